This design comes from an exercise in tuning for small area, a short achievable clock period and few clock cycles on the open sky130 flow, not from production work. RTL that was checked went through simulation tests only; none was proved equivalent to the original. Order is by start time. A run may have started before the one above it ended, and the first run may already hold edits. Some runs may be left out. An edit can pass the tests and still lose a function that they never use. Function not checked in runs 3, 4, 7, 9 to 21, 23 to 25, 28, 33 and 37: the RTL went through the layout flow alone. No activity file was given, so power comes from the tool's default toggle rates.

<file path="flow/run.sh">
#!/bin/bash
# synth_recipe.tcl (not shown) runs the flow's synth.tcl, then flattens the netlist and writes it again
# the make line also repeats each setting of config.mk as NAME=value (left out here)
make -C /OpenROAD-flow-scripts/flow DESIGN_CONFIG=/design/flow/config.mk WORK_HOME=/design/flow/orfs CLKGATE_MAP_FILE= SYNTH_SCRIPT=/design/flow/synth_recipe.tcl finish
</file>
<file path="flow/design.v">
module alu #(
   NBW_DATA       = 32
)(
   input  logic [NBW_DATA-1:0]   i_srcA,
   input  logic [NBW_DATA-1:0]   i_srcB,
   input  logic [3:0]            i_aluControl,
   output logic [NBW_DATA-1:0]   o_result,
   output logic                  o_zero
);
   always_comb begin
      case (i_aluControl)
         4'b0000: o_result = i_srcA + i_srcB;  
         4'b0001: o_result = i_srcA - i_srcB;  
         4'b0010: o_result = i_srcA & i_srcB;  
         4'b0011: o_result = i_srcA | i_srcB;  
         4'b0111: o_result = i_srcA ^ i_srcB;  
         4'b0101: o_result = (($signed(i_srcA)) < ($signed(i_srcB))) ? 32'b1 : 32'b0;  
         4'b0100: o_result = (i_srcA < i_srcB) ? 32'b1 : 32'b0;  
         4'b1000: o_result = (i_srcA << i_srcB[4:0]);  
         4'b1001: o_result = (i_srcA >> i_srcB[4:0]);  
         4'b1011: o_result = ($signed(i_srcA) >>> i_srcB[4:0]);  
         default: o_result = i_srcB;  
      endcase
   end
   assign o_zero = (o_result == '0) ? 1'b1 : 1'b0;
endmodule
module extend #(
   parameter   NBW_INST       = 32,
   parameter   NBW_REGISTER   = 32
)(
   input  logic [NBW_INST-1:0]      i_inst,
   input  logic [2:0]               i_immSrc,
   output logic [NBW_REGISTER-1:0]  o_immExt
);
   always_comb begin
      case(i_immSrc)
         3'b000: o_immExt = {{20{i_inst[31]}}, i_inst[31:20]};
         3'b001: o_immExt = {{20{i_inst[31]}}, i_inst[31:25], i_inst[11:7]};
         3'b010: o_immExt = {{20{i_inst[31]}}, i_inst[7], i_inst[30:25], i_inst[11:8], 1'b0};
         3'b011: o_immExt = {{12{i_inst[31]}}, i_inst[19:12], i_inst[20], i_inst[30:21], 1'b0};
         3'b100: o_immExt = {i_inst[31:12], 12'd0};
         default: o_immExt = {{20{i_inst[31]}}, i_inst[31:20]};
      endcase
   end
endmodule
module ctrl_unit #(
)(
   input  logic [6:0]   i_op,
   input  logic [2:0]   i_funct3,
   input  logic         i_funct7,
   output logic         o_regWrite,
   output logic [1:0]   o_resultSrc,
   output logic         o_memWrite,
   output logic         o_jump,
   output logic         o_branch,
   output logic [3:0]   o_aluControl,
   output logic         o_aluSrc,
   output logic [2:0]   o_immSrc,
   output logic         o_err_flag
);
   logic [1:0] ALUOp_w;
   logic [1:0] err_flag_w;
   assign o_err_flag = |err_flag_w;
   always_comb begin : Main_Decoder
      err_flag_w[0] = 1'b0;
      case(i_op)
         7'b0000011: begin  
            o_regWrite = 1'b1;
            o_immSrc = 3'b000;
            o_aluSrc = 1'b1;
            o_memWrite = 1'b0;
            o_resultSrc = 2'b01;
            o_branch = 1'b0;
            ALUOp_w = 2'b00;
            o_jump = 1'b0;
         end
         7'b0100011: begin  
            o_regWrite = 1'b0;
            o_immSrc = 3'b001;
            o_aluSrc = 1'b1;
            o_memWrite = 1'b1;
            o_resultSrc = 2'b00;  
            o_branch = 1'b0;
            ALUOp_w = 2'b00;
            o_jump = 1'b0;
         end
         7'b0110011: begin  
            o_regWrite = 1'b1;
            o_immSrc = 3'b000;  
            o_aluSrc = 1'b0;
            o_memWrite = 1'b0;
            o_resultSrc = 2'b00;
            o_branch = 1'b0;
            ALUOp_w = 2'b10;
            o_jump = 1'b0;
         end
         7'b1100011: begin  
            o_regWrite = 1'b0;
            o_immSrc = 3'b010;
            o_aluSrc = 1'b0;
            o_memWrite = 1'b0;
            o_resultSrc = 2'b00;  
            o_branch = 1'b1;
            ALUOp_w = 2'b01;
            o_jump = 1'b0;
         end
         7'b0010011: begin  
            o_regWrite = 1'b1;
            o_immSrc = 3'b000;
            o_aluSrc = 1'b1;
            o_memWrite = 1'b0;
            o_resultSrc = 2'b00;
            o_branch = 1'b0;
            ALUOp_w = 2'b10;
            o_jump = 1'b0;
         end
         7'b1101111: begin  
            o_regWrite = 1'b1;
            o_immSrc = 3'b011;
            o_aluSrc = 1'b0;
            o_memWrite = 1'b0;
            o_resultSrc = 2'b10;
            o_branch = 1'b0;
            ALUOp_w = 2'b11;  
            o_jump = 1'b1;
         end
         7'b1100111: begin  
            o_regWrite = 1'b1;
            o_immSrc = 3'b000;
            o_aluSrc = 1'b1;
            o_memWrite = 1'b0;
            o_resultSrc = 2'b10;
            o_branch = 1'b0;
            ALUOp_w = 2'b11;  
            o_jump = 1'b1;
         end
         7'b0110111: begin  
            o_regWrite = 1'b1;
            o_immSrc = 3'b100;
            o_aluSrc = 1'b1;
            o_memWrite = 1'b0;
            o_resultSrc = 2'b00;
            o_branch = 1'b0;
            ALUOp_w = 2'b11;
            o_jump = 1'b0;
         end
         7'b0010111: begin  
            o_regWrite = 1'b1;
            o_immSrc = 3'b100;
            o_aluSrc = 1'b0;
            o_memWrite = 1'b0;
            o_resultSrc = 2'b11;
            o_branch = 1'b0;
            ALUOp_w = 2'b11;
            o_jump = 1'b0;
         end
         default: begin
            o_regWrite = 1'b0;
            o_immSrc = 3'b000;
            o_aluSrc = 1'b0;
            o_memWrite = 1'b0;
            o_resultSrc = 2'b00;
            o_branch = 1'b0;
            ALUOp_w = 2'b11;
            o_jump = 1'b0;
            err_flag_w[0] = |i_op;
         end
      endcase
   end
   always_comb begin : ALU_Decoder
      err_flag_w[1] = 1'b0;
      case(ALUOp_w)
         2'b00: o_aluControl = 4'b0000;  
         2'b01: begin  
            case(i_funct3)
               3'b000:  o_aluControl = 4'b0001;  
               3'b001:  o_aluControl = 4'b0001;  
               3'b100:  o_aluControl = 4'b0101;  
               3'b101:  o_aluControl = 4'b0101;  
               3'b110:  o_aluControl = 4'b0100;  
               3'b111:  o_aluControl = 4'b0100;  
               default: begin
                  o_aluControl = 4'b0001;
                  err_flag_w[1] = 1'b1;
               end
            endcase
         end
         2'b10: begin
            case(i_funct3)
               3'b000: begin
                  if ({i_op[5],i_funct7} == 2'b11) begin 
                     o_aluControl = 4'b0001;  
                  end
                  else begin
                     o_aluControl = 4'b0000;  
                  end
               end
               3'b001: o_aluControl = 4'b1000;  
               3'b101: begin
                  case(i_funct7)
                     1'b0: o_aluControl = 4'b1001;  
                     1'b1: o_aluControl = 4'b1011;  
                  endcase
               end
               3'b010: o_aluControl = 4'b0101;  
               3'b011: o_aluControl = 4'b0100;  
               3'b100: o_aluControl = 4'b0111;  
               3'b110: o_aluControl = 4'b0011;  
               3'b111: o_aluControl = 4'b0010;  
               default: begin
                  o_aluControl = 4'b0000;
                  err_flag_w[1] = 1'b1;
               end
            endcase
         end
         default: o_aluControl = 4'b1111;  
      endcase
   end
endmodule
module reg_file #(
   parameter NBW_ADDR      = 5,
   parameter NBW_DATA      = 32
)(
   input  logic                  clk,
   input  logic                  rst_async_n,
   input  logic                  i_wr_en,
   input  logic [NBW_ADDR-1:0]   i_rd_addr_1,
   input  logic [NBW_ADDR-1:0]   i_rd_addr_2,
   input  logic [NBW_ADDR-1:0]   i_wr_addr,
   input  logic [NBW_DATA-1:0]   i_wr_dt,
   output logic [NBW_DATA-1:0]   o_rd_dt_1,
   output logic [NBW_DATA-1:0]   o_rd_dt_2
);
   logic [NBW_DATA-1:0]    reg_dt [(2**NBW_ADDR)-1:0];
   assign o_rd_dt_1 = reg_dt[i_rd_addr_1];
   assign o_rd_dt_2 = reg_dt[i_rd_addr_2];
   always_ff @( negedge clk or negedge rst_async_n ) begin
      if(!rst_async_n) begin
         for (int i = 0; i < (2**NBW_ADDR); i++) begin
            reg_dt[i] <= {NBW_DATA{1'b0}};
         end
      end
      else if (i_wr_en && (i_wr_addr != '0)) begin
         reg_dt[i_wr_addr] <= i_wr_dt;
      end
   end
endmodule
module ariscv_dec #(
   parameter NBW_INST      = 32,
   parameter NBW_PC        = 32,
   parameter NBW_REGISTER  = 32,
   parameter NBW_ADDR      = 5
)(
   input  logic                     de_aclk,
   input  logic                     reg_aclk,
   input  logic                     rst_async_n,
   input  logic [NBW_INST-1:0]      i_inst,
   input  logic [NBW_PC-1:0]        i_pc,
   input  logic [NBW_PC-1:0]        i_pc_plus4,
   input  logic [NBW_REGISTER-1:0]  i_wr_dt_reg,
   input  logic [NBW_ADDR-1:0]      i_wr_addr_reg,
   input  logic                     i_wr_en_reg,
   output logic [NBW_REGISTER-1:0]  o_rd1,
   output logic [NBW_REGISTER-1:0]  o_rd2,
   output logic [NBW_REGISTER-1:0]  o_immExt,
   output logic [NBW_ADDR-1:0]      o_wr_addr_reg,
   output logic [NBW_PC-1:0]        o_pc,
   output logic [NBW_PC-1:0]        o_pc_plus4,
   output logic                     o_regWrite,
   output logic [1:0]               o_resultSrc,
   output logic                     o_memWrite,
   output logic                     o_jump,
   output logic                     o_branch,
   output logic [3:0]               o_aluControl,
   output logic                     o_aluSrc,
   output logic [2:0]               o_funct3,
   input  logic                     i_flush_de,
   output logic [NBW_ADDR-1:0]      o_rs1_de,
   output logic [NBW_ADDR-1:0]      o_rs2_de
);
   logic [NBW_REGISTER-1:0]   immExt_w, immExt_ff;
   logic [NBW_REGISTER-1:0]   rd1_w, rd1_ff;
   logic [NBW_REGISTER-1:0]   rd2_w, rd2_ff;
   logic [NBW_ADDR-1:0]       rs1_w, rs1_ff, rs2_w, rs2_ff;
   logic         regWrite_w;
   logic [1:0]   resultSrc_w;
   logic         memWrite_w;
   logic         jump_w;
   logic         branch_w;
   logic [3:0]   aluControl_w;
   logic         aluSrc_w;
   logic [2:0]   immSrc_w;
   logic         err_flag_w, err_flag_ff;
   assign o_rd1 = rd1_ff;
   assign o_rd2 = rd2_ff;
   assign o_immExt = immExt_ff;
   assign o_rs1_de = rs1_ff;
   assign o_rs2_de = rs2_ff;
   assign rs1_w = i_inst[19:15];
   assign rs2_w = i_inst[24:20];
   always_ff @(posedge de_aclk or negedge rst_async_n) begin
      if (!rst_async_n) begin
         rd1_ff         <= '0;
         rd2_ff         <= '0;
         rs1_ff         <= '0;
         rs2_ff         <= '0;
         immExt_ff      <= '0;
         o_wr_addr_reg  <= '0;
         o_pc           <= '0;
         o_pc_plus4     <= '0;
         o_jump         <= '0;
         o_branch       <= '0;
         o_aluControl   <= '0;
         o_aluSrc       <= '0;
         o_memWrite     <= '0;
         o_regWrite     <= '0;
         o_resultSrc    <= '0;
         o_funct3       <= '0;
         err_flag_ff    <= '0;
      end
      else if (i_flush_de) begin
         rd1_ff         <= '0;
         rd2_ff         <= '0;
         rs1_ff         <= '0;
         rs2_ff         <= '0;
         immExt_ff      <= '0;
         o_wr_addr_reg  <= '0;
         o_pc           <= '0;
         o_pc_plus4     <= '0;
         o_jump         <= '0;
         o_branch       <= '0;
         o_aluControl   <= '0;
         o_aluSrc       <= '0;
         o_memWrite     <= '0;
         o_regWrite     <= '0;
         o_resultSrc    <= '0;
         o_funct3       <= '0;
         err_flag_ff    <= '0;
      end
      else begin
         rd1_ff         <= rd1_w;
         rd2_ff         <= rd2_w;
         rs1_ff         <= rs1_w;
         rs2_ff         <= rs2_w;
         immExt_ff      <= immExt_w;
         o_wr_addr_reg  <= i_inst[11:7];
         o_pc           <= i_pc;
         o_pc_plus4     <= i_pc_plus4;
         o_jump         <= jump_w;
         o_branch       <= branch_w;
         o_aluControl   <= aluControl_w;
         o_aluSrc       <= aluSrc_w;
         o_memWrite     <= memWrite_w;
         o_regWrite     <= regWrite_w;
         o_resultSrc    <= resultSrc_w;
         o_funct3       <= i_inst[14:12];
         err_flag_ff    <= err_flag_w || err_flag_ff;
      end
   end
   reg_file #(
      .NBW_ADDR      (NBW_ADDR),
      .NBW_DATA      (NBW_REGISTER)
   ) uu_reg_file (
      .clk           (reg_aclk),
      .rst_async_n   (rst_async_n),
      .i_wr_en       (i_wr_en_reg),
      .i_rd_addr_1   (rs1_w),
      .i_rd_addr_2   (rs2_w),
      .i_wr_addr     (i_wr_addr_reg),
      .i_wr_dt       (i_wr_dt_reg),
      .o_rd_dt_1     (rd1_w),
      .o_rd_dt_2     (rd2_w)
   );
   extend #(
      .NBW_INST      (NBW_INST),
      .NBW_REGISTER  (NBW_REGISTER)
   ) uu_extend (
      .i_inst        (i_inst),
      .i_immSrc      (immSrc_w),
      .o_immExt      (immExt_w)
   );
   ctrl_unit #(
   ) uu_ctrl_unit (
      .i_op          (i_inst[6:0]),
      .i_funct3      (i_inst[14:12]),
      .i_funct7      (i_inst[30]),
      .o_regWrite    (regWrite_w),
      .o_resultSrc   (resultSrc_w),
      .o_memWrite    (memWrite_w),
      .o_jump        (jump_w),
      .o_branch      (branch_w),
      .o_aluControl  (aluControl_w),
      .o_aluSrc      (aluSrc_w),
      .o_immSrc      (immSrc_w),
      .o_err_flag    (err_flag_w)
   );
endmodule
module ariscv_exec #(
   parameter NBW_PC                 = 32,
   parameter NBW_REGISTER           = 32,
   parameter NBW_ADDR               = 5
)(
   input  logic                     em_aclk,
   input  logic                     rst_async_n,
   input  logic [NBW_REGISTER-1:0]  i_rd1,
   input  logic [NBW_REGISTER-1:0]  i_rd2,
   input  logic [NBW_REGISTER-1:0]  i_immExt,
   input  logic [NBW_ADDR-1:0]      i_wr_addr_reg,
   input  logic [NBW_PC-1:0]        i_pc,
   input  logic [NBW_PC-1:0]        i_pc_plus4,
   input  logic                     i_regWrite,
   input  logic [1:0]               i_resultSrc,
   input  logic                     i_memWrite,
   input  logic                     i_jump,
   input  logic                     i_branch,
   input  logic [3:0]               i_aluControl,
   input  logic                     i_aluSrc,
   input  logic [2:0]               i_funct3,
   output logic [NBW_REGISTER-1:0]  o_aluResult,
   output logic [NBW_REGISTER-1:0]  o_writeData,
   output logic [NBW_ADDR-1:0]      o_wr_addr_reg,
   output logic [NBW_PC-1:0]        o_pc_plus4,
   output logic                     o_regWrite,
   output logic [1:0]               o_resultSrc,
   output logic                     o_memWrite,
   output logic [2:0]               o_funct3,
   output logic [NBW_PC-1:0]        o_pcTarget_ff,
   output logic [NBW_PC-1:0]        o_pcTarget,
   output logic                     o_PCSrc,
   input  logic [1:0]               i_forwardA,
   input  logic [1:0]               i_forwardB,
   input  logic [NBW_REGISTER-1:0]  i_result_wb
);
   logic  [NBW_REGISTER-1:0]        alu_srcB_w;
   logic                            zero_w;
   logic  [NBW_REGISTER-1:0]        aluResult_w, aluResult_ff;
   logic  [NBW_REGISTER-1:0]        writeData_w, writeData_ff;
   logic  [NBW_ADDR-1:0]            wr_addr_reg_w, wr_addr_reg_ff;
   logic  [NBW_PC-1:0]              pc_plus4_w, pc_plus4_ff;
   logic  [NBW_REGISTER-1:0]        srcA_forward_w, srcB_forward_w;
   assign o_aluResult = aluResult_ff;
   assign o_writeData = writeData_ff;
   assign o_wr_addr_reg = wr_addr_reg_ff;
   assign o_pc_plus4 = pc_plus4_ff;
   assign alu_srcB_w = (i_aluSrc) ? i_immExt : srcB_forward_w;
   assign o_pcTarget = (i_aluSrc) ? (i_immExt + srcA_forward_w) : (i_immExt + i_pc);
   assign o_PCSrc = i_jump | (i_branch & (zero_w ^ i_funct3[0] ^ i_funct3[2]));
   assign writeData_w = srcB_forward_w;
   assign wr_addr_reg_w = i_wr_addr_reg;
   assign pc_plus4_w = i_pc_plus4;
   always_comb begin : forwarding
      case(i_forwardA)
         2'b01:   srcA_forward_w = i_result_wb;
         2'b10:   srcA_forward_w = aluResult_ff;
         default: srcA_forward_w = i_rd1;
      endcase
      case(i_forwardB)
         2'b01:   srcB_forward_w = i_result_wb;
         2'b10:   srcB_forward_w = aluResult_ff;
         default: srcB_forward_w = i_rd2;
      endcase
   end
   always_ff @(posedge em_aclk or negedge rst_async_n) begin : em_reg
      if(!rst_async_n) begin
         aluResult_ff <= '0;
         writeData_ff <= '0;
         wr_addr_reg_ff <= '0;
         pc_plus4_ff <= '0;
         o_regWrite  <= '0;
         o_resultSrc <= '0;
         o_memWrite  <= '0;
         o_funct3 <= '0;
         o_pcTarget_ff <= '0;
      end
      else begin
         aluResult_ff <= aluResult_w;
         writeData_ff <= writeData_w;
         wr_addr_reg_ff <= wr_addr_reg_w;
         pc_plus4_ff <= pc_plus4_w;
         o_regWrite  <= i_regWrite;
         o_resultSrc <= i_resultSrc;
         o_memWrite  <= i_memWrite;
         o_funct3 <= i_funct3;
         o_pcTarget_ff <= o_pcTarget;
      end
   end
   alu #(
      .NBW_DATA      (NBW_REGISTER)
   ) uu_alu (
      .i_srcA        (srcA_forward_w),
      .i_srcB        (alu_srcB_w),
      .i_aluControl  (i_aluControl),
      .o_result      (aluResult_w),
      .o_zero        (zero_w)
   );
endmodule
module ariscv_fetch #(
   parameter NBW_INST   = 32,
   parameter NBW_PC     = 32
)(
   input  logic                  rst_async_n,
   input  logic                  pc_aclk,
   input  logic                  fd_aclk,
   input  logic                  i_pc_src,
   input  logic [NBW_PC-1:0]     i_pc_target,
   output logic [NBW_PC-1:0]     o_pc_fd,
   output logic [NBW_PC-1:0]     o_pc_plus4,
   output logic [NBW_INST-1:0]   o_inst,
   input  logic [NBW_INST-1:0]   i_inst,
   output logic [NBW_PC-1:0]     o_pc_mem,
   input logic                   i_stall_pc,
   input logic                   i_stall_fd,
   input logic                   i_flush_fd
);
   logic [NBW_PC-1:0]      pc_plus4_w;
   logic [NBW_PC-1:0]      next_pc_w;
   logic [NBW_PC-1:0]      pc_ff;
   logic [NBW_PC-1:0]      pc_fd_ff;
   logic [NBW_PC-1:0]      pc_plus4_ff;
   logic [NBW_INST-1:0]    inst_ff;
   assign o_pc_mem = pc_ff;
   assign o_inst = inst_ff;
   assign o_pc_fd = pc_fd_ff;
   assign o_pc_plus4 = pc_plus4_ff;
   assign pc_plus4_w = pc_ff + {{(NBW_PC-3){1'b0}}, 3'd4};
   assign next_pc_w = (i_pc_src) ?i_pc_target :pc_plus4_w;
   always_ff @(posedge pc_aclk or negedge rst_async_n) begin : pc_reg
      if (!rst_async_n) begin
         pc_ff <= '0;
      end
      else if (~i_stall_pc) begin
         pc_ff <= next_pc_w;
      end
   end
   always_ff @(posedge fd_aclk or negedge rst_async_n) begin : fd_reg
      if(!rst_async_n) begin
         inst_ff     <= '0;
         pc_fd_ff    <= '0;
         pc_plus4_ff <= '0;
      end
      else if (i_flush_fd) begin
         inst_ff     <= '0;
         pc_fd_ff    <= '0;
         pc_plus4_ff <= '0;
      end
      else if (~i_stall_fd)  begin
         inst_ff     <= i_inst;
         pc_fd_ff    <= pc_ff;
         pc_plus4_ff <= pc_plus4_w;
      end
   end
endmodule
module ariscv_mem #(
   parameter NBW_REGISTER        = 32,
   parameter NBW_ADDR            = 5,
   parameter NBW_PC              = 32
)(
   input  logic                     aclk,
   input  logic                     rst_async_n,
   input  logic [NBW_REGISTER-1:0]  i_aluResult,
   input  logic [NBW_REGISTER-1:0]  i_writeData,
   input  logic [NBW_ADDR-1:0]      i_wr_addr_reg,
   input  logic [NBW_PC-1:0]        i_pc_plus4,
   input  logic                     i_regWrite,
   input  logic [1:0]               i_resultSrc,
   input  logic                     i_memWrite,
   input  logic [2:0]               i_funct3,
   input  logic [NBW_PC-1:0]        i_pcTarget,
   output logic [NBW_REGISTER-1:0]  o_aluResult,
   output logic [NBW_REGISTER-1:0]  o_readData,
   output logic [NBW_ADDR-1:0]      o_wr_addr_reg,
   output logic [NBW_PC-1:0]        o_pc_plus4,
   output logic [NBW_PC-1:0]        o_pcTarget,
   output logic                     o_regWrite,
   output logic [1:0]               o_resultSrc,
   output logic [NBW_REGISTER-1:0]  o_writeData,
   output logic [NBW_REGISTER-1:0]  o_writeAddr,
   output logic                     o_memWrite,
   output logic [2:0]               o_writeWidth,
   input  logic [NBW_REGISTER-1:0]  i_readData
);
   assign o_writeData = i_writeData;
   assign o_writeAddr = i_aluResult;
   assign o_memWrite = i_memWrite;
   assign o_writeWidth = i_funct3;
   always_ff @( posedge aclk or negedge rst_async_n ) begin : mw_reg
      if(!rst_async_n) begin
         o_aluResult    <= '0;
         o_readData     <= '0;
         o_wr_addr_reg  <= '0;
         o_pc_plus4     <= '0;
         o_regWrite     <= '0;
         o_resultSrc    <= '0;
         o_pcTarget     <= '0;
      end
      else begin
         o_aluResult    <= i_aluResult;
         o_readData     <= i_readData;
         o_wr_addr_reg  <= i_wr_addr_reg;
         o_pc_plus4     <= i_pc_plus4;
         o_regWrite     <= i_regWrite;
         o_resultSrc    <= i_resultSrc;
         o_pcTarget     <= i_pcTarget;
      end
   end
endmodule
module ariscv_wb #(
   parameter NBW_REGISTER        = 32,
   parameter NBW_PC              = 32,
   parameter NBW_ADDR            = 5
)(
   input  logic [NBW_REGISTER-1:0]        i_readData,
   input  logic [NBW_REGISTER-1:0]        i_aluResult,
   input  logic [NBW_PC-1:0]              i_pc_plus4,
   input  logic [NBW_PC-1:0]              i_pcTarget,
   input  logic [NBW_ADDR-1:0]            i_wr_addr_reg,
   input  logic                           i_regWrite,
   input  logic [1:0]                     i_resultSrc,
   output logic [NBW_REGISTER-1:0]        o_result,
   output logic [NBW_ADDR-1:0]            o_wr_addr_reg,
   output logic                           o_regWrite
);
   assign o_wr_addr_reg = i_wr_addr_reg;
   assign o_regWrite = i_regWrite;
   always_comb begin
      case (i_resultSrc)
         2'b00: o_result = i_aluResult;
         2'b01: o_result = i_readData;
         2'b10: o_result = i_pc_plus4;
         2'b11: o_result = i_pcTarget;
      endcase
   end
endmodule
module ariscv_dtpath #(
   parameter NBW_ACLK      = 6,
   parameter NBW_INST      = 32,
   parameter NBW_REGISTER  = 32,
   parameter NBW_ADDR      = 32,
   parameter NBW_PC        = 32
)(
   input  logic [NBW_ACLK-1:0]   i_aclk,
   input  logic                  rst_async_n,
   input  logic [NBW_INST-1:0]   i_inst,
   output logic [NBW_PC-1:0]     o_pc,
   output logic [NBW_REGISTER-1:0]  o_writeData,
   output logic [NBW_REGISTER-1:0]  o_writeAddr,
   output logic                     o_memWrite,
   output logic [2:0]               o_writeWidth,
   input  logic [NBW_REGISTER-1:0]  i_readData
);
   logic                      pc_src;
   logic [NBW_PC-1:0]         pc_target;
   logic [NBW_PC-1:0]         pc_fd;
   logic [NBW_PC-1:0]         pc_plus4_fd;
   logic [NBW_INST-1:0]       inst;
   logic [NBW_REGISTER-1:0]   rd1;
   logic [NBW_REGISTER-1:0]   rd2;
   logic [NBW_REGISTER-1:0]   immExt;
   logic [NBW_ADDR-1:0]       wr_addr_reg_de;
   logic [NBW_PC-1:0]         pc_de;
   logic [NBW_PC-1:0]         pc_plus4_de;
   logic                      regWrite_de;
   logic [1:0]                resultSrc_de;
   logic                      memWrite_de;
   logic                      jump;
   logic                      branch;
   logic [3:0]                aluControl;
   logic                      aluSrc;
   logic [2:0]                funct3_de;
   logic [NBW_REGISTER-1:0]   wr_dt_reg;
   logic [NBW_ADDR-1:0]       wr_addr_reg_wd;
   logic                      wr_en_reg;
   logic [NBW_REGISTER-1:0]   aluResult_em;
   logic [NBW_REGISTER-1:0]   writeData;
   logic [NBW_ADDR-1:0]       wr_addr_reg_em;
   logic [NBW_PC-1:0]         pc_plus4_em;
   logic                      regWrite_em;
   logic [1:0]                resultSrc_em;
   logic                      memWrite_em;
   logic [2:0]                funct3_em;
   logic [NBW_PC-1:0]         pcTarget_em;
   logic [NBW_REGISTER-1:0]   aluResult_mw;
   logic [NBW_REGISTER-1:0]   readData_mw;
   logic [NBW_ADDR-1:0]       wr_addr_reg_mw;
   logic [NBW_PC-1:0]         pc_plus4_mw;
   logic [NBW_PC-1:0]         pcTarget_mw;
   logic                      regWrite_mw;
   logic [1:0]                resultSrc_mw;
   logic                      lw_stall;
   logic                      stall_pc;
   logic                      stall_fd;
   logic                      flush_fd;
   logic                      flush_de;
   logic [1:0]                forwardA_E;
   logic [1:0]                forwardB_E;
   logic [NBW_ADDR-1:0]       rs1_fd;
   logic [NBW_ADDR-1:0]       rs2_fd;
   logic [NBW_ADDR-1:0]       rs1_de;
   logic [NBW_ADDR-1:0]       rs2_de;
   assign rs1_fd = inst[19:15];
   assign rs2_fd = inst[24:20];
   assign lw_stall   = ((resultSrc_de[0]) & ((rs1_fd == wr_addr_reg_de) | (rs2_fd == wr_addr_reg_de))) ?1'b1 :1'b0;
   assign stall_pc   = lw_stall;
   assign stall_fd   = lw_stall;
   assign flush_fd   = pc_src;
   assign flush_de   = lw_stall | pc_src;
   always_comb begin : forwarding
      if (((rs1_de == wr_addr_reg_em) & regWrite_em) & (rs1_de != 0)) begin
         forwardA_E = 2'b10;
      end
      else if (((rs1_de == wr_addr_reg_wd) & wr_en_reg) & (rs1_de != 0)) begin
         forwardA_E = 2'b01;
      end
      else begin
         forwardA_E = 2'b00;
      end
      if (((rs2_de == wr_addr_reg_em) & regWrite_em) & (rs2_de != 0)) begin
         forwardB_E = 2'b10;
      end
      else if (((rs2_de == wr_addr_reg_wd) & wr_en_reg) & (rs2_de != 0)) begin
         forwardB_E = 2'b01;
      end
      else begin
         forwardB_E = 2'b00;
      end
   end
   ariscv_fetch #(
      .NBW_INST         (NBW_INST),
      .NBW_PC           (NBW_PC)
   ) uu_fetch (
      .rst_async_n      (rst_async_n),
      .pc_aclk          (i_aclk[0]),
      .fd_aclk          (i_aclk[1]),
      .i_pc_src         (pc_src),
      .i_pc_target      (pc_target),
      .o_pc_fd          (pc_fd),
      .o_pc_plus4       (pc_plus4_fd),
      .o_inst           (inst),
      .i_inst           (i_inst),
      .o_pc_mem         (o_pc),
      .i_stall_pc       (stall_pc),
      .i_stall_fd       (stall_fd),
      .i_flush_fd       (flush_fd)
   );
   ariscv_dec #(
      .NBW_INST      (NBW_INST),
      .NBW_PC        (NBW_PC),
      .NBW_REGISTER  (NBW_REGISTER),
      .NBW_ADDR      (NBW_ADDR)
   ) uu_dec (
      .de_aclk          (i_aclk[2]),
      .reg_aclk         (i_aclk[5]),
      .rst_async_n      (rst_async_n),
      .i_inst           (inst),
      .i_pc             (pc_fd),
      .i_pc_plus4       (pc_plus4_fd),
      .i_wr_dt_reg      (wr_dt_reg),
      .i_wr_addr_reg    (wr_addr_reg_wd),
      .i_wr_en_reg      (wr_en_reg),
      .o_rd1            (rd1),
      .o_rd2            (rd2),
      .o_immExt         (immExt),
      .o_wr_addr_reg    (wr_addr_reg_de),
      .o_pc             (pc_de),
      .o_pc_plus4       (pc_plus4_de),
      .o_regWrite       (regWrite_de),
      .o_resultSrc      (resultSrc_de),
      .o_memWrite       (memWrite_de),
      .o_jump           (jump),
      .o_branch         (branch),
      .o_aluControl     (aluControl),
      .o_aluSrc         (aluSrc),
      .o_funct3         (funct3_de),
      .i_flush_de      (flush_de),
      .o_rs1_de        (rs1_de),
      .o_rs2_de        (rs2_de)
   );
   ariscv_exec #(
      .NBW_PC        (NBW_PC),
      .NBW_REGISTER  (NBW_REGISTER),
      .NBW_ADDR      (NBW_ADDR)
   ) uu_exec (
      .em_aclk       (i_aclk[3]),
      .rst_async_n   (rst_async_n),
      .i_rd1         (rd1),
      .i_rd2         (rd2),
      .i_immExt      (immExt),
      .i_wr_addr_reg (wr_addr_reg_de),
      .i_pc          (pc_de),
      .i_pc_plus4    (pc_plus4_de),
      .i_regWrite    (regWrite_de),
      .i_resultSrc   (resultSrc_de),
      .i_memWrite    (memWrite_de),
      .i_jump        (jump),
      .i_branch      (branch),
      .i_aluControl  (aluControl),
      .i_aluSrc      (aluSrc),
      .i_funct3      (funct3_de),
      .o_aluResult   (aluResult_em),
      .o_writeData   (writeData),
      .o_wr_addr_reg (wr_addr_reg_em),
      .o_pc_plus4    (pc_plus4_em),
      .o_regWrite    (regWrite_em),
      .o_resultSrc   (resultSrc_em),
      .o_memWrite    (memWrite_em),
      .o_funct3      (funct3_em),
      .o_pcTarget_ff (pcTarget_em),
      .o_pcTarget    (pc_target),
      .o_PCSrc       (pc_src),
      .i_forwardA    (forwardA_E),
      .i_forwardB    (forwardB_E),
      .i_result_wb   (wr_dt_reg)
   );
   ariscv_mem #(
      .NBW_REGISTER  (NBW_REGISTER),
      .NBW_ADDR      (NBW_ADDR),
      .NBW_PC        (NBW_PC)
   ) uu_mem (
      .aclk          (i_aclk[4]),
      .rst_async_n   (rst_async_n),
      .i_aluResult   (aluResult_em),
      .i_writeData   (writeData),
      .i_wr_addr_reg (wr_addr_reg_em),
      .i_pc_plus4    (pc_plus4_em),
      .i_regWrite    (regWrite_em),
      .i_resultSrc   (resultSrc_em),
      .i_memWrite    (memWrite_em),
      .i_funct3      (funct3_em),
      .i_pcTarget    (pcTarget_em),
      .o_aluResult   (aluResult_mw),
      .o_readData    (readData_mw),
      .o_wr_addr_reg (wr_addr_reg_mw),
      .o_pc_plus4    (pc_plus4_mw),
      .o_pcTarget    (pcTarget_mw),
      .o_regWrite    (regWrite_mw),
      .o_resultSrc   (resultSrc_mw),
      .o_writeData   (o_writeData),
      .o_writeAddr   (o_writeAddr),
      .o_memWrite    (o_memWrite),
      .o_writeWidth  (o_writeWidth),
      .i_readData    (i_readData)
   );
   ariscv_wb #(
      .NBW_REGISTER  (NBW_REGISTER),
      .NBW_PC        (NBW_PC),
      .NBW_ADDR      (NBW_ADDR)
   ) uu_wb (
      .i_readData       (readData_mw),
      .i_aluResult      (aluResult_mw),
      .i_pc_plus4       (pc_plus4_mw),
      .i_pcTarget       (pcTarget_mw),
      .i_wr_addr_reg    (wr_addr_reg_mw),
      .i_regWrite       (regWrite_mw),
      .i_resultSrc      (resultSrc_mw),
      .o_result         (wr_dt_reg),
      .o_wr_addr_reg    (wr_addr_reg_wd),
      .o_regWrite       (wr_en_reg)
   );
endmodule
module ariscv #(
   parameter NBW_ACLK      = 6,
   parameter NBW_INST      = 32,
   parameter NBW_REGISTER  = 32,
   parameter NBW_ADDR      = 5,
   parameter NBW_PC        = 32
)(
   input logic                                  clk,
   input logic                                  rst_async_n,
   input  logic [NBW_INST-1:0]                  i_inst,
   output logic [NBW_PC-1:0]                    o_pc,
   output logic [NBW_REGISTER-1:0]              o_writeData,
   output logic [NBW_REGISTER-1:0]              o_writeAddr,
   output logic                                 o_memWrite,
   output logic [2:0]                           o_writeWidth,
   input  logic [NBW_REGISTER-1:0]              i_readData
);
   ariscv_dtpath #(
      .NBW_ACLK      (NBW_ACLK),
      .NBW_INST      (NBW_INST),
      .NBW_REGISTER  (NBW_REGISTER),
      .NBW_ADDR      (NBW_ADDR),
      .NBW_PC        (NBW_PC)
   ) uu_dtpath (
      .i_aclk        ({NBW_ACLK{clk}}),
      .rst_async_n   (rst_async_n),
      .i_inst        (i_inst),
      .o_pc          (o_pc),
      .o_writeData   (o_writeData),
      .o_writeAddr   (o_writeAddr),
      .o_memWrite    (o_memWrite),
      .o_writeWidth  (o_writeWidth),
      .i_readData    (i_readData)
   );
endmodule
</file>
<file path="flow/constraint.sdc">
create_clock -name core_clock -period 11.0 [get_ports {clk}]
set_input_delay 2.2000 -clock core_clock [delete_from_list [all_inputs] [get_ports {clk}]]
set_output_delay 2.2000 -clock core_clock [all_outputs]
set_load 0.01 [all_outputs]
</file>
<file path="flow/config.mk">
export PLATFORM = sky130hd
export DESIGN_NAME = ariscv
export DESIGN_NICKNAME = ariscv
export VERILOG_FILES = /design/flow/design.v
export SDC_FILE = /design/flow/constraint.sdc
export NUM_CORES = 8
export LEC_CHECK = 0
export CAP_MARGIN = 20
export CORE_MARGIN = 2
export CORE_UTILIZATION = 40
export SLEW_MARGIN = 20
</file>
==> qor.txt, run 1 <==
SYNTHESIS
----------------------------------------------------------------------------------------------------
Most frequently used flop master after synthesis                                        sky130_fd_sc_hd__dfrtn_1
Synthesized area per cell                                                                   9.37 µm²
Number of distinct library cell variants in the gate-level netlist after synthesis                95
Warnings from Yosys                                                                               11
Top cells by instance count after synthesis                                             sky130_fd_sc_hd__nand2_1 (1329), sky130_fd_sc_hd__o21ai_0 (1181), sky130_fd_sc_hd__dfrtn_1 (1024)
Syn Std Cell Area                                                                         0.0802 mm²
Yosys top cell area share                                                                      31.9%
Fraction of the yosys area taken by sequential cells                                           50.3%
EDFF count, synth                                                                                  0
Most area-hungry cell type in the Yosys netlist                                         sky130_fd_sc_hd__dfrtn_1
Post-synthesis instance total                                                                   8561
Synth area leaders                                                                      sky130_fd_sc_hd__dfrtn_1 (32%), sky130_fd_sc_hd__dfrtp_1 (18%), sky130_fd_sc_hd__o21ai_0 (7.4%)
Most frequently used cell type in the post-synthesis netlist                            sky130_fd_sc_hd__nand2_1
Flip-flop and latch count after synthesis                                                       1613
Fraction of registers with async set or reset after synthesis                                   100%

ROUTING
----------------------------------------------------------------------------------------------------
Detailed-routing iteration count for the pre-antenna-repair pass                                  14
Iteration-0 DRC count of the detailed router                                                   14200
Routed Wire Length                                                                         410000 µm
Final antenna-violating net count                                                                  0
Vias per Instance                                                                               6.88
DRC violations left                                                                                0
Wire length per cell                                                                         36.7 µm
Via count                                                                                      77000

GLOBAL ROUTE
----------------------------------------------------------------------------------------------------
Routing usage on met2                                                                          53.3%
Vias in the first global route                                                                 72000
Grt total ovfl                                                                                     0
Met1 routing resource usage after global routing                                               52.5%
Tot GR Track Use                                                                               39.2%
Pin count of the biggest net entering global routing                                             159
Global-route wire length before repair                                                     568000 µm
Busiest grt layer                                                                               met2
Met3 track demand over resource in global routing                                              14.0%
Initial antenna violation count                                                                   23

FLOORPLANNING
----------------------------------------------------------------------------------------------------
Number of top-level pins                                                                         166
X dimension of the die                                                                        452 µm
Core outline area                                                                          0.199 mm²
Initial standard-cell utilization of the core                                                  40.2%
Cell row count                                                                                   164
Die height                                                                                    452 µm
Area enclosed by the die boundary                                                          0.204 mm²

STA
----------------------------------------------------------------------------------------------------
Final min period                                                                             9.52 ns
Final setup TNS                                                                                 0 ns
Relative max-transition margin                                                                 6.50%
Final-report setup violation count                                                                 0
Setup repair after global routing missed its margin                                            false
Clock tree skew after final layout                                                          0.127 ns
Final count of pins violating max slew                                                             0
Maximum operating frequency                                                                  105 MHz
Slew at the pin closest to its max-slew limit                                                1.39 ns
Final-report hold violation count                                                                  0
Final period util                                                                              86.6%

LAYOUT
----------------------------------------------------------------------------------------------------
Fill cell count                                                                                19000
Area added between synthesis and finish                                                        13.5%
Max FFs per register                                                                            1024
Non-filler instance count after layout                                                         11200
Largest register by flop count                                                          uu_dtpath.uu_dec.uu_reg_file.reg_dt
Share of final-layout standard cells stronger than drive strength 1                            9.15%
Final-stage net count                                                                           8569

CRITICAL PATH
----------------------------------------------------------------------------------------------------
Critical-path maximum fanout                                                                      57
Critical Path AT                                                                            10.24 ns
Worst Reg2Reg Path Length in Cells                                                                28
Slowest-stage cell, CP                                                                  sky130_fd_sc_hd__dfrtp_4
R2r startpoint                                                                          uu_dtpath.uu_mem.o_resultSrc[0]
Crit Reg-Reg Endpoint                                                                   uu_dtpath.uu_fetch.pc_ff[18]
Nature of the critical path endpoint                                                        register
Maximum cell stage delay along the critical path                                             0.73 ns
Critical Path Start Type                                                                    register
Setup slack, reg-to-reg                                                                      1.48 ns
Critical setup path kind                                                                     reg2reg
Critical path required time                                                                 11.71 ns

MIN PATH
----------------------------------------------------------------------------------------------------
Tightest Hold Check Type                                                                     reg2reg
Hold Crit Endpoint                                                                      uu_dtpath.uu_mem.o_pc_plus4[23]
Cell depth of the worst min-delay path                                                             0
Worst Min Path Start                                                                    uu_dtpath.uu_exec.pc_plus4_ff[23]

CTS
----------------------------------------------------------------------------------------------------
Clock tree from TritonCTS                                                                        yes
Deepest level of the CTS H-tree                                                                    4
Hold-fix buffer count after cts                                                                    0
Later-pin clock latency in the skew report                                                   0.89 ns
Buffers inserted during post-CTS setup optimization                                                0
Max Root-Sink Buffers                                                                              3
TritonCTS Buffers                                                                                175
CTS root buffer                                                                         sky130_fd_sc_hd__clkbuf_16
Clock-pin slew reported for the worst setup and hold paths after clock tree synthesis        0.06 ns
Number of resized instances in the post-cts repair step                                            0
Number of clock sinks                                                                           1613

POWER
----------------------------------------------------------------------------------------------------
Final Total Pwr                                                                             0.0157 W
Worst supply voltage drop on vdd                                                            0.156 mV
Power per unit of standard cell area                                                      172 mW/mm²
Leakage component of the power                                                               38.5 nW

JOB
----------------------------------------------------------------------------------------------------
Number of max-capacitance violations reported                                                      0

PLACED DESIGN
----------------------------------------------------------------------------------------------------
IO buf count                                                                                     165
Placed insts                                                                                   10800
Post-DP HPWL                                                                               250000 µm
Routability congestion estimate from global placement                                           1.02

RUN STATUS
----------------------------------------------------------------------------------------------------
Run status                                                                  timing/DRC/antenna clean

metrics by stage:
step	hold WS (ns)	instance area, µm²	util, %	worst slack (ns)
after detailed placement	0.335	85100	42.7	1.81
after global routing	0.327	91000	45.6	1.17
after global placement	0.332	85100	42.7	1.80
after CTS	0.315	90900	45.6	1.77
final	0.316	91000	45.7	1.48
after floorplan	0.331	80200	-	3.29
power by group:
group          internal [W]  leakage, nW  switching, W
Clock               0.00339         2.84       0.00266
Sequential          0.00661         21.7      0.000522
Combinational      0.000888         13.9       0.00163
Total                0.0109         38.5       0.00481
cells by family after synthesis:
logic type | share of synthesized area (%)
AOI/OAI and AO/OA | 25.7
xor gates and xnor gates | 1.04
adders and majority gates | 2.12
buffers and inverters | 4.46
DFF | 50.3
muxes | 2.77
and+or+nand+nor | 13.6
worst max-delay path, delay by kind of cell, from the launching register on:
family | cells | cell delay, ns
compound gates | 10 | 3.16
xor+xnor | 1 | 0.09
fa+ha+maj | 2 | 0.68
buf+inv | 4 | 0.88
flops | 1 | 0.73
mux | 3 | 0.88
simple gates | 8 | 2.88
routing by layer:
layer | vias up | routed length (µm)
met2 | 6354 | 163000
met5 | - | 116
met4 | 12 | 33100
met1 | 37700 | 158000
met3 | 1834 | 56000
li1 | 31000 | -
worst max path at each step:
stage                                            startpoint                                         end  slack, ns
after floorplan                  uu_dtpath.uu_dec.rs2_ff[1]                 uu_dtpath.uu_fetch.pc_ff[0]       3.29
after global placement      uu_dtpath.uu_mem.o_resultSrc[0]                uu_dtpath.uu_fetch.pc_ff[17]       1.80
after detailed placement    uu_dtpath.uu_mem.o_resultSrc[0]                uu_dtpath.uu_fetch.pc_ff[17]       1.81
after CTS                 uu_dtpath.uu_mem.o_wr_addr_reg[2]  uu_dtpath.uu_dec.uu_reg_file.reg_dt[6][22]       1.77
after global routing        uu_dtpath.uu_mem.o_resultSrc[0]                uu_dtpath.uu_fetch.pc_ff[17]       1.17
final                       uu_dtpath.uu_mem.o_resultSrc[0]                uu_dtpath.uu_fetch.pc_ff[18]       1.48
cell type report:
| cell class | count | area [µm²] | share of cell area, % |
|---|---|---|---|
| timing repair buffer | 423 | 3840 | 4.21 |
| clock inverter | 61 | 679 | 0.746 |
| multi-input combinational | 6032 | 37200 | 40.9 |
| inverter | 124 | 468 | 0.514 |
| antenna | 13 | 32.5 | 0.0357 |
| clock buffer | 257 | 5120 | 5.63 |
| sequential | 1613 | 40400 | 44.3 |
| tap | 2656 | 3320 | 3.65 |
cells in the final DEF, fill, tap and decap left out, drive strengths merged, types with 32 or more instances in the layout:
cell type | Yosys | layout
and2 | 94 | 94
xnor2 | 75 | 75
nor2 | 418 | 418
clkdlybuf4s50 | 0 | 164
or3 | 63 | 63
nor3 | 99 | 99
and3 | 33 | 33
clkinv | 2 | 44
mux2 | 76 | 76
a22o | 322 | 322
dfrtp | 589 | 589
buf | 105 | 259
mux2i | 127 | 127
dfrtn | 1024 | 1024
nand2 | 1330 | 1330
o211ai | 54 | 54
clkbuf | 687 | 257
nand3 | 171 | 171
o31ai | 32 | 32
a31oi | 57 | 57
a211oi | 85 | 85
a21oi | 346 | 346
o32ai | 69 | 69
a221oi | 336 | 336
ha | 131 | 131
a22oi | 343 | 343
inv | 122 | 130
nand4 | 154 | 154
o21ai | 1205 | 1205
Testbench counts, summed over its fixed seeds: cycles 425,228.
==> inputs of run 2 (changes only) <==
==> flow/design.v (replaced) <==
module alu (
   input  logic [31:0]  i_a,
   input  logic [31:0]  i_b,
   input  logic [2:0]   i_op,
   input  logic         i_sub,       
   input  logic         i_arith,     
   output logic [31:0]  o_result,
   output logic         o_lt,
   output logic         o_ltu
);
   logic [32:0] sum;
   logic        lt, ltu;
   logic [31:0] shin, shout, shr;
   logic        left;
   assign sum = {1'b0, i_a} + {1'b0, i_b ^ {32{i_sub}}} + {32'd0, i_sub};
   assign ltu = ~sum[32];
   assign lt  = (i_a[31] ^ i_b[31]) ? i_a[31] : sum[31];
   assign o_lt  = lt;
   assign o_ltu = ltu;
   assign left = ~i_op[2];
   always_comb begin
      for (int i = 0; i < 32; i++) shin[i] = left ? i_a[31-i] : i_a[i];
   end
   assign shr = 32'($signed({i_arith & i_a[31], shin}) >>> i_b[4:0]);
   always_comb begin
      for (int i = 0; i < 32; i++) shout[i] = left ? shr[31-i] : shr[i];
   end
   always_comb begin
      case (i_op)
         3'd0:    o_result = sum[31:0];
         3'd1:    o_result = shout;
         3'd2:    o_result = {31'd0, lt};
         3'd3:    o_result = {31'd0, ltu};
         3'd4:    o_result = i_a ^ i_b;
         3'd5:    o_result = shout;
         3'd6:    o_result = i_a | i_b;
         default: o_result = i_a & i_b;
      endcase
   end
endmodule
module reg_file (
   input  logic         clk,
   input  logic         i_wr_en,
   input  logic [4:0]   i_wr_addr,
   input  logic [31:0]  i_wr_dt,
   input  logic [4:0]   i_rd_addr_1,
   input  logic [4:0]   i_rd_addr_2,
   output logic [31:0]  o_rd_dt_1,
   output logic [31:0]  o_rd_dt_2
);
   logic [31:0] regs [1:31];
   always_ff @(posedge clk) begin
      if (i_wr_en) regs[i_wr_addr] <= i_wr_dt;
   end
   always_comb begin
      o_rd_dt_1 = '0;
      o_rd_dt_2 = '0;
      for (int i = 1; i < 32; i++) begin
         o_rd_dt_1 = o_rd_dt_1 | ({32{i_rd_addr_1 == 5'(i)}} & regs[i]);
         o_rd_dt_2 = o_rd_dt_2 | ({32{i_rd_addr_2 == 5'(i)}} & regs[i]);
      end
   end
endmodule
module ariscv #(
   parameter NBW_ACLK      = 6,
   parameter NBW_INST      = 32,
   parameter NBW_REGISTER  = 32,
   parameter NBW_ADDR      = 5,
   parameter NBW_PC        = 32
)(
   input  logic                        clk,
   input  logic                        rst_async_n,
   input  logic [NBW_INST-1:0]         i_inst,
   output logic [NBW_PC-1:0]           o_pc,
   output logic [NBW_REGISTER-1:0]     o_writeData,
   output logic [NBW_REGISTER-1:0]     o_writeAddr,
   output logic                        o_memWrite,
   output logic [2:0]                  o_writeWidth,
   input  logic [NBW_REGISTER-1:0]     i_readData
);
   localparam logic [4:0] OP_LOAD = 5'b00000, OP_STORE = 5'b01000, OP_BRANCH = 5'b11000,
                          OP_JALR = 5'b11001, OP_JAL   = 5'b11011, OP_OPIMM  = 5'b00100,
                          OP_OP   = 5'b01100, OP_AUIPC = 5'b00101, OP_LUI    = 5'b01101;
   logic [11:2]   pc_q;
   logic          x_redirect;
   logic [11:2]   x_target;
   logic [4:0]    f_op;
   logic          f_jal, f_bck, f_pred, f_auipc;
   logic [11:2]   f_off, f_target;
   logic [12:2]   f_pc4;
   logic [12:2]   f_alt;
   assign o_pc = {20'd0, pc_q, 2'b00};
   assign f_op    = i_inst[6:2];
   assign f_jal   = (f_op == OP_JAL);
   assign f_bck   = (f_op == OP_BRANCH) & i_inst[31];
   assign f_pred  = f_jal | f_bck;
   assign f_auipc = (f_op == OP_AUIPC);
   assign f_off   = f_jal ? {i_inst[20], i_inst[30:22]} : {i_inst[7], i_inst[30:25], i_inst[11:9]};
   assign f_target = pc_q + f_off;
   assign f_pc4   = {1'b0, pc_q} + 11'd1;
   assign f_alt   = f_auipc ? {1'b0, pc_q} : (f_pred | (f_op != OP_BRANCH)) ? f_pc4 : {1'b0, f_target};
   always_ff @(posedge clk or negedge rst_async_n) begin
      if (!rst_async_n)   pc_q <= '0;
      else if (x_redirect) pc_q <= x_target;
      else if (f_pred)     pc_q <= f_target;
      else                 pc_q <= f_pc4[11:2];
   end
   logic          d_valid;
   logic [31:0]   d_ir;
   logic          d_pred;
   logic [12:2]   d_alt;
   always_ff @(posedge clk or negedge rst_async_n) begin
      if (!rst_async_n) d_valid <= 1'b0;
      else              d_valid <= ~x_redirect;
   end
   always_ff @(posedge clk) begin
      d_ir   <= i_inst;
      d_pred <= f_pred;
      d_alt  <= f_alt;
   end
   logic [4:0]    d_op;
   logic [2:0]    d_f3;
   logic [4:0]    d_rs1, d_rs2, d_rd;
   logic [31:0]   d_imm;
   logic          d_wen;
   logic [31:0]   d_rd1, d_rd2;
   assign d_op  = d_ir[6:2];
   assign d_f3  = d_ir[14:12];
   assign d_rs1 = d_ir[19:15];
   assign d_rs2 = d_ir[24:20];
   assign d_rd  = d_ir[11:7];
   always_comb begin
      case (d_op)
         OP_STORE: d_imm = {{20{d_ir[31]}}, d_ir[31:25], d_ir[11:7]};
         OP_LUI:   d_imm = {d_ir[31:12], 12'd0};
         OP_AUIPC: d_imm = {d_ir[31:12], d_alt[11:2], 2'b00};
         default:  d_imm = {{20{d_ir[31]}}, d_ir[31:20]};
      endcase
   end
   assign d_wen = (d_op != OP_STORE) & (d_op != OP_BRANCH) & (d_rd != 5'd0);
   logic          x_valid, x_wen;
   logic [4:0]    x_rd;
   logic [31:0]   x_result;
   logic          x_we;
   assign x_we = x_valid & x_wen;
   reg_file uu_rf (
      .clk         (clk),
      .i_wr_en     (x_we),
      .i_wr_addr   (x_rd),
      .i_wr_dt     (x_result),
      .i_rd_addr_1 (d_rs1),
      .i_rd_addr_2 (d_rs2),
      .o_rd_dt_1   (d_rd1),
      .o_rd_dt_2   (d_rd2)
   );
   logic [31:0]   x_a, x_b, x_imm;
   logic [2:0]    x_f3;
   logic [2:0]    x_aluop;
   logic          x_sub, x_arith, x_useimm;
   logic          x_load, x_store, x_branch, x_jalr, x_jal, x_lui;
   logic          x_pred;
   logic [12:2]   x_alt;
   always_ff @(posedge clk or negedge rst_async_n) begin
      if (!rst_async_n) x_valid <= 1'b0;
      else              x_valid <= d_valid & ~x_redirect;
   end
   always_ff @(posedge clk) begin
      x_a      <= (x_we && x_rd == d_rs1) ? x_result : d_rd1;
      x_b      <= (x_we && x_rd == d_rs2) ? x_result : d_rd2;
      x_imm    <= d_imm;
      x_rd     <= d_rd;
      x_wen    <= d_wen;
      x_f3     <= d_f3;
      x_aluop  <= (d_op == OP_OP || d_op == OP_OPIMM) ? d_f3 : 3'd0;
      x_sub    <= (d_op == OP_OP && d_f3 == 3'd0 && d_ir[30]) || d_op == OP_BRANCH ||
                  ((d_op == OP_OP || d_op == OP_OPIMM) && d_f3[2:1] == 2'b01);
      x_arith  <= d_ir[30];
      x_useimm <= (d_op != OP_OP) & (d_op != OP_BRANCH);
      x_load   <= (d_op == OP_LOAD);
      x_store  <= (d_op == OP_STORE);
      x_branch <= (d_op == OP_BRANCH);
      x_jalr   <= (d_op == OP_JALR);
      x_jal    <= (d_op == OP_JAL) | (d_op == OP_JALR);
      x_lui    <= (d_op == OP_LUI) | (d_op == OP_AUIPC);
      x_pred   <= d_pred;
      x_alt    <= d_alt;
   end
   logic [31:0]   x_srcb, x_alu;
   logic          x_lt, x_ltu, x_eq, x_cond, x_taken;
   logic [11:0]   x_addr;
   assign x_srcb = x_useimm ? x_imm : x_b;
   alu uu_alu (
      .i_a      (x_a),
      .i_b      (x_srcb),
      .i_op     (x_aluop),
      .i_sub    (x_sub),
      .i_arith  (x_arith),
      .o_result (x_alu),
      .o_lt     (x_lt),
      .o_ltu    (x_ltu)
   );
   assign x_eq = (x_a == x_b);
   always_comb begin
      case (x_f3[2:1])
         2'b00:   x_cond = x_eq;
         2'b10:   x_cond = x_lt;
         default: x_cond = x_ltu;
      endcase
   end
   assign x_taken = x_cond ^ x_f3[0];
   assign x_addr = x_a[11:0] + x_imm[11:0];
   assign x_redirect = x_valid & (x_jalr | (x_branch & (x_taken ^ x_pred)));
   assign x_target   = x_jalr ? x_addr[11:2] : x_alt[11:2];
   always_comb begin
      if (x_load)      x_result = i_readData;
      else if (x_jal)  x_result = {19'd0, x_alt, 2'b00};
      else if (x_lui)  x_result = x_imm;
      else             x_result = x_alu;
   end
   assign o_writeAddr  = {20'd0, x_addr};
   assign o_writeData  = x_b;
   assign o_writeWidth = x_f3;
   assign o_memWrite   = x_valid & x_store;
endmodule
==> run 2 against run 1 <==
Against the previous run:
- maximum frequency increased by 49%
- highest routed layer unchanged
- worst hold slack improved by 0.010 ns
- still clean on timing, DRC and antenna
- largest cell class unchanged
- cell count shrank 39%
- critical path type is now reg2out
- global-route usage fell by 1.6 points
- sequential power down 17%
- clock power shrank 32%
- core utilization grew 0.32 points
- via count decreased by 35%
- critical path depth decreased by 17
==> qor.txt, run 2 <==
RUN STATUS
----------------------------------------------------------------------------------------------------
Run status                                                                  timing/DRC/antenna clean

LAYOUT
----------------------------------------------------------------------------------------------------
Max FFs per register                                                                             992   -3.1%
Non-filler instance count after layout                                                          6794   -39%
Most frequent standard cell in the layout excluding fill and tap cells                  sky130_fd_sc_hd__edfxtp_1
Commonest non-fill, non-tap cells in the layout                                         sky130_fd_sc_hd__edfxtp_1 (992), sky130_fd_sc_hd__a22oi_1 (807), sky130_fd_sc_hd__nand2_1 (364)
Area added between synthesis and finish                                                        14.4%
Final-stage net count                                                                           4977   -42%
Largest register by flop count                                                            uu_rf.regs
Sequential cell area in the final layout                                                  0.0335 mm²   -17%
Post-layout util                                                                               46.0%   +0.32 points
Share of final-layout standard cells stronger than drive strength 1                            11.3%   +2.2 points
Fill cell count                                                                                12700   -33%
Footprint of the multi-input gates                                                        0.0221 mm²   -41%

ROUTING
----------------------------------------------------------------------------------------------------
Routed Wire Length                                                                         282000 µm   -31%
Final antenna-violating net count                                                                  0   unchanged
Wire length per cell                                                                         41.6 µm   +13%
Via count                                                                                      50200   -35%
DRC violations left                                                                                0   unchanged
Vias per Instance                                                                               7.39   +7.4%
Detailed-routing iteration count for the pre-antenna-repair pass                                  12   -2
Iteration-0 DRC count of the detailed router                                                   11300   -20%

FLOORPLANNING
----------------------------------------------------------------------------------------------------
Cell row count                                                                                   138   -16%
Number of top-level pins                                                                         166   unchanged
Core outline area                                                                          0.141 mm²   -29%
Initial standard-cell utilization of the core                                                  40.2%   about the same
X dimension of the die                                                                        381 µm   -16%
Die height                                                                                    381 µm   -16%
Area enclosed by the die boundary                                                          0.145 mm²   -29%

JOB
----------------------------------------------------------------------------------------------------
Number of max-capacitance violations reported                                                      0   unchanged

STA
----------------------------------------------------------------------------------------------------
Clock tree skew after final layout                                                         0.0644 ns   -0.0630 ns
Slew at the pin closest to its max-slew limit                                                1.34 ns   -0.0534 ns
Final-report hold violation count                                                                  0   unchanged
Setup repair after global routing missed its margin                                            false
Final min period                                                                             6.39 ns   -3.13 ns
Relative max-transition margin                                                                 10.6%   +4.1 points
Final setup TNS                                                                                 0 ns   unchanged
Final count of pins violating max slew                                                             0   unchanged
Final period util                                                                              58.1%   -28 points
Final-report setup violation count                                                                 0   unchanged
Maximum operating frequency                                                                  156 MHz   +49%

SYNTHESIS
----------------------------------------------------------------------------------------------------
Mux cell area share after synthesis                                                            3.70%   +0.92 points
Dominant combinational cell family by area after synthesis                              compound AO/OA/AOI/OAI gates
Top cells by instance count after synthesis                                             sky130_fd_sc_hd__edfxtp_1 (992), sky130_fd_sc_hd__a22oi_1 (807), sky130_fd_sc_hd__nand2_1 (365)
Warnings from Yosys                                                                                3   -8
Adder-cell area share of the yosys netlist                                                     2.67%   +0.55 points
Most area-hungry cell type in the Yosys netlist                                         sky130_fd_sc_hd__edfxtp_1
EDFF count, synth                                                                                992   +992
Synthesized area per cell                                                                   12.1 µm²   +29%
Post-synthesis instance total                                                                   4698   -45%
Flip-flop and latch count after synthesis                                                       1175   -27%
Fraction of registers with async set or reset after synthesis                                  1.02%   -99 points
Most frequently used cell type in the post-synthesis netlist                            sky130_fd_sc_hd__edfxtp_1
Synth area leaders                                                                      sky130_fd_sc_hd__edfxtp_1 (53%), sky130_fd_sc_hd__a22oi_1 (11%), sky130_fd_sc_hd__dfxtp_1 (6.0%)
Synthesized-area fraction occupied by ao, oa, aoi and oai cells                                19.8%   -5.9 points
Number of distinct library cell variants in the gate-level netlist after synthesis                97   +2.1%
Post-synthesis share of cell area spent on xor and xnor gates                                  1.90%   +0.86 points
Most frequently used flop master after synthesis                                        sky130_fd_sc_hd__edfxtp_1
Fraction of the yosys area taken by sequential cells                                           59.1%   +8.8 points
Simple-gate share of the synthesized area                                                      9.35%   -4.3 points
Yosys top cell area share                                                                      52.5%   +21 points
Syn Std Cell Area                                                                         0.0567 mm²   -29%

CTS
----------------------------------------------------------------------------------------------------
TritonCTS Buffers                                                                                116   -34%
Number of resized instances in the post-cts repair step                                            0   unchanged
Deepest level of the CTS H-tree                                                                    3   -1
Hold-fix buffer count after cts                                                                    0   unchanged
Clock tree from TritonCTS                                                                        yes
Number of clock sinks                                                                           1175   -27%
CTS root buffer                                                                         sky130_fd_sc_hd__clkbuf_16
Later-pin clock latency in the skew report                                                   0.80 ns   -0.09 ns
Buffers inserted during post-CTS setup optimization                                                0   unchanged
Clock-pin slew reported for the worst setup and hold paths after clock tree synthesis        0.06 ns   about the same
Max Root-Sink Buffers                                                                              3   unchanged

PLACED DESIGN
----------------------------------------------------------------------------------------------------
IO buf count                                                                                     121   -27%
Routability congestion estimate from global placement                                           1.04   +2.1%
Post-DP HPWL                                                                               169000 µm   -33%
Placed insts                                                                                    6562   -39%

GLOBAL ROUTE
----------------------------------------------------------------------------------------------------
Grt total ovfl                                                                                     0   unchanged
Global-route wire length before repair                                                     379000 µm   -33%
Pin count of the biggest net entering global routing                                              49   -69%
Initial antenna violation count                                                                   13   -43%
Tot GR Track Use                                                                               37.6%   -1.6 points
Busiest grt layer                                                                               met2
Routing usage on met2                                                                          52.9%   -0.35 points
Met3 track demand over resource in global routing                                              15.3%   +1.3 points
Vias in the first global route                                                                 46600   -35%
Met1 routing resource usage after global routing                                               45.9%   -6.6 points

CRITICAL PATH
----------------------------------------------------------------------------------------------------
Critical setup path kind                                                                     reg2out
Critical-path maximum fanout                                                                       8   -86%
Nature of the critical path endpoint                                                      output pin
Critical Path AT                                                                             4.19 ns   -6.05 ns
Critical path required time                                                                  8.80 ns   -2.91 ns
Critical Path Start Type                                                                    register

MIN PATH
----------------------------------------------------------------------------------------------------
Tightest Hold Check Type                                                                     reg2reg

POWER
----------------------------------------------------------------------------------------------------
Leakage component of the power                                                               22.2 nW   -42%
Power per unit of standard cell area                                                      198 mW/mm²   +15%
Worst supply voltage drop on vdd                                                            0.153 mV   -1.6%

-- run 2: critical path, stage by stage, from the launching register on --
cell and delay, ns:
sky130_fd_sc_hd__dfxtp_1 0.58, sky130_fd_sc_hd__ha_1 0.27, sky130_fd_sc_hd__inv_1 0.06, sky130_fd_sc_hd__fa_1 0.41, sky130_fd_sc_hd__nor2b_1 0.12, sky130_fd_sc_hd__o21ai_0 0.10, sky130_fd_sc_hd__a21boi_0 0.35, sky130_fd_sc_hd__o311ai_0 0.28
sky130_fd_sc_hd__a21oi_1 0.21, sky130_fd_sc_hd__a21oi_1 0.10, sky130_fd_sc_hd__xnor2_1 0.31, sky130_fd_sc_hd__clkdlybuf4s50_1 0.64
-- run 2: logic make-up (layout without fill, tap and decap cells) --
family                     Yosys count  in the layout
muxes                              182            182
AOI/OAI and AO/OA                 1509           1509
and+or+nand+nor                   1122           1122
buffers and inverters              467            623
adders and majority gates          119            119
other                                1             51
DFF                               1175           1175
xor gates and xnor gates           123            123
-- run 2: cell type report --
type	instances	area share [%]
Antenna cell	9	0.0347
Clock buffer	150	4.85
Clock inverter	71	1.13
Inverter	110	0.641
Multi-Input combinational cell	3097	34.1
Sequential cell	1175	51.7
Tap cell	1890	3.65
Timing Repair Buffer	292	3.89
-- run 2: per-stage QoR --
step                worst slack [ns]  hold WS (ns)  power (W)  instance area, µm²
floorplan                       5.73         0.310    0.00741               56900
global placement                4.85         0.312    0.00864               60900
detailed placement              4.85         0.315    0.00867               60900
CTS                             4.66         0.329     0.0127               64800
global route                    4.42         0.335     0.0131               64800
finish                          4.61         0.326     0.0128               64900
-- run 2: final timing paths --
kind,from,endpoint,slack [ns],depth (start not counted)
max,x_a[0],o_writeAddr[10],4.61,11
min,d_alt[12],x_alt[12],0.33,0
max reg2reg,x_useimm,uu_rf.regs[12][13],4.83,13
min reg2reg,d_alt[12],x_alt[12],0.33,0
max in group asynchronous,rst_async_n,pc_q[11],8.76,1
min in group asynchronous,rst_async_n,pc_q[3],1.83,1
-- run 2: routing by layer --
layer | up-vias | wire, µm
met5 | - | 85
met1 | 24000 | 93600
met2 | 5602 | 113000
li1 | 18900 | -
met4 | 10 | 27200
met3 | 1656 | 48200
-- run 2: power by group --
group | leakage [nW] | switching, W | internal, W
combinational | 9.78 | 0.00197 | 0.000859
clock | 1.88 | 0.00183 | 0.00226
sequential | 10.6 | 0.000305 | 0.00562
Testbench counts for the RTL of run 2, summed over its fixed seeds: cycles 378,374.
==> inputs of run 3 (changes only) <==
==> flow/design.v (replaced) <==
module alu (
   input  logic [31:0]  i_a,
   input  logic [31:0]  i_b,
   input  logic         i_sub,       
   input  logic         i_arith,     
   input  logic         i_left,      
   input  logic         i_sel_sum,
   input  logic         i_sel_sh,
   input  logic         i_sel_xor,
   input  logic         i_sel_or,
   input  logic         i_sel_and,
   input  logic         i_sel_lt,
   input  logic         i_sel_ltu,
   input  logic         i_sel_b,
   output logic [31:0]  o_result,
   output logic         o_lt,
   output logic         o_ltu
);
   logic [32:0] sum;
   logic [31:0] shin, shout, shr;
   assign sum   = {1'b0, i_a} + {1'b0, i_b ^ {32{i_sub}}} + {32'd0, i_sub};
   assign o_ltu = ~sum[32];
   assign o_lt  = (i_a[31] ^ i_b[31]) ? i_a[31] : sum[31];
   always_comb begin
      for (int i = 0; i < 32; i++) shin[i] = i_left ? i_a[31-i] : i_a[i];
   end
   assign shr = 32'($signed({i_arith & i_a[31], shin}) >>> i_b[4:0]);
   always_comb begin
      for (int i = 0; i < 32; i++) shout[i] = i_left ? shr[31-i] : shr[i];
   end
   assign o_result = ({32{i_sel_sum}} & sum[31:0])
                   | ({32{i_sel_sh}}  & shout)
                   | ({32{i_sel_xor}} & (i_a ^ i_b))
                   | ({32{i_sel_or}}  & (i_a | i_b))
                   | ({32{i_sel_and}} & (i_a & i_b))
                   | ({32{i_sel_b}}   & i_b)
                   | {31'd0, (i_sel_lt & o_lt) | (i_sel_ltu & o_ltu)};
endmodule
module reg_file (
   input  logic         clk,
   input  logic         i_wr_en,
   input  logic [4:0]   i_wr_addr,
   input  logic [31:0]  i_wr_dt,
   input  logic [4:0]   i_rd_addr_1,
   input  logic [4:0]   i_rd_addr_2,
   output logic [31:0]  o_rd_dt_1,
   output logic [31:0]  o_rd_dt_2
);
   logic [31:0] regs [1:31];
   always_ff @(posedge clk) begin
      if (i_wr_en) regs[i_wr_addr] <= i_wr_dt;
   end
   always_comb begin
      o_rd_dt_1 = '0;
      o_rd_dt_2 = '0;
      for (int i = 1; i < 32; i++) begin
         o_rd_dt_1 = o_rd_dt_1 | ({32{i_rd_addr_1 == 5'(i)}} & regs[i]);
         o_rd_dt_2 = o_rd_dt_2 | ({32{i_rd_addr_2 == 5'(i)}} & regs[i]);
      end
   end
endmodule
module ariscv #(
   parameter NBW_ACLK      = 6,
   parameter NBW_INST      = 32,
   parameter NBW_REGISTER  = 32,
   parameter NBW_ADDR      = 5,
   parameter NBW_PC        = 32
)(
   input  logic                        clk,
   input  logic                        rst_async_n,
   input  logic [NBW_INST-1:0]         i_inst,
   output logic [NBW_PC-1:0]           o_pc,
   output logic [NBW_REGISTER-1:0]     o_writeData,
   output logic [NBW_REGISTER-1:0]     o_writeAddr,
   output logic                        o_memWrite,
   output logic [2:0]                  o_writeWidth,
   input  logic [NBW_REGISTER-1:0]     i_readData
);
   localparam logic [4:0] OP_LOAD = 5'b00000, OP_STORE = 5'b01000, OP_BRANCH = 5'b11000,
                          OP_JALR = 5'b11001, OP_JAL   = 5'b11011, OP_OPIMM  = 5'b00100,
                          OP_OP   = 5'b01100, OP_AUIPC = 5'b00101, OP_LUI    = 5'b01101;
   logic          x_redirect;
   logic [11:2]   x_target;
   logic          d_stall;
   logic [11:2]   pc_q;
   logic [4:0]    f_op;
   logic          f_jal, f_br, f_pred, f_auipc;
   logic [11:2]   f_off, f_target;
   logic [12:2]   f_pc4;
   logic [12:2]   f_alt;
   assign o_pc = {20'd0, pc_q, 2'b00};
   assign f_op    = i_inst[6:2];
   assign f_jal   = (f_op == OP_JAL);
   assign f_br    = (f_op == OP_BRANCH) & (i_inst[31] | i_inst[12]);
   assign f_pred  = f_jal | f_br;
   assign f_auipc = (f_op == OP_AUIPC);
   assign f_off   = f_jal ? {i_inst[20], i_inst[30:22]} : {i_inst[7], i_inst[30:25], i_inst[11:9]};
   assign f_target = pc_q + f_off;
   assign f_pc4   = {1'b0, pc_q} + 11'd1;
   assign f_alt   = f_auipc ? {1'b0, pc_q} : (f_pred | (f_op != OP_BRANCH)) ? f_pc4 : {1'b0, f_target};
   always_ff @(posedge clk or negedge rst_async_n) begin
      if (!rst_async_n)    pc_q <= '0;
      else if (x_redirect) pc_q <= x_target;
      else if (d_stall)    pc_q <= pc_q;
      else if (f_pred)     pc_q <= f_target;
      else                 pc_q <= f_pc4[11:2];
   end
   logic          d_valid;
   logic [31:0]   d_ir;
   logic          d_pred;
   logic [12:2]   d_alt;
   always_ff @(posedge clk or negedge rst_async_n) begin
      if (!rst_async_n)  d_valid <= 1'b0;
      else if (!d_stall) d_valid <= ~x_redirect;
      else               d_valid <= d_valid & ~x_redirect;
   end
   always_ff @(posedge clk) begin
      if (!d_stall) begin
         d_ir   <= i_inst;
         d_pred <= f_pred;
         d_alt  <= f_alt;
      end
   end
   logic [4:0]    d_op;
   logic [2:0]    d_f3;
   logic [4:0]    d_rs1, d_rs2, d_rd;
   logic [31:0]   d_imm;
   logic          d_wen, d_useimm, d_mem, d_opx;
   logic [31:0]   d_rd1, d_rd2;
   assign d_op  = d_ir[6:2];
   assign d_f3  = d_ir[14:12];
   assign d_rs1 = d_ir[19:15];
   assign d_rs2 = d_ir[24:20];
   assign d_rd  = d_ir[11:7];
   always_comb begin
      case (d_op)
         OP_STORE: d_imm = {{20{d_ir[31]}}, d_ir[31:25], d_ir[11:7]};
         OP_LUI:   d_imm = {d_ir[31:12], 12'd0};
         OP_AUIPC: d_imm = {d_ir[31:12], d_alt[11:2], 2'b00};
         default:  d_imm = {{20{d_ir[31]}}, d_ir[31:20]};
      endcase
   end
   assign d_wen    = (d_op != OP_STORE) & (d_op != OP_BRANCH) & (d_rd != 5'd0);
   assign d_useimm = (d_op != OP_OP) & (d_op != OP_BRANCH) & (d_op != OP_STORE);
   assign d_mem    = (d_op == OP_LOAD) | (d_op == OP_STORE) | (d_op == OP_JALR);
   assign d_opx    = (d_op == OP_OP) | (d_op == OP_OPIMM);
   logic          x_valid, x_wen;
   logic [4:0]    x_rd;
   logic [31:0]   x_result;
   logic          x_we;
   logic          fwd_a, fwd_b;
   assign x_we  = x_valid & x_wen;
   assign fwd_a = x_we & (x_rd == d_rs1);
   assign fwd_b = x_we & (x_rd == d_rs2) & ~d_useimm;
   assign d_stall = d_valid & d_mem & fwd_a;
   reg_file uu_rf (
      .clk         (clk),
      .i_wr_en     (x_we),
      .i_wr_addr   (x_rd),
      .i_wr_dt     (x_result),
      .i_rd_addr_1 (d_rs1),
      .i_rd_addr_2 (d_rs2),
      .o_rd_dt_1   (d_rd1),
      .o_rd_dt_2   (d_rd2)
   );
   logic [31:0]   x_a, x_b;
   logic [11:0]   x_addr;
   logic [2:0]    x_f3;
   logic          x_sub, x_arith, x_left;
   logic          x_sel_sum, x_sel_sh, x_sel_xor, x_sel_or, x_sel_and, x_sel_lt, x_sel_ltu, x_sel_b;
   logic          x_load, x_store, x_branch, x_jalr, x_link;
   logic          x_pred;
   logic [12:2]   x_alt;
   always_ff @(posedge clk or negedge rst_async_n) begin
      if (!rst_async_n) x_valid <= 1'b0;
      else              x_valid <= d_valid & ~x_redirect & ~d_stall;
   end
   always_ff @(posedge clk) begin
      x_a       <= fwd_a ? x_result : d_rd1;
      x_b       <= fwd_b ? x_result : (d_useimm ? d_imm : d_rd2);
      x_addr    <= d_rd1[11:0] + d_imm[11:0];
      x_rd      <= d_rd;
      x_wen     <= d_wen;
      x_f3      <= d_f3;
      x_sub     <= (d_op == OP_BRANCH) | (d_opx & (d_f3[2:1] == 2'b01)) |
                   ((d_op == OP_OP) & (d_f3 == 3'd0) & d_ir[30]);
      x_arith   <= d_ir[30];
      x_left    <= ~d_f3[2];
      x_sel_sum <= d_opx & (d_f3 == 3'd0);
      x_sel_sh  <= d_opx & (d_f3[1:0] == 2'b01);
      x_sel_xor <= d_opx & (d_f3 == 3'd4);
      x_sel_or  <= d_opx & (d_f3 == 3'd6);
      x_sel_and <= d_opx & (d_f3 == 3'd7);
      x_sel_lt  <= d_opx & (d_f3 == 3'd2);
      x_sel_ltu <= d_opx & (d_f3 == 3'd3);
      x_sel_b   <= (d_op == OP_LUI) | (d_op == OP_AUIPC);
      x_load    <= (d_op == OP_LOAD);
      x_store   <= (d_op == OP_STORE);
      x_branch  <= (d_op == OP_BRANCH);
      x_jalr    <= (d_op == OP_JALR);
      x_link    <= (d_op == OP_JAL) | (d_op == OP_JALR);
      x_pred    <= d_pred;
      x_alt     <= d_alt;
   end
   logic [31:0]   x_alu;
   logic          x_lt, x_ltu, x_eq, x_cond, x_taken;
   alu uu_alu (
      .i_a       (x_a),
      .i_b       (x_b),
      .i_sub     (x_sub),
      .i_arith   (x_arith),
      .i_left    (x_left),
      .i_sel_sum (x_sel_sum),
      .i_sel_sh  (x_sel_sh),
      .i_sel_xor (x_sel_xor),
      .i_sel_or  (x_sel_or),
      .i_sel_and (x_sel_and),
      .i_sel_lt  (x_sel_lt),
      .i_sel_ltu (x_sel_ltu),
      .i_sel_b   (x_sel_b),
      .o_result  (x_alu),
      .o_lt      (x_lt),
      .o_ltu     (x_ltu)
   );
   assign x_eq = (x_a == x_b);
   always_comb begin
      case (x_f3[2:1])
         2'b00:   x_cond = x_eq;
         2'b10:   x_cond = x_lt;
         default: x_cond = x_ltu;
      endcase
   end
   assign x_taken = x_cond ^ x_f3[0];
   assign x_redirect = x_valid & (x_jalr | (x_branch & (x_taken ^ x_pred)));
   assign x_target   = x_jalr ? x_addr[11:2] : x_alt[11:2];
   assign x_result = x_load ? i_readData : (x_alu | {19'd0, {11{x_link}} & x_alt, 2'b00});
   assign o_writeAddr  = {20'd0, x_addr};
   assign o_writeData  = x_b;
   assign o_writeWidth = x_f3;
   assign o_memWrite   = x_valid & x_store;
endmodule
--- a/flow/config.mk
+++ b/flow/config.mk
@@ -8,4 +8,5 @@
 export CAP_MARGIN = 20
 export CORE_MARGIN = 2
 export CORE_UTILIZATION = 40
+export SETUP_SLACK_MARGIN = 5
 export SLEW_MARGIN = 20
==> run 3 against run 2 <==
Against the previous run:
- register-to-register slack better by 0.33 ns
- global-route usage decreased by 1.3 points
- worst hold slack improved by 0.014 ns
- synthesized cell count decreased by 8.0%
- critical path depth grew 7
- clock power down 7.6%
- die area decreased by 2.5%
- design area decreased by 3.0%
- first-iteration DRC count is 0.13% higher
- cell count decreased by 7.4%
==> qor.txt, run 3 <==
RUN STATUS
----------------------------------------------------------------------------------------------------
Run status                                                                  timing/DRC/antenna clean

SYNTHESIS
----------------------------------------------------------------------------------------------------
Most area-hungry cell type in the Yosys netlist                                         sky130_fd_sc_hd__edfxtp_1
Post-synthesis instance total                                                                   4320   -8.0%
Simple-gate share of the synthesized area                                                      8.04%   -1.3 points
Synthesized area per cell                                                                   12.8 µm²   +6.0%
Fraction of the yosys area taken by sequential cells                                           60.8%   +1.7 points
Post-synthesis share of cell area spent on xor and xnor gates                                  1.38%   -0.52 points
Number of distinct library cell variants in the gate-level netlist after synthesis                77   -21%
EDFF count, synth                                                                               1034   +4.2%
Synthesized-area fraction occupied by ao, oa, aoi and oai cells                                20.4%   +0.62 points
Dominant combinational cell family by area after synthesis                              compound AO/OA/AOI/OAI gates
Most frequently used cell type in the post-synthesis netlist                            sky130_fd_sc_hd__edfxtp_1
Fraction of registers with async set or reset after synthesis                                  1.04%   +0.014 points
Top cells by instance count after synthesis                                             sky130_fd_sc_hd__edfxtp_1 (1034), sky130_fd_sc_hd__a22oi_1 (490), sky130_fd_sc_hd__clkbuf_1 (248)
Warnings from Yosys                                                                                3   unchanged
Adder-cell area share of the yosys netlist                                                     2.74%   +0.070 points
Yosys top cell area share                                                                      56.2%   +3.7 points
Synth area leaders                                                                      sky130_fd_sc_hd__edfxtp_1 (56%), sky130_fd_sc_hd__a22oi_1 (6.7%), sky130_fd_sc_hd__dfxtp_1 (4.1%)
Mux cell area share after synthesis                                                            3.19%   -0.51 points
Flip-flop and latch count after synthesis                                                       1159   -1.4%
Syn Std Cell Area                                                                         0.0553 mm²   -2.6%
Most frequently used flop master after synthesis                                        sky130_fd_sc_hd__edfxtp_1

CTS
----------------------------------------------------------------------------------------------------
Later-pin clock latency in the skew report                                                   0.76 ns   -0.04 ns
Clock tree from TritonCTS                                                                        yes
Number of clock sinks                                                                           1159   -1.4%
Max Root-Sink Buffers                                                                              3   unchanged
TritonCTS Buffers                                                                                110   -5.2%
Deepest level of the CTS H-tree                                                                    3   unchanged
Clock-pin slew reported for the worst setup and hold paths after clock tree synthesis        0.07 ns   about the same
CTS root buffer                                                                         sky130_fd_sc_hd__clkbuf_16
Hold-fix buffer count after cts                                                                    0   unchanged

LAYOUT
----------------------------------------------------------------------------------------------------
Largest register by flop count                                                            uu_rf.regs
Max FFs per register                                                                             992   unchanged
Share of final-layout standard cells stronger than drive strength 1                            11.7%   +0.42 points
Final-stage net count                                                                           4582   -7.9%
Commonest non-fill, non-tap cells in the layout                                         sky130_fd_sc_hd__edfxtp_1 (1034), sky130_fd_sc_hd__a22oi_1 (490), sky130_fd_sc_hd__nand2_1 (240)
Most frequent standard cell in the layout excluding fill and tap cells                  sky130_fd_sc_hd__edfxtp_1
Largest registers                                                                       uu_rf.regs: 992 flops, x_a: 32 flops, x_b: 32 flops
Area added between synthesis and finish                                                        13.8%

STA
----------------------------------------------------------------------------------------------------
Final min period                                                                             5.84 ns   -0.555 ns
Maximum operating frequency                                                                  171 MHz   +9.5%
Final setup TNS                                                                                 0 ns   unchanged
Final period util                                                                              53.1%   -5.0 points
Final count of pins violating max slew                                                             0   unchanged
Relative max-transition margin                                                                 9.75%   -0.89 points
Clock tree skew after final layout                                                         0.0372 ns   -0.0272 ns
Slew at the pin closest to its max-slew limit                                                1.35 ns   +0.0166 ns
Setup repair after global routing missed its margin                                             true
Final-report setup violation count                                                                 0   unchanged
Final-report hold violation count                                                                  0   unchanged
Worst setup margin                                                                           5.16 ns   +0.555 ns

FLOORPLANNING
----------------------------------------------------------------------------------------------------
X dimension of the die                                                                        376 µm   -1.3%
Core outline area                                                                          0.137 mm²   -2.7%
Initial standard-cell utilization of the core                                                  40.2%   +0.043 points
Die height                                                                                    376 µm   -1.3%
Cell row count                                                                                   136   -1.4%
Number of top-level pins                                                                         166   unchanged
Area enclosed by the die boundary                                                          0.141 mm²   -2.5%

PLACED DESIGN
----------------------------------------------------------------------------------------------------
Routability congestion estimate from global placement                                          0.969   -7.3%
Post-place setup slack                                                                       4.18 ns   -0.669 ns
Post-DP HPWL                                                                               147000 µm   -13%
IO buf count                                                                                     121   unchanged

POWER
----------------------------------------------------------------------------------------------------
Share of total power in the clock network                                                      34.7%   +2.8 points
Worst supply voltage drop on vdd                                                            0.129 mV   -16%
Switching Power                                                                            0.00314 W   -23%
Power per unit of standard cell area                                                      173 mW/mm²   -12%
Leakage component of the power                                                               21.5 nW   -3.2%
Switching share of power                                                                       28.8%   -3.1 points
Sequential group share of total power                                                          48.3%   +2.2 points
Combinational cell fraction of total power                                                     17.0%   -5.0 points
Internal                                                                                   0.00775 W   -11%

ROUTING
----------------------------------------------------------------------------------------------------
Routed Wire Length                                                                         265000 µm   -6.1%
Vias per Instance                                                                               7.57   +2.4%
Wire length per cell                                                                         42.2 µm   +1.4%
Via count                                                                                      47600   -5.2%
Final antenna-violating net count                                                                  0   unchanged
Detailed-routing iteration count for the pre-antenna-repair pass                                   9   -3
DRC violations left                                                                                0   unchanged
Iteration-0 DRC count of the detailed router                                                   11300   +0.13%

CRITICAL PATH
----------------------------------------------------------------------------------------------------
Critical Path Start Type                                                                    register
Slowest-stage cell, CP                                                                  sky130_fd_sc_hd__or4_1
Crit path to                                                                              x_addr[10]
Critical Path AT                                                                             6.52 ns   +2.33 ns
Critical path launch point                                                                  d_ir[15]
Critical-path maximum fanout                                                                      19   +11
Critical path required time                                                                 11.68 ns   +2.88 ns
Critical setup path kind                                                                     reg2reg
Nature of the critical path endpoint                                                        register
CP dominant cell by count                                                               sky130_fd_sc_hd__a21oi_1
Cell breakdown of the critical path                                                     nand2b_1 > nor2_4 > buf_4 > a22oi_1 > nand3_1 > or4_1 > ha_1 > fa_1 > a21o_1 > a21oi_1 > o21bai_1 > a21oi_1 > nor2b_1 > o21a_1 > o21ai_0 > nand2b_1 > a21oi_1 > xnor2_1
Setup slack, reg-to-reg                                                                      5.16 ns   +0.33 ns
Crit Reg-Reg Endpoint                                                                     x_addr[10]
Maximum cell stage delay along the critical path                                             0.77 ns   +0.13 ns
R2r startpoint                                                                              d_ir[15]
Worst Reg2Reg Path Length in Cells                                                                18   +5

GLOBAL ROUTE
----------------------------------------------------------------------------------------------------
Grt total ovfl                                                                                     0   unchanged
Initial antenna violation count                                                                   11   -2
Vias in the first global route                                                                 43600   -6.4%
Pin count of the biggest net entering global routing                                              62   +27%
Global-route wire length before repair                                                     355000 µm   -6.3%
Tot GR Track Use                                                                               36.3%   -1.3 points

MIN PATH
----------------------------------------------------------------------------------------------------
Tightest Hold Check Type                                                                     reg2reg

JOB
----------------------------------------------------------------------------------------------------
Number of max-capacitance violations reported                                                      0   unchanged

==> run 3: cell count changes in the layout (fill, tap and decap cells not counted), sizes merged, moves of 58 or more <==
cell    previous run  this run
dfxtp            171       113
a22oi            807       490
xnor2            102        34
mux2i            131        38
a221oi            33       173
nand2            365       240
a22o              57       212
==> run 3: layout make-up <==
cell class,count,area [µm²]
inverters,114,429
well taps,1794,2240
clock buffers,140,2980
multi-input cells,2743,20700
diodes,6,15.0
flip-flops and latches,1159,33600
fillers,12100,74400
repair buffers,269,2350
clock inverters,65,529
==> run 3: worst max-delay path: cells and delay by family, from the launching register on <==
family	cells	cell delay [ns]
and+or+nand+nor	6	2.15
AOI/OAI and AO/OA	8	1.56
adders and majority gates	2	0.81
DFF	1	0.67
buffers and inverters	1	0.44
xor gates and xnor gates	1	0.13
==> run 3: kinds of logic (layout without fill, tap and decap cells) <==
logic type / Yosys count / after routing
buffers and inverters: 459 / 588
and+or+nand+nor: 913 / 913
adders and majority gates: 119 / 119
other: 1 / 48
AOI/OAI and AO/OA: 1464 / 1464
DFF: 1159 / 1159
xor gates and xnor gates: 87 / 87
muxes: 118 / 118
==> run 3: per-stage QoR <==
step,util [%],cells,power (W),instance area [µm²],hold WS (ns)
floorplan,-,4361,0.00632,55400,0.323
global placement,43.2,6076,0.00710,59300,0.332
detailed placement,43.2,6076,0.00711,59300,0.335
CTS,45.7,6281,0.0108,62800,0.342
global route,45.8,6284,0.0112,62900,0.348
finish,45.8,6290,0.0109,62900,0.340
==> run 3: worst min path at each step <==
stage,from,end,cells after the start
final,d_alt[12],x_alt[12],0
after global routing,d_alt[12],x_alt[12],0
after CTS,d_alt[12],x_alt[12],0
after detailed placement,d_alt[12],x_alt[12],0
after global placement,d_pred,x_pred,0
after floorplan,d_alt[12],x_alt[12],0
==> run 3: what timing repair did <==
| item | 4_1_cts | 5_1_grt |
|---|---|---|
| endpoints found under the setup margin | 1 | 3 |
| setup buffers | 0 | 0 |
| endpoints found under the hold margin | 0 | 0 |
| gates resized for setup | 1 | 3 |
==> run 3: layer usage <==
metal / GRT usage [%] / vias to the layer above / part of all wire, %
met5: 0 / - / 0.041
met4: 23.5 / 16 / 8.5
met3: 16.0 / 1513 / 17
met2: 52.6 / 5252 / 41
met1: 43.8 / 23100 / 33
li1: - / 17800 / -
==> run 3: power groups by stage <==
stage / Clock, W / Sequential (W) / Combinational (W)
after floorplan: 0 / 0.00523 / 0.00109
after global placement: 0 / 0.00535 / 0.00175
after detailed placement: 0 / 0.00535 / 0.00177
after CTS: 0.00377 / 0.00526 / 0.00178
after global routing: 0.00394 / 0.00527 / 0.00194
final: 0.00378 / 0.00526 / 0.00185
==> inputs of run 4 (changes only) <==
--- a/flow/design.v
+++ b/flow/design.v
@@ -41,8 +41,10 @@
    input  logic         i_wr_en,
    input  logic [4:0]   i_wr_addr,
    input  logic [31:0]  i_wr_dt,
-   input  logic [4:0]   i_rd_addr_1,
-   input  logic [4:0]   i_rd_addr_2,
+   input  logic [3:0]   i_rd1_lo,
+   input  logic [7:0]   i_rd1_hi,
+   input  logic [3:0]   i_rd2_lo,
+   input  logic [7:0]   i_rd2_hi,
    output logic [31:0]  o_rd_dt_1,
    output logic [31:0]  o_rd_dt_2
 );
@@ -54,8 +56,8 @@
       o_rd_dt_1 = '0;
       o_rd_dt_2 = '0;
       for (int i = 1; i < 32; i++) begin
-         o_rd_dt_1 = o_rd_dt_1 | ({32{i_rd_addr_1 == 5'(i)}} & regs[i]);
-         o_rd_dt_2 = o_rd_dt_2 | ({32{i_rd_addr_2 == 5'(i)}} & regs[i]);
+         o_rd_dt_1 = o_rd_dt_1 | ({32{i_rd1_lo[i%4] & i_rd1_hi[i/4]}} & regs[i]);
+         o_rd_dt_2 = o_rd_dt_2 | ({32{i_rd2_lo[i%4] & i_rd2_hi[i/4]}} & regs[i]);
       end
    end
 endmodule
@@ -85,7 +87,7 @@
    logic [11:2]   pc_q;
    logic [4:0]    f_op;
    logic          f_jal, f_br, f_pred, f_auipc;
-   logic [11:2]   f_off, f_target;
+   logic [11:2]   f_tj, f_tb, f_target;
    logic [12:2]   f_pc4;
    logic [12:2]   f_alt;
    assign o_pc = {20'd0, pc_q, 2'b00};
@@ -94,21 +96,25 @@
    assign f_br    = (f_op == OP_BRANCH) & (i_inst[31] | i_inst[12]);
    assign f_pred  = f_jal | f_br;
    assign f_auipc = (f_op == OP_AUIPC);
-   assign f_off   = f_jal ? {i_inst[20], i_inst[30:22]} : {i_inst[7], i_inst[30:25], i_inst[11:9]};
-   assign f_target = pc_q + f_off;
+   assign f_tj    = pc_q + {i_inst[20], i_inst[30:22]};
+   assign f_tb    = pc_q + {i_inst[7], i_inst[30:25], i_inst[11:9]};
+   assign f_target = f_jal ? f_tj : f_tb;
    assign f_pc4   = {1'b0, pc_q} + 11'd1;
-   assign f_alt   = f_auipc ? {1'b0, pc_q} : (f_pred | (f_op != OP_BRANCH)) ? f_pc4 : {1'b0, f_target};
+   assign f_alt   = f_auipc ? {1'b0, pc_q} : (f_pred | (f_op != OP_BRANCH)) ? f_pc4 : {1'b0, f_tb};
    always_ff @(posedge clk or negedge rst_async_n) begin
       if (!rst_async_n)    pc_q <= '0;
       else if (x_redirect) pc_q <= x_target;
       else if (d_stall)    pc_q <= pc_q;
-      else if (f_pred)     pc_q <= f_target;
+      else if (f_jal)      pc_q <= f_tj;
+      else if (f_br)       pc_q <= f_tb;
       else                 pc_q <= f_pc4[11:2];
    end
    logic          d_valid;
    logic [31:0]   d_ir;
    logic          d_pred;
    logic [12:2]   d_alt;
+   logic [3:0]    d_rs1_lo, d_rs2_lo;
+   logic [7:0]    d_rs1_hi, d_rs2_hi;
    always_ff @(posedge clk or negedge rst_async_n) begin
       if (!rst_async_n)  d_valid <= 1'b0;
       else if (!d_stall) d_valid <= ~x_redirect;
@@ -119,6 +125,14 @@
          d_ir   <= i_inst;
          d_pred <= f_pred;
          d_alt  <= f_alt;
+         for (int i = 0; i < 4; i++) begin
+            d_rs1_lo[i] <= (i_inst[16:15] == 2'(i));
+            d_rs2_lo[i] <= (i_inst[21:20] == 2'(i));
+         end
+         for (int i = 0; i < 8; i++) begin
+            d_rs1_hi[i] <= (i_inst[19:17] == 3'(i));
+            d_rs2_hi[i] <= (i_inst[24:22] == 3'(i));
+         end
       end
    end
    logic [4:0]    d_op;
@@ -158,8 +172,10 @@
       .i_wr_en     (x_we),
       .i_wr_addr   (x_rd),
       .i_wr_dt     (x_result),
-      .i_rd_addr_1 (d_rs1),
-      .i_rd_addr_2 (d_rs2),
+      .i_rd1_lo    (d_rs1_lo),
+      .i_rd1_hi    (d_rs1_hi),
+      .i_rd2_lo    (d_rs2_lo),
+      .i_rd2_hi    (d_rs2_hi),
       .o_rd_dt_1   (d_rd1),
       .o_rd_dt_2   (d_rd2)
    );
==> flow/flow/run.sh (new file) <==
#!/bin/bash
# The standard layout, with the resizer asked for more setup slack than
# the 11 ns clock needs. The SDC and every other setting are the standard flow's own.
# ORFS writes each step's log under orfs/logs/; the make output goes to flow.log.
set -o pipefail
bash standard.sh SETUP_SLACK_MARGIN=6.5 finish > flow.log 2>&1
==> flow/standard.sh (new file) <==
#!/bin/bash
# synth_recipe.tcl (not shown) runs the flow's synth.tcl, then flattens the netlist and writes it again
# the make line also repeats each setting of config.mk as NAME=value (left out here)
make -C /OpenROAD-flow-scripts/flow DESIGN_CONFIG=/design/flow/config.mk WORK_HOME=/design/flow/orfs CLKGATE_MAP_FILE= SYNTH_SCRIPT=/design/flow/synth_recipe.tcl "${@:-finish}"
--- a/flow/config.mk
+++ b/flow/config.mk
@@ -8,5 +8,4 @@
 export CAP_MARGIN = 20
 export CORE_MARGIN = 2
 export CORE_UTILIZATION = 40
-export SETUP_SLACK_MARGIN = 5
 export SLEW_MARGIN = 20
removed: flow/run.sh
==> run 4 against run 3 <==
Against the previous run:
- design area grew 3.3%
- synthesized area is 2.4% higher
- maximum frequency rose by 29%
- register-to-register slack better by 1.3 ns
- count of clock-buffer cells in the layout rose by 16
- via count rose by 2.0%
- clock skew is 0.020 ns higher
- largest power group unchanged
==> qor.txt, run 4 <==
FLOORPLANNING
----------------------------------------------------------------------------------------------------
Core outline area                                                                          0.140 mm²   +1.9%
Area enclosed by the die boundary                                                          0.144 mm²   +2.3%
Initial standard-cell utilization of the core                                                  40.4%   +0.20 points
Cell row count                                                                                   137   +0.74%
Number of top-level pins                                                                         166   unchanged
X dimension of the die                                                                        380 µm   +1.2%
Die height                                                                                    380 µm   +1.2%

CTS
----------------------------------------------------------------------------------------------------
CTS root buffer                                                                         sky130_fd_sc_hd__clkbuf_16
Clock tree from TritonCTS                                                                        yes
Later-pin clock latency in the skew report                                                   0.81 ns   +0.05 ns
Number of clock sinks                                                                           1183   +2.1%
Max Root-Sink Buffers                                                                              3   unchanged
Deepest level of the CTS H-tree                                                                    4   +1
TritonCTS Buffers                                                                                130   +18%
Clock-pin slew reported for the worst setup and hold paths after clock tree synthesis        0.06 ns   about the same

CRITICAL PATH
----------------------------------------------------------------------------------------------------
Family with the most delay on the worst path                                            compound AO/OA/AOI/OAI gates
Setup slack, reg-to-reg                                                                      6.49 ns   +1.33 ns
CP dominant cell by count                                                               sky130_fd_sc_hd__a21oi_1
Nature of the critical path endpoint                                                        register
Critical setup path kind                                                                     reg2reg
Critical path required time                                                                 11.43 ns   -0.25 ns
Slowest-stage cell, CP                                                                  sky130_fd_sc_hd__a21oi_1
Critical-path maximum fanout                                                                      32   +13
Count of buffer and inverter cells on the critical path                                            1   unchanged
Critical Path Start Type                                                                    register
Cell breakdown of the critical path                                                     buf_12 > xor2_1 > ha_1 > a21oi_1 > a21boi_0 > a311o_1 > a21oi_1 > o21ai_1 > a31oi_1 > xnor2_1 > a21oi_1 > nor2_2
Maximum cell stage delay along the critical path                                             0.87 ns   +0.10 ns
Critical Path AT                                                                             4.94 ns   -1.58 ns

STA
----------------------------------------------------------------------------------------------------
Final-report setup violation count                                                                 0   unchanged
Final period util                                                                              41.0%   -12 points
Relative max-transition margin                                                                 17.0%   +7.2 points
Slew at the pin closest to its max-slew limit                                                1.24 ns   -0.118 ns
Final min period                                                                             4.51 ns   -1.33 ns
Worst setup margin                                                                           6.49 ns   +1.33 ns
Final setup TNS                                                                                 0 ns   unchanged
Final-report hold violation count                                                                  0   unchanged
Maximum operating frequency                                                                  222 MHz   +29%
Setup repair after global routing missed its margin                                             true
Clock tree skew after final layout                                                         0.0570 ns   +0.0198 ns
Final count of pins violating max slew                                                             0   unchanged

POWER
----------------------------------------------------------------------------------------------------
Power per unit of standard cell area                                                      181 mW/mm²   +4.7%
Switching Power                                                                            0.00344 W   +9.6%
Worst supply voltage drop on vdd                                                            0.160 mV   +24%
Share of total power in the clock network                                                      37.3%   +2.6 points
Sequential group share of total power                                                          45.6%   -2.7 points
Combinational cell fraction of total power                                                     17.1%   about the same
Leakage component of the power                                                               22.1 nW   +2.8%
Switching share of power                                                                       29.2%   +0.40 points
Internal                                                                                   0.00833 W   +7.5%

SYNTHESIS
----------------------------------------------------------------------------------------------------
Most frequently used cell type in the post-synthesis netlist                            sky130_fd_sc_hd__edfxtp_1
Yosys top cell area share                                                                      56.2%   about the same
EDFF count, synth                                                                               1058   +2.3%
Fraction of the yosys area taken by sequential cells                                           60.7%   -0.13 points
Most frequently used flop master after synthesis                                        sky130_fd_sc_hd__edfxtp_1
Top cells by instance count after synthesis                                             sky130_fd_sc_hd__edfxtp_1 (1058), sky130_fd_sc_hd__a22oi_1 (363), sky130_fd_sc_hd__a221oi_1 (296)
Most area-hungry cell type in the Yosys netlist                                         sky130_fd_sc_hd__edfxtp_1
Post-synthesis instance total                                                                   4323   +0.069%
Synthesized area per cell                                                                   13.1 µm²   +2.3%
Flip-flop and latch count after synthesis                                                       1183   +2.1%
Synth area leaders                                                                      sky130_fd_sc_hd__edfxtp_1 (56%), sky130_fd_sc_hd__a22oi_1 (4.8%), sky130_fd_sc_hd__a221oi_1 (4.6%)
Number of distinct library cell variants in the gate-level netlist after synthesis                94   +22%
Fraction of registers with async set or reset after synthesis                                  1.01%   -0.021 points
Warnings from Yosys                                                                                3   unchanged
Syn Std Cell Area                                                                         0.0566 mm²   +2.4%

LAYOUT
----------------------------------------------------------------------------------------------------
Largest register by flop count                                                            uu_rf.regs
Largest registers                                                                       uu_rf.regs: 992 flops, x_a: 32 flops, x_b: 32 flops
Share of final-layout standard cells stronger than drive strength 1                            13.8%   +2.1 points
Fill cell count                                                                                12500   +2.9%
Most frequent standard cell in the layout excluding fill and tap cells                  sky130_fd_sc_hd__edfxtp_1
Area added between synthesis and finish                                                        14.8%
Final-stage net count                                                                           4606   +0.52%
Commonest non-fill, non-tap cells in the layout                                         sky130_fd_sc_hd__edfxtp_1 (1058), sky130_fd_sc_hd__a22oi_1 (363), sky130_fd_sc_hd__a221oi_1 (294)
Max FFs per register                                                                             992   unchanged
Final Instance Area                                                                       0.0649 mm²   +3.3%

GLOBAL ROUTE
----------------------------------------------------------------------------------------------------
Pin count of the biggest net entering global routing                                              58   -6.5%
Tot GR Track Use                                                                               36.4%   +0.13 points
Global-route wire length before repair                                                     367000 µm   +3.2%
Grt total ovfl                                                                                     0   unchanged
Vias in the first global route                                                                 44500   +2.1%
Initial antenna violation count                                                                   13   +2

PLACED DESIGN
----------------------------------------------------------------------------------------------------
IO buf count                                                                                     121   unchanged
Area of placed instances                                                                  0.0603 mm²   +1.7%
Post-place setup slack                                                                       5.45 ns   +1.27 ns
Post-DP HPWL                                                                               159000 µm   +7.6%
Routability congestion estimate from global placement                                          0.973   +0.49%

ROUTING
----------------------------------------------------------------------------------------------------
Wire length per cell                                                                         43.1 µm   +2.2%
Final antenna-violating net count                                                                  0   unchanged
Detailed-routing iteration count for the pre-antenna-repair pass                                  11   +2
Via count                                                                                      48600   +2.0%
Routed Wire Length                                                                         276000 µm   +4.2%
Iteration-0 DRC count of the detailed router                                                   11500   +1.4%
DRC violations left                                                                                0   unchanged
Vias per Instance                                                                               7.58   +0.15%

MIN PATH
----------------------------------------------------------------------------------------------------
Tightest Hold Check Type                                                                     reg2reg

RUN STATUS
----------------------------------------------------------------------------------------------------
Run status                                                                  timing/DRC/antenna clean

JOB
----------------------------------------------------------------------------------------------------
Number of max-capacitance violations reported                                                      0   unchanged

-- run 4: cell count changes in the layout (fill, tap and decap cells not counted), moves of 62 or more --
cell                       previous run  this run
sky130_fd_sc_hd__a22oi_1            490       363
sky130_fd_sc_hd__nand2_1            240       171
sky130_fd_sc_hd__a221o_1             71         2
sky130_fd_sc_hd__a221oi_1           172       294
sky130_fd_sc_hd__a22o_1             212       279
sky130_fd_sc_hd__nor2_4              94        32
-- run 4: metrics by stage --
stage          cells  hold WS (ns)  utilization (%)  power (W)
2_1_floorplan   4364         0.323                -    0.00651
6_report        6409         0.346             46.4     0.0118
5_1_grt         6400         0.350             46.4     0.0120
3_3_place_gp    6141         0.328             43.1    0.00734
4_1_cts         6384         0.345             46.2     0.0117
3_5_place_dp    6141         0.331             43.1    0.00735
-- run 4: repair_timing --
item / CTS / global route
endpoints found under the setup margin: 347 / 309
gates resized for setup: 31 / 29
setup buffers: 6 / 7
hold buffers: 0 / 0
pin swaps: 3 / 4
cloned: 2 / 3
-- run 4: worst paths after layout --
path / to / depth (start not counted) / start
max: uu_rf.regs[12][17] / 12 / x_sub
min: x_alt[12] / 0 / d_alt[12]
max reg2reg: uu_rf.regs[12][17] / 12 / x_sub
min reg2reg: x_alt[12] / 0 / d_alt[12]
max in group asynchronous: pc_q[5] / 1 / rst_async_n
min in group asynchronous: x_valid / 1 / rst_async_n
-- run 4: layer usage --
metal | vias to the layer above | share of wire [%] | wire length (µm) | track usage, %
met5 | - | 0.30 | 819 | 0.794
met4 | 18 | 9.6 | 26500 | 26.5
met3 | 1646 | 17 | 45900 | 15.1
met2 | 5462 | 41 | 112000 | 51.9
met1 | 23500 | 33 | 91100 | 44.2
li1 | 17900 | - | - | -
-- run 4: cell families after synthesis --
logic type / count (synthesis) / synth area share, %
simple gates: 811 / 7.31
mux: 122 / 3.60
fa+ha+maj: 123 / 2.77
buf+inv: 515 / 3.86
xor+xnor: 87 / 1.35
flops: 1183 / 60.7
compound gates: 1481 / 20.4
other cells: 1 / 0.00663
-- run 4: area by class of cell --
type | count | area, µm² | share of cell area [%]
Inverter | 122 | 469 | 0.723
Multi-Input combinational cell | 2668 | 20800 | 32.1
Timing Repair inverter | 3 | 22.5 | 0.0347
Timing Repair Buffer | 309 | 2700 | 4.16
Clock buffer | 156 | 3390 | 5.22
Antenna cell | 13 | 32.5 | 0.0501
Clock inverter | 79 | 821 | 1.26
Tap cell | 1876 | 2350 | 3.61
Sequential cell | 1183 | 34300 | 52.9
-- run 4: power groups by stage --
stage                     logic [W]  registers [W]  clock network, W
final                       0.00202        0.00537           0.00439
after global routing        0.00211        0.00538           0.00455
after global placement      0.00189        0.00545                 0
after CTS                   0.00192        0.00536           0.00438
after detailed placement    0.00190        0.00545                 0
after floorplan             0.00117        0.00534                 0
==> inputs of run 5 (changes only) <==
--- a/flow/design.v
+++ b/flow/design.v
@@ -113,6 +113,8 @@
    logic [31:0]   d_ir;
    logic          d_pred;
    logic [12:2]   d_alt;
+   logic          d_useimm, d_mem, d_wen, d_opx, d_load, d_store, d_branch, d_jalr, d_link, d_upper;
+   logic [1:0]    d_immsel;
    logic [3:0]    d_rs1_lo, d_rs2_lo;
    logic [7:0]    d_rs1_hi, d_rs2_hi;
    always_ff @(posedge clk or negedge rst_async_n) begin
@@ -125,6 +127,17 @@
          d_ir   <= i_inst;
          d_pred <= f_pred;
          d_alt  <= f_alt;
+         d_useimm <= (f_op != OP_OP) & (f_op != OP_BRANCH) & (f_op != OP_STORE);
+         d_mem    <= (f_op == OP_LOAD) | (f_op == OP_STORE) | (f_op == OP_JALR);
+         d_wen    <= (f_op != OP_STORE) & (f_op != OP_BRANCH) & (i_inst[11:7] != 5'd0);
+         d_opx    <= (f_op == OP_OP) | (f_op == OP_OPIMM);
+         d_load   <= (f_op == OP_LOAD);
+         d_store  <= (f_op == OP_STORE);
+         d_branch <= (f_op == OP_BRANCH);
+         d_jalr   <= (f_op == OP_JALR);
+         d_link   <= (f_op == OP_JAL) | (f_op == OP_JALR);
+         d_upper  <= (f_op == OP_LUI) | (f_op == OP_AUIPC);
+         d_immsel <= (f_op == OP_STORE) ? 2'd1 : (f_op == OP_LUI) ? 2'd2 : f_auipc ? 2'd3 : 2'd0;
          for (int i = 0; i < 4; i++) begin
             d_rs1_lo[i] <= (i_inst[16:15] == 2'(i));
             d_rs2_lo[i] <= (i_inst[21:20] == 2'(i));
@@ -135,29 +148,22 @@
          end
       end
    end
-   logic [4:0]    d_op;
    logic [2:0]    d_f3;
    logic [4:0]    d_rs1, d_rs2, d_rd;
    logic [31:0]   d_imm;
-   logic          d_wen, d_useimm, d_mem, d_opx;
    logic [31:0]   d_rd1, d_rd2;
-   assign d_op  = d_ir[6:2];
    assign d_f3  = d_ir[14:12];
    assign d_rs1 = d_ir[19:15];
    assign d_rs2 = d_ir[24:20];
    assign d_rd  = d_ir[11:7];
    always_comb begin
-      case (d_op)
-         OP_STORE: d_imm = {{20{d_ir[31]}}, d_ir[31:25], d_ir[11:7]};
-         OP_LUI:   d_imm = {d_ir[31:12], 12'd0};
-         OP_AUIPC: d_imm = {d_ir[31:12], d_alt[11:2], 2'b00};
-         default:  d_imm = {{20{d_ir[31]}}, d_ir[31:20]};
+      case (d_immsel)
+         2'd1:    d_imm = {{20{d_ir[31]}}, d_ir[31:25], d_ir[11:7]};
+         2'd2:    d_imm = {d_ir[31:12], 12'd0};
+         2'd3:    d_imm = {d_ir[31:12], d_alt[11:2], 2'b00};
+         default: d_imm = {{20{d_ir[31]}}, d_ir[31:20]};
       endcase
    end
-   assign d_wen    = (d_op != OP_STORE) & (d_op != OP_BRANCH) & (d_rd != 5'd0);
-   assign d_useimm = (d_op != OP_OP) & (d_op != OP_BRANCH) & (d_op != OP_STORE);
-   assign d_mem    = (d_op == OP_LOAD) | (d_op == OP_STORE) | (d_op == OP_JALR);
-   assign d_opx    = (d_op == OP_OP) | (d_op == OP_OPIMM);
    logic          x_valid, x_wen;
    logic [4:0]    x_rd;
    logic [31:0]   x_result;
@@ -198,8 +204,8 @@
       x_rd      <= d_rd;
       x_wen     <= d_wen;
       x_f3      <= d_f3;
-      x_sub     <= (d_op == OP_BRANCH) | (d_opx & (d_f3[2:1] == 2'b01)) |
-                   ((d_op == OP_OP) & (d_f3 == 3'd0) & d_ir[30]);
+      x_sub     <= d_branch | (d_opx & (d_f3[2:1] == 2'b01)) |
+                   (~d_useimm & d_opx & (d_f3 == 3'd0) & d_ir[30]);
       x_arith   <= d_ir[30];
       x_left    <= ~d_f3[2];
       x_sel_sum <= d_opx & (d_f3 == 3'd0);
@@ -209,12 +215,12 @@
       x_sel_and <= d_opx & (d_f3 == 3'd7);
       x_sel_lt  <= d_opx & (d_f3 == 3'd2);
       x_sel_ltu <= d_opx & (d_f3 == 3'd3);
-      x_sel_b   <= (d_op == OP_LUI) | (d_op == OP_AUIPC);
-      x_load    <= (d_op == OP_LOAD);
-      x_store   <= (d_op == OP_STORE);
-      x_branch  <= (d_op == OP_BRANCH);
-      x_jalr    <= (d_op == OP_JALR);
-      x_link    <= (d_op == OP_JAL) | (d_op == OP_JALR);
+      x_sel_b   <= d_upper;
+      x_load    <= d_load;
+      x_store   <= d_store;
+      x_branch  <= d_branch;
+      x_jalr    <= d_jalr;
+      x_link    <= d_link;
       x_pred    <= d_pred;
       x_alt     <= d_alt;
    end
==> flow/flow/run.sh (replaced) <==
#!/bin/bash
# The standard layout, with the resizer asked for more setup slack than
# the 11 ns clock needs. The SDC and every other setting are the standard flow's own.
# ORFS writes each step's log under orfs/logs/; the make output goes to flow.log.
set -o pipefail
bash standard.sh SETUP_SLACK_MARGIN=7 finish > flow.log 2>&1
==> run 5 against run 4 <==
Against the previous run:
- the layout now fails its checks (max-capacitance violations, max-slew violations)
- clock power down 9.3%
- via count up 3.9%
- maximum frequency rose by 9.8%
- core utilization is 0.98 points higher
- power is 1.0% higher
- first-iteration DRC count is 1.8% higher
- setup slack improved by 0.40 ns
- sequential power up 0.7%
- combinational power grew 24%
- sequential share of layout area decreased by 1.9 points
- flip-flop and latch count is 7 higher
- global-route usage grew 0.27 points
- critical path type unchanged
- highest routed layer unchanged
==> qor.txt, run 5 <==
SYNTHESIS
----------------------------------------------------------------------------------------------------
Fraction of the yosys area taken by sequential cells                                           60.0%   -0.71 points
Post-synthesis instance total                                                                   4496   +4.0%
Synth area leaders                                                                      sky130_fd_sc_hd__edfxtp_1 (56%), sky130_fd_sc_hd__a22oi_1 (6.2%), sky130_fd_sc_hd__dfxtp_1 (3.9%)
Fraction of registers with async set or reset after synthesis                                  1.01%   -0.0060 points
Yosys top cell area share                                                                      55.5%   -0.63 points
Most frequently used flop master after synthesis                                        sky130_fd_sc_hd__edfxtp_1
Most frequently used cell type in the post-synthesis netlist                            sky130_fd_sc_hd__edfxtp_1
EDFF count, synth                                                                               1065   +0.66%
Syn Std Cell Area                                                                         0.0576 mm²   +1.8%
Most area-hungry cell type in the Yosys netlist                                         sky130_fd_sc_hd__edfxtp_1
Warnings from Yosys                                                                                3   unchanged
Flip-flop and latch count after synthesis                                                       1190   +0.59%
Number of distinct library cell variants in the gate-level netlist after synthesis                92   -2.1%
Synthesized area per cell                                                                   12.8 µm²   -2.1%
Top cells by instance count after synthesis                                             sky130_fd_sc_hd__edfxtp_1 (1065), sky130_fd_sc_hd__a22oi_1 (476), sky130_fd_sc_hd__clkbuf_1 (309)

FLOORPLANNING
----------------------------------------------------------------------------------------------------
X dimension of the die                                                                        383 µm   +0.89%
Initial standard-cell utilization of the core                                                  40.2%   -0.26 points
Die height                                                                                    383 µm   +0.89%
Core outline area                                                                          0.143 mm²   +2.5%
Cell row count                                                                                   139   +1.5%
Area enclosed by the die boundary                                                          0.147 mm²   +1.8%
Number of top-level pins                                                                         166   unchanged

CRITICAL PATH
----------------------------------------------------------------------------------------------------
Worst Reg2Reg Path Length in Cells                                                                19   +7
Nature of the critical path endpoint                                                        register
Critical Path AT                                                                             4.61 ns   -0.33 ns
Critical-path maximum fanout                                                                      16   -50%
Setup slack, reg-to-reg                                                                      6.89 ns   +0.40 ns
Crit Reg-Reg Endpoint                                                                   uu_rf.regs[18][27]
Critical setup path kind                                                                     reg2reg
Critical path required time                                                                 11.51 ns   +0.08 ns
Critical Path Start Type                                                                    register
R2r startpoint                                                                                 x_sub

POWER
----------------------------------------------------------------------------------------------------
Power per unit of standard cell area                                                      175 mW/mm²   -3.4%
Worst supply voltage drop on vdd                                                            0.170 mV   +6.1%
Share of total power in the clock network                                                      33.4%   -3.9 points
Switching Power                                                                            0.00358 W   +4.0%
Internal                                                                                   0.00832 W   -0.18%
Leakage component of the power                                                               23.1 nW   +4.5%
Combinational cell fraction of total power                                                     21.1%   +4.0 points
Sequential group share of total power                                                          45.5%   about the same
Switching share of power                                                                       30.1%   +0.85 points

STA
----------------------------------------------------------------------------------------------------
Final setup TNS                                                                                 0 ns   unchanged
Final-report hold violation count                                                                  0   unchanged
Clock tree skew after final layout                                                          0.105 ns   +0.0484 ns
Final-report setup violation count                                                                 0   unchanged
Final period util                                                                              37.3%   -3.6 points
Slew at the pin closest to its max-slew limit                                                2.29 ns   +1.05 ns
Final min period                                                                             4.11 ns   -0.401 ns
Relative max-transition margin                                                                -52.4%   -69 points
Maximum operating frequency                                                                  243 MHz   +9.8%
Final count of pins violating max slew                                                             5   +5
Setup repair after global routing missed its margin                                             true
Worst hold margin                                                                           0.343 ns   -0.00266 ns

GLOBAL ROUTE
----------------------------------------------------------------------------------------------------
Global-route wire length before repair                                                     375000 µm   +2.2%
Initial antenna violation count                                                                   11   -2
Pin count of the biggest net entering global routing                                              53   -8.6%
Vias in the first global route                                                                 45900   +2.9%
Grt total ovfl                                                                                     0   unchanged
Tot GR Track Use                                                                               36.7%   +0.27 points

MIN PATH
----------------------------------------------------------------------------------------------------
Hold Crit Endpoint                                                                           x_store
Cell depth of the worst min-delay path                                                             0   unchanged
Tightest Hold Check Type                                                                     reg2reg
Worst Min Path Start                                                                         d_store

ROUTING
----------------------------------------------------------------------------------------------------
Vias per Instance                                                                               7.55   -0.35%
Iteration-0 DRC count of the detailed router                                                   11700   +1.8%
Routed Wire Length                                                                         284000 µm   +3.0%
DRC violations left                                                                                0   unchanged
Detailed-routing iteration count for the pre-antenna-repair pass                                  12   +1
Final antenna-violating net count                                                                  0   unchanged
Via count                                                                                      50500   +3.9%
Wire length per cell                                                                         42.6 µm   -1.3%

LAYOUT
----------------------------------------------------------------------------------------------------
Final-stage net count                                                                           4866   +5.6%
Area added between synthesis and finish                                                        18.0%
Largest register by flop count                                                            uu_rf.regs
Max FFs per register                                                                             992   unchanged
Commonest non-fill, non-tap cells in the layout                                         sky130_fd_sc_hd__edfxtp_1 (1065), sky130_fd_sc_hd__a22oi_1 (476), sky130_fd_sc_hd__a22o_1 (237), sky130_fd_sc_hd__a221oi_1 (237), sky130_fd_sc_hd__buf_4 (215)
Share of final-layout standard cells stronger than drive strength 1                            18.5%   +4.7 points
Most frequent standard cell in the layout excluding fill and tap cells                  sky130_fd_sc_hd__edfxtp_1
Largest registers                                                                       uu_rf.regs: 992 flops, x_a: 32 flops, x_b: 32 flops
Fill cell count                                                                                12600   +1.1%

CTS
----------------------------------------------------------------------------------------------------
Later-pin clock latency in the skew report                                                   0.80 ns   about the same
Hold-fix buffer count after cts                                                                    0   unchanged
Max Root-Sink Buffers                                                                              3   unchanged
CTS root buffer                                                                         sky130_fd_sc_hd__clkbuf_16
Clock tree from TritonCTS                                                                        yes
Clock-pin slew reported for the worst setup and hold paths after clock tree synthesis        0.07 ns   about the same
Number of clock sinks                                                                           1190   +0.59%
Deepest level of the CTS H-tree                                                                    3   -1
TritonCTS Buffers                                                                                117   -10%

PLACED DESIGN
----------------------------------------------------------------------------------------------------
Post-DP HPWL                                                                               157000 µm   -1.2%
Routability congestion estimate from global placement                                          0.964   -0.90%
IO buf count                                                                                     121   unchanged

JOB
----------------------------------------------------------------------------------------------------
Number of max-capacitance violations reported                                                      1   +1

RUN STATUS
----------------------------------------------------------------------------------------------------
Run status                                                                              complete, but fails checks
Checks that blocked a clean result                                                      max-capacitance violations, max-slew violations

==> run 5: cell types whose count changed in the layout (fill, tap and decap cells not counted), sizes merged, moves of 27 or more <==
cell and change:
a221oi -45, a222oi -31, a22o -41, a22oi +113, buf +82, clkdlybuf4s50 -34, clkinvlp +35, dlygate4sd2 +27
nand2 -47, nand3 +40
==> run 5: logic make-up (layout without fill, tap and decap cells) <==
family	count (synthesis)	after routing	synth area share, %
AOI/OAI and AO/OA	1546	1551	20.3
xor gates and xnor gates	86	86	1.31
adders and majority gates	123	123	2.72
buffers and inverters	552	781	3.98
DFF	1190	1190	60.0
muxes	156	156	4.03
other	1	50	0.00651
and+or+nand+nor	842	844	7.62
==> run 5: layout make-up <==
| cell class | count | area [µm²] | share of cell area [%] |
|---|---|---|---|
| antenna | 8 | 20.0 | 0.0295 |
| clock buffer | 141 | 3070 | 4.52 |
| clock inverter | 74 | 651 | 0.958 |
| inverter | 142 | 608 | 0.895 |
| multi-input combinational | 2802 | 22400 | 33.0 |
| sequential | 1190 | 34600 | 50.9 |
| tap | 1903 | 2380 | 3.50 |
| timing repair buffer | 402 | 4050 | 5.96 |
| timing repair inverter | 22 | 163 | 0.239 |
==> run 5: worst max-delay path by stage <==
| stage | start | to |
|---|---|---|
| after CTS | d_rs1_lo[3] | x_addr[10] |
| after global placement | x_sub | uu_rf.regs[11][0] |
| after global routing | x_sub | uu_rf.regs[19][29] |
| after floorplan | i_inst[22] | pc_q[8] |
| final | x_sub | uu_rf.regs[18][27] |
| after detailed placement | x_sub | uu_rf.regs[7][0] |
==> run 5: critical path, cell delays in order (launching register included) <==
cell                       delay (ns)
sky130_fd_sc_hd__dfxtp_4         0.40
sky130_fd_sc_hd__buf_12          0.17
sky130_fd_sc_hd__buf_8           0.13
sky130_fd_sc_hd__xor2_4          0.18
sky130_fd_sc_hd__ha_4            0.29
sky130_fd_sc_hd__buf_6           0.10
sky130_fd_sc_hd__nand3_2         0.06
sky130_fd_sc_hd__o211ai_1        0.19
sky130_fd_sc_hd__buf_4           0.19
sky130_fd_sc_hd__o221ai_4        0.18
sky130_fd_sc_hd__o31a_1          0.38
sky130_fd_sc_hd__o22a_2          0.26
sky130_fd_sc_hd__a211oi_4        0.31
sky130_fd_sc_hd__buf_4           0.18
sky130_fd_sc_hd__o21ai_4         0.06
sky130_fd_sc_hd__buf_4           0.15
sky130_fd_sc_hd__a31oi_4         0.18
sky130_fd_sc_hd__buf_12          0.18
sky130_fd_sc_hd__nor2_4          0.05
sky130_fd_sc_hd__buf_12          0.20
==> run 5: metal layers <==
| layer | vias to the layer above | global-route usage (%) | share of wire, % |
|---|---|---|---|
| met5 | - | 0.780 | 0.090 |
| met4 | 12 | 24.4 | 9.1 |
| met3 | 1723 | 16.5 | 18 |
| met2 | 5842 | 51.9 | 40 |
| met1 | 24200 | 45.0 | 33 |
| li1 | 18700 | - | - |
==> run 5: stage by stage <==
stage                     instances  setup WS, ns  utilization (%)  power [W]  cell area [µm²]
final                          6684          6.89             47.4     0.0119            67900
after global routing           6676          6.82             47.4     0.0122            67900
after CTS                      6609          6.98             46.5     0.0116            66600
after detailed placement       6293          5.28             42.7    0.00752            61200
after global placement         6292          5.39             42.7    0.00751            61100
after floorplan                4537          6.87                -    0.00667            57900
==> run 5: power groups by stage <==
stage	sequential, W	combinational, W	clock [W]
global route	0.00541	0.00261	0.00413
floorplan	0.00538	0.00128	0
CTS	0.00539	0.00224	0.00396
detailed placement	0.00551	0.00201	0
finish	0.00541	0.00251	0.00398
global placement	0.00551	0.00200	0
==> run 5: repair_timing <==
action / 4_1_cts / 5_1_grt
resized for setup: 241 / 156
setup buffers: 77 / 48
endpoints found under the setup margin: 1093 / 663
gates cloned: 24 / 18
pin swaps: 31 / 75
Testbench counts for the RTL of run 5, summed over its fixed seeds: cycles 367,173.
==> inputs of run 6 (changes only) <==
==> flow/flow/run.sh (replaced) <==
#!/bin/bash
# The standard layout, with the resizer asked for more setup slack than
# the 11 ns clock needs. The SDC and every other setting are the standard flow's own.
# ORFS writes each step's log under orfs/logs/; the make output goes to flow.log.
set -o pipefail
bash standard.sh SETUP_SLACK_MARGIN=7.5 finish > flow.log 2>&1
==> run 6 against run 5 <==
Against the previous run:
- largest cell class unchanged
- worst hold slack got worse by 0.00099 ns
- synthesized area is the same
- register-to-register slack gained 0.18 ns
- setup slack better by 0.18 ns
- the run now finishes clean
- count of clock-buffer cells in the layout fell by 5
- design area grew 5.8%
- maximum frequency increased by 4.5%
- die area unchanged
- critical path type unchanged
==> qor.txt, run 6 <==
RUN STATUS
----------------------------------------------------------------------------------------------------
Run status                                                                  timing/DRC/antenna clean

STA
----------------------------------------------------------------------------------------------------
Maximum operating frequency                                                                  254 MHz   +4.5%
Final min period                                                                             3.93 ns   -0.176 ns
Slew at the pin closest to its max-slew limit                                                1.25 ns   -1.04 ns
Clock tree skew after final layout                                                          0.120 ns   +0.0143 ns
Setup repair after global routing missed its margin                                             true
Final setup TNS                                                                                 0 ns   unchanged
Relative max-transition margin                                                                 16.6%   +69 points
Final-report setup violation count                                                                 0   unchanged
Final period util                                                                              35.7%   -1.6 points
Final count of pins violating max slew                                                             0   -5
Final-report hold violation count                                                                  0   unchanged
Worst setup margin                                                                           7.07 ns   +0.176 ns

CTS
----------------------------------------------------------------------------------------------------
Deepest level of the CTS H-tree                                                                    3   unchanged
Clock tree from TritonCTS                                                                        yes
Max Root-Sink Buffers                                                                              3   unchanged
CTS root buffer                                                                         sky130_fd_sc_hd__clkbuf_16
Later-pin clock latency in the skew report                                                   0.80 ns   about the same
Hold-fix buffer count after cts                                                                    0   unchanged
Number of clock sinks                                                                           1190   unchanged
TritonCTS Buffers                                                                                115   -1.7%
Clock-pin slew reported for the worst setup and hold paths after clock tree synthesis        0.07 ns   about the same

FLOORPLANNING
----------------------------------------------------------------------------------------------------
Die height                                                                                    383 µm   unchanged
X dimension of the die                                                                        383 µm   unchanged
Initial standard-cell utilization of the core                                                  40.2%   unchanged
Area enclosed by the die boundary                                                          0.147 mm²   unchanged
Cell row count                                                                                   139   unchanged
Number of top-level pins                                                                         166   unchanged
Core outline area                                                                          0.143 mm²   unchanged

SYNTHESIS
----------------------------------------------------------------------------------------------------
Number of distinct library cell variants in the gate-level netlist after synthesis                92   unchanged
Top cells by instance count after synthesis                                             sky130_fd_sc_hd__edfxtp_1 (1065), sky130_fd_sc_hd__a22oi_1 (476), sky130_fd_sc_hd__clkbuf_1 (309)
EDFF count, synth                                                                               1065   unchanged
Most frequently used flop master after synthesis                                        sky130_fd_sc_hd__edfxtp_1
Fraction of the yosys area taken by sequential cells                                           60.0%   unchanged
Fraction of registers with async set or reset after synthesis                                  1.01%   unchanged
Post-synthesis instance total                                                                   4496   unchanged
Synthesized area per cell                                                                   12.8 µm²   unchanged
Most area-hungry cell type in the Yosys netlist                                         sky130_fd_sc_hd__edfxtp_1
Yosys top cell area share                                                                      55.5%   unchanged
Syn Std Cell Area                                                                         0.0576 mm²   unchanged
Warnings from Yosys                                                                                3   unchanged
Synth area leaders                                                                      sky130_fd_sc_hd__edfxtp_1 (56%), sky130_fd_sc_hd__a22oi_1 (6.2%), sky130_fd_sc_hd__dfxtp_1 (3.9%)
Flip-flop and latch count after synthesis                                                       1190   unchanged
Most frequently used cell type in the post-synthesis netlist                            sky130_fd_sc_hd__edfxtp_1

ROUTING
----------------------------------------------------------------------------------------------------
Final antenna-violating net count                                                                  0   unchanged
DRC violations left                                                                                0   unchanged
Via count                                                                                      52700   +4.4%
Detailed-routing iteration count for the pre-antenna-repair pass                                  12   unchanged
Routed Wire Length                                                                         298000 µm   +4.9%
Vias per Instance                                                                               7.60   +0.68%
Iteration-0 DRC count of the detailed router                                                   12800   +9.8%
Wire length per cell                                                                         43.1 µm   +1.2%

CRITICAL PATH
----------------------------------------------------------------------------------------------------
Maximum cell stage delay along the critical path                                             0.40 ns   about the same
Crit Reg-Reg Endpoint                                                                   uu_rf.regs[30][28]
Critical Path AT                                                                             4.41 ns   -0.20 ns
Slowest-stage cell, CP                                                                  sky130_fd_sc_hd__o32a_4
Cell breakdown of the critical path                                                     buf_12 > buf_8 > xor2_1 > ha_1 > nand4_1 > buf_4 > nor3_4 > o2111ai_4 > a31oi_4 > o31a_1 > buf_6 > o21a_1 > nor3_4 > buf_6 > o32a_4
Critical setup path kind                                                                     reg2reg
Critical-path maximum fanout                                                                       8   -8
R2r startpoint                                                                                 x_sub
Critical Path Start Type                                                                    register
Setup slack, reg-to-reg                                                                      7.07 ns   +0.18 ns
Critical path required time                                                                 11.48 ns   -0.03 ns
Family with the most delay on the worst path                                            compound AO/OA/AOI/OAI gates
Count of buffer and inverter cells on the critical path                                            5   -3
Nature of the critical path endpoint                                                        register
Worst Reg2Reg Path Length in Cells                                                                15   -4

GLOBAL ROUTE
----------------------------------------------------------------------------------------------------
Tot GR Track Use                                                                               38.9%   +2.2 points
Vias in the first global route                                                                 48300   +5.4%
Global-route wire length before repair                                                     396000 µm   +5.7%
Routing usage on met2                                                                          54.1%   +2.2 points
Grt total ovfl                                                                                     0   unchanged
Pin count of the biggest net entering global routing                                              54   +1.9%
Initial antenna violation count                                                                   21   +10
Met3 track demand over resource in global routing                                              20.4%   +3.9 points
Busiest grt layer                                                                               met2
Met1 routing resource usage after global routing                                               46.1%   +1.1 points

MIN PATH
----------------------------------------------------------------------------------------------------
Hold Crit Endpoint                                                                            x_load
Tightest Hold Check Type                                                                     reg2reg
Worst Min Path Start                                                                          d_load
Cell depth of the worst min-delay path                                                             0   unchanged

LAYOUT
----------------------------------------------------------------------------------------------------
Share of final-layout standard cells stronger than drive strength 1                            27.4%   +8.9 points
Final Instance Area                                                                       0.0719 mm²   +5.8%
Footprint of the multi-input gates                                                        0.0238 mm²   +6.3%
Max FFs per register                                                                             992   unchanged
Final-stage net count                                                                           5101   +4.8%
Sequential cell area in the final layout                                                  0.0347 mm²   +0.29%
Largest registers                                                                       uu_rf.regs: 992 flops, x_a: 32 flops, x_b: 32 flops
Largest register by flop count                                                            uu_rf.regs
Most frequent standard cell in the layout excluding fill and tap cells                  sky130_fd_sc_hd__edfxtp_1
Area added between synthesis and finish                                                        24.9%
Commonest non-fill, non-tap cells in the layout                                         sky130_fd_sc_hd__edfxtp_1 (1065), sky130_fd_sc_hd__a22oi_1 (474), sky130_fd_sc_hd__buf_4 (350)
Fill cell count                                                                                12200   -3.1%
Post-layout util                                                                               50.2%   +2.8 points

POWER
----------------------------------------------------------------------------------------------------
Leakage component of the power                                                               24.8 nW   +7.3%
Worst supply voltage drop on vdd                                                            0.143 mV   -16%
Power per unit of standard cell area                                                      173 mW/mm²   -1.4%

PLACED DESIGN
----------------------------------------------------------------------------------------------------
IO buf count                                                                                     121   unchanged
Routability congestion estimate from global placement                                          0.977   +1.3%
Post-DP HPWL                                                                               161000 µm   +3.1%
Area of placed instances                                                                  0.0613 mm²   +0.26%
Post-place setup slack                                                                       5.69 ns   +0.404 ns

JOB
----------------------------------------------------------------------------------------------------
Number of max-capacitance violations reported                                                      0   -1

-- run 6: cell families after synthesis --
group | synth area share, %
AOI/OAI and AO/OA | 20.3
DFF | 60.0
and+or+nand+nor | 7.62
buffers and inverters | 3.98
muxes | 4.03
adders and majority gates | 2.72
xor gates and xnor gates | 1.31
other | 0.00651
-- run 6: through the flow --
stage,hold slack (ns),power (W),cells
2_1_floorplan,0.323,0.00669,4537
3_3_place_gp,0.327,0.00753,6296
3_5_place_dp,0.329,0.00754,6296
4_1_cts,0.345,0.0120,6822
5_1_grt,0.349,0.0127,6919
6_report,0.342,0.0124,6931
-- run 6: cell type report --
type                            count  share of cell area [%]
Sequential cell                  1190                    48.3
Inverter                          142                   0.908
Multi-Input combinational cell   2809                    33.1
Clock buffer                      136                    4.23
Clock inverter                     81                    1.09
Tap cell                         1903                    3.31
Timing Repair Buffer              625                    8.71
Timing Repair inverter             29                   0.311
Antenna cell                       16                  0.0557
-- run 6: how the worst max path moves through the flow --
stage | start | to | slack, ns | cells after the start
global placement | x_b[0] | uu_rf.regs[16][16] | 5.71 | 12
finish | x_sub | uu_rf.regs[30][28] | 7.07 | 15
detailed placement | i_inst[22] | pc_q[8] | 5.69 | 13
global route | x_sub | x_a[28] | 7.05 | 16
CTS | d_rs1_lo[3] | x_addr[10] | 7.16 | 17
floorplan | i_inst[22] | pc_q[8] | 6.86 | 12
-- run 6: routing by layer --
metal  wire length (µm)  up-vias  part of all wire, %
met5               1240        -                 0.41
met4              29400       37                  9.9
met3              55700     1928                   19
met2             117000     6149                   39
met1              94900    25400                   32
li1                   -    19200                    -
-- run 6: repair_timing --
action,CTS,global route
pin swaps,128,111
gates resized for setup,839,240
setup endpoints to repair,1411,1073
setup buffers,257,76
cloned,52,14
-- run 6: power breakdown --
group          leakage [nW]  switching [W]  internal (W)
registers              11.1       0.000252       0.00516
logic                  11.9        0.00171       0.00127
clock network          1.83        0.00186       0.00217
==> inputs of run 7 (changes only) <==
--- a/flow/design.v
+++ b/flow/design.v
@@ -14,27 +14,58 @@
    input  logic         i_sel_b,
    output logic [31:0]  o_result,
    output logic         o_lt,
-   output logic         o_ltu
+   output logic         o_ltu,
+   output logic         o_eq         
 );
    logic [32:0] sum;
-   logic [31:0] shin, shout, shr;
-   assign sum   = {1'b0, i_a} + {1'b0, i_b ^ {32{i_sub}}} + {32'd0, i_sub};
+   logic [31:0] shin, shl, shr, x;
+   add_sk #(.W(32)) uu_add (.i_a(i_a), .i_b(i_b), .i_cin(i_sub), .o_sum(sum[31:0]), .o_cout(sum[32]));
    assign o_ltu = ~sum[32];
-   assign o_lt  = (i_a[31] ^ i_b[31]) ? i_a[31] : sum[31];
+   assign o_lt  = (i_a[31] ^ ~i_b[31]) ? i_a[31] : sum[31];
+   assign x     = i_a ^ i_b;
+   assign o_eq  = &x;
    always_comb begin
       for (int i = 0; i < 32; i++) shin[i] = i_left ? i_a[31-i] : i_a[i];
    end
    assign shr = 32'($signed({i_arith & i_a[31], shin}) >>> i_b[4:0]);
    always_comb begin
-      for (int i = 0; i < 32; i++) shout[i] = i_left ? shr[31-i] : shr[i];
+      for (int i = 0; i < 32; i++) shl[i] = shr[31-i];
    end
    assign o_result = ({32{i_sel_sum}} & sum[31:0])
-                   | ({32{i_sel_sh}}  & shout)
-                   | ({32{i_sel_xor}} & (i_a ^ i_b))
+                   | ({32{i_sel_sh & ~i_left}} & shr)
+                   | ({32{i_sel_sh & i_left}}  & shl)
+                   | ({32{i_sel_xor}} & x)
                    | ({32{i_sel_or}}  & (i_a | i_b))
                    | ({32{i_sel_and}} & (i_a & i_b))
                    | ({32{i_sel_b}}   & i_b)
                    | {31'd0, (i_sel_lt & o_lt) | (i_sel_ltu & o_ltu)};
+endmodule
+module add_sk #(
+   parameter W = 32
+)(
+   input  logic [W-1:0]  i_a,
+   input  logic [W-1:0]  i_b,
+   input  logic          i_cin,
+   output logic [W-1:0]  o_sum,
+   output logic          o_cout
+);
+   logic [W:0] g0, p0, G, P;
+   assign g0 = {i_a & i_b, i_cin};
+   assign p0 = {i_a ^ i_b, 1'b0};
+   always_comb begin
+      G = g0;
+      P = p0;
+      for (int l = 0; (1 << l) <= W; l++) begin
+         for (int i = W; i >= 0; i--) begin
+            if ((i >> l) & 1) begin
+               G[i] = G[i] | (P[i] & G[((i >> l) << l) - 1]);
+               P[i] = P[i] & P[((i >> l) << l) - 1];
+            end
+         end
+      end
+   end
+   assign o_sum  = p0[W:1] ^ G[W-1:0];
+   assign o_cout = G[W];
 endmodule
 module reg_file (
    input  logic         clk,
@@ -96,8 +127,8 @@
    assign f_br    = (f_op == OP_BRANCH) & (i_inst[31] | i_inst[12]);
    assign f_pred  = f_jal | f_br;
    assign f_auipc = (f_op == OP_AUIPC);
-   assign f_tj    = pc_q + {i_inst[20], i_inst[30:22]};
-   assign f_tb    = pc_q + {i_inst[7], i_inst[30:25], i_inst[11:9]};
+   add_sk #(.W(10)) uu_tj (.i_a(pc_q), .i_b({i_inst[20], i_inst[30:22]}), .i_cin(1'b0), .o_sum(f_tj), .o_cout());
+   add_sk #(.W(10)) uu_tb (.i_a(pc_q), .i_b({i_inst[7], i_inst[30:25], i_inst[11:9]}), .i_cin(1'b0), .o_sum(f_tb), .o_cout());
    assign f_target = f_jal ? f_tj : f_tb;
    assign f_pc4   = {1'b0, pc_q} + 11'd1;
    assign f_alt   = f_auipc ? {1'b0, pc_q} : (f_pred | (f_op != OP_BRANCH)) ? f_pc4 : {1'b0, f_tb};
@@ -164,6 +195,9 @@
          default: d_imm = {{20{d_ir[31]}}, d_ir[31:20]};
       endcase
    end
+   logic          d_sub;
+   assign d_sub = d_branch | (d_opx & (d_f3[2:1] == 2'b01)) |
+                  (~d_useimm & d_opx & (d_f3 == 3'd0) & d_ir[30]);
    logic          x_valid, x_wen;
    logic [4:0]    x_rd;
    logic [31:0]   x_result;
@@ -185,6 +219,8 @@
       .o_rd_dt_1   (d_rd1),
       .o_rd_dt_2   (d_rd2)
    );
+   logic [11:0]   d_addr;
+   add_sk #(.W(12)) uu_addr (.i_a(d_rd1[11:0]), .i_b(d_imm[11:0]), .i_cin(1'b0), .o_sum(d_addr), .o_cout());
    logic [31:0]   x_a, x_b;
    logic [11:0]   x_addr;
    logic [2:0]    x_f3;
@@ -199,13 +235,12 @@
    end
    always_ff @(posedge clk) begin
       x_a       <= fwd_a ? x_result : d_rd1;
-      x_b       <= fwd_b ? x_result : (d_useimm ? d_imm : d_rd2);
-      x_addr    <= d_rd1[11:0] + d_imm[11:0];
+      x_b       <= {32{d_sub}} ^ (fwd_b ? x_result : (d_useimm ? d_imm : d_rd2));
+      x_addr    <= d_addr;
       x_rd      <= d_rd;
       x_wen     <= d_wen;
       x_f3      <= d_f3;
-      x_sub     <= d_branch | (d_opx & (d_f3[2:1] == 2'b01)) |
-                   (~d_useimm & d_opx & (d_f3 == 3'd0) & d_ir[30]);
+      x_sub     <= d_sub;
       x_arith   <= d_ir[30];
       x_left    <= ~d_f3[2];
       x_sel_sum <= d_opx & (d_f3 == 3'd0);
@@ -242,9 +277,9 @@
       .i_sel_b   (x_sel_b),
       .o_result  (x_alu),
       .o_lt      (x_lt),
-      .o_ltu     (x_ltu)
+      .o_ltu     (x_ltu),
+      .o_eq      (x_eq)
    );
-   assign x_eq = (x_a == x_b);
    always_comb begin
       case (x_f3[2:1])
          2'b00:   x_cond = x_eq;
==> flow/flow/run.sh (replaced) <==
#!/bin/bash
# The standard layout (standard.sh: its synthesis and ORFS steps, its SDC),
# with these changes to how the layout is made:
#  - the resizer is asked for more setup slack than the 11 ns clock needs;
#  - no gate cloning in timing repair (clones added after the last design
#    repair could leave slew violations);
#  - CTS without dummy loads;
#  - ports buffered with buf_2 instead of the default delay buffer.
# ORFS writes each step's log under orfs/logs/; make's output goes to flow.log.
set -o pipefail
bash standard.sh SETUP_SLACK_MARGIN=7 SKIP_GATE_CLONING=1 \
  "CTS_ARGS=-sink_clustering_enable -repair_clock_nets -dont_use_dummy_load" \
  "BUFFER_PORTS_ARGS=-buffer_cell sky130_fd_sc_hd__buf_2" \
  finish > flow.log 2>&1
==> run 7 against run 6 <==
Against the previous run:
- setup slack lost 0.15 ns
- count of clock-buffer cells in the layout shrank 20
- synthesized area shrank 0.68%
- synthesized cell count shrank 2.3%
- power shrank 11%
- core utilization shrank 4.5 points
- sequential share of layout area grew 5.1 points
- clock power shrank 14%
- cell count shrank 7.7%
- largest cell class unchanged
- wire length shrank 3.6%
- design area shrank 9.9%
==> qor.txt, run 7 <==
LAYOUT
----------------------------------------------------------------------------------------------------
Final-stage net count                                                                           4663   -8.6%
Most frequent standard cell in the layout excluding fill and tap cells                  sky130_fd_sc_hd__edfxtp_1
Commonest non-fill, non-tap cells in the layout                                         sky130_fd_sc_hd__edfxtp_1 (1065), sky130_fd_sc_hd__a22oi_1 (386), sky130_fd_sc_hd__a22o_1 (279), sky130_fd_sc_hd__a221oi_1 (279), sky130_fd_sc_hd__buf_4 (170)
Max FFs per register                                                                             992   unchanged
Area added between synthesis and finish                                                        13.3%
Largest register by flop count                                                            uu_rf.regs
Fill cell count                                                                                12500   +2.9%
Share of final-layout standard cells stronger than drive strength 1                            18.2%   -9.2 points
Largest registers                                                                       uu_rf.regs: 992 flops, x_a: 32 flops, x_b: 32 flops
Non-filler instance count after layout                                                          6398   -7.7%

ROUTING
----------------------------------------------------------------------------------------------------
Detailed-routing iteration count for the pre-antenna-repair pass                                  11   -1
Wire length per cell                                                                         45.0 µm   +4.4%
Final antenna-violating net count                                                                  0   unchanged
Highest Signal Layer                                                                            met5
Sum of met3 wire segment lengths after detailed routing                                     52700 µm   -5.4%
Vias per Instance                                                                               7.82   +2.8%
DRC violations left                                                                                0   unchanged
Via count                                                                                      50000   -5.1%
DRT met1 WL                                                                                 94800 µm   about the same
Iteration-0 DRC count of the detailed router                                                   12200   -5.0%
Routed Wire Length                                                                         288000 µm   -3.6%
Detail Route met2 WL                                                                       116000 µm   -1.2%

FLOORPLANNING
----------------------------------------------------------------------------------------------------
Cell row count                                                                                   138   -0.72%
X dimension of the die                                                                        382 µm   -0.34%
Area enclosed by the die boundary                                                          0.146 mm²   -0.68%
Die height                                                                                    382 µm   -0.34%
Number of top-level pins                                                                         166   unchanged
Core outline area                                                                          0.142 mm²   -1.1%
Initial standard-cell utilization of the core                                                  40.3%   +0.16 points

STA
----------------------------------------------------------------------------------------------------
Final count of pins violating max slew                                                             0   unchanged
Final min period                                                                             4.09 ns   +0.154 ns
Final-report setup violation count                                                                 0   unchanged
Worst setup margin                                                                           6.91 ns   -0.154 ns
Final period util                                                                              37.1%   +1.4 points
Final-report hold violation count                                                                  0   unchanged
Final setup TNS                                                                                 0 ns   unchanged
Clock tree skew after final layout                                                          0.131 ns   +0.0111 ns
Slew at the pin closest to its max-slew limit                                                1.26 ns   +0.0109 ns
Relative max-transition margin                                                                 15.5%   -1.2 points
Maximum operating frequency                                                                  245 MHz   -3.8%
Setup repair after global routing missed its margin                                             true

CRITICAL PATH
----------------------------------------------------------------------------------------------------
Critical Path AT                                                                             4.69 ns   +0.28 ns
Nature of the critical path endpoint                                                        register
Critical-path maximum fanout                                                                      17   +9
Critical setup path kind                                                                     reg2reg
Critical Path Start Type                                                                    register
Cell breakdown of the critical path                                                     and2_2 > buf_4 > a221o_1 > a221oi_1 > nand4_1 > nor3_2 > or3_1 > o21ai_1 > xnor2_1
Maximum cell stage delay along the critical path                                             0.67 ns   +0.27 ns
Family with the most delay on the worst path                                            simple AND/OR/NAND/NOR gates
Critical path required time                                                                 11.61 ns   +0.13 ns
Count of buffer and inverter cells on the critical path                                            1   -4
Slowest-stage cell, CP                                                                  sky130_fd_sc_hd__edfxtp_1

GLOBAL ROUTE
----------------------------------------------------------------------------------------------------
Grt total ovfl                                                                                     0   unchanged
Pin count of the biggest net entering global routing                                              70   +30%
Vias in the first global route                                                                 45400   -6.1%
Initial antenna violation count                                                                   22   +4.8%
Tot GR Track Use                                                                               37.8%   -1.1 points
Global-route wire length before repair                                                     382000 µm   -3.7%

CTS
----------------------------------------------------------------------------------------------------
CTS root buffer                                                                         sky130_fd_sc_hd__clkbuf_16
TritonCTS Buffers                                                                                116   +0.87%
Later-pin clock latency in the skew report                                                   0.79 ns   about the same
Clock-pin slew reported for the worst setup and hold paths after clock tree synthesis        0.06 ns   about the same
Max Root-Sink Buffers                                                                              3   unchanged
Number of clock sinks                                                                           1190   unchanged
Clock tree from TritonCTS                                                                        yes
Deepest level of the CTS H-tree                                                                    3   unchanged
Hold-fix buffer count after cts                                                                    0   unchanged

SYNTHESIS
----------------------------------------------------------------------------------------------------
Synth area leaders                                                                      sky130_fd_sc_hd__edfxtp_1 (56%), sky130_fd_sc_hd__a22oi_1 (5.1%), sky130_fd_sc_hd__a221oi_1 (4.4%)
Top cells by instance count after synthesis                                             sky130_fd_sc_hd__edfxtp_1 (1065), sky130_fd_sc_hd__a22oi_1 (388), sky130_fd_sc_hd__a221oi_1 (288)
Yosys top cell area share                                                                      55.9%   +0.38 points
Number of distinct library cell variants in the gate-level netlist after synthesis               103   +12%
Most frequently used flop master after synthesis                                        sky130_fd_sc_hd__edfxtp_1
Most area-hungry cell type in the Yosys netlist                                         sky130_fd_sc_hd__edfxtp_1
Syn Std Cell Area                                                                         0.0572 mm²   -0.68%
Most frequently used cell type in the post-synthesis netlist                            sky130_fd_sc_hd__edfxtp_1
Fraction of registers with async set or reset after synthesis                                  1.01%   unchanged
EDFF count, synth                                                                               1065   unchanged
Fraction of the yosys area taken by sequential cells                                           60.4%   +0.41 points
Post-synthesis instance total                                                                   4394   -2.3%
Warnings from Yosys                                                                                6   +3
Synthesized area per cell                                                                   13.0 µm²   +1.6%
Flip-flop and latch count after synthesis                                                       1190   unchanged

POWER
----------------------------------------------------------------------------------------------------
Power per unit of standard cell area                                                      171 mW/mm²   -0.82%
Final Total Pwr                                                                             0.0111 W   -11%
Leakage component of the power                                                               21.7 nW   -12%
Worst supply voltage drop on vdd                                                            0.143 mV   about the same

JOB
----------------------------------------------------------------------------------------------------
Number of max-capacitance violations reported                                                      0   unchanged

PLACED DESIGN
----------------------------------------------------------------------------------------------------
IO buf count                                                                                     121   unchanged
Post-DP HPWL                                                                               164000 µm   +1.5%
Post-place setup slack                                                                       4.92 ns   -0.767 ns
Placed insts                                                                                    6199   -1.5%
Routability congestion estimate from global placement                                           1.00   +2.5%

MIN PATH
----------------------------------------------------------------------------------------------------
Tightest Hold Check Type                                                                     reg2reg

RUN STATUS
----------------------------------------------------------------------------------------------------
Run status                                                                  timing/DRC/antenna clean

run 7: changes by cell type in the layout (fill, tap and decap cells not counted), sizes merged, moves of 40 or more:
cell           before  now
clkdlybuf4s50      46    0
clkinvlp           51    8
a221oi            253  293
buf               554  337
a22o              238  279
clkinv             60    2
a22oi             476  388
run 7: final cells by class:
type                    count  area (µm²)  area share [%]
clock buffers             116        2900            4.48
inverters                 127         526           0.811
well taps                1890        2360            3.65
flip-flops and latches   1190       34600            53.4
repair buffers            337        2670            4.12
multi-input cells        2721       21700            33.5
diodes                     17        42.5          0.0657
run 7: what timing repair did:
action,CTS,global route
resized for setup,164,94
pin swaps,31,24
setup endpoints to repair,1043,223
setup buffers,34,31
run 7: worst paths after layout:
kind                             start  depth (start not counted)  slack [ns]      end
setup reg to reg           d_rs2_hi[2]                          9        6.91  x_b[17]
min in group asynchronous  rst_async_n                          1        1.35  pc_q[6]
max in group asynchronous  rst_async_n                          1        9.42  pc_q[8]
setup / recovery           d_rs2_hi[2]                          9        6.91  x_b[17]
hold reg to reg                 d_pred                          0        0.34   x_pred
hold / removal                  d_pred                          0        0.34   x_pred
run 7: kinds of logic (layout without fill, tap and decap cells):
group	count (synthesis)	count (layout)	synth area share [%]
multiplexers	139	139	3.76
AND/OR/NAND/NOR	828	828	7.46
AO/OA/AOI/OAI	1536	1536	20.8
buffers and inverters	524	580	3.94
XOR/XNOR	72	72	1.12
flip-flops	1190	1190	60.4
other	1	59	0.00656
adder cells (fa/ha/maj)	104	104	2.49
run 7: worst register-to-register path: cells and delay by family (launching register included):
kind,cells,cell delay [ns]
DFF,1,0.67
xor gates and xnor gates,1,0.23
AOI/OAI and AO/OA,3,0.87
and+or+nand+nor,4,1.75
buffers and inverters,1,0.45
run 7: stage by stage:
step           area (µm²)  hold WS (ns)  util (%)
2_1_floorplan       57500         0.323         -
3_3_place_gp        60200         0.327      42.4
3_5_place_dp        60200         0.327      42.4
4_1_cts             64100         0.340      45.2
5_1_grt             64800         0.348      45.7
6_report            64800         0.339      45.7
run 7: per-layer routing:
metal  vias to the layer above  global-route usage, %
li1                      18200                      -
met2                      5867                   53.3
met5                         -                  0.661
met3                      1648                   19.2
met1                     24300                   45.9
met4                        34                   23.0
run 7: power by group:
part | leakage [nW] | internal [W] | switching, W
Sequential | 11.1 | 0.00515 | 0.000275
Clock | 1.43 | 0.00183 | 0.00165
Combinational | 9.19 | 0.000798 | 0.00139
Total | 21.7 | 0.00778 | 0.00331
==> inputs of run 8 (changes only) <==
==> flow/design.v: back to that of run 5 <==
==> run 8 against run 7 <==
Against the previous run:
- still clean on timing, DRC and antenna
- synthesized cell count is 2.3% higher
- wire length is 3.7% lower
- global-route usage is 1.7 points lower
- critical endpoint is now x_addr[11]
==> qor.txt, run 8 <==
RUN STATUS
----------------------------------------------------------------------------------------------------
Run status                                                                  timing/DRC/antenna clean

LAYOUT
----------------------------------------------------------------------------------------------------
Max FFs per register                                                                             992   unchanged
Commonest non-fill, non-tap cells in the layout                                         sky130_fd_sc_hd__edfxtp_1 (1065), sky130_fd_sc_hd__a22oi_1 (476), sky130_fd_sc_hd__a221oi_1 (242)
Share of final-layout standard cells stronger than drive strength 1                            18.0%   -0.17 points
Fill cell count                                                                                12700   +1.5%
Final-stage net count                                                                           4819   +3.3%
Largest registers                                                                       uu_rf.regs: 992 flops, x_a: 32 flops, x_b: 32 flops
Largest register by flop count                                                            uu_rf.regs
Area added between synthesis and finish                                                        13.7%
Most frequent standard cell in the layout excluding fill and tap cells                  sky130_fd_sc_hd__edfxtp_1

ROUTING
----------------------------------------------------------------------------------------------------
Highest Signal Layer                                                                            met5
Routed Wire Length                                                                         277000 µm   -3.7%
Sum of met3 wire segment lengths after detailed routing                                     48800 µm   -7.5%
Wire length per cell                                                                         42.4 µm   -5.7%
DRC violations left                                                                                0   unchanged
Vias per Instance                                                                               7.58   -3.1%
Via count                                                                                      49500   -1.0%
Final antenna-violating net count                                                                  0   unchanged
Iteration-0 DRC count of the detailed router                                                   11000   -10%
Detail Route met2 WL                                                                       113000 µm   -2.6%
DRT met1 WL                                                                                 92800 µm   -2.1%
Detailed-routing iteration count for the pre-antenna-repair pass                                  10   -1

CRITICAL PATH
----------------------------------------------------------------------------------------------------
Critical setup path kind                                                                     reg2reg
Maximum cell stage delay along the critical path                                             0.57 ns   -0.10 ns
Cell breakdown of the critical path                                                     and2_2 > buf_6 > a22o_1 > a221oi_1 > nand4_1 > or3_1 > ha_1 > inv_1 > o21bai_1 > a21oi_2 > o21ai_1 > o41ai_2 > xnor2_1
Nature of the critical path endpoint                                                        register
Critical-path maximum fanout                                                                      27   +10
Critical path required time                                                                 11.59 ns   -0.02 ns
Critical Path Start Type                                                                    register
Critical Path AT                                                                             4.61 ns   -0.08 ns
Slowest-stage cell, CP                                                                  sky130_fd_sc_hd__or3_1

FLOORPLANNING
----------------------------------------------------------------------------------------------------
Initial standard-cell utilization of the core                                                  40.2%   -0.16 points
Area enclosed by the die boundary                                                          0.147 mm²   +0.68%
Core outline area                                                                          0.143 mm²   +1.1%
X dimension of the die                                                                        383 µm   +0.34%
Number of top-level pins                                                                         166   unchanged
Cell row count                                                                                   139   +0.72%
Die height                                                                                    383 µm   +0.34%

GLOBAL ROUTE
----------------------------------------------------------------------------------------------------
Grt total ovfl                                                                                     0   unchanged
Initial antenna violation count                                                                    7   -68%
Vias in the first global route                                                                 45700   +0.70%
Global-route wire length before repair                                                     370000 µm   -3.1%
Pin count of the biggest net entering global routing                                              43   -39%
Tot GR Track Use                                                                               36.1%   -1.7 points

STA
----------------------------------------------------------------------------------------------------
Worst hold margin                                                                           0.342 ns   +0.00238 ns
Setup repair after global routing missed its margin                                             true
Final period util                                                                              36.6%   -0.60 points
Slew at the pin closest to its max-slew limit                                                1.33 ns   +0.0735 ns
Relative max-transition margin                                                                 10.5%   -4.9 points
Clock tree skew after final layout                                                          0.102 ns   -0.0287 ns
Final setup TNS                                                                                 0 ns   unchanged
Final-report setup violation count                                                                 0   unchanged
Final-report hold violation count                                                                  0   unchanged
Final count of pins violating max slew                                                             0   unchanged
Final min period                                                                             4.02 ns   -0.0657 ns
Maximum operating frequency                                                                  249 MHz   +1.6%

SYNTHESIS
----------------------------------------------------------------------------------------------------
Most frequently used flop master after synthesis                                        sky130_fd_sc_hd__edfxtp_1
Fraction of registers with async set or reset after synthesis                                  1.01%   unchanged
Flip-flop and latch count after synthesis                                                       1190   unchanged
Most frequently used cell type in the post-synthesis netlist                            sky130_fd_sc_hd__edfxtp_1
Top cells by instance count after synthesis                                             sky130_fd_sc_hd__edfxtp_1 (1065), sky130_fd_sc_hd__a22oi_1 (476), sky130_fd_sc_hd__clkbuf_1 (309)
Most area-hungry cell type in the Yosys netlist                                         sky130_fd_sc_hd__edfxtp_1
Number of distinct library cell variants in the gate-level netlist after synthesis                92   -11%
Warnings from Yosys                                                                                3   -3
Synth area leaders                                                                      sky130_fd_sc_hd__edfxtp_1 (56%), sky130_fd_sc_hd__a22oi_1 (6.2%), sky130_fd_sc_hd__dfxtp_1 (3.9%)
Fraction of the yosys area taken by sequential cells                                           60.0%   -0.41 points
Yosys top cell area share                                                                      55.5%   -0.38 points
Post-synthesis instance total                                                                   4496   +2.3%
Synthesized area per cell                                                                   12.8 µm²   -1.6%
Syn Std Cell Area                                                                         0.0576 mm²   +0.69%
EDFF count, synth                                                                               1065   unchanged

CTS
----------------------------------------------------------------------------------------------------
Deepest level of the CTS H-tree                                                                    3   unchanged
Later-pin clock latency in the skew report                                                   0.77 ns   -0.02 ns
Number of clock sinks                                                                           1190   unchanged
Hold-fix buffer count after cts                                                                    0   unchanged
TritonCTS Buffers                                                                                118   +1.7%
Max Root-Sink Buffers                                                                              3   unchanged
Clock tree from TritonCTS                                                                        yes
CTS root buffer                                                                         sky130_fd_sc_hd__clkbuf_16
Clock-pin slew reported for the worst setup and hold paths after clock tree synthesis        0.06 ns   about the same

JOB
----------------------------------------------------------------------------------------------------
Number of max-capacitance violations reported                                                      0   unchanged

PLACED DESIGN
----------------------------------------------------------------------------------------------------
Routability congestion estimate from global placement                                          0.978   -2.3%
Post-DP HPWL                                                                               159000 µm   -2.8%
IO buf count                                                                                     121   unchanged

POWER
----------------------------------------------------------------------------------------------------
Worst supply voltage drop on vdd                                                            0.150 mV   +5.2%
Final Total Pwr                                                                             0.0112 W   +0.58%
Power per unit of standard cell area                                                      170 mW/mm²   -0.50%
Leakage component of the power                                                               22.4 nW   +3.0%

MIN PATH
----------------------------------------------------------------------------------------------------
Tightest Hold Check Type                                                                     reg2reg

## run 8: changes by cell type in the layout (fill, tap and decap cells not counted), moves of 26 or more
cell                       before  now
sky130_fd_sc_hd__a221oi_1     279  242
sky130_fd_sc_hd__a22o_1       279  238
sky130_fd_sc_hd__a22oi_1      386  476
sky130_fd_sc_hd__buf_4        170  213
sky130_fd_sc_hd__ha_1          72  115
sky130_fd_sc_hd__nand3_1      117  148
sky130_fd_sc_hd__o21ai_0       83  109
## run 8: worst paths after layout
| check | startpoint | end | slack [ns] | cells after the start |
|---|---|---|---|---|
| max in group asynchronous | rst_async_n | x_valid | 9.40 | 1 |
| hold / removal | d_jalr | x_jalr | 0.34 | 0 |
| min in group asynchronous | rst_async_n | pc_q[3] | 1.37 | 1 |
| setup reg to reg | d_rs1_hi[2] | x_addr[11] | 6.98 | 13 |
| setup / recovery | d_rs1_hi[2] | x_addr[11] | 6.98 | 13 |
| hold reg to reg | d_jalr | x_jalr | 0.34 | 0 |
## run 8: logic make-up after synthesis
logic type               synth area share [%]
AO/OA/AOI/OAI                            20.3
flip-flops                               60.0
AND/OR/NAND/NOR                          7.62
buffers and inverters                    3.98
multiplexers                             4.03
adder cells (fa/ha/maj)                  2.72
XOR/XNOR                                 1.31
other                                 0.00651
## run 8: final cells by class
type / instances / area, µm² / area share (%)
flip-flops and latches: 1190 / 34500 / 52.7
well taps: 1903 / 2380 / 3.64
diodes: 4 / 10.0 / 0.0153
multi-input cells: 2795 / 22000 / 33.6
inverters: 142 / 614 / 0.938
clock buffers: 118 / 2950 / 4.51
repair buffers: 383 / 3010 / 4.60
## run 8: routing by layer
| metal | up-vias | global-route usage [%] |
|---|---|---|
| met5 | - | 0.942 |
| met4 | 16 | 22.2 |
| li1 | 18500 | - |
| met3 | 1457 | 17.0 |
| met2 | 5604 | 51.4 |
| met1 | 24000 | 44.2 |
## run 8: timing repair
action,in CTS,in global routing
pin swaps,21,31
setup buffers,64,47
resized for setup,118,80
endpoints found under the setup margin,1031,565
## run 8: power by group
part	switching [W]	internal, W	leakage [nW]	total, W
clock network	0.00162	0.00186	1.45	0.00349
logic	0.00140	0.000856	9.83	0.00225
registers	0.000274	0.00515	11.1	0.00542
total	0.00329	0.00787	22.4	0.0112
## run 8: through the flow
stage | worst slack (ns) | utilization [%] | cell area [µm²] | std cells
3_3_place_gp | 5.47 | 42.3 | 60600 | 6301
4_1_cts | 6.85 | 45.1 | 64600 | 6483
2_1_floorplan | 6.87 | - | 57900 | 4537
6_report | 6.98 | 45.7 | 65500 | 6535
5_1_grt | 6.93 | 45.7 | 65500 | 6532
3_5_place_dp | 5.42 | 42.3 | 60600 | 6301
## run 8: critical path, delay by kind of cell, from the launching register on
kind            cells  cell delay, ns
flops               1            0.51
fa+ha+maj           1            0.44
buf+inv             2            0.42
xor+xnor            1            0.12
compound gates      6            1.25
simple gates        3            1.13
Testbench counts for the RTL of run 8, summed over its fixed seeds: cycles 367,173.
==> inputs of run 9 (changes only) <==
--- a/flow/design.v
+++ b/flow/design.v
@@ -3,9 +3,9 @@
    input  logic [31:0]  i_b,
    input  logic         i_sub,       
    input  logic         i_arith,     
-   input  logic         i_left,      
    input  logic         i_sel_sum,
-   input  logic         i_sel_sh,
+   input  logic         i_sel_srx,   
+   input  logic         i_sel_sll,   
    input  logic         i_sel_xor,
    input  logic         i_sel_or,
    input  logic         i_sel_and,
@@ -14,27 +14,55 @@
    input  logic         i_sel_b,
    output logic [31:0]  o_result,
    output logic         o_lt,
-   output logic         o_ltu
+   output logic         o_ltu,
+   output logic         o_eq         
 );
    logic [32:0] sum;
-   logic [31:0] shin, shout, shr;
-   assign sum   = {1'b0, i_a} + {1'b0, i_b ^ {32{i_sub}}} + {32'd0, i_sub};
+   logic [31:0] shl, shr, x;
+   add_sk #(.W(32)) uu_add (.i_a(i_a), .i_b(i_b), .i_cin(i_sub), .o_sum(sum[31:0]), .o_cout(sum[32]));
    assign o_ltu = ~sum[32];
-   assign o_lt  = (i_a[31] ^ i_b[31]) ? i_a[31] : sum[31];
-   always_comb begin
-      for (int i = 0; i < 32; i++) shin[i] = i_left ? i_a[31-i] : i_a[i];
-   end
-   assign shr = 32'($signed({i_arith & i_a[31], shin}) >>> i_b[4:0]);
-   always_comb begin
-      for (int i = 0; i < 32; i++) shout[i] = i_left ? shr[31-i] : shr[i];
+   assign o_lt  = (i_a[31] ^ ~i_b[31]) ? i_a[31] : sum[31];
+   assign x     = i_a ^ i_b;
+   assign o_eq  = &x;
+   assign shr = 32'($signed({i_arith & i_a[31], i_a}) >>> i_b[4:0]);
+   always_comb begin
+      for (int i = 0; i < 32; i++) shl[i] = shr[31-i];
    end
    assign o_result = ({32{i_sel_sum}} & sum[31:0])
-                   | ({32{i_sel_sh}}  & shout)
-                   | ({32{i_sel_xor}} & (i_a ^ i_b))
+                   | ({32{i_sel_srx}} & shr)
+                   | ({32{i_sel_sll}} & shl)
+                   | ({32{i_sel_xor}} & x)
                    | ({32{i_sel_or}}  & (i_a | i_b))
                    | ({32{i_sel_and}} & (i_a & i_b))
                    | ({32{i_sel_b}}   & i_b)
                    | {31'd0, (i_sel_lt & o_lt) | (i_sel_ltu & o_ltu)};
+endmodule
+module add_sk #(
+   parameter W = 32
+)(
+   input  logic [W-1:0]  i_a,
+   input  logic [W-1:0]  i_b,
+   input  logic          i_cin,
+   output logic [W-1:0]  o_sum,
+   output logic          o_cout
+);
+   logic [W:0] g0, p0, G, P;
+   assign g0 = {i_a & i_b, i_cin};
+   assign p0 = {i_a ^ i_b, 1'b0};
+   always_comb begin
+      G = g0;
+      P = p0;
+      for (int l = 0; (1 << l) <= W; l++) begin
+         for (int i = W; i >= 0; i--) begin
+            if ((i >> l) & 1) begin
+               G[i] = G[i] | (P[i] & G[((i >> l) << l) - 1]);
+               P[i] = P[i] & P[((i >> l) << l) - 1];
+            end
+         end
+      end
+   end
+   assign o_sum  = p0[W:1] ^ G[W-1:0];
+   assign o_cout = G[W];
 endmodule
 module reg_file (
    input  logic         clk,
@@ -49,15 +77,28 @@
    output logic [31:0]  o_rd_dt_2
 );
    logic [31:0] regs [1:31];
+   logic [31:1] wsel, sel1, sel2;
+   logic        hit1, hit2;
+   always_comb begin
+      for (int i = 1; i < 32; i++) begin
+         wsel[i] = i_wr_en & (i_wr_addr == 5'(i));
+         sel1[i] = i_rd1_lo[i%4] & i_rd1_hi[i/4];
+         sel2[i] = i_rd2_lo[i%4] & i_rd2_hi[i/4];
+      end
+   end
    always_ff @(posedge clk) begin
-      if (i_wr_en) regs[i_wr_addr] <= i_wr_dt;
-   end
-   always_comb begin
-      o_rd_dt_1 = '0;
-      o_rd_dt_2 = '0;
       for (int i = 1; i < 32; i++) begin
-         o_rd_dt_1 = o_rd_dt_1 | ({32{i_rd1_lo[i%4] & i_rd1_hi[i/4]}} & regs[i]);
-         o_rd_dt_2 = o_rd_dt_2 | ({32{i_rd2_lo[i%4] & i_rd2_hi[i/4]}} & regs[i]);
+         if (wsel[i]) regs[i] <= i_wr_dt;
+      end
+   end
+   assign hit1 = |(sel1 & wsel);
+   assign hit2 = |(sel2 & wsel);
+   always_comb begin
+      o_rd_dt_1 = {32{hit1}} & i_wr_dt;
+      o_rd_dt_2 = {32{hit2}} & i_wr_dt;
+      for (int i = 1; i < 32; i++) begin
+         o_rd_dt_1 = o_rd_dt_1 | ({32{sel1[i] & ~wsel[i]}} & regs[i]);
+         o_rd_dt_2 = o_rd_dt_2 | ({32{sel2[i] & ~wsel[i]}} & regs[i]);
       end
    end
 endmodule
@@ -96,8 +137,8 @@
    assign f_br    = (f_op == OP_BRANCH) & (i_inst[31] | i_inst[12]);
    assign f_pred  = f_jal | f_br;
    assign f_auipc = (f_op == OP_AUIPC);
-   assign f_tj    = pc_q + {i_inst[20], i_inst[30:22]};
-   assign f_tb    = pc_q + {i_inst[7], i_inst[30:25], i_inst[11:9]};
+   add_sk #(.W(10)) uu_tj (.i_a(pc_q), .i_b({i_inst[20], i_inst[30:22]}), .i_cin(1'b0), .o_sum(f_tj), .o_cout());
+   add_sk #(.W(10)) uu_tb (.i_a(pc_q), .i_b({i_inst[7], i_inst[30:25], i_inst[11:9]}), .i_cin(1'b0), .o_sum(f_tb), .o_cout());
    assign f_target = f_jal ? f_tj : f_tb;
    assign f_pc4   = {1'b0, pc_q} + 11'd1;
    assign f_alt   = f_auipc ? {1'b0, pc_q} : (f_pred | (f_op != OP_BRANCH)) ? f_pc4 : {1'b0, f_tb};
@@ -164,6 +205,18 @@
          default: d_imm = {{20{d_ir[31]}}, d_ir[31:20]};
       endcase
    end
+   logic          d_sub, d_sll;
+   logic [31:0]   d_a, d_a_rev;
+   assign d_sll = d_opx & (d_f3 == 3'd1);
+   assign d_a   = fwd_a ? x_result : d_rd1;
+   always_comb begin
+      for (int i = 0; i < 32; i++) d_a_rev[i] = d_a[31-i];
+   end
+   assign d_sub = d_branch | (d_opx & (d_f3[2:1] == 2'b01)) |
+                  (~d_useimm & d_opx & (d_f3 == 3'd0) & d_ir[30]);
+   logic          w_we;
+   logic [4:0]    w_rd;
+   logic [31:0]   w_data;
    logic          x_valid, x_wen;
    logic [4:0]    x_rd;
    logic [31:0]   x_result;
@@ -175,9 +228,9 @@
    assign d_stall = d_valid & d_mem & fwd_a;
    reg_file uu_rf (
       .clk         (clk),
-      .i_wr_en     (x_we),
-      .i_wr_addr   (x_rd),
-      .i_wr_dt     (x_result),
+      .i_wr_en     (w_we),
+      .i_wr_addr   (w_rd),
+      .i_wr_dt     (w_data),
       .i_rd1_lo    (d_rs1_lo),
       .i_rd1_hi    (d_rs1_hi),
       .i_rd2_lo    (d_rs2_lo),
@@ -185,11 +238,13 @@
       .o_rd_dt_1   (d_rd1),
       .o_rd_dt_2   (d_rd2)
    );
+   logic [11:0]   d_addr;
+   add_sk #(.W(12)) uu_addr (.i_a(d_rd1[11:0]), .i_b(d_imm[11:0]), .i_cin(1'b0), .o_sum(d_addr), .o_cout());
    logic [31:0]   x_a, x_b;
    logic [11:0]   x_addr;
    logic [2:0]    x_f3;
-   logic          x_sub, x_arith, x_left;
-   logic          x_sel_sum, x_sel_sh, x_sel_xor, x_sel_or, x_sel_and, x_sel_lt, x_sel_ltu, x_sel_b;
+   logic          x_sub, x_arith;
+   logic          x_sel_sum, x_sel_srx, x_sel_sll, x_sel_xor, x_sel_or, x_sel_and, x_sel_lt, x_sel_ltu, x_sel_b;
    logic          x_load, x_store, x_branch, x_jalr, x_link;
    logic          x_pred;
    logic [12:2]   x_alt;
@@ -198,18 +253,17 @@
       else              x_valid <= d_valid & ~x_redirect & ~d_stall;
    end
    always_ff @(posedge clk) begin
-      x_a       <= fwd_a ? x_result : d_rd1;
-      x_b       <= fwd_b ? x_result : (d_useimm ? d_imm : d_rd2);
-      x_addr    <= d_rd1[11:0] + d_imm[11:0];
+      x_a       <= d_sll ? d_a_rev : d_a;
+      x_b       <= {32{d_sub}} ^ (fwd_b ? x_result : (d_useimm ? d_imm : d_rd2));
+      x_addr    <= d_addr;
       x_rd      <= d_rd;
       x_wen     <= d_wen;
       x_f3      <= d_f3;
-      x_sub     <= d_branch | (d_opx & (d_f3[2:1] == 2'b01)) |
-                   (~d_useimm & d_opx & (d_f3 == 3'd0) & d_ir[30]);
+      x_sub     <= d_sub;
       x_arith   <= d_ir[30];
-      x_left    <= ~d_f3[2];
       x_sel_sum <= d_opx & (d_f3 == 3'd0);
-      x_sel_sh  <= d_opx & (d_f3[1:0] == 2'b01);
+      x_sel_srx <= d_opx & (d_f3 == 3'd5);
+      x_sel_sll <= d_sll;
       x_sel_xor <= d_opx & (d_f3 == 3'd4);
       x_sel_or  <= d_opx & (d_f3 == 3'd6);
       x_sel_and <= d_opx & (d_f3 == 3'd7);
@@ -231,9 +285,9 @@
       .i_b       (x_b),
       .i_sub     (x_sub),
       .i_arith   (x_arith),
-      .i_left    (x_left),
       .i_sel_sum (x_sel_sum),
-      .i_sel_sh  (x_sel_sh),
+      .i_sel_srx (x_sel_srx),
+      .i_sel_sll (x_sel_sll),
       .i_sel_xor (x_sel_xor),
       .i_sel_or  (x_sel_or),
       .i_sel_and (x_sel_and),
@@ -242,9 +296,9 @@
       .i_sel_b   (x_sel_b),
       .o_result  (x_alu),
       .o_lt      (x_lt),
-      .o_ltu     (x_ltu)
+      .o_ltu     (x_ltu),
+      .o_eq      (x_eq)
    );
-   assign x_eq = (x_a == x_b);
    always_comb begin
       case (x_f3[2:1])
          2'b00:   x_cond = x_eq;
@@ -256,6 +310,14 @@
    assign x_redirect = x_valid & (x_jalr | (x_branch & (x_taken ^ x_pred)));
    assign x_target   = x_jalr ? x_addr[11:2] : x_alt[11:2];
    assign x_result = x_load ? i_readData : (x_alu | {19'd0, {11{x_link}} & x_alt, 2'b00});
+   always_ff @(posedge clk or negedge rst_async_n) begin
+      if (!rst_async_n) w_we <= 1'b0;
+      else              w_we <= x_we;
+   end
+   always_ff @(posedge clk) begin
+      w_rd   <= x_rd;
+      w_data <= x_result;
+   end
    assign o_writeAddr  = {20'd0, x_addr};
    assign o_writeData  = x_b;
    assign o_writeWidth = x_f3;
==> run 9 against run 8 <==
Against the previous run:
- flip-flop and latch count grew 38
- count of clock-buffer cells in the layout up 15
- synthesized area increased by 1.9%
- worst hold slack got worse by 0.0076 ns
- wire length up 7.3%
- first-iteration DRC count rose by 17%
- core utilization increased by 1.8 points
- maximum frequency decreased by 4.9%
- design area rose by 5.6%
- sequential power increased by 4.6%
- clock skew fell by 0.018 ns
- critical endpoint is now x_addr[8]
==> qor.txt, run 9 <==
GLOBAL ROUTE
----------------------------------------------------------------------------------------------------
Grt total ovfl                                                                                     0   unchanged
Global-route wire length before repair                                                     397000 µm   +7.3%
Initial antenna violation count                                                                   23   +16
Pin count of the biggest net entering global routing                                              74   +72%
Vias in the first global route                                                                 48400   +5.8%
Tot GR Track Use                                                                               38.0%   +1.9 points

ROUTING
----------------------------------------------------------------------------------------------------
Wire length per cell                                                                         43.4 µm   +2.4%
Vias per Instance                                                                               7.71   +1.7%
Routed Wire Length                                                                         297000 µm   +7.3%
DRC violations left                                                                                0   unchanged
Iteration-0 DRC count of the detailed router                                                   12800   +17%
Via count                                                                                      52800   +6.6%
Detailed-routing iteration count for the pre-antenna-repair pass                                  10   unchanged
Final antenna-violating net count                                                                  0   unchanged

LAYOUT
----------------------------------------------------------------------------------------------------
Max FFs per register                                                                             992   unchanged
Non-filler instance count after layout                                                          6848   +4.8%
Commonest non-fill, non-tap cells in the layout                                         sky130_fd_sc_hd__edfxtp_1 (1065), sky130_fd_sc_hd__a22oi_1 (693), sky130_fd_sc_hd__buf_4 (297)
Area added between synthesis and finish                                                        17.9%
Most frequent standard cell in the layout excluding fill and tap cells                  sky130_fd_sc_hd__edfxtp_1
Share of final-layout standard cells stronger than drive strength 1                            20.7%   +2.7 points
Largest register by flop count                                                            uu_rf.regs
Fill cell count                                                                                12700   +0.031%
Sequential cell area in the final layout                                                  0.0354 mm²   +2.5%
Footprint of the multi-input gates                                                        0.0234 mm²   +6.3%
Final-stage net count                                                                           5079   +5.4%
Post-layout util                                                                               47.5%   +1.8 points

FLOORPLANNING
----------------------------------------------------------------------------------------------------
Number of top-level pins                                                                         166   unchanged
Cell row count                                                                                   140   +0.72%
X dimension of the die                                                                        387 µm   +0.94%
Core outline area                                                                          0.146 mm²   +1.7%
Initial standard-cell utilization of the core                                                  40.3%   +0.081 points
Die height                                                                                    387 µm   +0.94%
Area enclosed by the die boundary                                                          0.150 mm²   +1.9%

SYNTHESIS
----------------------------------------------------------------------------------------------------
Synthesized-area fraction occupied by ao, oa, aoi and oai cells                                21.6%   +1.2 points
Warnings from Yosys                                                                                7   +4
Adder-cell area share of the yosys netlist                                                     2.42%   -0.30 points
Syn Std Cell Area                                                                         0.0587 mm²   +1.9%
Most area-hungry cell type in the Yosys netlist                                         sky130_fd_sc_hd__edfxtp_1
Fraction of registers with async set or reset after synthesis                                  1.06%   +0.050 points
Number of distinct library cell variants in the gate-level netlist after synthesis                92   unchanged
Yosys top cell area share                                                                      54.5%   -1.0 points
Fraction of the yosys area taken by sequential cells                                           60.2%   +0.19 points
Post-synthesis share of cell area spent on xor and xnor gates                                  1.01%   -0.29 points
Most frequently used flop master after synthesis                                        sky130_fd_sc_hd__edfxtp_1
Synthesized area per cell                                                                   12.7 µm²   -0.83%
Dominant combinational cell family by area after synthesis                              compound AO/OA/AOI/OAI gates
Mux cell area share after synthesis                                                            3.07%   -0.97 points
Top cells by instance count after synthesis                                             sky130_fd_sc_hd__edfxtp_1 (1065), sky130_fd_sc_hd__a22oi_1 (699), sky130_fd_sc_hd__clkbuf_1 (241)
EDFF count, synth                                                                               1065   unchanged
Simple-gate share of the synthesized area                                                      7.98%   +0.36 points
Post-synthesis instance total                                                                   4620   +2.8%
Flip-flop and latch count after synthesis                                                       1228   +3.2%
Most frequently used cell type in the post-synthesis netlist                            sky130_fd_sc_hd__edfxtp_1
Synth area leaders                                                                      sky130_fd_sc_hd__edfxtp_1 (54%), sky130_fd_sc_hd__a22oi_1 (8.9%), sky130_fd_sc_hd__dfxtp_1 (5.1%)

PLACED DESIGN
----------------------------------------------------------------------------------------------------
Routability congestion estimate from global placement                                          0.978   about the same
Post-DP HPWL                                                                               164000 µm   +3.2%
IO buf count                                                                                     121   unchanged
Placed insts                                                                                    6502   +3.2%

POWER
----------------------------------------------------------------------------------------------------
Worst supply voltage drop on vdd                                                            0.151 mV   +0.64%
Leakage component of the power                                                               23.3 nW   +4.1%
Power per unit of standard cell area                                                      169 mW/mm²   -0.80%
Final Total Pwr                                                                             0.0117 W   +4.8%

CTS
----------------------------------------------------------------------------------------------------
Later-pin clock latency in the skew report                                                   0.81 ns   +0.04 ns
Max Root-Sink Buffers                                                                              3   unchanged
Number of clock sinks                                                                           1228   +3.2%
TritonCTS Buffers                                                                                133   +13%
CTS root buffer                                                                         sky130_fd_sc_hd__clkbuf_16
Clock tree from TritonCTS                                                                        yes
Hold-fix buffer count after cts                                                                    0   unchanged
Deepest level of the CTS H-tree                                                                    4   +1
Clock-pin slew reported for the worst setup and hold paths after clock tree synthesis        0.06 ns   about the same

JOB
----------------------------------------------------------------------------------------------------
Number of max-capacitance violations reported                                                      0   unchanged

STA
----------------------------------------------------------------------------------------------------
Final-report hold violation count                                                                  0   unchanged
Final-report setup violation count                                                                 0   unchanged
Final period util                                                                              38.4%   +1.9 points
Maximum operating frequency                                                                  236 MHz   -4.9%
Clock tree skew after final layout                                                         0.0845 ns   -0.0176 ns
Final setup TNS                                                                                 0 ns   unchanged
Final count of pins violating max slew                                                             0   unchanged
Slew at the pin closest to its max-slew limit                                                1.22 ns   -0.116 ns
Worst hold margin                                                                           0.334 ns   -0.00763 ns
Final min period                                                                             4.23 ns   +0.208 ns
Setup repair after global routing missed its margin                                             true
Relative max-transition margin                                                                 18.8%   +8.2 points

RUN STATUS
----------------------------------------------------------------------------------------------------
Run status                                                                  timing/DRC/antenna clean

MIN PATH
----------------------------------------------------------------------------------------------------
Tightest Hold Check Type                                                                     reg2reg

CRITICAL PATH
----------------------------------------------------------------------------------------------------
Critical setup path kind                                                                     reg2reg
Critical Path Start Type                                                                    register
Critical Path AT                                                                             4.85 ns   +0.24 ns
Critical path required time                                                                 11.62 ns   +0.03 ns
Critical-path maximum fanout                                                                      19   -30%
Nature of the critical path endpoint                                                        register

## run 9: worst max-delay path: stages (launching register included)
cell and delay (ns):
sky130_fd_sc_hd__dfrtp_2 0.47, sky130_fd_sc_hd__buf_6 0.14, sky130_fd_sc_hd__and4b_4 0.29, sky130_fd_sc_hd__buf_6 0.16, sky130_fd_sc_hd__a21oi_4 0.06, sky130_fd_sc_hd__buf_6 0.28
sky130_fd_sc_hd__a22oi_1 0.26, sky130_fd_sc_hd__nand4_1 0.20, sky130_fd_sc_hd__nor4_4 0.64, sky130_fd_sc_hd__o21ai_2 0.17, sky130_fd_sc_hd__ha_1 0.38, sky130_fd_sc_hd__a21oi_1 0.22
sky130_fd_sc_hd__o21ai_2 0.10, sky130_fd_sc_hd__nand2_2 0.12, sky130_fd_sc_hd__nand2b_4 0.07, sky130_fd_sc_hd__fa_2 0.38, sky130_fd_sc_hd__xor2_1 0.17
## run 9: kinds of logic (layout without fill, tap and decap cells)
group	count (synthesis)	after routing
AO/OA/AOI/OAI	1691	1691
flip-flops	1228	1228
AND/OR/NAND/NOR	869	869
buffers and inverters	525	771
multiplexers	134	134
adder cells (fa/ha/maj)	104	104
XOR/XNOR	68	68
other	1	66
## run 9: worst paths after layout
kind | slack, ns | depth (start not counted) | to | start
max | 6.77 | 16 | x_addr[8] | w_we
min | 0.33 | 0 | x_store | d_store
max reg2reg | 6.77 | 16 | x_addr[8] | w_we
min reg2reg | 0.33 | 0 | x_store | d_store
max in group asynchronous | 9.36 | 1 | w_we | rst_async_n
min in group asynchronous | 1.36 | 1 | pc_q[8] | rst_async_n
## run 9: power by group
group,total (W),switching (W),internal (W)
combinational,0.00219,0.00136,0.000829
sequential,0.00567,0.000351,0.00532
clock,0.00383,0.00172,0.00211
total,0.0117,0.00343,0.00826
## run 9: what timing repair did
action / CTS / global route
resized for setup: 215 / 131
buffers inserted: 146 / 41
pin swaps: 50 / 59
endpoints found under the setup margin: 103 / 125
## run 9: area by class of cell
cell class / count / area share [%]
Sequential cell: 1228 / 51.2
Multi-Input combinational cell: 2908 / 33.8
Timing Repair Buffer: 497 / 5.91
Clock buffer: 133 / 4.81
Tap cell: 1917 / 3.47
Inverter: 141 / 0.792
Antenna cell: 24 / 0.0868
## run 9: per-layer routing
layer,vias to the layer above,track usage (%),wire length [µm]
li1,19400,-,-
met1,25500,45.9,97200
met2,5998,53.9,120000
met3,1789,18.9,54100
met4,32,23.8,25400
met5,-,0.415,313
## run 9: stage by stage
stage,area (µm²),setup WS (ns)
final,69200,6.77
after global routing,69100,6.73
after CTS,68100,6.91
after detailed placement,62600,4.69
after global placement,62600,4.74
after floorplan,59000,6.71
==> inputs of run 10 (changes only) <==
==> flow/design.v: back to that of run 7 <==
--- a/flow/config.mk
+++ b/flow/config.mk
@@ -7,5 +7,6 @@
 export LEC_CHECK = 0
 export CAP_MARGIN = 20
 export CORE_MARGIN = 2
-export CORE_UTILIZATION = 40
+export CORE_UTILIZATION = 55
+export PLACE_DENSITY = 0.7
 export SLEW_MARGIN = 20
==> run 10 against run 9 <==
Against the previous run:
- core utilization increased by 15 points
- clock skew increased by 0.018 ns
- critical path type unchanged
- power decreased by 4.3%
- largest cell class unchanged
- setup slack improved by 0.044 ns
- cell count decreased by 13%
- highest routed layer unchanged
- non-clock buffer count decreased by 105
- sequential share of layout area increased by 2.2 points
- global-route usage increased by 13 points
==> qor.txt, run 10 <==
STA
----------------------------------------------------------------------------------------------------
Slew at the pin closest to its max-slew limit                                                1.37 ns   +0.155 ns
Setup repair after global routing missed its margin                                             true
Relative max-transition margin                                                                 7.85%   -11 points
Final-report hold violation count                                                                  0   unchanged
Final setup TNS                                                                                 0 ns   unchanged
Final period util                                                                              38.0%   -0.40 points
Final min period                                                                             4.18 ns   -0.0441 ns
Maximum operating frequency                                                                  239 MHz   +1.1%
Final-report setup violation count                                                                 0   unchanged
Final count of pins violating max slew                                                             0   unchanged
Clock tree skew after final layout                                                          0.102 ns   +0.0176 ns

ROUTING
----------------------------------------------------------------------------------------------------
DRC violations left                                                                                0   unchanged
Routed Wire Length                                                                         279000 µm   -6.1%
Via count                                                                                      50300   -4.6%
Detailed-routing iteration count for the pre-antenna-repair pass                                  11   +1
Vias per Instance                                                                               8.48   +10%
Final antenna-violating net count                                                                  0   unchanged
Iteration-0 DRC count of the detailed router                                                   13400   +4.7%
Wire length per cell                                                                         47.0 µm   +8.3%

POWER
----------------------------------------------------------------------------------------------------
Power per unit of standard cell area                                                      172 mW/mm²   +1.9%
Worst supply voltage drop on vdd                                                            0.131 mV   -13%
Leakage component of the power                                                               22.1 nW   -5.2%

SYNTHESIS
----------------------------------------------------------------------------------------------------
Synth area leaders                                                                      sky130_fd_sc_hd__edfxtp_1 (56%), sky130_fd_sc_hd__a22oi_1 (5.1%), sky130_fd_sc_hd__a221oi_1 (4.4%)
Synthesized-area fraction occupied by ao, oa, aoi and oai cells                                20.8%   -0.76 points
Mux cell area share after synthesis                                                            3.76%   +0.69 points
Fraction of registers with async set or reset after synthesis                                  1.01%   -0.050 points
Simple-gate share of the synthesized area                                                      7.46%   -0.52 points
Most frequently used cell type in the post-synthesis netlist                            sky130_fd_sc_hd__edfxtp_1
Post-synthesis instance total                                                                   4394   -4.9%
Post-synthesis share of cell area spent on xor and xnor gates                                  1.12%   +0.10 points
Top cells by instance count after synthesis                                             sky130_fd_sc_hd__edfxtp_1 (1065), sky130_fd_sc_hd__a22oi_1 (388), sky130_fd_sc_hd__a221oi_1 (288)
Dominant combinational cell family by area after synthesis                              compound AO/OA/AOI/OAI gates
Syn Std Cell Area                                                                         0.0572 mm²   -2.5%
Most area-hungry cell type in the Yosys netlist                                         sky130_fd_sc_hd__edfxtp_1
Most frequently used flop master after synthesis                                        sky130_fd_sc_hd__edfxtp_1
EDFF count, synth                                                                               1065   unchanged
Fraction of the yosys area taken by sequential cells                                           60.4%   +0.23 points
Adder-cell area share of the yosys netlist                                                     2.49%   +0.063 points
Yosys top cell area share                                                                      55.9%   +1.4 points
Warnings from Yosys                                                                                6   -1
Number of distinct library cell variants in the gate-level netlist after synthesis               103   +12%
Flip-flop and latch count after synthesis                                                       1190   -3.1%
Synthesized area per cell                                                                   13.0 µm²   +2.5%

CRITICAL PATH
----------------------------------------------------------------------------------------------------
Setup slack, reg-to-reg                                                                      6.82 ns   +0.04 ns
Worst Reg2Reg Path Length in Cells                                                                 9   -7
Maximum cell stage delay along the critical path                                             1.05 ns   +0.41 ns
Critical-path maximum fanout                                                                      17   -2
Count of buffer and inverter cells on the critical path                                            1   -2
Critical setup path kind                                                                     reg2reg
Critical path required time                                                                 11.56 ns   -0.06 ns
Family with the most delay on the worst path                                            simple AND/OR/NAND/NOR gates
CP dominant cell by count                                                               sky130_fd_sc_hd__nor3_1
Critical Path Start Type                                                                    register
Nature of the critical path endpoint                                                        register
WP depth                                                                                           9   -7
Slowest-stage cell, CP                                                                  sky130_fd_sc_hd__nor3_1
Critical Path AT                                                                             4.75 ns   -0.10 ns
Cell breakdown of the critical path                                                     and2_2 > buf_4 > a22o_1 > a221oi_1 > nand4_1 > nor3_1 > nor3_1 > a21oi_1 > xnor2_1

LAYOUT
----------------------------------------------------------------------------------------------------
Final-stage net count                                                                           4720   -7.1%
Max FFs per register                                                                             992   unchanged
Largest register by flop count                                                            uu_rf.regs
Share of final-layout standard cells stronger than drive strength 1                            19.8%   -0.91 points
Non-filler instance count after layout                                                          5937   -13%
Most frequent standard cell in the layout excluding fill and tap cells                  sky130_fd_sc_hd__edfxtp_1
Area added between synthesis and finish                                                        13.5%
Largest registers                                                                       uu_rf.regs: 992 flops, x_a: 32 flops, x_b: 32 flops
Commonest non-fill, non-tap cells in the layout                                         sky130_fd_sc_hd__edfxtp_1 (1065), sky130_fd_sc_hd__a22oi_1 (387), sky130_fd_sc_hd__a22o_1 (279)

JOB
----------------------------------------------------------------------------------------------------
Number of max-capacitance violations reported                                                      0   unchanged

CTS
----------------------------------------------------------------------------------------------------
Hold-fix buffer count after cts                                                                    0   unchanged
Max Root-Sink Buffers                                                                              3   unchanged
CTS root buffer                                                                         sky130_fd_sc_hd__clkbuf_16
Clock tree from TritonCTS                                                                        yes
Later-pin clock latency in the skew report                                                   0.78 ns   -0.03 ns
TritonCTS Buffers                                                                                118   -11%
Clock-pin slew reported for the worst setup and hold paths after clock tree synthesis        0.06 ns   about the same
Deepest level of the CTS H-tree                                                                    3   -1
Number of clock sinks                                                                           1190   -3.1%

GLOBAL ROUTE
----------------------------------------------------------------------------------------------------
Initial antenna violation count                                                                   19   -17%
Grt total ovfl                                                                                     0   unchanged
Vias in the first global route                                                                 46600   -3.7%
Tot GR Track Use                                                                               50.6%   +13 points
Global-route wire length before repair                                                     372000 µm   -6.3%
Pin count of the biggest net entering global routing                                              54   -27%

FLOORPLANNING
----------------------------------------------------------------------------------------------------
Die height                                                                                    326 µm   -16%
Initial standard-cell utilization of the core                                                  55.3%   +15 points
X dimension of the die                                                                        326 µm   -16%
Number of top-level pins                                                                         166   unchanged
Core outline area                                                                          0.103 mm²   -29%
Area enclosed by the die boundary                                                          0.107 mm²   -29%
Cell row count                                                                                   118   -16%

PLACED DESIGN
----------------------------------------------------------------------------------------------------
IO buf count                                                                                     121   unchanged
Placed insts                                                                                    5699   -12%
Post-DP HPWL                                                                               159000 µm   -3.5%
Routability congestion estimate from global placement                                           1.02   +4.3%

MIN PATH
----------------------------------------------------------------------------------------------------
Tightest Hold Check Type                                                                     reg2reg
Cell depth of the worst min-delay path                                                             0   unchanged

RUN STATUS
----------------------------------------------------------------------------------------------------
Run status                                                                  timing/DRC/antenna clean

## run 10: changes by cell type in the layout (fill, tap and decap cells not counted), sizes merged, moves of 25 or more
cell and change:
nor2 +43, buf -103, a222oi +35, nor3 +53, and2 +53, a2111oi -44
and4 -37, a22o +127, a22oi -311, a221oi +130, nand2 -87, o22ai -25
dfxtp -37
## run 10: path summary, 6_finish.rpt
| path | from | endpoint |
|---|---|---|
| setup / recovery | d_rs2_hi[7] | x_b[16] |
| hold / removal | d_alt[12] | x_alt[12] |
| setup reg to reg | d_rs2_hi[7] | x_b[16] |
| hold reg to reg | d_alt[12] | x_alt[12] |
| max in group asynchronous | rst_async_n | pc_q[4] |
| min in group asynchronous | rst_async_n | x_valid |
## run 10: worst reg2reg max path, delay by kind of cell (launching register included)
family / cells / cell delay (ns)
buffers and inverters: 1 / 0.49
and+or+nand+nor: 4 / 1.95
xor gates and xnor gates: 1 / 0.08
DFF: 1 / 0.77
AOI/OAI and AO/OA: 3 / 0.73
## run 10: routing by layer
metal	track usage [%]	part of all wire (%)	wire length, µm	up-vias
li1	-	-	-	18200
met3	26.2	19	53200	2063
met4	37.8	11	30600	34
met5	3.11	0.32	884	-
met2	69.6	39	109000	6147
met1	59.9	31	85200	23800
## run 10: cells by family after synthesis
logic type                 after synthesis
xor gates and xnor gates                72
AOI/OAI and AO/OA                     1536
adders and majority gates              104
muxes                                  139
DFF                                   1190
other                                    1
buffers and inverters                  524
and+or+nand+nor                        828
## run 10: layout make-up
cell class,count,area (µm²)
Timing Repair Buffer,392,3270
Fill cell,7788,38400
Multi-Input combinational cell,2721,21800
Sequential cell,1190,34600
Tap cell,1380,1730
Clock buffer,118,2950
Antenna cell,9,22.5
Inverter,127,536
## run 10: timing repair
item,CTS,global route
buffers inserted,56,54
pin swaps,37,34
resized for setup,183,146
endpoints found under the setup margin,727,264
## run 10: stage by stage
step           hold WS, ns  utilization, %  instance area, µm²  setup slack, ns  power (W)
2_1_floorplan        0.323               -               57500             6.45    0.00660
3_3_place_gp         0.325            57.7               59600             5.51    0.00737
3_5_place_dp         0.328            57.7               59600             5.48    0.00739
4_1_cts              0.341            61.7               63800             6.93     0.0109
5_1_grt              0.344            62.8               64900             6.84     0.0114
6_report             0.340            62.8               64900             6.82     0.0112
## run 10: power breakdown
| part | total [W] | switching, W | internal, W |
|---|---|---|---|
| sequential | 0.00542 | 0.000260 | 0.00516 |
| combinational | 0.00230 | 0.00145 | 0.000851 |
| clock | 0.00347 | 0.00161 | 0.00186 |
| total | 0.0112 | 0.00332 | 0.00787 |
==> inputs of run 11 (changes only) <==
--- a/flow/design.v
+++ b/flow/design.v
@@ -13,6 +13,7 @@
    input  logic         i_sel_ltu,
    input  logic         i_sel_b,
    output logic [31:0]  o_result,
+   output logic [31:0]  o_sum,
    output logic         o_lt,
    output logic         o_ltu,
    output logic         o_eq         
@@ -20,6 +21,7 @@
    logic [32:0] sum;
    logic [31:0] shin, shl, shr, x;
    add_sk #(.W(32)) uu_add (.i_a(i_a), .i_b(i_b), .i_cin(i_sub), .o_sum(sum[31:0]), .o_cout(sum[32]));
+   assign o_sum = sum[31:0];
    assign o_ltu = ~sum[32];
    assign o_lt  = (i_a[31] ^ ~i_b[31]) ? i_a[31] : sum[31];
    assign x     = i_a ^ i_b;
@@ -114,7 +116,7 @@
                           OP_OP   = 5'b01100, OP_AUIPC = 5'b00101, OP_LUI    = 5'b01101;
    logic          x_redirect;
    logic [11:2]   x_target;
-   logic          d_stall;
+   logic          d_replay;
    logic [11:2]   pc_q;
    logic [4:0]    f_op;
    logic          f_jal, f_br, f_pred, f_auipc;
@@ -131,11 +133,11 @@
    add_sk #(.W(10)) uu_tb (.i_a(pc_q), .i_b({i_inst[7], i_inst[30:25], i_inst[11:9]}), .i_cin(1'b0), .o_sum(f_tb), .o_cout());
    assign f_target = f_jal ? f_tj : f_tb;
    assign f_pc4   = {1'b0, pc_q} + 11'd1;
-   assign f_alt   = f_auipc ? {1'b0, pc_q} : (f_pred | (f_op != OP_BRANCH)) ? f_pc4 : {1'b0, f_tb};
+   assign f_alt   = (f_auipc | (f_op == OP_LOAD) | (f_op == OP_STORE)) ? {1'b0, pc_q} : (f_pred | (f_op != OP_BRANCH)) ? f_pc4 : {1'b0, f_tb};
    always_ff @(posedge clk or negedge rst_async_n) begin
       if (!rst_async_n)    pc_q <= '0;
       else if (x_redirect) pc_q <= x_target;
-      else if (d_stall)    pc_q <= pc_q;
+      else if (d_replay)    pc_q <= d_alt[11:2];
       else if (f_jal)      pc_q <= f_tj;
       else if (f_br)       pc_q <= f_tb;
       else                 pc_q <= f_pc4[11:2];
@@ -150,33 +152,30 @@
    logic [7:0]    d_rs1_hi, d_rs2_hi;
    always_ff @(posedge clk or negedge rst_async_n) begin
       if (!rst_async_n)  d_valid <= 1'b0;
-      else if (!d_stall) d_valid <= ~x_redirect;
-      else               d_valid <= d_valid & ~x_redirect;
+      else               d_valid <= ~x_redirect & ~d_replay;
    end
    always_ff @(posedge clk) begin
-      if (!d_stall) begin
-         d_ir   <= i_inst;
-         d_pred <= f_pred;
-         d_alt  <= f_alt;
-         d_useimm <= (f_op != OP_OP) & (f_op != OP_BRANCH) & (f_op != OP_STORE);
-         d_mem    <= (f_op == OP_LOAD) | (f_op == OP_STORE) | (f_op == OP_JALR);
-         d_wen    <= (f_op != OP_STORE) & (f_op != OP_BRANCH) & (i_inst[11:7] != 5'd0);
-         d_opx    <= (f_op == OP_OP) | (f_op == OP_OPIMM);
-         d_load   <= (f_op == OP_LOAD);
-         d_store  <= (f_op == OP_STORE);
-         d_branch <= (f_op == OP_BRANCH);
-         d_jalr   <= (f_op == OP_JALR);
-         d_link   <= (f_op == OP_JAL) | (f_op == OP_JALR);
-         d_upper  <= (f_op == OP_LUI) | (f_op == OP_AUIPC);
-         d_immsel <= (f_op == OP_STORE) ? 2'd1 : (f_op == OP_LUI) ? 2'd2 : f_auipc ? 2'd3 : 2'd0;
-         for (int i = 0; i < 4; i++) begin
-            d_rs1_lo[i] <= (i_inst[16:15] == 2'(i));
-            d_rs2_lo[i] <= (i_inst[21:20] == 2'(i));
-         end
-         for (int i = 0; i < 8; i++) begin
-            d_rs1_hi[i] <= (i_inst[19:17] == 3'(i));
-            d_rs2_hi[i] <= (i_inst[24:22] == 3'(i));
-         end
+      d_ir   <= i_inst;
+      d_pred <= f_pred;
+      d_alt  <= f_alt;
+      d_useimm <= (f_op != OP_OP) & (f_op != OP_BRANCH) & (f_op != OP_STORE);
+      d_mem    <= (f_op == OP_LOAD) | (f_op == OP_STORE);
+      d_wen    <= (f_op != OP_STORE) & (f_op != OP_BRANCH) & (i_inst[11:7] != 5'd0);
+      d_opx    <= (f_op == OP_OP) | (f_op == OP_OPIMM);
+      d_load   <= (f_op == OP_LOAD);
+      d_store  <= (f_op == OP_STORE);
+      d_branch <= (f_op == OP_BRANCH);
+      d_jalr   <= (f_op == OP_JALR);
+      d_link   <= (f_op == OP_JAL) | (f_op == OP_JALR);
+      d_upper  <= (f_op == OP_LUI) | (f_op == OP_AUIPC);
+      d_immsel <= (f_op == OP_STORE) ? 2'd1 : (f_op == OP_LUI) ? 2'd2 : f_auipc ? 2'd3 : 2'd0;
+      for (int i = 0; i < 4; i++) begin
+         d_rs1_lo[i] <= (i_inst[16:15] == 2'(i));
+         d_rs2_lo[i] <= (i_inst[21:20] == 2'(i));
+      end
+      for (int i = 0; i < 8; i++) begin
+         d_rs1_hi[i] <= (i_inst[19:17] == 3'(i));
+         d_rs2_hi[i] <= (i_inst[24:22] == 3'(i));
       end
    end
    logic [2:0]    d_f3;
@@ -206,7 +205,7 @@
    assign x_we  = x_valid & x_wen;
    assign fwd_a = x_we & (x_rd == d_rs1);
    assign fwd_b = x_we & (x_rd == d_rs2) & ~d_useimm;
-   assign d_stall = d_valid & d_mem & fwd_a;
+   assign d_replay = d_valid & d_mem & fwd_a;
    reg_file uu_rf (
       .clk         (clk),
       .i_wr_en     (x_we),
@@ -231,7 +230,7 @@
    logic [12:2]   x_alt;
    always_ff @(posedge clk or negedge rst_async_n) begin
       if (!rst_async_n) x_valid <= 1'b0;
-      else              x_valid <= d_valid & ~x_redirect & ~d_stall;
+      else              x_valid <= d_valid & ~x_redirect & ~d_replay;
    end
    always_ff @(posedge clk) begin
       x_a       <= fwd_a ? x_result : d_rd1;
@@ -261,6 +260,7 @@
    end
    logic [31:0]   x_alu;
    logic          x_lt, x_ltu, x_eq, x_cond, x_taken;
+   logic [31:0]   x_sum;
    alu uu_alu (
       .i_a       (x_a),
       .i_b       (x_b),
@@ -276,6 +276,7 @@
       .i_sel_ltu (x_sel_ltu),
       .i_sel_b   (x_sel_b),
       .o_result  (x_alu),
+      .o_sum     (x_sum),
       .o_lt      (x_lt),
       .o_ltu     (x_ltu),
       .o_eq      (x_eq)
@@ -289,7 +290,7 @@
    end
    assign x_taken = x_cond ^ x_f3[0];
    assign x_redirect = x_valid & (x_jalr | (x_branch & (x_taken ^ x_pred)));
-   assign x_target   = x_jalr ? x_addr[11:2] : x_alt[11:2];
+   assign x_target   = x_jalr ? x_sum[11:2] : x_alt[11:2];
    assign x_result = x_load ? i_readData : (x_alu | {19'd0, {11{x_link}} & x_alt, 2'b00});
    assign o_writeAddr  = {20'd0, x_addr};
    assign o_writeData  = x_b;
--- a/flow/config.mk
+++ b/flow/config.mk
@@ -7,6 +7,5 @@
 export LEC_CHECK = 0
 export CAP_MARGIN = 20
 export CORE_MARGIN = 2
-export CORE_UTILIZATION = 55
-export PLACE_DENSITY = 0.7
+export CORE_UTILIZATION = 40
 export SLEW_MARGIN = 20
==> run 11 against run 10 <==
Against the previous run:
- critical path depth did not move
- non-clock buffer count fell by 28
- global-route usage shrank 13 points
- cell count grew 9.5%
- die area rose by 37%
- synthesized area grew 0.21%
- clock power rose by 2%
- sequential power decreased by 0.9%
- maximum frequency decreased by 1.5%
- worst hold slack lost 0.017 ns
- count of clock-buffer cells in the layout is 2 higher
- core utilization down 17 points
- highest routed layer unchanged
==> qor.txt, run 11 <==
RUN STATUS
----------------------------------------------------------------------------------------------------
Run status                                                                  timing/DRC/antenna clean

CTS
----------------------------------------------------------------------------------------------------
Clock tree from TritonCTS                                                                        yes
Later-pin clock latency in the skew report                                                   0.80 ns   +0.02 ns
Clock-pin slew reported for the worst setup and hold paths after clock tree synthesis        0.05 ns   about the same
CTS root buffer                                                                         sky130_fd_sc_hd__clkbuf_16
Deepest level of the CTS H-tree                                                                    3   unchanged
Max Root-Sink Buffers                                                                              3   unchanged
Number of clock sinks                                                                           1190   unchanged
TritonCTS Buffers                                                                                120   +1.7%

STA
----------------------------------------------------------------------------------------------------
Relative max-transition margin                                                                 9.49%   +1.6 points
Final setup TNS                                                                                 0 ns   unchanged
Final-report hold violation count                                                                  0   unchanged
Final min period                                                                             4.25 ns   +0.0623 ns
Final count of pins violating max slew                                                             0   unchanged
Maximum operating frequency                                                                  235 MHz   -1.5%
Final-report setup violation count                                                                 0   unchanged
Slew at the pin closest to its max-slew limit                                                1.35 ns   -0.0244 ns
Setup repair after global routing missed its margin                                             true
Final period util                                                                              38.6%   +0.57 points
Clock tree skew after final layout                                                          0.126 ns   +0.0235 ns

SYNTHESIS
----------------------------------------------------------------------------------------------------
Fraction of the yosys area taken by sequential cells                                           59.0%   -1.4 points
Warnings from Yosys                                                                                6   unchanged
Flip-flop and latch count after synthesis                                                       1190   unchanged
Simple-gate share of the synthesized area                                                      7.81%   +0.35 points
Post-synthesis share of cell area spent on xor and xnor gates                                  1.25%   +0.14 points
Mux cell area share after synthesis                                                            4.39%   +0.63 points
Most area-hungry cell type in the Yosys netlist                                         sky130_fd_sc_hd__edfxtp_1
Adder-cell area share of the yosys netlist                                                     2.48%   -0.0052 points
Most frequently used cell type in the post-synthesis netlist                            sky130_fd_sc_hd__edfxtp_1
Yosys top cell area share                                                                      52.0%   -3.9 points
Synth area leaders                                                                      sky130_fd_sc_hd__edfxtp_1 (52%), sky130_fd_sc_hd__dfxtp_1 (6.5%), sky130_fd_sc_hd__a22oi_1 (5.4%)
Synthesized-area fraction occupied by ao, oa, aoi and oai cells                                21.0%   +0.21 points
Post-synthesis instance total                                                                   4484   +2.0%
Dominant combinational cell family by area after synthesis                              compound AO/OA/AOI/OAI gates
Syn Std Cell Area                                                                         0.0573 mm²   +0.21%
Fraction of registers with async set or reset after synthesis                                  1.01%   unchanged
Most frequently used flop master after synthesis                                        sky130_fd_sc_hd__edfxtp_1
Top cells by instance count after synthesis                                             sky130_fd_sc_hd__edfxtp_1 (992), sky130_fd_sc_hd__a22oi_1 (415), sky130_fd_sc_hd__a22o_1 (282)
Number of distinct library cell variants in the gate-level netlist after synthesis               101   -1.9%
EDFF count, synth                                                                                992   -6.9%
Synthesized area per cell                                                                   12.8 µm²   -1.8%

CRITICAL PATH
----------------------------------------------------------------------------------------------------
CP dominant cell by count                                                               sky130_fd_sc_hd__nor3_1
Slowest-stage cell, CP                                                                  sky130_fd_sc_hd__nor3_1
Cell breakdown of the critical path                                                     and2_2 > buf_4 > a22o_1 > a221oi_1 > nand4_1 > nor3_1 > nor3_1 > a31oi_1 > xnor2_1
Critical path required time                                                                 11.54 ns   -0.02 ns
Critical Path AT                                                                             4.78 ns   +0.03 ns
Worst Reg2Reg Path Length in Cells                                                                 9   unchanged
Critical Path Start Type                                                                    register
Nature of the critical path endpoint                                                        register
Critical-path maximum fanout                                                                      18   +1
Critical setup path kind                                                                     reg2reg
Maximum cell stage delay along the critical path                                             1.03 ns   -0.02 ns

POWER
----------------------------------------------------------------------------------------------------
Power per unit of standard cell area                                                      172 mW/mm²   -0.22%
Leakage component of the power                                                               21.9 nW   -0.80%
Worst supply voltage drop on vdd                                                            0.136 mV   +3.8%
Final Total Pwr                                                                             0.0112 W   about the same

LAYOUT
----------------------------------------------------------------------------------------------------
Commonest non-fill, non-tap cells in the layout                                         sky130_fd_sc_hd__edfxtp_1 (992), sky130_fd_sc_hd__a22oi_1 (414), sky130_fd_sc_hd__a22o_1 (282)
Final-stage net count                                                                           4773   +1.1%
Largest register by flop count                                                            uu_rf.regs
Post-layout util                                                                               45.8%   -17 points
Largest registers                                                                       uu_rf.regs: 992 flops, x_a: 32 flops, x_b: 32 flops
Max FFs per register                                                                             992   unchanged
Share of final-layout standard cells stronger than drive strength 1                            18.8%   -1.0 points
Area added between synthesis and finish                                                        13.5%   about the same
Most frequent standard cell in the layout excluding fill and tap cells                  sky130_fd_sc_hd__edfxtp_1

FLOORPLANNING
----------------------------------------------------------------------------------------------------
X dimension of the die                                                                        383 µm   +17%
Area enclosed by the die boundary                                                          0.146 mm²   +37%
Number of top-level pins                                                                         166   unchanged
Initial standard-cell utilization of the core                                                  40.4%   -15 points
Cell row count                                                                                   138   +17%
Die height                                                                                    383 µm   +17%
Core outline area                                                                          0.142 mm²   +37%

MIN PATH
----------------------------------------------------------------------------------------------------
Tightest Hold Check Type                                                                     reg2reg
Cell depth of the worst min-delay path                                                             0   unchanged

PLACED DESIGN
----------------------------------------------------------------------------------------------------
Post-DP HPWL                                                                               165000 µm   +3.7%
IO buf count                                                                                     121   unchanged
Routability congestion estimate from global placement                                           1.02   about the same

GLOBAL ROUTE
----------------------------------------------------------------------------------------------------
Initial antenna violation count                                                                   23   +4
Pin count of the biggest net entering global routing                                              61   +13%
Grt total ovfl                                                                                     0   unchanged
Vias in the first global route                                                                 46000   -1.2%
Global-route wire length before repair                                                     382000 µm   +2.7%
Tot GR Track Use                                                                               37.8%   -13 points

JOB
----------------------------------------------------------------------------------------------------
Number of max-capacitance violations reported                                                      0   unchanged

ROUTING
----------------------------------------------------------------------------------------------------
Via count                                                                                      50200   -0.31%
Iteration-0 DRC count of the detailed router                                                   11600   -14%
Routed Wire Length                                                                         287000 µm   +2.6%
Wire length per cell                                                                         44.1 µm   -6.3%
Detailed-routing iteration count for the pre-antenna-repair pass                                  12   +1
Final antenna-violating net count                                                                  0   unchanged
DRC violations left                                                                                0   unchanged
Vias per Instance                                                                               7.72   -9.0%

run 11: report_power, final:
group          internal, W  switching, W  total, W
registers          0.00510      0.000268   0.00537
logic             0.000850       0.00142   0.00227
clock network      0.00189       0.00165   0.00354
run 11: stage by stage:
stage	setup slack, ns	cell area (µm²)	hold slack [ns]	std cells
floorplan	6.88	57700	0.310	4525
global placement	5.65	60400	0.312	6305
detailed placement	5.65	60400	0.312	6305
CTS	6.91	64100	0.326	6451
global route	6.92	65000	0.329	6491
finish	6.75	65100	0.322	6502
run 11: cell families (layout without fill, tap and decap cells):
family	after synthesis	in the layout
AOI/OAI and AO/OA	1551	1551
xor gates and xnor gates	81	81
adders and majority gates	104	104
buffers and inverters	532	608
DFF	1190	1190
muxes	162	162
other	1	53
and+or+nand+nor	863	863
run 11: final cells by class:
class	instances	area [µm²]
Inverter	124	493
Fill cell	12700	76900
Multi-Input combinational cell	2803	22400
Timing Repair Buffer	364	2820
Sequential cell	1190	33900
Clock buffer	120	3000
Antenna cell	11	27.5
Tap cell	1890	2360
run 11: per-layer routing:
metal  global-route usage [%]  wire, µm  part of all wire [%]  up-vias
met3                     17.2     50800                    18     1732
met4                     27.0     28400                   9.9       26
met1                     45.0     92100                    32    24100
li1                         -         -                     -    18500
met2                     53.7    115000                    40     5839
met5                    0.694       453                  0.16        -
run 11: critical path, delay by kind of cell, from the launching register on:
family / cells / cell delay [ns]
AOI/OAI and AO/OA: 3 / 0.87
buffers and inverters: 1 / 0.44
DFF: 1 / 0.48
and+or+nand+nor: 4 / 2.08
xor gates and xnor gates: 1 / 0.09
run 11: timing repair:
action                                  in CTS  in global routing
pin swaps                                   11                 34
gates resized for setup                    124                133
hold buffers                                 0                  0
endpoints found under the setup margin     815                202
buffers inserted                            26                 38
run 11: path summary, 6_finish.rpt:
kind	startpoint	end	slack, ns
worst max-delay path	d_rs2_hi[2]	x_b[19]	6.75
worst min-delay path	d_ir[7]	x_rd[0]	0.32
worst max register to register	d_rs2_hi[2]	x_b[19]	6.75
worst min register to register	d_ir[7]	x_rd[0]	0.32
max in group asynchronous	rst_async_n	pc_q[8]	9.34
min in group asynchronous	rst_async_n	x_valid	1.40
==> inputs of run 12 (changes only) <==
==> flow/design.v: back to that of run 7 <==
==> flow/flow/run.sh (replaced) <==
#!/bin/bash
# The standard layout (standard.sh: its synthesis and ORFS steps, its SDC),
# with these changes to how the layout is made:
#  - the resizer is asked for more setup slack than the 11 ns clock needs;
#  - no gate cloning in timing repair (clones added after the last design
#    repair could leave slew violations);
#  - CTS without dummy loads, and with smaller clock buffers;
#  - ports buffered with buf_2 instead of the default delay buffer.
# ORFS writes each step's log under orfs/logs/; make's output goes to flow.log.
set -o pipefail
bash standard.sh SETUP_SLACK_MARGIN=7 SKIP_GATE_CLONING=1 \
  "CTS_ARGS=-sink_clustering_enable -repair_clock_nets -dont_use_dummy_load -buf_list {sky130_fd_sc_hd__clkbuf_4 sky130_fd_sc_hd__clkbuf_8}" \
  "BUFFER_PORTS_ARGS=-buffer_cell sky130_fd_sc_hd__buf_2" \
  finish > flow.log 2>&1
==> run 12 against run 11 <==
Against the previous run:
- highest routed layer unchanged
- worst hold slack improved by 0.016 ns
- wire length rose by 0.87%
- register-to-register slack better by 0.096 ns
==> qor.txt, run 12 <==
STA
----------------------------------------------------------------------------------------------------
Final min period                                                                             4.15 ns   -0.0956 ns
Relative max-transition margin                                                                 14.8%   +5.3 points
Setup repair after global routing missed its margin                                             true
Clock tree skew after final layout                                                          0.156 ns   +0.0304 ns
Slew at the pin closest to its max-slew limit                                                1.27 ns   -0.0784 ns
Final-report setup violation count                                                                 0   unchanged
Final setup TNS                                                                                 0 ns   unchanged
Final count of pins violating max slew                                                             0   unchanged
Final period util                                                                              37.7%   -0.87 points
Maximum operating frequency                                                                  241 MHz   +2.3%
Final-report hold violation count                                                                  0   unchanged

CRITICAL PATH
----------------------------------------------------------------------------------------------------
Maximum cell stage delay along the critical path                                             0.79 ns   -0.24 ns
Setup slack, reg-to-reg                                                                      6.85 ns   +0.10 ns
Count of buffer and inverter cells on the critical path                                            1   unchanged
Worst Reg2Reg Path Length in Cells                                                                 9   unchanged
Nature of the critical path endpoint                                                        register
Slowest-stage cell, CP                                                                  sky130_fd_sc_hd__edfxtp_1
WP depth                                                                                           9   unchanged
Critical path required time                                                                 11.72 ns   +0.18 ns
Crit Reg-Reg Endpoint                                                                        x_b[28]
Cell breakdown of the critical path                                                     and2_2 > buf_4 > a22o_1 > a221oi_1 > o21ai_0 > nor4_1 > nor3_1 > a21oi_1 > xnor2_1
R2r startpoint                                                                           d_rs2_lo[0]
Critical setup path kind                                                                     reg2reg
Family with the most delay on the worst path                                            simple AND/OR/NAND/NOR gates
Critical path launch point                                                               d_rs2_lo[0]
Critical Path Start Type                                                                    register
Critical-path maximum fanout                                                                      17   -1
Critical Path AT                                                                             4.87 ns   +0.09 ns
Crit path to                                                                                 x_b[28]

ROUTING
----------------------------------------------------------------------------------------------------
Vias per Instance                                                                               7.80   +1.1%
Detailed-routing iteration count for the pre-antenna-repair pass                                  12   unchanged
Wire length per cell                                                                         44.8 µm   +1.6%
Final antenna-violating net count                                                                  0   unchanged
Via count                                                                                      50400   +0.37%
Iteration-0 DRC count of the detailed router                                                   12600   +9.3%
Routed Wire Length                                                                         289000 µm   +0.87%
DRC violations left                                                                                0   unchanged

PLACED DESIGN
----------------------------------------------------------------------------------------------------
Post-DP HPWL                                                                               164000 µm   -0.41%
Routability congestion estimate from global placement                                           1.00   -1.7%
Area of placed instances                                                                  0.0602 mm²   -0.46%
IO buf count                                                                                     121   unchanged

LAYOUT
----------------------------------------------------------------------------------------------------
Share of final-layout standard cells stronger than drive strength 1                            19.3%   +0.50 points
Largest registers                                                                       uu_rf.regs: 992 flops, x_a: 32 flops, x_b: 32 flops
Max FFs per register                                                                             992   unchanged
Final Instance Area                                                                       0.0644 mm²   -1.0%
Final-stage net count                                                                           4731   -0.88%
Post-layout util                                                                               45.4%   -0.42 points
Commonest non-fill, non-tap cells in the layout                                         sky130_fd_sc_hd__edfxtp_1 (1065), sky130_fd_sc_hd__a22oi_1 (387), sky130_fd_sc_hd__a22o_1 (279), sky130_fd_sc_hd__a221oi_1 (279), sky130_fd_sc_hd__clkbuf_8 (188)
Most frequent standard cell in the layout excluding fill and tap cells                  sky130_fd_sc_hd__edfxtp_1
Area added between synthesis and finish                                                        12.6%
Largest register by flop count                                                            uu_rf.regs

SYNTHESIS
----------------------------------------------------------------------------------------------------
Most frequently used flop master after synthesis                                        sky130_fd_sc_hd__edfxtp_1
Post-synthesis instance total                                                                   4394   -2.0%
Fraction of the yosys area taken by sequential cells                                           60.4%   +1.4 points
Fraction of registers with async set or reset after synthesis                                  1.01%   unchanged
Most area-hungry cell type in the Yosys netlist                                         sky130_fd_sc_hd__edfxtp_1
Warnings from Yosys                                                                                6   unchanged
Flip-flop and latch count after synthesis                                                       1190   unchanged
Yosys top cell area share                                                                      55.9%   +3.9 points
Number of distinct library cell variants in the gate-level netlist after synthesis               103   +2.0%
Synth area leaders                                                                      sky130_fd_sc_hd__edfxtp_1 (56%), sky130_fd_sc_hd__a22oi_1 (5.1%), sky130_fd_sc_hd__a221oi_1 (4.4%)
Synthesized area per cell                                                                   13.0 µm²   +1.8%
Syn Std Cell Area                                                                         0.0572 mm²   -0.21%
EDFF count, synth                                                                               1065   +7.4%
Top cells by instance count after synthesis                                             sky130_fd_sc_hd__edfxtp_1 (1065), sky130_fd_sc_hd__a22oi_1 (388), sky130_fd_sc_hd__a221oi_1 (288)
Most frequently used cell type in the post-synthesis netlist                            sky130_fd_sc_hd__edfxtp_1

CTS
----------------------------------------------------------------------------------------------------
Number of clock sinks                                                                           1190   unchanged
Clock tree from TritonCTS                                                                        yes
TritonCTS Buffers                                                                                185   +54%
CTS root buffer                                                                         sky130_fd_sc_hd__clkbuf_8
Hold-fix buffer count after cts                                                                    0   unchanged
Later-pin clock latency in the skew report                                                   1.00 ns   +0.20 ns
Max Root-Sink Buffers                                                                              3   unchanged
Deepest level of the CTS H-tree                                                                    4   +1
Clock-pin slew reported for the worst setup and hold paths after clock tree synthesis        0.06 ns   about the same

FLOORPLANNING
----------------------------------------------------------------------------------------------------
Die height                                                                                    382 µm   -0.10%
Number of top-level pins                                                                         166   unchanged
Area enclosed by the die boundary                                                          0.146 mm²   -0.21%
X dimension of the die                                                                        382 µm   -0.10%
Cell row count                                                                                   138   unchanged
Initial standard-cell utilization of the core                                                  40.3%   about the same
Core outline area                                                                          0.142 mm²   -0.12%

GLOBAL ROUTE
----------------------------------------------------------------------------------------------------
Grt total ovfl                                                                                     0   unchanged
Pin count of the biggest net entering global routing                                              70   +15%
Tot GR Track Use                                                                               38.1%   +0.31 points
Initial antenna violation count                                                                   20   -13%
Vias in the first global route                                                                 46000   -0.076%
Global-route wire length before repair                                                     383000 µm   +0.43%

POWER
----------------------------------------------------------------------------------------------------
Worst supply voltage drop on vdd                                                           0.0884 mV   -35%
Power per unit of standard cell area                                                      167 mW/mm²   -2.9%
Leakage component of the power                                                               21.6 nW   -1.2%

RUN STATUS
----------------------------------------------------------------------------------------------------
Run status                                                                  timing/DRC/antenna clean

MIN PATH
----------------------------------------------------------------------------------------------------
Tightest Hold Check Type                                                                     reg2reg

JOB
----------------------------------------------------------------------------------------------------
Number of max-capacitance violations reported                                                      0   unchanged

-- run 12: cell types whose count changed after synthesis, moves of 13 or more --
| cell | delta |
|---|---|
| sky130_fd_sc_hd__edfxtp_1 | +73 |
| sky130_fd_sc_hd__a22oi_1 | -27 |
| sky130_fd_sc_hd__dfxtp_1 | -73 |
| sky130_fd_sc_hd__and2_0 | -13 |
| sky130_fd_sc_hd__o21ai_1 | +23 |
| sky130_fd_sc_hd__nand3_1 | -20 |
| sky130_fd_sc_hd__mux4_2 | -15 |
-- run 12: through the flow --
stage	hold WS, ns	std cells	setup slack [ns]	power [W]
2_1_floorplan	0.323	4435	6.45	0.00660
3_3_place_gp	0.327	6199	4.97	0.00738
3_5_place_dp	0.327	6199	4.92	0.00739
4_1_cts	0.340	6413	6.94	0.0105
5_1_grt	0.349	6453	6.96	0.0110
6_report	0.338	6458	6.85	0.0107
-- run 12: what timing repair did --
item,4_1_cts,5_1_grt
setup endpoints to repair,1043,289
setup buffers,29,35
resized for setup,126,117
pin swaps,11,36
-- run 12: routing by layer --
metal | vias to the layer above | global-route usage [%] | wire, µm
met4 | 28 | 23.9 | 24400
met3 | 1685 | 18.9 | 53200
met5 | - | 2.98 | 1050
li1 | 18200 | - | -
met1 | 24400 | 46.4 | 95000
met2 | 5990 | 53.2 | 116000
-- run 12: worst min path at each step --
stage	start	endpoint	slack [ns]	cells past startpoint
floorplan	d_alt[12]	x_alt[12]	0.32	0
global placement	d_alt[12]	x_alt[12]	0.33	0
detailed placement	d_pred	x_pred	0.33	0
CTS	d_pred	x_pred	0.34	0
global route	d_load	x_load	0.35	0
finish	d_pred	x_pred	0.34	0
-- run 12: cells by family after synthesis --
kind of cell               Yosys count  share of synthesized area, %
muxes                              139                          3.76
buffers and inverters              524                          3.94
AOI/OAI and AO/OA                 1536                          20.8
and+or+nand+nor                    828                          7.46
DFF                               1190                          60.4
adders and majority gates          104                          2.49
other                                1                       0.00656
xor gates and xnor gates            72                          1.12
-- run 12: area by class of cell --
class	count	area (µm²)
Antenna cell	9	22.5
Clock buffer	185	2550
Fill cell	12600	77400
Inverter	127	522
Multi-Input combinational cell	2721	21700
Sequential cell	1190	34600
Tap cell	1890	2360
Timing Repair Buffer	336	2660
-- run 12: power breakdown --
part	switching (W)	internal [W]	total [W]
sequential	0.000274	0.00516	0.00543
clock	0.00165	0.00147	0.00312
combinational	0.00139	0.000796	0.00219
-- run 12: worst register-to-register path, cell delays in order (launching register included) --
cell	delay (ns)
sky130_fd_sc_hd__edfxtp_1	0.79
sky130_fd_sc_hd__and2_2	0.78
sky130_fd_sc_hd__buf_4	0.44
sky130_fd_sc_hd__a22o_1	0.26
sky130_fd_sc_hd__a221oi_1	0.23
sky130_fd_sc_hd__o21ai_0	0.14
sky130_fd_sc_hd__nor4_1	0.73
sky130_fd_sc_hd__nor3_1	0.11
sky130_fd_sc_hd__a21oi_1	0.18
sky130_fd_sc_hd__xnor2_1	0.26
==> inputs of run 13 (changes only) <==
--- a/flow/design.v
+++ b/flow/design.v
@@ -13,6 +13,7 @@
    input  logic         i_sel_ltu,
    input  logic         i_sel_b,
    output logic [31:0]  o_result,
+   output logic [31:0]  o_sum,
    output logic         o_lt,
    output logic         o_ltu,
    output logic         o_eq         
@@ -20,6 +21,7 @@
    logic [32:0] sum;
    logic [31:0] shin, shl, shr, x;
    add_sk #(.W(32)) uu_add (.i_a(i_a), .i_b(i_b), .i_cin(i_sub), .o_sum(sum[31:0]), .o_cout(sum[32]));
+   assign o_sum = sum[31:0];
    assign o_ltu = ~sum[32];
    assign o_lt  = (i_a[31] ^ ~i_b[31]) ? i_a[31] : sum[31];
    assign x     = i_a ^ i_b;
@@ -72,10 +74,8 @@
    input  logic         i_wr_en,
    input  logic [4:0]   i_wr_addr,
    input  logic [31:0]  i_wr_dt,
-   input  logic [3:0]   i_rd1_lo,
-   input  logic [7:0]   i_rd1_hi,
-   input  logic [3:0]   i_rd2_lo,
-   input  logic [7:0]   i_rd2_hi,
+   input  logic [31:1]  i_rd1_sel,
+   input  logic [31:1]  i_rd2_sel,
    output logic [31:0]  o_rd_dt_1,
    output logic [31:0]  o_rd_dt_2
 );
@@ -87,8 +87,8 @@
       o_rd_dt_1 = '0;
       o_rd_dt_2 = '0;
       for (int i = 1; i < 32; i++) begin
-         o_rd_dt_1 = o_rd_dt_1 | ({32{i_rd1_lo[i%4] & i_rd1_hi[i/4]}} & regs[i]);
-         o_rd_dt_2 = o_rd_dt_2 | ({32{i_rd2_lo[i%4] & i_rd2_hi[i/4]}} & regs[i]);
+         o_rd_dt_1 = o_rd_dt_1 | ({32{i_rd1_sel[i]}} & regs[i]);
+         o_rd_dt_2 = o_rd_dt_2 | ({32{i_rd2_sel[i]}} & regs[i]);
       end
    end
 endmodule
@@ -114,7 +114,7 @@
                           OP_OP   = 5'b01100, OP_AUIPC = 5'b00101, OP_LUI    = 5'b01101;
    logic          x_redirect;
    logic [11:2]   x_target;
-   logic          d_stall;
+   logic          d_replay;
    logic [11:2]   pc_q;
    logic [4:0]    f_op;
    logic          f_jal, f_br, f_pred, f_auipc;
@@ -131,11 +131,11 @@
    add_sk #(.W(10)) uu_tb (.i_a(pc_q), .i_b({i_inst[7], i_inst[30:25], i_inst[11:9]}), .i_cin(1'b0), .o_sum(f_tb), .o_cout());
    assign f_target = f_jal ? f_tj : f_tb;
    assign f_pc4   = {1'b0, pc_q} + 11'd1;
-   assign f_alt   = f_auipc ? {1'b0, pc_q} : (f_pred | (f_op != OP_BRANCH)) ? f_pc4 : {1'b0, f_tb};
+   assign f_alt   = (f_auipc | (f_op == OP_LOAD) | (f_op == OP_STORE)) ? {1'b0, pc_q} : (f_pred | (f_op != OP_BRANCH)) ? f_pc4 : {1'b0, f_tb};
    always_ff @(posedge clk or negedge rst_async_n) begin
       if (!rst_async_n)    pc_q <= '0;
       else if (x_redirect) pc_q <= x_target;
-      else if (d_stall)    pc_q <= pc_q;
+      else if (d_replay)    pc_q <= d_alt[11:2];
       else if (f_jal)      pc_q <= f_tj;
       else if (f_br)       pc_q <= f_tb;
       else                 pc_q <= f_pc4[11:2];
@@ -146,37 +146,29 @@
    logic [12:2]   d_alt;
    logic          d_useimm, d_mem, d_wen, d_opx, d_load, d_store, d_branch, d_jalr, d_link, d_upper;
    logic [1:0]    d_immsel;
-   logic [3:0]    d_rs1_lo, d_rs2_lo;
-   logic [7:0]    d_rs1_hi, d_rs2_hi;
+   logic [31:1]   d_rs1_sel, d_rs2_sel;
    always_ff @(posedge clk or negedge rst_async_n) begin
       if (!rst_async_n)  d_valid <= 1'b0;
-      else if (!d_stall) d_valid <= ~x_redirect;
-      else               d_valid <= d_valid & ~x_redirect;
+      else               d_valid <= ~x_redirect & ~d_replay;
    end
    always_ff @(posedge clk) begin
-      if (!d_stall) begin
-         d_ir   <= i_inst;
-         d_pred <= f_pred;
-         d_alt  <= f_alt;
-         d_useimm <= (f_op != OP_OP) & (f_op != OP_BRANCH) & (f_op != OP_STORE);
-         d_mem    <= (f_op == OP_LOAD) | (f_op == OP_STORE) | (f_op == OP_JALR);
-         d_wen    <= (f_op != OP_STORE) & (f_op != OP_BRANCH) & (i_inst[11:7] != 5'd0);
-         d_opx    <= (f_op == OP_OP) | (f_op == OP_OPIMM);
-         d_load   <= (f_op == OP_LOAD);
-         d_store  <= (f_op == OP_STORE);
-         d_branch <= (f_op == OP_BRANCH);
-         d_jalr   <= (f_op == OP_JALR);
-         d_link   <= (f_op == OP_JAL) | (f_op == OP_JALR);
-         d_upper  <= (f_op == OP_LUI) | (f_op == OP_AUIPC);
-         d_immsel <= (f_op == OP_STORE) ? 2'd1 : (f_op == OP_LUI) ? 2'd2 : f_auipc ? 2'd3 : 2'd0;
-         for (int i = 0; i < 4; i++) begin
-            d_rs1_lo[i] <= (i_inst[16:15] == 2'(i));
-            d_rs2_lo[i] <= (i_inst[21:20] == 2'(i));
-         end
-         for (int i = 0; i < 8; i++) begin
-            d_rs1_hi[i] <= (i_inst[19:17] == 3'(i));
-            d_rs2_hi[i] <= (i_inst[24:22] == 3'(i));
-         end
+      d_ir   <= i_inst;
+      d_pred <= f_pred;
+      d_alt  <= f_alt;
+      d_useimm <= (f_op != OP_OP) & (f_op != OP_BRANCH) & (f_op != OP_STORE);
+      d_mem    <= (f_op == OP_LOAD) | (f_op == OP_STORE);
+      d_wen    <= (f_op != OP_STORE) & (f_op != OP_BRANCH) & (i_inst[11:7] != 5'd0);
+      d_opx    <= (f_op == OP_OP) | (f_op == OP_OPIMM);
+      d_load   <= (f_op == OP_LOAD);
+      d_store  <= (f_op == OP_STORE);
+      d_branch <= (f_op == OP_BRANCH);
+      d_jalr   <= (f_op == OP_JALR);
+      d_link   <= (f_op == OP_JAL) | (f_op == OP_JALR);
+      d_upper  <= (f_op == OP_LUI) | (f_op == OP_AUIPC);
+      d_immsel <= (f_op == OP_STORE) ? 2'd1 : (f_op == OP_LUI) ? 2'd2 : f_auipc ? 2'd3 : 2'd0;
+      for (int i = 1; i < 32; i++) begin
+         d_rs1_sel[i] <= (i_inst[19:15] == 5'(i));
+         d_rs2_sel[i] <= (i_inst[24:20] == 5'(i));
       end
    end
    logic [2:0]    d_f3;
@@ -206,16 +198,14 @@
    assign x_we  = x_valid & x_wen;
    assign fwd_a = x_we & (x_rd == d_rs1);
    assign fwd_b = x_we & (x_rd == d_rs2) & ~d_useimm;
-   assign d_stall = d_valid & d_mem & fwd_a;
+   assign d_replay = d_valid & d_mem & fwd_a;
    reg_file uu_rf (
       .clk         (clk),
       .i_wr_en     (x_we),
       .i_wr_addr   (x_rd),
       .i_wr_dt     (x_result),
-      .i_rd1_lo    (d_rs1_lo),
-      .i_rd1_hi    (d_rs1_hi),
-      .i_rd2_lo    (d_rs2_lo),
-      .i_rd2_hi    (d_rs2_hi),
+      .i_rd1_sel   (d_rs1_sel),
+      .i_rd2_sel   (d_rs2_sel),
       .o_rd_dt_1   (d_rd1),
       .o_rd_dt_2   (d_rd2)
    );
@@ -231,7 +221,7 @@
    logic [12:2]   x_alt;
    always_ff @(posedge clk or negedge rst_async_n) begin
       if (!rst_async_n) x_valid <= 1'b0;
-      else              x_valid <= d_valid & ~x_redirect & ~d_stall;
+      else              x_valid <= d_valid & ~x_redirect & ~d_replay;
    end
    always_ff @(posedge clk) begin
       x_a       <= fwd_a ? x_result : d_rd1;
@@ -261,6 +251,7 @@
    end
    logic [31:0]   x_alu;
    logic          x_lt, x_ltu, x_eq, x_cond, x_taken;
+   logic [31:0]   x_sum;
    alu uu_alu (
       .i_a       (x_a),
       .i_b       (x_b),
@@ -276,6 +267,7 @@
       .i_sel_ltu (x_sel_ltu),
       .i_sel_b   (x_sel_b),
       .o_result  (x_alu),
+      .o_sum     (x_sum),
       .o_lt      (x_lt),
       .o_ltu     (x_ltu),
       .o_eq      (x_eq)
@@ -289,7 +281,7 @@
    end
    assign x_taken = x_cond ^ x_f3[0];
    assign x_redirect = x_valid & (x_jalr | (x_branch & (x_taken ^ x_pred)));
-   assign x_target   = x_jalr ? x_addr[11:2] : x_alt[11:2];
+   assign x_target   = x_jalr ? x_sum[11:2] : x_alt[11:2];
    assign x_result = x_load ? i_readData : (x_alu | {19'd0, {11{x_link}} & x_alt, 2'b00});
    assign o_writeAddr  = {20'd0, x_addr};
    assign o_writeData  = x_b;
==> run 13 against run 12 <==
Against the previous run:
- largest power group unchanged
- power grew 2.5%
- via count shrank 0.27%
- critical path depth grew 3
- first-iteration DRC count shrank 5.6%
- count of clock-buffer cells in the layout grew 15
- sequential share of layout area shrank 0.33 points
- setup slack gained 0.094 ns
- combinational power is essentially flat
- the layout now fails its checks (max-capacitance violations, max-slew violations)
- non-clock buffer count grew 40
- wire length shrank 0.98%
- clock skew grew 0.0090 ns
==> qor.txt, run 13 <==
RUN STATUS
----------------------------------------------------------------------------------------------------
Run status                                                                              complete, but fails checks
Checks that blocked a clean result                                                      max-capacitance violations, max-slew violations

CTS
----------------------------------------------------------------------------------------------------
TritonCTS Buffers                                                                                200   +8.1%
Later-pin clock latency in the skew report                                                   1.00 ns   about the same
Deepest level of the CTS H-tree                                                                    4   unchanged
Max Root-Sink Buffers                                                                              3   unchanged
Hold-fix buffer count after cts                                                                    0   unchanged
Number of clock sinks                                                                           1228   +3.2%
Clock-pin slew reported for the worst setup and hold paths after clock tree synthesis        0.06 ns   about the same
CTS root buffer                                                                         sky130_fd_sc_hd__clkbuf_8
Clock tree from TritonCTS                                                                        yes

SYNTHESIS
----------------------------------------------------------------------------------------------------
Yosys top cell area share                                                                      52.0%   -3.9 points
Most area-hungry cell type in the Yosys netlist                                         sky130_fd_sc_hd__edfxtp_1
Synth area leaders                                                                      sky130_fd_sc_hd__edfxtp_1 (52%), sky130_fd_sc_hd__dfxtp_1 (7.8%), sky130_fd_sc_hd__a22oi_1 (6.5%)
Fraction of registers with async set or reset after synthesis                                 0.977%   -0.031 points
Warnings from Yosys                                                                                6   unchanged
Most frequently used flop master after synthesis                                        sky130_fd_sc_hd__edfxtp_1
Fraction of the yosys area taken by sequential cells                                           60.3%   -0.065 points
Number of distinct library cell variants in the gate-level netlist after synthesis                84   -18%
Synthesized area per cell                                                                   12.8 µm²   -1.5%
Post-synthesis instance total                                                                   4470   +1.7%
Most frequently used cell type in the post-synthesis netlist                            sky130_fd_sc_hd__edfxtp_1
Flip-flop and latch count after synthesis                                                       1228   +3.2%
Syn Std Cell Area                                                                         0.0573 mm²   +0.19%
Top cells by instance count after synthesis                                             sky130_fd_sc_hd__edfxtp_1 (992), sky130_fd_sc_hd__a22oi_1 (496), sky130_fd_sc_hd__clkbuf_1 (264)
EDFF count, synth                                                                                992   -6.9%

FLOORPLANNING
----------------------------------------------------------------------------------------------------
Initial standard-cell utilization of the core                                                  40.4%   about the same
Die height                                                                                    383 µm   about the same
Area enclosed by the die boundary                                                          0.146 mm²   +0.19%
Number of top-level pins                                                                         166   unchanged
Core outline area                                                                          0.142 mm²   +0.12%
Cell row count                                                                                   138   unchanged
X dimension of the die                                                                        383 µm   about the same

ROUTING
----------------------------------------------------------------------------------------------------
Final antenna-violating net count                                                                  0   unchanged
Wire length per cell                                                                         43.3 µm   -3.4%
Iteration-0 DRC count of the detailed router                                                   11900   -5.6%
Routed Wire Length                                                                         286000 µm   -0.98%
Detailed-routing iteration count for the pre-antenna-repair pass                                  11   -1
Vias per Instance                                                                               7.59   -2.7%
DRC violations left                                                                                0   unchanged
Via count                                                                                      50200   -0.27%

STA
----------------------------------------------------------------------------------------------------
Relative max-transition margin                                                                -13.0%   -28 points
Final setup TNS                                                                                 0 ns   unchanged
Clock tree skew after final layout                                                          0.165 ns   +0.00901 ns
Maximum operating frequency                                                                  246 MHz   +2.3%
Final-report setup violation count                                                                 0   unchanged
Final count of pins violating max slew                                                             8   +8
Final-report hold violation count                                                                  0   unchanged
Final min period                                                                             4.06 ns   -0.0941 ns
Slew at the pin closest to its max-slew limit                                                1.68 ns   +0.413 ns
Setup repair after global routing missed its margin                                             true
Final period util                                                                              36.9%   -0.86 points

CRITICAL PATH
----------------------------------------------------------------------------------------------------
Critical path required time                                                                 11.80 ns   +0.08 ns
Critical setup path kind                                                                     reg2reg
Maximum cell stage delay along the critical path                                             0.59 ns   -0.20 ns
Count of buffer and inverter cells on the critical path                                            1   unchanged
Nature of the critical path endpoint                                                        register
Cell breakdown of the critical path                                                     buf_6 > a222oi_1 > nand3_1 > or4_1 > ha_1 > a21o_1 > a21o_1 > a21oi_1 > o21ai_2 > a21o_1 > fa_1 > xor2_1
Critical Path Start Type                                                                    register
Family with the most delay on the worst path                                            compound AO/OA/AOI/OAI gates
CP dominant cell by count                                                               sky130_fd_sc_hd__a21o_1
Critical Path AT                                                                             4.86 ns   about the same
Slowest-stage cell, CP                                                                  sky130_fd_sc_hd__or4_1
Critical-path maximum fanout                                                                      32   +15

GLOBAL ROUTE
----------------------------------------------------------------------------------------------------
Vias in the first global route                                                                 46600   +1.3%
Initial antenna violation count                                                                   22   +10%
Tot GR Track Use                                                                               37.7%   -0.36 points
Grt total ovfl                                                                                     0   unchanged
Pin count of the biggest net entering global routing                                              57   -19%
Global-route wire length before repair                                                     382000 µm   -0.41%

POWER
----------------------------------------------------------------------------------------------------
Leakage component of the power                                                               21.8 nW   +1.0%
Switching Power                                                                            0.00335 W   +0.94%
Worst supply voltage drop on vdd                                                           0.0942 mV   +6.5%
Switching share of power                                                                       30.4%   -0.47 points
Combinational cell fraction of total power                                                     19.9%   -0.5 points
Final Total Pwr                                                                             0.0110 W   +2.5%
Power per unit of standard cell area                                                      169 mW/mm²   +1.4%
Internal                                                                                   0.00766 W   +3.2%
Sequential group share of total power                                                          50.1%   -0.5 points
Share of total power in the clock network                                                      30.0%   +0.9 points

JOB
----------------------------------------------------------------------------------------------------
Number of max-capacitance violations reported                                                      1   +1

PLACED DESIGN
----------------------------------------------------------------------------------------------------
IO buf count                                                                                     121   unchanged
Post-DP HPWL                                                                               164000 µm   about the same
Routability congestion estimate from global placement                                          0.978   -2.3%

LAYOUT
----------------------------------------------------------------------------------------------------
Largest registers                                                                       uu_rf.regs: 992 flops, x_a: 32 flops, x_b: 32 flops
Share of final-layout standard cells stronger than drive strength 1                            20.0%   +0.71 points
Final-stage net count                                                                           4879   +3.1%
Most frequent standard cell in the layout excluding fill and tap cells                  sky130_fd_sc_hd__edfxtp_1
Max FFs per register                                                                             992   unchanged
Area added between synthesis and finish                                                        13.5%
Commonest non-fill, non-tap cells in the layout                                         sky130_fd_sc_hd__edfxtp_1 (992), sky130_fd_sc_hd__a22oi_1 (495), sky130_fd_sc_hd__a22o_1 (242), sky130_fd_sc_hd__a221oi_1 (242), sky130_fd_sc_hd__clkbuf_8 (201)
Largest register by flop count                                                            uu_rf.regs

MIN PATH
----------------------------------------------------------------------------------------------------
Tightest Hold Check Type                                                                     reg2reg

[run 13: path summary, 6_finish.rpt]
kind / from / to / slack (ns) / cells past startpoint
max: d_rs1_sel[11] / x_addr[8] / 6.94 / 12
min: d_load / x_load / 0.33 / 0
max reg2reg: d_rs1_sel[11] / x_addr[8] / 6.94 / 12
min reg2reg: d_load / x_load / 0.33 / 0
max in group asynchronous: rst_async_n / x_valid / 9.59 / 1
min in group asynchronous: rst_async_n / pc_q[6] / 1.17 / 1
[run 13: routing by layer]
layer  track usage (%)  part of all wire [%]  vias to the layer above
met5             0.926                  0.17                        -
met4              25.6                   8.9                       26
met3              18.3                    18                     1645
met2              53.4                    41                     5656
met1              45.0                    33                    24300
li1                  -                     -                    18600
[run 13: power groups by stage]
stage               Combinational [W]  Sequential [W]  Clock (W)
finish                        0.00220         0.00552    0.00330
global route                  0.00230         0.00552    0.00348
CTS                           0.00202         0.00551    0.00328
detailed placement            0.00190         0.00561          0
global placement              0.00189         0.00561          0
floorplan                     0.00123         0.00546          0
[run 13: stage by stage]
stage | utilization [%] | hold slack (ns) | cell area (µm²) | instances | setup slack, ns
6_report | 45.8 | 0.325 | 65100 | 6619 | 6.94
5_1_grt | 45.8 | 0.325 | 65000 | 6605 | 6.95
4_1_cts | 45.2 | 0.321 | 64200 | 6550 | 6.98
3_5_place_dp | 42.7 | 0.312 | 60500 | 6306 | 5.19
3_3_place_gp | 42.6 | 0.313 | 60500 | 6305 | 5.18
2_1_floorplan | - | 0.310 | 57600 | 4511 | 6.83
[run 13: cell type report]
cell class                 instances  area (µm²)
multi-input combinational       2779       21700
inverter                         124         532
tap                             1890        2360
timing repair buffer             376        2950
antenna                           22        55.1
fill                           12700       76900
sequential                      1228       34800
clock buffer                     200        2750
[run 13: repair_timing]
action | CTS | global route
gates resized for setup | 109 | 112
pin swaps | 20 | 21
buffers inserted | 44 | 47
endpoints found under the setup margin | 1054 | 422
[run 13: cell families after synthesis]
logic type | count (synthesis) | synth area share (%)
other | 1 | 0.00654
XOR/XNOR | 78 | 1.19
multiplexers | 135 | 3.97
AO/OA/AOI/OAI | 1558 | 20.8
AND/OR/NAND/NOR | 862 | 7.58
buffers and inverters | 504 | 3.68
flip-flops | 1228 | 60.3
adder cells (fa/ha/maj) | 104 | 2.48
==> inputs of run 14 (changes only) <==
--- a/flow/design.v
+++ b/flow/design.v
@@ -16,16 +16,16 @@
    output logic [31:0]  o_sum,
    output logic         o_lt,
    output logic         o_ltu,
-   output logic         o_eq         
+   output logic         o_eq
 );
    logic [32:0] sum;
    logic [31:0] shin, shl, shr, x;
-   add_sk #(.W(32)) uu_add (.i_a(i_a), .i_b(i_b), .i_cin(i_sub), .o_sum(sum[31:0]), .o_cout(sum[32]));
+   add_sk #(.W(32)) uu_add (.i_a(i_a), .i_b(i_b ^ {32{i_sub}}), .i_cin(i_sub), .o_sum(sum[31:0]), .o_cout(sum[32]));
    assign o_sum = sum[31:0];
    assign o_ltu = ~sum[32];
-   assign o_lt  = (i_a[31] ^ ~i_b[31]) ? i_a[31] : sum[31];
+   assign o_lt  = (i_a[31] ^ i_b[31]) ? i_a[31] : sum[31];
    assign x     = i_a ^ i_b;
-   assign o_eq  = &x;
+   assign o_eq  = ~|x;
    always_comb begin
       for (int i = 0; i < 32; i++) shin[i] = i_left ? i_a[31-i] : i_a[i];
    end
@@ -117,7 +117,7 @@
    logic          d_replay;
    logic [11:2]   pc_q;
    logic [4:0]    f_op;
-   logic          f_jal, f_br, f_pred, f_auipc;
+   logic          f_jal, f_br, f_pred, f_auipc, f_rs2;
    logic [11:2]   f_tj, f_tb, f_target;
    logic [12:2]   f_pc4;
    logic [12:2]   f_alt;
@@ -127,6 +127,7 @@
    assign f_br    = (f_op == OP_BRANCH) & (i_inst[31] | i_inst[12]);
    assign f_pred  = f_jal | f_br;
    assign f_auipc = (f_op == OP_AUIPC);
+   assign f_rs2   = (f_op == OP_OP) | (f_op == OP_BRANCH) | (f_op == OP_STORE);
    add_sk #(.W(10)) uu_tj (.i_a(pc_q), .i_b({i_inst[20], i_inst[30:22]}), .i_cin(1'b0), .o_sum(f_tj), .o_cout());
    add_sk #(.W(10)) uu_tb (.i_a(pc_q), .i_b({i_inst[7], i_inst[30:25], i_inst[11:9]}), .i_cin(1'b0), .o_sum(f_tb), .o_cout());
    assign f_target = f_jal ? f_tj : f_tb;
@@ -155,7 +156,7 @@
       d_ir   <= i_inst;
       d_pred <= f_pred;
       d_alt  <= f_alt;
-      d_useimm <= (f_op != OP_OP) & (f_op != OP_BRANCH) & (f_op != OP_STORE);
+      d_useimm <= ~f_rs2;
       d_mem    <= (f_op == OP_LOAD) | (f_op == OP_STORE);
       d_wen    <= (f_op != OP_STORE) & (f_op != OP_BRANCH) & (i_inst[11:7] != 5'd0);
       d_opx    <= (f_op == OP_OP) | (f_op == OP_OPIMM);
@@ -168,7 +169,7 @@
       d_immsel <= (f_op == OP_STORE) ? 2'd1 : (f_op == OP_LUI) ? 2'd2 : f_auipc ? 2'd3 : 2'd0;
       for (int i = 1; i < 32; i++) begin
          d_rs1_sel[i] <= (i_inst[19:15] == 5'(i));
-         d_rs2_sel[i] <= (i_inst[24:20] == 5'(i));
+         d_rs2_sel[i] <= (i_inst[24:20] == 5'(i)) & f_rs2;
       end
    end
    logic [2:0]    d_f3;
@@ -225,7 +226,7 @@
    end
    always_ff @(posedge clk) begin
       x_a       <= fwd_a ? x_result : d_rd1;
-      x_b       <= {32{d_sub}} ^ (fwd_b ? x_result : (d_useimm ? d_imm : d_rd2));
+      x_b       <= fwd_b ? x_result : (d_rd2 | ({32{d_useimm}} & d_imm));
       x_addr    <= d_addr;
       x_rd      <= d_rd;
       x_wen     <= d_wen;
--- a/flow/config.mk
+++ b/flow/config.mk
@@ -5,7 +5,7 @@
 export SDC_FILE = /design/flow/constraint.sdc
 export NUM_CORES = 8
 export LEC_CHECK = 0
-export CAP_MARGIN = 20
+export CAP_MARGIN = 35
 export CORE_MARGIN = 2
 export CORE_UTILIZATION = 40
-export SLEW_MARGIN = 20
+export SLEW_MARGIN = 35
==> run 14 against run 13 <==
Against the previous run:
- global-route usage increased by 0.28 points
- combinational power decreased by 11%
- wire length decreased by 0.26%
- first-iteration DRC count decreased by 3.4%
- critical endpoint is now pc_q[7]
- clock skew decreased by 0.057 ns
- sequential share of layout area increased by 0.33 points
- critical path type unchanged
- design area decreased by 0.79%
- largest power group unchanged
- the run now finishes clean
- worst hold slack improved by 0.00097 ns
- highest routed layer unchanged
- sequential power decreased by 0.9%
==> qor.txt, run 14 <==
CRITICAL PATH
----------------------------------------------------------------------------------------------------
Count of buffer and inverter cells on the critical path                                            3   +2
Setup slack, reg-to-reg                                                                      6.18 ns   -0.76 ns
Critical-path maximum fanout                                                                       9   -72%
Cell breakdown of the critical path                                                     buf_12 > buf_8 > xor2_1 > ha_1 > a21o_1 > a21o_1 > a21o_1 > a32oi_2 > a211oi_4 > o31ai_2 > nor2b_4 > fa_1 > nand2b_1 > nand3_1 > o31a_1 > o21ai_2 > xnor2_1 > a21oi_1 > nor2b_1 > buf_6 > mux2_2
Nature of the critical path endpoint                                                        register
Critical setup path kind                                                                     reg2reg
WP depth                                                                                          21   +9
Crit path to                                                                                 pc_q[7]
Critical Path AT                                                                             5.58 ns   +0.72 ns
Maximum cell stage delay along the critical path                                             0.47 ns   -0.12 ns
Slowest-stage cell, CP                                                                  sky130_fd_sc_hd__fa_1
Critical path launch point                                                                     x_sub
Critical Path Start Type                                                                    register
Worst Reg2Reg Path Length in Cells                                                                21   +9
Critical path required time                                                                 11.76 ns   -0.04 ns
R2r startpoint                                                                                 x_sub
Family with the most delay on the worst path                                            compound AO/OA/AOI/OAI gates
Crit Reg-Reg Endpoint                                                                        pc_q[7]
CP dominant cell by count                                                               sky130_fd_sc_hd__a21o_1

SYNTHESIS
----------------------------------------------------------------------------------------------------
EDFF count, synth                                                                                992   unchanged
Post-synthesis instance total                                                                   4312   -3.5%
Syn Std Cell Area                                                                         0.0567 mm²   -1.0%
Synthesized area per cell                                                                   13.2 µm²   +2.6%
Fraction of the yosys area taken by sequential cells                                           61.0%   +0.64 points
Top cells by instance count after synthesis                                             sky130_fd_sc_hd__edfxtp_1 (992), sky130_fd_sc_hd__a22oi_1 (488), sky130_fd_sc_hd__clkbuf_1 (239)
Most frequently used cell type in the post-synthesis netlist                            sky130_fd_sc_hd__edfxtp_1
Number of distinct library cell variants in the gate-level netlist after synthesis                92   +9.5%
Synth area leaders                                                                      sky130_fd_sc_hd__edfxtp_1 (53%), sky130_fd_sc_hd__dfxtp_1 (7.9%), sky130_fd_sc_hd__a22oi_1 (6.5%)
Most area-hungry cell type in the Yosys netlist                                         sky130_fd_sc_hd__edfxtp_1
Flip-flop and latch count after synthesis                                                       1228   unchanged
Most frequently used flop master after synthesis                                        sky130_fd_sc_hd__edfxtp_1
Fraction of registers with async set or reset after synthesis                                 0.977%   unchanged
Warnings from Yosys                                                                                6   unchanged
Yosys top cell area share                                                                      52.5%   +0.55 points

GLOBAL ROUTE
----------------------------------------------------------------------------------------------------
Pin count of the biggest net entering global routing                                              72   +26%
Initial antenna violation count                                                                   20   -9.1%
Global-route wire length before repair                                                     381000 µm   -0.26%
Vias in the first global route                                                                 45800   -1.7%
Tot GR Track Use                                                                               38.0%   +0.28 points
Grt total ovfl                                                                                     0   unchanged

CTS
----------------------------------------------------------------------------------------------------
Max Root-Sink Buffers                                                                              3   unchanged
Deepest level of the CTS H-tree                                                                    4   unchanged
Clock tree from TritonCTS                                                                        yes
Clock-pin slew reported for the worst setup and hold paths after clock tree synthesis        0.06 ns   about the same
Number of clock sinks                                                                           1228   unchanged
TritonCTS Buffers                                                                                196   -2.0%
Hold-fix buffer count after cts                                                                    0   unchanged
CTS root buffer                                                                         sky130_fd_sc_hd__clkbuf_8
Later-pin clock latency in the skew report                                                   0.94 ns   -0.06 ns

STA
----------------------------------------------------------------------------------------------------
Slew at the pin closest to its max-slew limit                                                1.19 ns   -0.494 ns
Relative max-transition margin                                                                 20.8%   +34 points
Worst setup margin                                                                           6.18 ns   -0.760 ns
Final-report hold violation count                                                                  0   unchanged
Setup repair after global routing missed its margin                                             true
Final period util                                                                              43.8%   +6.9 points
Final count of pins violating max slew                                                             0   -8
Maximum operating frequency                                                                  208 MHz   -16%
Final setup TNS                                                                                 0 ns   unchanged
Clock tree skew after final layout                                                          0.108 ns   -0.0573 ns
Final-report setup violation count                                                                 0   unchanged
Final min period                                                                             4.82 ns   +0.760 ns

PLACED DESIGN
----------------------------------------------------------------------------------------------------
Post-place setup slack                                                                       5.41 ns   +0.223 ns
Post-DP HPWL                                                                               162000 µm   -1.1%
IO buf count                                                                                     121   unchanged
Routability congestion estimate from global placement                                          0.995   +1.7%

FLOORPLANNING
----------------------------------------------------------------------------------------------------
Initial standard-cell utilization of the core                                                  40.2%   -0.18 points
Core outline area                                                                          0.141 mm²   -0.61%
Cell row count                                                                                   138   unchanged
X dimension of the die                                                                        381 µm   -0.52%
Die height                                                                                    381 µm   -0.52%
Area enclosed by the die boundary                                                          0.145 mm²   -1.0%
Number of top-level pins                                                                         166   unchanged

LAYOUT
----------------------------------------------------------------------------------------------------
Max FFs per register                                                                             992   unchanged
Fill cell count                                                                                12500   -1.3%
Most frequent standard cell in the layout excluding fill and tap cells                  sky130_fd_sc_hd__edfxtp_1
Commonest non-fill, non-tap cells in the layout                                         sky130_fd_sc_hd__edfxtp_1 (992), sky130_fd_sc_hd__a22oi_1 (488), sky130_fd_sc_hd__a22o_1 (226)
Share of final-layout standard cells stronger than drive strength 1                            19.1%   -0.91 points
Largest registers                                                                       uu_rf.regs: 992 flops, x_a: 32 flops, x_b: 32 flops
Area added between synthesis and finish                                                        13.8%
Largest register by flop count                                                            uu_rf.regs
Final-stage net count                                                                           4765   -2.3%

RUN STATUS
----------------------------------------------------------------------------------------------------
Run status                                                                  timing/DRC/antenna clean

POWER
----------------------------------------------------------------------------------------------------
Worst supply voltage drop on vdd                                                            0.138 mV   +47%
Leakage component of the power                                                               22.1 nW   +1.2%
Power per unit of standard cell area                                                      165 mW/mm²   -2.3%

ROUTING
----------------------------------------------------------------------------------------------------
Sum of met3 wire segment lengths after detailed routing                                     50100 µm   -0.47%
Wire length per cell                                                                         44.1 µm   +2.0%
Detail Route met2 WL                                                                       116000 µm   -0.56%
Highest Signal Layer                                                                            met5
DRC violations left                                                                                0   unchanged
Iteration-0 DRC count of the detailed router                                                   11500   -3.4%
Vias per Instance                                                                               7.63   +0.63%
Via count                                                                                      49400   -1.6%
DRT met1 WL                                                                                 92200 µm   -1.4%
Final antenna-violating net count                                                                  0   unchanged
Detailed-routing iteration count for the pre-antenna-repair pass                                  12   +1
Routed Wire Length                                                                         286000 µm   -0.26%

JOB
----------------------------------------------------------------------------------------------------
Number of max-capacitance violations reported                                                      0   -1

MIN PATH
----------------------------------------------------------------------------------------------------
Tightest Hold Check Type                                                                     reg2reg

run 14: cell count changes after synthesis, moves of 18 or more:
cell / previous run / this run
sky130_fd_sc_hd__a21oi_1: 169 / 101
sky130_fd_sc_hd__a222oi_1: 37 / 68
sky130_fd_sc_hd__clkbuf_1: 264 / 239
sky130_fd_sc_hd__ha_1: 88 / 118
sky130_fd_sc_hd__mux2i_1: 35 / 54
sky130_fd_sc_hd__mux4_2: 71 / 46
sky130_fd_sc_hd__nand2_1: 148 / 130
sky130_fd_sc_hd__nand3_1: 136 / 110
sky130_fd_sc_hd__nor2_1: 206 / 186
sky130_fd_sc_hd__nor3_1: 81 / 61
sky130_fd_sc_hd__o211ai_1: 46 / 28
sky130_fd_sc_hd__xnor2_1: 60 / 33
sky130_fd_sc_hd__xor2_1: 18 / 51
run 14: power breakdown:
| group | leakage [nW] | switching, W | internal (W) |
|---|---|---|---|
| clock network | 1.41 | 0.00169 | 0.00156 |
| logic | 9.50 | 0.00122 | 0.000732 |
| registers | 11.2 | 0.000252 | 0.00522 |
| total | 22.1 | 0.00317 | 0.00751 |
run 14: metal layers:
metal,global-route usage [%],vias up
li1,-,18100
met4,27.2,32
met1,45.0,23600
met5,0.827,-
met2,54.1,5860
met3,17.6,1757
run 14: how the worst min path moves through the flow:
stage,slack [ns],cells past startpoint,startpoint,to
5_1_grt,0.33,0,d_pred,x_pred
6_report,0.33,0,d_pred,x_pred
3_3_place_gp,0.31,0,d_store,x_store
4_1_cts,0.33,0,d_pred,x_pred
2_1_floorplan,0.31,0,d_alt[12],x_alt[12]
3_5_place_dp,0.31,0,d_link,x_link
run 14: cell type report:
cell class / count / area [µm²] / share of cell area [%]
repair buffers: 362 / 3060 / 4.74
diodes: 15 / 37.5 / 0.0581
clock buffers: 196 / 2700 / 4.18
flip-flops and latches: 1228 / 34700 / 53.7
inverters: 128 / 528 / 0.818
well taps: 1890 / 2360 / 3.66
multi-input cells: 2651 / 21200 / 32.8
run 14: timing repair:
item | CTS | global route
pin swaps | 30 | 28
gates resized for setup | 135 | 68
setup endpoints to repair | 974 | 529
buffers inserted | 56 | 34
run 14: per-stage QoR:
step,power (W),instances,cell area (µm²),utilization (%),hold slack [ns]
final,0.0107,6470,64600,45.8,0.326
after floorplan,0.00654,4353,57000,-,0.310
after CTS,0.0105,6420,63900,45.3,0.329
after global placement,0.00726,6165,59900,42.5,0.314
after global routing,0.0110,6461,64500,45.7,0.332
after detailed placement,0.00728,6168,60000,42.6,0.314
run 14: cell families (layout without fill, tap and decap cells):
group / count (synthesis) / count (layout) / share of synthesized area [%]
AO/OA/AOI/OAI: 1471 / 1471 / 20.2
multiplexers: 153 / 153 / 4.03
other: 1 / 57 / 0.00661
XOR/XNOR: 84 / 84 / 1.30
buffers and inverters: 474 / 686 / 3.58
flip-flops: 1228 / 1228 / 61.0
adder cells (fa/ha/maj): 132 / 132 / 3.10
AND/OR/NAND/NOR: 769 / 769 / 6.86
==> inputs of run 15 (changes only) <==
==> flow/design.v: back to that of run 13 <==
==> run 15 against run 14 <==
Against the previous run:
- highest routed layer unchanged
- sequential share of layout area is 0.47 points lower
- wire length rose by 0.41%
- synthesized cell count increased by 3.7%
- setup slack better by 0.75 ns
- power grew 3.0%
- still clean on timing, DRC and antenna
- synthesized area up 1.1%
- flip-flop and latch count did not move
- via count rose by 1.6%
- core utilization rose by 0.22 points
- critical path depth fell by 4
- critical endpoint is now pc_q[2]
==> qor.txt, run 15 <==
FLOORPLANNING
----------------------------------------------------------------------------------------------------
Area enclosed by the die boundary                                                          0.146 mm²   +1.0%
X dimension of the die                                                                        383 µm   +0.52%
Cell row count                                                                                   138   unchanged
Die height                                                                                    383 µm   +0.52%
Initial standard-cell utilization of the core                                                  40.4%   +0.18 points
Core outline area                                                                          0.142 mm²   +0.61%
Number of top-level pins                                                                         166   unchanged

ROUTING
----------------------------------------------------------------------------------------------------
DRC violations left                                                                                0   unchanged
Detailed-routing iteration count for the pre-antenna-repair pass                                   8   -4
Vias per Instance                                                                               7.58   -0.74%
Via count                                                                                      50200   +1.6%
Wire length per cell                                                                         43.3 µm   -1.9%
Highest Signal Layer                                                                            met5
Final antenna-violating net count                                                                  0   unchanged
Iteration-0 DRC count of the detailed router                                                   11400   -0.78%
Routed Wire Length                                                                         287000 µm   +0.41%
DRT met1 WL                                                                                 94100 µm   +2.0%
Detail Route met2 WL                                                                       116000 µm   +0.46%
Sum of met3 wire segment lengths after detailed routing                                     50300 µm   +0.37%

SYNTHESIS
----------------------------------------------------------------------------------------------------
Fraction of registers with async set or reset after synthesis                                 0.977%   unchanged
Yosys top cell area share                                                                      52.0%   -0.55 points
EDFF count, synth                                                                                992   unchanged
Post-synthesis instance total                                                                   4470   +3.7%
Flip-flop and latch count after synthesis                                                       1228   unchanged
Most frequently used cell type in the post-synthesis netlist                            sky130_fd_sc_hd__edfxtp_1
Most frequently used flop master after synthesis                                        sky130_fd_sc_hd__edfxtp_1
Syn Std Cell Area                                                                         0.0573 mm²   +1.1%
Synthesized area per cell                                                                   12.8 µm²   -2.5%
Fraction of the yosys area taken by sequential cells                                           60.3%   -0.64 points
Number of distinct library cell variants in the gate-level netlist after synthesis                84   -8.7%
Top cells by instance count after synthesis                                             sky130_fd_sc_hd__edfxtp_1 (992), sky130_fd_sc_hd__a22oi_1 (496), sky130_fd_sc_hd__clkbuf_1 (264)
Most area-hungry cell type in the Yosys netlist                                         sky130_fd_sc_hd__edfxtp_1
Synth area leaders                                                                      sky130_fd_sc_hd__edfxtp_1 (52%), sky130_fd_sc_hd__dfxtp_1 (7.8%), sky130_fd_sc_hd__a22oi_1 (6.5%)
Warnings from Yosys                                                                                6   unchanged

CRITICAL PATH
----------------------------------------------------------------------------------------------------
Critical path required time                                                                 11.72 ns   -0.04 ns
Critical path launch point                                                                    x_b[8]
CP dominant cell by count                                                               sky130_fd_sc_hd__a211oi_4
R2r startpoint                                                                                x_b[8]
Cell breakdown of the critical path                                                     inv_1 > ha_4 > o21a_1 > a211oi_4 > o211a_1 > o211ai_1 > buf_4 > a31oi_4 > o21bai_4 > fa_2 > inv_2 > a221o_1 > a211oi_2 > a311o_2 > buf_6 > a211oi_4 > a21oi_2
Critical Path Start Type                                                                    register
Critical Path AT                                                                             4.80 ns   -0.78 ns
Crit Reg-Reg Endpoint                                                                        pc_q[2]
Maximum cell stage delay along the critical path                                             0.47 ns   about the same
Critical setup path kind                                                                     reg2reg
Nature of the critical path endpoint                                                        register
Worst Reg2Reg Path Length in Cells                                                                17   -19%
Slowest-stage cell, CP                                                                  sky130_fd_sc_hd__dfxtp_2
Crit path to                                                                                 pc_q[2]
Critical-path maximum fanout                                                                       6   -3
Setup slack, reg-to-reg                                                                      6.93 ns   +0.75 ns

GLOBAL ROUTE
----------------------------------------------------------------------------------------------------
Tot GR Track Use                                                                               37.7%   -0.30 points
Grt total ovfl                                                                                     0   unchanged
Pin count of the biggest net entering global routing                                              57   -21%
Global-route wire length before repair                                                     382000 µm   +0.19%
Initial antenna violation count                                                                   23   +15%
Vias in the first global route                                                                 46400   +1.2%

STA
----------------------------------------------------------------------------------------------------
Clock tree skew after final layout                                                          0.114 ns   +0.00621 ns
Maximum operating frequency                                                                  246 MHz   +18%
Final min period                                                                             4.07 ns   -0.745 ns
Final period util                                                                              37.0%   -6.8 points
Relative max-transition margin                                                                 25.7%   +4.9 points
Final setup TNS                                                                                 0 ns   unchanged
Final-report setup violation count                                                                 0   unchanged
Setup repair after global routing missed its margin                                             true
Final count of pins violating max slew                                                             0   unchanged
Slew at the pin closest to its max-slew limit                                                1.11 ns   -0.0738 ns
Final-report hold violation count                                                                  0   unchanged

CTS
----------------------------------------------------------------------------------------------------
Later-pin clock latency in the skew report                                                   0.95 ns   about the same
Deepest level of the CTS H-tree                                                                    4   unchanged
Number of clock sinks                                                                           1228   unchanged
Max Root-Sink Buffers                                                                              3   unchanged
Clock-pin slew reported for the worst setup and hold paths after clock tree synthesis        0.05 ns   about the same
CTS root buffer                                                                         sky130_fd_sc_hd__clkbuf_8
TritonCTS Buffers                                                                                198   +1.0%
Clock tree from TritonCTS                                                                        yes

MIN PATH
----------------------------------------------------------------------------------------------------
Tightest Hold Check Type                                                                     reg2reg
Cell depth of the worst min-delay path                                                             0   unchanged

LAYOUT
----------------------------------------------------------------------------------------------------
Commonest non-fill, non-tap cells in the layout                                         sky130_fd_sc_hd__edfxtp_1 (992), sky130_fd_sc_hd__a22oi_1 (495), sky130_fd_sc_hd__a22o_1 (242)
Max FFs per register                                                                             992   unchanged
Share of final-layout standard cells stronger than drive strength 1                            20.4%   +1.3 points
Non-filler instance count after layout                                                          6621   +2.3%
Area added between synthesis and finish                                                        13.9%   about the same
Largest registers                                                                       uu_rf.regs: 992 flops, x_a: 32 flops, x_b: 32 flops
Final-stage net count                                                                           4886   +2.5%
Most frequent standard cell in the layout excluding fill and tap cells                  sky130_fd_sc_hd__edfxtp_1
Largest register by flop count                                                            uu_rf.regs

JOB
----------------------------------------------------------------------------------------------------
Number of max-capacitance violations reported                                                      0   unchanged

PLACED DESIGN
----------------------------------------------------------------------------------------------------
Post-DP HPWL                                                                               164000 µm   +1.4%
Routability congestion estimate from global placement                                          0.978   -1.6%
IO buf count                                                                                     121   unchanged
Placed insts                                                                                    6309   +2.3%

RUN STATUS
----------------------------------------------------------------------------------------------------
Run status                                                                  timing/DRC/antenna clean

POWER
----------------------------------------------------------------------------------------------------
Power per unit of standard cell area                                                      169 mW/mm²   +1.9%
Leakage component of the power                                                               21.9 nW   -0.80%
Worst supply voltage drop on vdd                                                           0.0827 mV   -40%

## run 15: changes by cell type after synthesis, sizes merged, moves of 20 or more
cell / before / now
nand3: 110 / 136
nor2: 186 / 207
a21oi: 102 / 172
a222oi: 68 / 37
xnor2: 33 / 60
nor3: 61 / 81
xor2: 51 / 18
ha: 118 / 88
clkbuf: 239 / 264
## run 15: worst min path at each step
| stage | startpoint | endpoint | slack [ns] |
|---|---|---|---|
| floorplan | d_alt[12] | x_alt[12] | 0.31 |
| global placement | d_link | x_link | 0.31 |
| detailed placement | d_jalr | x_jalr | 0.31 |
| CTS | d_jalr | x_jalr | 0.32 |
| global route | d_alt[12] | x_alt[12] | 0.34 |
| finish | d_load | x_load | 0.32 |
## run 15: where the power goes
| part | leakage (nW) | total, W | switching [W] | internal (W) |
|---|---|---|---|---|
| registers | 11.2 | 0.00552 | 0.000286 | 0.00523 |
| clock network | 1.42 | 0.00326 | 0.00169 | 0.00157 |
| logic | 9.29 | 0.00222 | 0.00137 | 0.000850 |
## run 15: layout make-up
| cell class | count | area, µm² |
|---|---|---|
| multi-input cells | 2779 | 21700 |
| diodes | 17 | 42.5 |
| well taps | 1890 | 2360 |
| clock buffers | 198 | 2730 |
| fillers | 12700 | 76700 |
| flip-flops and latches | 1228 | 34800 |
| repair buffers | 385 | 3100 |
| inverters | 124 | 532 |
## run 15: stage by stage
| stage | power, W | setup slack [ns] | util (%) | hold slack (ns) | instance area (µm²) |
|---|---|---|---|---|---|
| after floorplan | 0.00669 | 6.83 | - | 0.310 | 57600 |
| after global placement | 0.00750 | 5.18 | 42.6 | 0.313 | 60500 |
| after global routing | 0.0113 | 6.86 | 45.9 | 0.335 | 65200 |
| after detailed placement | 0.00752 | 5.20 | 42.8 | 0.312 | 60700 |
| after CTS | 0.0108 | 6.98 | 45.3 | 0.324 | 64300 |
| final | 0.0110 | 6.93 | 46.0 | 0.325 | 65300 |
## run 15: cell families (layout without fill, tap and decap cells)
family	Yosys count	count (layout)	synth area share, %
compound gates	1558	1558	20.8
simple gates	862	862	7.58
mux	135	135	3.97
buf+inv	504	707	3.68
flops	1228	1228	60.3
fa+ha+maj	104	104	2.48
xor+xnor	78	78	1.19
other cells	1	59	0.00654
## run 15: critical path, delay by kind of cell (launching register included)
family / cells / cell delay, ns
adders and majority gates: 2 / 0.67
DFF: 1 / 0.47
AOI/OAI and AO/OA: 11 / 2.20
buffers and inverters: 4 / 0.56
## run 15: metal layers
metal	up-vias	GRT usage (%)
met3	1572	17.6
met4	24	25.9
li1	18600	-
met5	-	0
met2	5606	53.5
met1	24400	45.3
## run 15: repair_timing
action | CTS | global route
setup buffers | 44 | 50
pin swaps | 21 | 26
setup endpoints to repair | 1074 | 382
hold endpoints to repair | 0 | 0
hold buffers | 0 | 0
gates resized for setup | 118 | 103
==> inputs of run 16 (changes only) <==
--- a/flow/design.v
+++ b/flow/design.v
@@ -117,7 +117,7 @@
    logic          d_replay;
    logic [11:2]   pc_q;
    logic [4:0]    f_op;
-   logic          f_jal, f_br, f_pred, f_auipc;
+   logic          f_jal, f_br, f_pred, f_auipc, f_rs2;
    logic [11:2]   f_tj, f_tb, f_target;
    logic [12:2]   f_pc4;
    logic [12:2]   f_alt;
@@ -127,6 +127,7 @@
    assign f_br    = (f_op == OP_BRANCH) & (i_inst[31] | i_inst[12]);
    assign f_pred  = f_jal | f_br;
    assign f_auipc = (f_op == OP_AUIPC);
+   assign f_rs2   = (f_op == OP_OP) | (f_op == OP_BRANCH) | (f_op == OP_STORE);
    add_sk #(.W(10)) uu_tj (.i_a(pc_q), .i_b({i_inst[20], i_inst[30:22]}), .i_cin(1'b0), .o_sum(f_tj), .o_cout());
    add_sk #(.W(10)) uu_tb (.i_a(pc_q), .i_b({i_inst[7], i_inst[30:25], i_inst[11:9]}), .i_cin(1'b0), .o_sum(f_tb), .o_cout());
    assign f_target = f_jal ? f_tj : f_tb;
@@ -155,7 +156,7 @@
       d_ir   <= i_inst;
       d_pred <= f_pred;
       d_alt  <= f_alt;
-      d_useimm <= (f_op != OP_OP) & (f_op != OP_BRANCH) & (f_op != OP_STORE);
+      d_useimm <= ~f_rs2;
       d_mem    <= (f_op == OP_LOAD) | (f_op == OP_STORE);
       d_wen    <= (f_op != OP_STORE) & (f_op != OP_BRANCH) & (i_inst[11:7] != 5'd0);
       d_opx    <= (f_op == OP_OP) | (f_op == OP_OPIMM);
@@ -168,7 +169,7 @@
       d_immsel <= (f_op == OP_STORE) ? 2'd1 : (f_op == OP_LUI) ? 2'd2 : f_auipc ? 2'd3 : 2'd0;
       for (int i = 1; i < 32; i++) begin
          d_rs1_sel[i] <= (i_inst[19:15] == 5'(i));
-         d_rs2_sel[i] <= (i_inst[24:20] == 5'(i));
+         d_rs2_sel[i] <= (i_inst[24:20] == 5'(i)) & f_rs2;
       end
    end
    logic [2:0]    d_f3;
@@ -225,7 +226,7 @@
    end
    always_ff @(posedge clk) begin
       x_a       <= fwd_a ? x_result : d_rd1;
-      x_b       <= {32{d_sub}} ^ (fwd_b ? x_result : (d_useimm ? d_imm : d_rd2));
+      x_b       <= {32{d_sub}} ^ (fwd_b ? x_result : (d_rd2 | ({32{d_useimm}} & d_imm)));
       x_addr    <= d_addr;
       x_rd      <= d_rd;
       x_wen     <= d_wen;
==> run 16 against run 15 <==
Against the previous run:
- still clean on timing, DRC and antenna
- register-to-register slack better by 0.02 ns
- power down 2.9%
- setup slack better by 0.016 ns
- worst hold slack about the same
- core utilization up 0.074 points
- wire length down 0.62%
- sequential power down 0.7%
- synthesized area down 1.5%
- critical path type unchanged
- largest power group unchanged
==> qor.txt, run 16 <==
LAYOUT
----------------------------------------------------------------------------------------------------
Max FFs per register                                                                             992   unchanged
Commonest non-fill, non-tap cells in the layout                                         sky130_fd_sc_hd__edfxtp_1 (992), sky130_fd_sc_hd__a22oi_1 (500), sky130_fd_sc_hd__a221oi_1 (226)
Area added between synthesis and finish                                                        14.1%
Share of final-layout standard cells stronger than drive strength 1                            19.8%   -0.53 points
Largest registers                                                                       uu_rf.regs: 992 flops, x_a: 32 flops, x_b: 32 flops
Footprint of the multi-input gates                                                        0.0212 mm²   -2.6%
Most frequent standard cell in the layout excluding fill and tap cells                  sky130_fd_sc_hd__edfxtp_1
Final-stage net count                                                                           4776   -2.3%
Fill cell count                                                                                12500   -1.3%
Post-layout util                                                                               46.0%   +0.074 points
Final Instance Area                                                                       0.0644 mm²   -1.3%
Largest register by flop count                                                            uu_rf.regs
Sequential cell area in the final layout                                                  0.0348 mm²   about the same
Non-filler instance count after layout                                                          6491   -2.0%

SYNTHESIS
----------------------------------------------------------------------------------------------------
Synthesized area per cell                                                                   12.9 µm²   +0.85%
Fraction of registers with async set or reset after synthesis                                 0.977%   unchanged
Warnings from Yosys                                                                                6   unchanged
Synth area leaders                                                                      sky130_fd_sc_hd__edfxtp_1 (53%), sky130_fd_sc_hd__dfxtp_1 (7.9%), sky130_fd_sc_hd__a22oi_1 (6.6%)
Yosys top cell area share                                                                      52.8%   +0.78 points
Number of distinct library cell variants in the gate-level netlist after synthesis                88   +4.8%
Most frequently used cell type in the post-synthesis netlist                            sky130_fd_sc_hd__edfxtp_1
Most area-hungry cell type in the Yosys netlist                                         sky130_fd_sc_hd__edfxtp_1
EDFF count, synth                                                                                992   unchanged
Flip-flop and latch count after synthesis                                                       1228   unchanged
Post-synthesis instance total                                                                   4367   -2.3%
Top cells by instance count after synthesis                                             sky130_fd_sc_hd__edfxtp_1 (992), sky130_fd_sc_hd__a22oi_1 (500), sky130_fd_sc_hd__clkbuf_1 (248)
Syn Std Cell Area                                                                         0.0565 mm²   -1.5%
Fraction of the yosys area taken by sequential cells                                           61.2%   +0.91 points
Most frequently used flop master after synthesis                                        sky130_fd_sc_hd__edfxtp_1

MIN PATH
----------------------------------------------------------------------------------------------------
Tightest Hold Check Type                                                                     reg2reg

RUN STATUS
----------------------------------------------------------------------------------------------------
Run status                                                                  timing/DRC/antenna clean

STA
----------------------------------------------------------------------------------------------------
Final min period                                                                             4.06 ns   -0.0161 ns
Final period util                                                                              36.9%   -0.15 points
Maximum operating frequency                                                                  247 MHz   +0.40%
Worst hold margin                                                                           0.325 ns   +0.000440 ns
Clock tree skew after final layout                                                          0.158 ns   +0.0438 ns
Final-report setup violation count                                                                 0   unchanged
Final setup TNS                                                                                 0 ns   unchanged
Relative max-transition margin                                                                 26.9%   +1.2 points
Final-report hold violation count                                                                  0   unchanged
Setup repair after global routing missed its margin                                             true
Slew at the pin closest to its max-slew limit                                                1.09 ns   -0.0257 ns
Final count of pins violating max slew                                                             0   unchanged

CRITICAL PATH
----------------------------------------------------------------------------------------------------
Slowest-stage cell, CP                                                                  sky130_fd_sc_hd__or4_4
Nature of the critical path endpoint                                                        register
Critical setup path kind                                                                     reg2reg
Critical Path AT                                                                             4.81 ns   about the same
Critical path required time                                                                 11.76 ns   +0.04 ns
Critical Path Start Type                                                                    register
Cell breakdown of the critical path                                                     buf_4 > a22oi_1 > nand3_1 > or4_4 > ha_1 > a21o_1 > a21o_1 > a21o_1 > a21oi_4 > o21bai_2 > fa_2 > xor2_2
CP dominant cell by count                                                               sky130_fd_sc_hd__a21o_1
Critical-path maximum fanout                                                                      26   +20
Maximum cell stage delay along the critical path                                             0.54 ns   +0.07 ns

ROUTING
----------------------------------------------------------------------------------------------------
Vias per Instance                                                                               7.55   -0.40%
Iteration-0 DRC count of the detailed router                                                   11400   -0.70%
Final antenna-violating net count                                                                  0   unchanged
Routed Wire Length                                                                         285000 µm   -0.62%
Wire length per cell                                                                         43.9 µm   +1.4%
DRC violations left                                                                                0   unchanged
Detailed-routing iteration count for the pre-antenna-repair pass                                  13   +5
Via count                                                                                      49000   -2.4%

CTS
----------------------------------------------------------------------------------------------------
Number of clock sinks                                                                           1228   unchanged
Later-pin clock latency in the skew report                                                   0.98 ns   +0.03 ns
TritonCTS Buffers                                                                                194   -2.0%
Clock-pin slew reported for the worst setup and hold paths after clock tree synthesis        0.06 ns   about the same
Max Root-Sink Buffers                                                                              3   unchanged
Clock tree from TritonCTS                                                                        yes
Deepest level of the CTS H-tree                                                                    4   unchanged
CTS root buffer                                                                         sky130_fd_sc_hd__clkbuf_8

POWER
----------------------------------------------------------------------------------------------------
Power per unit of standard cell area                                                      166 mW/mm²   -1.7%
Worst supply voltage drop on vdd                                                            0.114 mV   +37%
Leakage component of the power                                                               21.7 nW   -0.78%

JOB
----------------------------------------------------------------------------------------------------
Number of max-capacitance violations reported                                                      0   unchanged

FLOORPLANNING
----------------------------------------------------------------------------------------------------
Die height                                                                                    380 µm   -0.73%
Initial standard-cell utilization of the core                                                  40.4%   about the same
X dimension of the die                                                                        380 µm   -0.73%
Number of top-level pins                                                                         166   unchanged
Core outline area                                                                          0.140 mm²   -1.4%
Cell row count                                                                                   137   -0.72%
Area enclosed by the die boundary                                                          0.144 mm²   -1.5%

GLOBAL ROUTE
----------------------------------------------------------------------------------------------------
Global-route wire length before repair                                                     378000 µm   -0.85%
Tot GR Track Use                                                                               37.7%   about the same
Pin count of the biggest net entering global routing                                              49   -14%
Met1 routing resource usage after global routing                                               45.7%   +0.41 points
Met3 track demand over resource in global routing                                              15.3%   -2.3 points
Busiest grt layer                                                                               met2
Initial antenna violation count                                                                   19   -17%
Vias in the first global route                                                                 45700   -1.5%
Grt total ovfl                                                                                     0   unchanged
Routing usage on met2                                                                          54.5%   +1.0 points

PLACED DESIGN
----------------------------------------------------------------------------------------------------
Post-DP HPWL                                                                               162000 µm   -1.1%
Area of placed instances                                                                  0.0600 mm²   -1.2%
IO buf count                                                                                     121   unchanged
Routability congestion estimate from global placement                                          0.986   +0.81%
Placed insts                                                                                    6212   -1.5%

run 16: cell types whose count changed after synthesis, moves of 16 or more:
cell                       before  now
sky130_fd_sc_hd__o211ai_1      46   30
sky130_fd_sc_hd__nand4_1      121  146
sky130_fd_sc_hd__a211oi_1      32   13
sky130_fd_sc_hd__mux4_2        71   43
sky130_fd_sc_hd__a22o_1       242  221
sky130_fd_sc_hd__clkbuf_1     264  248
sky130_fd_sc_hd__a21oi_1      169  113
sky130_fd_sc_hd__a222oi_1      37   71
sky130_fd_sc_hd__o21ai_1        4   33
sky130_fd_sc_hd__inv_1        121  103
sky130_fd_sc_hd__nor2_1       206  232
sky130_fd_sc_hd__mux2i_1       35   54
run 16: where the power goes:
| part | switching [W] | total, W | internal, W |
|---|---|---|---|
| clock | 0.00167 | 0.00322 | 0.00154 |
| sequential | 0.000257 | 0.00548 | 0.00523 |
| combinational | 0.00125 | 0.00198 | 0.000728 |
run 16: cells by family (layout without fill, tap and decap cells):
group | Yosys count | in the layout | share of synthesized area [%]
compound gates | 1498 | 1498 | 20.4
flops | 1228 | 1228 | 61.2
simple gates | 867 | 867 | 7.63
buf+inv | 457 | 653 | 3.45
mux | 135 | 135 | 3.51
fa+ha+maj | 104 | 104 | 2.52
xor+xnor | 77 | 77 | 1.19
other cells | 1 | 53 | 0.00664
run 16: metrics by stage:
step,setup slack [ns],power (W)
after floorplan,6.80,0.00656
after global placement,5.21,0.00730
after detailed placement,5.21,0.00731
after CTS,6.98,0.0105
after global routing,6.86,0.0109
final,6.94,0.0107
run 16: repair_timing:
item / 4_1_cts / 5_1_grt
resized for setup: 118 / 107
setup buffers: 43 / 31
cloned: 0 / 0
hold buffers: 0 / 0
setup endpoints to repair: 816 / 254
pin swaps: 19 / 23
run 16: critical path, delay by kind of cell (launching register included):
kind	cells	cell delay [ns]
compound gates	6	1.25
fa+ha+maj	2	0.75
simple gates	2	0.65
flops	1	0.45
buf+inv	1	0.42
xor+xnor	1	0.28
run 16: layout make-up:
type / instances / share of cell area, %
antenna: 11 / 0.0427
inverter: 108 / 0.715
clock buffer: 194 / 4.15
tap: 1876 / 3.64
sequential: 1228 / 54.0
timing repair buffer: 351 / 4.64
multi-input combinational: 2723 / 32.9
run 16: per-layer routing:
metal | wire (µm) | share of wire (%)
met5 | 315 | 0.11
met4 | 25400 | 8.9
met3 | 48300 | 17
met2 | 117000 | 41
met1 | 93700 | 33
run 16: final timing paths:
kind / cells after the start / startpoint / slack, ns / endpoint
worst max-delay path: 12 / d_rs1_sel[24] / 6.94 / x_addr[8]
worst min-delay path: 0 / d_upper / 0.33 / x_sel_b
worst max register to register: 12 / d_rs1_sel[24] / 6.94 / x_addr[8]
worst min register to register: 0 / d_upper / 0.33 / x_sel_b
max in group asynchronous: 1 / rst_async_n / 9.56 / d_valid
min in group asynchronous: 1 / rst_async_n / 1.21 / pc_q[9]
==> inputs of run 17 (changes only) <==
--- a/flow/design.v
+++ b/flow/design.v
@@ -117,7 +117,7 @@
    logic          d_replay;
    logic [11:2]   pc_q;
    logic [4:0]    f_op;
-   logic          f_jal, f_br, f_pred, f_auipc, f_rs2;
+   logic          f_jal, f_br, f_pred, f_auipc;
    logic [11:2]   f_tj, f_tb, f_target;
    logic [12:2]   f_pc4;
    logic [12:2]   f_alt;
@@ -127,7 +127,6 @@
    assign f_br    = (f_op == OP_BRANCH) & (i_inst[31] | i_inst[12]);
    assign f_pred  = f_jal | f_br;
    assign f_auipc = (f_op == OP_AUIPC);
-   assign f_rs2   = (f_op == OP_OP) | (f_op == OP_BRANCH) | (f_op == OP_STORE);
    add_sk #(.W(10)) uu_tj (.i_a(pc_q), .i_b({i_inst[20], i_inst[30:22]}), .i_cin(1'b0), .o_sum(f_tj), .o_cout());
    add_sk #(.W(10)) uu_tb (.i_a(pc_q), .i_b({i_inst[7], i_inst[30:25], i_inst[11:9]}), .i_cin(1'b0), .o_sum(f_tb), .o_cout());
    assign f_target = f_jal ? f_tj : f_tb;
@@ -156,7 +155,7 @@
       d_ir   <= i_inst;
       d_pred <= f_pred;
       d_alt  <= f_alt;
-      d_useimm <= ~f_rs2;
+      d_useimm <= (f_op != OP_OP) & (f_op != OP_BRANCH) & (f_op != OP_STORE);
       d_mem    <= (f_op == OP_LOAD) | (f_op == OP_STORE);
       d_wen    <= (f_op != OP_STORE) & (f_op != OP_BRANCH) & (i_inst[11:7] != 5'd0);
       d_opx    <= (f_op == OP_OP) | (f_op == OP_OPIMM);
@@ -169,7 +168,7 @@
       d_immsel <= (f_op == OP_STORE) ? 2'd1 : (f_op == OP_LUI) ? 2'd2 : f_auipc ? 2'd3 : 2'd0;
       for (int i = 1; i < 32; i++) begin
          d_rs1_sel[i] <= (i_inst[19:15] == 5'(i));
-         d_rs2_sel[i] <= (i_inst[24:20] == 5'(i)) & f_rs2;
+         d_rs2_sel[i] <= (i_inst[24:20] == 5'(i));
       end
    end
    logic [2:0]    d_f3;
@@ -226,7 +225,7 @@
    end
    always_ff @(posedge clk) begin
       x_a       <= fwd_a ? x_result : d_rd1;
-      x_b       <= {32{d_sub}} ^ (fwd_b ? x_result : (d_rd2 | ({32{d_useimm}} & d_imm)));
+      x_b       <= {32{d_sub}} ^ (fwd_b ? x_result : (d_useimm ? d_imm : d_rd2));
       x_addr    <= d_addr;
       x_rd      <= d_rd;
       x_wen     <= d_wen;
==> flow/flow/run.sh (replaced) <==
#!/bin/bash
# The standard layout (standard.sh: its synthesis and ORFS steps, its SDC),
# with these changes to how the layout is made:
#  - the resizer is asked for more setup slack than the 11 ns clock needs,
#    working on the worst fifth of the endpoints;
#  - no gate cloning in timing repair (clones added after the last design
#    repair could leave slew violations);
#  - CTS without dummy loads, and with smaller clock buffers;
#  - ports buffered with buf_2 instead of the default delay buffer.
# ORFS writes each step's log under orfs/logs/; make's output goes to flow.log.
set -o pipefail
bash standard.sh SETUP_SLACK_MARGIN=7 SKIP_GATE_CLONING=1 TNS_END_PERCENT=20 \
  "CTS_ARGS=-sink_clustering_enable -repair_clock_nets -dont_use_dummy_load -buf_list {sky130_fd_sc_hd__clkbuf_4 sky130_fd_sc_hd__clkbuf_8}" \
  "BUFFER_PORTS_ARGS=-buffer_cell sky130_fd_sc_hd__buf_2" \
  finish > flow.log 2>&1
==> run 17 against run 16 <==
Against the previous run:
- still clean on timing, DRC and antenna
- core utilization shrank 0.38 points
- worst hold slack lost 0.013 ns
- design area up 0.64%
- synthesized cell count up 2.4%
- via count rose by 1.8%
- sequential power is 1% higher
- power increased by 2.4%
- clock skew decreased by 0.025 ns
- cell count up 1.4%
==> qor.txt, run 17 <==
RUN STATUS
----------------------------------------------------------------------------------------------------
Run status                                                                  timing/DRC/antenna clean

SYNTHESIS
----------------------------------------------------------------------------------------------------
Syn Std Cell Area                                                                         0.0573 mm²   +1.5%
Most frequently used cell type in the post-synthesis netlist                            sky130_fd_sc_hd__edfxtp_1
Post-synthesis instance total                                                                   4470   +2.4%
Synth area leaders                                                                      sky130_fd_sc_hd__edfxtp_1 (52%), sky130_fd_sc_hd__dfxtp_1 (7.8%), sky130_fd_sc_hd__a22oi_1 (6.5%)
Most area-hungry cell type in the Yosys netlist                                         sky130_fd_sc_hd__edfxtp_1
Fraction of the yosys area taken by sequential cells                                           60.3%   -0.91 points
Warnings from Yosys                                                                                6   unchanged
EDFF count, synth                                                                                992   unchanged
Fraction of registers with async set or reset after synthesis                                 0.977%   unchanged
Number of distinct library cell variants in the gate-level netlist after synthesis                84   -4.5%
Top cells by instance count after synthesis                                             sky130_fd_sc_hd__edfxtp_1 (992), sky130_fd_sc_hd__a22oi_1 (496), sky130_fd_sc_hd__clkbuf_1 (264)
Yosys top cell area share                                                                      52.0%   -0.78 points
Most frequently used flop master after synthesis                                        sky130_fd_sc_hd__edfxtp_1
Flip-flop and latch count after synthesis                                                       1228   unchanged
Synthesized area per cell                                                                   12.8 µm²   -0.84%

CTS
----------------------------------------------------------------------------------------------------
Max Root-Sink Buffers                                                                              3   unchanged
Hold-fix buffer count after cts                                                                    0   unchanged
Later-pin clock latency in the skew report                                                   0.96 ns   -0.02 ns
Clock tree from TritonCTS                                                                        yes
Clock-pin slew reported for the worst setup and hold paths after clock tree synthesis        0.06 ns   about the same
TritonCTS Buffers                                                                                197   +1.5%
Deepest level of the CTS H-tree                                                                    4   unchanged
CTS root buffer                                                                         sky130_fd_sc_hd__clkbuf_8
Number of clock sinks                                                                           1228   unchanged

PLACED DESIGN
----------------------------------------------------------------------------------------------------
Routability congestion estimate from global placement                                           1.00   +1.7%
IO buf count                                                                                     121   unchanged
Placed insts                                                                                    6310   +1.6%
Post-DP HPWL                                                                               168000 µm   +3.6%
Area of placed instances                                                                  0.0607 mm²   +1.2%

FLOORPLANNING
----------------------------------------------------------------------------------------------------
Number of top-level pins                                                                         166   unchanged
Die height                                                                                    383 µm   +0.74%
X dimension of the die                                                                        383 µm   +0.74%
Area enclosed by the die boundary                                                          0.146 mm²   +1.5%
Cell row count                                                                                   138   +0.73%
Core outline area                                                                          0.142 mm²   +1.5%
Initial standard-cell utilization of the core                                                  40.4%   about the same

CRITICAL PATH
----------------------------------------------------------------------------------------------------
Critical path launch point                                                                   x_a[31]
Worst Reg2Reg Path Length in Cells                                                                 7   -5
Crit path to                                                                            uu_rf.regs[20][3]
Nature of the critical path endpoint                                                        register
Critical-path maximum fanout                                                                      31   +19%
Critical setup path kind                                                                     reg2reg
Crit Reg-Reg Endpoint                                                                   uu_rf.regs[20][3]
Critical Path AT                                                                             4.93 ns   +0.12 ns
Setup slack, reg-to-reg                                                                      6.69 ns   -0.25 ns
R2r startpoint                                                                               x_a[31]
Critical Path Start Type                                                                    register
Critical path required time                                                                 11.62 ns   -0.14 ns

LAYOUT
----------------------------------------------------------------------------------------------------
Final Instance Area                                                                       0.0648 mm²   +0.64%
Area added between synthesis and finish                                                        13.1%
Largest registers                                                                       uu_rf.regs: 992 flops, x_a: 32 flops, x_b: 32 flops
Non-filler instance count after layout                                                          6579   +1.4%
Commonest non-fill, non-tap cells in the layout                                         sky130_fd_sc_hd__edfxtp_1 (992), sky130_fd_sc_hd__a22oi_1 (495), sky130_fd_sc_hd__a22o_1 (242)
Final-stage net count                                                                           4850   +1.5%
Fill cell count                                                                                12700   +1.6%
Most frequent standard cell in the layout excluding fill and tap cells                  sky130_fd_sc_hd__edfxtp_1
Largest register by flop count                                                            uu_rf.regs
Share of final-layout standard cells stronger than drive strength 1                            19.4%   -0.44 points
Max FFs per register                                                                             992   unchanged

ROUTING
----------------------------------------------------------------------------------------------------
Iteration-0 DRC count of the detailed router                                                   10700   -5.9%
DRC violations left                                                                                0   unchanged
Via count                                                                                      49900   +1.8%
Wire length per cell                                                                         43.8 µm   -0.33%
Final antenna-violating net count                                                                  0   unchanged
Detailed-routing iteration count for the pre-antenna-repair pass                                  13   unchanged
Vias per Instance                                                                               7.58   +0.47%
Routed Wire Length                                                                         288000 µm   +1.0%

JOB
----------------------------------------------------------------------------------------------------
Number of max-capacitance violations reported                                                      0   unchanged

GLOBAL ROUTE
----------------------------------------------------------------------------------------------------
Grt total ovfl                                                                                     0   unchanged
Met3 track demand over resource in global routing                                              17.8%   +2.5 points
Met1 routing resource usage after global routing                                               45.2%   -0.45 points
Vias in the first global route                                                                 46600   +2.1%
Pin count of the biggest net entering global routing                                              78   +59%
Initial antenna violation count                                                                   25   +6
Tot GR Track Use                                                                               38.0%   +0.33 points
Busiest grt layer                                                                               met2
Routing usage on met2                                                                          54.8%   +0.32 points
Global-route wire length before repair                                                     385000 µm   +1.7%

POWER
----------------------------------------------------------------------------------------------------
Power per unit of standard cell area                                                      169 mW/mm²   +1.8%
Leakage component of the power                                                               21.7 nW   -0.12%
Worst supply voltage drop on vdd                                                            0.131 mV   +15%

STA
----------------------------------------------------------------------------------------------------
Setup repair after global routing missed its margin                                             true
Final-report hold violation count                                                                  0   unchanged
Relative max-transition margin                                                                 27.7%   +0.87 points
Final setup TNS                                                                                 0 ns   unchanged
Clock tree skew after final layout                                                          0.132 ns   -0.0255 ns
Final min period                                                                             4.31 ns   +0.254 ns
Maximum operating frequency                                                                  232 MHz   -5.9%
Final-report setup violation count                                                                 0   unchanged
Final period util                                                                              39.2%   +2.3 points
Final count of pins violating max slew                                                             0   unchanged
Slew at the pin closest to its max-slew limit                                                1.08 ns   -0.00467 ns

MIN PATH
----------------------------------------------------------------------------------------------------
Tightest Hold Check Type                                                                     reg2reg

==> run 17: cell count changes in the layout (fill, tap and decap cells not counted), sizes merged, moves of 15 or more <==
cell | before | now
o211ai | 31 | 46
mux4 | 46 | 71
mux2i | 54 | 35
nor2 | 232 | 207
a211oi | 14 | 32
nand4 | 146 | 121
a222oi | 71 | 37
a21oi | 114 | 172
a22o | 221 | 242
o21ai | 127 | 86
==> run 17: area by class of cell <==
class,count,area [µm²],share of cell area (%)
inverter,124,518,0.799
multi-input combinational,2779,21700,33.5
clock buffer,197,2710,4.18
tap,1890,2360,3.65
sequential,1228,34800,53.6
timing repair buffer,350,2750,4.25
antenna,11,27.5,0.0425
==> run 17: per-layer routing <==
metal  vias up  part of all wire [%]
met4        30                   8.8
met3      1529                    17
li1      18500                     -
met2      5533                    41
met5         -                  0.12
met1     24300                    33
==> run 17: kinds of logic (layout without fill, tap and decap cells) <==
group / count (synthesis) / in the layout / share of synthesized area (%)
flops: 1228 / 1228 / 60.3
simple gates: 862 / 862 / 7.58
buf+inv: 504 / 671 / 3.68
xor+xnor: 78 / 78 / 1.19
fa+ha+maj: 104 / 104 / 2.48
other cells: 1 / 53 / 0.00654
mux: 135 / 135 / 3.97
compound gates: 1558 / 1558 / 20.8
==> run 17: power by group <==
group | switching (W) | internal [W]
clock | 0.00170 | 0.00156
combinational | 0.00133 | 0.000808
sequential | 0.000302 | 0.00523
==> run 17: worst min path at each step <==
stage / startpoint / endpoint / slack (ns) / depth (start not counted)
after floorplan: d_alt[12] / x_alt[12] / 0.31 / 0
after global placement: d_upper / x_sel_b / 0.31 / 0
after detailed placement: d_load / x_load / 0.31 / 0
after CTS: d_ir[9] / x_rd[2] / 0.31 / 0
after global routing: d_wen / x_wen / 0.33 / 0
final: d_ir[9] / x_rd[2] / 0.31 / 0
==> run 17: through the flow <==
stage	util (%)	setup WS [ns]	hold slack [ns]	total power [W]
final	45.7	6.69	0.313	0.0109
after global routing	45.7	6.81	0.334	0.0112
after global placement	42.6	4.97	0.312	0.00749
after detailed placement	42.8	5.28	0.313	0.00751
after floorplan	-	6.70	0.310	0.00668
after CTS	45.2	6.83	0.315	0.0108
==> run 17: repair_timing <==
item                        CTS  global route
pin swaps                    18            16
setup endpoints to repair  1075           370
buffers inserted             36            24
resized for setup            93           101
gates cloned                  0             0
==> run 17: worst max-delay path, cell delays in order (launching register included) <==
cell                      delay, ns
sky130_fd_sc_hd__dfxtp_1       0.98
sky130_fd_sc_hd__nor4b_1       0.50
sky130_fd_sc_hd__nor3_1        0.21
sky130_fd_sc_hd__o22ai_1       0.56
sky130_fd_sc_hd__o21ai_0       0.16
sky130_fd_sc_hd__a31oi_1       0.45
sky130_fd_sc_hd__o22ai_2       0.39
sky130_fd_sc_hd__inv_1         0.72
==> inputs of run 18 (changes only) <==
==> flow/flow/run.sh (replaced) <==
#!/bin/bash
# The standard layout (standard.sh: its synthesis and ORFS steps, its SDC),
# with these changes to how the layout is made:
#  - the resizer is asked for more setup slack than the 11 ns clock needs;
#  - no gate cloning in timing repair (clones added after the last design
#    repair could leave slew violations);
#  - CTS without dummy loads, with larger sink clusters;
#  - ports buffered with buf_2 instead of the default delay buffer.
# ORFS writes each step's log under orfs/logs/; make's output goes to flow.log.
set -o pipefail
bash standard.sh SETUP_SLACK_MARGIN=7 SKIP_GATE_CLONING=1 \
  "CTS_ARGS=-sink_clustering_enable -repair_clock_nets -dont_use_dummy_load -sink_clustering_size 25 -sink_clustering_max_diameter 100 -buf_list {sky130_fd_sc_hd__clkbuf_8 sky130_fd_sc_hd__clkbuf_16}" \
  "BUFFER_PORTS_ARGS=-buffer_cell sky130_fd_sc_hd__buf_2" \
  finish > flow.log 2>&1
==> run 18 against run 17 <==
Against the previous run:
- maximum frequency rose by 8.4%
- largest power group unchanged
- critical path type unchanged
- count of clock-buffer cells in the layout fell by 140
- synthesized cell count did not move
- setup slack improved by 0.33 ns
- non-clock buffer count rose by 34
- register-to-register slack improved by 0.33 ns
- largest cell class unchanged
==> qor.txt, run 18 <==
FLOORPLANNING
----------------------------------------------------------------------------------------------------
Initial standard-cell utilization of the core                                                  40.4%   unchanged
Cell row count                                                                                   138   unchanged
Area enclosed by the die boundary                                                          0.146 mm²   unchanged
Number of top-level pins                                                                         166   unchanged
X dimension of the die                                                                        383 µm   unchanged
Core outline area                                                                          0.142 mm²   unchanged
Die height                                                                                    383 µm   unchanged

STA
----------------------------------------------------------------------------------------------------
Slew at the pin closest to its max-slew limit                                                1.09 ns   +0.00886 ns
Final min period                                                                             3.98 ns   -0.333 ns
Final setup TNS                                                                                 0 ns   unchanged
Clock tree skew after final layout                                                          0.132 ns   -0.000632 ns
Final-report hold violation count                                                                  0   unchanged
Relative max-transition margin                                                                 27.1%   -0.59 points
Setup repair after global routing missed its margin                                             true
Final-report setup violation count                                                                 0   unchanged
Final count of pins violating max slew                                                             0   unchanged
Final period util                                                                              36.2%   -3.0 points
Maximum operating frequency                                                                  251 MHz   +8.4%

PLACED DESIGN
----------------------------------------------------------------------------------------------------
IO buf count                                                                                     121   unchanged
Routability congestion estimate from global placement                                          0.978   -2.5%
Placed insts                                                                                    6309   -0.016%
Area of placed instances                                                                  0.0607 mm²   about the same
Post-DP HPWL                                                                               164000 µm   -2.4%

ROUTING
----------------------------------------------------------------------------------------------------
Detailed-routing iteration count for the pre-antenna-repair pass                                  10   -3
Iteration-0 DRC count of the detailed router                                                   11400   +6.3%
Final antenna-violating net count                                                                  0   unchanged
Vias per Instance                                                                               7.65   +0.86%
Via count                                                                                      49500   -0.81%
Wire length per cell                                                                         44.0 µm   +0.48%
DRC violations left                                                                                0   unchanged
Routed Wire Length                                                                         284000 µm   -1.2%

CTS
----------------------------------------------------------------------------------------------------
CTS root buffer                                                                         sky130_fd_sc_hd__clkbuf_16
Deepest level of the CTS H-tree                                                                    2   -2
Clock-pin slew reported for the worst setup and hold paths after clock tree synthesis        0.10 ns   +0.04 ns
Max Root-Sink Buffers                                                                              3   unchanged
Clock tree from TritonCTS                                                                        yes
Later-pin clock latency in the skew report                                                   0.76 ns   -0.20 ns
TritonCTS Buffers                                                                                 57   -71%
Hold-fix buffer count after cts                                                                    0   unchanged
Number of clock sinks                                                                           1228   unchanged

LAYOUT
----------------------------------------------------------------------------------------------------
Largest register by flop count                                                            uu_rf.regs
Largest registers                                                                       uu_rf.regs: 992 flops, x_a: 32 flops, x_b: 32 flops
Final-stage net count                                                                           4744   -2.2%
Most frequent standard cell in the layout excluding fill and tap cells                  sky130_fd_sc_hd__edfxtp_1
Fill cell count                                                                                12800   +0.26%
Final Instance Area                                                                       0.0639 mm²   -1.4%
Share of final-layout standard cells stronger than drive strength 1                            17.7%   -1.7 points
Post-layout util                                                                               45.0%   -0.65 points
Max FFs per register                                                                             992   unchanged
Sequential cell area in the final layout                                                  0.0348 mm²   about the same
Commonest non-fill, non-tap cells in the layout                                         sky130_fd_sc_hd__edfxtp_1 (992), sky130_fd_sc_hd__a22oi_1 (495), sky130_fd_sc_hd__a22o_1 (242)
Footprint of the multi-input gates                                                        0.0217 mm²   about the same
Area added between synthesis and finish                                                        11.5%
Non-filler instance count after layout                                                          6470   -1.7%

CRITICAL PATH
----------------------------------------------------------------------------------------------------
Critical Path AT                                                                             4.47 ns   -0.46 ns
Critical-path maximum fanout                                                                      40   +29%
Nature of the critical path endpoint                                                        register
Critical Path Start Type                                                                    register
Critical path required time                                                                 11.50 ns   -0.12 ns
Critical setup path kind                                                                     reg2reg

SYNTHESIS
----------------------------------------------------------------------------------------------------
Most area-hungry cell type in the Yosys netlist                                         sky130_fd_sc_hd__edfxtp_1
Yosys top cell area share                                                                      52.0%   unchanged
Fraction of the yosys area taken by sequential cells                                           60.3%   unchanged
Most frequently used cell type in the post-synthesis netlist                            sky130_fd_sc_hd__edfxtp_1
Post-synthesis instance total                                                                   4470   unchanged
Synth area leaders                                                                      sky130_fd_sc_hd__edfxtp_1 (52%), sky130_fd_sc_hd__dfxtp_1 (7.8%), sky130_fd_sc_hd__a22oi_1 (6.5%)
Syn Std Cell Area                                                                         0.0573 mm²   unchanged
Fraction of registers with async set or reset after synthesis                                 0.977%   unchanged
Number of distinct library cell variants in the gate-level netlist after synthesis                84   unchanged
Top cells by instance count after synthesis                                             sky130_fd_sc_hd__edfxtp_1 (992), sky130_fd_sc_hd__a22oi_1 (496), sky130_fd_sc_hd__clkbuf_1 (264)
Flip-flop and latch count after synthesis                                                       1228   unchanged
Warnings from Yosys                                                                                6   unchanged
EDFF count, synth                                                                                992   unchanged
Most frequently used flop master after synthesis                                        sky130_fd_sc_hd__edfxtp_1
Synthesized area per cell                                                                   12.8 µm²   unchanged

POWER
----------------------------------------------------------------------------------------------------
Leakage component of the power                                                               21.2 nW   -2.4%
Power per unit of standard cell area                                                      158 mW/mm²   -6.4%
Final Total Pwr                                                                             0.0101 W   -7.7%
Worst supply voltage drop on vdd                                                            0.115 mV   -12%

GLOBAL ROUTE
----------------------------------------------------------------------------------------------------
Initial antenna violation count                                                                   19   -24%
Global-route wire length before repair                                                     378000 µm   -1.9%
Grt total ovfl                                                                                     0   unchanged
Vias in the first global route                                                                 45100   -3.4%
Tot GR Track Use                                                                               37.2%   -0.83 points
Pin count of the biggest net entering global routing                                              79   +1.3%

JOB
----------------------------------------------------------------------------------------------------
Number of max-capacitance violations reported                                                      0   unchanged

MIN PATH
----------------------------------------------------------------------------------------------------
Tightest Hold Check Type                                                                     reg2reg

RUN STATUS
----------------------------------------------------------------------------------------------------
Run status                                                                  timing/DRC/antenna clean

==> run 18: changes by cell type in the layout (fill, tap and decap cells not counted), sizes merged <==
cell,delta
buf,+33
clkbuf,-139
diode,-3
clkinvlp,+2
clkinv,-1
inv,-1
==> run 18: worst max-delay path, stage by stage, from the launching register on <==
cell and delay (ns):
sky130_fd_sc_hd__dfxtp_4 0.45, sky130_fd_sc_hd__buf_12 0.29, sky130_fd_sc_hd__mux4_2 0.54, sky130_fd_sc_hd__mux2_2 0.31
sky130_fd_sc_hd__mux2i_1 0.20, sky130_fd_sc_hd__a2bb2oi_1 0.51, sky130_fd_sc_hd__o221ai_1 0.32, sky130_fd_sc_hd__o32ai_4 0.35
sky130_fd_sc_hd__buf_12 0.19, sky130_fd_sc_hd__clkinvlp_4 0.29, sky130_fd_sc_hd__buf_4 0.31
==> run 18: worst paths after layout <==
check	slack [ns]	cells after the start	from	end
setup / recovery	7.02	10	x_b[0]	uu_rf.regs[5][8]
hold / removal	0.32	0	d_load	x_load
setup reg to reg	7.02	10	x_b[0]	uu_rf.regs[5][8]
hold reg to reg	0.32	0	d_load	x_load
max in group asynchronous	9.38	1	rst_async_n	pc_q[9]
min in group asynchronous	1.39	1	rst_async_n	pc_q[6]
==> run 18: routing by layer <==
metal / track usage, % / wire, µm / vias up
met4: 24.9 / 26000 / 25
met2: 53.2 / 116000 / 5596
met1: 45.4 / 92700 / 24000
li1: - / - / 18400
met3: 16.0 / 49800 / 1541
met5: 0.198 / 213 / -
==> run 18: power breakdown <==
group	internal (W)	total, W	leakage, nW	switching (W)
clock	0.000922	0.00238	0.702	0.00146
combinational	0.000844	0.00221	9.29	0.00137
sequential	0.00522	0.00550	11.2	0.000275
total	0.00699	0.0101	21.2	0.00310
==> run 18: metrics by stage <==
stage | hold WS (ns) | setup WS (ns)
2_1_floorplan | 0.310 | 6.83
3_3_place_gp | 0.313 | 5.18
3_5_place_dp | 0.312 | 5.20
4_1_cts | 0.326 | 7.01
5_1_grt | 0.332 | 6.92
6_report | 0.322 | 7.02
==> run 18: cell type report <==
cell class	count	area share, %
Tap cell	1890	3.70
Inverter	124	0.826
Timing Repair Buffer	384	4.85
Sequential cell	1228	54.4
Multi-Input combinational cell	2779	33.9
Clock buffer	57	2.23
Antenna cell	8	0.0313
==> run 18: cells by family (layout without fill, tap and decap cells) <==
| family | count (synthesis) | after routing | synth area share [%] |
|---|---|---|---|
| buffers and inverters | 504 | 565 | 3.68 |
| AO/OA/AOI/OAI | 1558 | 1558 | 20.8 |
| adder cells (fa/ha/maj) | 104 | 104 | 2.48 |
| flip-flops | 1228 | 1228 | 60.3 |
| multiplexers | 135 | 135 | 3.97 |
| other | 1 | 50 | 0.00654 |
| XOR/XNOR | 78 | 78 | 1.19 |
| AND/OR/NAND/NOR | 862 | 862 | 7.58 |
==> run 18: timing repair <==
action / in CTS / in global routing
setup buffers: 47 / 46
gates resized for setup: 108 / 104
endpoints found under the setup margin: 1039 / 351
pin swaps: 21 / 19
==> inputs of run 19 (changes only) <==
--- a/flow/design.v
+++ b/flow/design.v
@@ -117,7 +117,7 @@
    logic          d_replay;
    logic [11:2]   pc_q;
    logic [4:0]    f_op;
-   logic          f_jal, f_br, f_pred, f_auipc;
+   logic          f_jal, f_br, f_pred, f_auipc, f_rs2;
    logic [11:2]   f_tj, f_tb, f_target;
    logic [12:2]   f_pc4;
    logic [12:2]   f_alt;
@@ -127,6 +127,7 @@
    assign f_br    = (f_op == OP_BRANCH) & (i_inst[31] | i_inst[12]);
    assign f_pred  = f_jal | f_br;
    assign f_auipc = (f_op == OP_AUIPC);
+   assign f_rs2   = (f_op == OP_OP) | (f_op == OP_BRANCH) | (f_op == OP_STORE);
    add_sk #(.W(10)) uu_tj (.i_a(pc_q), .i_b({i_inst[20], i_inst[30:22]}), .i_cin(1'b0), .o_sum(f_tj), .o_cout());
    add_sk #(.W(10)) uu_tb (.i_a(pc_q), .i_b({i_inst[7], i_inst[30:25], i_inst[11:9]}), .i_cin(1'b0), .o_sum(f_tb), .o_cout());
    assign f_target = f_jal ? f_tj : f_tb;
@@ -155,7 +156,7 @@
       d_ir   <= i_inst;
       d_pred <= f_pred;
       d_alt  <= f_alt;
-      d_useimm <= (f_op != OP_OP) & (f_op != OP_BRANCH) & (f_op != OP_STORE);
+      d_useimm <= ~f_rs2;
       d_mem    <= (f_op == OP_LOAD) | (f_op == OP_STORE);
       d_wen    <= (f_op != OP_STORE) & (f_op != OP_BRANCH) & (i_inst[11:7] != 5'd0);
       d_opx    <= (f_op == OP_OP) | (f_op == OP_OPIMM);
@@ -168,7 +169,7 @@
       d_immsel <= (f_op == OP_STORE) ? 2'd1 : (f_op == OP_LUI) ? 2'd2 : f_auipc ? 2'd3 : 2'd0;
       for (int i = 1; i < 32; i++) begin
          d_rs1_sel[i] <= (i_inst[19:15] == 5'(i));
-         d_rs2_sel[i] <= (i_inst[24:20] == 5'(i));
+         d_rs2_sel[i] <= (i_inst[24:20] == 5'(i)) & f_rs2;
       end
    end
    logic [2:0]    d_f3;
@@ -225,7 +226,7 @@
    end
    always_ff @(posedge clk) begin
       x_a       <= fwd_a ? x_result : d_rd1;
-      x_b       <= {32{d_sub}} ^ (fwd_b ? x_result : (d_useimm ? d_imm : d_rd2));
+      x_b       <= {32{d_sub}} ^ (fwd_b ? x_result : (d_rd2 | ({32{d_useimm}} & d_imm)));
       x_addr    <= d_addr;
       x_rd      <= d_rd;
       x_wen     <= d_wen;
==> run 19 against run 18 <==
Against the previous run:
- highest routed layer unchanged
- critical path depth increased by 4
- non-clock buffer count shrank 36
- register-to-register slack lost 0.09 ns
- still clean on timing, DRC and antenna
- count of clock-buffer cells in the layout down 2
- critical endpoint is now x_addr[8]
- global-route usage is essentially flat
==> qor.txt, run 19 <==
STA
----------------------------------------------------------------------------------------------------
Setup repair after global routing missed its margin                                             true
Final min period                                                                             4.07 ns   +0.0948 ns
Clock tree skew after final layout                                                          0.111 ns   -0.0202 ns
Final count of pins violating max slew                                                             0   unchanged
Final period util                                                                              37.0%   +0.86 points
Worst hold margin                                                                           0.336 ns   +0.0138 ns
Maximum operating frequency                                                                  246 MHz   -2.3%
Final-report hold violation count                                                                  0   unchanged
Final setup TNS                                                                                 0 ns   unchanged
Relative max-transition margin                                                                 24.4%   -2.7 points
Slew at the pin closest to its max-slew limit                                                1.13 ns   +0.0322 ns
Final-report setup violation count                                                                 0   unchanged

FLOORPLANNING
----------------------------------------------------------------------------------------------------
Core outline area                                                                          0.140 mm²   -1.4%
X dimension of the die                                                                        380 µm   -0.73%
Cell row count                                                                                   137   -0.72%
Initial standard-cell utilization of the core                                                  40.4%   about the same
Number of top-level pins                                                                         166   unchanged
Area enclosed by the die boundary                                                          0.144 mm²   -1.5%
Die height                                                                                    380 µm   -0.73%

PLACED DESIGN
----------------------------------------------------------------------------------------------------
Area of placed instances                                                                  0.0600 mm²   -1.2%
IO buf count                                                                                     121   unchanged
Routability congestion estimate from global placement                                          0.986   +0.81%
Post-DP HPWL                                                                               162000 µm   -1.1%
Placed insts                                                                                    6212   -1.5%

SYNTHESIS
----------------------------------------------------------------------------------------------------
Simple-gate share of the synthesized area                                                      7.63%   +0.052 points
Synth area leaders                                                                      sky130_fd_sc_hd__edfxtp_1 (53%), sky130_fd_sc_hd__dfxtp_1 (7.9%), sky130_fd_sc_hd__a22oi_1 (6.6%)
Dominant combinational cell family by area after synthesis                              compound AO/OA/AOI/OAI gates
Most frequently used cell type in the post-synthesis netlist                            sky130_fd_sc_hd__edfxtp_1
EDFF count, synth                                                                                992   unchanged
Fraction of registers with async set or reset after synthesis                                 0.977%   unchanged
Most frequently used flop master after synthesis                                        sky130_fd_sc_hd__edfxtp_1
Top cells by instance count after synthesis                                             sky130_fd_sc_hd__edfxtp_1 (992), sky130_fd_sc_hd__a22oi_1 (500), sky130_fd_sc_hd__clkbuf_1 (248)
Synthesized area per cell                                                                   12.9 µm²   +0.85%
Syn Std Cell Area                                                                         0.0565 mm²   -1.5%
Number of distinct library cell variants in the gate-level netlist after synthesis                88   +4.8%
Fraction of the yosys area taken by sequential cells                                           61.2%   +0.91 points
Yosys top cell area share                                                                      52.8%   +0.78 points
Most area-hungry cell type in the Yosys netlist                                         sky130_fd_sc_hd__edfxtp_1
Adder-cell area share of the yosys netlist                                                     2.52%   +0.037 points
Synthesized-area fraction occupied by ao, oa, aoi and oai cells                                20.4%   -0.31 points
Post-synthesis instance total                                                                   4367   -2.3%
Warnings from Yosys                                                                                6   unchanged
Flip-flop and latch count after synthesis                                                       1228   unchanged
Post-synthesis share of cell area spent on xor and xnor gates                                  1.19%   +0.0024 points
Mux cell area share after synthesis                                                            3.51%   -0.46 points

CRITICAL PATH
----------------------------------------------------------------------------------------------------
Nature of the critical path endpoint                                                        register
Critical setup path kind                                                                     reg2reg
Critical Path Start Type                                                                    register
Slowest-stage cell, CP                                                                  sky130_fd_sc_hd__or4_4
Critical path required time                                                                 11.54 ns   +0.04 ns
CP dominant cell by count                                                               sky130_fd_sc_hd__a21o_1
Count of buffer and inverter cells on the critical path                                            1   -3
Cell breakdown of the critical path                                                     buf_12 > a22o_1 > a221oi_2 > nand3_1 > or4_4 > ha_4 > a21o_1 > a21o_1 > a21o_1 > a21o_1 > a21oi_4 > o21bai_1 > fa_2 > xor2_2
Crit Reg-Reg Endpoint                                                                      x_addr[8]
Maximum cell stage delay along the critical path                                             0.60 ns   +0.06 ns
Critical Path AT                                                                             4.61 ns   +0.14 ns
Family with the most delay on the worst path                                            compound AO/OA/AOI/OAI gates
Critical-path maximum fanout                                                                       8   -80%
Worst Reg2Reg Path Length in Cells                                                                14   +4
R2r startpoint                                                                          d_rs1_sel[17]
Setup slack, reg-to-reg                                                                      6.93 ns   -0.09 ns

RUN STATUS
----------------------------------------------------------------------------------------------------
Run status                                                                  timing/DRC/antenna clean

CTS
----------------------------------------------------------------------------------------------------
Later-pin clock latency in the skew report                                                   0.75 ns   about the same
Clock tree from TritonCTS                                                                        yes
CTS root buffer                                                                         sky130_fd_sc_hd__clkbuf_16
Max Root-Sink Buffers                                                                              3   unchanged
Clock-pin slew reported for the worst setup and hold paths after clock tree synthesis        0.10 ns   about the same
TritonCTS Buffers                                                                                 55   -3.5%
Number of clock sinks                                                                           1228   unchanged
Deepest level of the CTS H-tree                                                                    2   unchanged
Hold-fix buffer count after cts                                                                    0   unchanged

GLOBAL ROUTE
----------------------------------------------------------------------------------------------------
Vias in the first global route                                                                 44500   -1.3%
Pin count of the biggest net entering global routing                                              65   -18%
Global-route wire length before repair                                                     374000 µm   -1.0%
Initial antenna violation count                                                                   15   -4
Grt total ovfl                                                                                     0   unchanged
Tot GR Track Use                                                                               37.2%   -0.045 points

LAYOUT
----------------------------------------------------------------------------------------------------
Non-filler instance count after layout                                                          6347   -1.9%
Largest registers                                                                       uu_rf.regs: 992 flops, x_a: 32 flops, x_b: 32 flops
Commonest non-fill, non-tap cells in the layout                                         sky130_fd_sc_hd__edfxtp_1 (992), sky130_fd_sc_hd__a22oi_1 (500), sky130_fd_sc_hd__a221oi_1 (226)
Area added between synthesis and finish                                                        11.7%
Share of final-layout standard cells stronger than drive strength 1                            17.0%   -0.66 points
Most frequent standard cell in the layout excluding fill and tap cells                  sky130_fd_sc_hd__edfxtp_1
Fill cell count                                                                                12600   -0.89%
Largest register by flop count                                                            uu_rf.regs
Max FFs per register                                                                             992   unchanged
Final Instance Area                                                                       0.0631 mm²   -1.3%
Final-stage net count                                                                           4634   -2.3%

POWER
----------------------------------------------------------------------------------------------------
Worst supply voltage drop on vdd                                                            0.151 mV   +32%
Final Total Pwr                                                                            0.00977 W   -3.2%
Leakage component of the power                                                               21.0 nW   -0.85%
Power per unit of standard cell area                                                      155 mW/mm²   -2.0%

ROUTING
----------------------------------------------------------------------------------------------------
Via count                                                                                      48300   -2.5%
Final antenna-violating net count                                                                  0   unchanged
Detailed-routing iteration count for the pre-antenna-repair pass                                  10   unchanged
DRC violations left                                                                                0   unchanged
Wire length per cell                                                                         44.4 µm   +0.98%
Vias per Instance                                                                               7.60   -0.60%
Iteration-0 DRC count of the detailed router                                                   11200   -1.4%
Routed Wire Length                                                                         282000 µm   -0.94%

JOB
----------------------------------------------------------------------------------------------------
Number of max-capacitance violations reported                                                      0   unchanged

MIN PATH
----------------------------------------------------------------------------------------------------
Hold Crit Endpoint                                                                           x_sel_b
Worst Min Path Start                                                                         d_upper
Cell depth of the worst min-delay path                                                             0   unchanged
Tightest Hold Check Type                                                                     reg2reg

## run 19: worst max-delay path by stage
stage | from | endpoint | slack (ns) | depth (start not counted)
after floorplan | i_inst[10] | pc_q[10] | 6.80 | 11
after CTS | x_b[0] | uu_rf.regs[10][31] | 7.00 | 16
after global routing | x_b[0] | uu_rf.regs[12][31] | 6.82 | 16
final | d_rs1_sel[17] | x_addr[8] | 6.93 | 14
after global placement | x_b[2] | x_b[31] | 5.21 | 18
after detailed placement | x_b[2] | x_b[31] | 5.21 | 18
## run 19: power breakdown
| group | internal, W | switching (W) | leakage, nW |
|---|---|---|---|
| registers | 0.00521 | 0.000256 | 11.2 |
| logic | 0.000725 | 0.00125 | 9.09 |
| clock network | 0.000893 | 0.00143 | 0.678 |
| total | 0.00683 | 0.00294 | 21.0 |
## run 19: worst register-to-register path, delay by kind of cell, from the launching register on
family / cells / cell delay (ns)
adders and majority gates: 2 / 0.68
xor gates and xnor gates: 1 / 0.29
DFF: 1 / 0.42
buffers and inverters: 1 / 0.17
AOI/OAI and AO/OA: 8 / 1.56
and+or+nand+nor: 2 / 0.75
## run 19: cells by family after synthesis
family | Yosys count
other | 1
xor gates and xnor gates | 77
and+or+nand+nor | 867
adders and majority gates | 104
DFF | 1228
AOI/OAI and AO/OA | 1498
muxes | 135
buffers and inverters | 457
## run 19: area by class of cell
| class | instances | area (µm²) | share of cell area [%] |
|---|---|---|---|
| repair buffers | 348 | 2980 | 4.73 |
| inverters | 108 | 460 | 0.730 |
| clock buffers | 55 | 1380 | 2.18 |
| diodes | 9 | 22.5 | 0.0357 |
| flip-flops and latches | 1228 | 34800 | 55.1 |
| well taps | 1876 | 2350 | 3.72 |
| multi-input cells | 2723 | 21100 | 33.5 |
## run 19: timing repair
action | in CTS | in global routing
setup buffers | 43 | 28
endpoints found under the setup margin | 746 | 351
pin swaps | 17 | 24
resized for setup | 129 | 101
## run 19: routing by layer
metal	vias up	routed length [µm]	track usage, %
met2	5287	115000	53.4
li1	18000	-	-
met5	-	89	0
met3	1488	47200	14.5
met4	14	26900	27.2
met1	23500	92700	45.3
## run 19: through the flow
step / setup slack [ns] / utilization [%]
6_report: 6.93 / 45.1
5_1_grt: 6.82 / 45.1
4_1_cts: 7.00 / 44.6
3_5_place_dp: 5.21 / 42.9
3_3_place_gp: 5.21 / 42.8
2_1_floorplan: 6.80 / -
==> inputs of run 20 (changes only) <==
--- a/flow/flow/run.sh
+++ b/flow/flow/run.sh
@@ -9,6 +9,6 @@
 # ORFS writes each step's log under orfs/logs/; make's output goes to flow.log.
 set -o pipefail
 bash standard.sh SETUP_SLACK_MARGIN=7 SKIP_GATE_CLONING=1 \
-  "CTS_ARGS=-sink_clustering_enable -repair_clock_nets -dont_use_dummy_load -sink_clustering_size 25 -sink_clustering_max_diameter 100 -buf_list {sky130_fd_sc_hd__clkbuf_8 sky130_fd_sc_hd__clkbuf_16}" \
+  "CTS_ARGS=-sink_clustering_enable -repair_clock_nets -dont_use_dummy_load -sink_clustering_size 16 -sink_clustering_max_diameter 80 -buf_list {sky130_fd_sc_hd__clkbuf_8 sky130_fd_sc_hd__clkbuf_16}" \
   "BUFFER_PORTS_ARGS=-buffer_cell sky130_fd_sc_hd__buf_2" \
   finish > flow.log 2>&1
==> run 20 against run 19 <==
Against the previous run:
- worst hold slack worse by 0.0073 ns
- combinational power is 3% higher
- wire length is 0.71% higher
- design area is 1.8% higher
- clock power is 29% higher
- critical path depth is 3 higher
- register-to-register slack better by 0.02 ns
- cell count is 0.84% higher
- via count is 0.97% higher
- power is 7.4% higher
- count of clock-buffer cells in the layout is 34 higher
- largest cell class unchanged
- highest routed layer unchanged
==> qor.txt, run 20 <==
POWER
----------------------------------------------------------------------------------------------------
Share of total power in the clock network                                                      28.6%   +4.8 points
Switching share of power                                                                       29.6%   -0.50 points
Internal                                                                                   0.00739 W   +8.2%
Power per unit of standard cell area                                                      163 mW/mm²   +5.5%
Worst supply voltage drop on vdd                                                            0.141 mV   -6.9%
Combinational cell fraction of total power                                                     19.2%   -1.0 points
Switching Power                                                                            0.00310 W   +5.6%
Sequential group share of total power                                                          52.1%   -3.9 points
Leakage component of the power                                                               21.5 nW   +2.6%

JOB
----------------------------------------------------------------------------------------------------
Number of max-capacitance violations reported                                                      0   unchanged

CTS
----------------------------------------------------------------------------------------------------
Later-pin clock latency in the skew report                                                   0.75 ns   about the same
Clock tree from TritonCTS                                                                        yes
Number of clock sinks                                                                           1228   unchanged
Deepest level of the CTS H-tree                                                                    3   +1
Hold-fix buffer count after cts                                                                    0   unchanged
CTS root buffer                                                                         sky130_fd_sc_hd__clkbuf_16
Clock-pin slew reported for the worst setup and hold paths after clock tree synthesis        0.08 ns   -0.02 ns
Max Root-Sink Buffers                                                                              3   unchanged
TritonCTS Buffers                                                                                 89   +62%

LAYOUT
----------------------------------------------------------------------------------------------------
Area added between synthesis and finish                                                        13.8%
Share of final-layout standard cells stronger than drive strength 1                            18.2%   +1.2 points
Most frequent standard cell in the layout excluding fill and tap cells                  sky130_fd_sc_hd__edfxtp_1
Post-layout util                                                                               45.9%   +0.83 points
Commonest non-fill, non-tap cells in the layout                                         sky130_fd_sc_hd__edfxtp_1 (992), sky130_fd_sc_hd__a22oi_1 (499), sky130_fd_sc_hd__a221oi_1 (225)
Largest registers                                                                       uu_rf.regs: 992 flops, x_a: 32 flops, x_b: 32 flops
Max FFs per register                                                                             992   unchanged
Fill cell count                                                                                12500   -0.82%
Largest register by flop count                                                            uu_rf.regs
Final-stage net count                                                                           4682   +1.0%
Non-filler instance count after layout                                                          6400   +0.84%

PLACED DESIGN
----------------------------------------------------------------------------------------------------
Placed insts                                                                                    6212   unchanged
Post-place setup slack                                                                       5.21 ns   unchanged
Post-DP HPWL                                                                               162000 µm   unchanged
IO buf count                                                                                     121   unchanged
Routability congestion estimate from global placement                                          0.986   unchanged

CRITICAL PATH
----------------------------------------------------------------------------------------------------
Slowest-stage cell, CP                                                                  sky130_fd_sc_hd__fa_2
Worst Reg2Reg Path Length in Cells                                                                17   +3
Critical Path Start Type                                                                    register
R2r startpoint                                                                                x_b[3]
Critical-path maximum fanout                                                                      15   +7
Critical setup path kind                                                                     reg2reg
Cell breakdown of the critical path                                                     clkinv_8 > ha_4 > a21oi_2 > nor2b_4 > o31a_4 > o211ai_1 > a21o_1 > nand2_1 > a21o_1 > a21o_4 > fa_2 > a221oi_2 > o21ai_1 > o21ba_4 > nor2_4 > buf_12 > buf_12
Critical path launch point                                                                    x_b[3]
Crit Reg-Reg Endpoint                                                                   uu_rf.regs[19][31]
Nature of the critical path endpoint                                                        register
Setup slack, reg-to-reg                                                                      6.95 ns   +0.02 ns
Critical Path AT                                                                             4.49 ns   -0.12 ns
Count of buffer and inverter cells on the critical path                                            3   +2
Maximum cell stage delay along the critical path                                             0.43 ns   -0.17 ns
Critical path required time                                                                 11.44 ns   -0.10 ns
Family with the most delay on the worst path                                            compound AO/OA/AOI/OAI gates
Crit path to                                                                            uu_rf.regs[19][31]
WP depth                                                                                          17   +3

STA
----------------------------------------------------------------------------------------------------
Final setup TNS                                                                                 0 ns   unchanged
Slew at the pin closest to its max-slew limit                                                1.14 ns   +0.0171 ns
Setup repair after global routing missed its margin                                             true
Final count of pins violating max slew                                                             0   unchanged
Final min period                                                                             4.05 ns   -0.0227 ns
Worst setup margin                                                                           6.95 ns   +0.0227 ns
Relative max-transition margin                                                                 23.1%   -1.4 points
Final-report setup violation count                                                                 0   unchanged
Final-report hold violation count                                                                  0   unchanged
Maximum operating frequency                                                                  247 MHz   +0.56%
Final period util                                                                              36.8%   -0.21 points
Clock tree skew after final layout                                                          0.106 ns   -0.00588 ns

SYNTHESIS
----------------------------------------------------------------------------------------------------
Number of distinct library cell variants in the gate-level netlist after synthesis                88   unchanged
Warnings from Yosys                                                                                6   unchanged
Most frequently used flop master after synthesis                                        sky130_fd_sc_hd__edfxtp_1
Syn Std Cell Area                                                                         0.0565 mm²   unchanged
Top cells by instance count after synthesis                                             sky130_fd_sc_hd__edfxtp_1 (992), sky130_fd_sc_hd__a22oi_1 (500), sky130_fd_sc_hd__clkbuf_1 (248)
Post-synthesis instance total                                                                   4367   unchanged
Most frequently used cell type in the post-synthesis netlist                            sky130_fd_sc_hd__edfxtp_1
Synthesized area per cell                                                                   12.9 µm²   unchanged
Yosys top cell area share                                                                      52.8%   unchanged
Synth area leaders                                                                      sky130_fd_sc_hd__edfxtp_1 (53%), sky130_fd_sc_hd__dfxtp_1 (7.9%), sky130_fd_sc_hd__a22oi_1 (6.6%)
Flip-flop and latch count after synthesis                                                       1228   unchanged
Fraction of registers with async set or reset after synthesis                                 0.977%   unchanged
Most area-hungry cell type in the Yosys netlist                                         sky130_fd_sc_hd__edfxtp_1
Fraction of the yosys area taken by sequential cells                                           61.2%   unchanged
EDFF count, synth                                                                                992   unchanged

GLOBAL ROUTE
----------------------------------------------------------------------------------------------------
Vias in the first global route                                                                 44900   +0.97%
Initial antenna violation count                                                                   19   +4
Global-route wire length before repair                                                     376000 µm   +0.62%
Tot GR Track Use                                                                               37.5%   +0.33 points
Grt total ovfl                                                                                     0   unchanged
Pin count of the biggest net entering global routing                                              65   unchanged

ROUTING
----------------------------------------------------------------------------------------------------
Iteration-0 DRC count of the detailed router                                                   10900   -2.3%
Wire length per cell                                                                         44.3 µm   -0.12%
Routed Wire Length                                                                         284000 µm   +0.71%
Final antenna-violating net count                                                                  0   unchanged
Vias per Instance                                                                               7.61   +0.13%
Via count                                                                                      48700   +0.97%
DRC violations left                                                                                0   unchanged
Detailed-routing iteration count for the pre-antenna-repair pass                                  12   +2

FLOORPLANNING
----------------------------------------------------------------------------------------------------
Initial standard-cell utilization of the core                                                  40.4%   unchanged
X dimension of the die                                                                        380 µm   unchanged
Number of top-level pins                                                                         166   unchanged
Area enclosed by the die boundary                                                          0.144 mm²   unchanged
Die height                                                                                    380 µm   unchanged
Cell row count                                                                                   137   unchanged
Core outline area                                                                          0.140 mm²   unchanged

RUN STATUS
----------------------------------------------------------------------------------------------------
Run status                                                                  timing/DRC/antenna clean

MIN PATH
----------------------------------------------------------------------------------------------------
Tightest Hold Check Type                                                                     reg2reg

[run 20: cell counts after synthesis]
No cell type changed its count.
[run 20: power by group through the flow]
stage | clock network (W) | logic, W | registers [W]
final | 0.00300 | 0.00202 | 0.00547
after global routing | 0.00313 | 0.00211 | 0.00548
after CTS | 0.00299 | 0.00185 | 0.00546
after detailed placement | 0 | 0.00174 | 0.00557
after global placement | 0 | 0.00173 | 0.00557
after floorplan | 0 | 0.00110 | 0.00546
[run 20: per-stage QoR]
stage	area [µm²]	power, W	hold slack (ns)
floorplan	56900	0.00656	0.310
detailed placement	60000	0.00731	0.312
finish	64200	0.0105	0.329
CTS	63300	0.0103	0.320
global placement	59800	0.00730	0.311
global route	64200	0.0107	0.321
[run 20: layer usage]
metal	vias to the layer above	GRT usage, %	wire [µm]
met5	-	0	465
met4	22	26.5	27000
met3	1580	16.0	47600
met2	5374	53.8	116000
met1	23700	45.2	93200
li1	18100	-	-
[run 20: timing repair]
item	CTS	global route
setup endpoints to repair	772	295
resized for setup	133	118
buffers inserted	51	34
pin swaps	19	33
[run 20: layout make-up]
| type | count | area [µm²] | share of cell area, % |
|---|---|---|---|
| Clock buffer | 89 | 2230 | 3.47 |
| Timing Repair Buffer | 362 | 3190 | 4.96 |
| Antenna cell | 14 | 35.0 | 0.0545 |
| Multi-Input combinational cell | 2723 | 21200 | 33.0 |
| Sequential cell | 1228 | 34800 | 54.1 |
| Inverter | 108 | 460 | 0.717 |
| Tap cell | 1876 | 2350 | 3.65 |
[run 20: worst min path at each step]
| stage | startpoint | end | slack [ns] | cells after the start |
|---|---|---|---|---|
| finish | d_wen | x_wen | 0.33 | 0 |
| global route | d_wen | x_wen | 0.32 | 0 |
| CTS | d_wen | x_wen | 0.32 | 0 |
| detailed placement | d_pred | x_pred | 0.31 | 0 |
| global placement | d_store | x_store | 0.31 | 0 |
| floorplan | d_alt[12] | x_alt[12] | 0.31 | 0 |
[run 20: cell families (layout without fill, tap and decap cells)]
family | count (synthesis) | in the layout | synth area share, %
AND/OR/NAND/NOR | 867 | 867 | 7.63
AO/OA/AOI/OAI | 1498 | 1498 | 20.4
XOR/XNOR | 77 | 77 | 1.19
other | 1 | 56 | 0.00664
buffers and inverters | 457 | 559 | 3.45
flip-flops | 1228 | 1228 | 61.2
adder cells (fa/ha/maj) | 104 | 104 | 2.52
multiplexers | 135 | 135 | 3.51
==> inputs of run 21 (changes only) <==
--- a/flow/design.v
+++ b/flow/design.v
@@ -16,16 +16,18 @@
    output logic [31:0]  o_sum,
    output logic         o_lt,
    output logic         o_ltu,
-   output logic         o_eq         
+   output logic         o_eq
 );
    logic [32:0] sum;
    logic [31:0] shin, shl, shr, x;
-   add_sk #(.W(32)) uu_add (.i_a(i_a), .i_b(i_b), .i_cin(i_sub), .o_sum(sum[31:0]), .o_cout(sum[32]));
+   logic [31:0] bx;
+   vec_xor #(.W(32)) uu_bx (.i_a(i_b), .i_b({32{i_sub}}), .o_y(bx));
+   add_sk #(.W(32)) uu_add (.i_a(i_a), .i_b(bx), .i_cin(i_sub), .o_sum(sum[31:0]), .o_cout(sum[32]));
    assign o_sum = sum[31:0];
    assign o_ltu = ~sum[32];
-   assign o_lt  = (i_a[31] ^ ~i_b[31]) ? i_a[31] : sum[31];
+   assign o_lt  = (i_a[31] ^ i_b[31]) ? i_a[31] : sum[31];
    assign x     = i_a ^ i_b;
-   assign o_eq  = &x;
+   assign o_eq  = ~|x;
    always_comb begin
       for (int i = 0; i < 32; i++) shin[i] = i_left ? i_a[31-i] : i_a[i];
    end
@@ -51,9 +53,11 @@
    output logic [W-1:0]  o_sum,
    output logic          o_cout
 );
-   logic [W:0] g0, p0, G, P;
+   logic [W:0]   g0, p0, G, P;
+   logic [W-1:0] p;
+   vec_xor #(.W(W)) uu_p (.i_a(i_a), .i_b(i_b), .o_y(p));
    assign g0 = {i_a & i_b, i_cin};
-   assign p0 = {i_a ^ i_b, 1'b0};
+   assign p0 = {p, 1'b0};
    always_comb begin
       G = g0;
       P = p0;
@@ -66,8 +70,17 @@
          end
       end
    end
-   assign o_sum  = p0[W:1] ^ G[W-1:0];
+   vec_xor #(.W(W)) uu_sum (.i_a(p), .i_b(G[W-1:0]), .o_y(o_sum));
    assign o_cout = G[W];
+endmodule
+module vec_xor #(
+   parameter W = 32
+)(
+   input  logic [W-1:0]  i_a,
+   input  logic [W-1:0]  i_b,
+   output logic [W-1:0]  o_y
+);
+   assign o_y = i_a ^ i_b;
 endmodule
 module reg_file (
    input  logic         clk,
@@ -226,7 +239,7 @@
    end
    always_ff @(posedge clk) begin
       x_a       <= fwd_a ? x_result : d_rd1;
-      x_b       <= {32{d_sub}} ^ (fwd_b ? x_result : (d_rd2 | ({32{d_useimm}} & d_imm)));
+      x_b       <= fwd_b ? x_result : (d_rd2 | ({32{d_useimm}} & d_imm));
       x_addr    <= d_addr;
       x_rd      <= d_rd;
       x_wen     <= d_wen;
--- a/flow/flow/run.sh
+++ b/flow/flow/run.sh
@@ -9,6 +9,6 @@
 # ORFS writes each step's log under orfs/logs/; make's output goes to flow.log.
 set -o pipefail
 bash standard.sh SETUP_SLACK_MARGIN=7 SKIP_GATE_CLONING=1 \
-  "CTS_ARGS=-sink_clustering_enable -repair_clock_nets -dont_use_dummy_load -sink_clustering_size 16 -sink_clustering_max_diameter 80 -buf_list {sky130_fd_sc_hd__clkbuf_8 sky130_fd_sc_hd__clkbuf_16}" \
+  "CTS_ARGS=-sink_clustering_enable -repair_clock_nets -dont_use_dummy_load -sink_clustering_size 25 -sink_clustering_max_diameter 100 -buf_list {sky130_fd_sc_hd__clkbuf_8 sky130_fd_sc_hd__clkbuf_16}" \
   "BUFFER_PORTS_ARGS=-buffer_cell sky130_fd_sc_hd__buf_2" \
   finish > flow.log 2>&1
--- a/flow/config.mk
+++ b/flow/config.mk
@@ -9,3 +9,5 @@
 export CORE_MARGIN = 2
 export CORE_UTILIZATION = 40
 export SLEW_MARGIN = 35
+export SYNTH_HIERARCHICAL = 1
+export SYNTH_MINIMUM_KEEP_SIZE = 0
==> run 21 against run 20 <==
Against the previous run:
- still clean on timing, DRC and antenna
- cell count fell by 0.38%
- critical path depth rose by 1
- wire length fell by 24%
- first-iteration DRC count fell by 30%
- non-clock buffer count fell by 11
- core utilization fell by 1.1 points
- worst hold slack improved by 0.0057 ns
- design area fell by 1.3%
- clock power fell by 23%
- count of clock-buffer cells in the layout fell by 33
- power fell by 7.9%
- critical path type unchanged
- largest power group unchanged
==> qor.txt, run 21 <==
POWER
----------------------------------------------------------------------------------------------------
Final Total Pwr                                                                            0.00967 W   -7.9%
Worst supply voltage drop on vdd                                                            0.118 mV   -16%
Leakage component of the power                                                               21.7 nW   +0.79%
Combinational cell fraction of total power                                                     19.6%   +0.4 points
Power per unit of standard cell area                                                      152 mW/mm²   -6.7%
Switching Power                                                                            0.00282 W   -9.1%
Sequential group share of total power                                                          56.4%   +4.3 points
Switching share of power                                                                       29.2%   -0.40 points
Share of total power in the clock network                                                      23.9%   -4.7 points
Internal                                                                                   0.00685 W   -7.3%

SYNTHESIS
----------------------------------------------------------------------------------------------------
Syn Std Cell Area                                                                         0.0571 mm²   +1.1%
Synthesized area per cell                                                                   13.1 µm²   +1.5%
Warnings from Yosys                                                                               12   +6
Post-synthesis instance total                                                                   4351   -0.37%

STA
----------------------------------------------------------------------------------------------------
Final-report hold violation count                                                                  0   unchanged
Final-report setup violation count                                                                 0   unchanged
Final min period                                                                             4.38 ns   +0.327 ns
Relative max-transition margin                                                                 40.9%   +18 points
Final period util                                                                              39.8%   +3.0 points
Slew at the pin closest to its max-slew limit                                               0.877 ns   -0.266 ns
Maximum operating frequency                                                                  229 MHz   -7.5%
Setup repair after global routing missed its margin                                             true
Final count of pins violating max slew                                                             0   unchanged
Final setup TNS                                                                                 0 ns   unchanged
Clock tree skew after final layout                                                         0.0959 ns   -0.00970 ns

LAYOUT
----------------------------------------------------------------------------------------------------
Non-filler instance count after layout                                                          6376   -0.38%
Area added between synthesis and finish                                                        11.0%
Final Instance Area                                                                       0.0634 mm²   -1.3%
Max FFs per register                                                                             992   unchanged
Largest register by flop count                                                            uu_rf.regs
Share of final-layout standard cells stronger than drive strength 1                            17.1%   -1.2 points
Commonest non-fill, non-tap cells in the layout                                         sky130_fd_sc_hd__edfxtp_1 (992), sky130_fd_sc_hd__a22oi_1 (782), sky130_fd_sc_hd__dfxtp_1 (214)
Most frequent standard cell in the layout excluding fill and tap cells                  sky130_fd_sc_hd__edfxtp_1
Fill cell count                                                                                12700   +1.5%
Final-stage net count                                                                           4604   -1.7%
Largest registers                                                                       uu_rf.regs: 992 flops, x_a: 32 flops, x_b: 32 flops
Post-layout util                                                                               44.8%   -1.1 points

JOB
----------------------------------------------------------------------------------------------------
Number of max-capacitance violations reported                                                      0   unchanged

RUN STATUS
----------------------------------------------------------------------------------------------------
Run status                                                                  timing/DRC/antenna clean

MIN PATH
----------------------------------------------------------------------------------------------------
Cell depth of the worst min-delay path                                                             0   unchanged
Tightest Hold Check Type                                                                     reg2reg

PLACED DESIGN
----------------------------------------------------------------------------------------------------
Post-DP HPWL                                                                               133000 µm   -18%
IO buf count                                                                                     121   unchanged
Area of placed instances                                                                  0.0601 mm²   +0.15%
Placed insts                                                                                    6209   -0.048%
Routability congestion estimate from global placement                                          0.989   +0.28%

CTS
----------------------------------------------------------------------------------------------------
Clock-pin slew reported for the worst setup and hold paths after clock tree synthesis        0.11 ns   +0.03 ns
Max Root-Sink Buffers                                                                              3   unchanged
Number of clock sinks                                                                           1228   unchanged
Hold-fix buffer count after cts                                                                    0   unchanged
TritonCTS Buffers                                                                                 56   -37%
CTS root buffer                                                                         sky130_fd_sc_hd__clkbuf_16
Clock tree from TritonCTS                                                                        yes
Later-pin clock latency in the skew report                                                   0.71 ns   -0.04 ns
Deepest level of the CTS H-tree                                                                    2   -1

CRITICAL PATH
----------------------------------------------------------------------------------------------------
Crit path to                                                                                pc_q[11]
Critical setup path kind                                                                     reg2reg
R2r startpoint                                                                                 x_sub
Setup slack, reg-to-reg                                                                      6.62 ns   -0.33 ns
Critical Path Start Type                                                                    register
Nature of the critical path endpoint                                                        register
Critical path required time                                                                 11.64 ns   +0.20 ns
Worst Reg2Reg Path Length in Cells                                                                18   +1
Critical path launch point                                                                     x_sub
Crit Reg-Reg Endpoint                                                                       pc_q[11]
Critical Path AT                                                                             5.02 ns   +0.53 ns
Critical-path maximum fanout                                                                      10   -5

FLOORPLANNING
----------------------------------------------------------------------------------------------------
Cell row count                                                                                   138   +0.73%
X dimension of the die                                                                        382 µm   +0.57%
Area enclosed by the die boundary                                                          0.146 mm²   +1.1%
Core outline area                                                                          0.142 mm²   +1.2%
Die height                                                                                    382 µm   +0.57%
Initial standard-cell utilization of the core                                                  40.3%   about the same
Number of top-level pins                                                                         166   unchanged

GLOBAL ROUTE
----------------------------------------------------------------------------------------------------
Tot GR Track Use                                                                               28.2%   -9.3 points
Pin count of the biggest net entering global routing                                              65   unchanged
Grt total ovfl                                                                                     0   unchanged
Global-route wire length before repair                                                     297000 µm   -21%
Initial antenna violation count                                                                   22   +3
Vias in the first global route                                                                 39900   -11%

ROUTING
----------------------------------------------------------------------------------------------------
Final antenna-violating net count                                                                  0   unchanged
Via count                                                                                      43000   -12%
Vias per Instance                                                                               6.75   -11%
Iteration-0 DRC count of the detailed router                                                    7643   -30%
Wire length per cell                                                                         33.8 µm   -24%
Detailed-routing iteration count for the pre-antenna-repair pass                                   9   -3
Routed Wire Length                                                                         216000 µm   -24%
DRC violations left                                                                                0   unchanged

-- run 21: per-stage QoR --
stage,setup slack (ns),hold WS [ns]
3_3_place_gp,5.56,0.312
5_1_grt,6.51,0.339
6_report,6.62,0.334
3_5_place_dp,5.50,0.315
2_1_floorplan,6.72,0.310
4_1_cts,6.64,0.331
-- run 21: how the worst min path moves through the flow --
stage                          from   endpoint  slack (ns)
after global placement       d_load     x_load        0.31
after global routing        d_store    x_store        0.34
after detailed placement     d_pred     x_pred        0.31
after CTS                   d_store    x_store        0.33
after floorplan           d_alt[12]  x_alt[12]        0.31
final                        d_load     x_load        0.33
-- run 21: layout make-up --
class                      instances  area, µm²  area share (%)
inverter                         102        384           0.606
sequential                      1228      34600            54.5
timing repair buffer             351       3000            4.73
tap                             1890       2360            3.73
clock buffer                      56       1400            2.21
multi-input combinational       2734      21600            34.1
antenna                           15       37.5          0.0592
-- run 21: per-layer routing --
metal	global-route usage [%]	vias to the layer above	share of wire, %
met3	7.15	419	13
met5	0	-	0.022
met4	11.6	8	4.5
li1	-	17900	-
met1	37.8	21700	38
met2	43.5	3022	45
-- run 21: timing repair --
action,4_1_cts,5_1_grt
endpoints found under the hold margin,0,0
setup endpoints to repair,1070,722
buffers inserted,78,18
pin swaps,37,31
resized for setup,111,32
-- run 21: power by group through the flow --
stage | logic [W] | clock network [W] | registers, W
global route | 0.00200 | 0.00248 | 0.00547
CTS | 0.00180 | 0.00234 | 0.00544
detailed placement | 0.00166 | 0 | 0.00554
global placement | 0.00165 | 0 | 0.00554
floorplan | 0.00109 | 0 | 0.00548
finish | 0.00190 | 0.00232 | 0.00545
-- run 21: worst max-delay path: stages, from the launching register on --
cell	delay (ns)
sky130_fd_sc_hd__dfxtp_4	0.39
sky130_fd_sc_hd__buf_12	0.17
sky130_fd_sc_hd__xor2_1	0.24
sky130_fd_sc_hd__xor2_1	0.33
sky130_fd_sc_hd__nand4_1	0.25
sky130_fd_sc_hd__nor2_4	0.26
sky130_fd_sc_hd__o2111a_2	0.37
sky130_fd_sc_hd__o21ai_4	0.10
sky130_fd_sc_hd__o21ai_4	0.22
sky130_fd_sc_hd__a41oi_4	0.18
sky130_fd_sc_hd__o21ai_2	0.21
sky130_fd_sc_hd__xor2_2	0.12
sky130_fd_sc_hd__mux2_4	0.33
sky130_fd_sc_hd__mux2i_4	0.23
sky130_fd_sc_hd__a2111oi_4	0.10
sky130_fd_sc_hd__nor3b_2	0.19
sky130_fd_sc_hd__buf_6	0.16
sky130_fd_sc_hd__mux2_4	0.30
sky130_fd_sc_hd__a31oi_1	0.13
==> inputs of run 22 (changes only) <==
--- a/flow/design.v
+++ b/flow/design.v
@@ -16,18 +16,16 @@
    output logic [31:0]  o_sum,
    output logic         o_lt,
    output logic         o_ltu,
-   output logic         o_eq
+   output logic         o_eq         
 );
    logic [32:0] sum;
    logic [31:0] shin, shl, shr, x;
-   logic [31:0] bx;
-   vec_xor #(.W(32)) uu_bx (.i_a(i_b), .i_b({32{i_sub}}), .o_y(bx));
-   add_sk #(.W(32)) uu_add (.i_a(i_a), .i_b(bx), .i_cin(i_sub), .o_sum(sum[31:0]), .o_cout(sum[32]));
+   add_sk #(.W(32)) uu_add (.i_a(i_a), .i_b(i_b), .i_cin(i_sub), .o_sum(sum[31:0]), .o_cout(sum[32]));
    assign o_sum = sum[31:0];
    assign o_ltu = ~sum[32];
-   assign o_lt  = (i_a[31] ^ i_b[31]) ? i_a[31] : sum[31];
+   assign o_lt  = (i_a[31] ^ ~i_b[31]) ? i_a[31] : sum[31];
    assign x     = i_a ^ i_b;
-   assign o_eq  = ~|x;
+   assign o_eq  = &x;
    always_comb begin
       for (int i = 0; i < 32; i++) shin[i] = i_left ? i_a[31-i] : i_a[i];
    end
@@ -53,11 +51,9 @@
    output logic [W-1:0]  o_sum,
    output logic          o_cout
 );
-   logic [W:0]   g0, p0, G, P;
-   logic [W-1:0] p;
-   vec_xor #(.W(W)) uu_p (.i_a(i_a), .i_b(i_b), .o_y(p));
+   logic [W:0] g0, p0, G, P;
    assign g0 = {i_a & i_b, i_cin};
-   assign p0 = {p, 1'b0};
+   assign p0 = {i_a ^ i_b, 1'b0};
    always_comb begin
       G = g0;
       P = p0;
@@ -70,17 +66,17 @@
          end
       end
    end
-   vec_xor #(.W(W)) uu_sum (.i_a(p), .i_b(G[W-1:0]), .o_y(o_sum));
+   sum_xor #(.W(W)) uu_sum (.i_p(p0[W:1]), .i_c(G[W-1:0]), .o_s(o_sum));
    assign o_cout = G[W];
 endmodule
-module vec_xor #(
+module sum_xor #(
    parameter W = 32
 )(
-   input  logic [W-1:0]  i_a,
-   input  logic [W-1:0]  i_b,
-   output logic [W-1:0]  o_y
+   input  logic [W-1:0]  i_p,
+   input  logic [W-1:0]  i_c,
+   output logic [W-1:0]  o_s
 );
-   assign o_y = i_a ^ i_b;
+   assign o_s = i_p ^ i_c;
 endmodule
 module reg_file (
    input  logic         clk,
@@ -239,7 +235,7 @@
    end
    always_ff @(posedge clk) begin
       x_a       <= fwd_a ? x_result : d_rd1;
-      x_b       <= fwd_b ? x_result : (d_rd2 | ({32{d_useimm}} & d_imm));
+      x_b       <= {32{d_sub}} ^ (fwd_b ? x_result : (d_rd2 | ({32{d_useimm}} & d_imm)));
       x_addr    <= d_addr;
       x_rd      <= d_rd;
       x_wen     <= d_wen;
==> run 22 against run 21 <==
Against the previous run:
- synthesized cell count is 2.5% higher
- critical endpoint is now pc_q[9]
- design area fell by 0.94%
- core utilization fell by 0.90 points
- still clean on timing, DRC and antenna
- critical path depth decreased by 7
- largest cell class unchanged
- sequential power hardly changed
- maximum frequency increased by 9.8%
==> qor.txt, run 22 <==
RUN STATUS
----------------------------------------------------------------------------------------------------
Run status                                                                  timing/DRC/antenna clean

CRITICAL PATH
----------------------------------------------------------------------------------------------------
Nature of the critical path endpoint                                                        register
Count of buffer and inverter cells on the critical path                                            2   unchanged
Critical-path maximum fanout                                                                       3   -7
Cell breakdown of the critical path                                                     buf_2 > ha_4 > a21o_1 > a31o_1 > a31oi_2 > inv_1 > xor2_1 > nor4_1 > a311oi_1 > a211oi_1 > o22ai_1
Critical setup path kind                                                                      in2reg
Critical Path AT                                                                             4.51 ns   -0.51 ns
Maximum cell stage delay along the critical path                                             0.33 ns   -0.06 ns
Critical Path Start Type                                                                  input port
Critical path required time                                                                 11.53 ns   -0.11 ns
Slowest-stage cell, CP                                                                  sky130_fd_sc_hd__a31oi_2
Family with the most delay on the worst path                                            compound AO/OA/AOI/OAI gates

SYNTHESIS
----------------------------------------------------------------------------------------------------
Post-synthesis instance total                                                                   4460   +2.5%
Syn Std Cell Area                                                                         0.0575 mm²   +0.64%
Synthesized area per cell                                                                   12.9 µm²   -1.8%
Warnings from Yosys                                                                               12   unchanged

STA
----------------------------------------------------------------------------------------------------
Relative max-transition margin                                                                 36.9%   -4.1 points
Final-report setup violation count                                                                 0   unchanged
Final min period                                                                             3.98 ns   -0.391 ns
Slew at the pin closest to its max-slew limit                                               0.947 ns   +0.0704 ns
Final period util                                                                              36.2%   -3.6 points
Setup repair after global routing missed its margin                                             true
Maximum operating frequency                                                                  251 MHz   +9.8%
Clock tree skew after final layout                                                          0.104 ns   +0.00808 ns
Final setup TNS                                                                                 0 ns   unchanged
Final-report hold violation count                                                                  0   unchanged
Final count of pins violating max slew                                                             0   unchanged

LAYOUT
----------------------------------------------------------------------------------------------------
Most frequent standard cell in the layout excluding fill and tap cells                  sky130_fd_sc_hd__edfxtp_1
Share of final-layout standard cells stronger than drive strength 1                            14.3%   -2.8 points
Final Instance Area                                                                       0.0628 mm²   -0.94%
Commonest non-fill, non-tap cells in the layout                                         sky130_fd_sc_hd__edfxtp_1 (992), sky130_fd_sc_hd__a22oi_1 (806), sky130_fd_sc_hd__nand2_1 (198)
Largest register by flop count                                                            uu_rf.regs
Max FFs per register                                                                             992   unchanged
Final-stage net count                                                                           4713   +2.4%
Area added between synthesis and finish                                                        9.31%
Fill cell count                                                                                13000   +1.9%
Largest registers                                                                       uu_rf.regs: 992 flops, x_a: 32 flops, x_b: 32 flops

POWER
----------------------------------------------------------------------------------------------------
Worst supply voltage drop on vdd                                                            0.136 mV   +15%
Leakage component of the power                                                               21.8 nW   +0.64%
Power per unit of standard cell area                                                      154 mW/mm²   +0.99%

PLACED DESIGN
----------------------------------------------------------------------------------------------------
IO buf count                                                                                     121   unchanged
Area of placed instances                                                                  0.0603 mm²   +0.37%
Post-DP HPWL                                                                               137000 µm   +3.1%
Routability congestion estimate from global placement                                           1.00   +1.3%

ROUTING
----------------------------------------------------------------------------------------------------
Routed Wire Length                                                                         211000 µm   -2.3%
DRC violations left                                                                                0   unchanged
Via count                                                                                      43200   +0.28%
Detailed-routing iteration count for the pre-antenna-repair pass                                   7   -2
Iteration-0 DRC count of the detailed router                                                    7711   +0.89%
Final antenna-violating net count                                                                  0   unchanged
Wire length per cell                                                                         32.8 µm   -3.0%
Vias per Instance                                                                               6.72   -0.42%

CTS
----------------------------------------------------------------------------------------------------
TritonCTS Buffers                                                                                 56   unchanged
Hold-fix buffer count after cts                                                                    0   unchanged
Clock tree from TritonCTS                                                                        yes
Number of clock sinks                                                                           1228   unchanged
Later-pin clock latency in the skew report                                                   0.73 ns   +0.02 ns
Clock-pin slew reported for the worst setup and hold paths after clock tree synthesis        0.07 ns   -0.04 ns
Max Root-Sink Buffers                                                                              3   unchanged
CTS root buffer                                                                         sky130_fd_sc_hd__clkbuf_16
Deepest level of the CTS H-tree                                                                    2   unchanged

FLOORPLANNING
----------------------------------------------------------------------------------------------------
X dimension of the die                                                                        383 µm   +0.31%
Core outline area                                                                          0.143 mm²   +1.1%
Cell row count                                                                                   139   +0.72%
Number of top-level pins                                                                         166   unchanged
Die height                                                                                    383 µm   +0.31%
Initial standard-cell utilization of the core                                                  40.2%   -0.18 points
Area enclosed by the die boundary                                                          0.147 mm²   +0.63%

GLOBAL ROUTE
----------------------------------------------------------------------------------------------------
Pin count of the biggest net entering global routing                                              62   -4.6%
Tot GR Track Use                                                                               27.3%   -0.90 points
Grt total ovfl                                                                                     0   unchanged
Vias in the first global route                                                                 39800   -0.37%
Initial antenna violation count                                                                   22   unchanged
Global-route wire length before repair                                                     291000 µm   -2.1%

JOB
----------------------------------------------------------------------------------------------------
Number of max-capacitance violations reported                                                      0   unchanged

MIN PATH
----------------------------------------------------------------------------------------------------
Tightest Hold Check Type                                                                     reg2reg

run 22: per-stage QoR:
step	setup slack, ns	utilization, %	power, W	std cells	hold slack, ns
global route	6.95	43.9	0.00998	6420	0.336
CTS	6.97	43.4	0.00956	6388	0.328
finish	7.02	43.9	0.00967	6421	0.329
floorplan	7.04	-	0.00660	4507	0.310
detailed placement	6.03	42.1	0.00728	6319	0.313
global placement	6.12	42.1	0.00726	6317	0.312
run 22: repair_timing:
action | 4_1_cts | 5_1_grt
gates resized for setup | 68 | 57
setup buffers | 13 | 31
pin swaps | 7 | 14
setup endpoints to repair | 859 | 379
run 22: metal layers:
metal  global-route usage (%)  up-vias  wire length, µm
met4                     10.2       12             9000
met2                     42.6     2932            94500
li1                         -    18100                -
met3                     6.14      398            25100
met5                        0        -               69
met1                     37.1    21700            82100
run 22: where the power goes:
part | internal (W) | total (W) | switching, W | leakage, nW
clock network | 0.000909 | 0.00231 | 0.00140 | 0.690
registers | 0.00521 | 0.00547 | 0.000257 | 11.2
logic | 0.000703 | 0.00189 | 0.00119 | 9.98
run 22: final cells by class:
type / instances / area [µm²] / share of cell area, %
Multi-Input combinational cell: 2806 / 21600 / 34.5
Sequential cell: 1228 / 34600 / 55.2
Inverter: 135 / 510 / 0.813
Clock buffer: 56 / 1400 / 2.23
Antenna cell: 2 / 5.00 / 0.00797
Timing Repair Buffer: 291 / 2230 / 3.55
Tap cell: 1903 / 2380 / 3.79
run 22: final timing paths:
path                              from      end  slack, ns  cells after the start
setup / recovery            i_inst[11]  pc_q[9]       7.02                     11
hold / removal                 d_upper  x_sel_b       0.33                      0
setup reg to reg                x_b[2]  pc_q[3]       7.03                     14
hold reg to reg                d_upper  x_sel_b       0.33                      0
max in group asynchronous  rst_async_n  pc_q[9]       9.31                      1
min in group asynchronous  rst_async_n  pc_q[2]       1.40                      1
Testbench counts for the RTL of run 22, summed over its fixed seeds: cycles 365,440.
==> inputs of run 23 (changes only) <==
--- a/flow/design.v
+++ b/flow/design.v
@@ -78,6 +78,13 @@
 );
    assign o_s = i_p ^ i_c;
 endmodule
+module rf_sel31 (
+   input  logic [31:1]  i_d,
+   input  logic [31:1]  i_sel,
+   output logic         o_y
+);
+   assign o_y = |(i_d & i_sel);
+endmodule
 module reg_file (
    input  logic         clk,
    input  logic         i_wr_en,
@@ -92,13 +99,13 @@
    always_ff @(posedge clk) begin
       if (i_wr_en) regs[i_wr_addr] <= i_wr_dt;
    end
-   always_comb begin
-      o_rd_dt_1 = '0;
-      o_rd_dt_2 = '0;
-      for (int i = 1; i < 32; i++) begin
-         o_rd_dt_1 = o_rd_dt_1 | ({32{i_rd1_sel[i]}} & regs[i]);
-         o_rd_dt_2 = o_rd_dt_2 | ({32{i_rd2_sel[i]}} & regs[i]);
+   for (genvar b = 0; b < 32; b++) begin : g_bit
+      logic [31:1] col;
+      for (genvar i = 1; i < 32; i++) begin : g_reg
+         assign col[i] = regs[i][b];
       end
+      rf_sel31 uu_rd1 (.i_d(col), .i_sel(i_rd1_sel), .o_y(o_rd_dt_1[b]));
+      rf_sel31 uu_rd2 (.i_d(col), .i_sel(i_rd2_sel), .o_y(o_rd_dt_2[b]));
    end
 endmodule
 module ariscv #(
==> run 23 against run 22 <==
Against the previous run:
- register-to-register slack got worse by 0.07 ns
- sequential power hardly changed
- maximum frequency is 1.5% lower
- critical endpoint is now uu_rf.regs[17][2]
- still clean
- power is 0.20% higher
==> qor.txt, run 23 <==
SYNTHESIS
----------------------------------------------------------------------------------------------------
Syn Std Cell Area                                                                         0.0566 mm²   -1.6%
Synthesized area per cell                                                                   13.3 µm²   +3.5%
Post-synthesis instance total                                                                   4241   -4.9%
Warnings from Yosys                                                                               12   unchanged

FLOORPLANNING
----------------------------------------------------------------------------------------------------
Initial standard-cell utilization of the core                                                  40.4%   +0.29 points
Die height                                                                                    380 µm   -0.78%
Number of top-level pins                                                                         166   unchanged
Area enclosed by the die boundary                                                          0.144 mm²   -1.5%
Core outline area                                                                          0.140 mm²   -2.3%
X dimension of the die                                                                        380 µm   -0.78%
Cell row count                                                                                   137   -1.4%

STA
----------------------------------------------------------------------------------------------------
Relative max-transition margin                                                                 37.8%   +0.96 points
Maximum operating frequency                                                                  247 MHz   -1.5%
Clock tree skew after final layout                                                         0.0769 ns   -0.0271 ns
Final-report hold violation count                                                                  0   unchanged
Final min period                                                                             4.04 ns   +0.0599 ns
Final-report setup violation count                                                                 0   unchanged
Slew at the pin closest to its max-slew limit                                               0.933 ns   -0.0144 ns
Setup repair after global routing missed its margin                                             true
Final period util                                                                              36.8%   +0.54 points
Final setup TNS                                                                                 0 ns   unchanged
Worst hold margin                                                                           0.332 ns   +0.00238 ns
Final count of pins violating max slew                                                             0   unchanged

ROUTING
----------------------------------------------------------------------------------------------------
Sum of met3 wire segment lengths after detailed routing                                     25400 µm   +1.2%
Iteration-0 DRC count of the detailed router                                                    7074   -8.3%
Highest Signal Layer                                                                            met5
Routed Wire Length                                                                         215000 µm   +2.0%
Vias per Instance                                                                               6.77   +0.68%
DRT met1 WL                                                                                 83100 µm   +1.3%
Via count                                                                                      43200   +0.067%
Detail Route met2 WL                                                                        96500 µm   +2.2%
Wire length per cell                                                                         33.7 µm   +2.6%
Final antenna-violating net count                                                                  0   unchanged
Detailed-routing iteration count for the pre-antenna-repair pass                                   7   unchanged
DRC violations left                                                                                0   unchanged

LAYOUT
----------------------------------------------------------------------------------------------------
Largest registers                                                                       uu_rf.regs: 992 flops, x_a: 32 flops, x_b: 32 flops
Most frequent standard cell in the layout excluding fill and tap cells                  sky130_fd_sc_hd__edfxtp_1
Post-layout util                                                                               44.8%   +0.95 points
Footprint of the multi-input gates                                                        0.0214 mm²   -0.98%
Non-filler instance count after layout                                                          6382   -0.61%
Largest register by flop count                                                            uu_rf.regs
Final-stage net count                                                                           4696   -0.36%
Area added between synthesis and finish                                                        10.9%
Commonest non-fill, non-tap cells in the layout                                         sky130_fd_sc_hd__edfxtp_1 (992), sky130_fd_sc_hd__a22oi_1 (786), sky130_fd_sc_hd__nand2_1 (199)
Final Instance Area                                                                       0.0627 mm²   -0.16%
Fill cell count                                                                                12700   -2.4%
Sequential cell area in the final layout                                                  0.0346 mm²   about the same
Share of final-layout standard cells stronger than drive strength 1                            14.9%   +0.59 points
Max FFs per register                                                                             992   unchanged

CRITICAL PATH
----------------------------------------------------------------------------------------------------
Critical Path Start Type                                                                    register
Critical setup path kind                                                                     reg2reg
Critical path required time                                                                 11.34 ns   -0.19 ns
Nature of the critical path endpoint                                                        register
Critical Path AT                                                                             4.39 ns   -0.12 ns
Critical-path maximum fanout                                                                      31   +28

CTS
----------------------------------------------------------------------------------------------------
Number of clock sinks                                                                           1228   unchanged
Later-pin clock latency in the skew report                                                   0.72 ns   about the same
Hold-fix buffer count after cts                                                                    0   unchanged
TritonCTS Buffers                                                                                 58   +3.6%
Deepest level of the CTS H-tree                                                                    2   unchanged
Max Root-Sink Buffers                                                                              3   unchanged
Clock tree from TritonCTS                                                                        yes
CTS root buffer                                                                         sky130_fd_sc_hd__clkbuf_16
Clock-pin slew reported for the worst setup and hold paths after clock tree synthesis        0.10 ns   +0.03 ns

GLOBAL ROUTE
----------------------------------------------------------------------------------------------------
Global-route wire length before repair                                                     298000 µm   +2.7%
Initial antenna violation count                                                                   23   +4.5%
Grt total ovfl                                                                                     0   unchanged
Pin count of the biggest net entering global routing                                              66   +6.5%
Tot GR Track Use                                                                               28.5%   +1.2 points
Vias in the first global route                                                                 40500   +1.9%

RUN STATUS
----------------------------------------------------------------------------------------------------
Run status                                                                  timing/DRC/antenna clean

POWER
----------------------------------------------------------------------------------------------------
Worst supply voltage drop on vdd                                                            0.129 mV   -4.8%
Leakage component of the power                                                               21.8 nW   about the same
Power per unit of standard cell area                                                      155 mW/mm²   +0.36%

PLACED DESIGN
----------------------------------------------------------------------------------------------------
Post-DP HPWL                                                                               135000 µm   -1.9%
Routability congestion estimate from global placement                                          0.936   -6.6%
Area of placed instances                                                                  0.0601 mm²   -0.43%
IO buf count                                                                                     121   unchanged
Placed insts                                                                                    6252   -1.1%

JOB
----------------------------------------------------------------------------------------------------
Number of max-capacitance violations reported                                                      0   unchanged

MIN PATH
----------------------------------------------------------------------------------------------------
Tightest Hold Check Type                                                                     reg2reg

## run 23: what timing repair did
action / 4_1_cts / 5_1_grt
pin swaps: 4 / 13
setup endpoints to repair: 1046 / 806
gates cloned: 0 / 0
gates resized for setup: 76 / 50
setup buffers: 41 / 23
## run 23: worst max-delay path, cell delays in order, from the launching register on
cell                       delay, ns
sky130_fd_sc_hd__dfxtp_2        0.36
sky130_fd_sc_hd__buf_16         0.16
sky130_fd_sc_hd__buf_12         0.13
sky130_fd_sc_hd__mux2_2         0.32
sky130_fd_sc_hd__mux4_2         0.54
sky130_fd_sc_hd__nor2_1         0.14
sky130_fd_sc_hd__a31oi_1        0.06
sky130_fd_sc_hd__a222oi_1       0.46
sky130_fd_sc_hd__o221ai_1       0.31
sky130_fd_sc_hd__a21oi_1        0.20
sky130_fd_sc_hd__nor2_1         0.05
sky130_fd_sc_hd__a21oi_1        0.52
sky130_fd_sc_hd__inv_2          0.44
## run 23: worst paths after layout
check | to | slack, ns | startpoint | cells past startpoint
max in group asynchronous | pc_q[3] | 9.34 | rst_async_n | 1
min reg2reg | x_load | 0.33 | d_load | 0
min | x_load | 0.33 | d_load | 0
max | uu_rf.regs[17][2] | 6.96 | x_b[1] | 12
max reg2reg | uu_rf.regs[17][2] | 6.96 | x_b[1] | 12
min in group asynchronous | pc_q[11] | 1.39 | rst_async_n | 1
## run 23: where the power goes
part / internal (W) / switching (W)
Clock: 0.000939 / 0.00142
Combinational: 0.000713 / 0.00117
Sequential: 0.00521 / 0.000240
Total: 0.00686 / 0.00283
## run 23: stage by stage
step                      power, W  setup WS [ns]
after floorplan            0.00659           7.00
after global placement     0.00725           5.61
after detailed placement   0.00726           5.57
after CTS                  0.00960           7.00
after global routing       0.00999           6.84
final                      0.00969           6.96
## run 23: layer usage
| metal | global-route usage, % | vias to the layer above |
|---|---|---|
| met1 | 38.1 | 21800 |
| li1 | - | 18000 |
| met4 | 11.7 | 12 |
| met2 | 44.7 | 2908 |
| met3 | 6.47 | 466 |
| met5 | 0 | - |
## run 23: area by class of cell
cell class                      instances  area share (%)
Sequential cell                      1228            55.2
Multi-Input combinational cell       2779            34.2
Tap cell                             1876            3.74
Timing Repair Buffer                  303            3.63
Clock buffer                           58            2.31
Inverter                              131           0.902
Antenna cell                            7          0.0279
==> inputs of run 24 (changes only) <==
--- a/flow/design.v
+++ b/flow/design.v
@@ -4,7 +4,6 @@
    input  logic         i_sub,       
    input  logic         i_arith,     
    input  logic         i_left,      
-   input  logic         i_sel_sum,
    input  logic         i_sel_sh,
    input  logic         i_sel_xor,
    input  logic         i_sel_or,
@@ -12,7 +11,7 @@
    input  logic         i_sel_lt,
    input  logic         i_sel_ltu,
    input  logic         i_sel_b,
-   output logic [31:0]  o_result,
+   output logic [31:0]  o_rest,
    output logic [31:0]  o_sum,
    output logic         o_lt,
    output logic         o_ltu,
@@ -33,8 +32,7 @@
    always_comb begin
       for (int i = 0; i < 32; i++) shl[i] = shr[31-i];
    end
-   assign o_result = ({32{i_sel_sum}} & sum[31:0])
-                   | ({32{i_sel_sh & ~i_left}} & shr)
+   assign o_rest   = ({32{i_sel_sh & ~i_left}} & shr)
                    | ({32{i_sel_sh & i_left}}  & shl)
                    | ({32{i_sel_xor}} & x)
                    | ({32{i_sel_or}}  & (i_a | i_b))
@@ -108,6 +106,25 @@
       rf_sel31 uu_rd2 (.i_d(col), .i_sel(i_rd2_sel), .o_y(o_rd_dt_2[b]));
    end
 endmodule
+module res_sel (
+   input  logic [31:0]  i_sum,
+   input  logic         i_sel,
+   input  logic [31:0]  i_rest,
+   output logic [31:0]  o_y
+);
+   assign o_y = ({32{i_sel}} & i_sum) | i_rest;
+endmodule
+module fwd_sel (
+   input  logic         i_fwd,
+   input  logic         i_inv,
+   input  logic [31:0]  i_sum,
+   input  logic         i_sel,
+   input  logic [31:0]  i_rest,
+   input  logic [31:0]  i_other,
+   output logic [31:0]  o_y
+);
+   assign o_y = {32{i_inv}} ^ (i_fwd ? (({32{i_sel}} & i_sum) | i_rest) : i_other);
+endmodule
 module ariscv #(
    parameter NBW_ACLK      = 6,
    parameter NBW_INST      = 32,
@@ -129,6 +146,8 @@
                           OP_JALR = 5'b11001, OP_JAL   = 5'b11011, OP_OPIMM  = 5'b00100,
                           OP_OP   = 5'b01100, OP_AUIPC = 5'b00101, OP_LUI    = 5'b01101;
    logic          x_redirect;
+   logic [31:0]   x_sum, x_rest;
+   logic          x_sel_sum;
    logic [11:2]   x_target;
    logic          d_replay;
    logic [11:2]   pc_q;
@@ -228,11 +247,16 @@
    );
    logic [11:0]   d_addr;
    add_sk #(.W(12)) uu_addr (.i_a(d_rd1[11:0]), .i_b(d_imm[11:0]), .i_cin(1'b0), .o_sum(d_addr), .o_cout());
+   logic [31:0]   d_a, d_b;
+   fwd_sel uu_fwd_a (.i_fwd(fwd_a), .i_inv(1'b0), .i_sum(x_sum), .i_sel(x_sel_sum),
+                     .i_rest(x_rest), .i_other(d_rd1), .o_y(d_a));
+   fwd_sel uu_fwd_b (.i_fwd(fwd_b), .i_inv(d_sub), .i_sum(x_sum), .i_sel(x_sel_sum),
+                     .i_rest(x_rest), .i_other(d_rd2 | ({32{d_useimm}} & d_imm)), .o_y(d_b));
    logic [31:0]   x_a, x_b;
    logic [11:0]   x_addr;
    logic [2:0]    x_f3;
    logic          x_sub, x_arith, x_left;
-   logic          x_sel_sum, x_sel_sh, x_sel_xor, x_sel_or, x_sel_and, x_sel_lt, x_sel_ltu, x_sel_b;
+   logic          x_sel_sh, x_sel_xor, x_sel_or, x_sel_and, x_sel_lt, x_sel_ltu, x_sel_b;
    logic          x_load, x_store, x_branch, x_jalr, x_link;
    logic          x_pred;
    logic [12:2]   x_alt;
@@ -241,8 +265,8 @@
       else              x_valid <= d_valid & ~x_redirect & ~d_replay;
    end
    always_ff @(posedge clk) begin
-      x_a       <= fwd_a ? x_result : d_rd1;
-      x_b       <= {32{d_sub}} ^ (fwd_b ? x_result : (d_rd2 | ({32{d_useimm}} & d_imm)));
+      x_a       <= d_a;
+      x_b       <= d_b;
       x_addr    <= d_addr;
       x_rd      <= d_rd;
       x_wen     <= d_wen;
@@ -268,14 +292,12 @@
    end
    logic [31:0]   x_alu;
    logic          x_lt, x_ltu, x_eq, x_cond, x_taken;
-   logic [31:0]   x_sum;
    alu uu_alu (
       .i_a       (x_a),
       .i_b       (x_b),
       .i_sub     (x_sub),
       .i_arith   (x_arith),
       .i_left    (x_left),
-      .i_sel_sum (x_sel_sum),
       .i_sel_sh  (x_sel_sh),
       .i_sel_xor (x_sel_xor),
       .i_sel_or  (x_sel_or),
@@ -283,7 +305,7 @@
       .i_sel_lt  (x_sel_lt),
       .i_sel_ltu (x_sel_ltu),
       .i_sel_b   (x_sel_b),
-      .o_result  (x_alu),
+      .o_rest    (x_alu),
       .o_sum     (x_sum),
       .o_lt      (x_lt),
       .o_ltu     (x_ltu),
@@ -299,7 +321,8 @@
    assign x_taken = x_cond ^ x_f3[0];
    assign x_redirect = x_valid & (x_jalr | (x_branch & (x_taken ^ x_pred)));
    assign x_target   = x_jalr ? x_sum[11:2] : x_alt[11:2];
-   assign x_result = x_load ? i_readData : (x_alu | {19'd0, {11{x_link}} & x_alt, 2'b00});
+   assign x_rest = x_load ? i_readData : (x_alu | {19'd0, {11{x_link}} & x_alt, 2'b00});
+   res_sel uu_res (.i_sum(x_sum), .i_sel(x_sel_sum), .i_rest(x_rest), .o_y(x_result));
    assign o_writeAddr  = {20'd0, x_addr};
    assign o_writeData  = x_b;
    assign o_writeWidth = x_f3;
==> run 24 against run 23 <==
Against the previous run:
- critical endpoint is now uu_rf.regs[31][16]
- cell count is 1.8% higher
- largest cell class unchanged
- synthesized area is 2.3% higher
- power grew 2.7%
- combinational power is 13% higher
==> qor.txt, run 24 <==
SYNTHESIS
----------------------------------------------------------------------------------------------------
Warnings from Yosys                                                                               12   unchanged
Syn Std Cell Area                                                                         0.0579 mm²   +2.3%
Synthesized area per cell                                                                   13.2 µm²   -1.3%
Post-synthesis instance total                                                                   4394   +3.6%

LAYOUT
----------------------------------------------------------------------------------------------------
Commonest non-fill, non-tap cells in the layout                                         sky130_fd_sc_hd__edfxtp_1 (992), sky130_fd_sc_hd__a22oi_1 (775), sky130_fd_sc_hd__nor2_1 (207)
Most frequent standard cell in the layout excluding fill and tap cells                  sky130_fd_sc_hd__edfxtp_1
Area added between synthesis and finish                                                        9.22%
Share of final-layout standard cells stronger than drive strength 1                            16.0%   +1.1 points
Sequential cell area in the final layout                                                  0.0346 mm²   about the same
Final Instance Area                                                                       0.0632 mm²   +0.79%
Footprint of the multi-input gates                                                        0.0227 mm²   +5.8%
Final-stage net count                                                                           4786   +1.9%
Max FFs per register                                                                             992   unchanged
Fill cell count                                                                                13100   +3.2%
Largest register by flop count                                                            uu_rf.regs
Non-filler instance count after layout                                                          6496   +1.8%
Largest registers                                                                       uu_rf.regs: 992 flops, x_a: 32 flops, x_b: 32 flops

GLOBAL ROUTE
----------------------------------------------------------------------------------------------------
Global-route wire length before repair                                                     296000 µm   -0.92%
Grt total ovfl                                                                                     0   unchanged
Initial antenna violation count                                                                   10   -57%
Vias in the first global route                                                                 40400   -0.42%
Pin count of the biggest net entering global routing                                              69   +4.5%
Tot GR Track Use                                                                               27.6%   -0.89 points

ROUTING
----------------------------------------------------------------------------------------------------
Detailed-routing iteration count for the pre-antenna-repair pass                                  20   +13
Routed Wire Length                                                                         210000 µm   -2.2%
Iteration-0 DRC count of the detailed router                                                    6713   -5.1%
DRC violations left                                                                                0   unchanged
Wire length per cell                                                                         32.4 µm   -3.9%
Via count                                                                                      43000   -0.36%
Vias per Instance                                                                               6.62   -2.1%
Final antenna-violating net count                                                                  0   unchanged

FLOORPLANNING
----------------------------------------------------------------------------------------------------
Die height                                                                                    384 µm   +1.1%
Number of top-level pins                                                                         166   unchanged
Area enclosed by the die boundary                                                          0.148 mm²   +2.3%
X dimension of the die                                                                        384 µm   +1.1%
Initial standard-cell utilization of the core                                                  40.3%   -0.16 points
Core outline area                                                                          0.144 mm²   +2.7%
Cell row count                                                                                   139   +1.5%

PLACED DESIGN
----------------------------------------------------------------------------------------------------
Placed insts                                                                                    6422   +2.7%
IO buf count                                                                                     121   unchanged
Routability congestion estimate from global placement                                           1.01   +8.1%
Area of placed instances                                                                  0.0614 mm²   +2.2%
Post-DP HPWL                                                                               138000 µm   +2.5%

CRITICAL PATH
----------------------------------------------------------------------------------------------------
Worst Reg2Reg Path Length in Cells                                                                 9   -3
Cell breakdown of the critical path                                                     buf_6 > xor2_1 > mux2i_1 > a21oi_1 > o21ai_0 > a21oi_1 > a2111o_1 > mux2_2 > a21o_2
Critical path required time                                                                 11.34 ns   about the same
Setup slack, reg-to-reg                                                                      7.02 ns   +0.06 ns
Critical setup path kind                                                                     reg2reg
Maximum cell stage delay along the critical path                                             0.57 ns   +0.03 ns
Critical Path AT                                                                             4.32 ns   -0.07 ns
CP dominant cell by count                                                               sky130_fd_sc_hd__a21oi_1
Crit Reg-Reg Endpoint                                                                   uu_rf.regs[31][16]
Critical-path maximum fanout                                                                      54   +74%
Slowest-stage cell, CP                                                                  sky130_fd_sc_hd__o21ai_0
Nature of the critical path endpoint                                                        register
Family with the most delay on the worst path                                            compound AO/OA/AOI/OAI gates
R2r startpoint                                                                                x_left
Count of buffer and inverter cells on the critical path                                            1   -2
WP depth                                                                                           9   -3
Critical Path Start Type                                                                    register

MIN PATH
----------------------------------------------------------------------------------------------------
Hold Crit Endpoint                                                                            x_link
Tightest Hold Check Type                                                                     reg2reg
Cell depth of the worst min-delay path                                                             0   unchanged
Worst Min Path Start                                                                          d_link

STA
----------------------------------------------------------------------------------------------------
Relative max-transition margin                                                                 31.6%   -6.3 points
Maximum operating frequency                                                                  251 MHz   +1.6%
Final min period                                                                             3.98 ns   -0.0622 ns
Clock tree skew after final layout                                                         0.0844 ns   +0.00753 ns
Final setup TNS                                                                                 0 ns   unchanged
Setup repair after global routing missed its margin                                            false
Final count of pins violating max slew                                                             0   unchanged
Final period util                                                                              36.2%   -0.57 points
Final-report setup violation count                                                                 0   unchanged
Final-report hold violation count                                                                  0   unchanged
Slew at the pin closest to its max-slew limit                                                1.00 ns   +0.0679 ns

JOB
----------------------------------------------------------------------------------------------------
Number of max-capacitance violations reported                                                      0   unchanged

CTS
----------------------------------------------------------------------------------------------------
Hold-fix buffer count after cts                                                                    0   unchanged
TritonCTS Buffers                                                                                 56   -3.4%
Deepest level of the CTS H-tree                                                                    2   unchanged
CTS root buffer                                                                         sky130_fd_sc_hd__clkbuf_16
Clock-pin slew reported for the worst setup and hold paths after clock tree synthesis        0.09 ns   about the same
Clock tree from TritonCTS                                                                        yes
Max Root-Sink Buffers                                                                              3   unchanged
Later-pin clock latency in the skew report                                                   0.71 ns   about the same
Number of clock sinks                                                                           1228   unchanged

RUN STATUS
----------------------------------------------------------------------------------------------------
Run status                                                                  timing/DRC/antenna clean

POWER
----------------------------------------------------------------------------------------------------
Worst supply voltage drop on vdd                                                            0.133 mV   +2.8%
Power per unit of standard cell area                                                      158 mW/mm²   +1.9%
Leakage component of the power                                                               21.9 nW   +0.32%

run 24: final cells by class:
cell class,instances,area share [%]
clock buffer,56,2.22
timing repair buffer,256,2.74
tap,1903,3.77
inverter,98,0.588
multi-input combinational,2951,35.9
sequential,1228,54.8
antenna,4,0.0158
run 24: metrics by stage:
step	setup slack (ns)	hold WS (ns)	util (%)	power [W]
floorplan	7.03	0.310	-	0.00686
global route	6.98	0.341	44.0	0.0103
global placement	5.89	0.313	42.6	0.00760
finish	7.02	0.336	44.0	0.00996
detailed placement	6.09	0.313	42.7	0.00762
CTS	7.00	0.335	43.9	0.00990
run 24: metal layers:
metal | up-vias | wire length [µm] | GRT usage [%]
met5 | - | 22 | 0
met4 | 4 | 8600 | 9.29
met3 | 392 | 24400 | 6.57
met2 | 2640 | 95400 | 43.8
met1 | 21600 | 81800 | 37.1
li1 | 18400 | - | -
run 24: worst reg2reg max path: stages (launching register included):
cell	delay [ns]
sky130_fd_sc_hd__dfxtp_2	0.31
sky130_fd_sc_hd__buf_6	0.41
sky130_fd_sc_hd__xor2_1	0.26
sky130_fd_sc_hd__mux2i_1	0.47
sky130_fd_sc_hd__a21oi_1	0.18
sky130_fd_sc_hd__o21ai_0	0.57
sky130_fd_sc_hd__a21oi_1	0.23
sky130_fd_sc_hd__a2111o_1	0.49
sky130_fd_sc_hd__mux2_2	0.33
sky130_fd_sc_hd__a21o_2	0.42
run 24: what timing repair did:
item,CTS,global route
buffers inserted,13,1
pin swaps,4,2
setup endpoints to repair,662,509
gates resized for setup,64,23
run 24: worst max path at each step:
| stage | to | start | slack (ns) |
|---|---|---|---|
| CTS | uu_rf.regs[24][10] | x_a[31] | 7.00 |
| finish | uu_rf.regs[31][16] | x_left | 7.02 |
| global placement | uu_rf.regs[15][0] | x_b[1] | 5.89 |
| global route | uu_rf.regs[3][0] | x_a[21] | 6.98 |
| floorplan | pc_q[11] | i_inst[11] | 7.03 |
| detailed placement | uu_rf.regs[4][0] | x_a[8] | 6.09 |
run 24: report_power, final:
part	internal [W]	total, W	leakage [nW]	switching [W]
clock	0.000908	0.00232	0.690	0.00141
combinational	0.000757	0.00214	10.1	0.00138
sequential	0.00523	0.00550	11.2	0.000278
total	0.00689	0.00996	21.9	0.00306
==> inputs of run 25 (changes only) <==
--- a/flow/design.v
+++ b/flow/design.v
@@ -21,8 +21,7 @@
    logic [31:0] shin, shl, shr, x;
    add_sk #(.W(32)) uu_add (.i_a(i_a), .i_b(i_b), .i_cin(i_sub), .o_sum(sum[31:0]), .o_cout(sum[32]));
    assign o_sum = sum[31:0];
-   assign o_ltu = ~sum[32];
-   assign o_lt  = (i_a[31] ^ ~i_b[31]) ? i_a[31] : sum[31];
+   cmp_lt uu_cmp (.i_a(i_a), .i_b(i_b), .i_cin(i_sub), .o_ltu(o_ltu), .o_lt(o_lt));
    assign x     = i_a ^ i_b;
    assign o_eq  = &x;
    always_comb begin
@@ -76,6 +75,31 @@
 );
    assign o_s = i_p ^ i_c;
 endmodule
+module cmp_lt (
+   input  logic [31:0]  i_a,
+   input  logic [31:0]  i_b,
+   input  logic         i_cin,
+   output logic         o_ltu,
+   output logic         o_lt
+);
+   logic [31:0] g, p;
+   logic        c31;
+   always_comb begin
+      g = {i_a[30:0] & i_b[30:0], i_cin};
+      p = {i_a[30:0] | i_b[30:0], 1'b0};
+      for (int l = 1; l < 32; l = l * 2) begin
+         for (int i = 31; i >= 0; i--) begin
+            if ((i % (2 * l)) == (2 * l - 1)) begin
+               g[i] = g[i] | (p[i] & g[i-l]);
+               p[i] = p[i] & p[i-l];
+            end
+         end
+      end
+      c31 = g[31];
+   end
+   assign o_ltu = ~((i_a[31] & i_b[31]) | ((i_a[31] | i_b[31]) & c31));
+   assign o_lt  = ~((~i_a[31] & ~i_b[31]) | ((~i_a[31] | ~i_b[31]) & c31));
+endmodule
 module rf_sel31 (
    input  logic [31:1]  i_d,
    input  logic [31:1]  i_sel,
==> run 25 against run 24 <==
Against the previous run:
- still clean on timing, DRC and antenna
- global-route usage is 0.92 points higher
- register-to-register slack worse by 0.11 ns
- clock skew is 0.054 ns higher
- setup slack worse by 0.11 ns
- via count is 3.5% higher
- synthesized area is 0.70% higher
==> qor.txt, run 25 <==
RUN STATUS
----------------------------------------------------------------------------------------------------
Run status                                                                  timing/DRC/antenna clean

ROUTING
----------------------------------------------------------------------------------------------------
Final antenna-violating net count                                                                  0   unchanged
Detailed-routing iteration count for the pre-antenna-repair pass                                  10   -50%
Vias per Instance                                                                               6.71   +1.3%
DRC violations left                                                                                0   unchanged
Iteration-0 DRC count of the detailed router                                                    6779   +0.98%
Via count                                                                                      44500   +3.5%
Routed Wire Length                                                                         219000 µm   +4.3%
Wire length per cell                                                                         33.1 µm   +2.2%

CRITICAL PATH
----------------------------------------------------------------------------------------------------
Setup slack, reg-to-reg                                                                      6.91 ns   -0.11 ns
Critical path required time                                                                 11.33 ns   about the same
Critical setup path kind                                                                     reg2reg
Cell breakdown of the critical path                                                     buf_16 > nor2b_2 > a22o_1 > o31ai_1 > o211a_1 > o21ai_1 > o221ai_1 > mux2_2 > a21o_2
Nature of the critical path endpoint                                                        register
Critical Path Start Type                                                                    register
Critical Path AT                                                                             4.42 ns   +0.10 ns
Slowest-stage cell, CP                                                                  sky130_fd_sc_hd__dfxtp_4
Maximum cell stage delay along the critical path                                             0.55 ns   -0.02 ns
Critical-path maximum fanout                                                                      51   -5.6%

STA
----------------------------------------------------------------------------------------------------
Relative max-transition margin                                                                 33.8%   +2.2 points
Final min period                                                                             4.09 ns   +0.110 ns
Final setup TNS                                                                                 0 ns   unchanged
Final-report hold violation count                                                                  0   unchanged
Clock tree skew after final layout                                                          0.138 ns   +0.0539 ns
Setup repair after global routing missed its margin                                             true
Final period util                                                                              37.2%   +1.0 points
Slew at the pin closest to its max-slew limit                                               0.991 ns   -0.00912 ns
Final-report setup violation count                                                                 0   unchanged
Final count of pins violating max slew                                                             0   unchanged
Maximum operating frequency                                                                  244 MHz   -2.7%

POWER
----------------------------------------------------------------------------------------------------
Worst supply voltage drop on vdd                                                            0.134 mV   +0.86%
Leakage component of the power                                                               22.0 nW   +0.35%
Power per unit of standard cell area                                                      158 mW/mm²   +0.45%
Final Total Pwr                                                                             0.0101 W   +1.1%
Switching Power                                                                            0.00318 W   +3.9%
Sequential group share of total power                                                          54.8%   -0.5 points
Switching share of power                                                                       31.6%   +0.83 points
Internal                                                                                   0.00689 W   about the same
Share of total power in the clock network                                                      23.2%   about the same
Combinational cell fraction of total power                                                     22.0%   +0.5 points

SYNTHESIS
----------------------------------------------------------------------------------------------------
Post-synthesis instance total                                                                   4530   +3.1%
Warnings from Yosys                                                                               13   +1
Synthesized area per cell                                                                   12.9 µm²   -2.3%
Syn Std Cell Area                                                                         0.0583 mm²   +0.70%

FLOORPLANNING
----------------------------------------------------------------------------------------------------
Cell row count                                                                                   140   +0.72%
Initial standard-cell utilization of the core                                                  40.1%   -0.15 points
X dimension of the die                                                                        386 µm   +0.35%
Die height                                                                                    386 µm   +0.35%
Number of top-level pins                                                                         166   unchanged
Area enclosed by the die boundary                                                          0.149 mm²   +0.70%
Core outline area                                                                          0.145 mm²   +1.1%

CTS
----------------------------------------------------------------------------------------------------
Hold-fix buffer count after cts                                                                    0   unchanged
Later-pin clock latency in the skew report                                                   0.75 ns   +0.04 ns
Clock tree from TritonCTS                                                                        yes
CTS root buffer                                                                         sky130_fd_sc_hd__clkbuf_16
TritonCTS Buffers                                                                                 57   +1.8%
Max Root-Sink Buffers                                                                              3   unchanged
Number of clock sinks                                                                           1228   unchanged
Deepest level of the CTS H-tree                                                                    2   unchanged
Clock-pin slew reported for the worst setup and hold paths after clock tree synthesis        0.09 ns   about the same

JOB
----------------------------------------------------------------------------------------------------
Number of max-capacitance violations reported                                                      0   unchanged

LAYOUT
----------------------------------------------------------------------------------------------------
Commonest non-fill, non-tap cells in the layout                                         sky130_fd_sc_hd__edfxtp_1 (992), sky130_fd_sc_hd__a22oi_1 (811), sky130_fd_sc_hd__nor2_1 (206)
Most frequent standard cell in the layout excluding fill and tap cells                  sky130_fd_sc_hd__edfxtp_1
Area added between synthesis and finish                                                        9.21%   about the same
Non-filler instance count after layout                                                          6634   +2.1%
Final-stage net count                                                                           4913   +2.7%
Largest register by flop count                                                            uu_rf.regs
Largest registers                                                                       uu_rf.regs: 992 flops, x_a: 32 flops, x_b: 32 flops
Max FFs per register                                                                             992   unchanged
Share of final-layout standard cells stronger than drive strength 1                            15.0%   -1.0 points
Post-layout util                                                                               43.8%   -0.17 points

PLACED DESIGN
----------------------------------------------------------------------------------------------------
IO buf count                                                                                     121   unchanged
Placed insts                                                                                    6569   +2.3%
Routability congestion estimate from global placement                                          0.977   -3.4%
Post-DP HPWL                                                                               145000 µm   +4.7%

GLOBAL ROUTE
----------------------------------------------------------------------------------------------------
Pin count of the biggest net entering global routing                                              65   -5.8%
Global-route wire length before repair                                                     307000 µm   +3.7%
Tot GR Track Use                                                                               28.5%   +0.92 points
Vias in the first global route                                                                 41800   +3.6%
Initial antenna violation count                                                                   10   unchanged
Grt total ovfl                                                                                     0   unchanged

MIN PATH
----------------------------------------------------------------------------------------------------
Tightest Hold Check Type                                                                     reg2reg

-- run 25: changes by cell type in the layout (fill, tap and decap cells not counted), moves of 7 or more --
cell                       before  now
sky130_fd_sc_hd__a22oi_1      775  811
sky130_fd_sc_hd__mux2i_1       61   80
sky130_fd_sc_hd__o22ai_1       19   36
sky130_fd_sc_hd__nand2b_1      16   23
sky130_fd_sc_hd__a221o_1       21    5
sky130_fd_sc_hd__dfxtp_1      187  195
sky130_fd_sc_hd__a21oi_1       68   77
sky130_fd_sc_hd__mux4_2        33   11
sky130_fd_sc_hd__a31oi_1       15   26
sky130_fd_sc_hd__mux2_2        39   32
sky130_fd_sc_hd__o211ai_1      12   32
sky130_fd_sc_hd__nand2_1      175  197
sky130_fd_sc_hd__o221ai_1       9   23
-- run 25: cell type report --
class	instances	area, µm²
fillers	13200	81600
flip-flops and latches	1228	34600
multi-input cells	3077	23100
well taps	1917	2400
repair buffers	254	1720
clock buffers	57	1430
inverters	100	384
diodes	1	2.50
-- run 25: what timing repair did --
item                       4_1_cts  5_1_grt
setup endpoints to repair     1048      633
cloned                           0        0
pin swaps                        0        2
setup buffers                    1        4
gates resized for setup         63       35
-- run 25: metrics by stage --
stage / worst slack (ns) / area (µm²) / hold WS [ns]
after global placement: 5.73 / 61700 / 0.312
after floorplan: 7.03 / 58500 / 0.310
after CTS: 6.91 / 63400 / 0.335
after detailed placement: 6.01 / 61800 / 0.312
final: 6.91 / 63700 / 0.334
after global routing: 6.95 / 63700 / 0.339
-- run 25: power by group through the flow --
| stage | Combinational [W] | Clock, W | Sequential, W |
|---|---|---|---|
| floorplan | 0.00136 | 0 | 0.00552 |
| global placement | 0.00210 | 0 | 0.00561 |
| detailed placement | 0.00211 | 0 | 0.00561 |
| CTS | 0.00215 | 0.00235 | 0.00550 |
| global route | 0.00237 | 0.00249 | 0.00553 |
| finish | 0.00222 | 0.00234 | 0.00551 |
-- run 25: path summary, 6_finish.rpt --
kind,from,end,cells past startpoint
max,x_b[1],uu_rf.regs[14][20],9
min,d_link,x_link,0
max reg2reg,x_b[1],uu_rf.regs[14][20],9
min reg2reg,d_link,x_link,0
max in group asynchronous,rst_async_n,pc_q[9],1
min in group asynchronous,rst_async_n,pc_q[11],1
-- run 25: critical path, delay by kind of cell, from the launching register on --
kind	cells	cell delay (ns)
buffers and inverters	1	0.32
AOI/OAI and AO/OA	6	1.92
and+or+nand+nor	1	0.49
DFF	1	0.55
muxes	1	0.38
-- run 25: routing by layer --
metal  up-vias  routed length, µm  track usage (%)  share of wire, %
li1      18900                  -                -                 -
met1     22400              84600             37.5                39
met2      2713             101000             45.5                46
met3       450              22800             5.59                10
met4         6              11400             13.0               5.2
met5         -                 45                0             0.021
==> inputs of run 26 (changes only) <==
==> flow/design.v: back to that of run 22 <==
--- a/flow/flow/run.sh
+++ b/flow/flow/run.sh
@@ -8,7 +8,7 @@
 #  - ports buffered with buf_2 instead of the default delay buffer.
 # ORFS writes each step's log under orfs/logs/; make's output goes to flow.log.
 set -o pipefail
-bash standard.sh SETUP_SLACK_MARGIN=7 SKIP_GATE_CLONING=1 \
+bash standard.sh SETUP_SLACK_MARGIN=7.4 SKIP_GATE_CLONING=1 \
   "CTS_ARGS=-sink_clustering_enable -repair_clock_nets -dont_use_dummy_load -sink_clustering_size 25 -sink_clustering_max_diameter 100 -buf_list {sky130_fd_sc_hd__clkbuf_8 sky130_fd_sc_hd__clkbuf_16}" \
   "BUFFER_PORTS_ARGS=-buffer_cell sky130_fd_sc_hd__buf_2" \
   finish > flow.log 2>&1
==> run 26 against run 25 <==
Against the previous run:
- flip-flop and latch count unchanged
- cell count down 0.15%
- combinational power up 9.9%
- synthesized cell count down 1.5%
- critical path depth up 9
- non-clock buffer count up 235
- via count up 2.0%
- die area down 1.4%
- sequential power down 1%
- maximum frequency up 4.0%
- critical path type unchanged
- largest power group unchanged
- highest routed layer unchanged
==> qor.txt, run 26 <==
ROUTING
----------------------------------------------------------------------------------------------------
Routed Wire Length                                                                         232000 µm   +5.5%
Final antenna-violating net count                                                                  0   unchanged
Vias per Instance                                                                               6.86   +2.2%
Wire length per cell                                                                         35.0 µm   +5.7%
Via count                                                                                      45400   +2.0%
Detailed-routing iteration count for the pre-antenna-repair pass                                  14   +4
Iteration-0 DRC count of the detailed router                                                    7950   +17%
DRC violations left                                                                                0   unchanged

LAYOUT
----------------------------------------------------------------------------------------------------
Most frequent standard cell in the layout excluding fill and tap cells                  sky130_fd_sc_hd__edfxtp_1
Largest registers                                                                       uu_rf.regs: 992 flops, x_a: 32 flops, x_b: 32 flops
Commonest non-fill, non-tap cells in the layout                                         sky130_fd_sc_hd__edfxtp_1 (992), sky130_fd_sc_hd__a22oi_1 (801), sky130_fd_sc_hd__buf_4 (201)
Sequential cell area in the final layout                                                  0.0347 mm²   +0.32%
Footprint of the multi-input gates                                                        0.0226 mm²   -2.3%
Max FFs per register                                                                             992   unchanged
Share of final-layout standard cells stronger than drive strength 1                            21.7%   +6.7 points
Area added between synthesis and finish                                                        16.1%
Fill cell count                                                                                12600   -4.3%
Largest register by flop count                                                            uu_rf.regs
Final-stage net count                                                                           4911   -0.041%

SYNTHESIS
----------------------------------------------------------------------------------------------------
Warnings from Yosys                                                                               12   -1
Post-synthesis instance total                                                                   4460   -1.5%
Synthesized area per cell                                                                   12.9 µm²   +0.15%
Syn Std Cell Area                                                                         0.0575 mm²   -1.4%

CTS
----------------------------------------------------------------------------------------------------
TritonCTS Buffers                                                                                 56   -1.8%
Deepest level of the CTS H-tree                                                                    2   unchanged
Clock-pin slew reported for the worst setup and hold paths after clock tree synthesis        0.10 ns   about the same
CTS root buffer                                                                         sky130_fd_sc_hd__clkbuf_16
Hold-fix buffer count after cts                                                                    0   unchanged
Clock tree from TritonCTS                                                                        yes
Max Root-Sink Buffers                                                                              3   unchanged
Number of clock sinks                                                                           1228   unchanged
Later-pin clock latency in the skew report                                                   0.72 ns   -0.03 ns

MIN PATH
----------------------------------------------------------------------------------------------------
Tightest Hold Check Type                                                                     reg2reg

FLOORPLANNING
----------------------------------------------------------------------------------------------------
Cell row count                                                                                   139   -0.71%
Core outline area                                                                          0.143 mm²   -1.4%
Initial standard-cell utilization of the core                                                  40.2%   about the same
Number of top-level pins                                                                         166   unchanged
X dimension of the die                                                                        383 µm   -0.69%
Area enclosed by the die boundary                                                          0.147 mm²   -1.4%
Die height                                                                                    383 µm   -0.69%

STA
----------------------------------------------------------------------------------------------------
Maximum operating frequency                                                                  254 MHz   +4.0%
Final period util                                                                              35.8%   -1.4 points
Setup repair after global routing missed its margin                                             true
Final count of pins violating max slew                                                             0   unchanged
Slew at the pin closest to its max-slew limit                                               0.966 ns   -0.0258 ns
Final min period                                                                             3.93 ns   -0.159 ns
Clock tree skew after final layout                                                         0.0902 ns   -0.0481 ns
Final-report setup violation count                                                                 0   unchanged
Relative max-transition margin                                                                 35.4%   +1.6 points
Final setup TNS                                                                                 0 ns   unchanged
Final-report hold violation count                                                                  0   unchanged

POWER
----------------------------------------------------------------------------------------------------
Worst supply voltage drop on vdd                                                            0.130 mV   -3.2%
Leakage component of the power                                                               23.3 nW   +6.1%
Final Total Pwr                                                                             0.0102 W   +0.95%
Power per unit of standard cell area                                                      152 mW/mm²   -3.7%

GLOBAL ROUTE
----------------------------------------------------------------------------------------------------
Vias in the first global route                                                                 41200   -1.6%
Grt total ovfl                                                                                     0   unchanged
Tot GR Track Use                                                                               29.6%   +1.1 points
Initial antenna violation count                                                                   26   +16
Pin count of the biggest net entering global routing                                              54   -17%
Global-route wire length before repair                                                     312000 µm   +1.8%

CRITICAL PATH
----------------------------------------------------------------------------------------------------
Critical Path Start Type                                                                    register
Critical-path maximum fanout                                                                      15   -71%
Critical path required time                                                                 11.42 ns   +0.09 ns
Critical setup path kind                                                                     reg2reg
Nature of the critical path endpoint                                                        register
Critical Path AT                                                                             4.36 ns   -0.06 ns

PLACED DESIGN
----------------------------------------------------------------------------------------------------
Routability congestion estimate from global placement                                           1.02   +4.0%
IO buf count                                                                                     121   unchanged
Post-DP HPWL                                                                               138000 µm   -4.8%

JOB
----------------------------------------------------------------------------------------------------
Number of max-capacitance violations reported                                                      0   unchanged

RUN STATUS
----------------------------------------------------------------------------------------------------
Run status                                                                  timing/DRC/antenna clean

## run 26: worst paths after layout
check                                     end  depth (start not counted)  slack (ns)        start
min reg2reg                            x_pred                          0        0.33       d_pred
min                                    x_pred                          0        0.33       d_pred
max reg2reg                uu_rf.regs[23][25]                         18        7.07       x_b[4]
max in group asynchronous             pc_q[9]                          1        9.28  rst_async_n
min in group asynchronous             pc_q[3]                          1        1.40  rst_async_n
max                        uu_rf.regs[23][25]                         18        7.07       x_b[4]
## run 26: power by group
part,total [W],switching [W],internal [W]
Sequential,0.00543,0.000206,0.00522
Combinational,0.00244,0.00146,0.000979
Clock,0.00230,0.00140,0.000908
## run 26: stage by stage
step | area, µm² | util [%] | hold WS, ns | setup slack, ns | cells
floorplan | 57700 | - | 0.310 | 7.07 | 4507
global placement | 60300 | 42.1 | 0.311 | 6.06 | 6318
detailed placement | 60300 | 42.1 | 0.312 | 5.98 | 6318
CTS | 64600 | 45.1 | 0.337 | 7.14 | 6517
global route | 66700 | 46.6 | 0.340 | 6.94 | 6619
finish | 66700 | 46.6 | 0.335 | 7.07 | 6624
## run 26: final cells by class
class	instances	area share, %
clock buffers	56	2.10
well taps	1903	3.57
repair buffers	489	7.59
diodes	7	0.0263
inverters	135	0.816
multi-input cells	2806	33.8
flip-flops and latches	1228	52.1
## run 26: worst max-delay path: stages (launching register included)
cell	delay (ns)
sky130_fd_sc_hd__dfxtp_2	0.34
sky130_fd_sc_hd__buf_12	0.12
sky130_fd_sc_hd__ha_4	0.29
sky130_fd_sc_hd__nand3_2	0.11
sky130_fd_sc_hd__nand3b_1	0.26
sky130_fd_sc_hd__a2bb2oi_4	0.19
sky130_fd_sc_hd__buf_12	0.16
sky130_fd_sc_hd__buf_6	0.12
sky130_fd_sc_hd__a2111oi_4	0.28
sky130_fd_sc_hd__o22a_2	0.21
sky130_fd_sc_hd__a21o_1	0.12
sky130_fd_sc_hd__xor2_1	0.07
sky130_fd_sc_hd__a222oi_1	0.27
sky130_fd_sc_hd__nand3_2	0.24
sky130_fd_sc_hd__nor2_2	0.18
sky130_fd_sc_hd__o211ai_1	0.09
sky130_fd_sc_hd__mux2_4	0.33
sky130_fd_sc_hd__buf_12	0.15
sky130_fd_sc_hd__buf_12	0.15
## run 26: what timing repair did
action / 4_1_cts / 5_1_grt
gates resized for setup: 302 / 266
endpoints found under the setup margin: 1097 / 816
buffers inserted: 143 / 98
pin swaps: 53 / 99
## run 26: per-layer routing
layer	routed length, µm	vias to the layer above	global-route usage [%]
met5	40	-	0
met1	86300	22900	40.5
li1	-	18500	-
met3	34000	541	8.02
met4	11400	6	11.6
met2	99800	3518	44.7
Testbench counts for the RTL of run 26, summed over its fixed seeds: cycles 365,440.
==> inputs of run 27 (changes only) <==
--- a/flow/design.v
+++ b/flow/design.v
@@ -3,39 +3,34 @@
    input  logic [31:0]  i_b,
    input  logic         i_sub,       
    input  logic         i_arith,     
-   input  logic         i_left,      
-   input  logic         i_sel_sum,
-   input  logic         i_sel_sh,
+   input  logic         i_sel_srx,   
+   input  logic         i_sel_sll,   
    input  logic         i_sel_xor,
    input  logic         i_sel_or,
    input  logic         i_sel_and,
    input  logic         i_sel_lt,
    input  logic         i_sel_ltu,
    input  logic         i_sel_b,
-   output logic [31:0]  o_result,
+   output logic [31:0]  o_rest,
    output logic [31:0]  o_sum,
    output logic         o_lt,
    output logic         o_ltu,
    output logic         o_eq         
 );
    logic [32:0] sum;
-   logic [31:0] shin, shl, shr, x;
+   logic [31:0] shl, shr, x;
    add_sk #(.W(32)) uu_add (.i_a(i_a), .i_b(i_b), .i_cin(i_sub), .o_sum(sum[31:0]), .o_cout(sum[32]));
    assign o_sum = sum[31:0];
    assign o_ltu = ~sum[32];
    assign o_lt  = (i_a[31] ^ ~i_b[31]) ? i_a[31] : sum[31];
    assign x     = i_a ^ i_b;
    assign o_eq  = &x;
-   always_comb begin
-      for (int i = 0; i < 32; i++) shin[i] = i_left ? i_a[31-i] : i_a[i];
-   end
-   assign shr = 32'($signed({i_arith & i_a[31], shin}) >>> i_b[4:0]);
+   assign shr = 32'($signed({i_arith & i_a[31], i_a}) >>> i_b[4:0]);
    always_comb begin
       for (int i = 0; i < 32; i++) shl[i] = shr[31-i];
    end
-   assign o_result = ({32{i_sel_sum}} & sum[31:0])
-                   | ({32{i_sel_sh & ~i_left}} & shr)
-                   | ({32{i_sel_sh & i_left}}  & shl)
+   assign o_rest   = ({32{i_sel_srx}} & shr)
+                   | ({32{i_sel_sll}} & shl)
                    | ({32{i_sel_xor}} & x)
                    | ({32{i_sel_or}}  & (i_a | i_b))
                    | ({32{i_sel_and}} & (i_a & i_b))
@@ -78,6 +73,13 @@
 );
    assign o_s = i_p ^ i_c;
 endmodule
+module rf_sel31 (
+   input  logic [31:1]  i_d,
+   input  logic [31:1]  i_sel,
+   output logic         o_y
+);
+   assign o_y = |(i_d & i_sel);
+endmodule
 module reg_file (
    input  logic         clk,
    input  logic         i_wr_en,
@@ -92,14 +94,39 @@
    always_ff @(posedge clk) begin
       if (i_wr_en) regs[i_wr_addr] <= i_wr_dt;
    end
-   always_comb begin
-      o_rd_dt_1 = '0;
-      o_rd_dt_2 = '0;
-      for (int i = 1; i < 32; i++) begin
-         o_rd_dt_1 = o_rd_dt_1 | ({32{i_rd1_sel[i]}} & regs[i]);
-         o_rd_dt_2 = o_rd_dt_2 | ({32{i_rd2_sel[i]}} & regs[i]);
+   for (genvar b = 0; b < 32; b++) begin : g_bit
+      logic [31:1] col;
+      for (genvar i = 1; i < 32; i++) begin : g_reg
+         assign col[i] = regs[i][b];
       end
+      rf_sel31 uu_rd1 (.i_d(col), .i_sel(i_rd1_sel), .o_y(o_rd_dt_1[b]));
+      rf_sel31 uu_rd2 (.i_d(col), .i_sel(i_rd2_sel), .o_y(o_rd_dt_2[b]));
+   end
+endmodule
+module res_sel (
+   input  logic [31:0]  i_sum,
+   input  logic         i_sel,
+   input  logic [31:0]  i_rest,
+   output logic [31:0]  o_y
+);
+   assign o_y = ({32{i_sel}} & i_sum) | i_rest;
+endmodule
+module fwd_sel (
+   input  logic         i_fwd,
+   input  logic         i_inv,
+   input  logic         i_rev,
+   input  logic [31:0]  i_sum,
+   input  logic         i_sel,
+   input  logic [31:0]  i_rest,
+   input  logic [31:0]  i_other,
+   output logic [31:0]  o_y
+);
+   logic [31:0] v, r;
+   assign v = {32{i_inv}} ^ (i_fwd ? (({32{i_sel}} & i_sum) | i_rest) : i_other);
+   always_comb begin
+      for (int i = 0; i < 32; i++) r[i] = v[31-i];
    end
+   assign o_y = i_rev ? r : v;
 endmodule
 module ariscv #(
    parameter NBW_ACLK      = 6,
@@ -122,6 +149,8 @@
                           OP_JALR = 5'b11001, OP_JAL   = 5'b11011, OP_OPIMM  = 5'b00100,
                           OP_OP   = 5'b01100, OP_AUIPC = 5'b00101, OP_LUI    = 5'b01101;
    logic          x_redirect;
+   logic [31:0]   x_sum, x_rest;
+   logic          x_sel_sum;
    logic [11:2]   x_target;
    logic          d_replay;
    logic [11:2]   pc_q;
@@ -221,11 +250,18 @@
    );
    logic [11:0]   d_addr;
    add_sk #(.W(12)) uu_addr (.i_a(d_rd1[11:0]), .i_b(d_imm[11:0]), .i_cin(1'b0), .o_sum(d_addr), .o_cout());
+   logic [31:0]   d_a, d_b;
+   logic          d_sll;
+   assign d_sll = d_opx & (d_f3 == 3'd1);
+   fwd_sel uu_fwd_a (.i_fwd(fwd_a), .i_inv(1'b0), .i_rev(d_sll), .i_sum(x_sum), .i_sel(x_sel_sum),
+                     .i_rest(x_rest), .i_other(d_rd1), .o_y(d_a));
+   fwd_sel uu_fwd_b (.i_fwd(fwd_b), .i_inv(d_sub), .i_rev(1'b0), .i_sum(x_sum), .i_sel(x_sel_sum),
+                     .i_rest(x_rest), .i_other(d_rd2 | ({32{d_useimm}} & d_imm)), .o_y(d_b));
    logic [31:0]   x_a, x_b;
    logic [11:0]   x_addr;
    logic [2:0]    x_f3;
-   logic          x_sub, x_arith, x_left;
-   logic          x_sel_sum, x_sel_sh, x_sel_xor, x_sel_or, x_sel_and, x_sel_lt, x_sel_ltu, x_sel_b;
+   logic          x_sub, x_arith;
+   logic          x_sel_srx, x_sel_sll, x_sel_xor, x_sel_or, x_sel_and, x_sel_lt, x_sel_ltu, x_sel_b;
    logic          x_load, x_store, x_branch, x_jalr, x_link;
    logic          x_pred;
    logic [12:2]   x_alt;
@@ -234,17 +270,17 @@
       else              x_valid <= d_valid & ~x_redirect & ~d_replay;
    end
    always_ff @(posedge clk) begin
-      x_a       <= fwd_a ? x_result : d_rd1;
-      x_b       <= {32{d_sub}} ^ (fwd_b ? x_result : (d_rd2 | ({32{d_useimm}} & d_imm)));
+      x_a       <= d_a;
+      x_b       <= d_b;
       x_addr    <= d_addr;
       x_rd      <= d_rd;
       x_wen     <= d_wen;
       x_f3      <= d_f3;
       x_sub     <= d_sub;
       x_arith   <= d_ir[30];
-      x_left    <= ~d_f3[2];
       x_sel_sum <= d_opx & (d_f3 == 3'd0);
-      x_sel_sh  <= d_opx & (d_f3[1:0] == 2'b01);
+      x_sel_srx <= d_opx & (d_f3 == 3'd5);
+      x_sel_sll <= d_sll;
       x_sel_xor <= d_opx & (d_f3 == 3'd4);
       x_sel_or  <= d_opx & (d_f3 == 3'd6);
       x_sel_and <= d_opx & (d_f3 == 3'd7);
@@ -261,22 +297,20 @@
    end
    logic [31:0]   x_alu;
    logic          x_lt, x_ltu, x_eq, x_cond, x_taken;
-   logic [31:0]   x_sum;
    alu uu_alu (
       .i_a       (x_a),
       .i_b       (x_b),
       .i_sub     (x_sub),
       .i_arith   (x_arith),
-      .i_left    (x_left),
-      .i_sel_sum (x_sel_sum),
-      .i_sel_sh  (x_sel_sh),
+      .i_sel_srx (x_sel_srx),
+      .i_sel_sll (x_sel_sll),
       .i_sel_xor (x_sel_xor),
       .i_sel_or  (x_sel_or),
       .i_sel_and (x_sel_and),
       .i_sel_lt  (x_sel_lt),
       .i_sel_ltu (x_sel_ltu),
       .i_sel_b   (x_sel_b),
-      .o_result  (x_alu),
+      .o_rest    (x_alu),
       .o_sum     (x_sum),
       .o_lt      (x_lt),
       .o_ltu     (x_ltu),
@@ -292,7 +326,8 @@
    assign x_taken = x_cond ^ x_f3[0];
    assign x_redirect = x_valid & (x_jalr | (x_branch & (x_taken ^ x_pred)));
    assign x_target   = x_jalr ? x_sum[11:2] : x_alt[11:2];
-   assign x_result = x_load ? i_readData : (x_alu | {19'd0, {11{x_link}} & x_alt, 2'b00});
+   assign x_rest = x_load ? i_readData : (x_alu | {19'd0, {11{x_link}} & x_alt, 2'b00});
+   res_sel uu_res (.i_sum(x_sum), .i_sel(x_sel_sum), .i_rest(x_rest), .o_y(x_result));
    assign o_writeAddr  = {20'd0, x_addr};
    assign o_writeData  = x_b;
    assign o_writeWidth = x_f3;
--- a/flow/flow/run.sh
+++ b/flow/flow/run.sh
@@ -8,7 +8,7 @@
 #  - ports buffered with buf_2 instead of the default delay buffer.
 # ORFS writes each step's log under orfs/logs/; make's output goes to flow.log.
 set -o pipefail
-bash standard.sh SETUP_SLACK_MARGIN=7.4 SKIP_GATE_CLONING=1 \
+bash standard.sh SETUP_SLACK_MARGIN=7 SKIP_GATE_CLONING=1 \
   "CTS_ARGS=-sink_clustering_enable -repair_clock_nets -dont_use_dummy_load -sink_clustering_size 25 -sink_clustering_max_diameter 100 -buf_list {sky130_fd_sc_hd__clkbuf_8 sky130_fd_sc_hd__clkbuf_16}" \
   "BUFFER_PORTS_ARGS=-buffer_cell sky130_fd_sc_hd__buf_2" \
   finish > flow.log 2>&1
==> run 27 against run 26 <==
Against the previous run:
- wire length is 4.6% lower
- count of clock-buffer cells in the layout stayed put
- non-clock buffer count is 221 lower
- clock power hardly changed
- global-route usage is 0.73 points lower
- via count is 3.9% lower
- worst hold slack better by 0.00063 ns
- setup slack worse by 0.054 ns
- critical path depth is 9 lower
- sequential power is 1% higher
- still clean
- maximum frequency is 1.4% lower
- sequential share of layout area is 2.6 points higher
==> qor.txt, run 27 <==
RUN STATUS
----------------------------------------------------------------------------------------------------
Run status                                                                  timing/DRC/antenna clean

LAYOUT
----------------------------------------------------------------------------------------------------
Non-filler instance count after layout                                                          6363   -3.9%
Final Instance Area                                                                       0.0633 mm²   -5.0%
Area added between synthesis and finish                                                        9.53%
Max FFs per register                                                                             992   unchanged
Fill cell count                                                                                13000   +2.7%
Most frequent standard cell in the layout excluding fill and tap cells                  sky130_fd_sc_hd__edfxtp_1
Largest register by flop count                                                            uu_rf.regs
Share of final-layout standard cells stronger than drive strength 1                            15.6%   -6.0 points
Largest registers                                                                       uu_rf.regs: 992 flops, x_a: 32 flops, x_b: 32 flops
Commonest non-fill, non-tap cells in the layout                                         sky130_fd_sc_hd__edfxtp_1 (992), sky130_fd_sc_hd__a22oi_1 (778), sky130_fd_sc_hd__dfxtp_1 (179)
Final-stage net count                                                                           4652   -5.3%

STA
----------------------------------------------------------------------------------------------------
Final count of pins violating max slew                                                             0   unchanged
Slew at the pin closest to its max-slew limit                                                1.09 ns   +0.119 ns
Maximum operating frequency                                                                  251 MHz   -1.4%
Final setup TNS                                                                                 0 ns   unchanged
Final min period                                                                             3.99 ns   +0.0539 ns
Clock tree skew after final layout                                                          0.105 ns   +0.0143 ns
Setup repair after global routing missed its margin                                             true
Final-report hold violation count                                                                  0   unchanged
Final-report setup violation count                                                                 0   unchanged
Relative max-transition margin                                                                 27.4%   -8.0 points
Final period util                                                                              36.3%   +0.49 points

CTS
----------------------------------------------------------------------------------------------------
Deepest level of the CTS H-tree                                                                    2   unchanged
Clock-pin slew reported for the worst setup and hold paths after clock tree synthesis        0.10 ns   about the same
TritonCTS Buffers                                                                                 56   unchanged
Clock tree from TritonCTS                                                                        yes
Hold-fix buffer count after cts                                                                    0   unchanged
Number of clock sinks                                                                           1228   unchanged
Max Root-Sink Buffers                                                                              3   unchanged
CTS root buffer                                                                         sky130_fd_sc_hd__clkbuf_16
Later-pin clock latency in the skew report                                                   0.75 ns   +0.03 ns

CRITICAL PATH
----------------------------------------------------------------------------------------------------
Critical Path Start Type                                                                    register
Count of buffer and inverter cells on the critical path                                            2   -3
Family with the most delay on the worst path                                            compound AO/OA/AOI/OAI gates
Setup slack, reg-to-reg                                                                      7.01 ns   -0.05 ns
Cell breakdown of the critical path                                                     inv_1 > a221oi_1 > buf_4 > mux2_4 > a211o_1 > a221o_1 > a21oi_1 > o21ai_0 > a21o_2
R2r startpoint                                                                               x_a[31]
Crit Reg-Reg Endpoint                                                                   uu_rf.regs[11][5]
WP depth                                                                                           9   -9
Crit path to                                                                            uu_rf.regs[11][5]
Critical setup path kind                                                                     reg2reg
Slowest-stage cell, CP                                                                  sky130_fd_sc_hd__o21ai_0
Maximum cell stage delay along the critical path                                             0.83 ns   +0.49 ns
Critical path launch point                                                                   x_a[31]
Nature of the critical path endpoint                                                        register
Critical path required time                                                                 11.39 ns   -0.03 ns
Critical-path maximum fanout                                                                      31   +16
Worst Reg2Reg Path Length in Cells                                                                 9   -9
Critical Path AT                                                                             4.38 ns   +0.02 ns

SYNTHESIS
----------------------------------------------------------------------------------------------------
Warnings from Yosys                                                                               13   +1
Syn Std Cell Area                                                                         0.0578 mm²   +0.64%
Post-synthesis instance total                                                                   4246   -4.8%
Synthesized area per cell                                                                   13.6 µm²   +5.7%

GLOBAL ROUTE
----------------------------------------------------------------------------------------------------
Tot GR Track Use                                                                               28.9%   -0.73 points
Initial antenna violation count                                                                   13   -50%
Grt total ovfl                                                                                     0   unchanged
Global-route wire length before repair                                                     306000 µm   -2.2%
Pin count of the biggest net entering global routing                                              96   +78%
Vias in the first global route                                                                 40700   -1.0%

ROUTING
----------------------------------------------------------------------------------------------------
Wire length per cell                                                                         34.7 µm   -0.73%
DRT met1 WL                                                                                 83300 µm   -3.4%
Detail Route met2 WL                                                                        95600 µm   -4.2%
DRC violations left                                                                                0   unchanged
Final antenna-violating net count                                                                  0   unchanged
Routed Wire Length                                                                         221000 µm   -4.6%
Highest Signal Layer                                                                            met5
Via count                                                                                      43700   -3.9%
Detailed-routing iteration count for the pre-antenna-repair pass                                  10   -4
Iteration-0 DRC count of the detailed router                                                    6591   -17%
Vias per Instance                                                                               6.86   about the same
Sum of met3 wire segment lengths after detailed routing                                     25900 µm   -24%

POWER
----------------------------------------------------------------------------------------------------
Worst supply voltage drop on vdd                                                            0.120 mV   -7.5%
Leakage component of the power                                                               22.4 nW   -3.9%
Power per unit of standard cell area                                                      159 mW/mm²   +4.1%

MIN PATH
----------------------------------------------------------------------------------------------------
Worst Min Path Start                                                                          d_pred
Tightest Hold Check Type                                                                     reg2reg

FLOORPLANNING
----------------------------------------------------------------------------------------------------
Cell row count                                                                                   139   unchanged
Initial standard-cell utilization of the core                                                  40.3%   +0.16 points
Area enclosed by the die boundary                                                          0.148 mm²   +0.63%
Die height                                                                                    384 µm   +0.32%
X dimension of the die                                                                        384 µm   +0.32%
Number of top-level pins                                                                         166   unchanged
Core outline area                                                                          0.143 mm²   +0.24%

PLACED DESIGN
----------------------------------------------------------------------------------------------------
Area of placed instances                                                                  0.0614 mm²   +1.7%
Post-DP HPWL                                                                               141000 µm   +2.4%
Routability congestion estimate from global placement                                          0.961   -5.5%
Placed insts                                                                                    6289   -0.46%
IO buf count                                                                                     121   unchanged

JOB
----------------------------------------------------------------------------------------------------
Number of max-capacitance violations reported                                                      0   unchanged

[run 27: per-stage QoR]
stage	utilization [%]	power [W]	hold WS, ns	setup WS (ns)
floorplan	-	0.00682	0.310	7.02
global placement	42.7	0.00764	0.311	6.29
detailed placement	42.8	0.00765	0.312	6.25
CTS	44.0	0.00997	0.335	7.01
global route	44.1	0.0104	0.339	6.93
finish	44.1	0.0101	0.336	7.01
[run 27: routing by layer]
metal	GRT usage, %	vias to the layer above
li1	-	18100
met1	37.9	22000
met2	43.1	3071
met3	7.00	528
met4	18.0	6
met5	0.195	-
[run 27: how the worst min path moves through the flow]
stage                 to  slack, ns  cells past startpoint
2_1_floorplan  x_alt[12]       0.31                      0
3_3_place_gp      x_jalr       0.31                      0
3_5_place_dp     x_store       0.31                      0
4_1_cts          x_store       0.33                      0
5_1_grt            x_wen       0.34                      0
6_report          x_pred       0.34                      0
[run 27: power breakdown]
group          switching [W]  internal [W]
sequential          0.000280       0.00523
combinational        0.00141      0.000805
clock                0.00142      0.000908
[run 27: area by class of cell]
cell class                      instances  area, µm²  area share (%)
Antenna cell                            5       12.5          0.0198
Clock buffer                           56       1400            2.21
Inverter                               98        369           0.583
Multi-Input combinational cell       2805      22700            35.8
Sequential cell                      1228      34600            54.7
Tap cell                             1903       2380            3.76
Timing Repair Buffer                  268       1860            2.94
[run 27: timing repair]
item	in CTS	in global routing
endpoints found under the hold margin	0	0
buffers inserted	11	2
gates resized for setup	61	38
pin swaps	6	4
setup endpoints to repair	247	80
[run 27: worst register-to-register path, stage by stage (launching register included)]
cell	delay, ns
sky130_fd_sc_hd__dfxtp_1	0.79
sky130_fd_sc_hd__inv_1	0.23
sky130_fd_sc_hd__a221oi_1	0.31
sky130_fd_sc_hd__buf_4	0.21
sky130_fd_sc_hd__mux2_4	0.20
sky130_fd_sc_hd__a211o_1	0.18
sky130_fd_sc_hd__a221o_1	0.25
sky130_fd_sc_hd__a21oi_1	0.06
sky130_fd_sc_hd__o21ai_0	0.83
sky130_fd_sc_hd__a21o_2	0.64
Testbench counts for the RTL of run 27, summed over its fixed seeds: cycles 365,440.
==> inputs of run 28 (changes only) <==
--- a/flow/design.v
+++ b/flow/design.v
@@ -237,26 +237,32 @@
    assign x_we  = x_valid & x_wen;
    assign fwd_a = x_we & (x_rd == d_rs1);
    assign fwd_b = x_we & (x_rd == d_rs2) & ~d_useimm;
+   logic          w_we;
+   logic [4:0]    w_rd;
+   logic [31:0]   w_data;
+   logic          fwdw_a, fwdw_b;
+   assign fwdw_a = w_we & (w_rd == d_rs1);
+   assign fwdw_b = w_we & (w_rd == d_rs2) & ~d_useimm;
    assign d_replay = d_valid & d_mem & fwd_a;
    reg_file uu_rf (
       .clk         (clk),
-      .i_wr_en     (x_we),
-      .i_wr_addr   (x_rd),
-      .i_wr_dt     (x_result),
+      .i_wr_en     (w_we),
+      .i_wr_addr   (w_rd),
+      .i_wr_dt     (w_data),
       .i_rd1_sel   (d_rs1_sel),
       .i_rd2_sel   (d_rs2_sel),
       .o_rd_dt_1   (d_rd1),
       .o_rd_dt_2   (d_rd2)
    );
    logic [11:0]   d_addr;
-   add_sk #(.W(12)) uu_addr (.i_a(d_rd1[11:0]), .i_b(d_imm[11:0]), .i_cin(1'b0), .o_sum(d_addr), .o_cout());
+   add_sk #(.W(12)) uu_addr (.i_a(fwdw_a ? w_data[11:0] : d_rd1[11:0]), .i_b(d_imm[11:0]), .i_cin(1'b0), .o_sum(d_addr), .o_cout());
    logic [31:0]   d_a, d_b;
    logic          d_sll;
    assign d_sll = d_opx & (d_f3 == 3'd1);
    fwd_sel uu_fwd_a (.i_fwd(fwd_a), .i_inv(1'b0), .i_rev(d_sll), .i_sum(x_sum), .i_sel(x_sel_sum),
-                     .i_rest(x_rest), .i_other(d_rd1), .o_y(d_a));
+                     .i_rest(x_rest), .i_other(fwdw_a ? w_data : d_rd1), .o_y(d_a));
    fwd_sel uu_fwd_b (.i_fwd(fwd_b), .i_inv(d_sub), .i_rev(1'b0), .i_sum(x_sum), .i_sel(x_sel_sum),
-                     .i_rest(x_rest), .i_other(d_rd2 | ({32{d_useimm}} & d_imm)), .o_y(d_b));
+                     .i_rest(x_rest), .i_other(fwdw_b ? w_data : (d_rd2 | ({32{d_useimm}} & d_imm))), .o_y(d_b));
    logic [31:0]   x_a, x_b;
    logic [11:0]   x_addr;
    logic [2:0]    x_f3;
@@ -328,6 +334,14 @@
    assign x_target   = x_jalr ? x_sum[11:2] : x_alt[11:2];
    assign x_rest = x_load ? i_readData : (x_alu | {19'd0, {11{x_link}} & x_alt, 2'b00});
    res_sel uu_res (.i_sum(x_sum), .i_sel(x_sel_sum), .i_rest(x_rest), .o_y(x_result));
+   always_ff @(posedge clk or negedge rst_async_n) begin
+      if (!rst_async_n) w_we <= 1'b0;
+      else              w_we <= x_we;
+   end
+   always_ff @(posedge clk) begin
+      w_rd   <= x_rd;
+      w_data <= x_result;
+   end
    assign o_writeAddr  = {20'd0, x_addr};
    assign o_writeData  = x_b;
    assign o_writeWidth = x_f3;
==> run 28 against run 27 <==
Against the previous run:
- still clean
- count of clock-buffer cells in the layout rose by 3
- combinational power up 7%
- critical endpoint is now x_addr[8]
- critical path type unchanged
- die area rose by 2.7%
- sequential share of layout area is 0.66 points lower
- power up 4.1%
- critical path depth up 2
- sequential power rose by 3%
- cell count grew 3.3%
==> qor.txt, run 28 <==
PLACED DESIGN
----------------------------------------------------------------------------------------------------
Area of placed instances                                                                  0.0631 mm²   +2.8%
Post-DP HPWL                                                                               151000 µm   +7.0%
Placed insts                                                                                    6480   +3.0%
Routability congestion estimate from global placement                                          0.974   +1.4%
IO buf count                                                                                     121   unchanged

MIN PATH
----------------------------------------------------------------------------------------------------
Worst Min Path Start                                                                          d_jalr
Cell depth of the worst min-delay path                                                             0   unchanged
Hold Crit Endpoint                                                                            x_jalr
Tightest Hold Check Type                                                                     reg2reg

STA
----------------------------------------------------------------------------------------------------
Clock tree skew after final layout                                                          0.130 ns   +0.0254 ns
Final-report hold violation count                                                                  0   unchanged
Final period util                                                                              36.7%   +0.42 points
Worst hold margin                                                                           0.337 ns   +0.00113 ns
Final setup TNS                                                                                 0 ns   unchanged
Final min period                                                                             4.03 ns   +0.0464 ns
Relative max-transition margin                                                                 32.9%   +5.5 points
Final-report setup violation count                                                                 0   unchanged
Final count of pins violating max slew                                                             0   unchanged
Setup repair after global routing missed its margin                                             true
Slew at the pin closest to its max-slew limit                                               0.996 ns   -0.0890 ns
Maximum operating frequency                                                                  248 MHz   -1.2%

CRITICAL PATH
----------------------------------------------------------------------------------------------------
R2r startpoint                                                                          d_rs1_sel[8]
Critical path required time                                                                 11.63 ns   +0.24 ns
Critical-path maximum fanout                                                                      32   +3.2%
Worst Reg2Reg Path Length in Cells                                                                11   +2
Crit Reg-Reg Endpoint                                                                      x_addr[8]
Critical Path Start Type                                                                    register
Critical setup path kind                                                                     reg2reg
Cell breakdown of the critical path                                                     buf_6 > a22oi_2 > nand4_1 > or4_4 > mux2_4 > ha_4 > nand3_1 > o22ai_2 > a41o_1 > a21o_1 > xor2_4
Setup slack, reg-to-reg                                                                      6.97 ns   -0.05 ns
Critical Path AT                                                                             4.66 ns   +0.28 ns
Slowest-stage cell, CP                                                                  sky130_fd_sc_hd__or4_4
Maximum cell stage delay along the critical path                                             0.71 ns   -0.12 ns
Nature of the critical path endpoint                                                        register

ROUTING
----------------------------------------------------------------------------------------------------
DRC violations left                                                                                0   unchanged
Iteration-0 DRC count of the detailed router                                                    7561   +15%
Vias per Instance                                                                               6.82   -0.53%
Routed Wire Length                                                                         234000 µm   +6.1%
Via count                                                                                      44900   +2.8%
Wire length per cell                                                                         35.6 µm   +2.7%
Final antenna-violating net count                                                                  0   unchanged
Detailed-routing iteration count for the pre-antenna-repair pass                                  10   unchanged

LAYOUT
----------------------------------------------------------------------------------------------------
Max FFs per register                                                                             992   unchanged
Non-filler instance count after layout                                                          6575   +3.3%
Area added between synthesis and finish                                                        10.3%
Most frequent standard cell in the layout excluding fill and tap cells                  sky130_fd_sc_hd__edfxtp_1
Final-stage net count                                                                           4825   +3.7%
Commonest non-fill, non-tap cells in the layout                                         sky130_fd_sc_hd__edfxtp_1 (992), sky130_fd_sc_hd__a22oi_1 (775), sky130_fd_sc_hd__dfxtp_1 (216)
Sequential cell area in the final layout                                                  0.0354 mm²   +2.2%
Fill cell count                                                                                13300   +3.0%
Post-layout util                                                                               44.4%   +0.24 points
Largest register by flop count                                                            uu_rf.regs
Share of final-layout standard cells stronger than drive strength 1                            16.9%   +1.2 points
Footprint of the multi-input gates                                                        0.0238 mm²   +5.0%
Final Instance Area                                                                       0.0655 mm²   +3.5%

RUN STATUS
----------------------------------------------------------------------------------------------------
Run status                                                                  timing/DRC/antenna clean

GLOBAL ROUTE
----------------------------------------------------------------------------------------------------
Tot GR Track Use                                                                               29.9%   +0.96 points
Global-route wire length before repair                                                     323000 µm   +5.6%
Vias in the first global route                                                                 41600   +2.0%
Pin count of the biggest net entering global routing                                              91   -5.2%
Initial antenna violation count                                                                   44   +31
Grt total ovfl                                                                                     0   unchanged

POWER
----------------------------------------------------------------------------------------------------
Share of total power in the clock network                                                      23.4%   +0.2 points
Leakage component of the power                                                               23.2 nW   +3.6%
Power per unit of standard cell area                                                      160 mW/mm²   +0.61%
Combinational cell fraction of total power                                                     22.5%   +0.5 points
Worst supply voltage drop on vdd                                                            0.141 mV   +18%
Sequential group share of total power                                                          54.1%   -0.7 points
Switching share of power                                                                       31.2%   +0.26 points
Switching Power                                                                            0.00326 W   +5.0%
Internal                                                                                   0.00720 W   +3.7%

SYNTHESIS
----------------------------------------------------------------------------------------------------
Post-synthesis instance total                                                                   4402   +3.7%
Warnings from Yosys                                                                               13   unchanged
Synthesized area per cell                                                                   13.5 µm²   -0.89%
Syn Std Cell Area                                                                         0.0594 mm²   +2.8%

CTS
----------------------------------------------------------------------------------------------------
CTS root buffer                                                                         sky130_fd_sc_hd__clkbuf_16
Deepest level of the CTS H-tree                                                                    2   unchanged
Clock-pin slew reported for the worst setup and hold paths after clock tree synthesis        0.10 ns   about the same
Number of clock sinks                                                                           1266   +3.1%
Later-pin clock latency in the skew report                                                   0.78 ns   +0.03 ns
TritonCTS Buffers                                                                                 59   +5.4%
Clock tree from TritonCTS                                                                        yes
Max Root-Sink Buffers                                                                              3   unchanged
Hold-fix buffer count after cts                                                                    0   unchanged

FLOORPLANNING
----------------------------------------------------------------------------------------------------
Core outline area                                                                          0.148 mm²   +2.9%
Initial standard-cell utilization of the core                                                  40.2%   -0.062 points
Cell row count                                                                                   141   +1.4%
Area enclosed by the die boundary                                                          0.152 mm²   +2.7%
Die height                                                                                    389 µm   +1.4%
Number of top-level pins                                                                         166   unchanged
X dimension of the die                                                                        389 µm   +1.4%

JOB
----------------------------------------------------------------------------------------------------
Number of max-capacitance violations reported                                                      0   unchanged

[run 28: cell types whose count changed in the layout (fill, tap and decap cells not counted), sizes merged, moves of 9 or more]
cell	before	now
a21o	165	134
a21oi	61	128
buf	268	288
dfxtp	224	261
diode	5	17
mux2	46	79
nand2	171	180
nor2	152	174
xor2	130	143
[run 28: stage by stage]
stage / total power, W / setup WS, ns
after floorplan: 0.00703 / 6.80
after global placement: 0.00787 / 6.24
after detailed placement: 0.00789 / 6.19
after CTS: 0.0103 / 7.01
after global routing: 0.0108 / 6.97
final: 0.0105 / 6.97
[run 28: worst max-delay path: cells and delay by family, from the launching register on]
family / cells / cell delay [ns]
and+or+nand+nor: 3 / 1.36
AOI/OAI and AO/OA: 4 / 1.00
muxes: 1 / 0.35
DFF: 1 / 0.32
adders and majority gates: 1 / 0.31
xor gates and xnor gates: 1 / 0.27
buffers and inverters: 1 / 0.23
[run 28: layer usage]
layer  up-vias  track usage (%)  routed length (µm)
li1      18600                -                   -
met1     22600             39.9               88200
met2      3100             43.9               99700
met3       537             8.80               30900
met4        52             15.8               15100
met5         -                0                 330
[run 28: worst max path at each step]
stage,start,endpoint,depth (start not counted)
2_1_floorplan,i_inst[11],pc_q[8],10
3_3_place_gp,x_b[1],pc_q[2],16
3_5_place_dp,x_b[1],pc_q[2],16
4_1_cts,d_rs1_sel[7],x_addr[9],11
5_1_grt,x_b[4],x_b[0],15
6_report,d_rs1_sel[8],x_addr[8],11
[run 28: timing repair]
item	4_1_cts	5_1_grt
pin swaps	19	21
setup buffers	16	3
endpoints found under the hold margin	0	0
resized for setup	86	73
cloned	0	0
endpoints found under the setup margin	76	29
[run 28: power groups by stage]
| stage | logic, W | registers [W] | clock network (W) |
|---|---|---|---|
| floorplan | 0.00133 | 0.00570 | 0 |
| global placement | 0.00214 | 0.00573 | 0 |
| detailed placement | 0.00215 | 0.00574 | 0 |
| CTS | 0.00223 | 0.00563 | 0.00246 |
| global route | 0.00249 | 0.00567 | 0.00260 |
| finish | 0.00236 | 0.00566 | 0.00244 |
[run 28: area by class of cell]
type | instances | area share [%]
sequential | 1266 | 54.0
multi-input combinational | 2920 | 36.3
tap | 1930 | 3.68
timing repair buffer | 288 | 3.10
clock buffer | 59 | 2.25
inverter | 95 | 0.556
antenna | 17 | 0.0649
==> inputs of run 29 (changes only) <==
--- a/flow/design.v
+++ b/flow/design.v
@@ -237,32 +237,26 @@
    assign x_we  = x_valid & x_wen;
    assign fwd_a = x_we & (x_rd == d_rs1);
    assign fwd_b = x_we & (x_rd == d_rs2) & ~d_useimm;
-   logic          w_we;
-   logic [4:0]    w_rd;
-   logic [31:0]   w_data;
-   logic          fwdw_a, fwdw_b;
-   assign fwdw_a = w_we & (w_rd == d_rs1);
-   assign fwdw_b = w_we & (w_rd == d_rs2) & ~d_useimm;
    assign d_replay = d_valid & d_mem & fwd_a;
    reg_file uu_rf (
       .clk         (clk),
-      .i_wr_en     (w_we),
-      .i_wr_addr   (w_rd),
-      .i_wr_dt     (w_data),
+      .i_wr_en     (x_we),
+      .i_wr_addr   (x_rd),
+      .i_wr_dt     (x_result),
       .i_rd1_sel   (d_rs1_sel),
       .i_rd2_sel   (d_rs2_sel),
       .o_rd_dt_1   (d_rd1),
       .o_rd_dt_2   (d_rd2)
    );
    logic [11:0]   d_addr;
-   add_sk #(.W(12)) uu_addr (.i_a(fwdw_a ? w_data[11:0] : d_rd1[11:0]), .i_b(d_imm[11:0]), .i_cin(1'b0), .o_sum(d_addr), .o_cout());
+   add_sk #(.W(12)) uu_addr (.i_a(d_rd1[11:0]), .i_b(d_imm[11:0]), .i_cin(1'b0), .o_sum(d_addr), .o_cout());
    logic [31:0]   d_a, d_b;
    logic          d_sll;
    assign d_sll = d_opx & (d_f3 == 3'd1);
    fwd_sel uu_fwd_a (.i_fwd(fwd_a), .i_inv(1'b0), .i_rev(d_sll), .i_sum(x_sum), .i_sel(x_sel_sum),
-                     .i_rest(x_rest), .i_other(fwdw_a ? w_data : d_rd1), .o_y(d_a));
+                     .i_rest(x_rest), .i_other(d_rd1), .o_y(d_a));
    fwd_sel uu_fwd_b (.i_fwd(fwd_b), .i_inv(d_sub), .i_rev(1'b0), .i_sum(x_sum), .i_sel(x_sel_sum),
-                     .i_rest(x_rest), .i_other(fwdw_b ? w_data : (d_rd2 | ({32{d_useimm}} & d_imm))), .o_y(d_b));
+                     .i_rest(x_rest), .i_other(d_rd2 | ({32{d_useimm}} & d_imm)), .o_y(d_b));
    logic [31:0]   x_a, x_b;
    logic [11:0]   x_addr;
    logic [2:0]    x_f3;
@@ -334,14 +328,6 @@
    assign x_target   = x_jalr ? x_sum[11:2] : x_alt[11:2];
    assign x_rest = x_load ? i_readData : (x_alu | {19'd0, {11{x_link}} & x_alt, 2'b00});
    res_sel uu_res (.i_sum(x_sum), .i_sel(x_sel_sum), .i_rest(x_rest), .o_y(x_result));
-   always_ff @(posedge clk or negedge rst_async_n) begin
-      if (!rst_async_n) w_we <= 1'b0;
-      else              w_we <= x_we;
-   end
-   always_ff @(posedge clk) begin
-      w_rd   <= x_rd;
-      w_data <= x_result;
-   end
    assign o_writeAddr  = {20'd0, x_addr};
    assign o_writeData  = x_b;
    assign o_writeWidth = x_f3;
--- a/flow/flow/run.sh
+++ b/flow/flow/run.sh
@@ -8,7 +8,7 @@
 #  - ports buffered with buf_2 instead of the default delay buffer.
 # ORFS writes each step's log under orfs/logs/; make's output goes to flow.log.
 set -o pipefail
-bash standard.sh SETUP_SLACK_MARGIN=7 SKIP_GATE_CLONING=1 \
+bash standard.sh SETUP_SLACK_MARGIN=7.5 SKIP_GATE_CLONING=1 \
   "CTS_ARGS=-sink_clustering_enable -repair_clock_nets -dont_use_dummy_load -sink_clustering_size 25 -sink_clustering_max_diameter 100 -buf_list {sky130_fd_sc_hd__clkbuf_8 sky130_fd_sc_hd__clkbuf_16}" \
   "BUFFER_PORTS_ARGS=-buffer_cell sky130_fd_sc_hd__buf_2" \
   finish > flow.log 2>&1
==> run 29 against run 28 <==
Against the previous run:
- non-clock buffer count is 125 higher
- sequential power is 3.5% lower
- clock power is 4% lower
- core utilization is 1.7 points higher
- die area is 2.7% lower
- critical path type unchanged
- highest routed layer unchanged
==> qor.txt, run 29 <==
RUN STATUS
----------------------------------------------------------------------------------------------------
Run status                                                                  timing/DRC/antenna clean

STA
----------------------------------------------------------------------------------------------------
Final min period                                                                             3.75 ns   -0.281 ns
Final-report hold violation count                                                                  0   unchanged
Final count of pins violating max slew                                                             0   unchanged
Clock tree skew after final layout                                                         0.0967 ns   -0.0333 ns
Setup repair after global routing missed its margin                                             true
Maximum operating frequency                                                                  266 MHz   +7.5%
Relative max-transition margin                                                                 25.2%   -7.7 points
Final-report setup violation count                                                                 0   unchanged
Slew at the pin closest to its max-slew limit                                                1.12 ns   +0.122 ns
Final setup TNS                                                                                 0 ns   unchanged
Worst hold margin                                                                           0.336 ns   -0.00115 ns
Final period util                                                                              34.1%   -2.6 points

FLOORPLANNING
----------------------------------------------------------------------------------------------------
Number of top-level pins                                                                         166   unchanged
Die height                                                                                    384 µm   -1.3%
Initial standard-cell utilization of the core                                                  40.3%   +0.062 points
X dimension of the die                                                                        384 µm   -1.3%
Area enclosed by the die boundary                                                          0.148 mm²   -2.7%
Core outline area                                                                          0.143 mm²   -2.8%
Cell row count                                                                                   139   -1.4%

ROUTING
----------------------------------------------------------------------------------------------------
Wire length per cell                                                                         34.6 µm   -2.9%
Via count                                                                                      44600   -0.63%
Iteration-0 DRC count of the detailed router                                                    7057   -6.7%
DRC violations left                                                                                0   unchanged
Detailed-routing iteration count for the pre-antenna-repair pass                                   8   -2
Vias per Instance                                                                               6.85   +0.39%
Routed Wire Length                                                                         225000 µm   -3.9%
Final antenna-violating net count                                                                  0   unchanged

POWER
----------------------------------------------------------------------------------------------------
Switching share of power                                                                       31.1%   -0.057 points
Leakage component of the power                                                               23.5 nW   +1.1%
Final Total Pwr                                                                             0.0106 W   +1.0%
Power per unit of standard cell area                                                      160 mW/mm²   about the same
Internal                                                                                   0.00728 W   +1.1%
Combinational cell fraction of total power                                                     26.2%   +3.7 points
Switching Power                                                                            0.00329 W   +0.85%
Sequential group share of total power                                                          51.6%   -2.5 points
Share of total power in the clock network                                                      22.2%   -1.2 points
Worst supply voltage drop on vdd                                                            0.147 mV   +4.1%

PLACED DESIGN
----------------------------------------------------------------------------------------------------
Routability congestion estimate from global placement                                          0.959   -1.5%
IO buf count                                                                                     121   unchanged
Area of placed instances                                                                  0.0615 mm²   -2.5%
Post-DP HPWL                                                                               142000 µm   -5.6%

GLOBAL ROUTE
----------------------------------------------------------------------------------------------------
Tot GR Track Use                                                                               29.5%   -0.39 points
Grt total ovfl                                                                                     0   unchanged
Initial antenna violation count                                                                   10   -77%
Pin count of the biggest net entering global routing                                              76   -16%
Vias in the first global route                                                                 41300   -0.63%
Global-route wire length before repair                                                     310000 µm   -3.8%

CRITICAL PATH
----------------------------------------------------------------------------------------------------
Critical setup path kind                                                                     reg2reg
Nature of the critical path endpoint                                                        register
Critical path required time                                                                 11.57 ns   -0.06 ns
Critical-path maximum fanout                                                                       4   -88%
Critical Path Start Type                                                                    register
Critical Path AT                                                                             4.33 ns   -0.33 ns

LAYOUT
----------------------------------------------------------------------------------------------------
Final Instance Area                                                                       0.0662 mm²   +0.97%
Area added between synthesis and finish                                                        14.4%
Final-stage net count                                                                           4798   -0.56%
Share of final-layout standard cells stronger than drive strength 1                            22.3%   +5.4 points
Largest registers                                                                       uu_rf.regs: 992 flops, x_a: 32 flops, x_b: 32 flops
Largest register by flop count                                                            uu_rf.regs
Commonest non-fill, non-tap cells in the layout                                         sky130_fd_sc_hd__edfxtp_1 (992), sky130_fd_sc_hd__a22oi_1 (778), sky130_fd_sc_hd__buf_4 (234)
Max FFs per register                                                                             992   unchanged
Fill cell count                                                                                12700   -4.8%
Most frequent standard cell in the layout excluding fill and tap cells                  sky130_fd_sc_hd__edfxtp_1

CTS
----------------------------------------------------------------------------------------------------
Deepest level of the CTS H-tree                                                                    2   unchanged
TritonCTS Buffers                                                                                 57   -3.4%
Max Root-Sink Buffers                                                                              3   unchanged
Number of clock sinks                                                                           1228   -3.0%
Clock tree from TritonCTS                                                                        yes
Later-pin clock latency in the skew report                                                   0.74 ns   -0.04 ns
Hold-fix buffer count after cts                                                                    0   unchanged
Clock-pin slew reported for the worst setup and hold paths after clock tree synthesis        0.11 ns   about the same
CTS root buffer                                                                         sky130_fd_sc_hd__clkbuf_16

JOB
----------------------------------------------------------------------------------------------------
Number of max-capacitance violations reported                                                      0   unchanged

SYNTHESIS
----------------------------------------------------------------------------------------------------
Warnings from Yosys                                                                               13   unchanged
Synthesized area per cell                                                                   13.6 µm²   +0.89%
Post-synthesis instance total                                                                   4246   -3.5%
Syn Std Cell Area                                                                         0.0578 mm²   -2.7%

MIN PATH
----------------------------------------------------------------------------------------------------
Tightest Hold Check Type                                                                     reg2reg

-- run 29: cell types whose count changed in the layout (fill, tap and decap cells not counted), sizes merged, moves of 5 or more --
cell	previous run	this run
mux2	79	46
buf	288	413
a21o	134	165
nor4	10	4
a21oi	128	61
nor2	174	152
nand2	180	171
xor2	143	130
dfxtp	261	224
a31oi	15	21
o22a	4	9
diode	17	4
-- run 29: path summary, 6_finish.rpt --
kind	from	endpoint	slack, ns	depth (start not counted)
worst max-delay path	x_a[14]	x_b[0]	7.25	14
worst min-delay path	d_jalr	x_jalr	0.34	0
worst max register to register	x_a[14]	x_b[0]	7.25	14
worst min register to register	d_jalr	x_jalr	0.34	0
max in group asynchronous	rst_async_n	pc_q[4]	9.33	1
min in group asynchronous	rst_async_n	pc_q[11]	1.39	1
-- run 29: what timing repair did --
action	CTS	global route
setup buffers	109	53
pin swaps	70	66
gates resized for setup	325	120
setup endpoints to repair	1121	414
-- run 29: layout make-up --
| type | count | area [µm²] | area share [%] |
|---|---|---|---|
| sequential | 1228 | 34800 | 52.6 |
| multi-input combinational | 2805 | 23800 | 36.0 |
| timing repair buffer | 413 | 3380 | 5.11 |
| tap | 1903 | 2380 | 3.60 |
| clock buffer | 57 | 1430 | 2.16 |
| inverter | 98 | 374 | 0.565 |
| antenna | 4 | 10.0 | 0.0151 |
-- run 29: metrics by stage --
stage          setup WS, ns  std cells  utilization, %
2_1_floorplan          7.05       4295               -
3_3_place_gp           6.35       6285            42.8
3_5_place_dp           6.27       6285            42.8
4_1_cts                7.28       6451            45.4
5_1_grt                7.10       6504            46.1
6_report               7.25       6508            46.1
-- run 29: critical path, cell delays in order, from the launching register on --
cell	delay [ns]
sky130_fd_sc_hd__dfxtp_4	0.37
sky130_fd_sc_hd__ha_4	0.28
sky130_fd_sc_hd__and4_4	0.26
sky130_fd_sc_hd__nand3b_1	0.13
sky130_fd_sc_hd__o22ai_4	0.20
sky130_fd_sc_hd__o211ai_4	0.16
sky130_fd_sc_hd__a211oi_2	0.26
sky130_fd_sc_hd__inv_2	0.06
sky130_fd_sc_hd__a222oi_1	0.32
sky130_fd_sc_hd__o2111ai_1	0.17
sky130_fd_sc_hd__a221o_1	0.31
sky130_fd_sc_hd__mux2_4	0.30
sky130_fd_sc_hd__a21o_1	0.17
sky130_fd_sc_hd__mux4_2	0.47
sky130_fd_sc_hd__xor2_1	0.15
-- run 29: power groups by stage --
| stage | Sequential (W) | Combinational [W] | Clock [W] |
|---|---|---|---|
| 2_1_floorplan | 0.00551 | 0.00133 | 0 |
| 3_3_place_gp | 0.00560 | 0.00204 | 0 |
| 3_5_place_dp | 0.00561 | 0.00206 | 0 |
| 4_1_cts | 0.00547 | 0.00252 | 0.00236 |
| 5_1_grt | 0.00547 | 0.00290 | 0.00252 |
| 6_report | 0.00546 | 0.00277 | 0.00235 |
-- run 29: layer usage --
metal,vias to the layer above,part of all wire (%),track usage (%)
met5,-,0.092,0
met4,8,7.6,18.8
met3,592,12,7.38
met2,3130,43,43.0
met1,22500,38,39.1
li1,18300,-,-
Testbench counts for the RTL of run 29, summed over its fixed seeds: cycles 365,440.
==> inputs of run 30 (changes only) <==
==> flow/design.v: back to that of run 22 <==
--- a/flow/flow/run.sh
+++ b/flow/flow/run.sh
@@ -8,7 +8,7 @@
 #  - ports buffered with buf_2 instead of the default delay buffer.
 # ORFS writes each step's log under orfs/logs/; make's output goes to flow.log.
 set -o pipefail
-bash standard.sh SETUP_SLACK_MARGIN=7.5 SKIP_GATE_CLONING=1 \
+bash standard.sh SETUP_SLACK_MARGIN=6.7 SKIP_GATE_CLONING=1 \
   "CTS_ARGS=-sink_clustering_enable -repair_clock_nets -dont_use_dummy_load -sink_clustering_size 25 -sink_clustering_max_diameter 100 -buf_list {sky130_fd_sc_hd__clkbuf_8 sky130_fd_sc_hd__clkbuf_16}" \
   "BUFFER_PORTS_ARGS=-buffer_cell sky130_fd_sc_hd__buf_2" \
   finish > flow.log 2>&1
==> run 30 against run 29 <==
Against the previous run:
- sequential share of layout area increased by 2.9 points
- sequential power about the same
- setup slack got worse by 0.44 ns
- combinational power decreased by 33%
- synthesized cell count increased by 5.0%
- maximum frequency decreased by 10%
- clock skew increased by 0.020 ns
- count of clock-buffer cells in the layout decreased by 1
- core utilization decreased by 2.6 points
- wire length decreased by 4.6%
- via count decreased by 3.7%
- cell count decreased by 1.5%
- largest power group unchanged
==> qor.txt, run 30 <==
ROUTING
----------------------------------------------------------------------------------------------------
Iteration-0 DRC count of the detailed router                                                    7115   +0.82%
Via count                                                                                      42900   -3.7%
Vias per Instance                                                                               6.70   -2.2%
Routed Wire Length                                                                         215000 µm   -4.6%
DRC violations left                                                                                0   unchanged
Wire length per cell                                                                         33.5 µm   -3.1%
Final antenna-violating net count                                                                  0   unchanged
Detailed-routing iteration count for the pre-antenna-repair pass                                  10   +2

POWER
----------------------------------------------------------------------------------------------------
Share of total power in the clock network                                                      24.0%   +1.8 points
Switching Power                                                                            0.00284 W   -14%
Internal                                                                                   0.00679 W   -6.8%
Power per unit of standard cell area                                                      154 mW/mm²   -3.4%
Combinational cell fraction of total power                                                     19.4%   -6.8 points
Sequential group share of total power                                                          56.6%   +5.0 points
Leakage component of the power                                                               21.7 nW   -7.6%
Worst supply voltage drop on vdd                                                            0.130 mV   -12%
Final Total Pwr                                                                            0.00962 W   -9.0%
Switching share of power                                                                       29.5%   -1.6 points

SYNTHESIS
----------------------------------------------------------------------------------------------------
Post-synthesis instance total                                                                   4460   +5.0%
Syn Std Cell Area                                                                         0.0575 mm²   -0.63%
Synthesized area per cell                                                                   12.9 µm²   -5.4%
Warnings from Yosys                                                                               12   -1

PLACED DESIGN
----------------------------------------------------------------------------------------------------
Area of placed instances                                                                  0.0603 mm²   -1.8%
Post-DP HPWL                                                                               140000 µm   -1.9%
Routability congestion estimate from global placement                                          0.980   +2.1%
Post-place setup slack                                                                       5.80 ns   -0.474 ns
IO buf count                                                                                     121   unchanged

FLOORPLANNING
----------------------------------------------------------------------------------------------------
Initial standard-cell utilization of the core                                                  40.2%   -0.16 points
Number of top-level pins                                                                         166   unchanged
Area enclosed by the die boundary                                                          0.147 mm²   -0.63%
X dimension of the die                                                                        383 µm   -0.31%
Core outline area                                                                          0.143 mm²   -0.24%
Cell row count                                                                                   139   unchanged
Die height                                                                                    383 µm   -0.31%

STA
----------------------------------------------------------------------------------------------------
Worst setup margin                                                                           6.81 ns   -0.436 ns
Final min period                                                                             4.19 ns   +0.436 ns
Slew at the pin closest to its max-slew limit                                               0.955 ns   -0.163 ns
Final period util                                                                              38.1%   +4.0 points
Final-report hold violation count                                                                  0   unchanged
Setup repair after global routing missed its margin                                             true
Final setup TNS                                                                                 0 ns   unchanged
Maximum operating frequency                                                                  239 MHz   -10%
Final-report setup violation count                                                                 0   unchanged
Clock tree skew after final layout                                                          0.117 ns   +0.0201 ns
Final count of pins violating max slew                                                             0   unchanged
Relative max-transition margin                                                                 36.3%   +11 points

LAYOUT
----------------------------------------------------------------------------------------------------
Fill cell count                                                                                13100   +2.8%
Largest register by flop count                                                            uu_rf.regs
Commonest non-fill, non-tap cells in the layout                                         sky130_fd_sc_hd__edfxtp_1 (992), sky130_fd_sc_hd__a22oi_1 (807), sky130_fd_sc_hd__dfxtp_1 (203)
Area added between synthesis and finish                                                        8.50%
Most frequent standard cell in the layout excluding fill and tap cells                  sky130_fd_sc_hd__edfxtp_1
Final Instance Area                                                                       0.0624 mm²   -5.8%
Final-stage net count                                                                           4696   -2.1%
Share of final-layout standard cells stronger than drive strength 1                            13.0%   -9.2 points
Largest registers                                                                       uu_rf.regs: 992 flops, x_a: 32 flops, x_b: 32 flops
Max FFs per register                                                                             992   unchanged

CRITICAL PATH
----------------------------------------------------------------------------------------------------
R2r startpoint                                                                                x_b[0]
Critical setup path kind                                                                     reg2out
Setup slack, reg-to-reg                                                                      6.81 ns   -0.44 ns
Critical-path maximum fanout                                                                      45   +41
Critical Path AT                                                                             1.99 ns   -2.34 ns
Critical path required time                                                                  8.80 ns   -2.77 ns
Critical path launch point                                                                    x_b[1]
Critical Path Start Type                                                                    register
Nature of the critical path endpoint                                                      output pin

GLOBAL ROUTE
----------------------------------------------------------------------------------------------------
Tot GR Track Use                                                                               28.1%   -1.4 points
Pin count of the biggest net entering global routing                                              62   -18%
Grt total ovfl                                                                                     0   unchanged
Vias in the first global route                                                                 40000   -3.2%
Initial antenna violation count                                                                   18   +8
Global-route wire length before repair                                                     297000 µm   -4.1%

CTS
----------------------------------------------------------------------------------------------------
TritonCTS Buffers                                                                                 56   -1.8%
Later-pin clock latency in the skew report                                                   0.74 ns   about the same
Number of clock sinks                                                                           1228   unchanged
Clock tree from TritonCTS                                                                        yes
Max Root-Sink Buffers                                                                              3   unchanged
Clock-pin slew reported for the worst setup and hold paths after clock tree synthesis        0.08 ns   -0.03 ns
Deepest level of the CTS H-tree                                                                    2   unchanged
CTS root buffer                                                                         sky130_fd_sc_hd__clkbuf_16

MIN PATH
----------------------------------------------------------------------------------------------------
Tightest Hold Check Type                                                                     reg2reg
Worst Min Path Start                                                                           d_wen

JOB
----------------------------------------------------------------------------------------------------
Number of max-capacitance violations reported                                                      0   unchanged

RUN STATUS
----------------------------------------------------------------------------------------------------
Run status                                                                  timing/DRC/antenna clean

[run 30: worst paths after layout]
check / to / cells past startpoint
hold reg to reg: x_wen / 0
hold / removal: x_wen / 0
setup / recovery: o_writeData[1] / 2
setup reg to reg: x_b[6] / 18
max in group asynchronous: pc_q[9] / 1
min in group asynchronous: pc_q[5] / 1
[run 30: metal layers]
metal	routed length [µm]	track usage, %	up-vias	share of wire [%]
met5	13	0	-	0.0060
met4	10700	12.4	2	5.0
met3	26300	5.93	439	12
met2	96300	43.8	2853	45
met1	81600	37.7	21600	38
li1	-	-	18100	-
[run 30: area by class of cell]
type	instances	area (µm²)	area share (%)
sequential	1228	34600	55.5
multi-input combinational	2806	21400	34.4
inverter	135	507	0.813
timing repair buffer	274	2020	3.25
clock buffer	56	1400	2.25
tap	1903	2380	3.82
antenna	6	15.0	0.0241
[run 30: what timing repair did]
item / CTS / global route
setup buffers: 11 / 11
gates resized for setup: 31 / 30
hold buffers: 0 / 0
setup endpoints to repair: 455 / 203
pin swaps: 5 / 7
[run 30: power groups by stage]
stage	sequential [W]	combinational (W)	clock [W]
2_1_floorplan	0.00547	0.00113	0
3_3_place_gp	0.00554	0.00175	0
3_5_place_dp	0.00554	0.00176	0
4_1_cts	0.00544	0.00179	0.00233
5_1_grt	0.00547	0.00198	0.00247
6_report	0.00545	0.00186	0.00231
[run 30: per-stage QoR]
stage                     cells  util (%)  hold slack, ns
after global routing       6402      43.6           0.342
after floorplan            4507         -           0.310
after CTS                  6390      43.3           0.332
final                      6408      43.6           0.330
after global placement     6322      42.1           0.310
after detailed placement   6323      42.1           0.314
[run 30: worst max-delay path, cell delays in order, from the launching register on]
cell	delay, ns
sky130_fd_sc_hd__dfxtp_4	0.53
sky130_fd_sc_hd__buf_6	0.47
sky130_fd_sc_hd__buf_2	0.25
Testbench counts for the RTL of run 30, summed over its fixed seeds: cycles 365,440.
==> inputs of run 31 (changes only) <==
==> flow/design.v: back to that of run 27 <==
==> run 31 against run 30 <==
Against the previous run:
- highest routed layer unchanged
- largest cell class unchanged
- worst hold slack gained 0.0060 ns
- die area rose by 0.63%
- first-iteration DRC count is 3.6% lower
- clock skew decreased by 0.013 ns
- flip-flop and latch count did not move
- via count increased by 1.4%
==> qor.txt, run 31 <==
STA
----------------------------------------------------------------------------------------------------
Final setup TNS                                                                                 0 ns   unchanged
Final-report setup violation count                                                                 0   unchanged
Clock tree skew after final layout                                                          0.104 ns   -0.0130 ns
Relative max-transition margin                                                                 30.2%   -6.1 points
Final min period                                                                             4.24 ns   +0.0526 ns
Final period util                                                                              38.6%   +0.48 points
Setup repair after global routing missed its margin                                             true
Final count of pins violating max slew                                                             0   unchanged
Slew at the pin closest to its max-slew limit                                                1.03 ns   +0.0791 ns
Final-report hold violation count                                                                  0   unchanged
Worst hold margin                                                                           0.336 ns   +0.00595 ns
Maximum operating frequency                                                                  236 MHz   -1.2%

ROUTING
----------------------------------------------------------------------------------------------------
Detailed-routing iteration count for the pre-antenna-repair pass                                   7   -3
Vias per Instance                                                                               6.85   +2.2%
Routed Wire Length                                                                         219000 µm   +2.1%
Final antenna-violating net count                                                                  0   unchanged
Wire length per cell                                                                         34.5 µm   +2.9%
DRC violations left                                                                                0   unchanged
Iteration-0 DRC count of the detailed router                                                    6860   -3.6%
Via count                                                                                      43500   +1.4%

FLOORPLANNING
----------------------------------------------------------------------------------------------------
Area enclosed by the die boundary                                                          0.148 mm²   +0.63%
Number of top-level pins                                                                         166   unchanged
Core outline area                                                                          0.143 mm²   +0.24%
X dimension of the die                                                                        384 µm   +0.32%
Cell row count                                                                                   139   unchanged
Die height                                                                                    384 µm   +0.32%
Initial standard-cell utilization of the core                                                  40.3%   +0.16 points

LAYOUT
----------------------------------------------------------------------------------------------------
Commonest non-fill, non-tap cells in the layout                                         sky130_fd_sc_hd__edfxtp_1 (992), sky130_fd_sc_hd__a22oi_1 (778), sky130_fd_sc_hd__dfxtp_1 (200)
Most frequent standard cell in the layout excluding fill and tap cells                  sky130_fd_sc_hd__edfxtp_1
Final Instance Area                                                                       0.0630 mm²   +0.97%
Post-layout util                                                                               43.9%   +0.31 points
Final-stage net count                                                                           4642   -1.1%
Largest register by flop count                                                            uu_rf.regs
Sequential cell area in the final layout                                                  0.0346 mm²   about the same
Fill cell count                                                                                12900   -0.98%
Largest registers                                                                       uu_rf.regs: 992 flops, x_a: 32 flops, x_b: 32 flops
Area added between synthesis and finish                                                        8.86%
Share of final-layout standard cells stronger than drive strength 1                            14.3%   +1.3 points
Max FFs per register                                                                             992   unchanged
Footprint of the multi-input gates                                                        0.0224 mm²   +4.8%

CRITICAL PATH
----------------------------------------------------------------------------------------------------
Crit Reg-Reg Endpoint                                                                     x_addr[11]
Critical Path Start Type                                                                    register
Critical Path AT                                                                             4.75 ns   +2.76 ns
CP dominant cell by count                                                               sky130_fd_sc_hd__o21ai_0
Worst Reg2Reg Path Length in Cells                                                                11   -7
Family with the most delay on the worst path                                            compound AO/OA/AOI/OAI gates
Setup slack, reg-to-reg                                                                      6.76 ns   -0.05 ns
R2r startpoint                                                                          d_rs1_sel[5]
Slowest-stage cell, CP                                                                  sky130_fd_sc_hd__or4_1
Maximum cell stage delay along the critical path                                             0.83 ns   +0.30 ns
Critical setup path kind                                                                     reg2reg
Critical-path maximum fanout                                                                      32   -29%
Nature of the critical path endpoint                                                        register
Cell breakdown of the critical path                                                     buf_4 > a22o_1 > a221oi_2 > nand3_1 > or4_1 > ha_1 > a21oi_1 > o21ai_0 > a32oi_1 > o21ai_0 > xor2_1
Critical path required time                                                                 11.51 ns   +2.71 ns
Count of buffer and inverter cells on the critical path                                            1   -1

MIN PATH
----------------------------------------------------------------------------------------------------
Hold Crit Endpoint                                                                            x_jalr
Worst Min Path Start                                                                          d_jalr
Tightest Hold Check Type                                                                     reg2reg
Cell depth of the worst min-delay path                                                             0   unchanged

GLOBAL ROUTE
----------------------------------------------------------------------------------------------------
Initial antenna violation count                                                                    8   -10
Tot GR Track Use                                                                               28.7%   +0.65 points
Global-route wire length before repair                                                     302000 µm   +1.7%
Pin count of the biggest net entering global routing                                              97   +56%
Vias in the first global route                                                                 40000   +0.030%
Grt total ovfl                                                                                     0   unchanged

PLACED DESIGN
----------------------------------------------------------------------------------------------------
Area of placed instances                                                                  0.0613 mm²   +1.7%
Post-DP HPWL                                                                               141000 µm   +0.87%
Routability congestion estimate from global placement                                          0.967   -1.3%
IO buf count                                                                                     121   unchanged

JOB
----------------------------------------------------------------------------------------------------
Number of max-capacitance violations reported                                                      0   unchanged

CTS
----------------------------------------------------------------------------------------------------
Deepest level of the CTS H-tree                                                                    2   unchanged
Later-pin clock latency in the skew report                                                   0.74 ns   about the same
Clock-pin slew reported for the worst setup and hold paths after clock tree synthesis        0.09 ns   about the same
CTS root buffer                                                                         sky130_fd_sc_hd__clkbuf_16
Max Root-Sink Buffers                                                                              3   unchanged
TritonCTS Buffers                                                                                 56   unchanged
Hold-fix buffer count after cts                                                                    0   unchanged
Clock tree from TritonCTS                                                                        yes
Number of clock sinks                                                                           1228   unchanged

SYNTHESIS
----------------------------------------------------------------------------------------------------
Syn Std Cell Area                                                                         0.0578 mm²   +0.64%
Warnings from Yosys                                                                               13   +1
Post-synthesis instance total                                                                   4246   -4.8%
Synthesized area per cell                                                                   13.6 µm²   +5.7%

POWER
----------------------------------------------------------------------------------------------------
Worst supply voltage drop on vdd                                                            0.128 mV   -1.3%
Leakage component of the power                                                               22.3 nW   +2.9%
Power per unit of standard cell area                                                      158 mW/mm²   +2.5%
Final Total Pwr                                                                            0.00996 W   +3.5%

RUN STATUS
----------------------------------------------------------------------------------------------------
Run status                                                                  timing/DRC/antenna clean

run 31: where the power goes:
part	internal (W)	switching (W)	leakage (nW)
sequential	0.00523	0.000271	11.2
clock	0.000908	0.00142	0.690
combinational	0.000762	0.00137	10.5
run 31: layout make-up:
cell class	instances	share of cell area [%]
Inverter	98	0.584
Timing Repair Buffer	258	2.77
Sequential cell	1228	55.0
Multi-Input combinational cell	2805	35.6
Tap cell	1903	3.78
Clock buffer	56	2.23
Antenna cell	6	0.0238
run 31: worst max path at each step:
| stage | slack, ns | startpoint | depth (start not counted) | endpoint |
|---|---|---|---|---|
| 2_1_floorplan | 6.87 | i_inst[11] | 10 | pc_q[8] |
| 3_3_place_gp | 6.24 | x_b[0] | 9 | uu_rf.regs[7][6] |
| 3_5_place_dp | 6.23 | x_b[1] | 16 | pc_q[11] |
| 6_report | 6.76 | d_rs1_sel[5] | 11 | x_addr[11] |
| 4_1_cts | 6.73 | x_b[10] | 16 | x_b[0] |
| 5_1_grt | 6.68 | x_b[10] | 16 | x_b[0] |
run 31: per-layer routing:
metal	part of all wire [%]	GRT usage, %
met4	7.1	17.1
met5	0.031	0
met3	12	7.15
met1	37	37.4
met2	44	43.2
run 31: per-stage QoR:
stage               setup slack [ns]  cells
CTS                             6.73   6343
floorplan                       6.87   4295
global route                    6.68   6349
detailed placement              6.23   6287
global placement                6.24   6287
finish                          6.76   6354
run 31: timing repair:
action                                  4_1_cts  5_1_grt
setup buffers                                 0        5
hold endpoints to repair                      0        0
endpoints found under the setup margin       91       45
pin swaps                                     0        2
gates resized for setup                      11       24
Testbench counts for the RTL of run 31, summed over its fixed seeds: cycles 365,440.
==> inputs of run 32 (changes only) <==
--- a/flow/flow/run.sh
+++ b/flow/flow/run.sh
@@ -8,7 +8,7 @@
 #  - ports buffered with buf_2 instead of the default delay buffer.
 # ORFS writes each step's log under orfs/logs/; make's output goes to flow.log.
 set -o pipefail
-bash standard.sh SETUP_SLACK_MARGIN=6.7 SKIP_GATE_CLONING=1 \
+bash standard.sh SETUP_SLACK_MARGIN=7.8 SKIP_GATE_CLONING=1 \
   "CTS_ARGS=-sink_clustering_enable -repair_clock_nets -dont_use_dummy_load -sink_clustering_size 25 -sink_clustering_max_diameter 100 -buf_list {sky130_fd_sc_hd__clkbuf_8 sky130_fd_sc_hd__clkbuf_16}" \
   "BUFFER_PORTS_ARGS=-buffer_cell sky130_fd_sc_hd__buf_2" \
   finish > flow.log 2>&1
==> run 32 against run 31 <==
Against the previous run:
- clock power hardly changed
- synthesized area did not move
- power up 11%
- critical path type unchanged
- maximum frequency increased by 7.8%
- synthesized cell count did not move
- wire length is 9.5% higher
- non-clock buffer count grew 282
- cell count is 4.5% higher
- combinational power is about 50% higher
- worst hold slack worse by 0.0021 ns
- die area is the same
- sequential power hardly changed
==> qor.txt, run 32 <==
RUN STATUS
----------------------------------------------------------------------------------------------------
Run status                                                                  timing/DRC/antenna clean

POWER
----------------------------------------------------------------------------------------------------
Leakage component of the power                                                               24.6 nW   +10%
Power per unit of standard cell area                                                      159 mW/mm²   +0.78%
Share of total power in the clock network                                                      21.4%   -2.0 points
Sequential group share of total power                                                          49.7%   -5.5 points
Switching share of power                                                                       31.6%   +0.88 points
Worst supply voltage drop on vdd                                                            0.159 mV   +24%
Internal                                                                                   0.00754 W   +9.3%
Switching Power                                                                            0.00349 W   +14%
Combinational cell fraction of total power                                                     29.0%   +7.6 points

GLOBAL ROUTE
----------------------------------------------------------------------------------------------------
Global-route wire length before repair                                                     320000 µm   +5.7%
Met3 track demand over resource in global routing                                              7.82%   +0.66 points
Initial antenna violation count                                                                   15   +7
Grt total ovfl                                                                                     0   unchanged
Routing usage on met2                                                                          44.7%   +1.5 points
Busiest grt layer                                                                               met2
Tot GR Track Use                                                                               30.5%   +1.8 points
Pin count of the biggest net entering global routing                                              79   -19%
Vias in the first global route                                                                 42100   +5.3%
Met1 routing resource usage after global routing                                               40.3%   +2.9 points

LAYOUT
----------------------------------------------------------------------------------------------------
Share of final-layout standard cells stronger than drive strength 1                            26.1%   +12 points
Largest registers                                                                       uu_rf.regs: 992 flops, x_a: 32 flops, x_b: 32 flops
Commonest non-fill, non-tap cells in the layout                                         sky130_fd_sc_hd__edfxtp_1 (992), sky130_fd_sc_hd__a22oi_1 (778), sky130_fd_sc_hd__buf_4 (247)
Largest register by flop count                                                            uu_rf.regs
Max FFs per register                                                                             992   unchanged
Final Instance Area                                                                       0.0692 mm²   +9.9%
Final-stage net count                                                                           4925   +6.1%
Most frequent standard cell in the layout excluding fill and tap cells                  sky130_fd_sc_hd__edfxtp_1
Area added between synthesis and finish                                                        19.6%

ROUTING
----------------------------------------------------------------------------------------------------
Wire length per cell                                                                         36.2 µm   +4.8%
Vias per Instance                                                                               6.88   +0.45%
Detailed-routing iteration count for the pre-antenna-repair pass                                  10   +3
DRC violations left                                                                                0   unchanged
Iteration-0 DRC count of the detailed router                                                    7959   +16%
Final antenna-violating net count                                                                  0   unchanged
Via count                                                                                      45700   +5.0%
Routed Wire Length                                                                         240000 µm   +9.5%

FLOORPLANNING
----------------------------------------------------------------------------------------------------
X dimension of the die                                                                        384 µm   unchanged
Core outline area                                                                          0.143 mm²   unchanged
Area enclosed by the die boundary                                                          0.148 mm²   unchanged
Cell row count                                                                                   139   unchanged
Number of top-level pins                                                                         166   unchanged
Die height                                                                                    384 µm   unchanged
Initial standard-cell utilization of the core                                                  40.3%   unchanged

CTS
----------------------------------------------------------------------------------------------------
Deepest level of the CTS H-tree                                                                    2   unchanged
Max Root-Sink Buffers                                                                              3   unchanged
Later-pin clock latency in the skew report                                                   0.76 ns   +0.02 ns
Number of clock sinks                                                                           1228   unchanged
Clock-pin slew reported for the worst setup and hold paths after clock tree synthesis        0.10 ns   about the same
CTS root buffer                                                                         sky130_fd_sc_hd__clkbuf_16
TritonCTS Buffers                                                                                 57   +1.8%
Hold-fix buffer count after cts                                                                    0   unchanged
Clock tree from TritonCTS                                                                        yes

STA
----------------------------------------------------------------------------------------------------
Relative max-transition margin                                                                 21.6%   -8.6 points
Slew at the pin closest to its max-slew limit                                                1.16 ns   +0.130 ns
Final-report setup violation count                                                                 0   unchanged
Worst hold margin                                                                           0.334 ns   -0.00212 ns
Final min period                                                                             3.93 ns   -0.307 ns
Maximum operating frequency                                                                  254 MHz   +7.8%
Clock tree skew after final layout                                                          0.123 ns   +0.0190 ns
Setup repair after global routing missed its margin                                             true
Final setup TNS                                                                                 0 ns   unchanged
Final-report hold violation count                                                                  0   unchanged
Final period util                                                                              35.8%   -2.8 points
Final count of pins violating max slew                                                             0   unchanged

MIN PATH
----------------------------------------------------------------------------------------------------
Worst Min Path Start                                                                          d_jalr
Tightest Hold Check Type                                                                     reg2reg

CRITICAL PATH
----------------------------------------------------------------------------------------------------
Critical-path maximum fanout                                                                       4   -88%
Critical setup path kind                                                                     reg2reg
Setup slack, reg-to-reg                                                                      7.07 ns   +0.31 ns
R2r startpoint                                                                                x_b[0]
Critical Path AT                                                                             4.50 ns   -0.25 ns
Critical Path Start Type                                                                    register
Nature of the critical path endpoint                                                        register
Critical path required time                                                                 11.56 ns   +0.05 ns
Critical path launch point                                                                    x_b[0]

SYNTHESIS
----------------------------------------------------------------------------------------------------
Syn Std Cell Area                                                                         0.0578 mm²   unchanged
Warnings from Yosys                                                                               13   unchanged
Post-synthesis instance total                                                                   4246   unchanged
Synthesized area per cell                                                                   13.6 µm²   unchanged

PLACED DESIGN
----------------------------------------------------------------------------------------------------
IO buf count                                                                                     121   unchanged
Routability congestion estimate from global placement                                          0.980   +1.3%
Post-DP HPWL                                                                               142000 µm   +0.67%
Area of placed instances                                                                  0.0617 mm²   +0.62%

JOB
----------------------------------------------------------------------------------------------------
Number of max-capacitance violations reported                                                      0   unchanged

==> run 32: cell types whose count changed in the layout (fill, tap and decap cells not counted), moves of 46 or more <==
| cell | change |
|---|---|
| sky130_fd_sc_hd__dfxtp_1 | -59 |
| sky130_fd_sc_hd__buf_6 | +94 |
| sky130_fd_sc_hd__dfxtp_4 | +47 |
| sky130_fd_sc_hd__buf_12 | +70 |
| sky130_fd_sc_hd__buf_4 | +119 |
| sky130_fd_sc_hd__ha_1 | -46 |
==> run 32: worst max-delay path: stages (launching register included) <==
cell and delay (ns):
sky130_fd_sc_hd__dfxtp_2 0.34, sky130_fd_sc_hd__buf_12 0.12, sky130_fd_sc_hd__buf_6 0.10, sky130_fd_sc_hd__buf_6 0.10, sky130_fd_sc_hd__buf_6 0.10, sky130_fd_sc_hd__buf_6 0.11
sky130_fd_sc_hd__buf_12 0.13, sky130_fd_sc_hd__mux2_4 0.28, sky130_fd_sc_hd__a32oi_4 0.35, sky130_fd_sc_hd__buf_6 0.15, sky130_fd_sc_hd__o21ai_2 0.06, sky130_fd_sc_hd__a211o_1 0.37
sky130_fd_sc_hd__a221o_1 0.42, sky130_fd_sc_hd__a21oi_2 0.14, sky130_fd_sc_hd__o21ai_2 0.13, sky130_fd_sc_hd__a21o_1 0.23, sky130_fd_sc_hd__mux4_2 0.46, sky130_fd_sc_hd__xor2_1 0.18
==> run 32: final timing paths <==
check | endpoint | cells after the start
max | x_a[6] | 17
min | x_jalr | 0
max reg2reg | x_a[6] | 17
min reg2reg | x_jalr | 0
max in group asynchronous | pc_q[6] | 1
min in group asynchronous | x_valid | 1
==> run 32: stage by stage <==
step | total power, W | setup WS (ns) | std cells | util (%)
2_1_floorplan | 0.00687 | 7.05 | 4295 | -
3_3_place_gp | 0.00768 | 6.44 | 6281 | 43.0
3_5_place_dp | 0.00770 | 6.40 | 6281 | 43.0
4_1_cts | 0.0106 | 7.10 | 6519 | 46.7
5_1_grt | 0.0113 | 6.96 | 6632 | 48.2
6_report | 0.0110 | 7.07 | 6643 | 48.2
==> run 32: layout make-up <==
class	count	area, µm²
Inverter	98	385
Sequential cell	1228	34800
Antenna cell	12	30.0
Multi-Input combinational cell	2805	24500
Clock buffer	57	1430
Fill cell	12400	74300
Tap cell	1903	2380
Timing Repair Buffer	540	5630
==> run 32: power groups by stage <==
stage	Sequential, W	Clock (W)	Combinational, W
finish	0.00548	0.00236	0.00319
global route	0.00549	0.00252	0.00332
detailed placement	0.00562	0	0.00207
global placement	0.00562	0	0.00206
CTS	0.00548	0.00237	0.00275
floorplan	0.00552	0	0.00135
==> run 32: what timing repair did <==
action                                   CTS  global route
endpoints found under the setup margin  1145           873
buffers inserted                         181           111
pin swaps                                114            93
resized for setup                        495           173
hold endpoints to repair                   0             0
==> run 32: metal layers <==
| metal | vias up | part of all wire (%) |
|---|---|---|
| li1 | 18600 | - |
| met1 | 22900 | 36 |
| met2 | 3508 | 42 |
| met3 | 670 | 13 |
| met4 | 10 | 8.2 |
| met5 | - | 0.12 |
==> inputs of run 33 (changes only) <==
--- a/flow/design.v
+++ b/flow/design.v
@@ -73,6 +73,31 @@
 );
    assign o_s = i_p ^ i_c;
 endmodule
+module cmp_lt (
+   input  logic [31:0]  i_a,
+   input  logic [31:0]  i_b,
+   input  logic         i_cin,
+   output logic         o_ltu,
+   output logic         o_lt
+);
+   logic [31:0] g, p;
+   logic        c31;
+   always_comb begin
+      g = {i_a[30:0] & i_b[30:0], i_cin};
+      p = {i_a[30:0] | i_b[30:0], 1'b0};
+      for (int l = 1; l < 32; l = l * 2) begin
+         for (int i = 31; i >= 0; i--) begin
+            if ((i % (2 * l)) == (2 * l - 1)) begin
+               g[i] = g[i] | (p[i] & g[i-l]);
+               p[i] = p[i] & p[i-l];
+            end
+         end
+      end
+      c31 = g[31];
+   end
+   assign o_ltu = ~((i_a[31] & i_b[31]) | ((i_a[31] | i_b[31]) & c31));
+   assign o_lt  = ~((~i_a[31] & ~i_b[31]) | ((~i_a[31] | ~i_b[31]) & c31));
+endmodule
 module rf_sel31 (
    input  logic [31:1]  i_d,
    input  logic [31:1]  i_sel,
@@ -152,7 +177,7 @@
    logic [31:0]   x_sum, x_rest;
    logic          x_sel_sum;
    logic [11:2]   x_target;
-   logic          d_replay;
+   logic          d_replay, d_fix, d_redir;
    logic [11:2]   pc_q;
    logic [4:0]    f_op;
    logic          f_jal, f_br, f_pred, f_auipc, f_rs2;
@@ -174,7 +199,7 @@
    always_ff @(posedge clk or negedge rst_async_n) begin
       if (!rst_async_n)    pc_q <= '0;
       else if (x_redirect) pc_q <= x_target;
-      else if (d_replay)    pc_q <= d_alt[11:2];
+      else if (d_redir)    pc_q <= d_alt[11:2];
       else if (f_jal)      pc_q <= f_tj;
       else if (f_br)       pc_q <= f_tb;
       else                 pc_q <= f_pc4[11:2];
@@ -188,7 +213,7 @@
    logic [31:1]   d_rs1_sel, d_rs2_sel;
    always_ff @(posedge clk or negedge rst_async_n) begin
       if (!rst_async_n)  d_valid <= 1'b0;
-      else               d_valid <= ~x_redirect & ~d_replay;
+      else               d_valid <= ~x_redirect & ~d_redir;
    end
    always_ff @(posedge clk) begin
       d_ir   <= i_inst;
@@ -238,6 +263,18 @@
    assign fwd_a = x_we & (x_rd == d_rs1);
    assign fwd_b = x_we & (x_rd == d_rs2) & ~d_useimm;
    assign d_replay = d_valid & d_mem & fwd_a;
+   logic          d_eq, d_lt, d_ltu, d_cond;
+   assign d_eq = ~|(d_rd1 ^ d_rd2);
+   cmp_lt uu_dcmp (.i_a(d_rd1), .i_b(~d_rd2), .i_cin(1'b1), .o_ltu(d_ltu), .o_lt(d_lt));
+   always_comb begin
+      case (d_f3[2:1])
+         2'b00:   d_cond = d_eq;
+         2'b10:   d_cond = d_lt;
+         default: d_cond = d_ltu;
+      endcase
+   end
+   assign d_fix   = d_valid & d_branch & ~fwd_a & ~fwd_b & (d_cond ^ d_f3[0] ^ d_pred);
+   assign d_redir = d_replay | d_fix;
    reg_file uu_rf (
       .clk         (clk),
       .i_wr_en     (x_we),
@@ -292,7 +329,7 @@
       x_branch  <= d_branch;
       x_jalr    <= d_jalr;
       x_link    <= d_link;
-      x_pred    <= d_pred;
+      x_pred    <= d_pred ^ d_fix;
       x_alt     <= d_alt;
    end
    logic [31:0]   x_alu;
--- a/flow/flow/run.sh
+++ b/flow/flow/run.sh
@@ -8,7 +8,7 @@
 #  - ports buffered with buf_2 instead of the default delay buffer.
 # ORFS writes each step's log under orfs/logs/; make's output goes to flow.log.
 set -o pipefail
-bash standard.sh SETUP_SLACK_MARGIN=7.8 SKIP_GATE_CLONING=1 \
+bash standard.sh SETUP_SLACK_MARGIN=7 SKIP_GATE_CLONING=1 \
   "CTS_ARGS=-sink_clustering_enable -repair_clock_nets -dont_use_dummy_load -sink_clustering_size 25 -sink_clustering_max_diameter 100 -buf_list {sky130_fd_sc_hd__clkbuf_8 sky130_fd_sc_hd__clkbuf_16}" \
   "BUFFER_PORTS_ARGS=-buffer_cell sky130_fd_sc_hd__buf_2" \
   finish > flow.log 2>&1
==> run 33 against run 32 <==
Against the previous run:
- sequential share of layout area increased by 2.6 points
- critical path depth is 3 higher
- synthesized area rose by 1.8%
- die area increased by 1.8%
- critical endpoint is now pc_q[5]
- global-route usage decreased by 1.4 points
- clock power hardly changed
- critical path type unchanged
==> qor.txt, run 33 <==
FLOORPLANNING
----------------------------------------------------------------------------------------------------
X dimension of the die                                                                        388 µm   +0.87%
Cell row count                                                                                   140   +0.72%
Die height                                                                                    388 µm   +0.87%
Core outline area                                                                          0.146 mm²   +1.7%
Number of top-level pins                                                                         166   unchanged
Area enclosed by the die boundary                                                          0.150 mm²   +1.8%
Initial standard-cell utilization of the core                                                  40.3%   about the same

PLACED DESIGN
----------------------------------------------------------------------------------------------------
Area of placed instances                                                                  0.0624 mm²   +1.1%
IO buf count                                                                                     121   unchanged
Post-DP HPWL                                                                               145000 µm   +2.0%
Routability congestion estimate from global placement                                          0.950   -3.1%

CRITICAL PATH
----------------------------------------------------------------------------------------------------
Critical Path Start Type                                                                    register
CP dominant cell by count                                                               sky130_fd_sc_hd__nor2_1
Family with the most delay on the worst path                                            simple AND/OR/NAND/NOR gates
Cell breakdown of the critical path                                                     buf_12 > a22o_1 > a221oi_2 > nand3_1 > or4_4 > inv_1 > nor2_1 > nor2_1 > nand3_2 > a2111oi_4 > nor4_2 > maj3_1 > nand2_1 > nor2_1 > a21oi_2 > o31ai_4 > xnor2_4 > buf_12 > o211ai_1 > o221ai_1
Critical Path AT                                                                             5.14 ns   +0.64 ns
Setup slack, reg-to-reg                                                                      6.40 ns   -0.67 ns
Crit Reg-Reg Endpoint                                                                        pc_q[5]
Critical setup path kind                                                                     reg2reg
R2r startpoint                                                                          d_rs2_sel[9]
Nature of the critical path endpoint                                                        register
Critical path launch point                                                              d_rs2_sel[9]
Worst Reg2Reg Path Length in Cells                                                                20   +3
Count of buffer and inverter cells on the critical path                                            3   -4
Critical-path maximum fanout                                                                      32   +28
WP depth                                                                                          20   +3
Maximum cell stage delay along the critical path                                             0.70 ns   +0.24 ns
Slowest-stage cell, CP                                                                  sky130_fd_sc_hd__or4_4
Critical path required time                                                                 11.54 ns   -0.02 ns

CTS
----------------------------------------------------------------------------------------------------
CTS root buffer                                                                         sky130_fd_sc_hd__clkbuf_16
Deepest level of the CTS H-tree                                                                    2   unchanged
Number of clock sinks                                                                           1228   unchanged
Clock tree from TritonCTS                                                                        yes
Clock-pin slew reported for the worst setup and hold paths after clock tree synthesis        0.10 ns   about the same
Max Root-Sink Buffers                                                                              3   unchanged
TritonCTS Buffers                                                                                 59   +3.5%
Later-pin clock latency in the skew report                                                   0.76 ns   about the same

POWER
----------------------------------------------------------------------------------------------------
Power per unit of standard cell area                                                      157 mW/mm²   -1.6%
Final Total Pwr                                                                             0.0103 W   -6.9%
Worst supply voltage drop on vdd                                                            0.132 mV   -16%
Leakage component of the power                                                               23.5 nW   -4.7%

ROUTING
----------------------------------------------------------------------------------------------------
Routed Wire Length                                                                         227000 µm   -5.4%
DRC violations left                                                                                0   unchanged
Vias per Instance                                                                               6.83   -0.70%
Detailed-routing iteration count for the pre-antenna-repair pass                                   8   -2
Final antenna-violating net count                                                                  0   unchanged
Iteration-0 DRC count of the detailed router                                                    7148   -10%
Wire length per cell                                                                         34.4 µm   -4.9%
Via count                                                                                      45100   -1.2%

STA
----------------------------------------------------------------------------------------------------
Clock tree skew after final layout                                                          0.127 ns   +0.00458 ns
Final setup TNS                                                                                 0 ns   unchanged
Final min period                                                                             4.60 ns   +0.665 ns
Final count of pins violating max slew                                                             0   unchanged
Relative max-transition margin                                                                 35.8%   +14 points
Final period util                                                                              41.8%   +6.0 points
Final-report setup violation count                                                                 0   unchanged
Maximum operating frequency                                                                  217 MHz   -14%
Final-report hold violation count                                                                  0   unchanged
Slew at the pin closest to its max-slew limit                                               0.959 ns   -0.205 ns
Setup repair after global routing missed its margin                                             true

LAYOUT
----------------------------------------------------------------------------------------------------
Area added between synthesis and finish                                                        11.2%
Commonest non-fill, non-tap cells in the layout                                         sky130_fd_sc_hd__edfxtp_1 (992), sky130_fd_sc_hd__a22oi_1 (780), sky130_fd_sc_hd__nand2_1 (253)
Most frequent standard cell in the layout excluding fill and tap cells                  sky130_fd_sc_hd__edfxtp_1
Largest registers                                                                       uu_rf.regs: 992 flops, x_a: 32 flops, x_b: 32 flops
Final-stage net count                                                                           4885   -0.81%
Largest register by flop count                                                            uu_rf.regs
Final Instance Area                                                                       0.0655 mm²   -5.4%
Max FFs per register                                                                             992   unchanged
Share of final-layout standard cells stronger than drive strength 1                            18.3%   -7.8 points

SYNTHESIS
----------------------------------------------------------------------------------------------------
Warnings from Yosys                                                                               14   +1
Synthesized area per cell                                                                   13.3 µm²   -2.7%
Post-synthesis instance total                                                                   4442   +4.6%
Syn Std Cell Area                                                                         0.0589 mm²   +1.8%

RUN STATUS
----------------------------------------------------------------------------------------------------
Run status                                                                  timing/DRC/antenna clean

MIN PATH
----------------------------------------------------------------------------------------------------
Cell depth of the worst min-delay path                                                             0   unchanged
Worst Min Path Start                                                                          d_link
Hold Crit Endpoint                                                                            x_link
Tightest Hold Check Type                                                                     reg2reg

GLOBAL ROUTE
----------------------------------------------------------------------------------------------------
Pin count of the biggest net entering global routing                                              71   -10%
Grt total ovfl                                                                                     0   unchanged
Vias in the first global route                                                                 42300   +0.27%
Initial antenna violation count                                                                    5   -10
Global-route wire length before repair                                                     315000 µm   -1.3%
Tot GR Track Use                                                                               29.1%   -1.4 points

JOB
----------------------------------------------------------------------------------------------------
Number of max-capacitance violations reported                                                      0   unchanged

## run 33: cell count changes in the layout (fill, tap and decap cells not counted), moves of 43 or more
cell and change:
sky130_fd_sc_hd__nand2_1 +100, sky130_fd_sc_hd__buf_12 -61, sky130_fd_sc_hd__buf_4 -99, sky130_fd_sc_hd__or4_1 -43, sky130_fd_sc_hd__buf_6 -77, sky130_fd_sc_hd__xor2_1 +48
## run 33: final cells by class
cell class                 count  area (µm²)
timing repair buffer         307        2300
inverter                     135         532
tap                         1917        2400
multi-input combinational   2959       24100
sequential                  1228       34700
antenna                        2        5.00
fill                       13200       80400
clock buffer                  59        1480
## run 33: power by group
group,switching (W),internal (W)
Sequential,0.000273,0.00523
Clock,0.00142,0.000953
Combinational,0.00149,0.000905
Total,0.00318,0.00709
## run 33: routing by layer
| metal | vias to the layer above | GRT usage (%) | wire length (µm) |
|---|---|---|---|
| li1 | 18700 | - | - |
| met3 | 568 | 6.86 | 26400 |
| met2 | 3105 | 43.9 | 99600 |
| met5 | - | 0 | 123 |
| met1 | 22700 | 38.1 | 85000 |
| met4 | 8 | 17.6 | 16200 |
## run 33: worst reg2reg max path: stages (launching register included)
cell and delay (ns):
sky130_fd_sc_hd__dfxtp_2 0.34, sky130_fd_sc_hd__buf_12 0.16, sky130_fd_sc_hd__a22o_1 0.27, sky130_fd_sc_hd__a221oi_2 0.18, sky130_fd_sc_hd__nand3_1 0.33, sky130_fd_sc_hd__or4_4 0.70, sky130_fd_sc_hd__inv_1 0.12, sky130_fd_sc_hd__nor2_1 0.07
sky130_fd_sc_hd__nor2_1 0.22, sky130_fd_sc_hd__nand3_2 0.17, sky130_fd_sc_hd__a2111oi_4 0.23, sky130_fd_sc_hd__nor4_2 0.08, sky130_fd_sc_hd__maj3_1 0.36, sky130_fd_sc_hd__nand2_1 0.07, sky130_fd_sc_hd__nor2_1 0.05, sky130_fd_sc_hd__a21oi_2 0.20
sky130_fd_sc_hd__o31ai_4 0.16, sky130_fd_sc_hd__xnor2_4 0.18, sky130_fd_sc_hd__buf_12 0.16, sky130_fd_sc_hd__o211ai_1 0.23, sky130_fd_sc_hd__o221ai_1 0.16
## run 33: metrics by stage
step                setup WS, ns  util (%)  hold WS, ns  instances
finish                      6.40      44.9        0.324       6607
global route                6.32      44.9        0.331       6605
CTS                         6.55      44.6        0.328       6586
detailed placement          5.19      42.8        0.312       6494
global placement            4.87      42.7        0.312       6494
floorplan                   7.02         -        0.310       4492
## run 33: worst max path at each step
stage               endpoint  slack (ns)
finish               pc_q[5]        6.40
global placement    pc_q[11]        4.87
global route         pc_q[4]        6.32
floorplan            pc_q[3]        7.02
CTS                  pc_q[6]        6.55
detailed placement   pc_q[9]        5.19
## run 33: repair_timing
action	in CTS	in global routing
hold buffers	0	0
endpoints found under the setup margin	612	96
setup buffers	33	19
resized for setup	203	70
pin swaps	54	25
==> inputs of run 34 (changes only) <==
==> flow/design.v: back to that of run 22 <==
==> flow/flow/run.sh (replaced) <==
#!/bin/bash
# The standard layout (standard.sh: its synthesis and ORFS steps, its SDC),
# with these changes to how the layout is made:
#  - the resizer is asked for more setup slack than the 11 ns clock needs;
#  - CTS without dummy loads, with larger sink clusters;
#  - ports buffered with buf_2 instead of the default delay buffer.
# ORFS writes each step's log under orfs/logs/; make's output goes to flow.log.
set -o pipefail
bash standard.sh SETUP_SLACK_MARGIN=7 \
  "CTS_ARGS=-sink_clustering_enable -repair_clock_nets -dont_use_dummy_load -sink_clustering_size 25 -sink_clustering_max_diameter 100 -buf_list {sky130_fd_sc_hd__clkbuf_8 sky130_fd_sc_hd__clkbuf_16}" \
  "BUFFER_PORTS_ARGS=-buffer_cell sky130_fd_sc_hd__buf_2" \
  finish > flow.log 2>&1
==> run 34 against run 33 <==
Against the previous run:
- synthesized cell count is 0.41% higher
- register-to-register slack better by 0.61 ns
- critical path type unchanged
- non-clock buffer count is 18 lower
- core utilization is 0.73 points lower
- synthesized area is 2.4% lower
- largest power group unchanged
- critical path depth is 7 lower
- clock power is 3% lower
- setup slack better by 0.61 ns
- count of clock-buffer cells in the layout is 3 lower
- still clean
- critical endpoint is now x_b[10]
- die area is 2.3% lower
- combinational power is 19% lower
==> qor.txt, run 34 <==
SYNTHESIS
----------------------------------------------------------------------------------------------------
Post-synthesis instance total                                                                   4460   +0.41%
Syn Std Cell Area                                                                         0.0575 mm²   -2.4%
Synthesized area per cell                                                                   12.9 µm²   -2.8%
Warnings from Yosys                                                                               12   -2

STA
----------------------------------------------------------------------------------------------------
Final-report setup violation count                                                                 0   unchanged
Slew at the pin closest to its max-slew limit                                                1.05 ns   +0.0869 ns
Final period util                                                                              36.3%   -5.6 points
Final count of pins violating max slew                                                             0   unchanged
Maximum operating frequency                                                                  251 MHz   +15%
Clock tree skew after final layout                                                         0.0972 ns   -0.0302 ns
Final min period                                                                             3.99 ns   -0.611 ns
Setup repair after global routing missed its margin                                             true
Final setup TNS                                                                                 0 ns   unchanged
Relative max-transition margin                                                                 30.3%   -5.6 points
Final-report hold violation count                                                                  0   unchanged

LAYOUT
----------------------------------------------------------------------------------------------------
Max FFs per register                                                                             992   unchanged
Final Instance Area                                                                       0.0632 mm²   -3.5%
Most frequent standard cell in the layout excluding fill and tap cells                  sky130_fd_sc_hd__edfxtp_1
Final-stage net count                                                                           4724   -3.3%
Share of final-layout standard cells stronger than drive strength 1                            15.0%   -3.3 points
Commonest non-fill, non-tap cells in the layout                                         sky130_fd_sc_hd__edfxtp_1 (992), sky130_fd_sc_hd__a22oi_1 (807), sky130_fd_sc_hd__nand2_1 (198)
Largest register by flop count                                                            uu_rf.regs
Largest registers                                                                       uu_rf.regs: 992 flops, x_a: 32 flops, x_b: 32 flops
Area added between synthesis and finish                                                        9.96%
Post-layout util                                                                               44.1%   -0.73 points

CRITICAL PATH
----------------------------------------------------------------------------------------------------
Critical setup path kind                                                                     reg2reg
Critical-path maximum fanout                                                                      33   +3.1%
Crit Reg-Reg Endpoint                                                                        x_b[10]
Critical Path Start Type                                                                    register
Critical path required time                                                                 11.60 ns   +0.06 ns
Family with the most delay on the worst path                                            compound AO/OA/AOI/OAI gates
Worst Reg2Reg Path Length in Cells                                                                13   -35%
Setup slack, reg-to-reg                                                                      7.01 ns   +0.61 ns
Maximum cell stage delay along the critical path                                             0.66 ns   -0.04 ns
Critical Path AT                                                                             4.59 ns   -0.55 ns
Count of buffer and inverter cells on the critical path                                            3   unchanged
Critical path launch point                                                                    x_b[1]
WP depth                                                                                          13   -35%
Cell breakdown of the critical path                                                     buf_4 > buf_4 > mux2_2 > mux4_2 > a21oi_1 > o21ai_0 > o21ai_0 > o21ai_1 > a21oi_2 > o21ai_2 > buf_6 > mux2i_1 > xnor2_1
R2r startpoint                                                                                x_b[1]
Crit path to                                                                                 x_b[10]
Slowest-stage cell, CP                                                                  sky130_fd_sc_hd__o21ai_0
Nature of the critical path endpoint                                                        register

POWER
----------------------------------------------------------------------------------------------------
Worst supply voltage drop on vdd                                                            0.134 mV   +1.2%
Switching share of power                                                                       29.5%   -1.5 points
Share of total power in the clock network                                                      23.8%   +0.7 points
Leakage component of the power                                                               22.0 nW   -6.4%
Power per unit of standard cell area                                                      154 mW/mm²   -2.0%
Switching Power                                                                            0.00287 W   -9.8%
Sequential group share of total power                                                          56.3%   +2.7 points
Combinational cell fraction of total power                                                     19.9%   -3.4 points
Internal                                                                                   0.00685 W   -3.4%
Final Total Pwr                                                                            0.00971 W   -5.4%

CTS
----------------------------------------------------------------------------------------------------
Clock-pin slew reported for the worst setup and hold paths after clock tree synthesis        0.10 ns   about the same
Clock tree from TritonCTS                                                                        yes
CTS root buffer                                                                         sky130_fd_sc_hd__clkbuf_16
Hold-fix buffer count after cts                                                                    0   unchanged
Max Root-Sink Buffers                                                                              3   unchanged
Number of clock sinks                                                                           1228   unchanged
Later-pin clock latency in the skew report                                                   0.72 ns   -0.04 ns
TritonCTS Buffers                                                                                 56   -5.1%
Deepest level of the CTS H-tree                                                                    2   unchanged

ROUTING
----------------------------------------------------------------------------------------------------
Detailed-routing iteration count for the pre-antenna-repair pass                                   7   -1
Iteration-0 DRC count of the detailed router                                                    7811   +9.3%
DRC violations left                                                                                0   unchanged
Final antenna-violating net count                                                                  0   unchanged
Via count                                                                                      43500   -3.6%
Wire length per cell                                                                         33.2 µm   -3.5%
Vias per Instance                                                                               6.76   -1.0%
Routed Wire Length                                                                         214000 µm   -6.0%

GLOBAL ROUTE
----------------------------------------------------------------------------------------------------
Grt total ovfl                                                                                     0   unchanged
Vias in the first global route                                                                 40000   -5.4%
Pin count of the biggest net entering global routing                                              62   -13%
Tot GR Track Use                                                                               27.7%   -1.4 points
Global-route wire length before repair                                                     295000 µm   -6.6%
Initial antenna violation count                                                                   25   +20

PLACED DESIGN
----------------------------------------------------------------------------------------------------
Routability congestion estimate from global placement                                           1.00   +5.4%
Area of placed instances                                                                  0.0603 mm²   -3.3%
IO buf count                                                                                     121   unchanged
Post-DP HPWL                                                                               137000 µm   -5.2%

FLOORPLANNING
----------------------------------------------------------------------------------------------------
Core outline area                                                                          0.143 mm²   -1.9%
Number of top-level pins                                                                         166   unchanged
Initial standard-cell utilization of the core                                                  40.2%   -0.19 points
Area enclosed by the die boundary                                                          0.147 mm²   -2.3%
Cell row count                                                                                   139   -0.71%
Die height                                                                                    383 µm   -1.2%
X dimension of the die                                                                        383 µm   -1.2%

MIN PATH
----------------------------------------------------------------------------------------------------
Tightest Hold Check Type                                                                     reg2reg

RUN STATUS
----------------------------------------------------------------------------------------------------
Run status                                                                  timing/DRC/antenna clean

JOB
----------------------------------------------------------------------------------------------------
Number of max-capacitance violations reported                                                      0   unchanged

run 34: timing repair:
item,CTS,global route
endpoints found under the setup margin,859,433
gates cloned,11,9
resized for setup,97,73
buffers inserted,20,15
pin swaps,9,13
run 34: stage by stage:
| stage | cells | hold WS (ns) | worst slack, ns |
|---|---|---|---|
| after floorplan | 4507 | 0.310 | 7.04 |
| after global routing | 6431 | 0.336 | 6.85 |
| after CTS | 6406 | 0.328 | 7.00 |
| after detailed placement | 6319 | 0.313 | 6.03 |
| final | 6436 | 0.329 | 7.01 |
| after global placement | 6317 | 0.312 | 6.12 |
run 34: layer usage:
metal | track usage, % | up-vias | routed length [µm]
li1 | - | 18100 | -
met3 | 6.55 | 383 | 26800
met4 | 10.2 | 12 | 8840
met5 | 0 | - | 75
met2 | 42.9 | 2959 | 95300
met1 | 37.8 | 22000 | 82600
run 34: cell type report:
| cell class | count | area (µm²) |
|---|---|---|
| diodes | 6 | 15.0 |
| clock buffers | 56 | 1400 |
| fillers | 12900 | 79900 |
| inverters | 135 | 507 |
| multi-input cells | 2819 | 22000 |
| flip-flops and latches | 1228 | 34700 |
| well taps | 1903 | 2380 |
| repair buffers | 289 | 2240 |
run 34: worst min-delay path by stage:
| stage | start | slack, ns | end | depth (start not counted) |
|---|---|---|---|---|
| 2_1_floorplan | d_alt[12] | 0.31 | x_alt[12] | 0 |
| 3_3_place_gp | d_jalr | 0.31 | x_jalr | 0 |
| 3_5_place_dp | d_upper | 0.31 | x_sel_b | 0 |
| 4_1_cts | d_upper | 0.33 | x_sel_b | 0 |
| 5_1_grt | d_upper | 0.34 | x_sel_b | 0 |
| 6_report | d_upper | 0.33 | x_sel_b | 0 |
run 34: power groups by stage:
stage	Sequential [W]	Clock, W	Combinational (W)
finish	0.00547	0.00231	0.00193
global route	0.00549	0.00249	0.00204
CTS	0.00545	0.00234	0.00181
detailed placement	0.00556	0	0.00172
global placement	0.00555	0	0.00171
floorplan	0.00547	0	0.00113
Testbench counts for the RTL of run 34, summed over its fixed seeds: cycles 365,440.
==> inputs of run 35 (changes only) <==
==> flow/flow/run.sh (replaced) <==
#!/bin/bash
# The standard layout (standard.sh: its synthesis and ORFS steps, its SDC),
# with these changes to how the layout is made:
#  - the resizer is asked for more setup slack than the 11 ns clock needs;
#  - no gate cloning in timing repair (clones added after the last design
#    repair could leave slew violations);
#  - CTS without dummy loads, with larger sink clusters;
#  - ports buffered with buf_2 instead of the default delay buffer.
# ORFS writes each step's log under orfs/logs/; make's output goes to flow.log.
set -o pipefail
bash standard.sh SETUP_SLACK_MARGIN=7.2 SKIP_GATE_CLONING=1 \
  "CTS_ARGS=-sink_clustering_enable -repair_clock_nets -dont_use_dummy_load -sink_clustering_size 25 -sink_clustering_max_diameter 100 -buf_list {sky130_fd_sc_hd__clkbuf_8 sky130_fd_sc_hd__clkbuf_16}" \
  "BUFFER_PORTS_ARGS=-buffer_cell sky130_fd_sc_hd__buf_2" \
  finish > flow.log 2>&1
==> run 35 against run 34 <==
Against the previous run:
- still clean on timing, DRC and antenna
- critical path depth is 1 lower
- synthesized area stayed put
- register-to-register slack better by 0.09 ns
- cell count is 0.44% higher
- clock skew is 0.028 ns lower
- maximum frequency is 2.2% higher
- first-iteration DRC count is 8.4% lower
- power is 0.49% higher
- setup slack better by 0.087 ns
- synthesized cell count stayed put
- combinational power is 5% higher
- critical endpoint is now pc_q[11]
- highest routed layer unchanged
==> qor.txt, run 35 <==
LAYOUT
----------------------------------------------------------------------------------------------------
Largest registers                                                                       uu_rf.regs: 992 flops, x_a: 32 flops, x_b: 32 flops
Footprint of the multi-input gates                                                        0.0219 mm²   -0.49%
Area added between synthesis and finish                                                        10.8%
Share of final-layout standard cells stronger than drive strength 1                            16.2%   +1.2 points
Final-stage net count                                                                           4753   +0.61%
Most frequent standard cell in the layout excluding fill and tap cells                  sky130_fd_sc_hd__edfxtp_1
Non-filler instance count after layout                                                          6464   +0.44%
Max FFs per register                                                                             992   unchanged
Commonest non-fill, non-tap cells in the layout                                         sky130_fd_sc_hd__edfxtp_1 (992), sky130_fd_sc_hd__a22oi_1 (804), sky130_fd_sc_hd__nand2_1 (197)
Largest register by flop count                                                            uu_rf.regs
Fill cell count                                                                                12800   -0.84%
Sequential cell area in the final layout                                                  0.0347 mm²   about the same

FLOORPLANNING
----------------------------------------------------------------------------------------------------
Number of top-level pins                                                                         166   unchanged
Core outline area                                                                          0.143 mm²   unchanged
Cell row count                                                                                   139   unchanged
Initial standard-cell utilization of the core                                                  40.2%   unchanged
X dimension of the die                                                                        383 µm   unchanged
Area enclosed by the die boundary                                                          0.147 mm²   unchanged
Die height                                                                                    383 µm   unchanged

MIN PATH
----------------------------------------------------------------------------------------------------
Tightest Hold Check Type                                                                     reg2reg
Cell depth of the worst min-delay path                                                             0   unchanged

ROUTING
----------------------------------------------------------------------------------------------------
DRC violations left                                                                                0   unchanged
Iteration-0 DRC count of the detailed router                                                    7152   -8.4%
Routed Wire Length                                                                         217000 µm   +1.8%
Final antenna-violating net count                                                                  0   unchanged
Detailed-routing iteration count for the pre-antenna-repair pass                                   7   unchanged
Wire length per cell                                                                         33.6 µm   +1.3%
Vias per Instance                                                                               6.74   -0.39%
Via count                                                                                      43500   +0.044%

GLOBAL ROUTE
----------------------------------------------------------------------------------------------------
Vias in the first global route                                                                 40000   +0.093%
Pin count of the biggest net entering global routing                                              62   unchanged
Global-route wire length before repair                                                     301000 µm   +2.1%
Grt total ovfl                                                                                     0   unchanged
Tot GR Track Use                                                                               28.4%   +0.68 points
Initial antenna violation count                                                                   20   -20%

CRITICAL PATH
----------------------------------------------------------------------------------------------------
Count of buffer and inverter cells on the critical path                                            3   unchanged
WP depth                                                                                          12   -1
Family with the most delay on the worst path                                            simple AND/OR/NAND/NOR gates
Nature of the critical path endpoint                                                        register
Critical setup path kind                                                                     reg2reg
Critical Path AT                                                                             4.45 ns   -0.14 ns
Worst Reg2Reg Path Length in Cells                                                                12   -1
Critical-path maximum fanout                                                                       8   -76%
Slowest-stage cell, CP                                                                  sky130_fd_sc_hd__or4_1
Cell breakdown of the critical path                                                     buf_12 > clkinvlp_4 > ha_4 > nand4_1 > or4_1 > nor2_1 > mux2i_2 > a2111oi_2 > nor3b_2 > buf_6 > a211oi_1 > a211oi_1
Critical Path Start Type                                                                    register
CP dominant cell by count                                                               sky130_fd_sc_hd__a211oi_1
Critical path required time                                                                 11.55 ns   -0.05 ns
Maximum cell stage delay along the critical path                                             0.63 ns   -0.03 ns

PLACED DESIGN
----------------------------------------------------------------------------------------------------
IO buf count                                                                                     121   unchanged
Post-DP HPWL                                                                               139000 µm   +1.1%
Placed insts                                                                                    6317   -0.032%
Routability congestion estimate from global placement                                          0.979   -2.2%

POWER
----------------------------------------------------------------------------------------------------
Power per unit of standard cell area                                                      153 mW/mm²   -0.24%
Worst supply voltage drop on vdd                                                            0.139 mV   +3.7%
Leakage component of the power                                                               22.1 nW   +0.85%

STA
----------------------------------------------------------------------------------------------------
Final count of pins violating max slew                                                             0   unchanged
Final setup TNS                                                                                 0 ns   unchanged
Slew at the pin closest to its max-slew limit                                               0.941 ns   -0.105 ns
Clock tree skew after final layout                                                         0.0689 ns   -0.0283 ns
Final period util                                                                              35.5%   -0.79 points
Final min period                                                                             3.90 ns   -0.0874 ns
Maximum operating frequency                                                                  256 MHz   +2.2%
Final-report setup violation count                                                                 0   unchanged
Setup repair after global routing missed its margin                                             true
Relative max-transition margin                                                                 37.1%   +6.8 points
Final-report hold violation count                                                                  0   unchanged

SYNTHESIS
----------------------------------------------------------------------------------------------------
Synthesized area per cell                                                                   12.9 µm²   unchanged
Syn Std Cell Area                                                                         0.0575 mm²   unchanged
Warnings from Yosys                                                                               12   unchanged
Post-synthesis instance total                                                                   4460   unchanged

CTS
----------------------------------------------------------------------------------------------------
Hold-fix buffer count after cts                                                                    0   unchanged
CTS root buffer                                                                         sky130_fd_sc_hd__clkbuf_16
Max Root-Sink Buffers                                                                              3   unchanged
Later-pin clock latency in the skew report                                                   0.71 ns   about the same
Number of clock sinks                                                                           1228   unchanged
TritonCTS Buffers                                                                                 55   -1.8%
Clock-pin slew reported for the worst setup and hold paths after clock tree synthesis        0.10 ns   about the same
Clock tree from TritonCTS                                                                        yes
Deepest level of the CTS H-tree                                                                    2   unchanged

JOB
----------------------------------------------------------------------------------------------------
Number of max-capacitance violations reported                                                      0   unchanged

RUN STATUS
----------------------------------------------------------------------------------------------------
Run status                                                                  timing/DRC/antenna clean

run 35: report_power, final:
group          internal [W]  leakage [nW]  switching [W]
Sequential          0.00521          11.2       0.000240
Clock              0.000893         0.678        0.00138
Combinational      0.000771          10.3        0.00126
Total               0.00688          22.1        0.00288
run 35: per-stage QoR:
step	worst slack [ns]	util (%)	area (µm²)	hold WS (ns)	total power (W)
global route	7.02	44.5	63600	0.339	0.0101
detailed placement	6.00	42.1	60300	0.316	0.00730
CTS	7.13	43.9	62900	0.335	0.00963
finish	7.10	44.5	63700	0.333	0.00976
global placement	6.04	42.1	60300	0.310	0.00728
floorplan	7.07	-	57700	0.310	0.00660
run 35: worst paths after layout:
check                             from  endpoint  slack [ns]
hold / removal                d_alt[9]  x_alt[9]        0.33
setup reg to reg                x_b[1]  pc_q[11]        7.10
max in group asynchronous  rst_async_n   pc_q[9]        9.31
hold reg to reg               d_alt[9]  x_alt[9]        0.33
min in group asynchronous  rst_async_n   pc_q[3]        1.40
setup / recovery                x_b[1]  pc_q[11]        7.10
run 35: timing repair:
action	CTS	global route
resized for setup	145	75
setup buffers	44	41
pin swaps	20	42
setup endpoints to repair	1010	564
run 35: cell type report:
class                      instances  area share (%)
antenna                            5          0.0197
clock buffer                      55            2.16
inverter                         135           0.816
multi-input combinational       2806            34.4
sequential                      1228            54.5
tap                             1903            3.74
timing repair buffer             332            4.41
run 35: metal layers:
layer / GRT usage, % / part of all wire, % / up-vias
met5: 0 / 0.018 / -
met4: 11.0 / 4.6 / 6
met3: 6.39 / 12 / 426
met2: 44.0 / 45 / 2980
met1: 38.8 / 39 / 22000
li1: - / - / 18200
==> inputs of run 36 (changes only) <==
--- a/flow/flow/run.sh
+++ b/flow/flow/run.sh
@@ -8,7 +8,7 @@
 #  - ports buffered with buf_2 instead of the default delay buffer.
 # ORFS writes each step's log under orfs/logs/; make's output goes to flow.log.
 set -o pipefail
-bash standard.sh SETUP_SLACK_MARGIN=7.2 SKIP_GATE_CLONING=1 \
+bash standard.sh SETUP_SLACK_MARGIN=7.35 SKIP_GATE_CLONING=1 \
   "CTS_ARGS=-sink_clustering_enable -repair_clock_nets -dont_use_dummy_load -sink_clustering_size 25 -sink_clustering_max_diameter 100 -buf_list {sky130_fd_sc_hd__clkbuf_8 sky130_fd_sc_hd__clkbuf_16}" \
   "BUFFER_PORTS_ARGS=-buffer_cell sky130_fd_sc_hd__buf_2" \
   finish > flow.log 2>&1
==> run 36 against run 35 <==
Against the previous run:
- still clean
- design area grew 2.4%
- sequential power is essentially flat
- critical path depth grew 4
- critical endpoint is now uu_rf.regs[23][28]
- clock skew grew 0.043 ns
- die area is the same
- synthesized area is the same
- maximum frequency shrank 2.1%
- via count grew 1.4%
- first-iteration DRC count grew 8.2%
- combinational power grew 9%
==> qor.txt, run 36 <==
RUN STATUS
----------------------------------------------------------------------------------------------------
Run status                                                                  timing/DRC/antenna clean

CRITICAL PATH
----------------------------------------------------------------------------------------------------
Cell breakdown of the critical path                                                     ha_4 > a21oi_1 > o21ai_2 > a2bb2oi_4 > nand2_4 > a21oi_4 > buf_6 > o21ai_2 > xor2_1 > a222oi_1 > nand3_1 > a21oi_2 > nand2_1 > mux2_4 > buf_12 > buf_12
Count of buffer and inverter cells on the critical path                                            3   unchanged
Critical setup path kind                                                                     reg2reg
Family with the most delay on the worst path                                            compound AO/OA/AOI/OAI gates
Critical Path AT                                                                             4.39 ns   -0.06 ns
Critical Path Start Type                                                                    register
Critical path required time                                                                 11.40 ns   -0.15 ns
Slowest-stage cell, CP                                                                  sky130_fd_sc_hd__dfxtp_2
Nature of the critical path endpoint                                                        register
Critical-path maximum fanout                                                                      15   +7
Maximum cell stage delay along the critical path                                             0.49 ns   -0.14 ns
Setup slack, reg-to-reg                                                                      7.01 ns   -0.08 ns

STA
----------------------------------------------------------------------------------------------------
Final-report hold violation count                                                                  0   unchanged
Clock tree skew after final layout                                                          0.111 ns   +0.0425 ns
Final period util                                                                              36.2%   +0.77 points
Slew at the pin closest to its max-slew limit                                               0.920 ns   -0.0216 ns
Final min period                                                                             3.99 ns   +0.0845 ns
Final count of pins violating max slew                                                             0   unchanged
Setup repair after global routing missed its margin                                             true
Final setup TNS                                                                                 0 ns   unchanged
Worst setup margin                                                                           7.01 ns   -0.0845 ns
Maximum operating frequency                                                                  251 MHz   -2.1%
Relative max-transition margin                                                                 38.5%   +1.4 points
Final-report setup violation count                                                                 0   unchanged

GLOBAL ROUTE
----------------------------------------------------------------------------------------------------
Met3 track demand over resource in global routing                                              7.35%   +0.96 points
Grt total ovfl                                                                                     0   unchanged
Initial antenna violation count                                                                   26   +30%
Routing usage on met2                                                                          44.3%   +0.34 points
Vias in the first global route                                                                 40300   +0.65%
Tot GR Track Use                                                                               28.8%   +0.37 points
Busiest grt layer                                                                               met2
Global-route wire length before repair                                                     304000 µm   +1.0%
Met1 routing resource usage after global routing                                               39.0%   +0.25 points
Pin count of the biggest net entering global routing                                              62   unchanged

MIN PATH
----------------------------------------------------------------------------------------------------
Tightest Hold Check Type                                                                     reg2reg

FLOORPLANNING
----------------------------------------------------------------------------------------------------
X dimension of the die                                                                        383 µm   unchanged
Number of top-level pins                                                                         166   unchanged
Area enclosed by the die boundary                                                          0.147 mm²   unchanged
Initial standard-cell utilization of the core                                                  40.2%   unchanged
Die height                                                                                    383 µm   unchanged
Core outline area                                                                          0.143 mm²   unchanged
Cell row count                                                                                   139   unchanged

POWER
----------------------------------------------------------------------------------------------------
Power per unit of standard cell area                                                      152 mW/mm²   -0.63%
Leakage component of the power                                                               22.7 nW   +2.7%
Worst supply voltage drop on vdd                                                            0.125 mV   -9.8%

CTS
----------------------------------------------------------------------------------------------------
Deepest level of the CTS H-tree                                                                    2   unchanged
Max Root-Sink Buffers                                                                              3   unchanged
Clock tree from TritonCTS                                                                        yes
Hold-fix buffer count after cts                                                                    0   unchanged
Later-pin clock latency in the skew report                                                   0.73 ns   +0.02 ns
Clock-pin slew reported for the worst setup and hold paths after clock tree synthesis        0.10 ns   about the same
Number of clock sinks                                                                           1228   unchanged
TritonCTS Buffers                                                                                 55   unchanged
CTS root buffer                                                                         sky130_fd_sc_hd__clkbuf_16

PLACED DESIGN
----------------------------------------------------------------------------------------------------
Post-place setup slack                                                                       5.80 ns   -0.198 ns
Area of placed instances                                                                  0.0603 mm²   about the same
Routability congestion estimate from global placement                                          0.992   +1.3%
Placed insts                                                                                    6317   unchanged
IO buf count                                                                                     121   unchanged
Post-DP HPWL                                                                               138000 µm   -0.46%

LAYOUT
----------------------------------------------------------------------------------------------------
Sequential cell area in the final layout                                                  0.0347 mm²   about the same
Share of final-layout standard cells stronger than drive strength 1                            18.6%   +2.4 points
Final Instance Area                                                                       0.0652 mm²   +2.4%
Most frequent standard cell in the layout excluding fill and tap cells                  sky130_fd_sc_hd__edfxtp_1
Largest registers                                                                       uu_rf.regs: 992 flops, x_a: 32 flops, x_b: 32 flops
Max FFs per register                                                                             992   unchanged
Footprint of the multi-input gates                                                        0.0222 mm²   +1.3%
Largest register by flop count                                                            uu_rf.regs
Final-stage net count                                                                           4824   +1.5%
Commonest non-fill, non-tap cells in the layout                                         sky130_fd_sc_hd__edfxtp_1 (992), sky130_fd_sc_hd__a22oi_1 (801), sky130_fd_sc_hd__nand2_1 (193)
Area added between synthesis and finish                                                        13.4%
Fill cell count                                                                                12700   -1.0%
Non-filler instance count after layout                                                          6540   +1.2%

ROUTING
----------------------------------------------------------------------------------------------------
Vias per Instance                                                                               6.75   +0.22%
Routed Wire Length                                                                         224000 µm   +2.8%
Iteration-0 DRC count of the detailed router                                                    7740   +8.2%
Via count                                                                                      44200   +1.4%
DRC violations left                                                                                0   unchanged
Detailed-routing iteration count for the pre-antenna-repair pass                                  10   +3
Wire length per cell                                                                         34.2 µm   +1.6%
Final antenna-violating net count                                                                  0   unchanged

SYNTHESIS
----------------------------------------------------------------------------------------------------
Synthesized area per cell                                                                   12.9 µm²   unchanged
Syn Std Cell Area                                                                         0.0575 mm²   unchanged
Post-synthesis instance total                                                                   4460   unchanged
Warnings from Yosys                                                                               12   unchanged

JOB
----------------------------------------------------------------------------------------------------
Number of max-capacitance violations reported                                                      0   unchanged

==> run 36: metrics by stage <==
| stage | hold WS, ns | util (%) | total power [W] |
|---|---|---|---|
| 2_1_floorplan | 0.310 | - | 0.00660 |
| 3_3_place_gp | 0.310 | 42.1 | 0.00729 |
| 3_5_place_dp | 0.312 | 42.1 | 0.00730 |
| 4_1_cts | 0.331 | 44.5 | 0.00972 |
| 5_1_grt | 0.344 | 45.5 | 0.0102 |
| 6_report | 0.329 | 45.5 | 0.00993 |
==> run 36: worst paths after layout <==
path                            depth (start not counted)        start            endpoint
worst max-delay path                                   16       x_b[8]  uu_rf.regs[23][28]
worst min-delay path                                    0       d_jalr              x_jalr
worst max register to register                         16       x_b[8]  uu_rf.regs[23][28]
worst min register to register                          0       d_jalr              x_jalr
max in group asynchronous                               1  rst_async_n             pc_q[6]
min in group asynchronous                               1  rst_async_n             pc_q[5]
==> run 36: layer usage <==
layer / up-vias / part of all wire (%)
met4: 10 / 4.4
met3: 456 / 14
li1: 18300 / -
met5: - / 0.024
met1: 22100 / 38
met2: 3215 / 44
==> run 36: what timing repair did <==
action / 4_1_cts / 5_1_grt
resized for setup: 233 / 147
setup endpoints to repair: 1085 / 839
setup buffers: 88 / 69
pin swaps: 50 / 49
==> run 36: power breakdown <==
part	switching (W)	internal, W
Combinational	0.00134	0.000866
Sequential	0.000229	0.00522
Clock	0.00139	0.000893
==> run 36: area by class of cell <==
cell class / count / share of cell area [%]
Clock buffer: 55 / 2.11
Inverter: 135 / 0.800
Multi-Input combinational cell: 2806 / 34.0
Tap cell: 1903 / 3.65
Sequential cell: 1228 / 53.2
Timing Repair Buffer: 403 / 6.20
Antenna cell: 10 / 0.0384
==> run 36: worst reg2reg max path, cell delays in order (launching register included) <==
cell and delay (ns):
sky130_fd_sc_hd__dfxtp_2 0.49, sky130_fd_sc_hd__ha_4 0.28, sky130_fd_sc_hd__a21oi_1 0.26, sky130_fd_sc_hd__o21ai_2 0.16, sky130_fd_sc_hd__a2bb2oi_4 0.35, sky130_fd_sc_hd__nand2_4 0.11
sky130_fd_sc_hd__a21oi_4 0.25, sky130_fd_sc_hd__buf_6 0.19, sky130_fd_sc_hd__o21ai_2 0.08, sky130_fd_sc_hd__xor2_1 0.17, sky130_fd_sc_hd__a222oi_1 0.30, sky130_fd_sc_hd__nand3_1 0.22
sky130_fd_sc_hd__a21oi_2 0.16, sky130_fd_sc_hd__nand2_1 0.06, sky130_fd_sc_hd__mux2_4 0.31, sky130_fd_sc_hd__buf_12 0.15, sky130_fd_sc_hd__buf_12 0.16
==> inputs of run 37 (changes only) <==
==> flow/design.v: back to that of run 24 <==
--- a/flow/flow/run.sh
+++ b/flow/flow/run.sh
@@ -8,7 +8,7 @@
 #  - ports buffered with buf_2 instead of the default delay buffer.
 # ORFS writes each step's log under orfs/logs/; make's output goes to flow.log.
 set -o pipefail
-bash standard.sh SETUP_SLACK_MARGIN=7.35 SKIP_GATE_CLONING=1 \
+bash standard.sh SETUP_SLACK_MARGIN=7.2 SKIP_GATE_CLONING=1 \
   "CTS_ARGS=-sink_clustering_enable -repair_clock_nets -dont_use_dummy_load -sink_clustering_size 25 -sink_clustering_max_diameter 100 -buf_list {sky130_fd_sc_hd__clkbuf_8 sky130_fd_sc_hd__clkbuf_16}" \
   "BUFFER_PORTS_ARGS=-buffer_cell sky130_fd_sc_hd__buf_2" \
   finish > flow.log 2>&1
==> run 37 against run 36 <==
Against the previous run:
- power is 2.8% higher
- global-route usage is 0.29 points lower
- count of clock-buffer cells in the layout is 2 higher
- non-clock buffer count is 94 lower
- design area is 1.3% lower
- clock skew is 0.0059 ns lower
- worst hold slack better by 0.0070 ns
- wire length is 1.7% lower
- register-to-register slack better by 0.16 ns
- clock power is 3% higher
- sequential power is 1% higher
- combinational power is 7% higher
- largest cell class unchanged
==> qor.txt, run 37 <==
CTS
----------------------------------------------------------------------------------------------------
Number of clock sinks                                                                           1228   unchanged
Deepest level of the CTS H-tree                                                                    2   unchanged
Hold-fix buffer count after cts                                                                    0   unchanged
Clock-pin slew reported for the worst setup and hold paths after clock tree synthesis        0.10 ns   about the same
TritonCTS Buffers                                                                                 57   +3.6%
Max Root-Sink Buffers                                                                              3   unchanged
Clock tree from TritonCTS                                                                        yes
CTS root buffer                                                                         sky130_fd_sc_hd__clkbuf_16
Later-pin clock latency in the skew report                                                   0.74 ns   about the same

LAYOUT
----------------------------------------------------------------------------------------------------
Fill cell count                                                                                13000   +2.2%
Share of final-layout standard cells stronger than drive strength 1                            18.4%   -0.19 points
Final-stage net count                                                                           4840   +0.33%
Non-filler instance count after layout                                                          6554   +0.21%
Commonest non-fill, non-tap cells in the layout                                         sky130_fd_sc_hd__edfxtp_1 (992), sky130_fd_sc_hd__a22oi_1 (776), sky130_fd_sc_hd__nor2_1 (206)
Most frequent standard cell in the layout excluding fill and tap cells                  sky130_fd_sc_hd__edfxtp_1
Footprint of the multi-input gates                                                        0.0231 mm²   +4.3%
Max FFs per register                                                                             992   unchanged
Area added between synthesis and finish                                                        11.2%
Largest registers                                                                       uu_rf.regs: 992 flops, x_a: 32 flops, x_b: 32 flops
Sequential cell area in the final layout                                                  0.0347 mm²   about the same
Largest register by flop count                                                            uu_rf.regs

GLOBAL ROUTE
----------------------------------------------------------------------------------------------------
Global-route wire length before repair                                                     304000 µm   +0.10%
Tot GR Track Use                                                                               28.5%   -0.29 points
Pin count of the biggest net entering global routing                                              65   +4.8%
Vias in the first global route                                                                 41300   +2.6%
Initial antenna violation count                                                                   16   -38%
Grt total ovfl                                                                                     0   unchanged

STA
----------------------------------------------------------------------------------------------------
Relative max-transition margin                                                                 35.0%   -3.5 points
Final setup TNS                                                                                 0 ns   unchanged
Clock tree skew after final layout                                                          0.106 ns   -0.00591 ns
Final-report setup violation count                                                                 0   unchanged
Slew at the pin closest to its max-slew limit                                               0.970 ns   +0.0499 ns
Final count of pins violating max slew                                                             0   unchanged
Setup repair after global routing missed its margin                                             true
Final period util                                                                              34.8%   -1.5 points
Maximum operating frequency                                                                  261 MHz   +4.2%
Final min period                                                                             3.82 ns   -0.161 ns
Final-report hold violation count                                                                  0   unchanged

ROUTING
----------------------------------------------------------------------------------------------------
Vias per Instance                                                                               6.74   -0.12%
Routed Wire Length                                                                         220000 µm   -1.7%
Final antenna-violating net count                                                                  0   unchanged
Detailed-routing iteration count for the pre-antenna-repair pass                                  25   +15
DRC violations left                                                                                0   unchanged
Wire length per cell                                                                         33.5 µm   -1.9%
Via count                                                                                      44200   +0.093%
Iteration-0 DRC count of the detailed router                                                    6740   -13%

FLOORPLANNING
----------------------------------------------------------------------------------------------------
Initial standard-cell utilization of the core                                                  40.3%   +0.14 points
Core outline area                                                                          0.144 mm²   +0.36%
X dimension of the die                                                                        384 µm   +0.35%
Cell row count                                                                                   139   unchanged
Number of top-level pins                                                                         166   unchanged
Die height                                                                                    384 µm   +0.35%
Area enclosed by the die boundary                                                          0.148 mm²   +0.70%

CRITICAL PATH
----------------------------------------------------------------------------------------------------
Maximum cell stage delay along the critical path                                             0.49 ns   about the same
Slowest-stage cell, CP                                                                  sky130_fd_sc_hd__mux4_2
Nature of the critical path endpoint                                                        register
Worst Reg2Reg Path Length in Cells                                                                10   -6
Critical Path Start Type                                                                    register
Cell breakdown of the critical path                                                     buf_16 > buf_4 > mux4_2 > mux2i_2 > nand2_1 > o2bb2ai_1 > o21ai_1 > o221ai_1 > mux2_2 > a21o_2
Critical path required time                                                                 11.31 ns   -0.09 ns
Family with the most delay on the worst path                                            multiplexers
Critical setup path kind                                                                     reg2reg
Count of buffer and inverter cells on the critical path                                            2   -1
Critical Path AT                                                                             4.13 ns   -0.26 ns
Critical-path maximum fanout                                                                      31   +16
WP depth                                                                                          10   -6

POWER
----------------------------------------------------------------------------------------------------
Final Total Pwr                                                                             0.0102 W   +2.8%
Sequential group share of total power                                                          54.0%   -0.8 points
Power per unit of standard cell area                                                      159 mW/mm²   +4.1%
Combinational cell fraction of total power                                                     23.1%   +0.9 points
Switching Power                                                                            0.00318 W   +7.5%
Worst supply voltage drop on vdd                                                            0.116 mV   -7.4%
Switching share of power                                                                       31.1%   +1.4 points
Internal                                                                                   0.00703 W   +0.77%
Leakage component of the power                                                               22.3 nW   -2.1%
Share of total power in the clock network                                                      22.9%   about the same

PLACED DESIGN
----------------------------------------------------------------------------------------------------
IO buf count                                                                                     121   unchanged
Post-DP HPWL                                                                               140000 µm   +1.4%
Routability congestion estimate from global placement                                          0.980   -1.2%
Placed insts                                                                                    6422   +1.7%

SYNTHESIS
----------------------------------------------------------------------------------------------------
Post-synthesis instance total                                                                   4394   -1.5%
Warnings from Yosys                                                                               12   unchanged
Syn Std Cell Area                                                                         0.0579 mm²   +0.71%
Synthesized area per cell                                                                   13.2 µm²   +2.2%

MIN PATH
----------------------------------------------------------------------------------------------------
Cell depth of the worst min-delay path                                                             0   unchanged
Tightest Hold Check Type                                                                     reg2reg

JOB
----------------------------------------------------------------------------------------------------
Number of max-capacitance violations reported                                                      0   unchanged

RUN STATUS
----------------------------------------------------------------------------------------------------
Run status                                                                  timing/DRC/antenna clean

run 37: area by class of cell:
| class | count | share of cell area (%) |
|---|---|---|
| Timing Repair Buffer | 309 | 3.67 |
| Tap cell | 1903 | 3.70 |
| Multi-Input combinational cell | 2951 | 35.9 |
| Clock buffer | 57 | 2.22 |
| Sequential cell | 1228 | 53.9 |
| Antenna cell | 8 | 0.0311 |
| Inverter | 98 | 0.581 |
run 37: power by group through the flow:
stage,Clock (W),Combinational (W),Sequential (W)
floorplan,0,0.00136,0.00550
global placement,0,0.00204,0.00559
detailed placement,0,0.00206,0.00559
CTS,0.00236,0.00219,0.00550
global route,0.00251,0.00251,0.00552
finish,0.00234,0.00236,0.00551
run 37: per-stage QoR:
stage | worst slack (ns) | utilization (%) | cell area (µm²) | hold WS (ns)
after floorplan | 7.05 | - | 58100 | 0.310
after global placement | 5.72 | 42.7 | 61300 | 0.312
after detailed placement | 5.96 | 42.7 | 61300 | 0.315
after CTS | 7.20 | 44.3 | 63600 | 0.338
after global routing | 7.16 | 44.8 | 64300 | 0.344
final | 7.18 | 44.8 | 64400 | 0.336
run 37: final timing paths:
kind / startpoint / slack (ns) / to
setup reg to reg: x_b[1] / 7.18 / uu_rf.regs[8][23]
max in group asynchronous: rst_async_n / 9.38 / pc_q[4]
setup / recovery: x_b[1] / 7.18 / uu_rf.regs[8][23]
hold / removal: d_pred / 0.34 / x_pred
hold reg to reg: d_pred / 0.34 / x_pred
min in group asynchronous: rst_async_n / 1.36 / pc_q[7]
run 37: worst reg2reg max path, cell delays in order (launching register included):
cell and delay [ns]:
sky130_fd_sc_hd__dfxtp_4 0.43, sky130_fd_sc_hd__buf_16 0.20, sky130_fd_sc_hd__buf_4 0.14, sky130_fd_sc_hd__mux4_2 0.49, sky130_fd_sc_hd__mux2i_2 0.36, sky130_fd_sc_hd__nand2_1 0.10, sky130_fd_sc_hd__o2bb2ai_1 0.16, sky130_fd_sc_hd__o21ai_1 0.29
sky130_fd_sc_hd__o221ai_1 0.35, sky130_fd_sc_hd__mux2_2 0.46, sky130_fd_sc_hd__a21o_2 0.45
run 37: timing repair:
action                                  in CTS  in global routing
resized for setup                          123                 79
cloned                                       0                  0
endpoints found under the hold margin        0                  0
buffers inserted                            34                 32
pin swaps                                   12                 13
endpoints found under the setup margin    1072                624
run 37: routing by layer:
| metal | GRT usage (%) | routed length, µm | vias up |
|---|---|---|---|
| met5 | 0 | 29 | - |
| met4 | 12.0 | 10700 | 4 |
| met3 | 6.65 | 26100 | 475 |
| met2 | 44.2 | 98000 | 2943 |
| met1 | 38.2 | 85000 | 22200 |
| li1 | - | - | 18500 |
==> inputs of run 38 (changes only) <==
==> flow/design.v: back to that of run 27 <==
==> run 38 against run 37 <==
Against the previous run:
- still clean
- combinational power is essentially flat
- critical path depth grew 6
- first-iteration DRC count down 1.1%
- synthesized area is essentially flat
- register-to-register slack hardly changed
- setup slack improved by 0.0026 ns
- worst hold slack got worse by 0.0028 ns
- core utilization is essentially flat
- critical path type unchanged
==> qor.txt, run 38 <==
LAYOUT
----------------------------------------------------------------------------------------------------
Final Instance Area                                                                       0.0643 mm²   -0.12%
Most frequent standard cell in the layout excluding fill and tap cells                  sky130_fd_sc_hd__edfxtp_1
Max FFs per register                                                                             992   unchanged
Area added between synthesis and finish                                                        11.2%   about the same
Final-stage net count                                                                           4711   -2.7%
Largest registers                                                                       uu_rf.regs: 992 flops, x_a: 32 flops, x_b: 32 flops
Commonest non-fill, non-tap cells in the layout                                         sky130_fd_sc_hd__edfxtp_1 (992), sky130_fd_sc_hd__a22oi_1 (778), sky130_fd_sc_hd__buf_4 (188)
Share of final-layout standard cells stronger than drive strength 1                            18.3%   -0.029 points
Largest register by flop count                                                            uu_rf.regs

RUN STATUS
----------------------------------------------------------------------------------------------------
Run status                                                                  timing/DRC/antenna clean

CTS
----------------------------------------------------------------------------------------------------
Deepest level of the CTS H-tree                                                                    2   unchanged
Later-pin clock latency in the skew report                                                   0.74 ns   about the same
Number of clock sinks                                                                           1228   unchanged
Clock tree from TritonCTS                                                                        yes
Max Root-Sink Buffers                                                                              3   unchanged
Clock-pin slew reported for the worst setup and hold paths after clock tree synthesis        0.10 ns   about the same
Hold-fix buffer count after cts                                                                    0   unchanged
CTS root buffer                                                                         sky130_fd_sc_hd__clkbuf_16
TritonCTS Buffers                                                                                 56   -1.8%

SYNTHESIS
----------------------------------------------------------------------------------------------------
Warnings from Yosys                                                                               13   +1
Synthesized area per cell                                                                   13.6 µm²   +3.4%
Syn Std Cell Area                                                                         0.0578 mm²   about the same
Post-synthesis instance total                                                                   4246   -3.4%

STA
----------------------------------------------------------------------------------------------------
Final setup TNS                                                                                 0 ns   unchanged
Slew at the pin closest to its max-slew limit                                               0.982 ns   +0.0129 ns
Final period util                                                                              34.7%   about the same
Final-report setup violation count                                                                 0   unchanged
Final-report hold violation count                                                                  0   unchanged
Clock tree skew after final layout                                                          0.143 ns   +0.0376 ns
Setup repair after global routing missed its margin                                             true
Final min period                                                                             3.82 ns   -0.00255 ns
Relative max-transition margin                                                                 33.7%   -1.3 points
Maximum operating frequency                                                                  262 MHz   about the same
Final count of pins violating max slew                                                             0   unchanged

FLOORPLANNING
----------------------------------------------------------------------------------------------------
Die height                                                                                    384 µm   about the same
Area enclosed by the die boundary                                                          0.148 mm²   about the same
Initial standard-cell utilization of the core                                                  40.3%   about the same
Number of top-level pins                                                                         166   unchanged
Core outline area                                                                          0.143 mm²   -0.12%
X dimension of the die                                                                        384 µm   about the same
Cell row count                                                                                   139   unchanged

ROUTING
----------------------------------------------------------------------------------------------------
DRC violations left                                                                                0   unchanged
Detailed-routing iteration count for the pre-antenna-repair pass                                   9   -64%
Wire length per cell                                                                         34.4 µm   +2.5%
Via count                                                                                      43700   -1.1%
Routed Wire Length                                                                         221000 µm   +0.43%
Iteration-0 DRC count of the detailed router                                                    6663   -1.1%
Final antenna-violating net count                                                                  0   unchanged
Vias per Instance                                                                               6.80   +0.90%

GLOBAL ROUTE
----------------------------------------------------------------------------------------------------
Tot GR Track Use                                                                               28.9%   +0.38 points
Initial antenna violation count                                                                   14   -2
Grt total ovfl                                                                                     0   unchanged
Global-route wire length before repair                                                     305000 µm   +0.20%
Vias in the first global route                                                                 40800   -1.4%
Pin count of the biggest net entering global routing                                              97   +49%

CRITICAL PATH
----------------------------------------------------------------------------------------------------
Count of buffer and inverter cells on the critical path                                            0   -2
Critical path required time                                                                 11.52 ns   +0.21 ns
Nature of the critical path endpoint                                                        register
Critical setup path kind                                                                     reg2reg
Critical-path maximum fanout                                                                       9   -71%
Family with the most delay on the worst path                                            compound AO/OA/AOI/OAI gates
Critical Path Start Type                                                                    register
Critical Path AT                                                                             4.34 ns   +0.21 ns
Maximum cell stage delay along the critical path                                             0.47 ns   -0.02 ns
Cell breakdown of the critical path                                                     ha_4 > a21o_1 > a31o_2 > a221o_1 > nor2_2 > a21oi_2 > xor2_2 > nand2_1 > o21ai_1 > nand2_1 > o2111ai_1 > a221o_1 > mux2_4 > a21o_1 > mux4_2 > xor2_1
Slowest-stage cell, CP                                                                  sky130_fd_sc_hd__dfxtp_4

PLACED DESIGN
----------------------------------------------------------------------------------------------------
Post-DP HPWL                                                                               141000 µm   +0.95%
Routability congestion estimate from global placement                                           1.01   +3.2%
IO buf count                                                                                     121   unchanged
Area of placed instances                                                                  0.0614 mm²   about the same

JOB
----------------------------------------------------------------------------------------------------
Number of max-capacitance violations reported                                                      0   unchanged

POWER
----------------------------------------------------------------------------------------------------
Power per unit of standard cell area                                                      159 mW/mm²   about the same
Worst supply voltage drop on vdd                                                            0.130 mV   +12%
Leakage component of the power                                                               22.8 nW   +2.2%

MIN PATH
----------------------------------------------------------------------------------------------------
Tightest Hold Check Type                                                                     reg2reg

==> run 38: worst register-to-register path, cell delays in order (launching register included) <==
cell and delay, ns:
sky130_fd_sc_hd__dfxtp_4 0.47, sky130_fd_sc_hd__ha_4 0.25, sky130_fd_sc_hd__a21o_1 0.17, sky130_fd_sc_hd__a31o_2 0.24
sky130_fd_sc_hd__a221o_1 0.38, sky130_fd_sc_hd__nor2_2 0.16, sky130_fd_sc_hd__a21oi_2 0.09, sky130_fd_sc_hd__xor2_2 0.18
sky130_fd_sc_hd__nand2_1 0.08, sky130_fd_sc_hd__o21ai_1 0.08, sky130_fd_sc_hd__nand2_1 0.08, sky130_fd_sc_hd__o2111ai_1 0.11
sky130_fd_sc_hd__a221o_1 0.31, sky130_fd_sc_hd__mux2_4 0.31, sky130_fd_sc_hd__a21o_1 0.17, sky130_fd_sc_hd__mux4_2 0.46
sky130_fd_sc_hd__xor2_1 0.15
==> run 38: layout make-up <==
| type | count | area (µm²) |
|---|---|---|
| repair buffers | 327 | 2330 |
| multi-input cells | 2805 | 23000 |
| diodes | 5 | 12.5 |
| flip-flops and latches | 1228 | 34700 |
| inverters | 98 | 374 |
| clock buffers | 56 | 1400 |
| fillers | 12800 | 79200 |
| well taps | 1903 | 2380 |
==> run 38: stage by stage <==
stage / power [W] / utilization (%) / setup WS [ns] / hold WS [ns] / cells
floorplan: 0.00682 / - / 7.05 / 0.310 / 4295
global placement: 0.00762 / 42.8 / 5.97 / 0.312 / 6288
detailed placement: 0.00764 / 42.8 / 6.18 / 0.312 / 6288
CTS: 0.0100 / 44.4 / 7.12 / 0.336 / 6380
global route: 0.0105 / 44.8 / 7.07 / 0.343 / 6418
finish: 0.0102 / 44.8 / 7.18 / 0.334 / 6422
==> run 38: metal layers <==
layer / share of wire (%) / up-vias / wire, µm / GRT usage [%]
li1: - / 18200 / - / -
met1: 38 / 22000 / 83200 / 38.0
met2: 43 / 3009 / 95100 / 42.9
met3: 12 / 545 / 26400 / 7.32
met4: 7.2 / 8 / 16000 / 17.3
met5: 0.020 / - / 45 / 0
==> run 38: timing repair <==
item,4_1_cts,5_1_grt
gates cloned,0,0
pin swaps,17,24
setup buffers,36,37
setup endpoints to repair,750,163
resized for setup,131,77
==> run 38: worst paths after layout <==
check | startpoint | to | slack [ns] | cells after the start
max reg2reg | x_a[26] | x_b[0] | 7.18 | 16
max in group asynchronous | rst_async_n | pc_q[4] | 9.37 | 1
min in group asynchronous | rst_async_n | pc_q[8] | 1.38 | 1
min reg2reg | d_load | x_load | 0.33 | 0
max | x_a[26] | x_b[0] | 7.18 | 16
min | d_load | x_load | 0.33 | 0
==> run 38: report_power, final <==
group,switching (W),internal [W],leakage (nW)
Combinational,0.00147,0.000906,10.9
Sequential,0.000242,0.00524,11.2
Clock,0.00142,0.000908,0.690
Total,0.00314,0.00705,22.8
Testbench counts for the RTL of run 38, summed over its fixed seeds: cycles 365,440.
==> inputs of run 39 (changes only) <==
--- a/flow/flow/run.sh
+++ b/flow/flow/run.sh
@@ -8,7 +8,7 @@
 #  - ports buffered with buf_2 instead of the default delay buffer.
 # ORFS writes each step's log under orfs/logs/; make's output goes to flow.log.
 set -o pipefail
-bash standard.sh SETUP_SLACK_MARGIN=7.2 SKIP_GATE_CLONING=1 \
+bash standard.sh SETUP_SLACK_MARGIN=7.3 SKIP_GATE_CLONING=1 \
   "CTS_ARGS=-sink_clustering_enable -repair_clock_nets -dont_use_dummy_load -sink_clustering_size 25 -sink_clustering_max_diameter 100 -buf_list {sky130_fd_sc_hd__clkbuf_8 sky130_fd_sc_hd__clkbuf_16}" \
   "BUFFER_PORTS_ARGS=-buffer_cell sky130_fd_sc_hd__buf_2" \
   finish > flow.log 2>&1
==> run 39 against run 38 <==
Against the previous run:
- non-clock buffer count up 13
- cell count up 0.37%
- flip-flop and latch count unchanged
- die area unchanged
- largest power group unchanged
- combinational power up 2%
- clock skew down 0.030 ns
==> qor.txt, run 39 <==
LAYOUT
----------------------------------------------------------------------------------------------------
Share of final-layout standard cells stronger than drive strength 1                            19.0%   +0.63 points
Final Instance Area                                                                       0.0646 mm²   +0.43%
Area added between synthesis and finish                                                        11.6%
Most frequent standard cell in the layout excluding fill and tap cells                  sky130_fd_sc_hd__edfxtp_1
Largest register by flop count                                                            uu_rf.regs
Final-stage net count                                                                           4725   +0.30%
Max FFs per register                                                                             992   unchanged
Commonest non-fill, non-tap cells in the layout                                         sky130_fd_sc_hd__edfxtp_1 (992), sky130_fd_sc_hd__a22oi_1 (778), sky130_fd_sc_hd__buf_4 (198)
Largest registers                                                                       uu_rf.regs: 992 flops, x_a: 32 flops, x_b: 32 flops

PLACED DESIGN
----------------------------------------------------------------------------------------------------
Routability congestion estimate from global placement                                          0.950   -6.1%
IO buf count                                                                                     121   unchanged
Area of placed instances                                                                  0.0614 mm²   about the same
Post-DP HPWL                                                                               142000 µm   +0.57%

SYNTHESIS
----------------------------------------------------------------------------------------------------
Post-synthesis instance total                                                                   4246   unchanged
Warnings from Yosys                                                                               13   unchanged
Synthesized area per cell                                                                   13.6 µm²   unchanged
Syn Std Cell Area                                                                         0.0578 mm²   unchanged

CRITICAL PATH
----------------------------------------------------------------------------------------------------
Nature of the critical path endpoint                                                        register
Critical path required time                                                                 11.48 ns   -0.04 ns
R2r startpoint                                                                               x_a[31]
Critical path launch point                                                                   x_a[31]
Critical setup path kind                                                                     reg2reg
Critical Path Start Type                                                                    register
Worst Reg2Reg Path Length in Cells                                                                10   -6
Setup slack, reg-to-reg                                                                      7.19 ns   about the same
Critical Path AT                                                                             4.29 ns   -0.05 ns
Crit Reg-Reg Endpoint                                                                   uu_rf.regs[13][9]
Critical-path maximum fanout                                                                      31   +22
Crit path to                                                                            uu_rf.regs[13][9]

FLOORPLANNING
----------------------------------------------------------------------------------------------------
Initial standard-cell utilization of the core                                                  40.3%   unchanged
Core outline area                                                                          0.143 mm²   unchanged
Number of top-level pins                                                                         166   unchanged
Area enclosed by the die boundary                                                          0.148 mm²   unchanged
X dimension of the die                                                                        384 µm   unchanged
Die height                                                                                    384 µm   unchanged
Cell row count                                                                                   139   unchanged

JOB
----------------------------------------------------------------------------------------------------
Number of max-capacitance violations reported                                                      0   unchanged

POWER
----------------------------------------------------------------------------------------------------
Switching share of power                                                                       30.8%   +0.054 points
Sequential group share of total power                                                          53.5%   -0.3 points
Worst supply voltage drop on vdd                                                            0.110 mV   -15%
Share of total power in the clock network                                                      22.8%   about the same
Leakage component of the power                                                               22.9 nW   +0.48%
Internal                                                                                   0.00710 W   +0.73%
Power per unit of standard cell area                                                      159 mW/mm²   +0.37%
Combinational cell fraction of total power                                                     23.7%   +0.3 points
Switching Power                                                                            0.00317 W   +0.98%

ROUTING
----------------------------------------------------------------------------------------------------
Vias per Instance                                                                               6.90   +1.4%
Detailed-routing iteration count for the pre-antenna-repair pass                                   9   unchanged
Final antenna-violating net count                                                                  0   unchanged
DRC violations left                                                                                0   unchanged
Iteration-0 DRC count of the detailed router                                                    7420   +11%
Via count                                                                                      44500   +1.8%
Wire length per cell                                                                         34.8 µm   +1.2%
Routed Wire Length                                                                         224000 µm   +1.6%

GLOBAL ROUTE
----------------------------------------------------------------------------------------------------
Vias in the first global route                                                                 40900   +0.30%
Pin count of the biggest net entering global routing                                              92   -5.2%
Initial antenna violation count                                                                   22   +8
Grt total ovfl                                                                                     0   unchanged
Global-route wire length before repair                                                     309000 µm   +1.4%
Tot GR Track Use                                                                               29.3%   +0.43 points

STA
----------------------------------------------------------------------------------------------------
Final-report hold violation count                                                                  0   unchanged
Final period util                                                                              34.6%   -0.096 points
Final-report setup violation count                                                                 0   unchanged
Clock tree skew after final layout                                                          0.113 ns   -0.0296 ns
Maximum operating frequency                                                                  262 MHz   +0.28%
Final setup TNS                                                                                 0 ns   unchanged
Setup repair after global routing missed its margin                                             true
Slew at the pin closest to its max-slew limit                                               0.913 ns   -0.0691 ns
Relative max-transition margin                                                                 39.1%   +5.4 points
Final min period                                                                             3.81 ns   -0.0106 ns
Final count of pins violating max slew                                                             0   unchanged

CTS
----------------------------------------------------------------------------------------------------
CTS root buffer                                                                         sky130_fd_sc_hd__clkbuf_16
Max Root-Sink Buffers                                                                              3   unchanged
TritonCTS Buffers                                                                                 57   +1.8%
Clock tree from TritonCTS                                                                        yes
Number of clock sinks                                                                           1228   unchanged
Deepest level of the CTS H-tree                                                                    2   unchanged
Later-pin clock latency in the skew report                                                   0.76 ns   +0.02 ns
Clock-pin slew reported for the worst setup and hold paths after clock tree synthesis        0.09 ns   about the same

RUN STATUS
----------------------------------------------------------------------------------------------------
Run status                                                                  timing/DRC/antenna clean

MIN PATH
----------------------------------------------------------------------------------------------------
Cell depth of the worst min-delay path                                                             0   unchanged
Tightest Hold Check Type                                                                     reg2reg

-- run 39: layer usage --
metal,vias to the layer above,GRT usage [%],wire length (µm)
met5,-,0.162,80
met2,3164,43.4,96800
met4,12,19.3,17300
li1,18200,-,-
met3,582,7.12,25900
met1,22500,38.2,84200
-- run 39: final cells by class --
| class | count | area, µm² |
|---|---|---|
| antenna | 15 | 37.5 |
| clock buffer | 57 | 1430 |
| fill | 12900 | 78900 |
| inverter | 98 | 372 |
| multi-input combinational | 2805 | 23200 |
| sequential | 1228 | 34800 |
| tap | 1903 | 2380 |
| timing repair buffer | 340 | 2440 |
-- run 39: through the flow --
step	setup slack [ns]	hold WS [ns]	instances	util [%]	power [W]
2_1_floorplan	7.05	0.310	4295	-	0.00682
6_report	7.19	0.334	6446	45.0	0.0103
4_1_cts	7.16	0.335	6374	44.4	0.0101
5_1_grt	7.13	0.339	6434	45.0	0.0106
3_5_place_dp	6.33	0.314	6288	42.8	0.00765
3_3_place_gp	6.14	0.312	6288	42.8	0.00763
-- run 39: worst max-delay path, cell delays in order, from the launching register on --
cell,delay [ns]
sky130_fd_sc_hd__dfxtp_1,0.80
sky130_fd_sc_hd__inv_1,0.25
sky130_fd_sc_hd__a221oi_1,0.34
sky130_fd_sc_hd__buf_4,0.21
sky130_fd_sc_hd__nor3_1,0.07
sky130_fd_sc_hd__nor4_1,0.36
sky130_fd_sc_hd__a221o_1,0.38
sky130_fd_sc_hd__a21oi_1,0.07
sky130_fd_sc_hd__o21ai_1,0.58
sky130_fd_sc_hd__a21o_1,0.14
sky130_fd_sc_hd__buf_4,0.37
-- run 39: worst min path at each step --
stage                         start   endpoint  slack, ns
after floorplan           d_alt[12]  x_alt[12]       0.31
after global placement      d_store    x_store       0.31
after detailed placement    d_upper    x_sel_b       0.31
after CTS                   d_upper    x_sel_b       0.34
after global routing        d_upper    x_sel_b       0.34
final                       d_upper    x_sel_b       0.33
-- run 39: timing repair --
item / 4_1_cts / 5_1_grt
pin swaps: 22 / 33
setup buffers: 29 / 57
hold buffers: 0 / 0
gates resized for setup: 148 / 98
hold endpoints to repair: 0 / 0
endpoints found under the setup margin: 825 / 228
-- run 39: power by group through the flow --
stage / logic [W] / registers [W] / clock network [W]
after floorplan: 0.00132 / 0.00550 / 0
after global placement: 0.00203 / 0.00560 / 0
after detailed placement: 0.00205 / 0.00560 / 0
after CTS: 0.00220 / 0.00552 / 0.00236
after global routing: 0.00256 / 0.00551 / 0.00250
final: 0.00243 / 0.00550 / 0.00234

[what the ideal ports hide]
The results above use ideal ports. As a check the final layouts listed here were re-extracted and re-timed, cells and wires unchanged.
Step 1 sets driving cells, clkbuf_16 on the clock port and buf_2 on the other inputs (assumed; they add their load-dependent delay and slew).
Step 2 adds t to the input delays and takes it off the output delays; t is the mean of the earliest and latest rising clock arrival at the registers after step 1. Input paths then give back, and output paths get back, about the clock's delay inside the block.
Slacks: no drivers / after step 1 / after step 2; pairs: no drivers / after step 1.
run | shift t [ns] | setup slack, ns | pins driven straight from the clock port
run 2 | 0.847 | 4.607 / 4.530 / 4.759 | 1
run 3 | 0.821 | 5.162 / 5.162 / 4.579 | 1
run 4 | 0.858 | 6.491 / 6.491 / 5.880 | 1
run 5 | 0.818 | 6.892 / 6.892 / 6.289 | 1
run 6 | 0.831 | 7.068 / 7.068 / 6.385 | 1
run 7 | 0.795 | 6.914 / 6.914 / 6.293 | 1
run 8 | 0.805 | 6.979 / 6.979 / 6.316 | 1
run 9 | 0.855 | 6.771 / 6.771 / 6.272 | 1
run 10 | 0.816 | 6.815 / 6.815 / 6.187 | 1
run 11 | 0.816 | 6.753 / 6.753 / 6.328 | 1
run 12 | 0.992 | 6.849 / 6.849 / 6.119 | 1
run 13 | 0.988 | 6.943 / 6.943 / 6.251 | 1
run 14 | 0.969 | 6.182 / 6.182 / 6.062 | 1
run 15 | 0.960 | 6.928 / 6.928 / 6.250 | 1
run 16 | 0.974 | 6.944 / 6.944 / 6.323 | 1
run 17 | 0.974 | 6.690 / 6.690 / 6.228 | 1
run 18 | 0.771 | 7.023 / 7.023 / 6.262 | 1
run 19 | 0.770 | 6.928 / 6.928 / 6.329 | 1
run 20 | 0.775 | 6.951 / 6.951 / 6.347 | 1
run 21 | 0.750 | 6.624 / 6.624 / 6.253 | 1
run 22 | 0.757 | 7.015 / 6.995 / 6.320 | 1
run 23 | 0.756 | 6.955 / 6.955 / 6.446 | 1
run 24 | 0.752 | 7.017 / 7.017 / 6.458 | 1
run 25 | 0.759 | 6.907 / 6.907 / 6.430 | 1
run 26 | 0.769 | 7.066 / 7.066 / 6.443 | 1
run 27 | 0.770 | 7.012 / 7.012 / 6.355 | 1
run 28 | 0.787 | 6.966 / 6.966 / 6.380 | 1
run 29 | 0.771 | 7.247 / 7.218 / 6.650 | 1
run 30 | 0.756 | 6.811 / 6.734 / 6.269 | 1
run 31 | 0.761 | 6.758 / 6.758 / 6.396 | 1
run 32 | 0.771 | 7.065 / 7.021 / 6.618 | 1
run 33 | 0.768 | 6.400 / 6.400 / 6.400 | 1
run 34 | 0.757 | 7.012 / 7.012 / 6.329 | 1
run 35 | 0.758 | 7.099 / 7.099 / 6.490 | 1
run 36 | 0.759 | 7.015 / 7.015 / 6.553 | 1
run 37 | 0.763 | 7.176 / 7.119 / 6.607 | 1
run 38 | 0.736 | 7.178 / 7.161 / 6.634 | 1
run 39 | 0.774 | 7.189 / 7.189 / 6.616 | 1
For run 18, which loses most, drivers alone change the setup slack by 0.000 ns; drivers and shift together by -0.761 ns.
